Background: an optimization exercise with open tools, aiming at small area, a short achievable clock period and few clock cycles per item. Do not read the settings as production practice. RTL that was checked went through simulation tests only; none was proved equivalent to the original. Runs are listed by start time; runs that overlapped did not see each other's results, and the first one shown may already differ from the original design. The series may have gaps, and a smaller design here may also do less where the tests do not look. Function not checked in runs 3 to 12, 14, 16 and 24 to 26: the RTL went through the layout flow alone. Power is estimated from default activity; no workload was simulated.

[run.sh]
#!/bin/bash
# synth_recipe.tcl (not shown) runs the flow's synth.tcl, then flattens the netlist and writes it again
# the make line also repeats each setting of config.mk as NAME=value (left out here)
make -C /OpenROAD-flow-scripts/flow DESIGN_CONFIG=/design/flow/config.mk WORK_HOME=/design/flow/orfs CLKGATE_MAP_FILE= SYNTH_SCRIPT=/design/flow/synth_recipe.tcl finish
[config.mk]
export PLATFORM = sky130hd
export DESIGN_NAME = fp32_mul
export DESIGN_NICKNAME = fp32_mul
export VERILOG_FILES = /design/flow/design.v
export SDC_FILE = /design/flow/constraint.sdc
export NUM_CORES = 4
export LEC_CHECK = 0
export CAP_MARGIN = 20
export CORE_MARGIN = 2
export CORE_UTILIZATION = 40
export SLEW_MARGIN = 20
[constraint.sdc]
create_clock -name core_clock -period 11.0 [get_ports {clk}]
set_input_delay 2.2000 -clock core_clock [delete_from_list [all_inputs] [get_ports {clk}]]
set_output_delay 2.2000 -clock core_clock [all_outputs]
set_load 0.01 [all_outputs]
[design.v]
module operand_analyzer (
    input [31:0] operand,
    output is_zero,
    output is_normalized,
    output is_denormalized,
    output is_infinity,
    output is_nan,
    output is_snan,       
    output is_qnan,       
    output sign          
);
    wire sign_bit = operand[31];
    wire [7:0] exponent = operand[30:23];
    wire [22:0] mantissa = operand[22:0];
    wire exponent_all_zero = (exponent == 8'h00);
    wire exponent_all_one = (exponent == 8'hFF);
    wire exponent_normal = !exponent_all_zero && !exponent_all_one;
    wire mantissa_all_zero = (mantissa == 23'h000000);
    wire mantissa_not_zero = (mantissa != 23'h000000);
    assign is_zero = exponent_all_zero && mantissa_all_zero;
    assign is_denormalized = exponent_all_zero && mantissa_not_zero;
    assign is_normalized = exponent_normal;
    assign is_infinity = exponent_all_one && mantissa_all_zero;
    assign is_nan = exponent_all_one && mantissa_not_zero;
    assign is_snan = is_nan && !mantissa[22];   
    assign is_qnan = is_nan && mantissa[22];    
    assign sign = sign_bit;
endmodule
module operation_analyzer (
    input wire [31:0] op_a,
    input wire [31:0] op_b,
    output wire [3:0] special_case  
);
    wire a_zero, a_normalized, a_denormalized, a_infinity, a_nan, a_snan, a_qnan, a_sign;
    operand_analyzer analyzer_a (
        .operand(op_a),
        .is_zero(a_zero),
        .is_normalized(a_normalized),
        .is_denormalized(a_denormalized),
        .is_infinity(a_infinity),
        .is_nan(a_nan),
        .is_snan(a_snan),
        .is_qnan(a_qnan),
        .sign(a_sign)
    );
    wire b_zero, b_normalized, b_denormalized, b_infinity, b_nan, b_snan, b_qnan, b_sign;
    operand_analyzer analyzer_b (
        .operand(op_b),
        .is_zero(b_zero),
        .is_normalized(b_normalized),
        .is_denormalized(b_denormalized),
        .is_infinity(b_infinity),
        .is_nan(b_nan),
        .is_snan(b_snan),
        .is_qnan(b_qnan),
        .sign(b_sign)
    );
    wire a_is_zero = a_zero || a_denormalized;
    wire b_is_zero = b_zero || b_denormalized;
    wire any_zero = a_is_zero || b_is_zero;
    wire any_infinity = a_infinity || b_infinity;
    wire any_nan = a_nan || b_nan;
    assign special_case[3] = any_nan;                             
    assign special_case[2] = any_zero && any_infinity && !any_nan;  
    assign special_case[1] = any_zero && !any_infinity && !any_nan;  
    assign special_case[0] = any_infinity && !any_zero && !any_nan;  
endmodule
module pre_res #(
    parameter EXP_W = 8,      
    parameter MANT_W = 23     
) (
    input wire [31:0] op_a,           
    input wire [31:0] op_b,           
    input wire [3:0] special_case,    
    output wire [31:0] result         
);
    wire sign_a = op_a[31];
    wire sign_b = op_b[31];
    wire [EXP_W-1:0] exp_a = op_a[30:23];
    wire [EXP_W-1:0] exp_b = op_b[30:23];
    wire [MANT_W-1:0] mant_a = op_a[22:0];
    wire [MANT_W-1:0] mant_b = op_b[22:0];
    wire result_sign = sign_a ^ sign_b;
    wire [EXP_W-1:0] exp_all_ones = {EXP_W{1'b1}};
    wire [EXP_W-1:0] exp_all_zeros = {EXP_W{1'b0}};
    wire [MANT_W-1:0] mant_all_zeros = {MANT_W{1'b0}};
    wire [MANT_W-1:0] mant_nan_pattern = {1'b1, {MANT_W-1{1'b0}}};
    wire [31:0] case1_result = {
        op_a[31],        
        op_a[30:23],     
        {1'b1, op_a[21:0]}  
    };
    wire [31:0] case2_result = {
        1'b1,            
        exp_all_ones,    
        mant_nan_pattern  
    };
    wire [31:0] case3_result = {
        result_sign,     
        exp_all_zeros,   
        mant_all_zeros   
    };
    wire [31:0] case4_result = {
        result_sign,     
        exp_all_ones,    
        mant_all_zeros   
    };
    assign result = special_case[3] ? case1_result :   
                   special_case[2] ? case2_result :   
                   special_case[1] ? case3_result :   
                   special_case[0] ? case4_result :   
                   {result_sign, exp_all_zeros, mant_all_zeros};  
endmodule
module rounding_module (
    input wire [1:0] round_mode,           
    input wire [TOTAL_WIDTH-1:0] input_value,   
    input wire sign_bit,                   
    output wire [HIGH_PART_WIDTH-1:0] rounded,  
    output wire precision_flag,            
    output wire overflow_flag,             
    output wire no_rounding_flag           
);
    parameter IS_DOUBLE = 0;
    parameter HIGH_PART_WIDTH = (IS_DOUBLE) ? 52 : 23;
    parameter LOW_PART_WIDTH = (IS_DOUBLE) ? 53 : 24;
    parameter TOTAL_WIDTH = (IS_DOUBLE) ? 106 : 48;
    wire increment_needed;                 
    wire [HIGH_PART_WIDTH-1:0] high_part;  
    wire [LOW_PART_WIDTH-1:0] low_part;    
    wire [HIGH_PART_WIDTH-1:0] incremented_value;  
    wire overflow_detected;                
    assign high_part = input_value[TOTAL_WIDTH-1:LOW_PART_WIDTH];
    assign low_part = input_value[LOW_PART_WIDTH-1:0];
    wire increment_zero;       
    wire increment_pinf;       
    wire increment_ninf;       
    wire increment_nearest;    
    assign increment_zero = 1'b0;
    assign increment_pinf = (!sign_bit) && (|low_part);
    assign increment_ninf = sign_bit && (|low_part);
    wire msb_guard = low_part[LOW_PART_WIDTH-1];
    wire other_guard_bits = |low_part[LOW_PART_WIDTH-2:0];
    wire lsb_high = high_part[0];
    assign increment_nearest = msb_guard && (other_guard_bits || lsb_high);
    assign increment_needed = 
        (round_mode == 2'b00) ? increment_zero :
        (round_mode == 2'b01) ? increment_pinf :
        (round_mode == 2'b10) ? increment_ninf :
        increment_nearest;
    assign incremented_value = high_part + increment_needed;
    assign overflow_detected = (&high_part) && increment_needed;
    assign rounded = overflow_detected ? 
                     {1'b0, {(HIGH_PART_WIDTH-1){1'b1}}} : 
                     incremented_value;
    assign precision_flag = (low_part == {LOW_PART_WIDTH{1'b0}});   
    assign overflow_flag = overflow_detected;
    assign no_rounding_flag = !increment_needed;       
endmodule
module exp_corr  #(
    parameter IS_DOUBLE  = 0,
    parameter EXP_WIDTH  = IS_DOUBLE == 1 ? 11 : 8,
    parameter MANT_WIDTH = IS_DOUBLE == 1 ? 52 : 23
)(
    input  wire                              overflow_flag,
    input  wire [2*MANT_WIDTH+1:0]           mantissa_product,
    input  wire [EXP_WIDTH-1:0]              exponent_a,
    input  wire [EXP_WIDTH-1:0]              exponent_b,
    output wire [EXP_WIDTH-1:0]              exponent_corrected
);
    localparam BIAS = IS_DOUBLE ? 1023 : 127;
    wire [EXP_WIDTH:0] exponent_sum;
    assign exponent_sum = exponent_a + exponent_b - BIAS;
    wire msb_pattern_01 = (mantissa_product[2*MANT_WIDTH+1:2*MANT_WIDTH] == 2'b01);
    wire msb_pattern_10 = (mantissa_product[2*MANT_WIDTH+1:2*MANT_WIDTH] == 2'b10);
    wire msb_pattern_11 = (mantissa_product[2*MANT_WIDTH+1:2*MANT_WIDTH] == 2'b11);
    wire [1:0] exponent_correction;
    assign exponent_correction = msb_pattern_01 ? {1'b0, overflow_flag} :            
                                 msb_pattern_10 ?  2'b01 :                           
                                 msb_pattern_11 ? (overflow_flag ? 2'b10 : 2'b01) :  
                                                   2'b00;                            
    assign exponent_corrected = exponent_sum + exponent_correction;
endmodule 
module real_mul #(
    parameter IS_DOUBLE = 0,
    parameter EXP_W = (IS_DOUBLE) ? 11 : 8,
    parameter MANT_W = (IS_DOUBLE) ? 52 : 23
) (
    input wire clk,
    input wire rst,
    input wire [63:0] op1,
    input wire [63:0] op2,
    output wire [63:0] result
);
    wire [31:0] op_a = IS_DOUBLE ? op1[63:32] : op1[31:0];
    wire [31:0] op_b = IS_DOUBLE ? op2[63:32] : op2[31:0];
    wire [3:0] special_case;
    wire sign_a, sign_b;
    wire [EXP_W-1:0] exp_a, exp_b;
    wire [MANT_W-1:0] mant_a, mant_b;
    wire [2*MANT_W+1:0] mantissa_product;
    wire [MANT_W:0] normalized_mant;
    wire [EXP_W-1:0] product_exp;
    wire exp_overflow;
    localparam TOTAL_WIDTH = (IS_DOUBLE) ? 106 : 48;
    localparam LOW_PART_WIDTH = (IS_DOUBLE) ? 53 : 24;
    wire [MANT_W-1:0] rounded_mant;
    wire rounding_overflow, rounding_precision, rounding_no_rounding;
    operation_analyzer analyzer (
        .op_a(op_a),
        .op_b(op_b),
        .special_case(special_case)
    );
    wire [31:0] result_special;
    pre_res #(
        .EXP_W(EXP_W),
        .MANT_W(MANT_W)
    ) pre_result (
        .op_a(op_a),
        .op_b(op_b),
        .special_case(special_case),
        .result(result_special)
    );
    wire has_special_case = |special_case;
    assign sign_a = op_a[31];
    assign sign_b = op_b[31];
    assign exp_a = op_a[30:23];
    assign exp_b = op_b[30:23];
    assign mant_a = op_a[22:0];
    assign mant_b = op_b[22:0];
    wire a_is_normalized = (exp_a != 0);
    wire b_is_normalized = (exp_b != 0);
    wire [MANT_W:0] extended_mant_a = {a_is_normalized, mant_a};
    wire [MANT_W:0] extended_mant_b = {b_is_normalized, mant_b};
    assign mantissa_product = extended_mant_a * extended_mant_b;
    wire need_normalization = mantissa_product[2*MANT_W+1];
    assign normalized_mant = need_normalization ? 
                            mantissa_product[2*MANT_W:MANT_W] : 
                            mantissa_product[2*MANT_W-1:MANT_W-1];
    exp_corr #(
        .IS_DOUBLE(IS_DOUBLE),
        .EXP_WIDTH(EXP_W),
        .MANT_WIDTH(MANT_W)
    ) exp_corrector (
        .overflow_flag(1'b0),  
        .mantissa_product(mantissa_product),
        .exponent_a(exp_a),
        .exponent_b(exp_b),
        .exponent_corrected(product_exp)
    );
    wire [TOTAL_WIDTH-1:0] rounding_input;
    assign rounding_input = {normalized_mant, mantissa_product[MANT_W-2:0], {(TOTAL_WIDTH-2*MANT_W-1){1'b0}}};
    rounding_module #(
        .IS_DOUBLE(IS_DOUBLE),
        .HIGH_PART_WIDTH(MANT_W),
        .LOW_PART_WIDTH(LOW_PART_WIDTH),
        .TOTAL_WIDTH(TOTAL_WIDTH)
    ) rounder (
        .round_mode(2'b11),  
        .input_value(rounding_input),
        .sign_bit(sign_a ^ sign_b),
        .rounded(rounded_mant),
        .precision_flag(rounding_precision),
        .overflow_flag(rounding_overflow),
        .no_rounding_flag(rounding_no_rounding)
    );
    wire [31:0] normal_result = {
        sign_a ^ sign_b,     
        product_exp,         
        rounded_mant         
    };
    wire [31:0] single_result = has_special_case ? result_special : normal_result;
    assign result = IS_DOUBLE ? {single_result, 32'b0} : {32'b0, single_result};
endmodule
module fp32_mul (
    input  wire        clk,
    input  wire        rst,
    input  wire        in_valid,
    input  wire [31:0] op_a,
    input  wire [31:0] op_b,
    output reg         out_valid,
    output reg  [31:0] result
);
    wire [63:0] product;
    real_mul #(.IS_DOUBLE(0)) u_mul (
        .clk(clk),
        .rst(rst),
        .op1({32'b0, op_a}),
        .op2({32'b0, op_b}),
        .result(product)
    );
    always @(posedge clk) begin
        if (rst)
            out_valid <= 1'b0;
        else
            out_valid <= in_valid;
        result <= product[31:0];
    end
endmodule
==> flow_summary.toml, run 1 <==
[status]
outcome = "complete, no violations"

[die]
rows = 86
ios = 100
start_util = 0.404
die_w_um = 240
core_um2 = 55000
die_area_um2 = 57400
die_y_um = 240

[worst_setup_path]
slowest_stage = "fa_1"
cpMostUsedCell = "fa_1"
worst-path-max-fanout = 13
cp.arrival_ns = 10.73
end_kind = "flop"
cp-start-kind = "input pin"
timing.critical_path.from = "op_b[27]"
path_class = "in -> reg"
slowest_delay_ns = 0.50
required_ns = 11.16

[logic_synthesis]
syn_area_per_cell_um2 = 8.42
postSynthCellCount = 2636
seq_area_frac_synth = 0.0298
ys_ff_latch = 33
synth_area_leaders = "fa_1, ha_1, inv_1, nand2_1, and2_1"
ys_warn_count = 1
synth_area_leader_cell = "fa_1"
synthFlopType = "dfxtp_1"
synth_area_um2 = 22200
ys_types = 89
synth_top_cell_area_share = 0.436
synth_edf_count = 0
async_flop_share = 0

[sta]
clock.fmax_ghz = 0.0946
setup_viol = 0
setup_slack_ns = 0.426
maxSlewHeadroom = 0.335
rsz0062_at_grt = "no"
period_share = 0.961
whs_ns = 2.45
slew_viol_final = 0
min_period_ns = 10.57
worst_slew_pin_slew_ns = 0.981
timing.final.hold_violations = 0

[cts]
cts_htree_levels = 2
root_buffer = "clkbuf_16"
clk_pin_slew_ns = 0.06
clock_tree.buffer_depth = 2
cts_tree = "built"
cts_sinks = 33
cts_buffers = 5

[placed_design]
dp_cells = 3474
port_buffers = 99
place_ws_ns = -0.0640
hpwl_mm = 53.2
gp_congestion = 0.905

[finish]
instances_no_fill = 3485
drive_gt1_frac = 0.0731
syn_to_final_growth_pct = 13.6
finalNetCount = 3473

[routing]
wirelength_mm = 63.8
drt_first_pass_iters = 6
drc = 0
drtAntennaViolNets = 0
wl_per_cell_um = 18.3
routed-via-count = 18300
drtIter0Drc = 1067
viasPerCell = 5.24

[global_routing]
grt_overflow_total = 0
grt_pass1_vias = 20100
grt_max_degree = 38
track_usage = 0.233
grt_pass1_wl_mm = 106
antenna_found_initial = 2

[worst_hold_path]
min-delay-start = "rst"
holdCritPathClass = "in -> reg"

[job]
max_cap_viol_count = 0
-- metrics by stage --
| stage | setup TNS [ns] | utilization | instance area (um^2) |
|---|---|---|---|
| finish | 0 | 0.458 | 25200 |
| global route | 0 | 0.458 | 25200 |
| CTS | 0 | 0.457 | 25100 |
| detailed placement | -0.0640 | 0.454 | 25000 |
| global placement | 0 | 0.454 | 25000 |
| floorplan | 0 | - | 22200 |
-- cell type report --
| cell class | count | area [um^2] |
|---|---|---|
| Sequential cell | 33 | 661 |
| Inverter | 533 | 2000 |
| Fill cell | 5390 | 29800 |
| Clock inverter | 3 | 65.1 |
| Multi-Input combinational cell | 1917 | 19000 |
| Tap cell | 748 | 936 |
| Antenna cell | 2 | 5.00 |
| Timing Repair Buffer | 244 | 2430 |
| Clock buffer | 5 | 125 |
-- worst paths after layout --
kind    endpoint  slack (ns)  cells after the start
max   result[30]        0.43                     37
min    out_valid        2.45                      2
-- state kept, by name, summed over array words and instances (netlist names) --
register	count
result	32
out_valid	1
-- cells in the final DEF, fill, tap and decap left out, drive strengths merged, types with 9 or more instances in the layout --
cell	Yosys	final
clkdlybuf4s50	0	94
o21ai	75	75
and2	218	218
inv	532	532
nand3	15	15
o21bai	9	9
nand4	26	26
xnor2	36	36
xor2	28	28
fa	483	483
a31oi	10	10
a211oi	12	12
dfxtp	33	33
and3	9	9
buf	18	145
a21oi	76	76
nor2	71	71
ha	189	189
nor4	22	22
nor3	26	26
a21o	17	17
nand2	471	471
-- synth_stat cells, drive strengths merged, types with 7 or more instances --
cell type,count
and3,9
xor2,28
and2,218
o21a,7
nor3,26
xnor2,36
nand3,15
o211ai,7
o31ai,8
fa,483
nand4,26
o21bai,9
buf,18
a21oi,76
ha,189
o21ai,75
clkbuf,135
inv,532
or2,8
nor2,71
a31oi,10
nand2b,7
a21o,17
nand2,471
a211oi,12
dfxtp,33
nor4,22
-- kinds of logic (layout without fill, tap and decap cells) --
family / count (synthesis) / in the layout / share of synthesized area
XOR/XNOR: 64 / 64 / 0.0263
adder cells (fa/ha/maj): 672 / 672 / 0.542
flip-flops: 33 / 33 / 0.0298
AND/OR/NAND/NOR: 894 / 894 / 0.193
AO/OA/AOI/OAI: 281 / 281 / 0.0885
buffers and inverters: 686 / 785 / 0.117
other: 0 / 2 / 0
multiplexers: 6 / 6 / 0.00271
-- worst max-delay path: cells and delay by family --
family,cells,cell delay (ns)
adders and majority gates,10,4.12
AOI/OAI and AO/OA,14,2.50
buffers and inverters,8,1.06
and+or+nand+nor,4,0.69
xor gates and xnor gates,1,0.15
-- what timing repair did --
| action | 4_1_cts | 5_1_grt |
|---|---|---|
| buffers inserted | 0 | 1 |
| setup endpoints to repair | 0 | 16 |
| resized for setup | 0 | 15 |
| hold buffers | 0 | 0 |
-- routing by layer --
metal | global-route usage | up-vias | share of wire
met3 | 0.0212 | 86 | 0.048
li1 | - | 8241 | -
met4 | 0.0617 | 0 | 0.026
met5 | 0 | - | 0
met2 | 0.408 | 542 | 0.50
met1 | 0.307 | 9396 | 0.43
Testbench counts, summed over its fixed seeds: cycles 16,000, items 16,000.
Power of run 1 is not shown: default switching activity piles up to over one toggle a cycle in this logic, so the estimate is an artifact.
==> run 2, diff against run 1 <==
==> design.v (replaced) <==
module fp32_mul (
    input  wire        clk,
    input  wire        rst,
    input  wire        in_valid,
    input  wire [31:0] op_a,
    input  wire [31:0] op_b,
    output reg         out_valid,
    output reg  [31:0] result
);
  wire [7:0]  ea = op_a[30:23];
  wire [7:0]  eb = op_b[30:23];
  wire [22:0] fa = op_a[22:0];
  wire [22:0] fb = op_b[22:0];
  wire a_zero = (ea == 8'h00);
  wire b_zero = (eb == 8'h00);
  wire a_emax = (ea == 8'hFF);
  wire b_emax = (eb == 8'hFF);
  wire a_nan = a_emax & (|fa);
  wire b_nan = b_emax & (|fb);
  wire any_nan = a_nan | b_nan;
  wire any_zero = a_zero | b_zero;
  wire any_inf = (a_emax & ~(|fa)) | (b_emax & ~(|fb));
  wire special = a_zero | b_zero | a_emax | b_emax;
  wire zinf = ~any_nan & any_zero & any_inf;
  wire [7:0] esum = ea + eb + 8'd129;
  wire [7:0] e0 = any_nan ? ea : any_zero ? (any_inf ? 8'hFF : 8'h00) :
                  any_inf ? 8'hFF : esum;
  wire s0 = any_nan ? op_a[31] : zinf ? 1'b1 : (op_a[31] ^ op_b[31]);
  wire [22:0] fa0 = (special & ~any_nan) ? 23'd0 : fa;
  wire [22:0] fb0 = special ? 23'd0 : fb;
  reg        v1, s1, q1;
  reg [7:0]  e1;
  reg [22:0] fa1, fb1;
  always @(posedge clk) begin
    if (rst) v1 <= 1'b0; else v1 <= in_valid;
    s1 <= s0;
    q1 <= any_nan | zinf;
    e1 <= e0;
    fa1 <= fa0;
    fb1 <= fb0;
  end
  wire [528:0] pp;
  genvar gi, gj;
  generate
    for (gi = 0; gi < 23; gi = gi + 1) begin : g_ppi
      for (gj = 0; gj < 23; gj = gj + 1) begin : g_ppj
        assign pp[gi*23+gj] = fa1[gi] & fb1[gj];
      end
    end
  endgenerate
  wire [22:0] za, zb;
  assign za[0] = 1'b1;
  assign zb[0] = 1'b1;
  generate
    for (gi = 1; gi < 23; gi = gi + 1) begin : g_tz
      assign za[gi] = za[gi-1] & ~fa1[gi-1];
      assign zb[gi] = zb[gi-1] & ~fb1[gi-1];
    end
  endgenerate
  wire [22:0] zab;
  generate
    for (gi = 0; gi < 23; gi = gi + 1) begin : g_zab
      assign zab[gi] = za[gi] & zb[22-gi];
    end
  endgenerate
  wire sticky1 = ~(|zab);
  wire hs0, hc0, fs0, fc0, hs1, hc1, fs1, fc1, fs2, fc2, hs2, hc2, fs3, fc3, fs4, fc4, fs5, fc5, hs3, hc3, fs6, fc6, fs7, fc7, fs8, fc8, fs9, fc9, hs4, hc4, fs10, fc10, fs11, fc11, fs12, fc12, fs13, fc13, hs5, hc5, fs14, fc14, fs15, fc15, fs16, fc16, fs17, fc17, fs18, fc18, fs19, fc19, fs20, fc20, fs21, fc21, fs22, fc22, fs23, fc23, hs6, hc6, fs24, fc24, hs7, hc7, fs25, fc25, fs26, fc26, hs8, hc8, fs27, fc27, fs28, fc28, fs29, fc29, hs9, hc9, fs30, fc30, fs31, fc31, fs32, fc32, fs33, fc33, hs10, hc10, fs34, fc34, fs35, fc35, fs36, fc36, fs37, fc37, fs38, fc38, hs11, hc11, fs39, fc39, fs40, fc40, fs41, fc41, fs42, fc42, fs43, fc43, fs44, fc44, fs45, fc45, fs46, fc46, fs47, fc47, fs48, fc48, fs49, fc49, fs50, fc50, fs51, fc51, fs52, fc52, fs53, fc53, fs54, fc54, fs55, fc55, fs56, fc56, fs57, fc57, fs58, fc58, fs59, fc59, fs60, fc60, fs61, fc61, fs62, fc62, fs63, fc63, fs64, fc64, fs65, fc65, fs66, fc66, fs67, fc67, fs68, fc68, fs69, fc69, fs70, fc70, fs71, fc71, fs72, fc72, fs73, fc73, fs74, fc74, fs75, fc75, fs76, fc76, fs77, fc77, fs78, fc78, fs79, fc79, fs80, fc80, fs81, fc81, fs82, fc82, fs83, fc83, fs84, fc84, fs85, fc85, fs86, fc86, fs87, fc87, fs88, fc88, fs89, fc89, fs90, fc90, fs91, fc91, fs92, fc92, fs93, fc93, fs94, fc94, fs95, fc95, fs96, fc96, fs97, fc97, fs98, fc98, fs99, fc99, fs100, fc100, fs101, fc101, fs102, fc102, fs103, fc103, fs104, fc104, fs105, fc105, fs106, fc106, fs107, fc107, fs108, fc108, fs109, fc109, fs110, fc110, fs111, fc111, fs112, fc112, fs113, fc113, fs114, fc114, fs115, fc115, fs116, fc116, fs117, fc117, fs118, fc118, fs119, fc119, hs12, hc12, fs120, fc120, hs13, hc13, fs121, fc121, fs122, fc122, hs14, hc14, fs123, fc123, fs124, fc124, fs125, fc125, hs15, hc15, fs126, fc126, fs127, fc127, fs128, fc128, fs129, fc129, fs130, fc130, fs131, fc131, fs132, fc132, fs133, fc133, fs134, fc134, fs135, fc135, fs136, fc136, fs137, fc137, fs138, fc138, fs139, fc139, fs140, fc140, fs141, fc141, fs142, fc142, fs143, fc143, fs144, fc144, fs145, fc145, fs146, fc146, fs147, fc147, fs148, fc148, fs149, fc149, fs150, fc150, fs151, fc151, fs152, fc152, fs153, fc153, fs154, fc154, fs155, fc155, fs156, fc156, fs157, fc157, fs158, fc158, fs159, fc159, fs160, fc160, fs161, fc161, fs162, fc162, fs163, fc163, fs164, fc164, fs165, fc165, fs166, fc166, fs167, fc167, fs168, fc168, fs169, fc169, fs170, fc170, fs171, fc171, fs172, fc172, fs173, fc173, fs174, fc174, fs175, fc175, fs176, fc176, fs177, fc177, fs178, fc178, fs179, fc179, fs180, fc180, fs181, fc181, fs182, fc182, fs183, fc183, fs184, fc184, fs185, fc185, fs186, fc186, fs187, fc187, fs188, fc188, fs189, fc189, fs190, fc190, fs191, fc191, fs192, fc192, fs193, fc193, fs194, fc194, fs195, fc195, fs196, fc196, fs197, fc197, fs198, fc198, fs199, fc199, fs200, fc200, fs201, fc201, fs202, fc202, fs203, fc203, fs204, fc204, fs205, fc205, fs206, fc206, fs207, fc207, fs208, fc208, fs209, fc209, fs210, fc210, fs211, fc211, fs212, fc212, fs213, fc213, fs214, fc214, fs215, fc215, fs216, fc216, fs217, fc217, fs218, fc218, fs219, fc219, fs220, fc220, fs221, fc221, fs222, fc222, fs223, fc223, hs16, hc16, fs224, fc224, hs17, hc17, fs225, fc225, fs226, fc226, hs18, hc18, fs227, fc227, fs228, fc228, fs229, fc229, fs230, fc230, fs231, fc231, fs232, fc232, fs233, fc233, fs234, fc234, fs235, fc235, fs236, fc236, fs237, fc237, fs238, fc238, fs239, fc239, fs240, fc240, fs241, fc241, fs242, fc242, fs243, fc243, fs244, fc244, fs245, fc245, fs246, fc246, fs247, fc247, fs248, fc248, fs249, fc249, fs250, fc250, fs251, fc251, fs252, fc252, fs253, fc253, fs254, fc254, fs255, fc255, fs256, fc256, fs257, fc257, fs258, fc258, fs259, fc259, fs260, fc260, fs261, fc261, fs262, fc262, fs263, fc263, fs264, fc264, fs265, fc265, fs266, fc266, fs267, fc267, fs268, fc268, fs269, fc269, fs270, fc270, fs271, fc271, fs272, fc272, fs273, fc273, fs274, fc274, fs275, fc275, fs276, fc276, fs277, fc277, fs278, fc278, fs279, fc279, fs280, fc280, fs281, fc281, fs282, fc282, fs283, fc283, fs284, fc284, fs285, fc285, fs286, fc286, fs287, fc287, fs288, fc288, fs289, fc289, fs290, fc290, fs291, fc291, fs292, fc292, fs293, fc293, fs294, fc294, fs295, fc295, fs296, fc296, fs297, fc297, fs298, fc298, fs299, fc299, fs300, fc300, fs301, fc301, fs302, fc302, fs303, fc303, fs304, fc304, fs305, fc305, fs306, fc306, fs307, fc307, fs308, fc308, fs309, fc309, fs310, fc310, fs311, fc311, fs312, fc312, fs313, fc313, fs314, fc314, fs315, fc315, fs316, fc316, fs317, fc317, fs318, fc318, fs319, fc319, fs320, fc320, fs321, fc321, fs322, fc322, hs19, hc19, fs323, fc323, hs20, hc20, fs324, fc324, fs325, fc325, fs326, fc326, fs327, fc327, fs328, fc328, fs329, fc329, fs330, fc330, fs331, fc331, fs332, fc332, fs333, fc333, fs334, fc334, fs335, fc335, fs336, fc336, fs337, fc337, fs338, fc338, fs339, fc339, fs340, fc340, fs341, fc341, fs342, fc342, fs343, fc343, fs344, fc344, fs345, fc345, fs346, fc346, fs347, fc347, fs348, fc348, fs349, fc349, fs350, fc350, fs351, fc351, fs352, fc352, fs353, fc353, fs354, fc354, fs355, fc355, fs356, fc356, fs357, fc357, fs358, fc358, fs359, fc359, fs360, fc360, fs361, fc361, fs362, fc362, fs363, fc363, fs364, fc364, fs365, fc365, fs366, fc366, fs367, fc367, fs368, fc368, fs369, fc369, fs370, fc370, fs371, fc371, fs372, fc372, fs373, fc373, fs374, fc374, fs375, fc375, fs376, fc376, fs377, fc377, fs378, fc378, fs379, fc379, fs380, fc380, fs381, fc381, fs382, fc382, fs383, fc383, fs384, fc384, fs385, fc385, fs386, fc386, fs387, fc387, fs388, fc388, fs389, fc389, fs390, fc390, fs391, fc391, fs392, fc392, fs393, fc393, fs394, fc394, fs395, fc395, fs396, fc396, fs397, fc397, fs398, fc398, hs21, hc21, fs399, fc399, fs400, fc400, fs401, fc401, fs402, fc402, fs403, fc403, fs404, fc404, fs405, fc405, fs406, fc406, fs407, fc407, fs408, fc408, fs409, fc409, fs410, fc410, fs411, fc411, fs412, fc412, fs413, fc413, fs414, fc414, fs415, fc415, fs416, fc416, fs417, fc417, fs418, fc418, fs419, fc419, fs420, fc420, fs421, fc421, fs422, fc422, fs423, fc423, fs424, fc424, fs425, fc425, fs426, fc426, fs427, fc427, fs428, fc428, fs429, fc429, fs430, fc430, fs431, fc431, fs432, fc432, fs433, fc433, fs434, fc434, fs435, fc435, fs436, fc436, fs437, fc437, fs438, fc438, fs439, fc439, hs22, hc22, fs440, fc440, fs441, fc441, fs442, fc442, fs443, fc443, fs444, fc444, fs445, fc445, fs446, fc446, fs447, fc447, fs448, fc448, fs449, fc449, fs450, fc450, fs451, fc451, fs452, fc452, fs453, fc453, fs454, fc454, fs455, fc455, fs456, fc456, fs457, fc457, fs458, fc458, fs459, fc459, fs460, fc460, fs461, fc461, fs462, fc462, fs463, fc463, fs464, fc464, fs465, fc465, fs466, fc466, fs467, fc467, fs468, fc468, fs469, fc469, fs470, fc470, fs471, fc471, fs472, fc472, fs473, fc473, fs474, fc474, fs475, fc475, fs476, fc476, fs477, fc477, fs478, fc478, fs479, fc479, fs480, fc480, fs481, fc481, fs482, fc482;
  assign hs0 = pp[19] ^ pp[41];
  assign hc0 = pp[19] & pp[41];
  assign fs0 = pp[20] ^ pp[42] ^ pp[64];
  assign fc0 = (pp[20] & pp[42]) | (pp[20] & pp[64]) | (pp[42] & pp[64]);
  assign hs1 = pp[86] ^ pp[108];
  assign hc1 = pp[86] & pp[108];
  assign fs1 = pp[21] ^ pp[43] ^ pp[65];
  assign fc1 = (pp[21] & pp[43]) | (pp[21] & pp[65]) | (pp[43] & pp[65]);
  assign fs2 = pp[87] ^ pp[109] ^ pp[131];
  assign fc2 = (pp[87] & pp[109]) | (pp[87] & pp[131]) | (pp[109] & pp[131]);
  assign hs2 = pp[153] ^ pp[175];
  assign hc2 = pp[153] & pp[175];
  assign fs3 = pp[22] ^ pp[44] ^ pp[66];
  assign fc3 = (pp[22] & pp[44]) | (pp[22] & pp[66]) | (pp[44] & pp[66]);
  assign fs4 = pp[88] ^ pp[110] ^ pp[132];
  assign fc4 = (pp[88] & pp[110]) | (pp[88] & pp[132]) | (pp[110] & pp[132]);
  assign fs5 = pp[154] ^ pp[176] ^ pp[198];
  assign fc5 = (pp[154] & pp[176]) | (pp[154] & pp[198]) | (pp[176] & pp[198]);
  assign hs3 = pp[220] ^ pp[242];
  assign hc3 = pp[220] & pp[242];
  assign fs6 = fa1[0] ^ fb1[0] ^ pp[45];
  assign fc6 = (fa1[0] & fb1[0]) | (fa1[0] & pp[45]) | (fb1[0] & pp[45]);
  assign fs7 = pp[67] ^ pp[89] ^ pp[111];
  assign fc7 = (pp[67] & pp[89]) | (pp[67] & pp[111]) | (pp[89] & pp[111]);
  assign fs8 = pp[133] ^ pp[155] ^ pp[177];
  assign fc8 = (pp[133] & pp[155]) | (pp[133] & pp[177]) | (pp[155] & pp[177]);
  assign fs9 = pp[199] ^ pp[221] ^ pp[243];
  assign fc9 = (pp[199] & pp[221]) | (pp[199] & pp[243]) | (pp[221] & pp[243]);
  assign hs4 = pp[265] ^ pp[287];
  assign hc4 = pp[265] & pp[287];
  assign fs10 = fa1[1] ^ fb1[1] ^ pp[68];
  assign fc10 = (fa1[1] & fb1[1]) | (fa1[1] & pp[68]) | (fb1[1] & pp[68]);
  assign fs11 = pp[90] ^ pp[112] ^ pp[134];
  assign fc11 = (pp[90] & pp[112]) | (pp[90] & pp[134]) | (pp[112] & pp[134]);
  assign fs12 = pp[156] ^ pp[178] ^ pp[200];
  assign fc12 = (pp[156] & pp[178]) | (pp[156] & pp[200]) | (pp[178] & pp[200]);
  assign fs13 = pp[222] ^ pp[244] ^ pp[266];
  assign fc13 = (pp[222] & pp[244]) | (pp[222] & pp[266]) | (pp[244] & pp[266]);
  assign hs5 = pp[288] ^ pp[310];
  assign hc5 = pp[288] & pp[310];
  assign fs14 = fa1[2] ^ fb1[2] ^ pp[91];
  assign fc14 = (fa1[2] & fb1[2]) | (fa1[2] & pp[91]) | (fb1[2] & pp[91]);
  assign fs15 = pp[113] ^ pp[135] ^ pp[157];
  assign fc15 = (pp[113] & pp[135]) | (pp[113] & pp[157]) | (pp[135] & pp[157]);
  assign fs16 = pp[179] ^ pp[201] ^ pp[223];
  assign fc16 = (pp[179] & pp[201]) | (pp[179] & pp[223]) | (pp[201] & pp[223]);
  assign fs17 = pp[245] ^ pp[267] ^ pp[289];
  assign fc17 = (pp[245] & pp[267]) | (pp[245] & pp[289]) | (pp[267] & pp[289]);
  assign fs18 = fa1[3] ^ fb1[3] ^ pp[114];
  assign fc18 = (fa1[3] & fb1[3]) | (fa1[3] & pp[114]) | (fb1[3] & pp[114]);
  assign fs19 = pp[136] ^ pp[158] ^ pp[180];
  assign fc19 = (pp[136] & pp[158]) | (pp[136] & pp[180]) | (pp[158] & pp[180]);
  assign fs20 = pp[202] ^ pp[224] ^ pp[246];
  assign fc20 = (pp[202] & pp[224]) | (pp[202] & pp[246]) | (pp[224] & pp[246]);
  assign fs21 = fa1[4] ^ fb1[4] ^ pp[137];
  assign fc21 = (fa1[4] & fb1[4]) | (fa1[4] & pp[137]) | (fb1[4] & pp[137]);
  assign fs22 = pp[159] ^ pp[181] ^ pp[203];
  assign fc22 = (pp[159] & pp[181]) | (pp[159] & pp[203]) | (pp[181] & pp[203]);
  assign fs23 = fa1[5] ^ fb1[5] ^ pp[160];
  assign fc23 = (fa1[5] & fb1[5]) | (fa1[5] & pp[160]) | (fb1[5] & pp[160]);
  assign hs6 = pp[13] ^ pp[35];
  assign hc6 = pp[13] & pp[35];
  assign fs24 = pp[14] ^ pp[36] ^ pp[58];
  assign fc24 = (pp[14] & pp[36]) | (pp[14] & pp[58]) | (pp[36] & pp[58]);
  assign hs7 = pp[80] ^ pp[102];
  assign hc7 = pp[80] & pp[102];
  assign fs25 = pp[15] ^ pp[37] ^ pp[59];
  assign fc25 = (pp[15] & pp[37]) | (pp[15] & pp[59]) | (pp[37] & pp[59]);
  assign fs26 = pp[81] ^ pp[103] ^ pp[125];
  assign fc26 = (pp[81] & pp[103]) | (pp[81] & pp[125]) | (pp[103] & pp[125]);
  assign hs8 = pp[147] ^ pp[169];
  assign hc8 = pp[147] & pp[169];
  assign fs27 = pp[16] ^ pp[38] ^ pp[60];
  assign fc27 = (pp[16] & pp[38]) | (pp[16] & pp[60]) | (pp[38] & pp[60]);
  assign fs28 = pp[82] ^ pp[104] ^ pp[126];
  assign fc28 = (pp[82] & pp[104]) | (pp[82] & pp[126]) | (pp[104] & pp[126]);
  assign fs29 = pp[148] ^ pp[170] ^ pp[192];
  assign fc29 = (pp[148] & pp[170]) | (pp[148] & pp[192]) | (pp[170] & pp[192]);
  assign hs9 = pp[214] ^ pp[236];
  assign hc9 = pp[214] & pp[236];
  assign fs30 = pp[17] ^ pp[39] ^ pp[61];
  assign fc30 = (pp[17] & pp[39]) | (pp[17] & pp[61]) | (pp[39] & pp[61]);
  assign fs31 = pp[83] ^ pp[105] ^ pp[127];
  assign fc31 = (pp[83] & pp[105]) | (pp[83] & pp[127]) | (pp[105] & pp[127]);
  assign fs32 = pp[149] ^ pp[171] ^ pp[193];
  assign fc32 = (pp[149] & pp[171]) | (pp[149] & pp[193]) | (pp[171] & pp[193]);
  assign fs33 = pp[215] ^ pp[237] ^ pp[259];
  assign fc33 = (pp[215] & pp[237]) | (pp[215] & pp[259]) | (pp[237] & pp[259]);
  assign hs10 = pp[281] ^ pp[303];
  assign hc10 = pp[281] & pp[303];
  assign fs34 = pp[18] ^ pp[40] ^ pp[62];
  assign fc34 = (pp[18] & pp[40]) | (pp[18] & pp[62]) | (pp[40] & pp[62]);
  assign fs35 = pp[84] ^ pp[106] ^ pp[128];
  assign fc35 = (pp[84] & pp[106]) | (pp[84] & pp[128]) | (pp[106] & pp[128]);
  assign fs36 = pp[150] ^ pp[172] ^ pp[194];
  assign fc36 = (pp[150] & pp[172]) | (pp[150] & pp[194]) | (pp[172] & pp[194]);
  assign fs37 = pp[216] ^ pp[238] ^ pp[260];
  assign fc37 = (pp[216] & pp[238]) | (pp[216] & pp[260]) | (pp[238] & pp[260]);
  assign fs38 = pp[282] ^ pp[304] ^ pp[326];
  assign fc38 = (pp[282] & pp[304]) | (pp[282] & pp[326]) | (pp[304] & pp[326]);
  assign hs11 = pp[348] ^ pp[370];
  assign hc11 = pp[348] & pp[370];
  assign fs39 = pp[63] ^ pp[85] ^ pp[107];
  assign fc39 = (pp[63] & pp[85]) | (pp[63] & pp[107]) | (pp[85] & pp[107]);
  assign fs40 = pp[129] ^ pp[151] ^ pp[173];
  assign fc40 = (pp[129] & pp[151]) | (pp[129] & pp[173]) | (pp[151] & pp[173]);
  assign fs41 = pp[195] ^ pp[217] ^ pp[239];
  assign fc41 = (pp[195] & pp[217]) | (pp[195] & pp[239]) | (pp[217] & pp[239]);
  assign fs42 = pp[261] ^ pp[283] ^ pp[305];
  assign fc42 = (pp[261] & pp[283]) | (pp[261] & pp[305]) | (pp[283] & pp[305]);
  assign fs43 = pp[327] ^ pp[349] ^ pp[371];
  assign fc43 = (pp[327] & pp[349]) | (pp[327] & pp[371]) | (pp[349] & pp[371]);
  assign fs44 = pp[393] ^ pp[415] ^ pp[437];
  assign fc44 = (pp[393] & pp[415]) | (pp[393] & pp[437]) | (pp[415] & pp[437]);
  assign fs45 = pp[130] ^ pp[152] ^ pp[174];
  assign fc45 = (pp[130] & pp[152]) | (pp[130] & pp[174]) | (pp[152] & pp[174]);
  assign fs46 = pp[196] ^ pp[218] ^ pp[240];
  assign fc46 = (pp[196] & pp[218]) | (pp[196] & pp[240]) | (pp[218] & pp[240]);
  assign fs47 = pp[262] ^ pp[284] ^ pp[306];
  assign fc47 = (pp[262] & pp[284]) | (pp[262] & pp[306]) | (pp[284] & pp[306]);
  assign fs48 = pp[328] ^ pp[350] ^ pp[372];
  assign fc48 = (pp[328] & pp[350]) | (pp[328] & pp[372]) | (pp[350] & pp[372]);
  assign fs49 = pp[394] ^ pp[416] ^ pp[438];
  assign fc49 = (pp[394] & pp[416]) | (pp[394] & pp[438]) | (pp[416] & pp[438]);
  assign fs50 = pp[460] ^ hs1 ^ hc0;
  assign fc50 = (pp[460] & hs1) | (pp[460] & hc0) | (hs1 & hc0);
  assign fs51 = pp[197] ^ pp[219] ^ pp[241];
  assign fc51 = (pp[197] & pp[219]) | (pp[197] & pp[241]) | (pp[219] & pp[241]);
  assign fs52 = pp[263] ^ pp[285] ^ pp[307];
  assign fc52 = (pp[263] & pp[285]) | (pp[263] & pp[307]) | (pp[285] & pp[307]);
  assign fs53 = pp[329] ^ pp[351] ^ pp[373];
  assign fc53 = (pp[329] & pp[351]) | (pp[329] & pp[373]) | (pp[351] & pp[373]);
  assign fs54 = pp[395] ^ pp[417] ^ pp[439];
  assign fc54 = (pp[395] & pp[417]) | (pp[395] & pp[439]) | (pp[417] & pp[439]);
  assign fs55 = pp[461] ^ pp[483] ^ hs2;
  assign fc55 = (pp[461] & pp[483]) | (pp[461] & hs2) | (pp[483] & hs2);
  assign fs56 = hc1 ^ fs1 ^ fs2;
  assign fc56 = (hc1 & fs1) | (hc1 & fs2) | (fs1 & fs2);
  assign fs57 = pp[264] ^ pp[286] ^ pp[308];
  assign fc57 = (pp[264] & pp[286]) | (pp[264] & pp[308]) | (pp[286] & pp[308]);
  assign fs58 = pp[330] ^ pp[352] ^ pp[374];
  assign fc58 = (pp[330] & pp[352]) | (pp[330] & pp[374]) | (pp[352] & pp[374]);
  assign fs59 = pp[396] ^ pp[418] ^ pp[440];
  assign fc59 = (pp[396] & pp[418]) | (pp[396] & pp[440]) | (pp[418] & pp[440]);
  assign fs60 = pp[462] ^ pp[484] ^ pp[506];
  assign fc60 = (pp[462] & pp[484]) | (pp[462] & pp[506]) | (pp[484] & pp[506]);
  assign fs61 = hs3 ^ hc2 ^ fs3;
  assign fc61 = (hs3 & hc2) | (hs3 & fs3) | (hc2 & fs3);
  assign fs62 = fs4 ^ fs5 ^ fc1;
  assign fc62 = (fs4 & fs5) | (fs4 & fc1) | (fs5 & fc1);
  assign fs63 = pp[309] ^ pp[331] ^ pp[353];
  assign fc63 = (pp[309] & pp[331]) | (pp[309] & pp[353]) | (pp[331] & pp[353]);
  assign fs64 = pp[375] ^ pp[397] ^ pp[419];
  assign fc64 = (pp[375] & pp[397]) | (pp[375] & pp[419]) | (pp[397] & pp[419]);
  assign fs65 = pp[441] ^ pp[463] ^ pp[485];
  assign fc65 = (pp[441] & pp[463]) | (pp[441] & pp[485]) | (pp[463] & pp[485]);
  assign fs66 = pp[507] ^ hs4 ^ hc3;
  assign fc66 = (pp[507] & hs4) | (pp[507] & hc3) | (hs4 & hc3);
  assign fs67 = fs6 ^ fs7 ^ fs8;
  assign fc67 = (fs6 & fs7) | (fs6 & fs8) | (fs7 & fs8);
  assign fs68 = fs9 ^ fc3 ^ fc4;
  assign fc68 = (fs9 & fc3) | (fs9 & fc4) | (fc3 & fc4);
  assign fs69 = pp[332] ^ pp[354] ^ pp[376];
  assign fc69 = (pp[332] & pp[354]) | (pp[332] & pp[376]) | (pp[354] & pp[376]);
  assign fs70 = pp[398] ^ pp[420] ^ pp[442];
  assign fc70 = (pp[398] & pp[420]) | (pp[398] & pp[442]) | (pp[420] & pp[442]);
  assign fs71 = pp[464] ^ pp[486] ^ pp[508];
  assign fc71 = (pp[464] & pp[486]) | (pp[464] & pp[508]) | (pp[486] & pp[508]);
  assign fs72 = hs5 ^ hc4 ^ fs10;
  assign fc72 = (hs5 & hc4) | (hs5 & fs10) | (hc4 & fs10);
  assign fs73 = fs11 ^ fs12 ^ fs13;
  assign fc73 = (fs11 & fs12) | (fs11 & fs13) | (fs12 & fs13);
  assign fs74 = fc6 ^ fc7 ^ fc8;
  assign fc74 = (fc6 & fc7) | (fc6 & fc8) | (fc7 & fc8);
  assign fs75 = pp[311] ^ pp[333] ^ pp[355];
  assign fc75 = (pp[311] & pp[333]) | (pp[311] & pp[355]) | (pp[333] & pp[355]);
  assign fs76 = pp[377] ^ pp[399] ^ pp[421];
  assign fc76 = (pp[377] & pp[399]) | (pp[377] & pp[421]) | (pp[399] & pp[421]);
  assign fs77 = pp[443] ^ pp[465] ^ pp[487];
  assign fc77 = (pp[443] & pp[465]) | (pp[443] & pp[487]) | (pp[465] & pp[487]);
  assign fs78 = pp[509] ^ hc5 ^ fs14;
  assign fc78 = (pp[509] & hc5) | (pp[509] & fs14) | (hc5 & fs14);
  assign fs79 = fs15 ^ fs16 ^ fs17;
  assign fc79 = (fs15 & fs16) | (fs15 & fs17) | (fs16 & fs17);
  assign fs80 = fc10 ^ fc11 ^ fc12;
  assign fc80 = (fc10 & fc11) | (fc10 & fc12) | (fc11 & fc12);
  assign fs81 = pp[268] ^ pp[290] ^ pp[312];
  assign fc81 = (pp[268] & pp[290]) | (pp[268] & pp[312]) | (pp[290] & pp[312]);
  assign fs82 = pp[334] ^ pp[356] ^ pp[378];
  assign fc82 = (pp[334] & pp[356]) | (pp[334] & pp[378]) | (pp[356] & pp[378]);
  assign fs83 = pp[400] ^ pp[422] ^ pp[444];
  assign fc83 = (pp[400] & pp[422]) | (pp[400] & pp[444]) | (pp[422] & pp[444]);
  assign fs84 = pp[466] ^ pp[488] ^ pp[510];
  assign fc84 = (pp[466] & pp[488]) | (pp[466] & pp[510]) | (pp[488] & pp[510]);
  assign fs85 = fs18 ^ fs19 ^ fs20;
  assign fc85 = (fs18 & fs19) | (fs18 & fs20) | (fs19 & fs20);
  assign fs86 = fc14 ^ fc15 ^ fc16;
  assign fc86 = (fc14 & fc15) | (fc14 & fc16) | (fc15 & fc16);
  assign fs87 = pp[225] ^ pp[247] ^ pp[269];
  assign fc87 = (pp[225] & pp[247]) | (pp[225] & pp[269]) | (pp[247] & pp[269]);
  assign fs88 = pp[291] ^ pp[313] ^ pp[335];
  assign fc88 = (pp[291] & pp[313]) | (pp[291] & pp[335]) | (pp[313] & pp[335]);
  assign fs89 = pp[357] ^ pp[379] ^ pp[401];
  assign fc89 = (pp[357] & pp[379]) | (pp[357] & pp[401]) | (pp[379] & pp[401]);
  assign fs90 = pp[423] ^ pp[445] ^ pp[467];
  assign fc90 = (pp[423] & pp[445]) | (pp[423] & pp[467]) | (pp[445] & pp[467]);
  assign fs91 = pp[489] ^ pp[511] ^ fs21;
  assign fc91 = (pp[489] & pp[511]) | (pp[489] & fs21) | (pp[511] & fs21);
  assign fs92 = fs22 ^ fc18 ^ fc19;
  assign fc92 = (fs22 & fc18) | (fs22 & fc19) | (fc18 & fc19);
  assign fs93 = pp[182] ^ pp[204] ^ pp[226];
  assign fc93 = (pp[182] & pp[204]) | (pp[182] & pp[226]) | (pp[204] & pp[226]);
  assign fs94 = pp[248] ^ pp[270] ^ pp[292];
  assign fc94 = (pp[248] & pp[270]) | (pp[248] & pp[292]) | (pp[270] & pp[292]);
  assign fs95 = pp[314] ^ pp[336] ^ pp[358];
  assign fc95 = (pp[314] & pp[336]) | (pp[314] & pp[358]) | (pp[336] & pp[358]);
  assign fs96 = pp[380] ^ pp[402] ^ pp[424];
  assign fc96 = (pp[380] & pp[402]) | (pp[380] & pp[424]) | (pp[402] & pp[424]);
  assign fs97 = pp[446] ^ pp[468] ^ pp[490];
  assign fc97 = (pp[446] & pp[468]) | (pp[446] & pp[490]) | (pp[468] & pp[490]);
  assign fs98 = pp[512] ^ fs23 ^ fc21;
  assign fc98 = (pp[512] & fs23) | (pp[512] & fc21) | (fs23 & fc21);
  assign fs99 = fa1[6] ^ fb1[6] ^ pp[183];
  assign fc99 = (fa1[6] & fb1[6]) | (fa1[6] & pp[183]) | (fb1[6] & pp[183]);
  assign fs100 = pp[205] ^ pp[227] ^ pp[249];
  assign fc100 = (pp[205] & pp[227]) | (pp[205] & pp[249]) | (pp[227] & pp[249]);
  assign fs101 = pp[271] ^ pp[293] ^ pp[315];
  assign fc101 = (pp[271] & pp[293]) | (pp[271] & pp[315]) | (pp[293] & pp[315]);
  assign fs102 = pp[337] ^ pp[359] ^ pp[381];
  assign fc102 = (pp[337] & pp[359]) | (pp[337] & pp[381]) | (pp[359] & pp[381]);
  assign fs103 = pp[403] ^ pp[425] ^ pp[447];
  assign fc103 = (pp[403] & pp[425]) | (pp[403] & pp[447]) | (pp[425] & pp[447]);
  assign fs104 = pp[469] ^ pp[491] ^ pp[513];
  assign fc104 = (pp[469] & pp[491]) | (pp[469] & pp[513]) | (pp[491] & pp[513]);
  assign fs105 = fa1[7] ^ fb1[7] ^ pp[206];
  assign fc105 = (fa1[7] & fb1[7]) | (fa1[7] & pp[206]) | (fb1[7] & pp[206]);
  assign fs106 = pp[228] ^ pp[250] ^ pp[272];
  assign fc106 = (pp[228] & pp[250]) | (pp[228] & pp[272]) | (pp[250] & pp[272]);
  assign fs107 = pp[294] ^ pp[316] ^ pp[338];
  assign fc107 = (pp[294] & pp[316]) | (pp[294] & pp[338]) | (pp[316] & pp[338]);
  assign fs108 = pp[360] ^ pp[382] ^ pp[404];
  assign fc108 = (pp[360] & pp[382]) | (pp[360] & pp[404]) | (pp[382] & pp[404]);
  assign fs109 = pp[426] ^ pp[448] ^ pp[470];
  assign fc109 = (pp[426] & pp[448]) | (pp[426] & pp[470]) | (pp[448] & pp[470]);
  assign fs110 = fa1[8] ^ fb1[8] ^ pp[229];
  assign fc110 = (fa1[8] & fb1[8]) | (fa1[8] & pp[229]) | (fb1[8] & pp[229]);
  assign fs111 = pp[251] ^ pp[273] ^ pp[295];
  assign fc111 = (pp[251] & pp[273]) | (pp[251] & pp[295]) | (pp[273] & pp[295]);
  assign fs112 = pp[317] ^ pp[339] ^ pp[361];
  assign fc112 = (pp[317] & pp[339]) | (pp[317] & pp[361]) | (pp[339] & pp[361]);
  assign fs113 = pp[383] ^ pp[405] ^ pp[427];
  assign fc113 = (pp[383] & pp[405]) | (pp[383] & pp[427]) | (pp[405] & pp[427]);
  assign fs114 = fa1[9] ^ fb1[9] ^ pp[252];
  assign fc114 = (fa1[9] & fb1[9]) | (fa1[9] & pp[252]) | (fb1[9] & pp[252]);
  assign fs115 = pp[274] ^ pp[296] ^ pp[318];
  assign fc115 = (pp[274] & pp[296]) | (pp[274] & pp[318]) | (pp[296] & pp[318]);
  assign fs116 = pp[340] ^ pp[362] ^ pp[384];
  assign fc116 = (pp[340] & pp[362]) | (pp[340] & pp[384]) | (pp[362] & pp[384]);
  assign fs117 = fa1[10] ^ fb1[10] ^ pp[275];
  assign fc117 = (fa1[10] & fb1[10]) | (fa1[10] & pp[275]) | (fb1[10] & pp[275]);
  assign fs118 = pp[297] ^ pp[319] ^ pp[341];
  assign fc118 = (pp[297] & pp[319]) | (pp[297] & pp[341]) | (pp[319] & pp[341]);
  assign fs119 = fa1[11] ^ fb1[11] ^ pp[298];
  assign fc119 = (fa1[11] & fb1[11]) | (fa1[11] & pp[298]) | (fb1[11] & pp[298]);
  assign hs12 = pp[9] ^ pp[31];
  assign hc12 = pp[9] & pp[31];
  assign fs120 = pp[10] ^ pp[32] ^ pp[54];
  assign fc120 = (pp[10] & pp[32]) | (pp[10] & pp[54]) | (pp[32] & pp[54]);
  assign hs13 = pp[76] ^ pp[98];
  assign hc13 = pp[76] & pp[98];
  assign fs121 = pp[11] ^ pp[33] ^ pp[55];
  assign fc121 = (pp[11] & pp[33]) | (pp[11] & pp[55]) | (pp[33] & pp[55]);
  assign fs122 = pp[77] ^ pp[99] ^ pp[121];
  assign fc122 = (pp[77] & pp[99]) | (pp[77] & pp[121]) | (pp[99] & pp[121]);
  assign hs14 = pp[143] ^ pp[165];
  assign hc14 = pp[143] & pp[165];
  assign fs123 = pp[12] ^ pp[34] ^ pp[56];
  assign fc123 = (pp[12] & pp[34]) | (pp[12] & pp[56]) | (pp[34] & pp[56]);
  assign fs124 = pp[78] ^ pp[100] ^ pp[122];
  assign fc124 = (pp[78] & pp[100]) | (pp[78] & pp[122]) | (pp[100] & pp[122]);
  assign fs125 = pp[144] ^ pp[166] ^ pp[188];
  assign fc125 = (pp[144] & pp[166]) | (pp[144] & pp[188]) | (pp[166] & pp[188]);
  assign hs15 = pp[210] ^ pp[232];
  assign hc15 = pp[210] & pp[232];
  assign fs126 = pp[57] ^ pp[79] ^ pp[101];
  assign fc126 = (pp[57] & pp[79]) | (pp[57] & pp[101]) | (pp[79] & pp[101]);
  assign fs127 = pp[123] ^ pp[145] ^ pp[167];
  assign fc127 = (pp[123] & pp[145]) | (pp[123] & pp[167]) | (pp[145] & pp[167]);
  assign fs128 = pp[189] ^ pp[211] ^ pp[233];
  assign fc128 = (pp[189] & pp[211]) | (pp[189] & pp[233]) | (pp[211] & pp[233]);
  assign fs129 = pp[255] ^ pp[277] ^ pp[299];
  assign fc129 = (pp[255] & pp[277]) | (pp[255] & pp[299]) | (pp[277] & pp[299]);
  assign fs130 = pp[124] ^ pp[146] ^ pp[168];
  assign fc130 = (pp[124] & pp[146]) | (pp[124] & pp[168]) | (pp[146] & pp[168]);
  assign fs131 = pp[190] ^ pp[212] ^ pp[234];
  assign fc131 = (pp[190] & pp[212]) | (pp[190] & pp[234]) | (pp[212] & pp[234]);
  assign fs132 = pp[256] ^ pp[278] ^ pp[300];
  assign fc132 = (pp[256] & pp[278]) | (pp[256] & pp[300]) | (pp[278] & pp[300]);
  assign fs133 = pp[322] ^ hs7 ^ hc6;
  assign fc133 = (pp[322] & hs7) | (pp[322] & hc6) | (hs7 & hc6);
  assign fs134 = pp[191] ^ pp[213] ^ pp[235];
  assign fc134 = (pp[191] & pp[213]) | (pp[191] & pp[235]) | (pp[213] & pp[235]);
  assign fs135 = pp[257] ^ pp[279] ^ pp[301];
  assign fc135 = (pp[257] & pp[279]) | (pp[257] & pp[301]) | (pp[279] & pp[301]);
  assign fs136 = pp[323] ^ pp[345] ^ hs8;
  assign fc136 = (pp[323] & pp[345]) | (pp[323] & hs8) | (pp[345] & hs8);
  assign fs137 = hc7 ^ fs25 ^ fs26;
  assign fc137 = (hc7 & fs25) | (hc7 & fs26) | (fs25 & fs26);
  assign fs138 = pp[258] ^ pp[280] ^ pp[302];
  assign fc138 = (pp[258] & pp[280]) | (pp[258] & pp[302]) | (pp[280] & pp[302]);
  assign fs139 = pp[324] ^ pp[346] ^ pp[368];
  assign fc139 = (pp[324] & pp[346]) | (pp[324] & pp[368]) | (pp[346] & pp[368]);
  assign fs140 = hs9 ^ hc8 ^ fs27;
  assign fc140 = (hs9 & hc8) | (hs9 & fs27) | (hc8 & fs27);
  assign fs141 = fs28 ^ fs29 ^ fc25;
  assign fc141 = (fs28 & fs29) | (fs28 & fc25) | (fs29 & fc25);
  assign fs142 = pp[325] ^ pp[347] ^ pp[369];
  assign fc142 = (pp[325] & pp[347]) | (pp[325] & pp[369]) | (pp[347] & pp[369]);
  assign fs143 = pp[391] ^ hs10 ^ hc9;
  assign fc143 = (pp[391] & hs10) | (pp[391] & hc9) | (hs10 & hc9);
  assign fs144 = fs30 ^ fs31 ^ fs32;
  assign fc144 = (fs30 & fs31) | (fs30 & fs32) | (fs31 & fs32);
  assign fs145 = fs33 ^ fc27 ^ fc28;
  assign fc145 = (fs33 & fc27) | (fs33 & fc28) | (fc27 & fc28);
  assign fs146 = pp[392] ^ pp[414] ^ hs11;
  assign fc146 = (pp[392] & pp[414]) | (pp[392] & hs11) | (pp[414] & hs11);
  assign fs147 = hc10 ^ fs34 ^ fs35;
  assign fc147 = (hc10 & fs34) | (hc10 & fs35) | (fs34 & fs35);
  assign fs148 = fs36 ^ fs37 ^ fs38;
  assign fc148 = (fs36 & fs37) | (fs36 & fs38) | (fs37 & fs38);
  assign fs149 = fc30 ^ fc31 ^ fc32;
  assign fc149 = (fc30 & fc31) | (fc30 & fc32) | (fc31 & fc32);
  assign fs150 = hs0 ^ hc11 ^ fs39;
  assign fc150 = (hs0 & hc11) | (hs0 & fs39) | (hc11 & fs39);
  assign fs151 = fs40 ^ fs41 ^ fs42;
  assign fc151 = (fs40 & fs41) | (fs40 & fs42) | (fs41 & fs42);
  assign fs152 = fs43 ^ fs44 ^ fc34;
  assign fc152 = (fs43 & fs44) | (fs43 & fc34) | (fs44 & fc34);
  assign fs153 = fc35 ^ fc36 ^ fc37;
  assign fc153 = (fc35 & fc36) | (fc35 & fc37) | (fc36 & fc37);
  assign fs154 = fs0 ^ fs45 ^ fs46;
  assign fc154 = (fs0 & fs45) | (fs0 & fs46) | (fs45 & fs46);
  assign fs155 = fs47 ^ fs48 ^ fs49;
  assign fc155 = (fs47 & fs48) | (fs47 & fs49) | (fs48 & fs49);
  assign fs156 = fc39 ^ fc40 ^ fc41;
  assign fc156 = (fc39 & fc40) | (fc39 & fc41) | (fc40 & fc41);
  assign fs157 = fc42 ^ fc43 ^ fc44;
  assign fc157 = (fc42 & fc43) | (fc42 & fc44) | (fc43 & fc44);
  assign fs158 = fc0 ^ fs51 ^ fs52;
  assign fc158 = (fc0 & fs51) | (fc0 & fs52) | (fs51 & fs52);
  assign fs159 = fs53 ^ fs54 ^ fc45;
  assign fc159 = (fs53 & fs54) | (fs53 & fc45) | (fs54 & fc45);
  assign fs160 = fc46 ^ fc47 ^ fc48;
  assign fc160 = (fc46 & fc47) | (fc46 & fc48) | (fc47 & fc48);
  assign fs161 = fc49 ^ fs55 ^ fc50;
  assign fc161 = (fc49 & fs55) | (fc49 & fc50) | (fs55 & fc50);
  assign fs162 = fc2 ^ fs57 ^ fs58;
  assign fc162 = (fc2 & fs57) | (fc2 & fs58) | (fs57 & fs58);
  assign fs163 = fs59 ^ fs60 ^ fc51;
  assign fc163 = (fs59 & fs60) | (fs59 & fc51) | (fs60 & fc51);
  assign fs164 = fc52 ^ fc53 ^ fc54;
  assign fc164 = (fc52 & fc53) | (fc52 & fc54) | (fc53 & fc54);
  assign fs165 = fc55 ^ fs61 ^ fs62;
  assign fc165 = (fc55 & fs61) | (fc55 & fs62) | (fs61 & fs62);
  assign fs166 = fc5 ^ fs63 ^ fs64;
  assign fc166 = (fc5 & fs63) | (fc5 & fs64) | (fs63 & fs64);
  assign fs167 = fs65 ^ fc57 ^ fc58;
  assign fc167 = (fs65 & fc57) | (fs65 & fc58) | (fc57 & fc58);
  assign fs168 = fc59 ^ fc60 ^ fs66;
  assign fc168 = (fc59 & fc60) | (fc59 & fs66) | (fc60 & fs66);
  assign fs169 = fs67 ^ fs68 ^ fc61;
  assign fc169 = (fs67 & fs68) | (fs67 & fc61) | (fs68 & fc61);
  assign fs170 = fc9 ^ fs69 ^ fs70;
  assign fc170 = (fc9 & fs69) | (fc9 & fs70) | (fs69 & fs70);
  assign fs171 = fs71 ^ fc63 ^ fc64;
  assign fc171 = (fs71 & fc63) | (fs71 & fc64) | (fc63 & fc64);
  assign fs172 = fc65 ^ fc66 ^ fs72;
  assign fc172 = (fc65 & fc66) | (fc65 & fs72) | (fc66 & fs72);
  assign fs173 = fs73 ^ fs74 ^ fc67;
  assign fc173 = (fs73 & fs74) | (fs73 & fc67) | (fs74 & fc67);
  assign fs174 = fc13 ^ fs75 ^ fs76;
  assign fc174 = (fc13 & fs75) | (fc13 & fs76) | (fs75 & fs76);
  assign fs175 = fs77 ^ fc69 ^ fc70;
  assign fc175 = (fs77 & fc69) | (fs77 & fc70) | (fc69 & fc70);
  assign fs176 = fc71 ^ fs78 ^ fs79;
  assign fc176 = (fc71 & fs78) | (fc71 & fs79) | (fs78 & fs79);
  assign fs177 = fs80 ^ fc72 ^ fc73;
  assign fc177 = (fs80 & fc72) | (fs80 & fc73) | (fc72 & fc73);
  assign fs178 = fc17 ^ fs81 ^ fs82;
  assign fc178 = (fc17 & fs81) | (fc17 & fs82) | (fs81 & fs82);
  assign fs179 = fs83 ^ fs84 ^ fc75;
  assign fc179 = (fs83 & fs84) | (fs83 & fc75) | (fs84 & fc75);
  assign fs180 = fc76 ^ fc77 ^ fs85;
  assign fc180 = (fc76 & fc77) | (fc76 & fs85) | (fc77 & fs85);
  assign fs181 = fs86 ^ fc78 ^ fc79;
  assign fc181 = (fs86 & fc78) | (fs86 & fc79) | (fc78 & fc79);
  assign fs182 = fc20 ^ fs87 ^ fs88;
  assign fc182 = (fc20 & fs87) | (fc20 & fs88) | (fs87 & fs88);
  assign fs183 = fs89 ^ fs90 ^ fc81;
  assign fc183 = (fs89 & fs90) | (fs89 & fc81) | (fs90 & fc81);
  assign fs184 = fc82 ^ fc83 ^ fc84;
  assign fc184 = (fc82 & fc83) | (fc82 & fc84) | (fc83 & fc84);
  assign fs185 = fs91 ^ fs92 ^ fc85;
  assign fc185 = (fs91 & fs92) | (fs91 & fc85) | (fs92 & fc85);
  assign fs186 = fc22 ^ fs93 ^ fs94;
  assign fc186 = (fc22 & fs93) | (fc22 & fs94) | (fs93 & fs94);
  assign fs187 = fs95 ^ fs96 ^ fs97;
  assign fc187 = (fs95 & fs96) | (fs95 & fs97) | (fs96 & fs97);
  assign fs188 = fc87 ^ fc88 ^ fc89;
  assign fc188 = (fc87 & fc88) | (fc87 & fc89) | (fc88 & fc89);
  assign fs189 = fc90 ^ fs98 ^ fc91;
  assign fc189 = (fc90 & fs98) | (fc90 & fc91) | (fs98 & fc91);
  assign fs190 = fc23 ^ fs99 ^ fs100;
  assign fc190 = (fc23 & fs99) | (fc23 & fs100) | (fs99 & fs100);
  assign fs191 = fs101 ^ fs102 ^ fs103;
  assign fc191 = (fs101 & fs102) | (fs101 & fs103) | (fs102 & fs103);
  assign fs192 = fs104 ^ fc93 ^ fc94;
  assign fc192 = (fs104 & fc93) | (fs104 & fc94) | (fc93 & fc94);
  assign fs193 = fc95 ^ fc96 ^ fc97;
  assign fc193 = (fc95 & fc96) | (fc95 & fc97) | (fc96 & fc97);
  assign fs194 = pp[492] ^ pp[514] ^ fs105;
  assign fc194 = (pp[492] & pp[514]) | (pp[492] & fs105) | (pp[514] & fs105);
  assign fs195 = fs106 ^ fs107 ^ fs108;
  assign fc195 = (fs106 & fs107) | (fs106 & fs108) | (fs107 & fs108);
  assign fs196 = fs109 ^ fc99 ^ fc100;
  assign fc196 = (fs109 & fc99) | (fs109 & fc100) | (fc99 & fc100);
  assign fs197 = fc101 ^ fc102 ^ fc103;
  assign fc197 = (fc101 & fc102) | (fc101 & fc103) | (fc102 & fc103);
  assign fs198 = pp[449] ^ pp[471] ^ pp[493];
  assign fc198 = (pp[449] & pp[471]) | (pp[449] & pp[493]) | (pp[471] & pp[493]);
  assign fs199 = pp[515] ^ fs110 ^ fs111;
  assign fc199 = (pp[515] & fs110) | (pp[515] & fs111) | (fs110 & fs111);
  assign fs200 = fs112 ^ fs113 ^ fc105;
  assign fc200 = (fs112 & fs113) | (fs112 & fc105) | (fs113 & fc105);
  assign fs201 = fc106 ^ fc107 ^ fc108;
  assign fc201 = (fc106 & fc107) | (fc106 & fc108) | (fc107 & fc108);
  assign fs202 = pp[406] ^ pp[428] ^ pp[450];
  assign fc202 = (pp[406] & pp[428]) | (pp[406] & pp[450]) | (pp[428] & pp[450]);
  assign fs203 = pp[472] ^ pp[494] ^ pp[516];
  assign fc203 = (pp[472] & pp[494]) | (pp[472] & pp[516]) | (pp[494] & pp[516]);
  assign fs204 = fs114 ^ fs115 ^ fs116;
  assign fc204 = (fs114 & fs115) | (fs114 & fs116) | (fs115 & fs116);
  assign fs205 = fc110 ^ fc111 ^ fc112;
  assign fc205 = (fc110 & fc111) | (fc110 & fc112) | (fc111 & fc112);
  assign fs206 = pp[363] ^ pp[385] ^ pp[407];
  assign fc206 = (pp[363] & pp[385]) | (pp[363] & pp[407]) | (pp[385] & pp[407]);
  assign fs207 = pp[429] ^ pp[451] ^ pp[473];
  assign fc207 = (pp[429] & pp[451]) | (pp[429] & pp[473]) | (pp[451] & pp[473]);
  assign fs208 = pp[495] ^ pp[517] ^ fs117;
  assign fc208 = (pp[495] & pp[517]) | (pp[495] & fs117) | (pp[517] & fs117);
  assign fs209 = fs118 ^ fc114 ^ fc115;
  assign fc209 = (fs118 & fc114) | (fs118 & fc115) | (fc114 & fc115);
  assign fs210 = pp[320] ^ pp[342] ^ pp[364];
  assign fc210 = (pp[320] & pp[342]) | (pp[320] & pp[364]) | (pp[342] & pp[364]);
  assign fs211 = pp[386] ^ pp[408] ^ pp[430];
  assign fc211 = (pp[386] & pp[408]) | (pp[386] & pp[430]) | (pp[408] & pp[430]);
  assign fs212 = pp[452] ^ pp[474] ^ pp[496];
  assign fc212 = (pp[452] & pp[474]) | (pp[452] & pp[496]) | (pp[474] & pp[496]);
  assign fs213 = pp[518] ^ fs119 ^ fc117;
  assign fc213 = (pp[518] & fs119) | (pp[518] & fc117) | (fs119 & fc117);
  assign fs214 = fa1[12] ^ fb1[12] ^ pp[321];
  assign fc214 = (fa1[12] & fb1[12]) | (fa1[12] & pp[321]) | (fb1[12] & pp[321]);
  assign fs215 = pp[343] ^ pp[365] ^ pp[387];
  assign fc215 = (pp[343] & pp[365]) | (pp[343] & pp[387]) | (pp[365] & pp[387]);
  assign fs216 = pp[409] ^ pp[431] ^ pp[453];
  assign fc216 = (pp[409] & pp[431]) | (pp[409] & pp[453]) | (pp[431] & pp[453]);
  assign fs217 = pp[475] ^ pp[497] ^ pp[519];
  assign fc217 = (pp[475] & pp[497]) | (pp[475] & pp[519]) | (pp[497] & pp[519]);
  assign fs218 = fa1[13] ^ fb1[13] ^ pp[344];
  assign fc218 = (fa1[13] & fb1[13]) | (fa1[13] & pp[344]) | (fb1[13] & pp[344]);
  assign fs219 = pp[366] ^ pp[388] ^ pp[410];
  assign fc219 = (pp[366] & pp[388]) | (pp[366] & pp[410]) | (pp[388] & pp[410]);
  assign fs220 = pp[432] ^ pp[454] ^ pp[476];
  assign fc220 = (pp[432] & pp[454]) | (pp[432] & pp[476]) | (pp[454] & pp[476]);
  assign fs221 = fa1[14] ^ fb1[14] ^ pp[367];
  assign fc221 = (fa1[14] & fb1[14]) | (fa1[14] & pp[367]) | (fb1[14] & pp[367]);
  assign fs222 = pp[389] ^ pp[411] ^ pp[433];
  assign fc222 = (pp[389] & pp[411]) | (pp[389] & pp[433]) | (pp[411] & pp[433]);
  assign fs223 = fa1[15] ^ fb1[15] ^ pp[390];
  assign fc223 = (fa1[15] & fb1[15]) | (fa1[15] & pp[390]) | (fb1[15] & pp[390]);
  assign hs16 = pp[6] ^ pp[28];
  assign hc16 = pp[6] & pp[28];
  assign fs224 = pp[7] ^ pp[29] ^ pp[51];
  assign fc224 = (pp[7] & pp[29]) | (pp[7] & pp[51]) | (pp[29] & pp[51]);
  assign hs17 = pp[73] ^ pp[95];
  assign hc17 = pp[73] & pp[95];
  assign fs225 = pp[8] ^ pp[30] ^ pp[52];
  assign fc225 = (pp[8] & pp[30]) | (pp[8] & pp[52]) | (pp[30] & pp[52]);
  assign fs226 = pp[74] ^ pp[96] ^ pp[118];
  assign fc226 = (pp[74] & pp[96]) | (pp[74] & pp[118]) | (pp[96] & pp[118]);
  assign hs18 = pp[140] ^ pp[162];
  assign hc18 = pp[140] & pp[162];
  assign fs227 = pp[53] ^ pp[75] ^ pp[97];
  assign fc227 = (pp[53] & pp[75]) | (pp[53] & pp[97]) | (pp[75] & pp[97]);
  assign fs228 = pp[119] ^ pp[141] ^ pp[163];
  assign fc228 = (pp[119] & pp[141]) | (pp[119] & pp[163]) | (pp[141] & pp[163]);
  assign fs229 = pp[185] ^ pp[207] ^ hs12;
  assign fc229 = (pp[185] & pp[207]) | (pp[185] & hs12) | (pp[207] & hs12);
  assign fs230 = pp[120] ^ pp[142] ^ pp[164];
  assign fc230 = (pp[120] & pp[142]) | (pp[120] & pp[164]) | (pp[142] & pp[164]);
  assign fs231 = pp[186] ^ pp[208] ^ pp[230];
  assign fc231 = (pp[186] & pp[208]) | (pp[186] & pp[230]) | (pp[208] & pp[230]);
  assign fs232 = hs13 ^ hc12 ^ fs120;
  assign fc232 = (hs13 & hc12) | (hs13 & fs120) | (hc12 & fs120);
  assign fs233 = pp[187] ^ pp[209] ^ pp[231];
  assign fc233 = (pp[187] & pp[209]) | (pp[187] & pp[231]) | (pp[209] & pp[231]);
  assign fs234 = pp[253] ^ hs14 ^ hc13;
  assign fc234 = (pp[253] & hs14) | (pp[253] & hc13) | (hs14 & hc13);
  assign fs235 = fs121 ^ fs122 ^ fc120;
  assign fc235 = (fs121 & fs122) | (fs121 & fc120) | (fs122 & fc120);
  assign fs236 = pp[254] ^ pp[276] ^ hs15;
  assign fc236 = (pp[254] & pp[276]) | (pp[254] & hs15) | (pp[276] & hs15);
  assign fs237 = hc14 ^ fs123 ^ fs124;
  assign fc237 = (hc14 & fs123) | (hc14 & fs124) | (fs123 & fs124);
  assign fs238 = fs125 ^ fc121 ^ fc122;
  assign fc238 = (fs125 & fc121) | (fs125 & fc122) | (fc121 & fc122);
  assign fs239 = hs6 ^ hc15 ^ fs126;
  assign fc239 = (hs6 & hc15) | (hs6 & fs126) | (hc15 & fs126);
  assign fs240 = fs127 ^ fs128 ^ fs129;
  assign fc240 = (fs127 & fs128) | (fs127 & fs129) | (fs128 & fs129);
  assign fs241 = fc123 ^ fc124 ^ fc125;
  assign fc241 = (fc123 & fc124) | (fc123 & fc125) | (fc124 & fc125);
  assign fs242 = fs24 ^ fs130 ^ fs131;
  assign fc242 = (fs24 & fs130) | (fs24 & fs131) | (fs130 & fs131);
  assign fs243 = fs132 ^ fc126 ^ fc127;
  assign fc243 = (fs132 & fc126) | (fs132 & fc127) | (fc126 & fc127);
  assign fs244 = fc128 ^ fc129 ^ fs133;
  assign fc244 = (fc128 & fc129) | (fc128 & fs133) | (fc129 & fs133);
  assign fs245 = fc24 ^ fs134 ^ fs135;
  assign fc245 = (fc24 & fs134) | (fc24 & fs135) | (fs134 & fs135);
  assign fs246 = fc130 ^ fc131 ^ fc132;
  assign fc246 = (fc130 & fc131) | (fc130 & fc132) | (fc131 & fc132);
  assign fs247 = fs136 ^ fc133 ^ fs137;
  assign fc247 = (fs136 & fc133) | (fs136 & fs137) | (fc133 & fs137);
  assign fs248 = fc26 ^ fs138 ^ fs139;
  assign fc248 = (fc26 & fs138) | (fc26 & fs139) | (fs138 & fs139);
  assign fs249 = fc134 ^ fc135 ^ fc136;
  assign fc249 = (fc134 & fc135) | (fc134 & fc136) | (fc135 & fc136);
  assign fs250 = fs140 ^ fs141 ^ fc137;
  assign fc250 = (fs140 & fs141) | (fs140 & fc137) | (fs141 & fc137);
  assign fs251 = fc29 ^ fs142 ^ fc138;
  assign fc251 = (fc29 & fs142) | (fc29 & fc138) | (fs142 & fc138);
  assign fs252 = fc139 ^ fs143 ^ fs144;
  assign fc252 = (fc139 & fs143) | (fc139 & fs144) | (fs143 & fs144);
  assign fs253 = fs145 ^ fc140 ^ fc141;
  assign fc253 = (fs145 & fc140) | (fs145 & fc141) | (fc140 & fc141);
  assign fs254 = fc33 ^ fc142 ^ fs146;
  assign fc254 = (fc33 & fc142) | (fc33 & fs146) | (fc142 & fs146);
  assign fs255 = fc143 ^ fs147 ^ fs148;
  assign fc255 = (fc143 & fs147) | (fc143 & fs148) | (fs147 & fs148);
  assign fs256 = fs149 ^ fc144 ^ fc145;
  assign fc256 = (fs149 & fc144) | (fs149 & fc145) | (fc144 & fc145);
  assign fs257 = fc38 ^ fc146 ^ fs150;
  assign fc257 = (fc38 & fc146) | (fc38 & fs150) | (fc146 & fs150);
  assign fs258 = fs151 ^ fs152 ^ fs153;
  assign fc258 = (fs151 & fs152) | (fs151 & fs153) | (fs152 & fs153);
  assign fs259 = fc147 ^ fc148 ^ fc149;
  assign fc259 = (fc147 & fc148) | (fc147 & fc149) | (fc148 & fc149);
  assign fs260 = fs50 ^ fs154 ^ fs155;
  assign fc260 = (fs50 & fs154) | (fs50 & fs155) | (fs154 & fs155);
  assign fs261 = fs156 ^ fs157 ^ fc150;
  assign fc261 = (fs156 & fs157) | (fs156 & fc150) | (fs157 & fc150);
  assign fs262 = fc151 ^ fc152 ^ fc153;
  assign fc262 = (fc151 & fc152) | (fc151 & fc153) | (fc152 & fc153);
  assign fs263 = fs56 ^ fs158 ^ fs159;
  assign fc263 = (fs56 & fs158) | (fs56 & fs159) | (fs158 & fs159);
  assign fs264 = fs160 ^ fc154 ^ fc155;
  assign fc264 = (fs160 & fc154) | (fs160 & fc155) | (fc154 & fc155);
  assign fs265 = fc156 ^ fc157 ^ fs161;
  assign fc265 = (fc156 & fc157) | (fc156 & fs161) | (fc157 & fs161);
  assign fs266 = fc56 ^ fs162 ^ fs163;
  assign fc266 = (fc56 & fs162) | (fc56 & fs163) | (fs162 & fs163);
  assign fs267 = fs164 ^ fc158 ^ fc159;
  assign fc267 = (fs164 & fc158) | (fs164 & fc159) | (fc158 & fc159);
  assign fs268 = fc160 ^ fc161 ^ fs165;
  assign fc268 = (fc160 & fc161) | (fc160 & fs165) | (fc161 & fs165);
  assign fs269 = fc62 ^ fs166 ^ fs167;
  assign fc269 = (fc62 & fs166) | (fc62 & fs167) | (fs166 & fs167);
  assign fs270 = fc162 ^ fc163 ^ fc164;
  assign fc270 = (fc162 & fc163) | (fc162 & fc164) | (fc163 & fc164);
  assign fs271 = fs168 ^ fs169 ^ fc165;
  assign fc271 = (fs168 & fs169) | (fs168 & fc165) | (fs169 & fc165);
  assign fs272 = fc68 ^ fs170 ^ fs171;
  assign fc272 = (fc68 & fs170) | (fc68 & fs171) | (fs170 & fs171);
  assign fs273 = fc166 ^ fc167 ^ fc168;
  assign fc273 = (fc166 & fc167) | (fc166 & fc168) | (fc167 & fc168);
  assign fs274 = fs172 ^ fs173 ^ fc169;
  assign fc274 = (fs172 & fs173) | (fs172 & fc169) | (fs173 & fc169);
  assign fs275 = fc74 ^ fs174 ^ fs175;
  assign fc275 = (fc74 & fs174) | (fc74 & fs175) | (fs174 & fs175);
  assign fs276 = fc170 ^ fc171 ^ fs176;
  assign fc276 = (fc170 & fc171) | (fc170 & fs176) | (fc171 & fs176);
  assign fs277 = fs177 ^ fc172 ^ fc173;
  assign fc277 = (fs177 & fc172) | (fs177 & fc173) | (fc172 & fc173);
  assign fs278 = fc80 ^ fs178 ^ fs179;
  assign fc278 = (fc80 & fs178) | (fc80 & fs179) | (fs178 & fs179);
  assign fs279 = fc174 ^ fc175 ^ fs180;
  assign fc279 = (fc174 & fc175) | (fc174 & fs180) | (fc175 & fs180);
  assign fs280 = fs181 ^ fc176 ^ fc177;
  assign fc280 = (fs181 & fc176) | (fs181 & fc177) | (fc176 & fc177);
  assign fs281 = fc86 ^ fs182 ^ fs183;
  assign fc281 = (fc86 & fs182) | (fc86 & fs183) | (fs182 & fs183);
  assign fs282 = fs184 ^ fc178 ^ fc179;
  assign fc282 = (fs184 & fc178) | (fs184 & fc179) | (fc178 & fc179);
  assign fs283 = fs185 ^ fc180 ^ fc181;
  assign fc283 = (fs185 & fc180) | (fs185 & fc181) | (fc180 & fc181);
  assign fs284 = fc92 ^ fs186 ^ fs187;
  assign fc284 = (fc92 & fs186) | (fc92 & fs187) | (fs186 & fs187);
  assign fs285 = fs188 ^ fc182 ^ fc183;
  assign fc285 = (fs188 & fc182) | (fs188 & fc183) | (fc182 & fc183);
  assign fs286 = fc184 ^ fs189 ^ fc185;
  assign fc286 = (fc184 & fs189) | (fc184 & fc185) | (fs189 & fc185);
  assign fs287 = fc98 ^ fs190 ^ fs191;
  assign fc287 = (fc98 & fs190) | (fc98 & fs191) | (fs190 & fs191);
  assign fs288 = fs192 ^ fs193 ^ fc186;
  assign fc288 = (fs192 & fs193) | (fs192 & fc186) | (fs193 & fc186);
  assign fs289 = fc187 ^ fc188 ^ fc189;
  assign fc289 = (fc187 & fc188) | (fc187 & fc189) | (fc188 & fc189);
  assign fs290 = fc104 ^ fs194 ^ fs195;
  assign fc290 = (fc104 & fs194) | (fc104 & fs195) | (fs194 & fs195);
  assign fs291 = fs196 ^ fs197 ^ fc190;
  assign fc291 = (fs196 & fs197) | (fs196 & fc190) | (fs197 & fc190);
  assign fs292 = fc191 ^ fc192 ^ fc193;
  assign fc292 = (fc191 & fc192) | (fc191 & fc193) | (fc192 & fc193);
  assign fs293 = fc109 ^ fs198 ^ fs199;
  assign fc293 = (fc109 & fs198) | (fc109 & fs199) | (fs198 & fs199);
  assign fs294 = fs200 ^ fs201 ^ fc194;
  assign fc294 = (fs200 & fs201) | (fs200 & fc194) | (fs201 & fc194);
  assign fs295 = fc195 ^ fc196 ^ fc197;
  assign fc295 = (fc195 & fc196) | (fc195 & fc197) | (fc196 & fc197);
  assign fs296 = fc113 ^ fs202 ^ fs203;
  assign fc296 = (fc113 & fs202) | (fc113 & fs203) | (fs202 & fs203);
  assign fs297 = fc198 ^ fs204 ^ fs205;
  assign fc297 = (fc198 & fs204) | (fc198 & fs205) | (fs204 & fs205);
  assign fs298 = fc199 ^ fc200 ^ fc201;
  assign fc298 = (fc199 & fc200) | (fc199 & fc201) | (fc200 & fc201);
  assign fs299 = fc116 ^ fs206 ^ fs207;
  assign fc299 = (fc116 & fs206) | (fc116 & fs207) | (fs206 & fs207);
  assign fs300 = fc202 ^ fc203 ^ fs208;
  assign fc300 = (fc202 & fc203) | (fc202 & fs208) | (fc203 & fs208);
  assign fs301 = fs209 ^ fc204 ^ fc205;
  assign fc301 = (fs209 & fc204) | (fs209 & fc205) | (fc204 & fc205);
  assign fs302 = fc118 ^ fs210 ^ fs211;
  assign fc302 = (fc118 & fs210) | (fc118 & fs211) | (fs210 & fs211);
  assign fs303 = fs212 ^ fc206 ^ fc207;
  assign fc303 = (fs212 & fc206) | (fs212 & fc207) | (fc206 & fc207);
  assign fs304 = fs213 ^ fc208 ^ fc209;
  assign fc304 = (fs213 & fc208) | (fs213 & fc209) | (fc208 & fc209);
  assign fs305 = fc119 ^ fs214 ^ fs215;
  assign fc305 = (fc119 & fs214) | (fc119 & fs215) | (fs214 & fs215);
  assign fs306 = fs216 ^ fs217 ^ fc210;
  assign fc306 = (fs216 & fs217) | (fs216 & fc210) | (fs217 & fc210);
  assign fs307 = fc211 ^ fc212 ^ fc213;
  assign fc307 = (fc211 & fc212) | (fc211 & fc213) | (fc212 & fc213);
  assign fs308 = pp[498] ^ pp[520] ^ fs218;
  assign fc308 = (pp[498] & pp[520]) | (pp[498] & fs218) | (pp[520] & fs218);
  assign fs309 = fs219 ^ fs220 ^ fc214;
  assign fc309 = (fs219 & fs220) | (fs219 & fc214) | (fs220 & fc214);
  assign fs310 = fc215 ^ fc216 ^ fc217;
  assign fc310 = (fc215 & fc216) | (fc215 & fc217) | (fc216 & fc217);
  assign fs311 = pp[455] ^ pp[477] ^ pp[499];
  assign fc311 = (pp[455] & pp[477]) | (pp[455] & pp[499]) | (pp[477] & pp[499]);
  assign fs312 = pp[521] ^ fs221 ^ fs222;
  assign fc312 = (pp[521] & fs221) | (pp[521] & fs222) | (fs221 & fs222);
  assign fs313 = fc218 ^ fc219 ^ fc220;
  assign fc313 = (fc218 & fc219) | (fc218 & fc220) | (fc219 & fc220);
  assign fs314 = pp[412] ^ pp[434] ^ pp[456];
  assign fc314 = (pp[412] & pp[434]) | (pp[412] & pp[456]) | (pp[434] & pp[456]);
  assign fs315 = pp[478] ^ pp[500] ^ pp[522];
  assign fc315 = (pp[478] & pp[500]) | (pp[478] & pp[522]) | (pp[500] & pp[522]);
  assign fs316 = fs223 ^ fc221 ^ fc222;
  assign fc316 = (fs223 & fc221) | (fs223 & fc222) | (fc221 & fc222);
  assign fs317 = fa1[16] ^ fb1[16] ^ pp[413];
  assign fc317 = (fa1[16] & fb1[16]) | (fa1[16] & pp[413]) | (fb1[16] & pp[413]);
  assign fs318 = pp[435] ^ pp[457] ^ pp[479];
  assign fc318 = (pp[435] & pp[457]) | (pp[435] & pp[479]) | (pp[457] & pp[479]);
  assign fs319 = pp[501] ^ pp[523] ^ fc223;
  assign fc319 = (pp[501] & pp[523]) | (pp[501] & fc223) | (pp[523] & fc223);
  assign fs320 = fa1[17] ^ fb1[17] ^ pp[436];
  assign fc320 = (fa1[17] & fb1[17]) | (fa1[17] & pp[436]) | (fb1[17] & pp[436]);
  assign fs321 = pp[458] ^ pp[480] ^ pp[502];
  assign fc321 = (pp[458] & pp[480]) | (pp[458] & pp[502]) | (pp[480] & pp[502]);
  assign fs322 = fa1[18] ^ fb1[18] ^ pp[459];
  assign fc322 = (fa1[18] & fb1[18]) | (fa1[18] & pp[459]) | (fb1[18] & pp[459]);
  assign hs19 = pp[4] ^ pp[26];
  assign hc19 = pp[4] & pp[26];
  assign fs323 = pp[5] ^ pp[27] ^ pp[49];
  assign fc323 = (pp[5] & pp[27]) | (pp[5] & pp[49]) | (pp[27] & pp[49]);
  assign hs20 = pp[71] ^ pp[93];
  assign hc20 = pp[71] & pp[93];
  assign fs324 = pp[50] ^ pp[72] ^ pp[94];
  assign fc324 = (pp[50] & pp[72]) | (pp[50] & pp[94]) | (pp[72] & pp[94]);
  assign fs325 = pp[116] ^ pp[138] ^ hs16;
  assign fc325 = (pp[116] & pp[138]) | (pp[116] & hs16) | (pp[138] & hs16);
  assign fs326 = pp[117] ^ pp[139] ^ pp[161];
  assign fc326 = (pp[117] & pp[139]) | (pp[117] & pp[161]) | (pp[139] & pp[161]);
  assign fs327 = hs17 ^ hc16 ^ fs224;
  assign fc327 = (hs17 & hc16) | (hs17 & fs224) | (hc16 & fs224);
  assign fs328 = pp[184] ^ hs18 ^ hc17;
  assign fc328 = (pp[184] & hs18) | (pp[184] & hc17) | (hs18 & hc17);
  assign fs329 = fs225 ^ fs226 ^ fc224;
  assign fc329 = (fs225 & fs226) | (fs225 & fc224) | (fs226 & fc224);
  assign fs330 = hc18 ^ fs227 ^ fs228;
  assign fc330 = (hc18 & fs227) | (hc18 & fs228) | (fs227 & fs228);
  assign fs331 = fc225 ^ fc226 ^ fs229;
  assign fc331 = (fc225 & fc226) | (fc225 & fs229) | (fc226 & fs229);
  assign fs332 = fs230 ^ fs231 ^ fc227;
  assign fc332 = (fs230 & fs231) | (fs230 & fc227) | (fs231 & fc227);
  assign fs333 = fc228 ^ fc229 ^ fs232;
  assign fc333 = (fc228 & fc229) | (fc228 & fs232) | (fc229 & fs232);
  assign fs334 = fs233 ^ fc230 ^ fc231;
  assign fc334 = (fs233 & fc230) | (fs233 & fc231) | (fc230 & fc231);
  assign fs335 = fs234 ^ fs235 ^ fc232;
  assign fc335 = (fs234 & fs235) | (fs234 & fc232) | (fs235 & fc232);
  assign fs336 = fc233 ^ fs236 ^ fc234;
  assign fc336 = (fc233 & fs236) | (fc233 & fc234) | (fs236 & fc234);
  assign fs337 = fs237 ^ fs238 ^ fc235;
  assign fc337 = (fs237 & fs238) | (fs237 & fc235) | (fs238 & fc235);
  assign fs338 = fc236 ^ fs239 ^ fs240;
  assign fc338 = (fc236 & fs239) | (fc236 & fs240) | (fs239 & fs240);
  assign fs339 = fs241 ^ fc237 ^ fc238;
  assign fc339 = (fs241 & fc237) | (fs241 & fc238) | (fc237 & fc238);
  assign fs340 = fs242 ^ fs243 ^ fc239;
  assign fc340 = (fs242 & fs243) | (fs242 & fc239) | (fs243 & fc239);
  assign fs341 = fc240 ^ fc241 ^ fs244;
  assign fc341 = (fc240 & fc241) | (fc240 & fs244) | (fc241 & fs244);
  assign fs342 = fs245 ^ fs246 ^ fc242;
  assign fc342 = (fs245 & fs246) | (fs245 & fc242) | (fs246 & fc242);
  assign fs343 = fc243 ^ fc244 ^ fs247;
  assign fc343 = (fc243 & fc244) | (fc243 & fs247) | (fc244 & fs247);
  assign fs344 = fs248 ^ fc245 ^ fc246;
  assign fc344 = (fs248 & fc245) | (fs248 & fc246) | (fc245 & fc246);
  assign fs345 = fs249 ^ fs250 ^ fc247;
  assign fc345 = (fs249 & fs250) | (fs249 & fc247) | (fs250 & fc247);
  assign fs346 = fs251 ^ fc248 ^ fc249;
  assign fc346 = (fs251 & fc248) | (fs251 & fc249) | (fc248 & fc249);
  assign fs347 = fs252 ^ fs253 ^ fc250;
  assign fc347 = (fs252 & fs253) | (fs252 & fc250) | (fs253 & fc250);
  assign fs348 = fc251 ^ fs254 ^ fs255;
  assign fc348 = (fc251 & fs254) | (fc251 & fs255) | (fs254 & fs255);
  assign fs349 = fs256 ^ fc252 ^ fc253;
  assign fc349 = (fs256 & fc252) | (fs256 & fc253) | (fc252 & fc253);
  assign fs350 = fc254 ^ fs257 ^ fs258;
  assign fc350 = (fc254 & fs257) | (fc254 & fs258) | (fs257 & fs258);
  assign fs351 = fs259 ^ fc255 ^ fc256;
  assign fc351 = (fs259 & fc255) | (fs259 & fc256) | (fc255 & fc256);
  assign fs352 = fs260 ^ fs261 ^ fs262;
  assign fc352 = (fs260 & fs261) | (fs260 & fs262) | (fs261 & fs262);
  assign fs353 = fc257 ^ fc258 ^ fc259;
  assign fc353 = (fc257 & fc258) | (fc257 & fc259) | (fc258 & fc259);
  assign fs354 = fs263 ^ fs264 ^ fc260;
  assign fc354 = (fs263 & fs264) | (fs263 & fc260) | (fs264 & fc260);
  assign fs355 = fc261 ^ fc262 ^ fs265;
  assign fc355 = (fc261 & fc262) | (fc261 & fs265) | (fc262 & fs265);
  assign fs356 = fs266 ^ fs267 ^ fc263;
  assign fc356 = (fs266 & fs267) | (fs266 & fc263) | (fs267 & fc263);
  assign fs357 = fc264 ^ fc265 ^ fs268;
  assign fc357 = (fc264 & fc265) | (fc264 & fs268) | (fc265 & fs268);
  assign fs358 = fs269 ^ fs270 ^ fc266;
  assign fc358 = (fs269 & fs270) | (fs269 & fc266) | (fs270 & fc266);
  assign fs359 = fc267 ^ fs271 ^ fc268;
  assign fc359 = (fc267 & fs271) | (fc267 & fc268) | (fs271 & fc268);
  assign fs360 = fs272 ^ fc269 ^ fc270;
  assign fc360 = (fs272 & fc269) | (fs272 & fc270) | (fc269 & fc270);
  assign fs361 = fs273 ^ fs274 ^ fc271;
  assign fc361 = (fs273 & fs274) | (fs273 & fc271) | (fs274 & fc271);
  assign fs362 = fs275 ^ fc272 ^ fc273;
  assign fc362 = (fs275 & fc272) | (fs275 & fc273) | (fc272 & fc273);
  assign fs363 = fs276 ^ fs277 ^ fc274;
  assign fc363 = (fs276 & fs277) | (fs276 & fc274) | (fs277 & fc274);
  assign fs364 = fs278 ^ fc275 ^ fs279;
  assign fc364 = (fs278 & fc275) | (fs278 & fs279) | (fc275 & fs279);
  assign fs365 = fs280 ^ fc276 ^ fc277;
  assign fc365 = (fs280 & fc276) | (fs280 & fc277) | (fc276 & fc277);
  assign fs366 = fs281 ^ fs282 ^ fc278;
  assign fc366 = (fs281 & fs282) | (fs281 & fc278) | (fs282 & fc278);
  assign fs367 = fs283 ^ fc279 ^ fc280;
  assign fc367 = (fs283 & fc279) | (fs283 & fc280) | (fc279 & fc280);
  assign fs368 = fs284 ^ fs285 ^ fc281;
  assign fc368 = (fs284 & fs285) | (fs284 & fc281) | (fs285 & fc281);
  assign fs369 = fc282 ^ fs286 ^ fc283;
  assign fc369 = (fc282 & fs286) | (fc282 & fc283) | (fs286 & fc283);
  assign fs370 = fs287 ^ fs288 ^ fc284;
  assign fc370 = (fs287 & fs288) | (fs287 & fc284) | (fs288 & fc284);
  assign fs371 = fc285 ^ fs289 ^ fc286;
  assign fc371 = (fc285 & fs289) | (fc285 & fc286) | (fs289 & fc286);
  assign fs372 = fs290 ^ fs291 ^ fs292;
  assign fc372 = (fs290 & fs291) | (fs290 & fs292) | (fs291 & fs292);
  assign fs373 = fc287 ^ fc288 ^ fc289;
  assign fc373 = (fc287 & fc288) | (fc287 & fc289) | (fc288 & fc289);
  assign fs374 = fs293 ^ fs294 ^ fs295;
  assign fc374 = (fs293 & fs294) | (fs293 & fs295) | (fs294 & fs295);
  assign fs375 = fc290 ^ fc291 ^ fc292;
  assign fc375 = (fc290 & fc291) | (fc290 & fc292) | (fc291 & fc292);
  assign fs376 = fs296 ^ fs297 ^ fs298;
  assign fc376 = (fs296 & fs297) | (fs296 & fs298) | (fs297 & fs298);
  assign fs377 = fc293 ^ fc294 ^ fc295;
  assign fc377 = (fc293 & fc294) | (fc293 & fc295) | (fc294 & fc295);
  assign fs378 = fs299 ^ fc296 ^ fs300;
  assign fc378 = (fs299 & fc296) | (fs299 & fs300) | (fc296 & fs300);
  assign fs379 = fs301 ^ fc297 ^ fc298;
  assign fc379 = (fs301 & fc297) | (fs301 & fc298) | (fc297 & fc298);
  assign fs380 = fs302 ^ fs303 ^ fc299;
  assign fc380 = (fs302 & fs303) | (fs302 & fc299) | (fs303 & fc299);
  assign fs381 = fs304 ^ fc300 ^ fc301;
  assign fc381 = (fs304 & fc300) | (fs304 & fc301) | (fc300 & fc301);
  assign fs382 = fs305 ^ fs306 ^ fc302;
  assign fc382 = (fs305 & fs306) | (fs305 & fc302) | (fs306 & fc302);
  assign fs383 = fc303 ^ fs307 ^ fc304;
  assign fc383 = (fc303 & fs307) | (fc303 & fc304) | (fs307 & fc304);
  assign fs384 = fs308 ^ fs309 ^ fs310;
  assign fc384 = (fs308 & fs309) | (fs308 & fs310) | (fs309 & fs310);
  assign fs385 = fc305 ^ fc306 ^ fc307;
  assign fc385 = (fc305 & fc306) | (fc305 & fc307) | (fc306 & fc307);
  assign fs386 = fs311 ^ fs312 ^ fs313;
  assign fc386 = (fs311 & fs312) | (fs311 & fs313) | (fs312 & fs313);
  assign fs387 = fc308 ^ fc309 ^ fc310;
  assign fc387 = (fc308 & fc309) | (fc308 & fc310) | (fc309 & fc310);
  assign fs388 = fs314 ^ fs315 ^ fc311;
  assign fc388 = (fs314 & fs315) | (fs314 & fc311) | (fs315 & fc311);
  assign fs389 = fs316 ^ fc312 ^ fc313;
  assign fc389 = (fs316 & fc312) | (fs316 & fc313) | (fc312 & fc313);
  assign fs390 = fs317 ^ fs318 ^ fc314;
  assign fc390 = (fs317 & fs318) | (fs317 & fc314) | (fs318 & fc314);
  assign fs391 = fc315 ^ fs319 ^ fc316;
  assign fc391 = (fc315 & fs319) | (fc315 & fc316) | (fs319 & fc316);
  assign fs392 = pp[524] ^ fs320 ^ fs321;
  assign fc392 = (pp[524] & fs320) | (pp[524] & fs321) | (fs320 & fs321);
  assign fs393 = fc317 ^ fc318 ^ fc319;
  assign fc393 = (fc317 & fc318) | (fc317 & fc319) | (fc318 & fc319);
  assign fs394 = pp[481] ^ pp[503] ^ pp[525];
  assign fc394 = (pp[481] & pp[503]) | (pp[481] & pp[525]) | (pp[503] & pp[525]);
  assign fs395 = fs322 ^ fc320 ^ fc321;
  assign fc395 = (fs322 & fc320) | (fs322 & fc321) | (fc320 & fc321);
  assign fs396 = fa1[19] ^ fb1[19] ^ pp[482];
  assign fc396 = (fa1[19] & fb1[19]) | (fa1[19] & pp[482]) | (fb1[19] & pp[482]);
  assign fs397 = pp[504] ^ pp[526] ^ fc322;
  assign fc397 = (pp[504] & pp[526]) | (pp[504] & fc322) | (pp[526] & fc322);
  assign fs398 = fa1[20] ^ fb1[20] ^ pp[505];
  assign fc398 = (fa1[20] & fb1[20]) | (fa1[20] & pp[505]) | (fb1[20] & pp[505]);
  assign hs21 = pp[3] ^ pp[25];
  assign hc21 = pp[3] & pp[25];
  assign fs399 = pp[48] ^ pp[70] ^ pp[92];
  assign fc399 = (pp[48] & pp[70]) | (pp[48] & pp[92]) | (pp[70] & pp[92]);
  assign fs400 = pp[115] ^ hs20 ^ hc19;
  assign fc400 = (pp[115] & hs20) | (pp[115] & hc19) | (hs20 & hc19);
  assign fs401 = hc20 ^ fs324 ^ fc323;
  assign fc401 = (hc20 & fs324) | (hc20 & fc323) | (fs324 & fc323);
  assign fs402 = fs326 ^ fc324 ^ fc325;
  assign fc402 = (fs326 & fc324) | (fs326 & fc325) | (fc324 & fc325);
  assign fs403 = fc326 ^ fs328 ^ fs329;
  assign fc403 = (fc326 & fs328) | (fc326 & fs329) | (fs328 & fs329);
  assign fs404 = fc328 ^ fs330 ^ fc329;
  assign fc404 = (fc328 & fs330) | (fc328 & fc329) | (fs330 & fc329);
  assign fs405 = fs332 ^ fc330 ^ fc331;
  assign fc405 = (fs332 & fc330) | (fs332 & fc331) | (fc330 & fc331);
  assign fs406 = fs334 ^ fc332 ^ fs335;
  assign fc406 = (fs334 & fc332) | (fs334 & fs335) | (fc332 & fs335);
  assign fs407 = fc334 ^ fs336 ^ fs337;
  assign fc407 = (fc334 & fs336) | (fc334 & fs337) | (fs336 & fs337);
  assign fs408 = fc336 ^ fs338 ^ fs339;
  assign fc408 = (fc336 & fs338) | (fc336 & fs339) | (fs338 & fs339);
  assign fs409 = fs340 ^ fc338 ^ fc339;
  assign fc409 = (fs340 & fc338) | (fs340 & fc339) | (fc338 & fc339);
  assign fs410 = fs342 ^ fc340 ^ fc341;
  assign fc410 = (fs342 & fc340) | (fs342 & fc341) | (fc340 & fc341);
  assign fs411 = fs344 ^ fc342 ^ fs345;
  assign fc411 = (fs344 & fc342) | (fs344 & fs345) | (fc342 & fs345);
  assign fs412 = fc344 ^ fs346 ^ fs347;
  assign fc412 = (fc344 & fs346) | (fc344 & fs347) | (fs346 & fs347);
  assign fs413 = fc346 ^ fs348 ^ fs349;
  assign fc413 = (fc346 & fs348) | (fc346 & fs349) | (fs348 & fs349);
  assign fs414 = fs350 ^ fs351 ^ fc348;
  assign fc414 = (fs350 & fs351) | (fs350 & fc348) | (fs351 & fc348);
  assign fs415 = fs352 ^ fs353 ^ fc350;
  assign fc415 = (fs352 & fs353) | (fs352 & fc350) | (fs353 & fc350);
  assign fs416 = fs354 ^ fc352 ^ fc353;
  assign fc416 = (fs354 & fc352) | (fs354 & fc353) | (fc352 & fc353);
  assign fs417 = fs356 ^ fc354 ^ fc355;
  assign fc417 = (fs356 & fc354) | (fs356 & fc355) | (fc354 & fc355);
  assign fs418 = fs358 ^ fc356 ^ fs359;
  assign fc418 = (fs358 & fc356) | (fs358 & fs359) | (fc356 & fs359);
  assign fs419 = fs360 ^ fc358 ^ fs361;
  assign fc419 = (fs360 & fc358) | (fs360 & fs361) | (fc358 & fs361);
  assign fs420 = fc360 ^ fs362 ^ fs363;
  assign fc420 = (fc360 & fs362) | (fc360 & fs363) | (fs362 & fs363);
  assign fs421 = fc362 ^ fs364 ^ fs365;
  assign fc421 = (fc362 & fs364) | (fc362 & fs365) | (fs364 & fs365);
  assign fs422 = fs366 ^ fs367 ^ fc364;
  assign fc422 = (fs366 & fs367) | (fs366 & fc364) | (fs367 & fc364);
  assign fs423 = fs368 ^ fc366 ^ fs369;
  assign fc423 = (fs368 & fc366) | (fs368 & fs369) | (fc366 & fs369);
  assign fs424 = fs370 ^ fc368 ^ fs371;
  assign fc424 = (fs370 & fc368) | (fs370 & fs371) | (fc368 & fs371);
  assign fs425 = fs372 ^ fc370 ^ fs373;
  assign fc425 = (fs372 & fc370) | (fs372 & fs373) | (fc370 & fs373);
  assign fs426 = fs374 ^ fs375 ^ fc372;
  assign fc426 = (fs374 & fs375) | (fs374 & fc372) | (fs375 & fc372);
  assign fs427 = fs376 ^ fs377 ^ fc374;
  assign fc427 = (fs376 & fs377) | (fs376 & fc374) | (fs377 & fc374);
  assign fs428 = fs378 ^ fs379 ^ fc376;
  assign fc428 = (fs378 & fs379) | (fs378 & fc376) | (fs379 & fc376);
  assign fs429 = fs380 ^ fs381 ^ fc378;
  assign fc429 = (fs380 & fs381) | (fs380 & fc378) | (fs381 & fc378);
  assign fs430 = fs382 ^ fc380 ^ fs383;
  assign fc430 = (fs382 & fc380) | (fs382 & fs383) | (fc380 & fs383);
  assign fs431 = fs384 ^ fc382 ^ fs385;
  assign fc431 = (fs384 & fc382) | (fs384 & fs385) | (fc382 & fs385);
  assign fs432 = fs386 ^ fs387 ^ fc384;
  assign fc432 = (fs386 & fs387) | (fs386 & fc384) | (fs387 & fc384);
  assign fs433 = fs388 ^ fs389 ^ fc386;
  assign fc433 = (fs388 & fs389) | (fs388 & fc386) | (fs389 & fc386);
  assign fs434 = fs390 ^ fc388 ^ fs391;
  assign fc434 = (fs390 & fc388) | (fs390 & fs391) | (fc388 & fs391);
  assign fs435 = fs392 ^ fc390 ^ fs393;
  assign fc435 = (fs392 & fc390) | (fs392 & fs393) | (fc390 & fs393);
  assign fs436 = fs394 ^ fs395 ^ fc392;
  assign fc436 = (fs394 & fs395) | (fs394 & fc392) | (fs395 & fc392);
  assign fs437 = fs396 ^ fc394 ^ fs397;
  assign fc437 = (fs396 & fc394) | (fs396 & fs397) | (fc394 & fs397);
  assign fs438 = pp[527] ^ fs398 ^ fc396;
  assign fc438 = (pp[527] & fs398) | (pp[527] & fc396) | (fs398 & fc396);
  assign fs439 = fa1[21] ^ fb1[21] ^ pp[528];
  assign fc439 = (fa1[21] & fb1[21]) | (fa1[21] & pp[528]) | (fb1[21] & pp[528]);
  assign hs22 = pp[2] ^ pp[24];
  assign hc22 = pp[2] & pp[24];
  assign fs440 = pp[47] ^ pp[69] ^ hs21;
  assign fc440 = (pp[47] & pp[69]) | (pp[47] & hs21) | (pp[69] & hs21);
  assign fs441 = hs19 ^ hc21 ^ fs399;
  assign fc441 = (hs19 & hc21) | (hs19 & fs399) | (hc21 & fs399);
  assign fs442 = fs323 ^ fc399 ^ fs400;
  assign fc442 = (fs323 & fc399) | (fs323 & fs400) | (fc399 & fs400);
  assign fs443 = fs325 ^ fc400 ^ fs401;
  assign fc443 = (fs325 & fc400) | (fs325 & fs401) | (fc400 & fs401);
  assign fs444 = fs327 ^ fc401 ^ fs402;
  assign fc444 = (fs327 & fc401) | (fs327 & fs402) | (fc401 & fs402);
  assign fs445 = fc327 ^ fc402 ^ fs403;
  assign fc445 = (fc327 & fc402) | (fc327 & fs403) | (fc402 & fs403);
  assign fs446 = fs331 ^ fs404 ^ fc403;
  assign fc446 = (fs331 & fs404) | (fs331 & fc403) | (fs404 & fc403);
  assign fs447 = fs333 ^ fc404 ^ fs405;
  assign fc447 = (fs333 & fc404) | (fs333 & fs405) | (fc404 & fs405);
  assign fs448 = fc333 ^ fc405 ^ fs406;
  assign fc448 = (fc333 & fc405) | (fc333 & fs406) | (fc405 & fs406);
  assign fs449 = fc335 ^ fs407 ^ fc406;
  assign fc449 = (fc335 & fs407) | (fc335 & fc406) | (fs407 & fc406);
  assign fs450 = fc337 ^ fs408 ^ fc407;
  assign fc450 = (fc337 & fs408) | (fc337 & fc407) | (fs408 & fc407);
  assign fs451 = fs341 ^ fs409 ^ fc408;
  assign fc451 = (fs341 & fs409) | (fs341 & fc408) | (fs409 & fc408);
  assign fs452 = fs343 ^ fc409 ^ fs410;
  assign fc452 = (fs343 & fc409) | (fs343 & fs410) | (fc409 & fs410);
  assign fs453 = fc343 ^ fc410 ^ fs411;
  assign fc453 = (fc343 & fc410) | (fc343 & fs411) | (fc410 & fs411);
  assign fs454 = fc345 ^ fs412 ^ fc411;
  assign fc454 = (fc345 & fs412) | (fc345 & fc411) | (fs412 & fc411);
  assign fs455 = fc347 ^ fs413 ^ fc412;
  assign fc455 = (fc347 & fs413) | (fc347 & fc412) | (fs413 & fc412);
  assign fs456 = fc349 ^ fs414 ^ fc413;
  assign fc456 = (fc349 & fs414) | (fc349 & fc413) | (fs414 & fc413);
  assign fs457 = fc351 ^ fs415 ^ fc414;
  assign fc457 = (fc351 & fs415) | (fc351 & fc414) | (fs415 & fc414);
  assign fs458 = fs355 ^ fs416 ^ fc415;
  assign fc458 = (fs355 & fs416) | (fs355 & fc415) | (fs416 & fc415);
  assign fs459 = fs357 ^ fc416 ^ fs417;
  assign fc459 = (fs357 & fc416) | (fs357 & fs417) | (fc416 & fs417);
  assign fs460 = fc357 ^ fc417 ^ fs418;
  assign fc460 = (fc357 & fc417) | (fc357 & fs418) | (fc417 & fs418);
  assign fs461 = fc359 ^ fs419 ^ fc418;
  assign fc461 = (fc359 & fs419) | (fc359 & fc418) | (fs419 & fc418);
  assign fs462 = fc361 ^ fs420 ^ fc419;
  assign fc462 = (fc361 & fs420) | (fc361 & fc419) | (fs420 & fc419);
  assign fs463 = fc363 ^ fs421 ^ fc420;
  assign fc463 = (fc363 & fs421) | (fc363 & fc420) | (fs421 & fc420);
  assign fs464 = fc365 ^ fs422 ^ fc421;
  assign fc464 = (fc365 & fs422) | (fc365 & fc421) | (fs422 & fc421);
  assign fs465 = fc367 ^ fs423 ^ fc422;
  assign fc465 = (fc367 & fs423) | (fc367 & fc422) | (fs423 & fc422);
  assign fs466 = fc369 ^ fs424 ^ fc423;
  assign fc466 = (fc369 & fs424) | (fc369 & fc423) | (fs424 & fc423);
  assign fs467 = fc371 ^ fs425 ^ fc424;
  assign fc467 = (fc371 & fs425) | (fc371 & fc424) | (fs425 & fc424);
  assign fs468 = fc373 ^ fs426 ^ fc425;
  assign fc468 = (fc373 & fs426) | (fc373 & fc425) | (fs426 & fc425);
  assign fs469 = fc375 ^ fs427 ^ fc426;
  assign fc469 = (fc375 & fs427) | (fc375 & fc426) | (fs427 & fc426);
  assign fs470 = fc377 ^ fs428 ^ fc427;
  assign fc470 = (fc377 & fs428) | (fc377 & fc427) | (fs428 & fc427);
  assign fs471 = fc379 ^ fs429 ^ fc428;
  assign fc471 = (fc379 & fs429) | (fc379 & fc428) | (fs429 & fc428);
  assign fs472 = fc381 ^ fs430 ^ fc429;
  assign fc472 = (fc381 & fs430) | (fc381 & fc429) | (fs430 & fc429);
  assign fs473 = fc383 ^ fs431 ^ fc430;
  assign fc473 = (fc383 & fs431) | (fc383 & fc430) | (fs431 & fc430);
  assign fs474 = fc385 ^ fs432 ^ fc431;
  assign fc474 = (fc385 & fs432) | (fc385 & fc431) | (fs432 & fc431);
  assign fs475 = fc387 ^ fs433 ^ fc432;
  assign fc475 = (fc387 & fs433) | (fc387 & fc432) | (fs433 & fc432);
  assign fs476 = fc389 ^ fs434 ^ fc433;
  assign fc476 = (fc389 & fs434) | (fc389 & fc433) | (fs434 & fc433);
  assign fs477 = fc391 ^ fs435 ^ fc434;
  assign fc477 = (fc391 & fs435) | (fc391 & fc434) | (fs435 & fc434);
  assign fs478 = fc393 ^ fs436 ^ fc435;
  assign fc478 = (fc393 & fs436) | (fc393 & fc435) | (fs436 & fc435);
  assign fs479 = fc395 ^ fs437 ^ fc436;
  assign fc479 = (fc395 & fs437) | (fc395 & fc436) | (fs437 & fc436);
  assign fs480 = fc397 ^ fs438 ^ fc437;
  assign fc480 = (fc397 & fs438) | (fc397 & fc437) | (fs438 & fc437);
  assign fs481 = fc398 ^ fs439 ^ fc438;
  assign fc481 = (fc398 & fs439) | (fc398 & fc438) | (fs439 & fc438);
  assign fs482 = fa1[22] ^ fb1[22] ^ fc439;
  assign fc482 = (fa1[22] & fb1[22]) | (fa1[22] & fc439) | (fb1[22] & fc439);
  reg [91:0] rq;
  reg        v2, s2, q2, st2;
  reg [7:0]  e2;
  always @(posedge clk) begin
    if (rst) v2 <= 1'b0; else v2 <= v1;
    s2 <= s1;
    q2 <= q1;
    st2 <= sticky1;
    e2 <= e1;
    rq[0] <= pp[0];
    rq[1] <= pp[1];
    rq[2] <= pp[23];
    rq[3] <= pp[46];
    rq[4] <= hs22;
    rq[5] <= fs440;
    rq[6] <= hc22;
    rq[7] <= fs441;
    rq[8] <= fc440;
    rq[9] <= fs442;
    rq[10] <= fc441;
    rq[11] <= fs443;
    rq[12] <= fc442;
    rq[13] <= fs444;
    rq[14] <= fc443;
    rq[15] <= fs445;
    rq[16] <= fc444;
    rq[17] <= fs446;
    rq[18] <= fc445;
    rq[19] <= fs447;
    rq[20] <= fc446;
    rq[21] <= fs448;
    rq[22] <= fc447;
    rq[23] <= fs449;
    rq[24] <= fc448;
    rq[25] <= fs450;
    rq[26] <= fc449;
    rq[27] <= fs451;
    rq[28] <= fc450;
    rq[29] <= fs452;
    rq[30] <= fc451;
    rq[31] <= fs453;
    rq[32] <= fc452;
    rq[33] <= fs454;
    rq[34] <= fc453;
    rq[35] <= fs455;
    rq[36] <= fc454;
    rq[37] <= fs456;
    rq[38] <= fc455;
    rq[39] <= fs457;
    rq[40] <= fc456;
    rq[41] <= fs458;
    rq[42] <= fc457;
    rq[43] <= fs459;
    rq[44] <= fc458;
    rq[45] <= fs460;
    rq[46] <= fc459;
    rq[47] <= fs461;
    rq[48] <= fc460;
    rq[49] <= fs462;
    rq[50] <= fc461;
    rq[51] <= fs463;
    rq[52] <= fc462;
    rq[53] <= fs464;
    rq[54] <= fc463;
    rq[55] <= fs465;
    rq[56] <= fc464;
    rq[57] <= fs466;
    rq[58] <= fc465;
    rq[59] <= fs467;
    rq[60] <= fc466;
    rq[61] <= fs468;
    rq[62] <= fc467;
    rq[63] <= fs469;
    rq[64] <= fc468;
    rq[65] <= fs470;
    rq[66] <= fc469;
    rq[67] <= fs471;
    rq[68] <= fc470;
    rq[69] <= fs472;
    rq[70] <= fc471;
    rq[71] <= fs473;
    rq[72] <= fc472;
    rq[73] <= fs474;
    rq[74] <= fc473;
    rq[75] <= fs475;
    rq[76] <= fc474;
    rq[77] <= fs476;
    rq[78] <= fc475;
    rq[79] <= fs477;
    rq[80] <= fc476;
    rq[81] <= fs478;
    rq[82] <= fc477;
    rq[83] <= fs479;
    rq[84] <= fc478;
    rq[85] <= fs480;
    rq[86] <= fc479;
    rq[87] <= fs481;
    rq[88] <= fc480;
    rq[89] <= fs482;
    rq[90] <= fc481;
    rq[91] <= fc482;
  end
  wire [47:0] xr, yr;
  assign xr = {1'b0, 1'b1, rq[89], rq[87], rq[85], rq[83], rq[81], rq[79], rq[77], rq[75], rq[73], rq[71], rq[69], rq[67], rq[65], rq[63], rq[61], rq[59], rq[57], rq[55], rq[53], rq[51], rq[49], rq[47], rq[45], rq[43], rq[41], rq[39], rq[37], rq[35], rq[33], rq[31], rq[29], rq[27], rq[25], rq[23], rq[21], rq[19], rq[17], rq[15], rq[13], rq[11], rq[9], rq[7], rq[5], rq[3], rq[1], rq[0]};
  assign yr = {1'b0, rq[91], rq[90], rq[88], rq[86], rq[84], rq[82], rq[80], rq[78], rq[76], rq[74], rq[72], rq[70], rq[68], rq[66], rq[64], rq[62], rq[60], rq[58], rq[56], rq[54], rq[52], rq[50], rq[48], rq[46], rq[44], rq[42], rq[40], rq[38], rq[36], rq[34], rq[32], rq[30], rq[28], rq[26], rq[24], rq[22], rq[20], rq[18], rq[16], rq[14], rq[12], rq[10], rq[8], rq[6], rq[4], rq[2], 1'b0};
  wire [47:0] p = xr + yr;
  wire p47 = p[47];
  wire [22:0] frac = p47 ? p[46:24] : p[45:23];
  wire guard = p47 ? p[23] : p[22];
  wire inc = guard & (st2 | frac[0]);
  wire [22:0] rnd = (inc & (&frac)) ? 23'h3FFFFF : frac + {22'd0, inc};
  wire [31:0] res = {s2, e2 + {7'd0, p47}, rnd[22] | q2, rnd[21:0]};
  always @(posedge clk) begin
    if (rst) out_valid <= 1'b0; else out_valid <= v2;
    result <= res;
  end
endmodule
==> run 2 against run 1 <==
Still clean on timing, DRC and antenna; non-clock buffer count fell by 97; clock-buffer cell count up 13; fmax grew 100%; via count grew 0.39%; synthesized area up 11%; cell area grew 7.5%; hold slack worse by 2.1 ns; first-iteration DRC count increased by 3.5%; sequential share of layout area is 12 points higher; critical path type is now reg -> reg; largest cell class unchanged.
==> flow_summary.toml, run 2 <==
[status]
outcome = "complete, no violations"

[cts]
cts_resized = 0
clock_tree.buffer_depth = 2
cts_buffers = 17
clk_latency_ns = 0.50
hold_buffers = 0
clk_pin_slew_ns = 0.08
root_buffer = "clkbuf_16"
cts_tree = "built"
cts_htree_levels = 4
cts_sinks = 193
post_cts_buffers = 0

[worst_setup_path]
reg2reg_slack_ns = 5.80
slowest_stage = "dfxtp_1"
worst-path-max-fanout = 25
critical-path-top-delay-family = "adder cells"
cp.arrival_ns = 5.58
path_class = "reg -> reg"
path_cells = "nand2_1 -> fa_1 -> inv_1 -> fa_1 -> inv_1 -> fa_1 -> inv_1 -> fa_1 -> inv_1 -> fa_1 -> fa_1 -> inv_1 -> fa_1"
cp-start-kind = "flop"
r2r-start = "fb1[21]"
end_kind = "flop"
slowest_delay_ns = 1.00
required_ns = 11.38
reg2reg_depth = 13
r2r-end = "rq[53]"
cpMostUsedCell = "fa_1"
critPathBufInv = 5

[logic_synthesis]
synth_top_cell_area_share = 0.392
synth_edf_count = 0
synth_compound_area_frac = 0.0749
syn_area_per_cell_um2 = 9.29
postSynthCellCount = 2658
synth_common_cells = "inv_1, fa_1, and2_1, nand2_1, dfxtp_1"
synth_area_leaders = "fa_1, dfxtp_1, and2_1, inv_1, ha_1"
synth_area_leader_cell = "fa_1"
synth_mux_area_frac = 0.00324
ys_types = 93
seq_area_frac_synth = 0.156
synthFlopType = "dfxtp_1"
synth_fa_ha_area_frac = 0.446
yosys.area_share.simple = 0.200
synthXorXnorAreaFrac = 0.0159
ys_ff_latch = 193
async_flop_share = 0
ys_warn_count = 1
synth_top_family_by_area = "adder cells"
yosysMostFrequentCell = "inv_1"
synth_area_um2 = 24700

[routing]
drtIter0Drc = 1104
drtAntennaViolNets = 0
wl_per_cell_um = 20.6
viasPerCell = 5.23
routed-via-count = 18300
drt_first_pass_iters = 5
drc = 0
wirelength_mm = 72.0

[pwr]
ir_drop_v = 0.000156
leakagePower_uw = 0.0125
p_per_area_nw_per_um2 = 275

[die]
start_util = 0.402
die_area_um2 = 63700
core_um2 = 61400
die_y_um = 252
rows = 91
die_w_um = 252
ios = 100

[sta]
period_share = 0.473
slew_viol_final = 0
setup_viol = 0
clock.fmax_ghz = 0.192
finalSetupTns_ns = 0
skew_ns = 0.0168
timing.final.hold_violations = 0
setup_slack_ns = 5.80
worst_slew_pin_slew_ns = 1.03
min_period_ns = 5.20
rsz0062_at_grt = "no"
whs_ns = 0.330
maxSlewHeadroom = 0.312

[global_routing]
track_usage = 0.236
grt_pass1_wl_mm = 113
grt_overflow_total = 0
antenna_found_initial = 2
grt_max_degree = 36
grt_pass1_vias = 20000

[worst_hold_path]
min-delay-start = "s1"
holdCritPathClass = "reg -> reg"
holdPathEnd = "s2"
whs_path_depth = 0

[finish]
finalNetCount = 3358
drive_gt1_frac = 0.0479
final_common_cell = "inv_1"
top_register = "rq"
fillers = 5883
diodes = 0
largest_reg_flops = 91
final_cell_mix = "inv_1, fa_1, and2_1, nand2_1, dfxtp_1"
syn_to_final_growth_pct = 9.71
largestRegisters = "rq x91, result x32"

[placed_design]
hpwl_mm = 53.4
port_buffers = 99
gp_congestion = 0.935
place_ws_ns = 5.79

[job]
max_cap_viol_count = 0
run 2: cell count changes after synthesis, moves of 9 or more:
cell | before | now
a21o_1 | 17 | 6
and2_1 | 218 | 402
and3_1 | 9 | 30
buf_2 | 14 | 4
clkbuf_1 | 134 | 107
dfxtp_1 | 33 | 193
ha_1 | 189 | 106
nand2_1 | 470 | 206
nand3_1 | 15 | 33
nor2_1 | 70 | 102
o211ai_1 | 7 | 16
o21ai_0 | 63 | 44
xor2_1 | 28 | 16
run 2: logic make-up after synthesis:
kind of cell,count (synthesis)
fa+ha+maj,590
flops,193
simple gates,902
mux,8
xor+xnor,44
buf+inv,656
compound gates,265
run 2: worst max-delay path by stage:
stage                  to  cells past startpoint     from
2_1_floorplan      rq[53]                     15  fb1[20]
3_3_place_gp       rq[53]                     13  fb1[21]
3_5_place_dp       rq[53]                     13  fb1[21]
4_1_cts            rq[53]                     13  fb1[21]
5_1_grt        result[21]                     17   rq[53]
6_report           rq[53]                     13  fb1[21]
run 2: power by group:
part | total (uW) | internal (uW) | switching [uW] | leakage (uW)
Combinational | 5690 | 2230 | 3460 | 0.0106
Sequential | 1110 | 1020 | 84.8 | 0.00162
Clock | 649 | 324 | 325 | 0.000287
run 2: cell type report:
class                           count  area, um^2  area share
Clock inverter                     14         170     0.00628
Inverter                          533        2000      0.0738
Tap cell                          790         988      0.0365
Clock buffer                       18         429      0.0158
Sequential cell                   193        3860       0.143
Timing Repair Buffer              147        1350      0.0499
Multi-Input combinational cell   1809       18300       0.675
run 2: metrics by stage:
step           instances  total power, uW   util  cell area [um^2]
6_report            3504             7440  0.441             27100
5_1_grt             3504             8250  0.441             27100
4_1_cts             3504             7460  0.441             27100
3_5_place_dp        3472             6790  0.432             26500
3_3_place_gp        3472             6670  0.432             26500
2_1_floorplan       2658             4960      -             24700
run 2: per-layer routing:
metal | share of wire | up-vias | global-route usage | wire length, um
met5 | 0 | - | 0 | 0
met4 | 0.030 | 0 | 0.0845 | 2150
met3 | 0.087 | 151 | 0.0590 | 6250
met2 | 0.46 | 766 | 0.379 | 33100
met1 | 0.42 | 9231 | 0.310 | 30500
li1 | - | 8189 | - | -
Testbench counts for the RTL of run 2, summed over its fixed seeds: cycles 16,016, items 16,000.
## Run 3: large edit since run 2, in outline
design.v: 1196 -> 698 lines; modules unchanged: 0
  fp32_mul: edited, 1196 -> 690 lines, shown in part
  fa: new, 4 lines
  ha: new, 4 lines
==> module fp32_mul as of run 3, first 48 of 690 lines <==
module fp32_mul (
    input  wire        clk,
    input  wire        rst,
    input  wire        in_valid,
    input  wire [31:0] op_a,
    input  wire [31:0] op_b,
    output reg         out_valid,
    output reg  [31:0] result
);
  wire [7:0]  ea = op_a[30:23];
  wire [7:0]  eb = op_b[30:23];
  wire [22:0] fa = op_a[22:0];
  wire [22:0] fb = op_b[22:0];
  wire a_zero = (ea == 8'h00);
  wire b_zero = (eb == 8'h00);
  wire a_emax = (ea == 8'hFF);
  wire b_emax = (eb == 8'hFF);
  wire a_nan = a_emax & (|fa);
  wire b_nan = b_emax & (|fb);
  wire any_nan = a_nan | b_nan;
  wire any_zero = a_zero | b_zero;
  wire any_inf = (a_emax & ~(|fa)) | (b_emax & ~(|fb));
  wire special = a_zero | b_zero | a_emax | b_emax;
  wire zinf = ~any_nan & any_zero & any_inf;
  wire [7:0] esum = ea + eb + 8'd129;
  wire [7:0] e0 = any_nan ? ea : any_zero ? (any_inf ? 8'hFF : 8'h00) :
                  any_inf ? 8'hFF : esum;
  wire s0 = any_nan ? op_a[31] : zinf ? 1'b1 : (op_a[31] ^ op_b[31]);
  wire [22:0] fa0 = (special & ~any_nan) ? 23'd0 : fa;
  wire [22:0] fb0 = special ? 23'd0 : fb;
  reg        v1, s1, q1;
  reg [7:0]  e1;
  reg [22:0] fa1, fb1;
  always @(posedge clk) begin
    if (rst) v1 <= 1'b0; else v1 <= in_valid;
    s1 <= s0;
    q1 <= any_nan | zinf;
    e1 <= e0;
    fa1 <= fa0;
    fb1 <= fb0;
  end
  wire [528:0] pp;
  genvar gi, gj;
  generate
    for (gi = 0; gi < 23; gi = gi + 1) begin : g_ppi
      for (gj = 0; gj < 23; gj = gj + 1) begin : g_ppj
        assign pp[gi*23+gj] = fa1[gi] & fb1[gj];
      end
==> module fa as of run 3 <==
module fa (input wire a, input wire b, input wire c, output wire s, output wire co);
  assign s = a ^ b ^ c;
  assign co = (a & b) | (a & c) | (b & c);
endmodule
==> module ha as of run 3 <==
module ha (input wire a, input wire b, output wire s, output wire co);
  assign s = a ^ b;
  assign co = a & b;
endmodule
--- a/config.mk
+++ b/config.mk
@@ -9,3 +9,4 @@
 export CORE_MARGIN = 2
 export CORE_UTILIZATION = 40
 export SLEW_MARGIN = 20
+export SYNTH_HIERARCHICAL = 1
==> run 3 against run 2 <==
Still clean on timing, DRC and antenna; synthesized area is 7.1% lower; first-iteration DRC count grew 7.9%; clock-buffer cell count down 1; cell count shrank 16%; via count shrank 10%; non-clock buffer count down 8; clock skew down 0.0031 ns; setup slack better by 0.0030 ns; flip-flop and latch count unchanged; die area down 6.9%; critical path type unchanged; largest cell class unchanged.
==> flow_summary.toml, run 3 <==
[die]
rows = 87
die_w_um = 244
die_y_um = 244
start_util = 0.405
core_um2 = 56600
die_area_um2 = 59300
ios = 100

[global_routing]
grt_pass1_vias = 18400
grt_use_met2 = 0.385
use_met1 = 0.327
antenna_found_initial = 2
grt_overflow_total = 0
gr-usage-met3 = 0.0552
track_usage = 0.242
busiest_layer = "met2"
grt_pass1_wl_mm = 108
grt_max_degree = 34

[logic_synthesis]
postSynthCellCount = 2130
synth_common_cells = "and2_1, fa_1, dfxtp_1, clkbuf_1, nand2_1"
ys_ff_latch = 193
synth_edf_count = 0
yosysMostFrequentCell = "and2_1"
synth_area_leader_cell = "fa_1"
synth_mux_area_frac = 0.00354
synth_area_leaders = "fa_1, dfxtp_1, and2_1, ha_1, clkbuf_1"
synth_top_family_by_area = "adder cells"
yosys.area_share.simple = 0.235
syn_area_per_cell_um2 = 10.8
synth_area_um2 = 23000
synthXorXnorAreaFrac = 0.0167
synthFlopType = "dfxtp_1"
ys_types = 97
async_flop_share = 0
seq_area_frac_synth = 0.168
synth_top_cell_area_share = 0.422
synth_compound_area_frac = 0.0828
synth_fa_ha_area_frac = 0.468
ys_warn_count = 7

[finish]
largestRegisters = "rq x91, result x32"
finalNetCount = 2799
fillers = 5341
final_cell_mix = "and2_1, fa_1, dfxtp_1, clkdlybuf4s50_1, nand2_1"
syn_to_final_growth_pct = 10.2
top_register = "rq"
diodes = 0
design_area_um2 = 25300
final_common_cell = "and2_1"
drive_gt1_frac = 0.0602
largest_reg_flops = 91

[worst_setup_path]
path_class = "reg -> reg"
reg2reg_slack_ns = 5.81
required_ns = 11.36
worst-path-max-fanout = 31
cpMostUsedCell = "ha_1"
reg2reg_depth = 18
r2r-end = "result[22]"
r2r-start = "rq[63]"
cp.arrival_ns = 5.56
timing.critical_path.from = "rq[63]"
path_cells = "ha_1 -> a21oi_1 -> o21ai_0 -> a221oi_1 -> o2bb2ai_1 -> nor3_4 -> buf_4 -> clkinv_2 -> a21oi_1 -> o21a_1 -> ha_1 -> ha_1 -> nand2_1 -> a21o_2 -> nor4_4 -> nand3_2 -> and3_1 -> or3_1"
cp-start-kind = "flop"
slowest_delay_ns = 0.53
slowest_stage = "a221oi_1"
end_kind = "flop"
crit_end = "result[22]"

[routing]
viasPerCell = 5.61
drt_first_pass_iters = 10
routed-via-count = 16400
wl_per_cell_um = 23.6
drc = 0
drtIter0Drc = 1191
drtAntennaViolNets = 0
wirelength_mm = 69.3

[cts]
root_buffer = "clkbuf_16"
hold_buffers = 0
clk_pin_slew_ns = 0.07
cts_buffers = 17
cts_resized = 0
cts_htree_levels = 4
cts_sinks = 193
cts_tree = "built"
clock_tree.buffer_depth = 2
post_cts_buffers = 0
clk_latency_ns = 0.49

[sta]
whs_ns = 0.328
finalSetupTns_ns = 0
timing.final.hold_violations = 0
skew_ns = 0.0138
setup_viol = 0
clock.fmax_ghz = 0.192
slew_viol_final = 0
min_period_ns = 5.19
rsz0062_at_grt = "no"
worst_slew_pin_slew_ns = 1.19
maxSlewHeadroom = 0.209
period_share = 0.472

[placed_design]
hpwl_mm = 50.7
gp_congestion = 0.924
port_buffers = 99
place_area_um2 = 24700

[status]
outcome = "complete, no violations"

[job]
max_cap_viol_count = 0

[worst_hold_path]
holdCritPathClass = "reg -> reg"
-- run 3: cell count changes after synthesis, moves of 6 or more --
| cell | before | now |
|---|---|---|
| inv_1 | 532 | 18 |
| ha_1 | 106 | 84 |
| nor2_1 | 102 | 72 |
| o21a_1 | 13 | 7 |
| nand2b_1 | 12 | 5 |
| and2_1 | 402 | 559 |
| nand3_1 | 33 | 22 |
| nor3_1 | 26 | 19 |
| a21oi_1 | 81 | 75 |
| a21o_1 | 6 | 23 |
| nand2_1 | 206 | 88 |
-- run 3: cell type report --
class                   instances  area, um^2  share of cell area
inverters                      19        72.6             0.00287
multi-input cells            1794       18500               0.731
repair buffers                139        1290              0.0510
well taps                     756         946              0.0374
flip-flops and latches        193        3870               0.153
clock inverters                15         185             0.00732
clock buffers                  17         425              0.0168
-- run 3: modules after synthesis, one instance, submodules excluded --
module / cells / flip-flops and latches / times used
fp32_mul: 1624 / 193 / 1
fa: 1 / 0 / 483
ha: 1 / 0 / 23
-- run 3: cells by family after synthesis --
group	Yosys count
AND/OR/NAND/NOR	906
adder cells (fa/ha/maj)	568
AO/OA/AOI/OAI	269
flip-flops	193
buffers and inverters	143
XOR/XNOR	43
multiplexers	8
-- run 3: worst min path at each step --
stage	from	end	slack, ns	cells after the start
3_3_place_gp	e1[0]	e2[0]	0.31	0
4_1_cts	e1[6]	e2[6]	0.33	0
5_1_grt	e1[3]	e2[3]	0.34	0
2_1_floorplan	e1[0]	e2[0]	0.31	0
3_5_place_dp	e1[6]	e2[6]	0.31	0
6_report	e1[0]	e2[0]	0.33	0
-- run 3: routing by layer --
metal,vias up,share of wire
met5,-,0
met4,0,0.030
met3,131,0.077
met2,664,0.46
met1,8526,0.43
li1,7121,-
-- run 3: worst max-delay path: cells and delay by family, from the launching register on --
| kind | cells | cell delay [ns] |
|---|---|---|
| AOI/OAI and AO/OA | 7 | 1.91 |
| adders and majority gates | 3 | 0.78 |
| buffers and inverters | 2 | 0.77 |
| DFF | 1 | 0.30 |
| and+or+nand+nor | 6 | 1.32 |
-- run 3: per-stage QoR --
stage / utilization / setup WS, ns / cells
floorplan: - / 6.38 / 2130
global placement: 0.436 / 5.99 / 2901
detailed placement: 0.436 / 5.91 / 2901
CTS: 0.447 / 5.90 / 2933
global route: 0.447 / 5.40 / 2933
finish: 0.447 / 5.81 / 2933
Power of run 3 is not shown: the default activity estimate is doubtful for this run.
==> run 4, diff against run 3 <==
--- a/config.mk
+++ b/config.mk
@@ -8,5 +8,5 @@
 export CAP_MARGIN = 20
 export CORE_MARGIN = 2
 export CORE_UTILIZATION = 40
-export SLEW_MARGIN = 20
+export SLEW_MARGIN = 60
 export SYNTH_HIERARCHICAL = 1
==> run 4 against run 3 <==
Setup slack improved by 0.022 ns; synthesized area did not move; critical path depth unchanged; largest cell class unchanged; non-clock buffer count rose by 2; cell area rose by 0.52%.
==> flow_summary.toml, run 4 <==
[status]
outcome = "complete, no violations"

[worst_setup_path]
slowest_stage = "a221oi_1"
critPathBufInv = 2
path_cells = "ha_1 -> a21oi_1 -> o21ai_0 -> a221oi_1 -> o2bb2ai_1 -> nor3_4 -> buf_4 -> clkinv_2 -> a21oi_1 -> o21a_1 -> ha_1 -> ha_1 -> nand2_1 -> a21o_2 -> nor4_4 -> nand3_2 -> and3_1 -> or3_1"
cp.arrival_ns = 5.54
cpMostUsedCell = "ha_1"
path_class = "reg -> reg"
end_kind = "flop"
slowest_delay_ns = 0.49
critical-path-top-delay-family = "compound AO/OA/AOI/OAI gates"
required_ns = 11.37
cp-start-kind = "flop"
worst-path-max-fanout = 31

[logic_synthesis]
seq_area_frac_synth = 0.168
synth_common_cells = "and2_1, fa_1, dfxtp_1, clkbuf_1, nand2_1"
async_flop_share = 0
synth_area_um2 = 23000
ys_ff_latch = 193
syn_area_per_cell_um2 = 10.8
postSynthCellCount = 2130
synth_area_leaders = "fa_1, dfxtp_1, and2_1, ha_1, clkbuf_1"
synth_area_leader_cell = "fa_1"
synthFlopType = "dfxtp_1"
yosysMostFrequentCell = "and2_1"
ys_types = 97
synth_top_cell_area_share = 0.422
synth_edf_count = 0
ys_warn_count = 7

[global_routing]
grt_max_degree = 34
grt_pass1_vias = 18400
track_usage = 0.244
antenna_found_initial = 4
grt_overflow_total = 0
grt_pass1_wl_mm = 109

[worst_hold_path]
holdCritPathClass = "reg -> reg"

[sta]
slew_viol_final = 0
worst_slew_pin_slew_ns = 0.603
min_period_ns = 5.17
clock.fmax_ghz = 0.193
timing.final.hold_violations = 0
rsz0062_at_grt = "no"
maxSlewHeadroom = 0.598
skew_ns = 0.0194
finalSetupTns_ns = 0
setup_viol = 0
period_share = 0.470

[die]
die_area_um2 = 59300
start_util = 0.405
die_w_um = 244
rows = 87
ios = 100
core_um2 = 56600
die_y_um = 244

[cts]
cts_sinks = 193
hold_buffers = 0
cts_resized = 0
cts_htree_levels = 4
clock_tree.buffer_depth = 2
post_cts_buffers = 0
root_buffer = "clkbuf_16"
clk_pin_slew_ns = 0.09
cts_buffers = 17
clk_latency_ns = 0.50
cts_tree = "built"

[finish]
seq_area_um2 = 3910
drive_gt1_frac = 0.0693
fillers = 5308
largest_reg_flops = 91
final_common_cell = "and2_1"
largestRegisters = "rq x91, result x32"
syn_to_final_growth_pct = 10.8
final_cell_mix = "and2_1, fa_1, dfxtp_1, clkdlybuf4s50_1, nand2_1"
top_register = "rq"
multi_input_area_um2 = 18600
finalNetCount = 2801

[routing]
drc = 0
viasPerCell = 5.60
routed-via-count = 16400
drt_first_pass_iters = 5
drtIter0Drc = 1109
wl_per_cell_um = 23.7
drtAntennaViolNets = 0
wirelength_mm = 69.7

[placed_design]
port_buffers = 99
hpwl_mm = 50.6
gp_congestion = 0.924

[job]
max_cap_viol_count = 0
## run 4: area by class of cell
cell class                      instances  area share
Antenna cell                            1   0.0000984
Timing Repair Buffer                  141      0.0512
Inverter                               19     0.00285
Tap cell                              756      0.0372
Clock inverter                         15     0.00733
Clock buffer                           17      0.0167
Sequential cell                       193       0.154
Multi-Input combinational cell       1794       0.731
## run 4: path summary, 6_finish.rpt
kind / start / end / slack, ns / cells past startpoint
worst max-delay path: rq[63] / result[22] / 5.83 / 18
worst min-delay path: e1[0] / e2[0] / 0.33 / 0
worst max register to register: rq[63] / result[22] / 5.83 / 18
worst min register to register: e1[0] / e2[0] / 0.33 / 0
## run 4: kinds of logic (layout without fill, tap and decap cells)
| group | count (synthesis) | after routing | synth area share |
|---|---|---|---|
| adders and majority gates | 568 | 568 | 0.468 |
| xor gates and xnor gates | 43 | 43 | 0.0167 |
| buffers and inverters | 143 | 192 | 0.0257 |
| AOI/OAI and AO/OA | 269 | 269 | 0.0828 |
| DFF | 193 | 193 | 0.168 |
| and+or+nand+nor | 906 | 906 | 0.235 |
| muxes | 8 | 8 | 0.00354 |
| other | 0 | 1 | 0 |
## run 4: worst reg2reg max path: cells and delay by family (launching register included)
family                     cells  cell delay [ns]
buffers and inverters          2             0.78
adders and majority gates      3             0.78
and+or+nand+nor                6             1.35
DFF                            1             0.31
AOI/OAI and AO/OA              7             1.83
## run 4: metrics by stage
step / hold WS, ns / worst slack [ns] / util / std cells / instance area (um^2)
after floorplan: 0.310 / 6.38 / - / 2130 / 23000
after global placement: 0.311 / 5.99 / 0.436 / 2901 / 24700
after detailed placement: 0.312 / 5.90 / 0.438 / 2901 / 24800
after CTS: 0.330 / 5.86 / 0.449 / 2933 / 25400
after global routing: 0.335 / 5.35 / 0.449 / 2935 / 25400
final: 0.327 / 5.83 / 0.449 / 2936 / 25400
## run 4: per-module statistics from Yosys, one instance, submodules excluded
module / area, um^2 / cells
fp32_mul: 13000 / 1624
fa: 20.0 / 1
ha: 12.5 / 1
## run 4: metal layers
metal / vias up / track usage / share of wire
met3: 117 / 0.0532 / 0.068
met5: - / 0 / 0
met2: 592 / 0.391 / 0.46
li1: 7113 / - / -
met4: 0 / 0.0734 / 0.027
met1: 8613 / 0.332 / 0.44
Power of run 4 is not shown: the default activity estimate is doubtful for this run.
==> run 5: too many edits to list; what changed since run 4 <==
design.v: 698 -> 749 lines; modules unchanged: 2
  fp32_mul: edited, 690 -> 722 lines, shown in part
  rnd23: new, 11 lines
  add8c: new, 4 lines
  fa1: new, 4 lines
==> module fp32_mul, changes in run 5, first 28 of 1345 lines <==
@@ -22,667 +22,699 @@
   wire any_inf = (a_emax & ~(|fa)) | (b_emax & ~(|fb));
   wire special = a_zero | b_zero | a_emax | b_emax;
   wire zinf = ~any_nan & any_zero & any_inf;
-  wire [7:0] esum = ea + eb + 8'd129;
-  wire [7:0] e0 = any_nan ? ea : any_zero ? (any_inf ? 8'hFF : 8'h00) :
-                  any_inf ? 8'hFF : esum;
   wire s0 = any_nan ? op_a[31] : zinf ? 1'b1 : (op_a[31] ^ op_b[31]);
   wire [22:0] fa0 = (special & ~any_nan) ? 23'd0 : fa;
   wire [22:0] fb0 = special ? 23'd0 : fb;
-  reg        v1, s1, q1;
-  reg [7:0]  e1;
-  reg [22:0] fa1, fb1;
+  wire [25:0] bx = {2'b01, fb0, 1'b0};
+  wire [11:0] one0, two0, neg0;
+  genvar gi;
+  generate
+    for (gi = 0; gi < 12; gi = gi + 1) begin : g_booth
+      assign one0[gi] = bx[2*gi+1] ^ bx[2*gi];
+      assign two0[gi] = (bx[2*gi+2] & ~bx[2*gi+1] & ~bx[2*gi]) |
+                        (~bx[2*gi+2] & bx[2*gi+1] & bx[2*gi]);
+      assign neg0[gi] = bx[2*gi+2] & ~(bx[2*gi+1] & bx[2*gi]);
+    end
+  endgenerate
+  reg        v1, s1, q1, nan1, zero1, inf1;
+  reg [7:0]  ea1, eb1;
+  reg [22:0] fa1;
+  reg [11:0] one1, two1, neg1;
==> module rnd23 as of run 5 <==
module rnd23 (input wire [22:0] f, input wire inc, output wire [22:0] r);
  wire [23:0] t;   
  assign t[0] = 1'b1;
  genvar i;
  generate
    for (i = 1; i < 24; i = i + 1) begin : g_t
      assign t[i] = &f[i-1:0];
    end
  endgenerate
  assign r = (inc & t[23]) ? 23'h3FFFFF : (f ^ ({23{inc}} & t[22:0]));
endmodule
==> module add8c as of run 5 <==
module add8c (input wire [7:0] a, input wire [7:0] b, output wire [7:0] s);
  wire [8:0] t = {a, 1'b1} + {b, 1'b1};
  assign s = t[8:1];
endmodule
==> module fa1 as of run 5 <==
module fa1 (input wire a, input wire b, output wire s, output wire co);
  assign s = ~(a ^ b);
  assign co = a | b;
endmodule
--- a/config.mk
+++ b/config.mk
@@ -8,5 +8,5 @@
 export CAP_MARGIN = 20
 export CORE_MARGIN = 2
 export CORE_UTILIZATION = 40
-export SLEW_MARGIN = 60
+export SLEW_MARGIN = 20
 export SYNTH_HIERARCHICAL = 1
==> run 5 against run 4 <==
Still clean; first-iteration DRC count up 31%; die area down 7.6%; synthesized cell count about the same; hold slack better by 0.0010 ns; flip-flop and latch count rose by 27.
==> flow_summary.toml, run 5 <==
[worst_setup_path]
end_kind = "flop"
cp.arrival_ns = 5.60
worst-path-max-fanout = 17
r2r-end = "result[0]"
timing.critical_path.from = "rq[11]"
reg2reg_slack_ns = 5.91
cp-start-kind = "flop"
path_class = "reg -> reg"
r2r-start = "rq[11]"
reg2reg_depth = 14
required_ns = 11.51

[global_routing]
grt_use_met2 = 0.406
grt_pass1_vias = 17900
track_usage = 0.233
grt_pass1_wl_mm = 99.2
grt_max_degree = 30
grt_overflow_total = 0
use_met1 = 0.281
gr-usage-met3 = 0.0378
busiest_layer = "met2"
antenna_found_initial = 0

[die]
rows = 84
core_um2 = 52400
ios = 100
die_y_um = 234
start_util = 0.404
die_area_um2 = 54800
die_w_um = 234

[worst_hold_path]
whs_path_depth = 0
holdPathEnd = "result[31]"
min-delay-start = "s2"
holdCritPathClass = "reg -> reg"

[sta]
timing.final.hold_violations = 0
maxSlewHeadroom = 0.186
period_share = 0.463
min_period_ns = 5.09
setup_viol = 0
skew_ns = 0.0170
rsz0062_at_grt = "no"
slew_viol_final = 0
finalSetupTns_ns = 0
worst_slew_pin_slew_ns = 1.22
clock.fmax_ghz = 0.197

[routing]
routed-via-count = 16600
drc = 0
drtIter0Drc = 1450
drtAntennaViolNets = 0
wirelength_mm = 62.5
drt_first_pass_iters = 5
viasPerCell = 5.80
wl_per_cell_um = 21.9

[cts]
clk_latency_ns = 0.57
post_cts_buffers = 0
hold_buffers = 0
clock_tree.buffer_depth = 3
clk_pin_slew_ns = 0.06
cts_resized = 0
cts_sinks = 220
cts_tree = "built"
cts_buffers = 27
cts_htree_levels = 1
root_buffer = "clkbuf_16"

[finish]
final_cell_mix = "xnor2_1, a22oi_1, fa_1, dfxtp_1, ha_1"
largest_reg_flops = 95
final_common_cell = "xnor2_1"
largestRegisters = "rq x95, result x32, fa1 x23"
top_register = "rq"
drive_gt1_frac = 0.0640
syn_to_final_growth_pct = 12.0
fillers = 4944
finalNetCount = 2603

[placed_design]
hpwl_mm = 42.9
port_buffers = 99
gp_congestion = 0.912

[logic_synthesis]
postSynthCellCount = 2129
synth_area_um2 = 21200
ys_warn_count = 7
syn_area_per_cell_um2 = 9.94

[status]
outcome = "complete, no violations"

[job]
max_cap_viol_count = 0
-- run 5: cell types whose count changed in the layout (fill, tap and decap cells not counted), sizes merged, moves of 45 or more --
cell,delta
and2,-514
xnor2,+304
a22oi,+260
fa,-228
inv,+90
ha,+45
-- run 5: per-stage QoR --
step | instances | utilization | instance area [um^2] | setup WS [ns] | hold WS [ns]
after floorplan | 2129 | - | 21200 | 6.88 | 0.310
after global placement | 2810 | 0.434 | 22800 | 6.13 | 0.316
after detailed placement | 2810 | 0.434 | 22800 | 6.07 | 0.318
after CTS | 2860 | 0.452 | 23700 | 6.02 | 0.333
after global routing | 2860 | 0.452 | 23700 | 5.53 | 0.339
final | 2861 | 0.452 | 23700 | 5.91 | 0.328
-- run 5: how the worst max path moves through the flow --
stage | end | slack, ns | cells past startpoint
2_1_floorplan | result[16] | 6.88 | 19
3_3_place_gp | result[7] | 6.13 | 16
3_5_place_dp | result[0] | 6.07 | 17
4_1_cts | result[0] | 6.02 | 17
5_1_grt | result[0] | 5.53 | 14
6_report | result[0] | 5.91 | 14
-- run 5: final cells by class --
type | count | area (um^2) | share of cell area
multi-input combinational | 1640 | 15700 | 0.662
clock inverter | 17 | 198 | 0.00833
inverter | 113 | 424 | 0.0179
tap | 688 | 861 | 0.0363
timing repair buffer | 149 | 1370 | 0.0576
antenna | 1 | 2.50 | 0.000105
clock buffer | 33 | 748 | 0.0315
sequential | 220 | 4410 | 0.186
-- run 5: metal layers --
layer  part of all wire  up-vias
li1                   -     7385
met1               0.39     8301
met2               0.49      710
met3              0.074      189
met4              0.045        0
met5                  0        -
-- run 5: worst max-delay path, stage by stage, from the launching register on --
cell and delay, ns:
dfxtp_1 0.33, inv_1 0.05, ha_1 0.34, and3_1 0.19, a2111oi_0 0.06, a211o_1 0.32, a211oi_1 0.62, a21oi_1 0.23
o21ai_0 0.25, xor2_1 0.45, and4_1 0.53, and3_1 0.62, nand4_1 0.60, nand2b_1 0.26, mux2_2 0.17
Power of run 5 is not shown: the default activity estimate is doubtful for this run.
==> run 6, diff against run 5 <==
--- a/design.v
+++ b/design.v
@@ -676,34 +676,413 @@
     e2 <= e1;
     rq <= {fc262, fs263, fc261, fs262, fc260, fs261, fc259, fs260, fc258, fs259, fc257, fs258, fc256, fs257, fc255, fs256, fc254, fs255, fc253, fs254, fc252, fs253, fc251, fs252, fc250, fs251, fc249, fs250, fc248, fs249, fc247, fs248, fc246, fs247, fc245, fs246, fc244, fs245, fc243, fs244, fc242, fs243, fc241, fs242, fc240, fs241, fc239, fs240, fc238, fs239, fc237, fs238, fc236, fs237, fc235, fs236, fc234, fs235, fc233, fs234, fc232, fs233, fc231, fs232, fc230, fs231, fc229, fs230, fc228, fs229, fc227, fs228, fc226, fs227, fc225, fs226, fc224, fs225, fc223, fs224, fc222, fs223, fc221, fs222, fc220, fs221, hc29, fs220, hc28, hs29, hs28, bp1[0], bp0[1], bp0[0], neg1[0]};
   end
-  wire z1, z2, z3, z4, z5, z6, z7, z8, z9, z10, z11, z12, z13, z14, z15, z16, z17, z18, z19, z20, z21, z22;
-  wire [47:0] xr = {rq[93], rq[91], rq[89], rq[87], rq[85], rq[83], rq[81], rq[79], rq[77], rq[75], rq[73], rq[71], rq[69], rq[67], rq[65], rq[63], rq[61], rq[59], rq[57], rq[55], rq[53], rq[51], rq[49], rq[47], rq[45], rq[43], rq[41], rq[39], rq[37], rq[35], rq[33], rq[31], rq[29], rq[27], rq[25], rq[23], rq[21], rq[19], rq[17], rq[15], rq[13], rq[11], rq[9], rq[7], rq[5], rq[3], rq[2], rq[0]};
-  wire [47:0] yr = {rq[94], rq[92], rq[90], rq[88], rq[86], rq[84], rq[82], rq[80], rq[78], rq[76], rq[74], rq[72], rq[70], rq[68], rq[66], rq[64], rq[62], rq[60], rq[58], rq[56], rq[54], rq[52], rq[50], rq[48], rq[46], rq[44], rq[42], rq[40], rq[38], rq[36], rq[34], rq[32], rq[30], rq[28], rq[26], rq[24], rq[22], rq[20], rq[18], rq[16], rq[14], rq[12], rq[10], rq[8], rq[6], rq[4], 1'b0, rq[1]};
-  wire [47:0] psum = xr + yr;
-  wire [25:0] h = psum[47:22];
-  assign z1 = rq[0] ^ rq[1];
-  assign z2 = (rq[2] ^ 1'b0) ^ (rq[0] | rq[1]);
-  assign z3 = (rq[3] ^ rq[4]) ^ (rq[2] | 1'b0);
-  assign z4 = (rq[5] ^ rq[6]) ^ (rq[3] | rq[4]);
-  assign z5 = (rq[7] ^ rq[8]) ^ (rq[5] | rq[6]);
-  assign z6 = (rq[9] ^ rq[10]) ^ (rq[7] | rq[8]);
-  assign z7 = (rq[11] ^ rq[12]) ^ (rq[9] | rq[10]);
-  assign z8 = (rq[13] ^ rq[14]) ^ (rq[11] | rq[12]);
-  assign z9 = (rq[15] ^ rq[16]) ^ (rq[13] | rq[14]);
-  assign z10 = (rq[17] ^ rq[18]) ^ (rq[15] | rq[16]);
-  assign z11 = (rq[19] ^ rq[20]) ^ (rq[17] | rq[18]);
-  assign z12 = (rq[21] ^ rq[22]) ^ (rq[19] | rq[20]);
-  assign z13 = (rq[23] ^ rq[24]) ^ (rq[21] | rq[22]);
-  assign z14 = (rq[25] ^ rq[26]) ^ (rq[23] | rq[24]);
-  assign z15 = (rq[27] ^ rq[28]) ^ (rq[25] | rq[26]);
-  assign z16 = (rq[29] ^ rq[30]) ^ (rq[27] | rq[28]);
-  assign z17 = (rq[31] ^ rq[32]) ^ (rq[29] | rq[30]);
-  assign z18 = (rq[33] ^ rq[34]) ^ (rq[31] | rq[32]);
-  assign z19 = (rq[35] ^ rq[36]) ^ (rq[33] | rq[34]);
-  assign z20 = (rq[37] ^ rq[38]) ^ (rq[35] | rq[36]);
-  assign z21 = (rq[39] ^ rq[40]) ^ (rq[37] | rq[38]);
-  assign z22 = (rq[41] ^ rq[42]) ^ (rq[39] | rq[40]);
-  wire sticky = z1 | z2 | z3 | z4 | z5 | z6 | z7 | z8 | z9 | z10 | z11 | z12 | z13 | z14 | z15 | z16 | z17 | z18 | z19 | z20 | z21 | z22;
+  wire gg1, pp2, gg3, pp4, gg5, pp6, gg7, pp8, gg9, pp10, gg11, pp12, gg13, pp14, gg15, pp16, gg17, pp18, gg19, pp20, gg21, pp22, gg23, pp24, gg25, pp26, gg27, pp28, gg29, pp30, gg31, pp32, gg33, pp34, gg35, pp36, gg37, pp38, gg39, pp40, gg41, pp42, gg43, pp44, gg45, pp46, gg47, pp48, gg49, pp50, gg51, pp52, gg53, pp54, gg55, pp56, gg57, pp58, gg59, pp60, gg61, pp62, gg63, pp64, gg65, pp66, gg67, pp68, gg69, pp70, gg71, pp72, gg73, pp74, gg75, pp76, gg77, pp78, gg79, pp80, gg81, pp82, gg83, pp84, gg85, pp86, gg87, pp88, gg89, pp90, gg91, pp92, gg93, pp94, gg95, pp96, g97, p98, g99, p100, g101, p102, g103, p104, g105, p106, g107, p108, g109, p110, g111, p112, g113, p114, g115, p116, g117, p118, g119, p120, g121, p122, g123, p124, g125, p126, g127, p128, g129, p130, g131, p132, g133, p134, g135, p136, g137, p138, g139, p140, g141, p142, g143, p144, g145, p146, g147, p148, g149, p150, g151, p152, g153, p154, g155, p156, g157, p158, g159, p160, g161, p162, g163, p164, g165, p166, g167, p168, g169, p170, g171, p172, g173, p174, g175, p176, g177, p178, g179, p180, g181, p182, g183, p184, g185, p186, g187, p188, g189, p190, g191, p192, g193, p194, g195, p196, g197, p198, g199, p200, g201, p202, g203, p204, g205, p206, g207, p208, g209, p210, g211, p212, g213, p214, g215, p216, g217, p218, g219, p220, g221, p222, g223, p224, g225, p226, g227, p228, g229, p230, g231, p232, g233, p234, g235, p236, g237, p238, g239, p240, g241, p242, g243, p244, g245, p246, g247, p248, g249, p250, g251, p252, g253, p254, g255, p256, g257, p258, g259, p260, g261, p262, g263, p264, g265, p266, g267, p268, g269, p270, g271, p272, g273, p274, g275, p276, g277, p278, g279, p280, g281, p282, g283, p284, g285, p286, g287, p288, g289, p290, g291, p292, g293, p294, g295, p296, g297, p298, g299, p300, g301, p302, g303, p304, g305, p306, g307, p308, g309, p310, g311, p312, g313, p314, g315, p316, g317, p318, g319, p320, g321, p322, g323, p324, g325, p326, g327, p328, g329, p330, g331, p332, g333, p334, g335, p336, g337, p338, g339, p340, g341, p342, g343, p344, g345, p346, g347, p348, g349, p350, g351, p352, g353, p354, g355, p356, z357, z358, z359, z360, z361, z362, z363, z364, z365, z366, z367, z368, z369, z370, z371, z372, z373, z374, z375, z376, z377, z378;
+  assign gg1 = rq[0] & rq[1];
+  assign pp2 = rq[0] ^ rq[1];
+  assign gg3 = rq[2] & 1'b0;
+  assign pp4 = rq[2] ^ 1'b0;
+  assign gg5 = rq[3] & rq[4];
+  assign pp6 = rq[3] ^ rq[4];
+  assign gg7 = rq[5] & rq[6];
+  assign pp8 = rq[5] ^ rq[6];
+  assign gg9 = rq[7] & rq[8];
+  assign pp10 = rq[7] ^ rq[8];
+  assign gg11 = rq[9] & rq[10];
+  assign pp12 = rq[9] ^ rq[10];
+  assign gg13 = rq[11] & rq[12];
+  assign pp14 = rq[11] ^ rq[12];
+  assign gg15 = rq[13] & rq[14];
+  assign pp16 = rq[13] ^ rq[14];
+  assign gg17 = rq[15] & rq[16];
+  assign pp18 = rq[15] ^ rq[16];
+  assign gg19 = rq[17] & rq[18];
+  assign pp20 = rq[17] ^ rq[18];
+  assign gg21 = rq[19] & rq[20];
+  assign pp22 = rq[19] ^ rq[20];
+  assign gg23 = rq[21] & rq[22];
+  assign pp24 = rq[21] ^ rq[22];
+  assign gg25 = rq[23] & rq[24];
+  assign pp26 = rq[23] ^ rq[24];
+  assign gg27 = rq[25] & rq[26];
+  assign pp28 = rq[25] ^ rq[26];
+  assign gg29 = rq[27] & rq[28];
+  assign pp30 = rq[27] ^ rq[28];
+  assign gg31 = rq[29] & rq[30];
+  assign pp32 = rq[29] ^ rq[30];
+  assign gg33 = rq[31] & rq[32];
+  assign pp34 = rq[31] ^ rq[32];
+  assign gg35 = rq[33] & rq[34];
+  assign pp36 = rq[33] ^ rq[34];
+  assign gg37 = rq[35] & rq[36];
+  assign pp38 = rq[35] ^ rq[36];
+  assign gg39 = rq[37] & rq[38];
+  assign pp40 = rq[37] ^ rq[38];
+  assign gg41 = rq[39] & rq[40];
+  assign pp42 = rq[39] ^ rq[40];
+  assign gg43 = rq[41] & rq[42];
+  assign pp44 = rq[41] ^ rq[42];
+  assign gg45 = rq[43] & rq[44];
+  assign pp46 = rq[43] ^ rq[44];
+  assign gg47 = rq[45] & rq[46];
+  assign pp48 = rq[45] ^ rq[46];
+  assign gg49 = rq[47] & rq[48];
+  assign pp50 = rq[47] ^ rq[48];
+  assign gg51 = rq[49] & rq[50];
+  assign pp52 = rq[49] ^ rq[50];
+  assign gg53 = rq[51] & rq[52];
+  assign pp54 = rq[51] ^ rq[52];
+  assign gg55 = rq[53] & rq[54];
+  assign pp56 = rq[53] ^ rq[54];
+  assign gg57 = rq[55] & rq[56];
+  assign pp58 = rq[55] ^ rq[56];
+  assign gg59 = rq[57] & rq[58];
+  assign pp60 = rq[57] ^ rq[58];
+  assign gg61 = rq[59] & rq[60];
+  assign pp62 = rq[59] ^ rq[60];
+  assign gg63 = rq[61] & rq[62];
+  assign pp64 = rq[61] ^ rq[62];
+  assign gg65 = rq[63] & rq[64];
+  assign pp66 = rq[63] ^ rq[64];
+  assign gg67 = rq[65] & rq[66];
+  assign pp68 = rq[65] ^ rq[66];
+  assign gg69 = rq[67] & rq[68];
+  assign pp70 = rq[67] ^ rq[68];
+  assign gg71 = rq[69] & rq[70];
+  assign pp72 = rq[69] ^ rq[70];
+  assign gg73 = rq[71] & rq[72];
+  assign pp74 = rq[71] ^ rq[72];
+  assign gg75 = rq[73] & rq[74];
+  assign pp76 = rq[73] ^ rq[74];
+  assign gg77 = rq[75] & rq[76];
+  assign pp78 = rq[75] ^ rq[76];
+  assign gg79 = rq[77] & rq[78];
+  assign pp80 = rq[77] ^ rq[78];
+  assign gg81 = rq[79] & rq[80];
+  assign pp82 = rq[79] ^ rq[80];
+  assign gg83 = rq[81] & rq[82];
+  assign pp84 = rq[81] ^ rq[82];
+  assign gg85 = rq[83] & rq[84];
+  assign pp86 = rq[83] ^ rq[84];
+  assign gg87 = rq[85] & rq[86];
+  assign pp88 = rq[85] ^ rq[86];
+  assign gg89 = rq[87] & rq[88];
+  assign pp90 = rq[87] ^ rq[88];
+  assign gg91 = rq[89] & rq[90];
+  assign pp92 = rq[89] ^ rq[90];
+  assign gg93 = rq[91] & rq[92];
+  assign pp94 = rq[91] ^ rq[92];
+  assign gg95 = rq[93] & rq[94];
+  assign pp96 = rq[93] ^ rq[94];
+  assign g97 = gg1 | (pp2 & 1'b0);
+  assign p98 = pp2 & 1'b0;
+  assign g99 = gg5 | (pp6 & gg3);
+  assign p100 = pp6 & pp4;
+  assign g101 = gg9 | (pp10 & gg7);
+  assign p102 = pp10 & pp8;
+  assign g103 = gg13 | (pp14 & gg11);
+  assign p104 = pp14 & pp12;
+  assign g105 = gg17 | (pp18 & gg15);
+  assign p106 = pp18 & pp16;
+  assign g107 = gg21 | (pp22 & gg19);
+  assign p108 = pp22 & pp20;
+  assign g109 = gg25 | (pp26 & gg23);
+  assign p110 = pp26 & pp24;
+  assign g111 = gg29 | (pp30 & gg27);
+  assign p112 = pp30 & pp28;
+  assign g113 = gg33 | (pp34 & gg31);
+  assign p114 = pp34 & pp32;
+  assign g115 = gg37 | (pp38 & gg35);
+  assign p116 = pp38 & pp36;
+  assign g117 = gg41 | (pp42 & gg39);
+  assign p118 = pp42 & pp40;
+  assign g119 = gg45 | (pp46 & gg43);
+  assign p120 = pp46 & pp44;
+  assign g121 = gg49 | (pp50 & gg47);
+  assign p122 = pp50 & pp48;
+  assign g123 = gg53 | (pp54 & gg51);
+  assign p124 = pp54 & pp52;
+  assign g125 = gg57 | (pp58 & gg55);
+  assign p126 = pp58 & pp56;
+  assign g127 = gg61 | (pp62 & gg59);
+  assign p128 = pp62 & pp60;
+  assign g129 = gg65 | (pp66 & gg63);
+  assign p130 = pp66 & pp64;
+  assign g131 = gg69 | (pp70 & gg67);
+  assign p132 = pp70 & pp68;
+  assign g133 = gg73 | (pp74 & gg71);
+  assign p134 = pp74 & pp72;
+  assign g135 = gg77 | (pp78 & gg75);
+  assign p136 = pp78 & pp76;
+  assign g137 = gg81 | (pp82 & gg79);
+  assign p138 = pp82 & pp80;
+  assign g139 = gg85 | (pp86 & gg83);
+  assign p140 = pp86 & pp84;
+  assign g141 = gg89 | (pp90 & gg87);
+  assign p142 = pp90 & pp88;
+  assign g143 = gg93 | (pp94 & gg91);
+  assign p144 = pp94 & pp92;
+  assign g145 = gg3 | (pp4 & g97);
+  assign p146 = pp4 & p98;
+  assign g147 = g99 | (p100 & g97);
+  assign p148 = p100 & p98;
+  assign g149 = gg11 | (pp12 & g101);
+  assign p150 = pp12 & p102;
+  assign g151 = g103 | (p104 & g101);
+  assign p152 = p104 & p102;
+  assign g153 = gg19 | (pp20 & g105);
+  assign p154 = pp20 & p106;
+  assign g155 = g107 | (p108 & g105);
+  assign p156 = p108 & p106;
+  assign g157 = gg27 | (pp28 & g109);
+  assign p158 = pp28 & p110;
+  assign g159 = g111 | (p112 & g109);
+  assign p160 = p112 & p110;
+  assign g161 = gg35 | (pp36 & g113);
+  assign p162 = pp36 & p114;
+  assign g163 = g115 | (p116 & g113);
+  assign p164 = p116 & p114;
+  assign g165 = gg43 | (pp44 & g117);
+  assign p166 = pp44 & p118;
+  assign g167 = g119 | (p120 & g117);
+  assign p168 = p120 & p118;
+  assign g169 = gg51 | (pp52 & g121);
+  assign p170 = pp52 & p122;
+  assign g171 = g123 | (p124 & g121);
+  assign p172 = p124 & p122;
+  assign g173 = gg59 | (pp60 & g125);
+  assign p174 = pp60 & p126;
+  assign g175 = g127 | (p128 & g125);
+  assign p176 = p128 & p126;
+  assign g177 = gg67 | (pp68 & g129);
+  assign p178 = pp68 & p130;
+  assign g179 = g131 | (p132 & g129);
+  assign p180 = p132 & p130;
+  assign g181 = gg75 | (pp76 & g133);
+  assign p182 = pp76 & p134;
+  assign g183 = g135 | (p136 & g133);
+  assign p184 = p136 & p134;
+  assign g185 = gg83 | (pp84 & g137);
+  assign p186 = pp84 & p138;
+  assign g187 = g139 | (p140 & g137);
+  assign p188 = p140 & p138;
+  assign g189 = gg91 | (pp92 & g141);
+  assign p190 = pp92 & p142;
+  assign g191 = g143 | (p144 & g141);
+  assign p192 = p144 & p142;
+  assign g193 = gg7 | (pp8 & g147);
+  assign p194 = pp8 & p148;
+  assign g195 = g101 | (p102 & g147);
+  assign p196 = p102 & p148;
+  assign g197 = g149 | (p150 & g147);
+  assign p198 = p150 & p148;
+  assign g199 = g151 | (p152 & g147);
+  assign p200 = p152 & p148;
+  assign g201 = gg23 | (pp24 & g155);
+  assign p202 = pp24 & p156;
+  assign g203 = g109 | (p110 & g155);
+  assign p204 = p110 & p156;
+  assign g205 = g157 | (p158 & g155);
+  assign p206 = p158 & p156;
+  assign g207 = g159 | (p160 & g155);
+  assign p208 = p160 & p156;
+  assign g209 = gg39 | (pp40 & g163);
+  assign p210 = pp40 & p164;
+  assign g211 = g117 | (p118 & g163);
+  assign p212 = p118 & p164;
+  assign g213 = g165 | (p166 & g163);
+  assign p214 = p166 & p164;
+  assign g215 = g167 | (p168 & g163);
+  assign p216 = p168 & p164;
+  assign g217 = gg55 | (pp56 & g171);
+  assign p218 = pp56 & p172;
+  assign g219 = g125 | (p126 & g171);
+  assign p220 = p126 & p172;
+  assign g221 = g173 | (p174 & g171);
+  assign p222 = p174 & p172;
+  assign g223 = g175 | (p176 & g171);
+  assign p224 = p176 & p172;
+  assign g225 = gg71 | (pp72 & g179);
+  assign p226 = pp72 & p180;
+  assign g227 = g133 | (p134 & g179);
+  assign p228 = p134 & p180;
+  assign g229 = g181 | (p182 & g179);
+  assign p230 = p182 & p180;
+  assign g231 = g183 | (p184 & g179);
+  assign p232 = p184 & p180;
+  assign g233 = gg87 | (pp88 & g187);
+  assign p234 = pp88 & p188;
+  assign g235 = g141 | (p142 & g187);
+  assign p236 = p142 & p188;
+  assign g237 = g189 | (p190 & g187);
+  assign p238 = p190 & p188;
+  assign g239 = g191 | (p192 & g187);
+  assign p240 = p192 & p188;
+  assign g241 = gg15 | (pp16 & g199);
+  assign p242 = pp16 & p200;
+  assign g243 = g105 | (p106 & g199);
+  assign p244 = p106 & p200;
+  assign g245 = g153 | (p154 & g199);
+  assign p246 = p154 & p200;
+  assign g247 = g155 | (p156 & g199);
+  assign p248 = p156 & p200;
+  assign g249 = g201 | (p202 & g199);
+  assign p250 = p202 & p200;
+  assign g251 = g203 | (p204 & g199);
+  assign p252 = p204 & p200;
+  assign g253 = g205 | (p206 & g199);
+  assign p254 = p206 & p200;
+  assign g255 = g207 | (p208 & g199);
+  assign p256 = p208 & p200;
+  assign g257 = gg47 | (pp48 & g215);
+  assign p258 = pp48 & p216;
+  assign g259 = g121 | (p122 & g215);
+  assign p260 = p122 & p216;
+  assign g261 = g169 | (p170 & g215);
+  assign p262 = p170 & p216;
+  assign g263 = g171 | (p172 & g215);
+  assign p264 = p172 & p216;
+  assign g265 = g217 | (p218 & g215);
+  assign p266 = p218 & p216;
+  assign g267 = g219 | (p220 & g215);
+  assign p268 = p220 & p216;
+  assign g269 = g221 | (p222 & g215);
+  assign p270 = p222 & p216;
+  assign g271 = g223 | (p224 & g215);
+  assign p272 = p224 & p216;
+  assign g273 = gg79 | (pp80 & g231);
+  assign p274 = pp80 & p232;
+  assign g275 = g137 | (p138 & g231);
+  assign p276 = p138 & p232;
+  assign g277 = g185 | (p186 & g231);
+  assign p278 = p186 & p232;
+  assign g279 = g187 | (p188 & g231);
+  assign p280 = p188 & p232;
+  assign g281 = g233 | (p234 & g231);
+  assign p282 = p234 & p232;
+  assign g283 = g235 | (p236 & g231);
+  assign p284 = p236 & p232;
+  assign g285 = g237 | (p238 & g231);
+  assign p286 = p238 & p232;
+  assign g287 = g239 | (p240 & g231);
+  assign p288 = p240 & p232;
+  assign g289 = gg31 | (pp32 & g255);
+  assign p290 = pp32 & p256;
+  assign g291 = g113 | (p114 & g255);
+  assign p292 = p114 & p256;
+  assign g293 = g161 | (p162 & g255);
+  assign p294 = p162 & p256;
+  assign g295 = g163 | (p164 & g255);
+  assign p296 = p164 & p256;
+  assign g297 = g209 | (p210 & g255);
+  assign p298 = p210 & p256;
+  assign g299 = g211 | (p212 & g255);
+  assign p300 = p212 & p256;
+  assign g301 = g213 | (p214 & g255);
+  assign p302 = p214 & p256;
+  assign g303 = g215 | (p216 & g255);
+  assign p304 = p216 & p256;
+  assign g305 = g257 | (p258 & g255);
+  assign p306 = p258 & p256;
+  assign g307 = g259 | (p260 & g255);
+  assign p308 = p260 & p256;
+  assign g309 = g261 | (p262 & g255);
+  assign p310 = p262 & p256;
+  assign g311 = g263 | (p264 & g255);
+  assign p312 = p264 & p256;
+  assign g313 = g265 | (p266 & g255);
+  assign p314 = p266 & p256;
+  assign g315 = g267 | (p268 & g255);
+  assign p316 = p268 & p256;
+  assign g317 = g269 | (p270 & g255);
+  assign p318 = p270 & p256;
+  assign g319 = g271 | (p272 & g255);
+  assign p320 = p272 & p256;
+  assign g321 = gg95 | (pp96 & g287);
+  assign p322 = pp96 & p288;
+  assign g323 = gg63 | (pp64 & g319);
+  assign p324 = pp64 & p320;
+  assign g325 = g129 | (p130 & g319);
+  assign p326 = p130 & p320;
+  assign g327 = g177 | (p178 & g319);
+  assign p328 = p178 & p320;
+  assign g329 = g179 | (p180 & g319);
+  assign p330 = p180 & p320;
+  assign g331 = g225 | (p226 & g319);
+  assign p332 = p226 & p320;
+  assign g333 = g227 | (p228 & g319);
+  assign p334 = p228 & p320;
+  assign g335 = g229 | (p230 & g319);
+  assign p336 = p230 & p320;
+  assign g337 = g231 | (p232 & g319);
+  assign p338 = p232 & p320;
+  assign g339 = g273 | (p274 & g319);
+  assign p340 = p274 & p320;
+  assign g341 = g275 | (p276 & g319);
+  assign p342 = p276 & p320;
+  assign g343 = g277 | (p278 & g319);
+  assign p344 = p278 & p320;
+  assign g345 = g279 | (p280 & g319);
+  assign p346 = p280 & p320;
+  assign g347 = g281 | (p282 & g319);
+  assign p348 = p282 & p320;
+  assign g349 = g283 | (p284 & g319);
+  assign p350 = p284 & p320;
+  assign g351 = g285 | (p286 & g319);
+  assign p352 = p286 & p320;
+  assign g353 = g287 | (p288 & g319);
+  assign p354 = p288 & p320;
+  assign g355 = g321 | (p322 & g319);
+  assign p356 = p322 & p320;
+  wire [25:0] h;
+  assign h[0] = pp46 ^ g301;
+  assign h[1] = pp48 ^ g303;
+  assign h[2] = pp50 ^ g305;
+  assign h[3] = pp52 ^ g307;
+  assign h[4] = pp54 ^ g309;
+  assign h[5] = pp56 ^ g311;
+  assign h[6] = pp58 ^ g313;
+  assign h[7] = pp60 ^ g315;
+  assign h[8] = pp62 ^ g317;
+  assign h[9] = pp64 ^ g319;
+  assign h[10] = pp66 ^ g323;
+  assign h[11] = pp68 ^ g325;
+  assign h[12] = pp70 ^ g327;
+  assign h[13] = pp72 ^ g329;
+  assign h[14] = pp74 ^ g331;
+  assign h[15] = pp76 ^ g333;
+  assign h[16] = pp78 ^ g335;
+  assign h[17] = pp80 ^ g337;
+  assign h[18] = pp82 ^ g339;
+  assign h[19] = pp84 ^ g341;
+  assign h[20] = pp86 ^ g343;
+  assign h[21] = pp88 ^ g345;
+  assign h[22] = pp90 ^ g347;
+  assign h[23] = pp92 ^ g349;
+  assign h[24] = pp94 ^ g351;
+  assign h[25] = pp96 ^ g353;
+  assign z357 = rq[0] ^ rq[1];
+  assign z358 = (rq[2] ^ 1'b0) ^ (rq[0] | rq[1]);
+  assign z359 = (rq[3] ^ rq[4]) ^ (rq[2] | 1'b0);
+  assign z360 = (rq[5] ^ rq[6]) ^ (rq[3] | rq[4]);
+  assign z361 = (rq[7] ^ rq[8]) ^ (rq[5] | rq[6]);
+  assign z362 = (rq[9] ^ rq[10]) ^ (rq[7] | rq[8]);
+  assign z363 = (rq[11] ^ rq[12]) ^ (rq[9] | rq[10]);
+  assign z364 = (rq[13] ^ rq[14]) ^ (rq[11] | rq[12]);
+  assign z365 = (rq[15] ^ rq[16]) ^ (rq[13] | rq[14]);
+  assign z366 = (rq[17] ^ rq[18]) ^ (rq[15] | rq[16]);
+  assign z367 = (rq[19] ^ rq[20]) ^ (rq[17] | rq[18]);
+  assign z368 = (rq[21] ^ rq[22]) ^ (rq[19] | rq[20]);
+  assign z369 = (rq[23] ^ rq[24]) ^ (rq[21] | rq[22]);
+  assign z370 = (rq[25] ^ rq[26]) ^ (rq[23] | rq[24]);
+  assign z371 = (rq[27] ^ rq[28]) ^ (rq[25] | rq[26]);
+  assign z372 = (rq[29] ^ rq[30]) ^ (rq[27] | rq[28]);
+  assign z373 = (rq[31] ^ rq[32]) ^ (rq[29] | rq[30]);
+  assign z374 = (rq[33] ^ rq[34]) ^ (rq[31] | rq[32]);
+  assign z375 = (rq[35] ^ rq[36]) ^ (rq[33] | rq[34]);
+  assign z376 = (rq[37] ^ rq[38]) ^ (rq[35] | rq[36]);
+  assign z377 = (rq[39] ^ rq[40]) ^ (rq[37] | rq[38]);
+  assign z378 = (rq[41] ^ rq[42]) ^ (rq[39] | rq[40]);
+  wire sticky = z357 | z358 | z359 | z360 | z361 | z362 | z363 | z364 | z365 | z366 | z367 | z368 | z369 | z370 | z371 | z372 | z373 | z374 | z375 | z376 | z377 | z378;
   wire [22:0] f0 = h[23:1];
   wire [22:0] f1 = h[24:2];
   wire i0 = h[0] & (sticky | h[1]);
==> run 6 against run 5 <==
Non-clock buffer count increased by 5; global-route usage decreased by 1.0 points; fmax increased by 5.7%; die area shrank 2.1%; utilization shrank 0.084 points; setup slack better by 0.27 ns; cell count shrank 3.0%; clock-buffer cell count increased by 2; hold slack improved by 0.00095 ns; synthesized area down 2.1%; first-iteration DRC count is 1.0% higher.
==> flow_summary.toml, run 6 <==
[status]
outcome = "complete, no violations"

[global_routing]
track_usage = 0.223
grt_pass1_vias = 16700
grt_overflow_total = 0
antenna_found_initial = 0
grt_max_degree = 30
grt_pass1_wl_mm = 93.9

[routing]
wirelength_mm = 59.8
routed-via-count = 15700
drtIter0Drc = 1465
wl_per_cell_um = 21.5
drt_first_pass_iters = 6
viasPerCell = 5.67
drc = 0
drtAntennaViolNets = 0

[placed_design]
hpwl_mm = 39.8
place_area_um2 = 22300
gp_congestion = 0.894
port_buffers = 99

[finish]
diodes = 0
final_common_cell = "xnor2_1"
final_cell_mix = "xnor2_1, a22oi_1, fa_1, dfxtp_1, ha_1"
finalNetCount = 2528
top_register = "rq"
design_area_um2 = 23200
fillers = 4892
syn_to_final_growth_pct = 11.8
largest_reg_flops = 95
largestRegisters = "rq x95, result x32, fa1 x23"
drive_gt1_frac = 0.0654

[die]
rows = 83
start_util = 0.404
die_w_um = 232
ios = 100
die_y_um = 232
core_um2 = 51300
die_area_um2 = 53600

[logic_synthesis]
syn_area_per_cell_um2 = 10.1
synth_area_um2 = 20700
postSynthCellCount = 2049
ys_warn_count = 7

[worst_setup_path]
cp.arrival_ns = 5.33
required_ns = 11.52
path_class = "reg -> reg"
cp-start-kind = "flop"
worst-path-max-fanout = 17
end_kind = "flop"

[job]
max_cap_viol_count = 0

[cts]
clock_tree.buffer_depth = 3
post_cts_buffers = 0
cts_tree = "built"
cts_sinks = 220
hold_buffers = 0
cts_htree_levels = 1
clk_pin_slew_ns = 0.06
root_buffer = "clkbuf_16"
cts_resized = 0
clk_latency_ns = 0.58
cts_buffers = 26

[sta]
skew_ns = 0.0366
rsz0062_at_grt = "no"
slew_viol_final = 0
setup_viol = 0
min_period_ns = 4.82
timing.final.hold_violations = 0
maxSlewHeadroom = 0.209
worst_slew_pin_slew_ns = 1.19
period_share = 0.438
finalSetupTns_ns = 0
clock.fmax_ghz = 0.208

[worst_hold_path]
holdCritPathClass = "reg -> reg"
[run 6: final timing paths]
check / start / to / slack, ns / cells past startpoint
setup reg to reg: rq[4] / result[0] / 6.18 / 16
hold / removal: s1 / s2 / 0.33 / 0
setup / recovery: rq[4] / result[0] / 6.18 / 16
hold reg to reg: s1 / s2 / 0.33 / 0
[run 6: per-layer routing]
layer / vias to the layer above / wire (um) / global-route usage
met5: - / 0 / 0
met4: 0 / 1900 / 0.0783
met3: 158 / 6190 / 0.0481
met2: 826 / 27000 / 0.361
met1: 7667 / 24600 / 0.294
li1: 7073 / - / -
[run 6: critical path: stages, from the launching register on]
cell and delay [ns]:
dfxtp_1 0.34, inv_1 0.05, ha_1 0.27, ha_1 0.18, a211oi_1 0.27, nor2_1 0.11
o2111ai_1 0.37, nand2_1 0.11, o21ai_0 0.30, nand2b_1 0.13, xor2_1 0.42, o21a_1 0.21
and4_1 0.41, and3_1 0.59, nand4_1 0.59, nand2b_1 0.23, mux2_2 0.18
[run 6: per-stage QoR]
stage / std cells / hold WS (ns) / worst slack (ns) / util
floorplan: 2049 / 0.310 / 6.42 / -
global placement: 2727 / 0.318 / 6.26 / 0.435
detailed placement: 2727 / 0.316 / 6.09 / 0.435
CTS: 2774 / 0.330 / 6.11 / 0.451
global route: 2774 / 0.346 / 5.54 / 0.452
finish: 2774 / 0.329 / 6.18 / 0.452
[run 6: area by class of cell]
| cell class | count | area (um^2) | area share |
|---|---|---|---|
| clock buffer | 35 | 734 | 0.0317 |
| inverter | 114 | 428 | 0.0185 |
| multi-input combinational | 1559 | 15200 | 0.657 |
| tap | 680 | 851 | 0.0367 |
| clock inverter | 12 | 116 | 0.00502 |
| sequential | 220 | 4410 | 0.190 |
| timing repair buffer | 154 | 1400 | 0.0606 |
Power of run 6 is not shown: the default activity estimate is doubtful for this run.
==> run 7, diff against run 6 <==
--- a/design.v
+++ b/design.v
@@ -23,7 +23,7 @@
   wire special = a_zero | b_zero | a_emax | b_emax;
   wire zinf = ~any_nan & any_zero & any_inf;
   wire s0 = any_nan ? op_a[31] : zinf ? 1'b1 : (op_a[31] ^ op_b[31]);
-  wire [22:0] fa0 = (special & ~any_nan) ? 23'd0 : fa;
+  wire kill0 = special & ~any_nan;
   wire [22:0] fb0 = special ? 23'd0 : fb;
   wire [25:0] bx = {2'b01, fb0, 1'b0};
   wire [11:0] one0, two0, neg0;
@@ -36,7 +36,7 @@
       assign neg0[gi] = bx[2*gi+2] & ~(bx[2*gi+1] & bx[2*gi]);
     end
   endgenerate
-  reg        v1, s1, q1, nan1, zero1, inf1;
+  reg        v1, s1, q1, kill1, nan1, zero1, inf1;
   reg [7:0]  ea1, eb1;
   reg [22:0] fa1;
   reg [11:0] one1, two1, neg1;
@@ -49,7 +49,8 @@
     inf1 <= any_inf;
     ea1 <= ea;
     eb1 <= eb;
-    fa1 <= fa0;
+    fa1 <= fa;
+    kill1 <= kill0;
     one1 <= one0;
     two1 <= two0;
     neg1 <= neg0;
@@ -667,12 +668,13 @@
   fa1 u_fa262 (.a(hs27), .b(fc219), .s(fs262), .co(fc262));
   fa1 u_fa263 (.a(~neg1[11]), .b(hc27), .s(fs263), .co(fc263));
   reg [94:0] rq;
-  reg        v2, s2, q2;
+  reg        v2, s2, q2, kill2;
   reg [7:0]  e2;
   always @(posedge clk) begin
     if (rst) v2 <= 1'b0; else v2 <= v1;
     s2 <= s1;
     q2 <= q1;
+    kill2 <= kill1;
     e2 <= e1;
     rq <= {fc262, fs263, fc261, fs262, fc260, fs261, fc259, fs260, fc258, fs259, fc257, fs258, fc256, fs257, fc255, fs256, fc254, fs255, fc253, fs254, fc252, fs253, fc251, fs252, fc250, fs251, fc249, fs250, fc248, fs249, fc247, fs248, fc246, fs247, fc245, fs246, fc244, fs245, fc243, fs244, fc242, fs243, fc241, fs242, fc240, fs241, fc239, fs240, fc238, fs239, fc237, fs238, fc236, fs237, fc235, fs236, fc234, fs235, fc233, fs234, fc232, fs233, fc231, fs232, fc230, fs231, fc229, fs230, fc228, fs229, fc227, fs228, fc226, fs227, fc225, fs226, fc224, fs225, fc223, fs224, fc222, fs223, fc221, fs222, fc220, fs221, hc29, fs220, hc28, hs29, hs28, bp1[0], bp0[1], bp0[0], neg1[0]};
   end
@@ -1083,19 +1085,30 @@
   assign z377 = (rq[39] ^ rq[40]) ^ (rq[37] | rq[38]);
   assign z378 = (rq[41] ^ rq[42]) ^ (rq[39] | rq[40]);
   wire sticky = z357 | z358 | z359 | z360 | z361 | z362 | z363 | z364 | z365 | z366 | z367 | z368 | z369 | z370 | z371 | z372 | z373 | z374 | z375 | z376 | z377 | z378;
-  wire [22:0] f0 = h[23:1];
-  wire [22:0] f1 = h[24:2];
-  wire i0 = h[0] & (sticky | h[1]);
-  wire i1 = h[1] & (sticky | h[2]);
+  reg        v3, s3, q3, st3;
+  reg [7:0]  e3;
+  reg [25:0] h3;
+  always @(posedge clk) begin
+    if (rst) v3 <= 1'b0; else v3 <= v2;
+    s3 <= s2;
+    q3 <= q2;
+    e3 <= e2;
+    st3 <= sticky & ~kill2;
+    h3 <= kill2 ? 26'd0 : h;
+  end
+  wire [22:0] f0 = h3[23:1];
+  wire [22:0] f1 = h3[24:2];
+  wire i0 = h3[0] & (st3 | h3[1]);
+  wire i1 = h3[1] & (st3 | h3[2]);
   wire [22:0] r0, r1;
   rnd23 u_r0 (.f(f0), .inc(i0), .r(r0));
   rnd23 u_r1 (.f(f1), .inc(i1), .r(r1));
-  wire p47 = h[25];
+  wire p47 = h3[25];
   wire [22:0] rnd = p47 ? r1 : r0;
-  wire [7:0] eo = e2 + {7'd0, p47};
-  wire [31:0] res = {s2, eo, rnd[22] | q2, rnd[21:0]};
+  wire [7:0] eo = e3 + {7'd0, p47};
+  wire [31:0] res = {s3, eo, rnd[22] | q3, rnd[21:0]};
   always @(posedge clk) begin
-    if (rst) out_valid <= 1'b0; else out_valid <= v2;
+    if (rst) out_valid <= 1'b0; else out_valid <= v3;
     result <= res;
   end
 endmodule
--- a/config.mk
+++ b/config.mk
@@ -7,6 +7,6 @@
 export LEC_CHECK = 0
 export CAP_MARGIN = 20
 export CORE_MARGIN = 2
-export CORE_UTILIZATION = 40
-export SLEW_MARGIN = 20
+export CORE_UTILIZATION = 60
+export SLEW_MARGIN = 70
 export SYNTH_HIERARCHICAL = 1
==> run 7 against run 6 <==
Register-to-register slack improved by 0.87 ns; setup slack improved by 0.87 ns; clock-buffer cell count increased by 4; critical path depth decreased by 8; via count increased by 1.2%; non-clock buffer count increased by 11; hold slack got worse by 0.0030 ns; first-iteration DRC count decreased by 10%.
==> flow_summary.toml, run 7 <==
[status]
outcome = "complete, no violations"

[worst_setup_path]
path_class = "reg -> reg"
reg2reg_slack_ns = 7.06
end_kind = "flop"
cp-start-kind = "flop"
worst-path-max-fanout = 18
reg2reg_depth = 8
required_ns = 11.44
cp.arrival_ns = 4.38

[cts]
post_cts_buffers = 0
clk_latency_ns = 0.58
root_buffer = "clkbuf_16"
clk_pin_slew_ns = 0.06
clock_tree.buffer_depth = 3
cts_htree_levels = 1
hold_buffers = 0
cts_tree = "built"
cts_resized = 0
cts_sinks = 260
cts_buffers = 30

[worst_hold_path]
holdCritPathClass = "reg -> reg"
whs_path_depth = 0

[die]
ios = 100
die_y_um = 193
core_um2 = 35300
start_util = 0.605
rows = 69
die_area_um2 = 37200
die_w_um = 193

[routing]
drtIter0Drc = 1316
drc = 0
drtAntennaViolNets = 0
wl_per_cell_um = 22.4
viasPerCell = 6.14
drt_first_pass_iters = 6
wirelength_mm = 58.0
routed-via-count = 15900

[sta]
setup_viol = 0
worst_slew_pin_slew_ns = 0.446
rsz0062_at_grt = "no"
setup_slack_ns = 7.06
whs_ns = 0.326
clock.fmax_ghz = 0.254
finalSetupTns_ns = 0
min_period_ns = 3.94
slew_viol_final = 0
period_share = 0.358
timing.final.hold_violations = 0
skew_ns = 0.0128
maxSlewHeadroom = 0.700

[placed_design]
port_buffers = 99
gp_congestion = 0.842
hpwl_mm = 38.9
place_ws_ns = 6.69

[pwr]
finalPower_uw = 7280
p_per_area_nw_per_um2 = 303
ir_drop_v = 0.000239
leakagePower_uw = 0.00963

[finish]
fillers = 2758
final_core_util = 0.679
syn_to_final_growth_pct = 12.2
drive_gt1_frac = 0.0839
final_common_cell = "xnor2_1"
largest_reg_flops = 95
seq_area_um2 = 5210
finalNetCount = 2562
final_cell_mix = "xnor2_1, a22oi_1, fa_1, dfxtp_1, ha_1"
largestRegisters = "rq x95, result x32, h3 x26"
top_register = "rq"
diodes = 0
multi_input_area_um2 = 15200

[global_routing]
grt_pass1_wl_mm = 90.1
grt_overflow_total = 0
grt_pass1_vias = 16200
antenna_found_initial = 0
track_usage = 0.317
grt_max_degree = 34

[job]
max_cap_viol_count = 0

[logic_synthesis]
syn_area_per_cell_um2 = 10.3
ys_warn_count = 7
postSynthCellCount = 2069
synth_area_um2 = 21400
-- run 7: routing by layer --
metal / vias to the layer above / track usage / part of all wire / routed length (um)
met5: - / 0 / 0 / 0
met4: 0 / 0.109 / 0.034 / 1990
met3: 166 / 0.0658 / 0.093 / 5370
met2: 762 / 0.505 / 0.45 / 26100
met1: 7821 / 0.431 / 0.42 / 24500
li1: 7167 / - / - / -
-- run 7: critical path, stage by stage (launching register included) --
cell and delay, ns:
dfxtp_1 0.55, buf_4 0.36, a22oi_1 0.13, xnor2_1 0.20
fa_1 0.48, fa_1 0.54, fa_1 0.55, fa_1 0.45
fa_1 0.53
-- run 7: final timing paths --
check | startpoint | endpoint
setup / recovery | fa1[16] | rq[61]
hold / removal | e2[3] | e3[3]
setup reg to reg | fa1[16] | rq[61]
hold reg to reg | e2[3] | e3[3]
-- run 7: stage by stage --
stage | cell area, um^2 | instances
floorplan | 21400 | 2069
global placement | 22800 | 2534
detailed placement | 22900 | 2538
CTS | 24000 | 2594
global route | 24000 | 2594
finish | 24000 | 2594
-- run 7: report_power, final --
group	switching (uW)	internal (uW)	total (uW)
registers	212	1370	1580
logic	2450	2170	4620
clock network	415	659	1070
-- run 7: layout make-up --
cell class | instances | area share
inverter | 111 | 0.0174
tap | 461 | 0.0240
clock inverter | 17 | 0.0112
timing repair buffer | 165 | 0.0635
sequential | 260 | 0.217
multi-input combinational | 1541 | 0.632
clock buffer | 39 | 0.0348
==> run 8, diff against run 7 <==
--- a/config.mk
+++ b/config.mk
@@ -7,6 +7,6 @@
 export LEC_CHECK = 0
 export CAP_MARGIN = 20
 export CORE_MARGIN = 2
-export CORE_UTILIZATION = 60
-export SLEW_MARGIN = 70
+export CORE_UTILIZATION = 40
+export SLEW_MARGIN = 20
 export SYNTH_HIERARCHICAL = 1
==> run 8 against run 7 <==
Still clean; clock skew up 0.036 ns; non-clock buffer count down 11; hold slack better by 0.00071 ns; total power down 1.4%; routed wire length up 2.8%; cell count up 8.2%; setup slack worse by 0.46 ns; sequential power about the same; first-iteration DRC count up 1.2%; sequential share of layout area down 0.10 points; largest cell class unchanged; highest routed layer unchanged.
==> flow_summary.toml, run 8 <==
[cts]
cts_resized = 0
cts_sinks = 260
clk_pin_slew_ns = 0.07
clk_latency_ns = 0.61
clock_tree.buffer_depth = 3
post_cts_buffers = 0
cts_tree = "built"
hold_buffers = 0
root_buffer = "clkbuf_16"
cts_htree_levels = 1
cts_buffers = 30

[sta]
rsz0062_at_grt = "no"
timing.final.hold_violations = 0
period_share = 0.401
maxSlewHeadroom = 0.132
min_period_ns = 4.41
slew_viol_final = 0
finalSetupTns_ns = 0
setup_viol = 0
skew_ns = 0.0489
clock.fmax_ghz = 0.227
worst_slew_pin_slew_ns = 1.30

[die]
start_util = 0.406
rows = 84
ios = 100
die_area_um2 = 55300
die_y_um = 235
core_um2 = 52700
die_w_um = 235

[placed_design]
gp_congestion = 0.856
hpwl_mm = 40.1
dp_cells = 2754
port_buffers = 99

[finish]
top_register = "rq"
drive_gt1_frac = 0.0722
final_common_cell = "xnor2_1"
largest_reg_flops = 95
finalNetCount = 2551
syn_to_final_growth_pct = 12.6
largestRegisters = "rq x95, result x32, h3 x26"
diodes = 0
final_cell_mix = "xnor2_1, a22oi_1, dfxtp_1, fa_1, ha_1"
fillers = 4843
instances_no_fill = 2807

[status]
outcome = "complete, no violations"

[worst_setup_path]
path_cells = "a22oi_1 -> xnor2_1 -> fa_1 -> fa_1 -> fa_1 -> fa_1 -> fa_1"
cp.arrival_ns = 4.85
cp-start-kind = "flop"
slowest_delay_ns = 1.18
critPathBufInv = 0
r2r-start = "two1[7]"
reg2reg_depth = 7
end_kind = "flop"
cp.depth = 7
path_class = "reg -> reg"
required_ns = 11.45
worst-path-max-fanout = 24
timing.critical_path.from = "two1[7]"
cpMostUsedCell = "fa_1"
critical-path-top-delay-family = "adder cells"
slowest_stage = "dfxtp_1"

[global_routing]
grt_max_degree = 34
track_usage = 0.214
grt_overflow_total = 0
antenna_found_initial = 0
grt_pass1_wl_mm = 94.6
grt_pass1_vias = 16800

[routing]
wl_per_cell_um = 21.2
drtIter0Drc = 1332
wirelength_mm = 59.6
routed-via-count = 15900
drc = 0
drt_first_pass_iters = 6
viasPerCell = 5.66
drtAntennaViolNets = 0

[worst_hold_path]
whs_path_depth = 0
holdCritPathClass = "reg -> reg"
min-delay-start = "e2[3]"

[pwr]
leakagePower_uw = 0.00954
ir_drop_v = 0.000169
p_per_area_nw_per_um2 = 298

[logic_synthesis]
syn_area_per_cell_um2 = 10.3
ys_warn_count = 7
postSynthCellCount = 2069
synth_area_um2 = 21400

[job]
max_cap_viol_count = 0
run 8: cell types whose count changed in the layout (fill, tap and decap cells not counted), sizes merged:
cell,delta
inv,-2
clkbuf,-4
buf,-10
clkinv,+2
run 8: worst register-to-register path: cells and delay by family, from the launching register on:
family                     cells  cell delay (ns)
DFF                            1             1.18
adders and majority gates      5             2.58
xor gates and xnor gates       1             0.27
AOI/OAI and AO/OA              1             0.21
run 8: layer usage:
layer	vias to the layer above	share of wire	global-route usage
met5	-	0	0
met2	762	0.45	0.343
met1	7848	0.43	0.288
li1	7136	-	-
met3	130	0.087	0.0430
met4	0	0.029	0.0761
run 8: report_power, final:
group | total, uW | internal (uW) | switching (uW)
clock | 1060 | 645 | 416
sequential | 1590 | 1370 | 218
combinational | 4530 | 2140 | 2390
total | 7180 | 4150 | 3020
run 8: worst paths after layout:
check	endpoint	slack, ns
worst min-delay path	e3[3]	0.33
worst max register to register	rq[53]	6.59
worst min register to register	e3[3]	0.33
worst max-delay path	rq[53]	6.59
run 8: area by class of cell:
cell class | count | area (um^2) | area share
Clock buffer | 36 | 813 | 0.0338
Clock inverter | 17 | 254 | 0.0105
Inverter | 111 | 417 | 0.0173
Multi-Input combinational cell | 1541 | 15100 | 0.628
Sequential cell | 260 | 5200 | 0.216
Tap cell | 688 | 861 | 0.0358
Timing Repair Buffer | 154 | 1400 | 0.0583
run 8: stage by stage:
stage / area (um^2) / hold slack (ns) / worst slack [ns] / power (uW) / utilization
global placement: 23000 / 0.313 / 6.51 / 6070 / 0.437
finish: 24100 / 0.327 / 6.59 / 7180 / 0.457
detailed placement: 23000 / 0.312 / 6.34 / 6170 / 0.437
global route: 24100 / 0.331 / 6.51 / 7990 / 0.457
floorplan: 21400 / 0.310 / 7.07 / 4820 / -
CTS: 24100 / 0.327 / 6.69 / 7270 / 0.457
==> run 9, diff against run 8 <==
--- a/config.mk
+++ b/config.mk
@@ -7,6 +7,6 @@
 export LEC_CHECK = 0
 export CAP_MARGIN = 20
 export CORE_MARGIN = 2
-export CORE_UTILIZATION = 40
-export SLEW_MARGIN = 20
+export CORE_UTILIZATION = 70
+export SLEW_MARGIN = 80
 export SYNTH_HIERARCHICAL = 1
==> run 9 against run 8 <==
Fmax grew 3.9%; utilization grew 37 points; die area shrank 42%; cell count decreased by 9.4%; combinational power up 4%; clock-buffer cell count down 8; clock power shrank 7%; synthesized cell count is the same; critical path depth up 2; global-route usage is 16 points higher; critical endpoint is now rq[55].
==> flow_summary.toml, run 9 <==
[global_routing]
grt_use_met2 = 0.593
antenna_found_initial = 1
grt_max_degree = 32
busiest_layer = "met2"
gr-usage-met3 = 0.102
grt_pass1_vias = 17600
grt_overflow_total = 0
track_usage = 0.371
use_met1 = 0.478
grt_pass1_wl_mm = 91.9

[sta]
timing.final.hold_violations = 0
setup_slack_ns = 6.76
whs_ns = 0.326
worst_slew_pin_slew_ns = 0.324
finalSetupTns_ns = 0
skew_ns = 0.0151
maxSlewHeadroom = 0.783
slew_viol_final = 0
rsz0062_at_grt = "no"
min_period_ns = 4.24
setup_viol = 0
period_share = 0.386
clock.fmax_ghz = 0.236

[finish]
finalNetCount = 2584
largestRegisters = "rq x95, result x32, h3 x26"
final_common_cell = "xnor2_1"
final_cell_mix = "xnor2_1, a22oi_1, fa_1, dfxtp_1, ha_1"
drive_gt1_frac = 0.108
largest_reg_flops = 95
syn_to_final_growth_pct = 15.2
diodes = 0
top_register = "rq"
final_core_util = 0.824

[die]
rows = 63
die_w_um = 179
die_y_um = 179
die_area_um2 = 32000
core_um2 = 29900
ios = 100
start_util = 0.716

[pwr]
p_seq_frac = 0.220
p_int_uw = 4170
leakagePower_uw = 0.00988
swShare = 0.430
switchingPower_uw = 3140
p_per_area_nw_per_um2 = 297
pwr-share-clk = 0.135
p_comb_frac = 0.645
ir_drop_v = 0.000174

[logic_synthesis]
synth_area_um2 = 21400
ys_warn_count = 7
syn_area_per_cell_um2 = 10.3
postSynthCellCount = 2069

[worst_setup_path]
worst-path-max-fanout = 17
cpMostUsedCell = "fa_1"
path_class = "reg -> reg"
cp.arrival_ns = 4.69
slowest_stage = "fa_1"
cp-start-kind = "flop"
end_kind = "flop"
path_cells = "buf_4 -> a22oi_1 -> clkdlybuf4s50_1 -> xnor2_2 -> fa_1 -> fa_1 -> fa_1 -> fa_1 -> fa_1"
required_ns = 11.44
slowest_delay_ns = 0.58

[placed_design]
place_ws_ns = 6.89
hpwl_mm = 40.1
gp_congestion = 0.896
port_buffers = 99

[routing]
drtAntennaViolNets = 0
viasPerCell = 6.57
drtIter0Drc = 1896
wl_per_cell_um = 23.1
drt_first_pass_iters = 8
drc = 0
routed-via-count = 16700
wirelength_mm = 58.8

[cts]
cts_buffers = 27
clk_latency_ns = 0.58
cts_tree = "built"
root_buffer = "clkbuf_16"
cts_htree_levels = 1
hold_buffers = 0
post_cts_buffers = 0
cts_resized = 0
clk_pin_slew_ns = 0.07
clock_tree.buffer_depth = 3
cts_sinks = 260

[worst_hold_path]
holdCritPathClass = "reg -> reg"

[job]
max_cap_viol_count = 0

[status]
outcome = "complete, no violations"
-- run 9: routing by layer --
layer / up-vias / share of wire
li1: 7215 / -
met2: 1070 / 0.46
met5: - / 0.00020
met4: 2 / 0.042
met3: 245 / 0.12
met1: 8181 / 0.38
-- run 9: cell type report --
class                      count  area [um^2]
sequential                   260         5240
multi-input combinational   1541        15400
clock buffer                  28          701
clock inverter                22          262
tap                          390          488
fill                        1775         5250
timing repair buffer         190         2140
inverter                     111          417
-- run 9: critical path, delay by kind of cell (launching register included) --
| family | cells | cell delay (ns) |
|---|---|---|
| buffers and inverters | 2 | 0.81 |
| DFF | 1 | 0.45 |
| adders and majority gates | 5 | 2.52 |
| AOI/OAI and AO/OA | 1 | 0.15 |
| xor gates and xnor gates | 1 | 0.16 |
-- run 9: path summary, 6_finish.rpt --
kind	startpoint	endpoint	slack, ns	cells after the start
setup / recovery	fa1[18]	rq[55]	6.76	9
hold / removal	e2[5]	e3[5]	0.33	0
setup reg to reg	fa1[18]	rq[55]	6.76	9
hold reg to reg	e2[5]	e3[5]	0.33	0
-- run 9: per-stage QoR --
step,area [um^2],cells,power [uW]
floorplan,21400,2069,4820
finish,24600,2542,7320
global route,24600,2542,7980
CTS,24400,2533,7270
detailed placement,23400,2483,6270
global placement,22700,2460,5920
-- run 9: power groups by stage --
stage | Clock [uW] | Combinational [uW] | Sequential [uW]
2_1_floorplan | 0 | 3240 | 1570
3_3_place_gp | 0 | 4310 | 1610
3_5_place_dp | 0 | 4650 | 1620
4_1_cts | 995 | 4670 | 1600
5_1_grt | 1030 | 5300 | 1640
6_report | 988 | 4720 | 1610
==> run 10, diff against run 9 <==
--- a/design.v
+++ b/design.v
@@ -372,7 +372,7 @@
   assign bp11[22] = ((one1[11] & am[23]) | (two1[11] & am[22])) ^ neg1[11];
   assign bp11[23] = ((one1[11] & am[24]) | (two1[11] & am[23])) ^ neg1[11];
   assign bp11[24] = (two1[11] & am[24]) ^ neg1[11];
-  wire hs0, hc0, hs1, hc1, fs0, fc0, hs2, hc2, fs1, fc1, hs3, hc3, fs2, fc2, fs3, fc3, hs4, hc4, fs4, fc4, fs5, fc5, hs5, hc5, fs6, fc6, fs7, fc7, fs8, fc8, hs6, hc6, fs9, fc9, fs10, fc10, fs11, fc11, hs7, hc7, fs12, fc12, fs13, fc13, fs14, fc14, fs15, fc15, fs16, fc16, fs17, fc17, fs18, fc18, fs19, fc19, fs20, fc20, fs21, fc21, fs22, fc22, fs23, fc23, fs24, fc24, fs25, fc25, fs26, fc26, fs27, fc27, fs28, fc28, fs29, fc29, fs30, fc30, hs8, hc8, fs31, fc31, fs32, fc32, fs33, fc33, fs34, fc34, fs35, fc35, hs9, hc9, fs36, fc36, fs37, fc37, fs38, fc38, hs10, hc10, fs39, fc39, hs11, hc11, hs12, hc12, hs13, hc13, fs40, fc40, hs14, hc14, fs41, fc41, hs15, hc15, fs42, fc42, fs43, fc43, hs16, hc16, fs44, fc44, fs45, fc45, hs17, hc17, fs46, fc46, fs47, fc47, fs48, fc48, fs49, fc49, fs50, fc50, fs51, fc51, fs52, fc52, fs53, fc53, fs54, fc54, fs55, fc55, fs56, fc56, fs57, fc57, fs58, fc58, fs59, fc59, fs60, fc60, fs61, fc61, fs62, fc62, fs63, fc63, fs64, fc64, fs65, fc65, fs66, fc66, fs67, fc67, fs68, fc68, fs69, fc69, fs70, fc70, fs71, fc71, fs72, fc72, fs73, fc73, fs74, fc74, fs75, fc75, fs76, fc76, fs77, fc77, fs78, fc78, fs79, fc79, fs80, fc80, fs81, fc81, fs82, fc82, fs83, fc83, fs84, fc84, fs85, fc85, fs86, fc86, fs87, fc87, fs88, fc88, fs89, fc89, fs90, fc90, fs91, fc91, fs92, fc92, fs93, fc93, fs94, fc94, fs95, fc95, fs96, fc96, fs97, fc97, fs98, fc98, fs99, fc99, fs100, fc100, fs101, fc101, fs102, fc102, fs103, fc103, fs104, fc104, fs105, fc105, fs106, fc106, fs107, fc107, fs108, fc108, fs109, fc109, fs110, fc110, hs18, hc18, fs111, fc111, hs19, hc19, hs20, hc20, hs21, hc21, fs112, fc112, hs22, hc22, fs113, fc113, hs23, hc23, fs114, fc114, fs115, fc115, fs116, fc116, fs117, fc117, fs118, fc118, fs119, fc119, fs120, fc120, fs121, fc121, fs122, fc122, fs123, fc123, fs124, fc124, fs125, fc125, fs126, fc126, fs127, fc127, fs128, fc128, fs129, fc129, fs130, fc130, fs131, fc131, fs132, fc132, fs133, fc133, fs134, fc134, fs135, fc135, fs136, fc136, fs137, fc137, fs138, fc138, fs139, fc139, fs140, fc140, fs141, fc141, fs142, fc142, fs143, fc143, fs144, fc144, fs145, fc145, fs146, fc146, fs147, fc147, fs148, fc148, fs149, fc149, fs150, fc150, fs151, fc151, fs152, fc152, fs153, fc153, fs154, fc154, fs155, fc155, fs156, fc156, fs157, fc157, fs158, fc158, fs159, fc159, fs160, fc160, fs161, fc161, fs162, fc162, fs163, fc163, fs164, fc164, fs165, fc165, fs166, fc166, fs167, fc167, fs168, fc168, fs169, fc169, fs170, fc170, fs171, fc171, fs172, fc172, fs173, fc173, fs174, fc174, fs175, fc175, fs176, fc176, fs177, fc177, fs178, fc178, fs179, fc179, hs24, hc24, hs25, hc25, hs26, hc26, fs180, fc180, fs181, fc181, fs182, fc182, fs183, fc183, fs184, fc184, fs185, fc185, fs186, fc186, fs187, fc187, fs188, fc188, fs189, fc189, fs190, fc190, fs191, fc191, fs192, fc192, fs193, fc193, fs194, fc194, fs195, fc195, fs196, fc196, fs197, fc197, fs198, fc198, fs199, fc199, fs200, fc200, fs201, fc201, fs202, fc202, fs203, fc203, fs204, fc204, fs205, fc205, fs206, fc206, fs207, fc207, fs208, fc208, fs209, fc209, fs210, fc210, fs211, fc211, fs212, fc212, fs213, fc213, fs214, fc214, fs215, fc215, fs216, fc216, fs217, fc217, fs218, fc218, fs219, fc219, hs27, hc27, hs28, hc28, hs29, hc29, fs220, fc220, fs221, fc221, fs222, fc222, fs223, fc223, fs224, fc224, fs225, fc225, fs226, fc226, fs227, fc227, fs228, fc228, fs229, fc229, fs230, fc230, fs231, fc231, fs232, fc232, fs233, fc233, fs234, fc234, fs235, fc235, fs236, fc236, fs237, fc237, fs238, fc238, fs239, fc239, fs240, fc240, fs241, fc241, fs242, fc242, fs243, fc243, fs244, fc244, fs245, fc245, fs246, fc246, fs247, fc247, fs248, fc248, fs249, fc249, fs250, fc250, fs251, fc251, fs252, fc252, fs253, fc253, fs254, fc254, fs255, fc255, fs256, fc256, fs257, fc257, fs258, fc258, fs259, fc259, fs260, fc260, fs261, fc261, fs262, fc262, fs263, fc263;
+  wire hs0, hc0, hs1, hc1, fs0, fc0, hs2, hc2, fs1, fc1, hs3, hc3, fs2, fc2, fs3, fc3, hs4, hc4, fs4, fc4, fs5, fc5, hs5, hc5, fs6, fc6, fs7, fc7, fs8, fc8, hs6, hc6, fs9, fc9, fs10, fc10, fs11, fc11, hs7, hc7, fs12, fc12, fs13, fc13, fs14, fc14, fs15, fc15, fs16, fc16, fs17, fc17, fs18, fc18, fs19, fc19, fs20, fc20, fs21, fc21, fs22, fc22, fs23, fc23, fs24, fc24, fs25, fc25, fs26, fc26, fs27, fc27, fs28, fc28, fs29, fc29, fs30, fc30, hs8, hc8, fs31, fc31, fs32, fc32, fs33, fc33, fs34, fc34, fs35, fc35, hs9, hc9, fs36, fc36, fs37, fc37, fs38, fc38, hs10, hc10, fs39, fc39, hs11, hc11, hs12, hc12, hs13, hc13, fs40, fc40, hs14, hc14, fs41, fc41, hs15, hc15, fs42, fc42, fs43, fc43, hs16, hc16, fs44, fc44, fs45, fc45, hs17, hc17, fs46, fc46, fs47, fc47, fs48, fc48, fs49, fc49, fs50, fc50, fs51, fc51, fs52, fc52, fs53, fc53, fs54, fc54, fs55, fc55, fs56, fc56, fs57, fc57, fs58, fc58, fs59, fc59, fs60, fc60, fs61, fc61, fs62, fc62, fs63, fc63, fs64, fc64, fs65, fc65, fs66, fc66, fs67, fc67, fs68, fc68, fs69, fc69, fs70, fc70, fs71, fc71, fs72, fc72, fs73, fc73, fs74, fc74, fs75, fc75, fs76, fc76, fs77, fc77, fs78, fc78, fs79, fc79, fs80, fc80, fs81, fc81, fs82, fc82, fs83, fc83, fs84, fc84, fs85, fc85, fs86, fc86, fs87, fc87, fs88, fc88, fs89, fc89, fs90, fc90, fs91, fc91, fs92, fc92, fs93, fc93, fs94, fc94, fs95, fc95, fs96, fc96, fs97, fc97, fs98, fc98, fs99, fc99, fs100, fc100, fs101, fc101, fs102, fc102, fs103, fc103, fs104, fc104, fs105, fc105, fs106, fc106, fs107, fc107, fs108, fc108, fs109, fc109, fs110, fc110, hs18, hc18, fs111, fc111, hs19, hc19, hs20, hc20, hs21, hc21, fs112, fc112, hs22, hc22, fs113, fc113, hs23, hc23, fs114, fc114, fs115, fc115, fs116, fc116, fs117, fc117, fs118, fc118, fs119, fc119, fs120, fc120, fs121, fc121, fs122, fc122, fs123, fc123, fs124, fc124, fs125, fc125, fs126, fc126, fs127, fc127, fs128, fc128, fs129, fc129, fs130, fc130, fs131, fc131, fs132, fc132, fs133, fc133, fs134, fc134, fs135, fc135, fs136, fc136, fs137, fc137, fs138, fc138, fs139, fc139, fs140, fc140, fs141, fc141, fs142, fc142, fs143, fc143, fs144, fc144, fs145, fc145, fs146, fc146, fs147, fc147, fs148, fc148, fs149, fc149, fs150, fc150, fs151, fc151, fs152, fc152, fs153, fc153, fs154, fc154, fs155, fc155, fs156, fc156, fs157, fc157, fs158, fc158, fs159, fc159, fs160, fc160, fs161, fc161, fs162, fc162, fs163, fc163, fs164, fc164, fs165, fc165, fs166, fc166, fs167, fc167, fs168, fc168, fs169, fc169, fs170, fc170, fs171, fc171, fs172, fc172, fs173, fc173, fs174, fc174, fs175, fc175, fs176, fc176, fs177, fc177, fs178, fc178, fs179, fc179, hs24, hc24, hs25, hc25, hs26, hc26, fs180, fc180, fs181, fc181, fs182, fc182, fs183, fc183, fs184, fc184, fs185, fc185, fs186, fc186, fs187, fc187, fs188, fc188, fs189, fc189, fs190, fc190, fs191, fc191, fs192, fc192, fs193, fc193, fs194, fc194, fs195, fc195, fs196, fc196, fs197, fc197, fs198, fc198, fs199, fc199, fs200, fc200, fs201, fc201, fs202, fc202, fs203, fc203, fs204, fc204, fs205, fc205, fs206, fc206, fs207, fc207, fs208, fc208, fs209, fc209, fs210, fc210, fs211, fc211, fs212, fc212, fs213, fc213, fs214, fc214, fs215, fc215, fs216, fc216, fs217, fc217, fs218, fc218, fs219, fc219, hs27, hc27;
   ha u_ha0 (.a(neg1[8]), .b(bp0[16]), .s(hs0), .co(hc0));
   ha u_ha1 (.a(bp0[17]), .b(bp1[15]), .s(hs1), .co(hc1));
   fa u_fa0 (.a(neg1[9]), .b(bp0[18]), .c(bp1[16]), .s(fs0), .co(fc0));
@@ -621,53 +621,7 @@
   fa u_fa218 (.a(bp11[22]), .b(hs24), .c(fc179), .s(fs218), .co(fc218));
   fa u_fa219 (.a(fa1[21]), .b(~neg1[10]), .c(bp11[23]), .s(fs219), .co(fc219));
   ha u_ha27 (.a(fa1[22]), .b(bp11[24]), .s(hs27), .co(hc27));
-  ha u_ha28 (.a(neg1[1]), .b(bp0[2]), .s(hs28), .co(hc28));
-  ha u_ha29 (.a(bp0[3]), .b(bp1[1]), .s(hs29), .co(hc29));
-  fa u_fa220 (.a(bp1[2]), .b(bp2[0]), .c(hs25), .s(fs220), .co(fc220));
-  fa u_fa221 (.a(bp2[1]), .b(hs26), .c(hc25), .s(fs221), .co(fc221));
-  fa u_fa222 (.a(hs20), .b(hc26), .c(fs180), .s(fs222), .co(fc222));
-  fa u_fa223 (.a(hc20), .b(fc180), .c(fs181), .s(fs223), .co(fc223));
-  fa u_fa224 (.a(fs112), .b(fs182), .c(fc181), .s(fs224), .co(fc224));
-  fa u_fa225 (.a(fc112), .b(fc182), .c(fs183), .s(fs225), .co(fc225));
-  fa u_fa226 (.a(fs115), .b(fs184), .c(fc183), .s(fs226), .co(fc226));
-  fa u_fa227 (.a(fc115), .b(fc184), .c(fs185), .s(fs227), .co(fc227));
-  fa u_fa228 (.a(fs119), .b(fs186), .c(fc185), .s(fs228), .co(fc228));
-  fa u_fa229 (.a(fc119), .b(fc186), .c(fs187), .s(fs229), .co(fc229));
-  fa u_fa230 (.a(fc121), .b(fs188), .c(fc187), .s(fs230), .co(fc230));
-  fa u_fa231 (.a(fc123), .b(fs189), .c(fc188), .s(fs231), .co(fc231));
-  fa u_fa232 (.a(fs127), .b(fs190), .c(fc189), .s(fs232), .co(fc232));
-  fa u_fa233 (.a(fc127), .b(fc190), .c(fs191), .s(fs233), .co(fc233));
-  fa u_fa234 (.a(fs131), .b(fs192), .c(fc191), .s(fs234), .co(fc234));
-  fa u_fa235 (.a(fc131), .b(fc192), .c(fs193), .s(fs235), .co(fc235));
-  fa u_fa236 (.a(fc133), .b(fs194), .c(fc193), .s(fs236), .co(fc236));
-  fa u_fa237 (.a(fc135), .b(fs195), .c(fc194), .s(fs237), .co(fc237));
-  fa u_fa238 (.a(fc137), .b(fs196), .c(fc195), .s(fs238), .co(fc238));
-  fa u_fa239 (.a(fc139), .b(fs197), .c(fc196), .s(fs239), .co(fc239));
-  fa u_fa240 (.a(fc141), .b(fs198), .c(fc197), .s(fs240), .co(fc240));
-  fa u_fa241 (.a(fc143), .b(fs199), .c(fc198), .s(fs241), .co(fc241));
-  fa u_fa242 (.a(fc145), .b(fs200), .c(fc199), .s(fs242), .co(fc242));
-  fa u_fa243 (.a(fc147), .b(fs201), .c(fc200), .s(fs243), .co(fc243));
-  fa u_fa244 (.a(fc149), .b(fs202), .c(fc201), .s(fs244), .co(fc244));
-  fa u_fa245 (.a(fc151), .b(fs203), .c(fc202), .s(fs245), .co(fc245));
-  fa u_fa246 (.a(fc153), .b(fs204), .c(fc203), .s(fs246), .co(fc246));
-  fa u_fa247 (.a(fc155), .b(fs205), .c(fc204), .s(fs247), .co(fc247));
-  fa u_fa248 (.a(fc157), .b(fs206), .c(fc205), .s(fs248), .co(fc248));
-  fa u_fa249 (.a(fc159), .b(fs207), .c(fc206), .s(fs249), .co(fc249));
-  fa u_fa250 (.a(fc161), .b(fs208), .c(fc207), .s(fs250), .co(fc250));
-  fa u_fa251 (.a(fc163), .b(fs209), .c(fc208), .s(fs251), .co(fc251));
-  fa u_fa252 (.a(fc165), .b(fs210), .c(fc209), .s(fs252), .co(fc252));
-  fa u_fa253 (.a(fc167), .b(fs211), .c(fc210), .s(fs253), .co(fc253));
-  fa u_fa254 (.a(fc169), .b(fs212), .c(fc211), .s(fs254), .co(fc254));
-  fa u_fa255 (.a(fc170), .b(fs213), .c(fc212), .s(fs255), .co(fc255));
-  fa u_fa256 (.a(fc173), .b(fs214), .c(fc213), .s(fs256), .co(fc256));
-  fa u_fa257 (.a(fc175), .b(fs215), .c(fc214), .s(fs257), .co(fc257));
-  fa u_fa258 (.a(fc177), .b(fs216), .c(fc215), .s(fs258), .co(fc258));
-  fa u_fa259 (.a(fc178), .b(fs217), .c(fc216), .s(fs259), .co(fc259));
-  fa1 u_fa260 (.a(fs218), .b(fc217), .s(fs260), .co(fc260));
-  fa u_fa261 (.a(hc24), .b(fs219), .c(fc218), .s(fs261), .co(fc261));
-  fa1 u_fa262 (.a(hs27), .b(fc219), .s(fs262), .co(fc262));
-  fa1 u_fa263 (.a(~neg1[11]), .b(hc27), .s(fs263), .co(fc263));
-  reg [94:0] rq;
+  reg [136:0] rq;
   reg        v2, s2, q2, kill2;
   reg [7:0]  e2;
   always @(posedge clk) begin
@@ -676,105 +630,152 @@
     q2 <= q1;
     kill2 <= kill1;
     e2 <= e1;
-    rq <= {fc262, fs263, fc261, fs262, fc260, fs261, fc259, fs260, fc258, fs259, fc257, fs258, fc256, fs257, fc255, fs256, fc254, fs255, fc253, fs254, fc252, fs253, fc251, fs252, fc250, fs251, fc249, fs250, fc248, fs249, fc247, fs248, fc246, fs247, fc245, fs246, fc244, fs245, fc243, fs244, fc242, fs243, fc241, fs242, fc240, fs241, fc239, fs240, fc238, fs239, fc237, fs238, fc236, fs237, fc235, fs236, fc234, fs235, fc233, fs234, fc232, fs233, fc231, fs232, fc230, fs231, fc229, fs230, fc228, fs229, fc227, fs228, fc226, fs227, fc225, fs226, fc224, fs225, fc223, fs224, fc222, fs223, fc221, fs222, fc220, fs221, hc29, fs220, hc28, hs29, hs28, bp1[0], bp0[1], bp0[0], neg1[0]};
+    rq <= {hc27, ~neg1[11], fc219, hs27, fc218, fs219, hc24, fc217, fs218, fc216, fs217, fc178, fc215, fs216, fc177, fc214, fs215, fc175, fc213, fs214, fc173, fc212, fs213, fc170, fc211, fs212, fc169, fc210, fs211, fc167, fc209, fs210, fc165, fc208, fs209, fc163, fc207, fs208, fc161, fc206, fs207, fc159, fc205, fs206, fc157, fc204, fs205, fc155, fc203, fs204, fc153, fc202, fs203, fc151, fc201, fs202, fc149, fc200, fs201, fc147, fc199, fs200, fc145, fc198, fs199, fc143, fc197, fs198, fc141, fc196, fs197, fc139, fc195, fs196, fc137, fc194, fs195, fc135, fc193, fs194, fc133, fc192, fs193, fc131, fc191, fs192, fs131, fc190, fs191, fc127, fc189, fs190, fs127, fc188, fs189, fc123, fc187, fs188, fc121, fc186, fs187, fc119, fc185, fs186, fs119, fc184, fs185, fc115, fc183, fs184, fs115, fc182, fs183, fc112, fc181, fs182, fs112, fc180, fs181, hc20, hc26, fs180, hs20, hc25, hs26, bp2[1], hs25, bp2[0], bp1[2], bp1[1], bp0[3], bp1[0], bp0[2], neg1[1], bp0[1], bp0[0], neg1[0]};
   end
+  wire hs28, hc28, hs29, hc29, fs220, fc220, fs221, fc221, fs222, fc222, fs223, fc223, fs224, fc224, fs225, fc225, fs226, fc226, fs227, fc227, fs228, fc228, fs229, fc229, fs230, fc230, fs231, fc231, fs232, fc232, fs233, fc233, fs234, fc234, fs235, fc235, fs236, fc236, fs237, fc237, fs238, fc238, fs239, fc239, fs240, fc240, fs241, fc241, fs242, fc242, fs243, fc243, fs244, fc244, fs245, fc245, fs246, fc246, fs247, fc247, fs248, fc248, fs249, fc249, fs250, fc250, fs251, fc251, fs252, fc252, fs253, fc253, fs254, fc254, fs255, fc255, fs256, fc256, fs257, fc257, fs258, fc258, fs259, fc259, fs260, fc260, fs261, fc261, fs262, fc262, fs263, fc263;
+  ha u_ha28 (.a(rq[3]), .b(rq[4]), .s(hs28), .co(hc28));
+  ha u_ha29 (.a(rq[6]), .b(rq[7]), .s(hs29), .co(hc29));
+  fa u_fa220 (.a(rq[8]), .b(rq[9]), .c(rq[10]), .s(fs220), .co(fc220));
+  fa u_fa221 (.a(rq[11]), .b(rq[12]), .c(rq[13]), .s(fs221), .co(fc221));
+  fa u_fa222 (.a(rq[14]), .b(rq[15]), .c(rq[16]), .s(fs222), .co(fc222));
+  fa u_fa223 (.a(rq[17]), .b(rq[18]), .c(rq[19]), .s(fs223), .co(fc223));
+  fa u_fa224 (.a(rq[20]), .b(rq[21]), .c(rq[22]), .s(fs224), .co(fc224));
+  fa u_fa225 (.a(rq[23]), .b(rq[24]), .c(rq[25]), .s(fs225), .co(fc225));
+  fa u_fa226 (.a(rq[26]), .b(rq[27]), .c(rq[28]), .s(fs226), .co(fc226));
+  fa u_fa227 (.a(rq[29]), .b(rq[30]), .c(rq[31]), .s(fs227), .co(fc227));
+  fa u_fa228 (.a(rq[32]), .b(rq[33]), .c(rq[34]), .s(fs228), .co(fc228));
+  fa u_fa229 (.a(rq[35]), .b(rq[36]), .c(rq[37]), .s(fs229), .co(fc229));
+  fa u_fa230 (.a(rq[38]), .b(rq[39]), .c(rq[40]), .s(fs230), .co(fc230));
+  fa u_fa231 (.a(rq[41]), .b(rq[42]), .c(rq[43]), .s(fs231), .co(fc231));
+  fa u_fa232 (.a(rq[44]), .b(rq[45]), .c(rq[46]), .s(fs232), .co(fc232));
+  fa u_fa233 (.a(rq[47]), .b(rq[48]), .c(rq[49]), .s(fs233), .co(fc233));
+  fa u_fa234 (.a(rq[50]), .b(rq[51]), .c(rq[52]), .s(fs234), .co(fc234));
+  fa u_fa235 (.a(rq[53]), .b(rq[54]), .c(rq[55]), .s(fs235), .co(fc235));
+  fa u_fa236 (.a(rq[56]), .b(rq[57]), .c(rq[58]), .s(fs236), .co(fc236));
+  fa u_fa237 (.a(rq[59]), .b(rq[60]), .c(rq[61]), .s(fs237), .co(fc237));
+  fa u_fa238 (.a(rq[62]), .b(rq[63]), .c(rq[64]), .s(fs238), .co(fc238));
+  fa u_fa239 (.a(rq[65]), .b(rq[66]), .c(rq[67]), .s(fs239), .co(fc239));
+  fa u_fa240 (.a(rq[68]), .b(rq[69]), .c(rq[70]), .s(fs240), .co(fc240));
+  fa u_fa241 (.a(rq[71]), .b(rq[72]), .c(rq[73]), .s(fs241), .co(fc241));
+  fa u_fa242 (.a(rq[74]), .b(rq[75]), .c(rq[76]), .s(fs242), .co(fc242));
+  fa u_fa243 (.a(rq[77]), .b(rq[78]), .c(rq[79]), .s(fs243), .co(fc243));
+  fa u_fa244 (.a(rq[80]), .b(rq[81]), .c(rq[82]), .s(fs244), .co(fc244));
+  fa u_fa245 (.a(rq[83]), .b(rq[84]), .c(rq[85]), .s(fs245), .co(fc245));
+  fa u_fa246 (.a(rq[86]), .b(rq[87]), .c(rq[88]), .s(fs246), .co(fc246));
+  fa u_fa247 (.a(rq[89]), .b(rq[90]), .c(rq[91]), .s(fs247), .co(fc247));
+  fa u_fa248 (.a(rq[92]), .b(rq[93]), .c(rq[94]), .s(fs248), .co(fc248));
+  fa u_fa249 (.a(rq[95]), .b(rq[96]), .c(rq[97]), .s(fs249), .co(fc249));
+  fa u_fa250 (.a(rq[98]), .b(rq[99]), .c(rq[100]), .s(fs250), .co(fc250));
+  fa u_fa251 (.a(rq[101]), .b(rq[102]), .c(rq[103]), .s(fs251), .co(fc251));
+  fa u_fa252 (.a(rq[104]), .b(rq[105]), .c(rq[106]), .s(fs252), .co(fc252));
+  fa u_fa253 (.a(rq[107]), .b(rq[108]), .c(rq[109]), .s(fs253), .co(fc253));
+  fa u_fa254 (.a(rq[110]), .b(rq[111]), .c(rq[112]), .s(fs254), .co(fc254));
+  fa u_fa255 (.a(rq[113]), .b(rq[114]), .c(rq[115]), .s(fs255), .co(fc255));
+  fa u_fa256 (.a(rq[116]), .b(rq[117]), .c(rq[118]), .s(fs256), .co(fc256));
+  fa u_fa257 (.a(rq[119]), .b(rq[120]), .c(rq[121]), .s(fs257), .co(fc257));
+  fa u_fa258 (.a(rq[122]), .b(rq[123]), .c(rq[124]), .s(fs258), .co(fc258));
+  fa u_fa259 (.a(rq[125]), .b(rq[126]), .c(rq[127]), .s(fs259), .co(fc259));
+  fa1 u_fa260 (.a(rq[128]), .b(rq[129]), .s(fs260), .co(fc260));
+  fa u_fa261 (.a(rq[130]), .b(rq[131]), .c(rq[132]), .s(fs261), .co(fc261));
+  fa1 u_fa262 (.a(rq[133]), .b(rq[134]), .s(fs262), .co(fc262));
+  fa1 u_fa263 (.a(rq[135]), .b(rq[136]), .s(fs263), .co(fc263));
   wire gg1, pp2, gg3, pp4, gg5, pp6, gg7, pp8, gg9, pp10, gg11, pp12, gg13, pp14, gg15, pp16, gg17, pp18, gg19, pp20, gg21, pp22, gg23, pp24, gg25, pp26, gg27, pp28, gg29, pp30, gg31, pp32, gg33, pp34, gg35, pp36, gg37, pp38, gg39, pp40, gg41, pp42, gg43, pp44, gg45, pp46, gg47, pp48, gg49, pp50, gg51, pp52, gg53, pp54, gg55, pp56, gg57, pp58, gg59, pp60, gg61, pp62, gg63, pp64, gg65, pp66, gg67, pp68, gg69, pp70, gg71, pp72, gg73, pp74, gg75, pp76, gg77, pp78, gg79, pp80, gg81, pp82, gg83, pp84, gg85, pp86, gg87, pp88, gg89, pp90, gg91, pp92, gg93, pp94, gg95, pp96, g97, p98, g99, p100, g101, p102, g103, p104, g105, p106, g107, p108, g109, p110, g111, p112, g113, p114, g115, p116, g117, p118, g119, p120, g121, p122, g123, p124, g125, p126, g127, p128, g129, p130, g131, p132, g133, p134, g135, p136, g137, p138, g139, p140, g141, p142, g143, p144, g145, p146, g147, p148, g149, p150, g151, p152, g153, p154, g155, p156, g157, p158, g159, p160, g161, p162, g163, p164, g165, p166, g167, p168, g169, p170, g171, p172, g173, p174, g175, p176, g177, p178, g179, p180, g181, p182, g183, p184, g185, p186, g187, p188, g189, p190, g191, p192, g193, p194, g195, p196, g197, p198, g199, p200, g201, p202, g203, p204, g205, p206, g207, p208, g209, p210, g211, p212, g213, p214, g215, p216, g217, p218, g219, p220, g221, p222, g223, p224, g225, p226, g227, p228, g229, p230, g231, p232, g233, p234, g235, p236, g237, p238, g239, p240, g241, p242, g243, p244, g245, p246, g247, p248, g249, p250, g251, p252, g253, p254, g255, p256, g257, p258, g259, p260, g261, p262, g263, p264, g265, p266, g267, p268, g269, p270, g271, p272, g273, p274, g275, p276, g277, p278, g279, p280, g281, p282, g283, p284, g285, p286, g287, p288, g289, p290, g291, p292, g293, p294, g295, p296, g297, p298, g299, p300, g301, p302, g303, p304, g305, p306, g307, p308, g309, p310, g311, p312, g313, p314, g315, p316, g317, p318, g319, p320, g321, p322, g323, p324, g325, p326, g327, p328, g329, p330, g331, p332, g333, p334, g335, p336, g337, p338, g339, p340, g341, p342, g343, p344, g345, p346, g347, p348, g349, p350, g351, p352, g353, p354, g355, p356, z357, z358, z359, z360, z361, z362, z363, z364, z365, z366, z367, z368, z369, z370, z371, z372, z373, z374, z375, z376, z377, z378;
   assign gg1 = rq[0] & rq[1];
   assign pp2 = rq[0] ^ rq[1];
   assign gg3 = rq[2] & 1'b0;
   assign pp4 = rq[2] ^ 1'b0;
-  assign gg5 = rq[3] & rq[4];
-  assign pp6 = rq[3] ^ rq[4];
-  assign gg7 = rq[5] & rq[6];
-  assign pp8 = rq[5] ^ rq[6];
-  assign gg9 = rq[7] & rq[8];
-  assign pp10 = rq[7] ^ rq[8];
-  assign gg11 = rq[9] & rq[10];
-  assign pp12 = rq[9] ^ rq[10];
-  assign gg13 = rq[11] & rq[12];
-  assign pp14 = rq[11] ^ rq[12];
-  assign gg15 = rq[13] & rq[14];
-  assign pp16 = rq[13] ^ rq[14];
-  assign gg17 = rq[15] & rq[16];
-  assign pp18 = rq[15] ^ rq[16];
-  assign gg19 = rq[17] & rq[18];
-  assign pp20 = rq[17] ^ rq[18];
-  assign gg21 = rq[19] & rq[20];
-  assign pp22 = rq[19] ^ rq[20];
-  assign gg23 = rq[21] & rq[22];
-  assign pp24 = rq[21] ^ rq[22];
-  assign gg25 = rq[23] & rq[24];
-  assign pp26 = rq[23] ^ rq[24];
-  assign gg27 = rq[25] & rq[26];
-  assign pp28 = rq[25] ^ rq[26];
-  assign gg29 = rq[27] & rq[28];
-  assign pp30 = rq[27] ^ rq[28];
-  assign gg31 = rq[29] & rq[30];
-  assign pp32 = rq[29] ^ rq[30];
-  assign gg33 = rq[31] & rq[32];
-  assign pp34 = rq[31] ^ rq[32];
-  assign gg35 = rq[33] & rq[34];
-  assign pp36 = rq[33] ^ rq[34];
-  assign gg37 = rq[35] & rq[36];
-  assign pp38 = rq[35] ^ rq[36];
-  assign gg39 = rq[37] & rq[38];
-  assign pp40 = rq[37] ^ rq[38];
-  assign gg41 = rq[39] & rq[40];
-  assign pp42 = rq[39] ^ rq[40];
-  assign gg43 = rq[41] & rq[42];
-  assign pp44 = rq[41] ^ rq[42];
-  assign gg45 = rq[43] & rq[44];
-  assign pp46 = rq[43] ^ rq[44];
-  assign gg47 = rq[45] & rq[46];
-  assign pp48 = rq[45] ^ rq[46];
-  assign gg49 = rq[47] & rq[48];
-  assign pp50 = rq[47] ^ rq[48];
-  assign gg51 = rq[49] & rq[50];
-  assign pp52 = rq[49] ^ rq[50];
-  assign gg53 = rq[51] & rq[52];
-  assign pp54 = rq[51] ^ rq[52];
-  assign gg55 = rq[53] & rq[54];
-  assign pp56 = rq[53] ^ rq[54];
-  assign gg57 = rq[55] & rq[56];
-  assign pp58 = rq[55] ^ rq[56];
-  assign gg59 = rq[57] & rq[58];
-  assign pp60 = rq[57] ^ rq[58];
-  assign gg61 = rq[59] & rq[60];
-  assign pp62 = rq[59] ^ rq[60];
-  assign gg63 = rq[61] & rq[62];
-  assign pp64 = rq[61] ^ rq[62];
-  assign gg65 = rq[63] & rq[64];
-  assign pp66 = rq[63] ^ rq[64];
-  assign gg67 = rq[65] & rq[66];
-  assign pp68 = rq[65] ^ rq[66];
-  assign gg69 = rq[67] & rq[68];
-  assign pp70 = rq[67] ^ rq[68];
-  assign gg71 = rq[69] & rq[70];
-  assign pp72 = rq[69] ^ rq[70];
-  assign gg73 = rq[71] & rq[72];
-  assign pp74 = rq[71] ^ rq[72];
-  assign gg75 = rq[73] & rq[74];
-  assign pp76 = rq[73] ^ rq[74];
-  assign gg77 = rq[75] & rq[76];
-  assign pp78 = rq[75] ^ rq[76];
-  assign gg79 = rq[77] & rq[78];
-  assign pp80 = rq[77] ^ rq[78];
-  assign gg81 = rq[79] & rq[80];
-  assign pp82 = rq[79] ^ rq[80];
-  assign gg83 = rq[81] & rq[82];
-  assign pp84 = rq[81] ^ rq[82];
-  assign gg85 = rq[83] & rq[84];
-  assign pp86 = rq[83] ^ rq[84];
-  assign gg87 = rq[85] & rq[86];
-  assign pp88 = rq[85] ^ rq[86];
-  assign gg89 = rq[87] & rq[88];
-  assign pp90 = rq[87] ^ rq[88];
-  assign gg91 = rq[89] & rq[90];
-  assign pp92 = rq[89] ^ rq[90];
-  assign gg93 = rq[91] & rq[92];
-  assign pp94 = rq[91] ^ rq[92];
-  assign gg95 = rq[93] & rq[94];
-  assign pp96 = rq[93] ^ rq[94];
+  assign gg5 = rq[5] & hs28;
+  assign pp6 = rq[5] ^ hs28;
+  assign gg7 = hs29 & hc28;
+  assign pp8 = hs29 ^ hc28;
+  assign gg9 = fs220 & hc29;
+  assign pp10 = fs220 ^ hc29;
+  assign gg11 = fs221 & fc220;
+  assign pp12 = fs221 ^ fc220;
+  assign gg13 = fs222 & fc221;
+  assign pp14 = fs222 ^ fc221;
+  assign gg15 = fs223 & fc222;
+  assign pp16 = fs223 ^ fc222;
+  assign gg17 = fs224 & fc223;
+  assign pp18 = fs224 ^ fc223;
+  assign gg19 = fs225 & fc224;
+  assign pp20 = fs225 ^ fc224;
+  assign gg21 = fs226 & fc225;
+  assign pp22 = fs226 ^ fc225;
+  assign gg23 = fs227 & fc226;
+  assign pp24 = fs227 ^ fc226;
+  assign gg25 = fs228 & fc227;
+  assign pp26 = fs228 ^ fc227;
+  assign gg27 = fs229 & fc228;
+  assign pp28 = fs229 ^ fc228;
+  assign gg29 = fs230 & fc229;
+  assign pp30 = fs230 ^ fc229;
+  assign gg31 = fs231 & fc230;
+  assign pp32 = fs231 ^ fc230;
+  assign gg33 = fs232 & fc231;
+  assign pp34 = fs232 ^ fc231;
+  assign gg35 = fs233 & fc232;
+  assign pp36 = fs233 ^ fc232;
+  assign gg37 = fs234 & fc233;
+  assign pp38 = fs234 ^ fc233;
+  assign gg39 = fs235 & fc234;
+  assign pp40 = fs235 ^ fc234;
+  assign gg41 = fs236 & fc235;
+  assign pp42 = fs236 ^ fc235;
+  assign gg43 = fs237 & fc236;
+  assign pp44 = fs237 ^ fc236;
+  assign gg45 = fs238 & fc237;
+  assign pp46 = fs238 ^ fc237;
+  assign gg47 = fs239 & fc238;
+  assign pp48 = fs239 ^ fc238;
+  assign gg49 = fs240 & fc239;
+  assign pp50 = fs240 ^ fc239;
+  assign gg51 = fs241 & fc240;
+  assign pp52 = fs241 ^ fc240;
+  assign gg53 = fs242 & fc241;
+  assign pp54 = fs242 ^ fc241;
+  assign gg55 = fs243 & fc242;
+  assign pp56 = fs243 ^ fc242;
+  assign gg57 = fs244 & fc243;
+  assign pp58 = fs244 ^ fc243;
+  assign gg59 = fs245 & fc244;
+  assign pp60 = fs245 ^ fc244;
+  assign gg61 = fs246 & fc245;
+  assign pp62 = fs246 ^ fc245;
+  assign gg63 = fs247 & fc246;
+  assign pp64 = fs247 ^ fc246;
+  assign gg65 = fs248 & fc247;
+  assign pp66 = fs248 ^ fc247;
+  assign gg67 = fs249 & fc248;
+  assign pp68 = fs249 ^ fc248;
+  assign gg69 = fs250 & fc249;
+  assign pp70 = fs250 ^ fc249;
+  assign gg71 = fs251 & fc250;
+  assign pp72 = fs251 ^ fc250;
+  assign gg73 = fs252 & fc251;
+  assign pp74 = fs252 ^ fc251;
+  assign gg75 = fs253 & fc252;
+  assign pp76 = fs253 ^ fc252;
+  assign gg77 = fs254 & fc253;
+  assign pp78 = fs254 ^ fc253;
+  assign gg79 = fs255 & fc254;
+  assign pp80 = fs255 ^ fc254;
+  assign gg81 = fs256 & fc255;
+  assign pp82 = fs256 ^ fc255;
+  assign gg83 = fs257 & fc256;
+  assign pp84 = fs257 ^ fc256;
+  assign gg85 = fs258 & fc257;
+  assign pp86 = fs258 ^ fc257;
+  assign gg87 = fs259 & fc258;
+  assign pp88 = fs259 ^ fc258;
+  assign gg89 = fs260 & fc259;
+  assign pp90 = fs260 ^ fc259;
+  assign gg91 = fs261 & fc260;
+  assign pp92 = fs261 ^ fc260;
+  assign gg93 = fs262 & fc261;
+  assign pp94 = fs262 ^ fc261;
+  assign gg95 = fs263 & fc262;
+  assign pp96 = fs263 ^ fc262;
   assign g97 = gg1 | (pp2 & 1'b0);
   assign p98 = pp2 & 1'b0;
   assign g99 = gg5 | (pp6 & gg3);
@@ -1064,26 +1065,26 @@
   assign h[25] = pp96 ^ g353;
   assign z357 = rq[0] ^ rq[1];
   assign z358 = (rq[2] ^ 1'b0) ^ (rq[0] | rq[1]);
-  assign z359 = (rq[3] ^ rq[4]) ^ (rq[2] | 1'b0);
-  assign z360 = (rq[5] ^ rq[6]) ^ (rq[3] | rq[4]);
-  assign z361 = (rq[7] ^ rq[8]) ^ (rq[5] | rq[6]);
-  assign z362 = (rq[9] ^ rq[10]) ^ (rq[7] | rq[8]);
-  assign z363 = (rq[11] ^ rq[12]) ^ (rq[9] | rq[10]);
-  assign z364 = (rq[13] ^ rq[14]) ^ (rq[11] | rq[12]);
-  assign z365 = (rq[15] ^ rq[16]) ^ (rq[13] | rq[14]);
-  assign z366 = (rq[17] ^ rq[18]) ^ (rq[15] | rq[16]);
-  assign z367 = (rq[19] ^ rq[20]) ^ (rq[17] | rq[18]);
-  assign z368 = (rq[21] ^ rq[22]) ^ (rq[19] | rq[20]);
-  assign z369 = (rq[23] ^ rq[24]) ^ (rq[21] | rq[22]);
-  assign z370 = (rq[25] ^ rq[26]) ^ (rq[23] | rq[24]);
-  assign z371 = (rq[27] ^ rq[28]) ^ (rq[25] | rq[26]);
-  assign z372 = (rq[29] ^ rq[30]) ^ (rq[27] | rq[28]);
-  assign z373 = (rq[31] ^ rq[32]) ^ (rq[29] | rq[30]);
-  assign z374 = (rq[33] ^ rq[34]) ^ (rq[31] | rq[32]);
-  assign z375 = (rq[35] ^ rq[36]) ^ (rq[33] | rq[34]);
-  assign z376 = (rq[37] ^ rq[38]) ^ (rq[35] | rq[36]);
-  assign z377 = (rq[39] ^ rq[40]) ^ (rq[37] | rq[38]);
-  assign z378 = (rq[41] ^ rq[42]) ^ (rq[39] | rq[40]);
+  assign z359 = (rq[5] ^ hs28) ^ (rq[2] | 1'b0);
+  assign z360 = (hs29 ^ hc28) ^ (rq[5] | hs28);
+  assign z361 = (fs220 ^ hc29) ^ (hs29 | hc28);
+  assign z362 = (fs221 ^ fc220) ^ (fs220 | hc29);
+  assign z363 = (fs222 ^ fc221) ^ (fs221 | fc220);
+  assign z364 = (fs223 ^ fc222) ^ (fs222 | fc221);
+  assign z365 = (fs224 ^ fc223) ^ (fs223 | fc222);
+  assign z366 = (fs225 ^ fc224) ^ (fs224 | fc223);
+  assign z367 = (fs226 ^ fc225) ^ (fs225 | fc224);
+  assign z368 = (fs227 ^ fc226) ^ (fs226 | fc225);
+  assign z369 = (fs228 ^ fc227) ^ (fs227 | fc226);
+  assign z370 = (fs229 ^ fc228) ^ (fs228 | fc227);
+  assign z371 = (fs230 ^ fc229) ^ (fs229 | fc228);
+  assign z372 = (fs231 ^ fc230) ^ (fs230 | fc229);
+  assign z373 = (fs232 ^ fc231) ^ (fs231 | fc230);
+  assign z374 = (fs233 ^ fc232) ^ (fs232 | fc231);
+  assign z375 = (fs234 ^ fc233) ^ (fs233 | fc232);
+  assign z376 = (fs235 ^ fc234) ^ (fs234 | fc233);
+  assign z377 = (fs236 ^ fc235) ^ (fs235 | fc234);
+  assign z378 = (fs237 ^ fc236) ^ (fs236 | fc235);
   wire sticky = z357 | z358 | z359 | z360 | z361 | z362 | z363 | z364 | z365 | z366 | z367 | z368 | z369 | z370 | z371 | z372 | z373 | z374 | z375 | z376 | z377 | z378;
   reg        v3, s3, q3, st3;
   reg [7:0]  e3;
--- a/config.mk
+++ b/config.mk
@@ -7,6 +7,6 @@
 export LEC_CHECK = 0
 export CAP_MARGIN = 20
 export CORE_MARGIN = 2
-export CORE_UTILIZATION = 70
-export SLEW_MARGIN = 80
+export CORE_UTILIZATION = 60
+export SLEW_MARGIN = 70
 export SYNTH_HIERARCHICAL = 1
==> run 10 against run 9 <==
Setup slack gained 0.53 ns; fmax is 14% higher; via count shrank 0.90%; global-route usage is 5.5 points lower; clock skew is 0.0033 ns higher; highest routed layer is now met4; still clean on timing, DRC and antenna.
==> flow_summary.toml, run 10 <==
[cts]
post_cts_buffers = 0
clock_tree.buffer_depth = 3
cts_htree_levels = 2
clk_latency_ns = 0.55
root_buffer = "clkbuf_16"
cts_tree = "built"
cts_sinks = 302
cts_resized = 0
hold_buffers = 0
clk_pin_slew_ns = 0.05
cts_buffers = 35

[worst_setup_path]
path_class = "in -> reg"
critical-path-top-delay-family = "simple AND/OR/NAND/NOR gates"
cp.arrival_ns = 4.15
worst-path-max-fanout = 13
end_kind = "flop"
path_cells = "clkdlybuf4s50_1 -> nor4_1 -> nand2_1 -> nand2_1 -> nor3_4 -> buf_2 -> buf_2 -> and2_1 -> ha_1"
critPathBufInv = 3
slowest_stage = "clkdlybuf4s50_1"
cp.depth = 9
required_ns = 11.44
reg2reg_depth = 12
cp-start-kind = "input pin"
slowest_delay_ns = 0.43

[logic_synthesis]
syn_area_per_cell_um2 = 10.4
ys_warn_count = 7
postSynthCellCount = 2131
synth_area_um2 = 22300

[finish]
syn_to_final_growth_pct = 12.3
final_cell_mix = "xnor2_1, dfxtp_1, a22oi_1, fa_1, ha_1"
largestRegisters = "rq x137, result x32, h3 x26"
final_core_util = 0.683
diodes = 0
final_common_cell = "xnor2_1"
largest_reg_flops = 137
finalNetCount = 2629
design_area_um2 = 25000
top_register = "rq"
drive_gt1_frac = 0.0817
fillers = 2874

[die]
ios = 100
rows = 70
start_util = 0.608
core_um2 = 36600
die_y_um = 197
die_w_um = 197
die_area_um2 = 38600

[sta]
timing.final.hold_violations = 0
clock.fmax_ghz = 0.269
worst_slew_pin_slew_ns = 0.456
period_share = 0.338
slew_viol_final = 0
finalSetupTns_ns = 0
maxSlewHeadroom = 0.696
rsz0062_at_grt = "no"
setup_slack_ns = 7.29
skew_ns = 0.0184
min_period_ns = 3.71
setup_viol = 0

[pwr]
ir_drop_v = 0.000211
p_int_uw = 4540
leakagePower_uw = 0.0100
pwr-share-clk = 0.149
p_per_area_nw_per_um2 = 318
p_comb_frac = 0.625
p_seq_frac = 0.227
switchingPower_uw = 3410
swShare = 0.429

[routing]
drtAntennaViolNets = 0
drc = 0
drt_first_pass_iters = 6
viasPerCell = 6.20
drtIter0Drc = 1422
wirelength_mm = 58.6
wl_per_cell_um = 21.9
routed-via-count = 16600

[global_routing]
grt_pass1_wl_mm = 94.7
grt_pass1_vias = 17700
track_usage = 0.316
grt_max_degree = 30
grt_overflow_total = 0
antenna_found_initial = 0

[status]
outcome = "complete, no violations"

[worst_hold_path]
holdCritPathClass = "reg -> reg"
whs_path_depth = 0

[placed_design]
port_buffers = 99
place_ws_ns = 6.71
gp_congestion = 0.870
hpwl_mm = 39.7
place_area_um2 = 23800

[job]
max_cap_viol_count = 0
-- run 10: routing by layer --
metal  global-route usage  vias to the layer above  wire length (um)
met5                    0                        -                 0
met1                0.396                     8070             22900
met2                0.515                      913             27200
met4                0.128                        0              2220
li1                     -                     7395                 -
met3               0.0914                      185              6310
-- run 10: power groups by stage --
stage	combinational, uW	clock (uW)	sequential (uW)
6_report	4960	1180	1800
2_1_floorplan	3590	0	1800
5_1_grt	5670	1250	1850
3_3_place_gp	4810	0	1820
3_5_place_dp	4970	0	1830
4_1_cts	5000	1210	1800
-- run 10: final timing paths --
check / start / end / slack [ns]
min reg2reg: e2[5] / e3[5] / 0.32
max reg2reg: rq[38] / h3[9] / 7.44
min: e2[5] / e3[5] / 0.32
max: op_a[27] / one1[1] / 7.29
-- run 10: layout make-up --
| type | count | area [um^2] | share of cell area |
|---|---|---|---|
| tap | 468 | 586 | 0.0234 |
| clock inverter | 14 | 184 | 0.00736 |
| timing repair buffer | 166 | 1530 | 0.0612 |
| sequential | 302 | 6060 | 0.242 |
| clock buffer | 49 | 1000 | 0.0400 |
| multi-input combinational | 1556 | 15200 | 0.608 |
| inverter | 115 | 432 | 0.0173 |
-- run 10: per-stage QoR --
step,power (uW),cells,hold WS [ns]
6_report,7950,2670,0.324
4_1_cts,8010,2669,0.325
3_3_place_gp,6620,2599,0.310
5_1_grt,8770,2670,0.324
3_5_place_dp,6790,2606,0.312
2_1_floorplan,5400,2131,0.310
==> run 11, diff against run 10 <==
==> flow/run.sh (new file) <==
#!/bin/bash
# Layout flow: the standard ORFS flow (standard.sh, unchanged synthesis),
# with the port buffers made from a regular buffer cell rather than the
# delay-buffer cell that buffer_ports picks by default.
set -euo pipefail
cd "$(dirname "$0")/.."
bash standard.sh "BUFFER_PORTS_ARGS=-buffer_cell sky130_fd_sc_hd__buf_2" finish > flow_make.log 2>&1
==> standard.sh (new file) <==
#!/bin/bash
# synth_recipe.tcl (not shown) runs the flow's synth.tcl, then flattens the netlist and writes it again
# the make line also repeats each setting of config.mk as NAME=value (left out here)
make -C /OpenROAD-flow-scripts/flow DESIGN_CONFIG=/design/flow/config.mk WORK_HOME=/design/flow/orfs CLKGATE_MAP_FILE= SYNTH_SCRIPT=/design/flow/synth_recipe.tcl "${@:-finish}"
removed: run.sh
==> run 11 against run 10 <==
Fmax increased by 4.1%; clock skew increased by 0.0071 ns; utilization decreased by 1.6 points; routed wire length decreased by 0.28%; cell count decreased by 0.19%; critical path type is now reg -> reg; critical endpoint is now h3[9]; largest power group unchanged.
==> flow_summary.toml, run 11 <==
[sta]
clock.fmax_ghz = 0.280
worst_slew_pin_slew_ns = 0.446
skew_ns = 0.0254
slew_viol_final = 0
timing.final.hold_violations = 0
finalSetupTns_ns = 0
setup_viol = 0
min_period_ns = 3.57
period_share = 0.324
rsz0062_at_grt = "no"
maxSlewHeadroom = 0.703

[routing]
viasPerCell = 6.17
wirelength_mm = 58.4
drc = 0
drt_first_pass_iters = 6
drtIter0Drc = 1342
drtAntennaViolNets = 0
wl_per_cell_um = 21.9
routed-via-count = 16400

[worst_setup_path]
r2r-start = "rq[38]"
worst-path-max-fanout = 4
r2r-end = "h3[9]"
path_cells = "fa_1 -> inv_1 -> ha_1 -> and4_1 -> o211a_1 -> a211oi_2 -> a21oi_2 -> o21ai_2 -> inv_1 -> a21boi_0 -> fa_1 -> nor2_1"
critical-path-top-delay-family = "adder cells"
cp.arrival_ns = 4.04
end_kind = "flop"
critPathBufInv = 2
reg2reg_slack_ns = 7.43
cp-start-kind = "flop"
slowest_delay_ns = 0.57
slowest_stage = "fa_1"
reg2reg_depth = 12
path_class = "reg -> reg"
required_ns = 11.48
cp.depth = 12

[placed_design]
port_buffers = 99
gp_congestion = 0.844
hpwl_mm = 39.3

[cts]
post_cts_buffers = 0
hold_buffers = 0
root_buffer = "clkbuf_16"
cts_buffers = 34
clk_latency_ns = 0.56
cts_sinks = 302
clk_pin_slew_ns = 0.06
cts_htree_levels = 2
cts_tree = "built"
cts_resized = 0
clock_tree.buffer_depth = 3

[die]
die_w_um = 197
rows = 70
core_um2 = 36600
die_y_um = 197
ios = 100
start_util = 0.608
die_area_um2 = 38600

[job]
max_cap_viol_count = 0

[finish]
drive_gt1_frac = 0.128
largest_reg_flops = 137
final_core_util = 0.666
syn_to_final_growth_pct = 9.64
finalNetCount = 2623
final_cell_mix = "xnor2_1, dfxtp_1, a22oi_1, fa_1, ha_1"
fillers = 2963
top_register = "rq"
largestRegisters = "rq x137, result x32, h3 x26"
final_common_cell = "xnor2_1"

[global_routing]
track_usage = 0.313
antenna_found_initial = 3
grt_max_degree = 30
grt_overflow_total = 0
grt_pass1_vias = 17300
grt_pass1_wl_mm = 93.8

[worst_hold_path]
holdPathEnd = "e3[3]"
holdCritPathClass = "reg -> reg"
whs_path_depth = 0
min-delay-start = "e2[3]"

[status]
outcome = "complete, no violations"

[logic_synthesis]
ys_warn_count = 7
syn_area_per_cell_um2 = 10.4
postSynthCellCount = 2131
synth_area_um2 = 22300

[pwr]
p_per_area_nw_per_um2 = 319
ir_drop_v = 0.000207
leakagePower_uw = 0.00995
## run 11: how the worst max path moves through the flow
| stage | start | to | slack, ns |
|---|---|---|---|
| global placement | op_b[23] | one1[11] | 6.99 |
| detailed placement | op_a[27] | one1[1] | 7.01 |
| finish | rq[38] | h3[9] | 7.43 |
| CTS | rq[38] | h3[9] | 7.45 |
| floorplan | op_a[24] | one1[1] | 7.55 |
| global route | rq[38] | h3[9] | 7.26 |
## run 11: per-layer routing
layer | track usage | vias up | part of all wire
met3 | 0.0787 | 149 | 0.098
met5 | 0 | - | 0.00022
met2 | 0.505 | 793 | 0.46
li1 | - | 7376 | -
met4 | 0.119 | 2 | 0.033
met1 | 0.410 | 8115 | 0.41
## run 11: final cells by class
type,count,area [um^2],share of cell area
tap,468,586,0.0240
sequential,302,6080,0.249
inverter,115,432,0.0177
multi-input combinational,1556,15200,0.623
antenna,2,5.00,0.000205
timing repair buffer,161,996,0.0408
clock buffer,46,978,0.0401
clock inverter,15,128,0.00523
## run 11: through the flow
| stage | hold WS, ns | power [uW] | std cells | setup slack, ns | cell area, um^2 |
|---|---|---|---|---|---|
| 3_5_place_dp | 0.312 | 6710 | 2602 | 7.01 | 23300 |
| 3_3_place_gp | 0.310 | 6540 | 2595 | 6.99 | 23100 |
| 6_report | 0.324 | 7790 | 2665 | 7.43 | 24400 |
| 2_1_floorplan | 0.310 | 5400 | 2131 | 7.55 | 22300 |
| 4_1_cts | 0.326 | 7860 | 2663 | 7.45 | 24400 |
| 5_1_grt | 0.338 | 8590 | 2665 | 7.26 | 24400 |
## run 11: report_power, final
part           leakage (uW)  internal, uW  switching (uW)  total [uW]
sequential          0.00254          1550             254        1810
combinational       0.00686          2210            2660        4870
clock              0.000544           654             461        1110
--- run 12: outline of the changes from run 11 ---
design.v: 1142 -> 1345 lines; modules unchanged: 5
  fp32_mul: edited, 1115 -> 1318 lines, shown in part
==> module fp32_mul, changes in run 12, first 58 of 927 lines <==
@@ -9,21 +9,12 @@
 );
   wire [7:0]  ea = op_a[30:23];
   wire [7:0]  eb = op_b[30:23];
-  wire [22:0] fa = op_a[22:0];
   wire [22:0] fb = op_b[22:0];
   wire a_zero = (ea == 8'h00);
   wire b_zero = (eb == 8'h00);
   wire a_emax = (ea == 8'hFF);
   wire b_emax = (eb == 8'hFF);
-  wire a_nan = a_emax & (|fa);
-  wire b_nan = b_emax & (|fb);
-  wire any_nan = a_nan | b_nan;
-  wire any_zero = a_zero | b_zero;
-  wire any_inf = (a_emax & ~(|fa)) | (b_emax & ~(|fb));
   wire special = a_zero | b_zero | a_emax | b_emax;
-  wire zinf = ~any_nan & any_zero & any_inf;
-  wire s0 = any_nan ? op_a[31] : zinf ? 1'b1 : (op_a[31] ^ op_b[31]);
-  wire kill0 = special & ~any_nan;
   wire [22:0] fb0 = special ? 23'd0 : fb;
   wire [25:0] bx = {2'b01, fb0, 1'b0};
   wire [11:0] one0, two0, neg0;
@@ -36,29 +27,37 @@
       assign neg0[gi] = bx[2*gi+2] & ~(bx[2*gi+1] & bx[2*gi]);
     end
   endgenerate
-  reg        v1, s1, q1, kill1, nan1, zero1, inf1;
+  reg        v1, sa1, sb1, az1, bz1, am1, bm1, fbnz1;
   reg [7:0]  ea1, eb1;
   reg [22:0] fa1;
   reg [11:0] one1, two1, neg1;
   always @(posedge clk) begin
     if (rst) v1 <= 1'b0; else v1 <= in_valid;
-    s1 <= s0;
-    q1 <= any_nan | zinf;
-    nan1 <= any_nan;
-    zero1 <= any_zero;
-    inf1 <= any_inf;
+    sa1 <= op_a[31];
+    sb1 <= op_b[31];
+    az1 <= a_zero;
+    bz1 <= b_zero;
+    am1 <= a_emax;
+    bm1 <= b_emax;
+    fbnz1 <= |fb;
     ea1 <= ea;
     eb1 <= eb;
-    fa1 <= fa;
-    kill1 <= kill0;
+    fa1 <= op_a[22:0];
     one1 <= one0;
     two1 <= two0;
     neg1 <= neg0;
   end
+  wire any_nan = (am1 & (|fa1)) | (bm1 & fbnz1);
+  wire any_zero = az1 | bz1;
+  wire any_inf = (am1 & ~(|fa1)) | (bm1 & ~fbnz1);
+  wire zinf = ~any_nan & any_zero & any_inf;
==> run 12 against run 11 <==
Cell area up 2.9%; sequential share of layout area is 0.63 points lower; hold slack lost 0.0015 ns; register-to-register slack gained 0.04 ns; first-iteration DRC count up 40%; critical path type unchanged; cell count is 4.4% higher; fmax is 1.1% higher; via count rose by 4.7%.
==> flow_summary.toml, run 12 <==
[global_routing]
antenna_found_initial = 2
track_usage = 0.326
grt_max_degree = 30
grt_overflow_total = 0
grt_pass1_vias = 17500
grt_pass1_wl_mm = 97.9

[die]
ios = 100
start_util = 0.608
die_area_um2 = 39800
die_y_um = 199
core_um2 = 37700
rows = 71
die_w_um = 199

[finish]
design_area_um2 = 25100
multi_input_area_um2 = 15700
final_cell_mix = "xnor2_1, dfxtp_1, a22oi_1, fa_1, ha_1"
final_common_cell = "xnor2_1"
final_core_util = 0.667
largest_reg_flops = 137
largestRegisters = "rq x137, result x32, h3 x26"
fillers = 3075
finalNetCount = 2697
seq_area_um2 = 6100
top_register = "rq"
drive_gt1_frac = 0.121
syn_to_final_growth_pct = 9.59

[sta]
clock.fmax_ghz = 0.283
setup_viol = 0
maxSlewHeadroom = 0.687
min_period_ns = 3.53
period_share = 0.321
worst_slew_pin_slew_ns = 0.470
timing.final.hold_violations = 0
finalSetupTns_ns = 0
skew_ns = 0.0159
slew_viol_final = 0
rsz0062_at_grt = "no"
setup_slack_ns = 7.47

[worst_setup_path]
cp-start-kind = "flop"
path_class = "reg -> reg"
end_kind = "flop"
cp.arrival_ns = 3.97
worst-path-max-fanout = 5
required_ns = 11.44

[placed_design]
place_ws_ns = 7.14
port_buffers = 99
gp_congestion = 0.889
place_area_um2 = 23900
hpwl_mm = 42.2

[routing]
viasPerCell = 6.19
wirelength_mm = 63.4
drc = 0
drt_first_pass_iters = 7
drtIter0Drc = 1885
wl_per_cell_um = 22.8
routed-via-count = 17200
drtAntennaViolNets = 0

[cts]
cts_sinks = 304
cts_htree_levels = 2
cts_resized = 0
clk_latency_ns = 0.57
root_buffer = "clkbuf_16"
post_cts_buffers = 0
hold_buffers = 0
cts_tree = "built"
cts_buffers = 35
clock_tree.buffer_depth = 3
clk_pin_slew_ns = 0.06

[logic_synthesis]
ys_warn_count = 7
postSynthCellCount = 2224
syn_area_per_cell_um2 = 10.3
synth_area_um2 = 22900

[worst_hold_path]
holdCritPathClass = "reg -> reg"

[job]
max_cap_viol_count = 0

[status]
outcome = "complete, no violations"
## run 12: final cells by class
| cell class | instances | area share |
|---|---|---|
| Inverter | 117 | 0.0175 |
| Clock inverter | 14 | 0.00712 |
| Antenna cell | 1 | 0.0000996 |
| Tap cell | 511 | 0.0255 |
| Timing Repair Buffer | 163 | 0.0412 |
| Multi-Input combinational cell | 1624 | 0.627 |
| Sequential cell | 304 | 0.243 |
| Clock buffer | 47 | 0.0391 |
## run 12: path summary, 6_finish.rpt
path	start	endpoint	slack, ns	cells after the start
worst max register to register	rq[29]	h3[18]	7.47	11
worst min-delay path	q2	q3	0.32	0
worst min register to register	q2	q3	0.32	0
worst max-delay path	rq[29]	h3[18]	7.47	11
## run 12: stage by stage
| stage | cells | hold slack [ns] |
|---|---|---|
| floorplan | 2224 | 0.310 |
| global placement | 2714 | 0.311 |
| detailed placement | 2717 | 0.312 |
| CTS | 2778 | 0.325 |
| global route | 2780 | 0.338 |
| finish | 2781 | 0.323 |
## run 12: critical path: stages (launching register included)
cell and delay, ns:
dfxtp_1 0.31, fa_1 0.69, inv_1 0.07, ha_1 0.41, nor2_1 0.07, o31ai_1 0.39
nand4_1 0.23, a211oi_2 0.41, o211ai_2 0.23, a21boi_2 0.25, nor4_1 0.07, a311o_1 0.27
## run 12: layer usage
metal	global-route usage	vias up	share of wire
met5	0	-	0.00020
met4	0.123	2	0.037
met3	0.0942	218	0.11
met2	0.505	963	0.43
met1	0.434	8352	0.42
li1	-	7677	-
Power of run 12 is not shown: the default activity estimate is doubtful for this run.
==> run 13, diff against run 12 <==
--- a/design.v
+++ b/design.v
@@ -678,7 +678,7 @@
   fa u_fa261 (.a(rq[130]), .b(rq[131]), .c(rq[132]), .s(fs261), .co(fc261));
   fa1 u_fa262 (.a(rq[133]), .b(rq[134]), .s(fs262), .co(fc262));
   fa1 u_fa263 (.a(rq[135]), .b(rq[136]), .s(fs263), .co(fc263));
-  wire gg1, pp2, gg3, pp4, gg5, pp6, gg7, pp8, gg9, pp10, gg11, pp12, gg13, pp14, gg15, pp16, gg17, pp18, gg19, pp20, gg21, pp22, gg23, pp24, gg25, pp26, gg27, pp28, gg29, pp30, gg31, pp32, gg33, pp34, gg35, pp36, gg37, pp38, gg39, pp40, gg41, pp42, gg43, pp44, gg45, pp46, gg47, pp48, gg49, pp50, gg51, pp52, gg53, pp54, gg55, pp56, gg57, pp58, gg59, pp60, gg61, pp62, gg63, pp64, gg65, pp66, gg67, pp68, gg69, pp70, gg71, pp72, gg73, pp74, gg75, pp76, gg77, pp78, gg79, pp80, gg81, pp82, gg83, pp84, gg85, pp86, gg87, pp88, gg89, pp90, gg91, pp92, gg93, pp94, gg95, pp96, g97, p98, g99, p100, g101, p102, g103, p104, g105, p106, g107, p108, g109, p110, g111, p112, g113, p114, g115, p116, g117, p118, g119, p120, g121, p122, g123, p124, g125, p126, g127, p128, g129, p130, g131, p132, g133, p134, g135, p136, g137, p138, g139, p140, g141, p142, g143, p144, g145, p146, g147, p148, g149, p150, g151, p152, g153, p154, g155, p156, g157, p158, g159, p160, g161, p162, g163, p164, g165, p166, g167, p168, g169, p170, g171, p172, g173, p174, g175, p176, g177, p178, g179, p180, g181, p182, g183, p184, g185, p186, g187, p188, g189, p190, g191, p192, g193, p194, g195, p196, g197, p198, g199, p200, g201, p202, g203, p204, g205, p206, g207, p208, g209, p210, g211, p212, g213, p214, g215, p216, g217, p218, g219, p220, g221, p222, g223, p224, g225, p226, g227, p228, g229, p230, g231, p232, g233, p234, g235, p236, g237, p238, g239, p240, g241, p242, g243, p244, g245, p246, g247, p248, g249, p250, g251, p252, g253, p254, g255, p256, g257, p258, g259, p260, g261, p262, g263, p264, g265, p266, g267, p268, g269, p270, g271, p272, g273, p274, g275, p276, g277, p278, g279, p280, g281, p282, g283, p284, g285, p286, g287, p288, g289, p290, g291, p292, g293, p294, g295, p296, g297, p298, g299, p300, g301, p302, g303, p304, g305, p306, g307, p308, g309, p310, g311, p312, g313, p314, g315, p316, g317, p318, g319, p320, g321, p322, g323, p324, g325, p326, g327, p328, g329, p330, g331, p332, g333, p334, g335, p336, g337, p338, g339, p340, g341, p342, g343, p344, g345, p346, g347, p348, g349, p350, g351, p352, g353, p354, g355, p356, g357, p358, g359, p360, g361, p362, g363, p364, g365, p366, g367, p368, g369, p370, g371, p372, g373, p374, g375, p376, g377, p378, g379, p380, g381, p382, g383, p384, g385, p386, g387, p388, g389, p390, g391, p392, g393, p394, g395, p396, g397, p398, g399, p400, g401, p402, g403, p404, g405, p406, g407, p408, g409, p410, g411, p412, g413, p414, g415, p416, g417, p418, g419, p420, g421, p422, g423, p424, g425, p426, g427, p428, g429, p430, g431, p432, g433, p434, g435, p436, g437, p438, g439, p440, g441, p442, g443, p444, g445, p446, g447, p448, g449, p450, g451, p452, g453, p454, g455, p456, g457, p458, g459, p460, g461, p462, g463, p464, g465, p466, g467, p468, g469, p470, g471, p472, g473, p474, g475, p476, g477, p478, g479, p480, g481, p482, g483, p484, g485, p486, g487, p488, g489, p490, g491, p492, g493, p494, g495, p496, g497, p498, g499, p500, g501, p502, g503, p504, g505, p506, g507, p508, g509, p510, g511, p512, g513, p514, g515, p516, g517, p518, g519, p520, g521, p522, g523, p524, g525, p526, g527, p528, g529, p530, g531, p532, g533, p534, g535, p536, g537, p538, g539, p540, g541, p542, g543, p544, g545, p546, g547, p548, g549, p550, g551, p552, g553, p554, g555, p556, g557, p558, z559, z560, z561, z562, z563, z564, z565, z566, z567, z568, z569, z570, z571, z572, z573, z574, z575, z576, z577, z578, z579, z580;
+  wire gg1, pp2, gg3, pp4, gg5, pp6, gg7, pp8, gg9, pp10, gg11, pp12, gg13, pp14, gg15, pp16, gg17, pp18, gg19, pp20, gg21, pp22, gg23, pp24, gg25, pp26, gg27, pp28, gg29, pp30, gg31, pp32, gg33, pp34, gg35, pp36, gg37, pp38, gg39, pp40, gg41, pp42, gg43, pp44, gg45, pp46, gg47, pp48, gg49, pp50, gg51, pp52, gg53, pp54, gg55, pp56, gg57, pp58, gg59, pp60, gg61, pp62, gg63, pp64, gg65, pp66, gg67, pp68, gg69, pp70, gg71, pp72, gg73, pp74, gg75, pp76, gg77, pp78, gg79, pp80, gg81, pp82, gg83, pp84, gg85, pp86, gg87, pp88, gg89, pp90, gg91, pp92, gg93, pp94, gg95, pp96, g97, p98, g99, p100, g101, p102, g103, p104, g105, p106, g107, p108, g109, p110, g111, p112, g113, p114, g115, p116, g117, p118, g119, p120, g121, p122, g123, p124, g125, p126, g127, p128, g129, p130, g131, p132, g133, p134, g135, p136, g137, p138, g139, p140, g141, p142, g143, p144, g145, p146, g147, p148, g149, p150, g151, p152, g153, p154, g155, p156, g157, p158, g159, p160, g161, p162, g163, p164, g165, p166, g167, p168, g169, p170, g171, p172, g173, p174, g175, p176, g177, p178, g179, p180, g181, p182, g183, p184, g185, p186, g187, p188, g189, p190, g191, p192, g193, p194, g195, p196, g197, p198, g199, p200, g201, p202, g203, p204, g205, p206, g207, p208, g209, p210, g211, p212, g213, p214, g215, p216, g217, p218, g219, p220, g221, p222, g223, p224, g225, p226, g227, p228, g229, p230, g231, p232, g233, p234, g235, p236, g237, p238, g239, p240, g241, p242, g243, p244, g245, p246, g247, p248, g249, p250, g251, p252, g253, p254, g255, p256, g257, p258, g259, p260, g261, p262, g263, p264, g265, p266, g267, p268, g269, p270, g271, p272, g273, p274, g275, p276, g277, p278, g279, p280, g281, p282, g283, p284, g285, p286, g287, p288, g289, p290, g291, p292, g293, p294, g295, p296, g297, p298, g299, p300, g301, p302, g303, p304, g305, p306, g307, p308, g309, p310, g311, p312, g313, p314, g315, p316, g317, p318, g319, p320, g321, p322, g323, p324, g325, p326, g327, p328, g329, p330, g331, p332, g333, p334, g335, p336, g337, p338, g339, p340, g341, p342, g343, p344, g345, p346, g347, p348, g349, p350, g351, p352, g353, p354, g355, p356, z357, z358, z359, z360, z361, z362, z363, z364, z365, z366, z367, z368, z369, z370, z371, z372, z373, z374, z375, z376, z377, z378;
   assign gg1 = rq[0] & rq[1];
   assign pp2 = rq[0] ^ rq[1];
   assign gg3 = rq[2] & 1'b0;
@@ -777,516 +777,314 @@
   assign pp96 = fs263 ^ fc262;
   assign g97 = gg1 | (pp2 & 1'b0);
   assign p98 = pp2 & 1'b0;
-  assign g99 = gg3 | (pp4 & gg1);
-  assign p100 = pp4 & pp2;
-  assign g101 = gg5 | (pp6 & gg3);
-  assign p102 = pp6 & pp4;
-  assign g103 = gg7 | (pp8 & gg5);
-  assign p104 = pp8 & pp6;
-  assign g105 = gg9 | (pp10 & gg7);
-  assign p106 = pp10 & pp8;
-  assign g107 = gg11 | (pp12 & gg9);
-  assign p108 = pp12 & pp10;
-  assign g109 = gg13 | (pp14 & gg11);
-  assign p110 = pp14 & pp12;
-  assign g111 = gg15 | (pp16 & gg13);
-  assign p112 = pp16 & pp14;
-  assign g113 = gg17 | (pp18 & gg15);
-  assign p114 = pp18 & pp16;
-  assign g115 = gg19 | (pp20 & gg17);
-  assign p116 = pp20 & pp18;
-  assign g117 = gg21 | (pp22 & gg19);
-  assign p118 = pp22 & pp20;
-  assign g119 = gg23 | (pp24 & gg21);
-  assign p120 = pp24 & pp22;
-  assign g121 = gg25 | (pp26 & gg23);
-  assign p122 = pp26 & pp24;
-  assign g123 = gg27 | (pp28 & gg25);
-  assign p124 = pp28 & pp26;
-  assign g125 = gg29 | (pp30 & gg27);
-  assign p126 = pp30 & pp28;
-  assign g127 = gg31 | (pp32 & gg29);
-  assign p128 = pp32 & pp30;
-  assign g129 = gg33 | (pp34 & gg31);
-  assign p130 = pp34 & pp32;
-  assign g131 = gg35 | (pp36 & gg33);
-  assign p132 = pp36 & pp34;
-  assign g133 = gg37 | (pp38 & gg35);
-  assign p134 = pp38 & pp36;
-  assign g135 = gg39 | (pp40 & gg37);
-  assign p136 = pp40 & pp38;
-  assign g137 = gg41 | (pp42 & gg39);
-  assign p138 = pp42 & pp40;
-  assign g139 = gg43 | (pp44 & gg41);
-  assign p140 = pp44 & pp42;
-  assign g141 = gg45 | (pp46 & gg43);
-  assign p142 = pp46 & pp44;
-  assign g143 = gg47 | (pp48 & gg45);
-  assign p144 = pp48 & pp46;
-  assign g145 = gg49 | (pp50 & gg47);
-  assign p146 = pp50 & pp48;
-  assign g147 = gg51 | (pp52 & gg49);
-  assign p148 = pp52 & pp50;
-  assign g149 = gg53 | (pp54 & gg51);
-  assign p150 = pp54 & pp52;
-  assign g151 = gg55 | (pp56 & gg53);
-  assign p152 = pp56 & pp54;
-  assign g153 = gg57 | (pp58 & gg55);
-  assign p154 = pp58 & pp56;
-  assign g155 = gg59 | (pp60 & gg57);
-  assign p156 = pp60 & pp58;
-  assign g157 = gg61 | (pp62 & gg59);
-  assign p158 = pp62 & pp60;
-  assign g159 = gg63 | (pp64 & gg61);
-  assign p160 = pp64 & pp62;
-  assign g161 = gg65 | (pp66 & gg63);
-  assign p162 = pp66 & pp64;
-  assign g163 = gg67 | (pp68 & gg65);
-  assign p164 = pp68 & pp66;
-  assign g165 = gg69 | (pp70 & gg67);
-  assign p166 = pp70 & pp68;
-  assign g167 = gg71 | (pp72 & gg69);
-  assign p168 = pp72 & pp70;
-  assign g169 = gg73 | (pp74 & gg71);
-  assign p170 = pp74 & pp72;
-  assign g171 = gg75 | (pp76 & gg73);
-  assign p172 = pp76 & pp74;
-  assign g173 = gg77 | (pp78 & gg75);
-  assign p174 = pp78 & pp76;
-  assign g175 = gg79 | (pp80 & gg77);
-  assign p176 = pp80 & pp78;
-  assign g177 = gg81 | (pp82 & gg79);
-  assign p178 = pp82 & pp80;
-  assign g179 = gg83 | (pp84 & gg81);
-  assign p180 = pp84 & pp82;
-  assign g181 = gg85 | (pp86 & gg83);
-  assign p182 = pp86 & pp84;
-  assign g183 = gg87 | (pp88 & gg85);
-  assign p184 = pp88 & pp86;
-  assign g185 = gg89 | (pp90 & gg87);
-  assign p186 = pp90 & pp88;
-  assign g187 = gg91 | (pp92 & gg89);
-  assign p188 = pp92 & pp90;
-  assign g189 = gg93 | (pp94 & gg91);
-  assign p190 = pp94 & pp92;
-  assign g191 = gg95 | (pp96 & gg93);
-  assign p192 = pp96 & pp94;
-  assign g193 = g99 | (p100 & 1'b0);
-  assign p194 = p100 & 1'b0;
-  assign g195 = g101 | (p102 & g97);
-  assign p196 = p102 & p98;
-  assign g197 = g103 | (p104 & g99);
-  assign p198 = p104 & p100;
-  assign g199 = g105 | (p106 & g101);
-  assign p200 = p106 & p102;
-  assign g201 = g107 | (p108 & g103);
-  assign p202 = p108 & p104;
-  assign g203 = g109 | (p110 & g105);
-  assign p204 = p110 & p106;
-  assign g205 = g111 | (p112 & g107);
-  assign p206 = p112 & p108;
-  assign g207 = g113 | (p114 & g109);
-  assign p208 = p114 & p110;
-  assign g209 = g115 | (p116 & g111);
-  assign p210 = p116 & p112;
-  assign g211 = g117 | (p118 & g113);
-  assign p212 = p118 & p114;
-  assign g213 = g119 | (p120 & g115);
-  assign p214 = p120 & p116;
-  assign g215 = g121 | (p122 & g117);
-  assign p216 = p122 & p118;
-  assign g217 = g123 | (p124 & g119);
-  assign p218 = p124 & p120;
-  assign g219 = g125 | (p126 & g121);
-  assign p220 = p126 & p122;
-  assign g221 = g127 | (p128 & g123);
-  assign p222 = p128 & p124;
-  assign g223 = g129 | (p130 & g125);
-  assign p224 = p130 & p126;
-  assign g225 = g131 | (p132 & g127);
-  assign p226 = p132 & p128;
-  assign g227 = g133 | (p134 & g129);
-  assign p228 = p134 & p130;
-  assign g229 = g135 | (p136 & g131);
-  assign p230 = p136 & p132;
-  assign g231 = g137 | (p138 & g133);
-  assign p232 = p138 & p134;
-  assign g233 = g139 | (p140 & g135);
-  assign p234 = p140 & p136;
-  assign g235 = g141 | (p142 & g137);
-  assign p236 = p142 & p138;
-  assign g237 = g143 | (p144 & g139);
-  assign p238 = p144 & p140;
-  assign g239 = g145 | (p146 & g141);
-  assign p240 = p146 & p142;
-  assign g241 = g147 | (p148 & g143);
-  assign p242 = p148 & p144;
-  assign g243 = g149 | (p150 & g145);
-  assign p244 = p150 & p146;
-  assign g245 = g151 | (p152 & g147);
-  assign p246 = p152 & p148;
-  assign g247 = g153 | (p154 & g149);
-  assign p248 = p154 & p150;
-  assign g249 = g155 | (p156 & g151);
-  assign p250 = p156 & p152;
-  assign g251 = g157 | (p158 & g153);
-  assign p252 = p158 & p154;
-  assign g253 = g159 | (p160 & g155);
-  assign p254 = p160 & p156;
-  assign g255 = g161 | (p162 & g157);
-  assign p256 = p162 & p158;
-  assign g257 = g163 | (p164 & g159);
-  assign p258 = p164 & p160;
-  assign g259 = g165 | (p166 & g161);
-  assign p260 = p166 & p162;
-  assign g261 = g167 | (p168 & g163);
-  assign p262 = p168 & p164;
-  assign g263 = g169 | (p170 & g165);
-  assign p264 = p170 & p166;
-  assign g265 = g171 | (p172 & g167);
-  assign p266 = p172 & p168;
-  assign g267 = g173 | (p174 & g169);
-  assign p268 = p174 & p170;
-  assign g269 = g175 | (p176 & g171);
-  assign p270 = p176 & p172;
-  assign g271 = g177 | (p178 & g173);
-  assign p272 = p178 & p174;
-  assign g273 = g179 | (p180 & g175);
-  assign p274 = p180 & p176;
-  assign g275 = g181 | (p182 & g177);
-  assign p276 = p182 & p178;
-  assign g277 = g183 | (p184 & g179);
-  assign p278 = p184 & p180;
-  assign g279 = g185 | (p186 & g181);
-  assign p280 = p186 & p182;
-  assign g281 = g187 | (p188 & g183);
-  assign p282 = p188 & p184;
-  assign g283 = g189 | (p190 & g185);
-  assign p284 = p190 & p186;
-  assign g285 = g191 | (p192 & g187);
-  assign p286 = p192 & p188;
-  assign g287 = g197 | (p198 & 1'b0);
-  assign p288 = p198 & 1'b0;
-  assign g289 = g199 | (p200 & g97);
-  assign p290 = p200 & p98;
-  assign g291 = g201 | (p202 & g193);
-  assign p292 = p202 & p194;
-  assign g293 = g203 | (p204 & g195);
-  assign p294 = p204 & p196;
-  assign g295 = g205 | (p206 & g197);
-  assign p296 = p206 & p198;
-  assign g297 = g207 | (p208 & g199);
-  assign p298 = p208 & p200;
-  assign g299 = g209 | (p210 & g201);
-  assign p300 = p210 & p202;
-  assign g301 = g211 | (p212 & g203);
-  assign p302 = p212 & p204;
-  assign g303 = g213 | (p214 & g205);
-  assign p304 = p214 & p206;
-  assign g305 = g215 | (p216 & g207);
-  assign p306 = p216 & p208;
-  assign g307 = g217 | (p218 & g209);
-  assign p308 = p218 & p210;
-  assign g309 = g219 | (p220 & g211);
-  assign p310 = p220 & p212;
-  assign g311 = g221 | (p222 & g213);
-  assign p312 = p222 & p214;
-  assign g313 = g223 | (p224 & g215);
-  assign p314 = p224 & p216;
-  assign g315 = g225 | (p226 & g217);
-  assign p316 = p226 & p218;
-  assign g317 = g227 | (p228 & g219);
-  assign p318 = p228 & p220;
-  assign g319 = g229 | (p230 & g221);
-  assign p320 = p230 & p222;
-  assign g321 = g231 | (p232 & g223);
-  assign p322 = p232 & p224;
-  assign g323 = g233 | (p234 & g225);
-  assign p324 = p234 & p226;
-  assign g325 = g235 | (p236 & g227);
-  assign p326 = p236 & p228;
-  assign g327 = g237 | (p238 & g229);
-  assign p328 = p238 & p230;
-  assign g329 = g239 | (p240 & g231);
-  assign p330 = p240 & p232;
-  assign g331 = g241 | (p242 & g233);
-  assign p332 = p242 & p234;
-  assign g333 = g243 | (p244 & g235);
-  assign p334 = p244 & p236;
-  assign g335 = g245 | (p246 & g237);
-  assign p336 = p246 & p238;
-  assign g337 = g247 | (p248 & g239);
-  assign p338 = p248 & p240;
-  assign g339 = g249 | (p250 & g241);
-  assign p340 = p250 & p242;
-  assign g341 = g251 | (p252 & g243);
-  assign p342 = p252 & p244;
-  assign g343 = g253 | (p254 & g245);
-  assign p344 = p254 & p246;
-  assign g345 = g255 | (p256 & g247);
-  assign p346 = p256 & p248;
-  assign g347 = g257 | (p258 & g249);
-  assign p348 = p258 & p250;
-  assign g349 = g259 | (p260 & g251);
-  assign p350 = p260 & p252;
-  assign g351 = g261 | (p262 & g253);
-  assign p352 = p262 & p254;
-  assign g353 = g263 | (p264 & g255);
-  assign p354 = p264 & p256;
-  assign g355 = g265 | (p266 & g257);
-  assign p356 = p266 & p258;
-  assign g357 = g267 | (p268 & g259);
-  assign p358 = p268 & p260;
-  assign g359 = g269 | (p270 & g261);
-  assign p360 = p270 & p262;
-  assign g361 = g271 | (p272 & g263);
-  assign p362 = p272 & p264;
-  assign g363 = g273 | (p274 & g265);
-  assign p364 = p274 & p266;
-  assign g365 = g275 | (p276 & g267);
-  assign p366 = p276 & p268;
-  assign g367 = g277 | (p278 & g269);
-  assign p368 = p278 & p270;
-  assign g369 = g279 | (p280 & g271);
-  assign p370 = p280 & p272;
-  assign g371 = g281 | (p282 & g273);
-  assign p372 = p282 & p274;
-  assign g373 = g283 | (p284 & g275);
-  assign p374 = p284 & p276;
-  assign g375 = g285 | (p286 & g277);
-  assign p376 = p286 & p278;
-  assign g377 = g295 | (p296 & 1'b0);
-  assign p378 = p296 & 1'b0;
-  assign g379 = g297 | (p298 & g97);
-  assign p380 = p298 & p98;
-  assign g381 = g299 | (p300 & g193);
-  assign p382 = p300 & p194;
-  assign g383 = g301 | (p302 & g195);
-  assign p384 = p302 & p196;
-  assign g385 = g303 | (p304 & g287);
-  assign p386 = p304 & p288;
-  assign g387 = g305 | (p306 & g289);
-  assign p388 = p306 & p290;
-  assign g389 = g307 | (p308 & g291);
-  assign p390 = p308 & p292;
-  assign g391 = g309 | (p310 & g293);
-  assign p392 = p310 & p294;
-  assign g393 = g311 | (p312 & g295);
-  assign p394 = p312 & p296;
-  assign g395 = g313 | (p314 & g297);
-  assign p396 = p314 & p298;
-  assign g397 = g315 | (p316 & g299);
-  assign p398 = p316 & p300;
-  assign g399 = g317 | (p318 & g301);
-  assign p400 = p318 & p302;
-  assign g401 = g319 | (p320 & g303);
-  assign p402 = p320 & p304;
-  assign g403 = g321 | (p322 & g305);
-  assign p404 = p322 & p306;
-  assign g405 = g323 | (p324 & g307);
-  assign p406 = p324 & p308;
-  assign g407 = g325 | (p326 & g309);
-  assign p408 = p326 & p310;
-  assign g409 = g327 | (p328 & g311);
-  assign p410 = p328 & p312;
-  assign g411 = g329 | (p330 & g313);
-  assign p412 = p330 & p314;
-  assign g413 = g331 | (p332 & g315);
-  assign p414 = p332 & p316;
-  assign g415 = g333 | (p334 & g317);
-  assign p416 = p334 & p318;
-  assign g417 = g335 | (p336 & g319);
-  assign p418 = p336 & p320;
-  assign g419 = g337 | (p338 & g321);
-  assign p420 = p338 & p322;
-  assign g421 = g339 | (p340 & g323);
-  assign p422 = p340 & p324;
-  assign g423 = g341 | (p342 & g325);
-  assign p424 = p342 & p326;
-  assign g425 = g343 | (p344 & g327);
-  assign p426 = p344 & p328;
-  assign g427 = g345 | (p346 & g329);
-  assign p428 = p346 & p330;
-  assign g429 = g347 | (p348 & g331);
-  assign p430 = p348 & p332;
-  assign g431 = g349 | (p350 & g333);
-  assign p432 = p350 & p334;
-  assign g433 = g351 | (p352 & g335);
-  assign p434 = p352 & p336;
-  assign g435 = g353 | (p354 & g337);
-  assign p436 = p354 & p338;
-  assign g437 = g355 | (p356 & g339);
-  assign p438 = p356 & p340;
-  assign g439 = g357 | (p358 & g341);
-  assign p440 = p358 & p342;
-  assign g441 = g359 | (p360 & g343);
-  assign p442 = p360 & p344;
-  assign g443 = g361 | (p362 & g345);
-  assign p444 = p362 & p346;
-  assign g445 = g363 | (p364 & g347);
-  assign p446 = p364 & p348;
-  assign g447 = g365 | (p366 & g349);
-  assign p448 = p366 & p350;
-  assign g449 = g367 | (p368 & g351);
-  assign p450 = p368 & p352;
-  assign g451 = g369 | (p370 & g353);
-  assign p452 = p370 & p354;
-  assign g453 = g371 | (p372 & g355);
-  assign p454 = p372 & p356;
-  assign g455 = g373 | (p374 & g357);
-  assign p456 = p374 & p358;
-  assign g457 = g375 | (p376 & g359);
-  assign p458 = p376 & p360;
-  assign g459 = g393 | (p394 & 1'b0);
-  assign p460 = p394 & 1'b0;
-  assign g461 = g395 | (p396 & g97);
-  assign p462 = p396 & p98;
-  assign g463 = g397 | (p398 & g193);
-  assign p464 = p398 & p194;
-  assign g465 = g399 | (p400 & g195);
-  assign p466 = p400 & p196;
-  assign g467 = g401 | (p402 & g287);
-  assign p468 = p402 & p288;
-  assign g469 = g403 | (p404 & g289);
-  assign p470 = p404 & p290;
-  assign g471 = g405 | (p406 & g291);
-  assign p472 = p406 & p292;
-  assign g473 = g407 | (p408 & g293);
-  assign p474 = p408 & p294;
-  assign g475 = g409 | (p410 & g377);
-  assign p476 = p410 & p378;
-  assign g477 = g411 | (p412 & g379);
-  assign p478 = p412 & p380;
-  assign g479 = g413 | (p414 & g381);
-  assign p480 = p414 & p382;
-  assign g481 = g415 | (p416 & g383);
-  assign p482 = p416 & p384;
-  assign g483 = g417 | (p418 & g385);
-  assign p484 = p418 & p386;
-  assign g485 = g419 | (p420 & g387);
-  assign p486 = p420 & p388;
-  assign g487 = g421 | (p422 & g389);
-  assign p488 = p422 & p390;
-  assign g489 = g423 | (p424 & g391);
-  assign p490 = p424 & p392;
-  assign g491 = g425 | (p426 & g393);
-  assign p492 = p426 & p394;
-  assign g493 = g427 | (p428 & g395);
-  assign p494 = p428 & p396;
-  assign g495 = g429 | (p430 & g397);
-  assign p496 = p430 & p398;
-  assign g497 = g431 | (p432 & g399);
-  assign p498 = p432 & p400;
-  assign g499 = g433 | (p434 & g401);
-  assign p500 = p434 & p402;
-  assign g501 = g435 | (p436 & g403);
-  assign p502 = p436 & p404;
-  assign g503 = g437 | (p438 & g405);
-  assign p504 = p438 & p406;
-  assign g505 = g439 | (p440 & g407);
-  assign p506 = p440 & p408;
-  assign g507 = g441 | (p442 & g409);
-  assign p508 = p442 & p410;
-  assign g509 = g443 | (p444 & g411);
-  assign p510 = p444 & p412;
-  assign g511 = g445 | (p446 & g413);
-  assign p512 = p446 & p414;
-  assign g513 = g447 | (p448 & g415);
-  assign p514 = p448 & p416;
-  assign g515 = g449 | (p450 & g417);
-  assign p516 = p450 & p418;
-  assign g517 = g451 | (p452 & g419);
-  assign p518 = p452 & p420;
-  assign g519 = g453 | (p454 & g421);
-  assign p520 = p454 & p422;
-  assign g521 = g455 | (p456 & g423);
-  assign p522 = p456 & p424;
-  assign g523 = g457 | (p458 & g425);
-  assign p524 = p458 & p426;
-  assign g525 = g491 | (p492 & 1'b0);
-  assign p526 = p492 & 1'b0;
-  assign g527 = g493 | (p494 & g97);
-  assign p528 = p494 & p98;
-  assign g529 = g495 | (p496 & g193);
-  assign p530 = p496 & p194;
-  assign g531 = g497 | (p498 & g195);
-  assign p532 = p498 & p196;
-  assign g533 = g499 | (p500 & g287);
-  assign p534 = p500 & p288;
-  assign g535 = g501 | (p502 & g289);
-  assign p536 = p502 & p290;
-  assign g537 = g503 | (p504 & g291);
-  assign p538 = p504 & p292;
-  assign g539 = g505 | (p506 & g293);
-  assign p540 = p506 & p294;
-  assign g541 = g507 | (p508 & g377);
-  assign p542 = p508 & p378;
-  assign g543 = g509 | (p510 & g379);
-  assign p544 = p510 & p380;
-  assign g545 = g511 | (p512 & g381);
-  assign p546 = p512 & p382;
-  assign g547 = g513 | (p514 & g383);
-  assign p548 = p514 & p384;
-  assign g549 = g515 | (p516 & g385);
-  assign p550 = p516 & p386;
-  assign g551 = g517 | (p518 & g387);
-  assign p552 = p518 & p388;
-  assign g553 = g519 | (p520 & g389);
-  assign p554 = p520 & p390;
-  assign g555 = g521 | (p522 & g391);
-  assign p556 = p522 & p392;
-  assign g557 = g523 | (p524 & g459);
-  assign p558 = p524 & p460;
+  assign g99 = gg5 | (pp6 & gg3);
+  assign p100 = pp6 & pp4;
+  assign g101 = gg9 | (pp10 & gg7);
+  assign p102 = pp10 & pp8;
+  assign g103 = gg13 | (pp14 & gg11);
+  assign p104 = pp14 & pp12;
+  assign g105 = gg17 | (pp18 & gg15);
+  assign p106 = pp18 & pp16;
+  assign g107 = gg21 | (pp22 & gg19);
+  assign p108 = pp22 & pp20;
+  assign g109 = gg25 | (pp26 & gg23);
+  assign p110 = pp26 & pp24;
+  assign g111 = gg29 | (pp30 & gg27);
+  assign p112 = pp30 & pp28;
+  assign g113 = gg33 | (pp34 & gg31);
+  assign p114 = pp34 & pp32;
+  assign g115 = gg37 | (pp38 & gg35);
+  assign p116 = pp38 & pp36;
+  assign g117 = gg41 | (pp42 & gg39);
+  assign p118 = pp42 & pp40;
+  assign g119 = gg45 | (pp46 & gg43);
+  assign p120 = pp46 & pp44;
+  assign g121 = gg49 | (pp50 & gg47);
+  assign p122 = pp50 & pp48;
+  assign g123 = gg53 | (pp54 & gg51);
+  assign p124 = pp54 & pp52;
+  assign g125 = gg57 | (pp58 & gg55);
+  assign p126 = pp58 & pp56;
+  assign g127 = gg61 | (pp62 & gg59);
+  assign p128 = pp62 & pp60;
+  assign g129 = gg65 | (pp66 & gg63);
+  assign p130 = pp66 & pp64;
+  assign g131 = gg69 | (pp70 & gg67);
+  assign p132 = pp70 & pp68;
+  assign g133 = gg73 | (pp74 & gg71);
+  assign p134 = pp74 & pp72;
+  assign g135 = gg77 | (pp78 & gg75);
+  assign p136 = pp78 & pp76;
+  assign g137 = gg81 | (pp82 & gg79);
+  assign p138 = pp82 & pp80;
+  assign g139 = gg85 | (pp86 & gg83);
+  assign p140 = pp86 & pp84;
+  assign g141 = gg89 | (pp90 & gg87);
+  assign p142 = pp90 & pp88;
+  assign g143 = gg93 | (pp94 & gg91);
+  assign p144 = pp94 & pp92;
+  assign g145 = gg3 | (pp4 & g97);
+  assign p146 = pp4 & p98;
+  assign g147 = g99 | (p100 & g97);
+  assign p148 = p100 & p98;
+  assign g149 = gg11 | (pp12 & g101);
+  assign p150 = pp12 & p102;
+  assign g151 = g103 | (p104 & g101);
+  assign p152 = p104 & p102;
+  assign g153 = gg19 | (pp20 & g105);
+  assign p154 = pp20 & p106;
+  assign g155 = g107 | (p108 & g105);
+  assign p156 = p108 & p106;
+  assign g157 = gg27 | (pp28 & g109);
+  assign p158 = pp28 & p110;
+  assign g159 = g111 | (p112 & g109);
+  assign p160 = p112 & p110;
+  assign g161 = gg35 | (pp36 & g113);
+  assign p162 = pp36 & p114;
+  assign g163 = g115 | (p116 & g113);
+  assign p164 = p116 & p114;
+  assign g165 = gg43 | (pp44 & g117);
+  assign p166 = pp44 & p118;
+  assign g167 = g119 | (p120 & g117);
+  assign p168 = p120 & p118;
+  assign g169 = gg51 | (pp52 & g121);
+  assign p170 = pp52 & p122;
+  assign g171 = g123 | (p124 & g121);
+  assign p172 = p124 & p122;
+  assign g173 = gg59 | (pp60 & g125);
+  assign p174 = pp60 & p126;
+  assign g175 = g127 | (p128 & g125);
+  assign p176 = p128 & p126;
+  assign g177 = gg67 | (pp68 & g129);
+  assign p178 = pp68 & p130;
+  assign g179 = g131 | (p132 & g129);
+  assign p180 = p132 & p130;
+  assign g181 = gg75 | (pp76 & g133);
+  assign p182 = pp76 & p134;
+  assign g183 = g135 | (p136 & g133);
+  assign p184 = p136 & p134;
+  assign g185 = gg83 | (pp84 & g137);
+  assign p186 = pp84 & p138;
+  assign g187 = g139 | (p140 & g137);
+  assign p188 = p140 & p138;
+  assign g189 = gg91 | (pp92 & g141);
+  assign p190 = pp92 & p142;
+  assign g191 = g143 | (p144 & g141);
+  assign p192 = p144 & p142;
+  assign g193 = gg7 | (pp8 & g147);
+  assign p194 = pp8 & p148;
+  assign g195 = g101 | (p102 & g147);
+  assign p196 = p102 & p148;
+  assign g197 = g149 | (p150 & g147);
+  assign p198 = p150 & p148;
+  assign g199 = g151 | (p152 & g147);
+  assign p200 = p152 & p148;
+  assign g201 = gg23 | (pp24 & g155);
+  assign p202 = pp24 & p156;
+  assign g203 = g109 | (p110 & g155);
+  assign p204 = p110 & p156;
+  assign g205 = g157 | (p158 & g155);
+  assign p206 = p158 & p156;
+  assign g207 = g159 | (p160 & g155);
+  assign p208 = p160 & p156;
+  assign g209 = gg39 | (pp40 & g163);
+  assign p210 = pp40 & p164;
+  assign g211 = g117 | (p118 & g163);
+  assign p212 = p118 & p164;
+  assign g213 = g165 | (p166 & g163);
+  assign p214 = p166 & p164;
+  assign g215 = g167 | (p168 & g163);
+  assign p216 = p168 & p164;
+  assign g217 = gg55 | (pp56 & g171);
+  assign p218 = pp56 & p172;
+  assign g219 = g125 | (p126 & g171);
+  assign p220 = p126 & p172;
+  assign g221 = g173 | (p174 & g171);
+  assign p222 = p174 & p172;
+  assign g223 = g175 | (p176 & g171);
+  assign p224 = p176 & p172;
+  assign g225 = gg71 | (pp72 & g179);
+  assign p226 = pp72 & p180;
+  assign g227 = g133 | (p134 & g179);
+  assign p228 = p134 & p180;
+  assign g229 = g181 | (p182 & g179);
+  assign p230 = p182 & p180;
+  assign g231 = g183 | (p184 & g179);
+  assign p232 = p184 & p180;
+  assign g233 = gg87 | (pp88 & g187);
+  assign p234 = pp88 & p188;
+  assign g235 = g141 | (p142 & g187);
+  assign p236 = p142 & p188;
+  assign g237 = g189 | (p190 & g187);
+  assign p238 = p190 & p188;
+  assign g239 = g191 | (p192 & g187);
+  assign p240 = p192 & p188;
+  assign g241 = gg15 | (pp16 & g199);
+  assign p242 = pp16 & p200;
+  assign g243 = g105 | (p106 & g199);
+  assign p244 = p106 & p200;
+  assign g245 = g153 | (p154 & g199);
+  assign p246 = p154 & p200;
+  assign g247 = g155 | (p156 & g199);
+  assign p248 = p156 & p200;
+  assign g249 = g201 | (p202 & g199);
+  assign p250 = p202 & p200;
+  assign g251 = g203 | (p204 & g199);
+  assign p252 = p204 & p200;
+  assign g253 = g205 | (p206 & g199);
+  assign p254 = p206 & p200;
+  assign g255 = g207 | (p208 & g199);
+  assign p256 = p208 & p200;
+  assign g257 = gg47 | (pp48 & g215);
+  assign p258 = pp48 & p216;
+  assign g259 = g121 | (p122 & g215);
+  assign p260 = p122 & p216;
+  assign g261 = g169 | (p170 & g215);
+  assign p262 = p170 & p216;
+  assign g263 = g171 | (p172 & g215);
+  assign p264 = p172 & p216;
+  assign g265 = g217 | (p218 & g215);
+  assign p266 = p218 & p216;
+  assign g267 = g219 | (p220 & g215);
+  assign p268 = p220 & p216;
+  assign g269 = g221 | (p222 & g215);
+  assign p270 = p222 & p216;
+  assign g271 = g223 | (p224 & g215);
+  assign p272 = p224 & p216;
+  assign g273 = gg79 | (pp80 & g231);
+  assign p274 = pp80 & p232;
+  assign g275 = g137 | (p138 & g231);
+  assign p276 = p138 & p232;
+  assign g277 = g185 | (p186 & g231);
+  assign p278 = p186 & p232;
+  assign g279 = g187 | (p188 & g231);
+  assign p280 = p188 & p232;
+  assign g281 = g233 | (p234 & g231);
+  assign p282 = p234 & p232;
+  assign g283 = g235 | (p236 & g231);
+  assign p284 = p236 & p232;
+  assign g285 = g237 | (p238 & g231);
+  assign p286 = p238 & p232;
+  assign g287 = g239 | (p240 & g231);
+  assign p288 = p240 & p232;
+  assign g289 = gg31 | (pp32 & g255);
+  assign p290 = pp32 & p256;
+  assign g291 = g113 | (p114 & g255);
+  assign p292 = p114 & p256;
+  assign g293 = g161 | (p162 & g255);
+  assign p294 = p162 & p256;
+  assign g295 = g163 | (p164 & g255);
+  assign p296 = p164 & p256;
+  assign g297 = g209 | (p210 & g255);
+  assign p298 = p210 & p256;
+  assign g299 = g211 | (p212 & g255);
+  assign p300 = p212 & p256;
+  assign g301 = g213 | (p214 & g255);
+  assign p302 = p214 & p256;
+  assign g303 = g215 | (p216 & g255);
+  assign p304 = p216 & p256;
+  assign g305 = g257 | (p258 & g255);
+  assign p306 = p258 & p256;
+  assign g307 = g259 | (p260 & g255);
+  assign p308 = p260 & p256;
+  assign g309 = g261 | (p262 & g255);
+  assign p310 = p262 & p256;
+  assign g311 = g263 | (p264 & g255);
+  assign p312 = p264 & p256;
+  assign g313 = g265 | (p266 & g255);
+  assign p314 = p266 & p256;
+  assign g315 = g267 | (p268 & g255);
+  assign p316 = p268 & p256;
+  assign g317 = g269 | (p270 & g255);
+  assign p318 = p270 & p256;
+  assign g319 = g271 | (p272 & g255);
+  assign p320 = p272 & p256;
+  assign g321 = gg95 | (pp96 & g287);
+  assign p322 = pp96 & p288;
+  assign g323 = gg63 | (pp64 & g319);
+  assign p324 = pp64 & p320;
+  assign g325 = g129 | (p130 & g319);
+  assign p326 = p130 & p320;
+  assign g327 = g177 | (p178 & g319);
+  assign p328 = p178 & p320;
+  assign g329 = g179 | (p180 & g319);
+  assign p330 = p180 & p320;
+  assign g331 = g225 | (p226 & g319);
+  assign p332 = p226 & p320;
+  assign g333 = g227 | (p228 & g319);
+  assign p334 = p228 & p320;
+  assign g335 = g229 | (p230 & g319);
+  assign p336 = p230 & p320;
+  assign g337 = g231 | (p232 & g319);
+  assign p338 = p232 & p320;
+  assign g339 = g273 | (p274 & g319);
+  assign p340 = p274 & p320;
+  assign g341 = g275 | (p276 & g319);
+  assign p342 = p276 & p320;
+  assign g343 = g277 | (p278 & g319);
+  assign p344 = p278 & p320;
+  assign g345 = g279 | (p280 & g319);
+  assign p346 = p280 & p320;
+  assign g347 = g281 | (p282 & g319);
+  assign p348 = p282 & p320;
+  assign g349 = g283 | (p284 & g319);
+  assign p350 = p284 & p320;
+  assign g351 = g285 | (p286 & g319);
+  assign p352 = p286 & p320;
+  assign g353 = g287 | (p288 & g319);
+  assign p354 = p288 & p320;
+  assign g355 = g321 | (p322 & g319);
+  assign p356 = p322 & p320;
   wire [25:0] h;
-  assign h[0] = pp46 ^ g471;
-  assign h[1] = pp48 ^ g473;
-  assign h[2] = pp50 ^ g475;
-  assign h[3] = pp52 ^ g477;
-  assign h[4] = pp54 ^ g479;
-  assign h[5] = pp56 ^ g481;
-  assign h[6] = pp58 ^ g483;
-  assign h[7] = pp60 ^ g485;
-  assign h[8] = pp62 ^ g487;
-  assign h[9] = pp64 ^ g489;
-  assign h[10] = pp66 ^ g525;
-  assign h[11] = pp68 ^ g527;
-  assign h[12] = pp70 ^ g529;
-  assign h[13] = pp72 ^ g531;
-  assign h[14] = pp74 ^ g533;
-  assign h[15] = pp76 ^ g535;
-  assign h[16] = pp78 ^ g537;
-  assign h[17] = pp80 ^ g539;
-  assign h[18] = pp82 ^ g541;
-  assign h[19] = pp84 ^ g543;
-  assign h[20] = pp86 ^ g545;
-  assign h[21] = pp88 ^ g547;
-  assign h[22] = pp90 ^ g549;
-  assign h[23] = pp92 ^ g551;
-  assign h[24] = pp94 ^ g553;
-  assign h[25] = pp96 ^ g555;
-  assign z559 = rq[0] ^ rq[1];
-  assign z560 = (rq[2] ^ 1'b0) ^ (rq[0] | rq[1]);
-  assign z561 = (rq[5] ^ hs28) ^ (rq[2] | 1'b0);
-  assign z562 = (hs29 ^ hc28) ^ (rq[5] | hs28);
-  assign z563 = (fs220 ^ hc29) ^ (hs29 | hc28);
-  assign z564 = (fs221 ^ fc220) ^ (fs220 | hc29);
-  assign z565 = (fs222 ^ fc221) ^ (fs221 | fc220);
-  assign z566 = (fs223 ^ fc222) ^ (fs222 | fc221);
-  assign z567 = (fs224 ^ fc223) ^ (fs223 | fc222);
-  assign z568 = (fs225 ^ fc224) ^ (fs224 | fc223);
-  assign z569 = (fs226 ^ fc225) ^ (fs225 | fc224);
-  assign z570 = (fs227 ^ fc226) ^ (fs226 | fc225);
-  assign z571 = (fs228 ^ fc227) ^ (fs227 | fc226);
-  assign z572 = (fs229 ^ fc228) ^ (fs228 | fc227);
-  assign z573 = (fs230 ^ fc229) ^ (fs229 | fc228);
-  assign z574 = (fs231 ^ fc230) ^ (fs230 | fc229);
-  assign z575 = (fs232 ^ fc231) ^ (fs231 | fc230);
-  assign z576 = (fs233 ^ fc232) ^ (fs232 | fc231);
-  assign z577 = (fs234 ^ fc233) ^ (fs233 | fc232);
-  assign z578 = (fs235 ^ fc234) ^ (fs234 | fc233);
-  assign z579 = (fs236 ^ fc235) ^ (fs235 | fc234);
-  assign z580 = (fs237 ^ fc236) ^ (fs236 | fc235);
-  wire sticky = z559 | z560 | z561 | z562 | z563 | z564 | z565 | z566 | z567 | z568 | z569 | z570 | z571 | z572 | z573 | z574 | z575 | z576 | z577 | z578 | z579 | z580;
+  assign h[0] = pp46 ^ g301;
+  assign h[1] = pp48 ^ g303;
+  assign h[2] = pp50 ^ g305;
+  assign h[3] = pp52 ^ g307;
+  assign h[4] = pp54 ^ g309;
+  assign h[5] = pp56 ^ g311;
+  assign h[6] = pp58 ^ g313;
+  assign h[7] = pp60 ^ g315;
+  assign h[8] = pp62 ^ g317;
+  assign h[9] = pp64 ^ g319;
+  assign h[10] = pp66 ^ g323;
+  assign h[11] = pp68 ^ g325;
+  assign h[12] = pp70 ^ g327;
+  assign h[13] = pp72 ^ g329;
+  assign h[14] = pp74 ^ g331;
+  assign h[15] = pp76 ^ g333;
+  assign h[16] = pp78 ^ g335;
+  assign h[17] = pp80 ^ g337;
+  assign h[18] = pp82 ^ g339;
+  assign h[19] = pp84 ^ g341;
+  assign h[20] = pp86 ^ g343;
+  assign h[21] = pp88 ^ g345;
+  assign h[22] = pp90 ^ g347;
+  assign h[23] = pp92 ^ g349;
+  assign h[24] = pp94 ^ g351;
+  assign h[25] = pp96 ^ g353;
+  assign z357 = rq[0] ^ rq[1];
+  assign z358 = (rq[2] ^ 1'b0) ^ (rq[0] | rq[1]);
+  assign z359 = (rq[5] ^ hs28) ^ (rq[2] | 1'b0);
+  assign z360 = (hs29 ^ hc28) ^ (rq[5] | hs28);
+  assign z361 = (fs220 ^ hc29) ^ (hs29 | hc28);
+  assign z362 = (fs221 ^ fc220) ^ (fs220 | hc29);
+  assign z363 = (fs222 ^ fc221) ^ (fs221 | fc220);
+  assign z364 = (fs223 ^ fc222) ^ (fs222 | fc221);
+  assign z365 = (fs224 ^ fc223) ^ (fs223 | fc222);
+  assign z366 = (fs225 ^ fc224) ^ (fs224 | fc223);
+  assign z367 = (fs226 ^ fc225) ^ (fs225 | fc224);
+  assign z368 = (fs227 ^ fc226) ^ (fs226 | fc225);
+  assign z369 = (fs228 ^ fc227) ^ (fs227 | fc226);
+  assign z370 = (fs229 ^ fc228) ^ (fs228 | fc227);
+  assign z371 = (fs230 ^ fc229) ^ (fs229 | fc228);
+  assign z372 = (fs231 ^ fc230) ^ (fs230 | fc229);
+  assign z373 = (fs232 ^ fc231) ^ (fs231 | fc230);
+  assign z374 = (fs233 ^ fc232) ^ (fs232 | fc231);
+  assign z375 = (fs234 ^ fc233) ^ (fs233 | fc232);
+  assign z376 = (fs235 ^ fc234) ^ (fs234 | fc233);
+  assign z377 = (fs236 ^ fc235) ^ (fs235 | fc234);
+  assign z378 = (fs237 ^ fc236) ^ (fs236 | fc235);
+  wire sticky = z357 | z358 | z359 | z360 | z361 | z362 | z363 | z364 | z365 | z366 | z367 | z368 | z369 | z370 | z371 | z372 | z373 | z374 | z375 | z376 | z377 | z378;
   reg        v3, s3, q3, st3, kill3;
   reg [7:0]  e3;
   reg [25:0] h3;
==> run 13 against run 12 <==
Still clean; setup slack got worse by 0.013 ns; hold slack improved by 0.0019 ns; sequential share of layout area increased by 0.64 points; first-iteration DRC count decreased by 15%; register-to-register slack about the same; synthesized cell count decreased by 4.0%; cell area decreased by 2.4%; critical endpoint is now h3[19].
==> flow_summary.toml, run 13 <==
[status]
outcome = "complete, no violations"

[global_routing]
grt_pass1_wl_mm = 97.2
antenna_found_initial = 1
grt_pass1_vias = 17700
grt_overflow_total = 0
track_usage = 0.327
grt_max_degree = 30

[finish]
syn_to_final_growth_pct = 9.80
largestRegisters = "rq x137, result x32, h3 x26"
largest_reg_flops = 137
top_register = "rq"
design_area_um2 = 24500
final_common_cell = "xnor2_1"
drive_gt1_frac = 0.117
finalNetCount = 2606
final_cell_mix = "xnor2_1, dfxtp_1, a22oi_1, fa_1, ha_1"

[sta]
worst_slew_pin_slew_ns = 0.472
maxSlewHeadroom = 0.686
setup_viol = 0
clock.fmax_ghz = 0.282
finalSetupTns_ns = 0
min_period_ns = 3.54
slew_viol_final = 0
period_share = 0.322
rsz0062_at_grt = "no"
skew_ns = 0.0221
timing.final.hold_violations = 0

[die]
rows = 70
start_util = 0.610
ios = 100
die_y_um = 197
core_um2 = 36600
die_w_um = 197
die_area_um2 = 38700

[pwr]
p_per_area_nw_per_um2 = 326
ir_drop_v = 0.000185
leakagePower_uw = 0.0100

[routing]
drtAntennaViolNets = 0
drt_first_pass_iters = 6
wl_per_cell_um = 23.3
wirelength_mm = 61.5
viasPerCell = 6.23
drtIter0Drc = 1600
routed-via-count = 16500
drc = 0

[worst_setup_path]
worst-path-max-fanout = 9
slowest_stage = "fa_1"
r2r-end = "h3[19]"
cp-start-kind = "flop"
reg2reg_depth = 11
end_kind = "flop"
timing.critical_path.from = "rq[38]"
path_cells = "fa_1 -> inv_1 -> ha_1 -> and4_1 -> a221oi_2 -> a21oi_2 -> o2111ai_2 -> a21boi_1 -> o21a_1 -> or4b_1 -> o311ai_1"
r2r-start = "rq[38]"
crit_end = "h3[19]"
path_class = "reg -> reg"
slowest_delay_ns = 0.56
cp.arrival_ns = 4.02
required_ns = 11.48
reg2reg_slack_ns = 7.46

[worst_hold_path]
holdCritPathClass = "reg -> reg"
whs_path_depth = 0

[placed_design]
gp_congestion = 0.862
hpwl_mm = 39.9
port_buffers = 99
place_area_um2 = 23200

[cts]
clk_latency_ns = 0.58
root_buffer = "clkbuf_16"
cts_tree = "built"
clk_pin_slew_ns = 0.05
hold_buffers = 0
cts_buffers = 37
cts_resized = 0
clock_tree.buffer_depth = 3
post_cts_buffers = 0
cts_sinks = 304
cts_htree_levels = 2

[job]
max_cap_viol_count = 0

[logic_synthesis]
synth_area_um2 = 22300
postSynthCellCount = 2134
ys_warn_count = 7
syn_area_per_cell_um2 = 10.5
==> run 13: per-layer routing <==
metal,up-vias,track usage,routed length (um)
met1,8141,0.443,25500
li1,7302,-,-
met2,886,0.503,27500
met4,0,0.132,1970
met5,-,0,0
met3,155,0.0818,6550
==> run 13: worst min-delay path by stage <==
stage	from	endpoint	slack, ns
6_report	e2[3]	e3[3]	0.32
5_1_grt	e2[4]	e3[4]	0.33
2_1_floorplan	e2[0]	e3[0]	0.31
4_1_cts	e2[3]	e3[3]	0.32
3_5_place_dp	e2[0]	e3[0]	0.31
3_3_place_gp	s3	result[31]	0.31
==> run 13: final cells by class <==
class                   count  area [um^2]
diodes                      1         2.50
clock buffers              47         1000
clock inverters            16          239
fillers                  2914        12100
inverters                 113          424
multi-input cells        1537        15100
flip-flops and latches    304         6100
well taps                 468          586
repair buffers            160         1020
==> run 13: through the flow <==
| step | setup WS [ns] | power, uW | std cells | util | hold WS (ns) |
|---|---|---|---|---|---|
| finish | 7.46 | 7980 | 2646 | 0.669 | 0.325 |
| global route | 7.23 | 8730 | 2645 | 0.669 | 0.329 |
| CTS | 7.47 | 8010 | 2644 | 0.667 | 0.324 |
| detailed placement | 7.11 | 6710 | 2581 | 0.634 | 0.312 |
| global placement | 7.09 | 6530 | 2578 | 0.631 | 0.310 |
| floorplan | 7.37 | 5320 | 2134 | - | 0.310 |
==> run 13: report_power, final <==
| part | internal [uW] | switching (uW) |
|---|---|---|
| logic | 2170 | 2740 |
| registers | 1560 | 267 |
| clock network | 746 | 494 |
==> run 13: critical path: cells and delay by family, from the launching register on <==
kind            cells  cell delay, ns
compound gates      6            1.37
fa+ha+maj           2            0.90
buf+inv             1            0.05
flops               1            0.31
simple gates        2            0.78
Testbench counts for the RTL of run 13, summed over its fixed seeds: cycles 16,024, items 16,000.
## Run 14: large edit since run 13, in outline
design.v: 1143 -> 1027 lines; modules unchanged: 5
  fp32_mul: edited, 1116 -> 987 lines, shown in part
  pgc: new, 4 lines
  ao21: new, 3 lines
  and2m: new, 3 lines
  xor2m: new, 3 lines
==> module fp32_mul, changes in run 14, first 4 of 645 lines <==
@@ -678,390 +678,261 @@
   fa u_fa261 (.a(rq[130]), .b(rq[131]), .c(rq[132]), .s(fs261), .co(fc261));
   fa1 u_fa262 (.a(rq[133]), .b(rq[134]), .s(fs262), .co(fc262));
   fa1 u_fa263 (.a(rq[135]), .b(rq[136]), .s(fs263), .co(fc263));
==> module pgc as of run 14 <==
module pgc (input wire gh, input wire ph, input wire gl, input wire pl, output wire g, output wire p);
  assign g = gh | (ph & gl);
  assign p = ph & pl;
endmodule
==> module ao21 as of run 14 <==
module ao21 (input wire a, input wire b, input wire c, output wire y);
  assign y = (a & b) | c;
endmodule
==> module and2m as of run 14 <==
module and2m (input wire a, input wire b, output wire y);
  assign y = a & b;
endmodule
==> module xor2m as of run 14 <==
module xor2m (input wire a, input wire b, output wire y);
  assign y = a ^ b;
endmodule
==> run 14 against run 13 <==
Hold slack worse by 0.0029 ns; critical path type is now in -> reg; still clean on timing, DRC and antenna; combinational power increased by 7.7%; synthesized area grew 3.6%; cell area rose by 3.4%; clock-buffer cell count rose by 4; total power grew 4.5%; clock skew increased by 0.0028 ns; sequential share of layout area shrank 0.84 points.
==> flow_summary.toml, run 14 <==
[status]
outcome = "complete, no violations"

[worst_setup_path]
worst-path-max-fanout = 21
reg2reg_slack_ns = 7.64
reg2reg_depth = 7
end_kind = "flop"
cp.arrival_ns = 3.97
cp-start-kind = "input pin"
path_class = "in -> reg"
r2r-end = "rq[63]"
r2r-start = "fa1[12]"
required_ns = 11.49

[die]
die_area_um2 = 40100
die_y_um = 200
rows = 71
ios = 100
core_um2 = 37800
die_w_um = 200
start_util = 0.611

[cts]
cts_htree_levels = 2
cts_resized = 0
cts_sinks = 304
hold_buffers = 0
clock_tree.buffer_depth = 3
root_buffer = "clkbuf_16"
clk_latency_ns = 0.57
post_cts_buffers = 0
cts_buffers = 35
cts_tree = "built"
clk_pin_slew_ns = 0.06

[finish]
drive_gt1_frac = 0.125
largestRegisters = "rq x137, result x32, h3 x26"
top_register = "rq"
final_common_cell = "xnor2_1"
syn_to_final_growth_pct = 9.60
final_cell_mix = "xnor2_1, dfxtp_1, a22oi_1, fa_1, and2_1"
diodes = 0
finalNetCount = 2646
design_area_um2 = 25300
largest_reg_flops = 137

[pwr]
p_per_area_nw_per_um2 = 329
switchingPower_uw = 3610
p_seq_frac = 0.218
swShare = 0.433
ir_drop_v = 0.000168
p_comb_frac = 0.635
pwr-share-clk = 0.147
leakagePower_uw = 0.0108
p_int_uw = 4730

[routing]
drtIter0Drc = 1532
drc = 0
routed-via-count = 16800
wl_per_cell_um = 22.1
wirelength_mm = 61.4
drtAntennaViolNets = 0
viasPerCell = 6.04
drt_first_pass_iters = 8

[global_routing]
grt_use_met2 = 0.475
antenna_found_initial = 0
use_met1 = 0.421
track_usage = 0.308
grt_max_degree = 30
busiest_layer = "met2"
grt_pass1_wl_mm = 96.8
grt_overflow_total = 0
gr-usage-met3 = 0.0887
grt_pass1_vias = 17400

[sta]
skew_ns = 0.0250
finalSetupTns_ns = 0
setup_viol = 0
timing.final.hold_violations = 0
rsz0062_at_grt = "no"
slew_viol_final = 0
clock.fmax_ghz = 0.288
setup_slack_ns = 7.53
min_period_ns = 3.47
period_share = 0.316

[placed_design]
hpwl_mm = 40.6
port_buffers = 99
place_area_um2 = 24000
gp_congestion = 0.838
place_ws_ns = 6.93

[worst_hold_path]
holdCritPathClass = "reg -> reg"
min-delay-start = "e2[4]"
whs_path_depth = 0
holdPathEnd = "e3[4]"

[logic_synthesis]
synth_area_um2 = 23100
ys_warn_count = 7
syn_area_per_cell_um2 = 10.4
postSynthCellCount = 2215

[job]
max_cap_viol_count = 0
run 14: layer usage:
metal | share of wire | vias to the layer above | wire length [um]
met2 | 0.45 | 830 | 27700
met5 | 0 | - | 0
li1 | - | 7536 | -
met4 | 0.027 | 0 | 1650
met1 | 0.42 | 8274 | 25800
met3 | 0.10 | 145 | 6320
run 14: how the worst max path moves through the flow:
stage	cells after the start	slack, ns	startpoint	to
detailed placement	9	6.93	op_b[23]	neg1[7]
CTS	9	7.52	op_b[23]	neg1[7]
floorplan	7	7.33	op_b[23]	neg1[1]
global placement	8	6.96	op_b[23]	neg1[4]
global route	9	7.40	op_b[23]	neg1[7]
finish	9	7.53	op_b[23]	neg1[7]
run 14: cell type report:
type,count,area (um^2)
Timing Repair Buffer,167,1130
Fill cell,2990,12500
Clock inverter,12,206
Clock buffer,51,1020
Sequential cell,304,6100
Inverter,107,402
Multi-Input combinational cell,1626,15800
Tap cell,511,639
run 14: power groups by stage:
stage	registers (uW)	clock network, uW	logic [uW]
6_report	1820	1230	5290
4_1_cts	1830	1260	5310
2_1_floorplan	1820	0	3900
3_3_place_gp	1840	0	5120
5_1_grt	1870	1300	5950
3_5_place_dp	1850	0	5280
run 14: through the flow:
step	utilization	hold slack [ns]	std cells	power, uW
after floorplan	-	0.310	2217	5720
after global placement	0.631	0.311	2706	6960
after detailed placement	0.635	0.313	2713	7130
after CTS	0.668	0.322	2776	8400
after global routing	0.670	0.327	2778	9120
final	0.670	0.322	2778	8340
run 14: critical path: stages:
cell and delay, ns:
buf_2 0.11, or4_1 0.57, nor2_4 0.14, or4_1 0.13, buf_4 0.22, buf_16 0.20
nor2_1 0.06, ha_1 0.19, nor3_2 0.15
==> run 15, diff against run 14 <==
==> design.v: back to that of run 13 <==
--- a/config.mk
+++ b/config.mk
@@ -8,5 +8,7 @@
 export CAP_MARGIN = 20
 export CORE_MARGIN = 2
 export CORE_UTILIZATION = 60
+export CTS_CLUSTER_DIAMETER = 60
+export CTS_CLUSTER_SIZE = 30
 export SLEW_MARGIN = 70
 export SYNTH_HIERARCHICAL = 1
==> run 15 against run 14 <==
Cell area down 3.6%; critical endpoint is now h3[19]; largest power group unchanged; die area shrank 3.4%; setup slack got worse by 0.055 ns; largest cell class unchanged; total power decreased by 4.6%; cell count fell by 5.0%; sequential power about the same; hold slack about the same.
==> flow_summary.toml, run 15 <==
[worst_setup_path]
worst-path-max-fanout = 9
cp-start-kind = "flop"
cp.arrival_ns = 4.05
end_kind = "flop"
path_class = "reg -> reg"
required_ns = 11.52

[finish]
final_core_util = 0.668
largestRegisters = "rq x137, result x32, h3 x26"
top_register = "rq"
finalNetCount = 2600
final_common_cell = "xnor2_1"
fillers = 2927
diodes = 0
drive_gt1_frac = 0.117
final_cell_mix = "xnor2_1, dfxtp_1, a22oi_1, fa_1, ha_1"
instances_no_fill = 2639
largest_reg_flops = 137
syn_to_final_growth_pct = 9.53

[sta]
slew_viol_final = 0
min_period_ns = 3.53
clock.fmax_ghz = 0.283
whs_ns = 0.322
period_share = 0.321
setup_viol = 0
timing.final.hold_violations = 0
skew_ns = 0.0328
finalSetupTns_ns = 0
rsz0062_at_grt = "no"
maxSlewHeadroom = 0.695
worst_slew_pin_slew_ns = 0.457

[worst_hold_path]
holdCritPathClass = "reg -> reg"

[routing]
drtIter0Drc = 1684
drt_first_pass_iters = 6
drtAntennaViolNets = 0
wl_per_cell_um = 23.2
drc = 0
viasPerCell = 6.27
routed-via-count = 16500
wirelength_mm = 61.2

[job]
max_cap_viol_count = 0

[global_routing]
antenna_found_initial = 1
grt_pass1_wl_mm = 97.0
grt_pass1_vias = 17600
grt_max_degree = 30
track_usage = 0.323
grt_overflow_total = 0

[pwr]
ir_drop_v = 0.000224
leakagePower_uw = 0.00999
p_per_area_nw_per_um2 = 326

[logic_synthesis]
synth_area_um2 = 22300
ys_warn_count = 7
postSynthCellCount = 2134
syn_area_per_cell_um2 = 10.5

[die]
die_area_um2 = 38700
die_y_um = 197
die_w_um = 197
core_um2 = 36600
start_util = 0.610
ios = 100
rows = 70

[cts]
clk_latency_ns = 0.61
post_cts_buffers = 0
root_buffer = "clkbuf_16"
clk_pin_slew_ns = 0.09
hold_buffers = 0
cts_htree_levels = 1
cts_resized = 0
cts_buffers = 31
cts_tree = "built"
cts_sinks = 304
clock_tree.buffer_depth = 3

[placed_design]
dp_cells = 2581
port_buffers = 99
gp_congestion = 0.862
hpwl_mm = 39.9

[status]
outcome = "complete, no violations"
-- run 15: area by class of cell --
cell class                      count  area (um^2)  area share
Clock buffer                       36          825      0.0337
Inverter                          113          424      0.0174
Clock inverter                     21          352      0.0144
Timing Repair Buffer              160         1020      0.0418
Tap cell                          468          586      0.0240
Multi-Input combinational cell   1537        15100       0.619
Sequential cell                   304         6100       0.250
-- run 15: worst paths after layout --
check | slack (ns) | endpoint | startpoint | depth (start not counted)
setup reg to reg | 7.47 | h3[19] | rq[38] | 11
hold / removal | 0.32 | e3[5] | e2[5] | 0
hold reg to reg | 0.32 | e3[5] | e2[5] | 0
setup / recovery | 7.47 | h3[19] | rq[38] | 11
-- run 15: worst max-delay path, cell delays in order (launching register included) --
cell and delay [ns]:
dfxtp_1 0.32, fa_1 0.56, inv_1 0.05, ha_1 0.34, and4_1 0.29, a221oi_2 0.38
a21oi_2 0.17, o2111ai_2 0.30, a21boi_1 0.13, o21a_1 0.30, or4b_1 0.50, o311ai_1 0.10
-- run 15: report_power, final --
part / switching (uW) / internal [uW]
combinational: 2760 / 2180
sequential: 269 / 1560
clock: 538 / 651
-- run 15: layer usage --
metal	share of wire	up-vias	track usage
li1	-	7295	-
met1	0.41	8156	0.439
met2	0.45	912	0.510
met3	0.11	178	0.0813
met4	0.029	2	0.102
met5	0.00020	-	0
-- run 15: metrics by stage --
step | area, um^2 | worst slack, ns | power [uW]
finish | 24400 | 7.47 | 7960
global route | 24400 | 7.20 | 8700
CTS | 24400 | 7.46 | 7960
detailed placement | 23200 | 7.11 | 6710
global placement | 23100 | 7.09 | 6530
floorplan | 22300 | 7.37 | 5320
Testbench counts for the RTL of run 15, summed over its fixed seeds: cycles 16,024, items 16,000.
==> run 16: too many edits to list; what changed since run 15 <==
design.v: 1143 -> 1044 lines; modules unchanged: 5
  fp32_mul: edited, 1116 -> 984 lines, shown in part
  pgc: new, 4 lines, not shown
  ao21: new, 3 lines
  pgn: new, 4 lines, not shown
  pgp: new, 4 lines, not shown
  aoi21m: new, 3 lines
  oai21m: new, 3 lines
  nand2m: new, 3 lines
  xnor2m: new, 3 lines
  and2m: new, 3 lines
  xor2m: new, 3 lines
==> module fp32_mul, changes in run 16, first 4 of 688 lines <==
@@ -678,413 +678,281 @@
   fa u_fa261 (.a(rq[130]), .b(rq[131]), .c(rq[132]), .s(fs261), .co(fc261));
   fa1 u_fa262 (.a(rq[133]), .b(rq[134]), .s(fs262), .co(fc262));
   fa1 u_fa263 (.a(rq[135]), .b(rq[136]), .s(fs263), .co(fc263));
==> module ao21 as of run 16 <==
module ao21 (input wire a, input wire b, input wire c, output wire y);
  assign y = (a & b) | c;
endmodule
==> module aoi21m as of run 16 <==
module aoi21m (input wire a, input wire b, input wire c, output wire y);
  assign y = ~((a & b) | c);
endmodule
==> module oai21m as of run 16 <==
module oai21m (input wire a, input wire b, input wire c, output wire y);
  assign y = ~((a | b) & c);
endmodule
==> module nand2m as of run 16 <==
module nand2m (input wire a, input wire b, output wire y);
  assign y = ~(a & b);
endmodule
==> module xnor2m as of run 16 <==
module xnor2m (input wire a, input wire b, output wire y);
  assign y = ~(a ^ b);
endmodule
==> module and2m as of run 16 <==
module and2m (input wire a, input wire b, output wire y);
  assign y = a & b;
endmodule
==> module xor2m as of run 16 <==
module xor2m (input wire a, input wire b, output wire y);
  assign y = a ^ b;
endmodule
--- a/config.mk
+++ b/config.mk
@@ -8,7 +8,5 @@
 export CAP_MARGIN = 20
 export CORE_MARGIN = 2
 export CORE_UTILIZATION = 60
-export CTS_CLUSTER_DIAMETER = 60
-export CTS_CLUSTER_SIZE = 30
 export SLEW_MARGIN = 70
 export SYNTH_HIERARCHICAL = 1
==> run 16 against run 15 <==
Flip-flop and latch count stayed put; still clean; synthesized cell count is 5.4% higher; highest routed layer is now met4; critical path type is now in -> reg; sequential share of layout area is 0.84 points lower; hold slack better by 0.0011 ns; clock-buffer cell count is 15 higher; routed wire length is 1.0% lower; die area is 3.0% higher.
==> flow_summary.toml, run 16 <==
[routing]
routed-via-count = 17000
viasPerCell = 6.03
drt_first_pass_iters = 6
drtIter0Drc = 1445
drc = 0
wl_per_cell_um = 21.5
wirelength_mm = 60.6
drtAntennaViolNets = 0

[sta]
rsz0062_at_grt = "no"
timing.final.hold_violations = 0
whs_ns = 0.323
finalSetupTns_ns = 0
min_period_ns = 3.44
setup_viol = 0
clock.fmax_ghz = 0.291
skew_ns = 0.0137
period_share = 0.313
slew_viol_final = 0

[worst_setup_path]
critical-path-top-delay-family = "simple AND/OR/NAND/NOR gates"
r2r-start = "fa1[12]"
end_kind = "flop"
cp.arrival_ns = 3.91
critPathBufInv = 2
path_class = "in -> reg"
cpMostUsedCell = "or4_1"
slowest_delay_ns = 0.58
r2r-end = "rq[63]"
reg2reg_slack_ns = 7.67
worst-path-max-fanout = 31
cp-start-kind = "input pin"
path_cells = "buf_2 -> or4_1 -> nor2_4 -> or4_1 -> buf_6 -> nor2_1 -> ha_1 -> nor3_2"
required_ns = 11.47
slowest_stage = "or4_1"
reg2reg_depth = 7

[die]
rows = 71
ios = 100
die_area_um2 = 39900
die_y_um = 200
start_util = 0.610
core_um2 = 37700
die_w_um = 200

[cts]
cts_sinks = 304
clock_tree.buffer_depth = 3
cts_buffers = 36
clk_pin_slew_ns = 0.06
root_buffer = "clkbuf_16"
post_cts_buffers = 0
clk_latency_ns = 0.55
hold_buffers = 0
cts_resized = 0
cts_htree_levels = 2
cts_tree = "built"

[global_routing]
grt_max_degree = 32
antenna_found_initial = 0
track_usage = 0.309
grt_overflow_total = 0
grt_pass1_wl_mm = 94.8
grt_pass1_vias = 17400

[finish]
diodes = 0
drive_gt1_frac = 0.161
top_register = "rq"
design_area_um2 = 25200
fillers = 3082
syn_to_final_growth_pct = 9.75
largest_reg_flops = 137
final_common_cell = "xnor2_1"
final_cell_mix = "xnor2_1, dfxtp_1, a22oi_1, fa_1, inv_1"
finalNetCount = 2683
largestRegisters = "rq x137, result x32, h3 x26"

[worst_hold_path]
whs_path_depth = 0
min-delay-start = "kill2"
holdCritPathClass = "reg -> reg"
holdPathEnd = "kill3"

[logic_synthesis]
syn_area_per_cell_um2 = 10.2
ys_warn_count = 7
synth_area_um2 = 23000
postSynthCellCount = 2250

[status]
outcome = "complete, no violations"

[placed_design]
place_area_um2 = 23900
gp_congestion = 0.818
port_buffers = 99
hpwl_mm = 40.3

[job]
max_cap_viol_count = 0
## run 16: layer usage
layer  part of all wire  global-route usage
met5                  0                   0
met4              0.022              0.0922
met1               0.42               0.421
met2               0.46               0.490
met3              0.099              0.0768
## run 16: layout make-up
type | count | area [um^2] | area share
tap | 511 | 639 | 0.0253
multi-input combinational | 1622 | 15700 | 0.622
inverter | 145 | 544 | 0.0216
timing repair buffer | 169 | 1110 | 0.0440
clock inverter | 14 | 141 | 0.00560
clock buffer | 51 | 1020 | 0.0404
sequential | 304 | 6090 | 0.241
## run 16: through the flow
step,setup slack [ns],cells,util
floorplan,7.33,2251,-
finish,7.56,2816,0.670
detailed placement,7.00,2750,0.636
global placement,6.95,2746,0.632
global route,7.43,2816,0.670
CTS,7.54,2815,0.666
## run 16: how the worst max path moves through the flow
stage	slack, ns	start	cells after the start	endpoint
6_report	7.56	op_b[23]	8	neg1[3]
5_1_grt	7.43	op_b[23]	8	neg1[3]
3_5_place_dp	7.00	op_b[23]	8	neg1[9]
3_3_place_gp	6.95	op_b[23]	8	neg1[4]
4_1_cts	7.54	op_b[23]	8	neg1[3]
2_1_floorplan	7.33	op_b[23]	7	neg1[1]
Power of run 16 is not shown: the default activity estimate is doubtful for this run.
==> run 17, diff against run 16 <==
==> design.v: back to that of run 13 <==
--- a/config.mk
+++ b/config.mk
@@ -8,5 +8,7 @@
 export CAP_MARGIN = 20
 export CORE_MARGIN = 2
 export CORE_UTILIZATION = 60
+export CTS_CLUSTER_DIAMETER = 120
+export CTS_CLUSTER_SIZE = 25
 export SLEW_MARGIN = 70
 export SYNTH_HIERARCHICAL = 1
==> run 17 against run 16 <==
Global-route usage up 0.87 points; synthesized cell count is 5.2% lower; still clean; sequential share of layout area up 1.6 points; fmax decreased by 3.9%; critical path depth rose by 4; setup slack worse by 0.14 ns; routed wire length decreased by 0.73%; cell area shrank 6.0%; highest routed layer is now met5; flip-flop and latch count did not move.
==> flow_summary.toml, run 17 <==
[cts]
cts_tree = "built"
cts_buffers = 16
clk_latency_ns = 0.55
hold_buffers = 0
root_buffer = "clkbuf_16"
clock_tree.buffer_depth = 3
post_cts_buffers = 0
cts_sinks = 304
cts_resized = 0
clk_pin_slew_ns = 0.11
cts_htree_levels = 1

[sta]
min_period_ns = 3.58
clock.fmax_ghz = 0.279
rsz0062_at_grt = "no"
skew_ns = 0.0420
period_share = 0.325
slew_viol_final = 0
worst_slew_pin_slew_ns = 0.453
maxSlewHeadroom = 0.696
timing.final.hold_violations = 0
finalSetupTns_ns = 0
setup_viol = 0

[pwr]
leakagePower_uw = 0.00964
finalPower_uw = 7340
ir_drop_v = 0.000177
p_per_area_nw_per_um2 = 309

[global_routing]
grt_pass1_vias = 17400
grt_overflow_total = 0
grt_pass1_wl_mm = 95.4
track_usage = 0.318
antenna_found_initial = 1
grt_max_degree = 30

[routing]
viasPerCell = 6.29
drt_first_pass_iters = 8
drc = 0
drtIter0Drc = 1629
wl_per_cell_um = 23.1
wirelength_mm = 60.1
routed-via-count = 16400
drtAntennaViolNets = 0

[placed_design]
gp_congestion = 0.862
hpwl_mm = 39.9
place_area_um2 = 23200
port_buffers = 99

[finish]
final_cell_mix = "xnor2_1, dfxtp_1, a22oi_1, fa_1, ha_1"
syn_to_final_growth_pct = 6.35
final_core_util = 0.648
final_common_cell = "xnor2_1"
design_area_um2 = 23700
finalNetCount = 2586
top_register = "rq"
diodes = 0
drive_gt1_frac = 0.101
largest_reg_flops = 137
largestRegisters = "rq x137, result x32, h3 x26"
fillers = 3020

[job]
max_cap_viol_count = 0

[die]
ios = 100
die_w_um = 197
die_area_um2 = 38700
start_util = 0.610
rows = 70
die_y_um = 197
core_um2 = 36600

[worst_hold_path]
whs_path_depth = 0
min-delay-start = "e2[2]"
holdPathEnd = "e3[2]"
holdCritPathClass = "reg -> reg"

[worst_setup_path]
r2r-start = "rq[26]"
cp-start-kind = "flop"
r2r-end = "h3[19]"
cp.arrival_ns = 4.03
reg2reg_slack_ns = 7.42
worst-path-max-fanout = 9
required_ns = 11.45
end_kind = "flop"
reg2reg_depth = 12
path_class = "reg -> reg"

[logic_synthesis]
syn_area_per_cell_um2 = 10.5
ys_warn_count = 7
postSynthCellCount = 2134
synth_area_um2 = 22300

[status]
outcome = "complete, no violations"
## run 17: layer usage
layer,track usage,part of all wire,up-vias
met2,0.499,0.45,876
met3,0.0729,0.10,157
met4,0.0955,0.029,4
met1,0.440,0.42,8086
li1,-,-,7244
met5,0.0102,0.00083,-
## run 17: critical path, cell delays in order (launching register included)
cell and delay (ns):
dfxtp_1 0.33, fa_1 0.57, inv_1 0.05, ha_1 0.31
a21oi_1 0.13, o21ai_0 0.15, a221oi_2 0.42, a21oi_2 0.17
o2111ai_2 0.30, a21boi_1 0.13, o21a_1 0.30, or4b_1 0.50
o311ai_1 0.10
## run 17: power breakdown
| part | internal (uW) | switching [uW] |
|---|---|---|
| Sequential | 1560 | 265 |
| Clock | 272 | 367 |
| Combinational | 2160 | 2720 |
| Total | 3990 | 3350 |
## run 17: worst max path at each step
stage                  start      end  depth (start not counted)
floorplan           op_a[23]  one1[2]                          7
detailed placement  op_a[23]  one1[1]                          6
global placement    op_a[23]  one1[1]                          6
finish                rq[26]   h3[19]                         12
global route          rq[56]   h3[25]                         12
CTS                   rq[26]   h3[19]                         12
## run 17: cell type report
| type | count | area (um^2) | area share |
|---|---|---|---|
| clock buffers | 17 | 404 | 0.0170 |
| multi-input cells | 1537 | 15100 | 0.637 |
| inverters | 113 | 424 | 0.0179 |
| flip-flops and latches | 304 | 6100 | 0.257 |
| repair buffers | 161 | 1050 | 0.0443 |
| well taps | 468 | 586 | 0.0247 |
| clock inverters | 3 | 41.3 | 0.00174 |
## run 17: metrics by stage
step / std cells / setup WS, ns / hold slack (ns)
6_report: 2603 / 7.42 / 0.324
5_1_grt: 2603 / 7.19 / 0.337
4_1_cts: 2601 / 7.44 / 0.324
3_5_place_dp: 2581 / 7.11 / 0.312
3_3_place_gp: 2578 / 7.09 / 0.310
2_1_floorplan: 2134 / 7.37 / 0.310
Testbench counts for the RTL of run 17, summed over its fixed seeds: cycles 16,024, items 16,000.
## Run 18: large edit since run 17, in outline
design.v: 1143 -> 1051 lines; modules unchanged: 5
  fp32_mul: edited, 1116 -> 991 lines, shown in part
  pgc: new, 4 lines, not shown
  ao21: new, 3 lines
  pgn: new, 4 lines, not shown
  pgp: new, 4 lines, not shown
  aoi21m: new, 3 lines
  oai21m: new, 3 lines
  nand2m: new, 3 lines
  xnor2m: new, 3 lines
  and2m: new, 3 lines
  xor2m: new, 3 lines
==> module fp32_mul, changes in run 18, first 17 of 718 lines <==
@@ -15,16 +15,23 @@
   wire a_emax = (ea == 8'hFF);
   wire b_emax = (eb == 8'hFF);
   wire special = a_zero | b_zero | a_emax | b_emax;
-  wire [22:0] fb0 = special ? 23'd0 : fb;
-  wire [25:0] bx = {2'b01, fb0, 1'b0};
+  wire [25:0] bx = {2'b01, fb, 1'b0};
   wire [11:0] one0, two0, neg0;
   genvar gi;
   generate
     for (gi = 0; gi < 12; gi = gi + 1) begin : g_booth
-      assign one0[gi] = bx[2*gi+1] ^ bx[2*gi];
-      assign two0[gi] = (bx[2*gi+2] & ~bx[2*gi+1] & ~bx[2*gi]) |
-                        (~bx[2*gi+2] & bx[2*gi+1] & bx[2*gi]);
-      assign neg0[gi] = bx[2*gi+2] & ~(bx[2*gi+1] & bx[2*gi]);
+      wire one_r = bx[2*gi+1] ^ bx[2*gi];
+      wire two_r = (bx[2*gi+2] & ~bx[2*gi+1] & ~bx[2*gi]) |
==> module ao21 as of run 18 <==
module ao21 (input wire a, input wire b, input wire c, output wire y);
  assign y = (a & b) | c;
endmodule
==> module aoi21m as of run 18 <==
module aoi21m (input wire a, input wire b, input wire c, output wire y);
  assign y = ~((a & b) | c);
endmodule
==> module oai21m as of run 18 <==
module oai21m (input wire a, input wire b, input wire c, output wire y);
  assign y = ~((a | b) & c);
endmodule
==> module nand2m as of run 18 <==
module nand2m (input wire a, input wire b, output wire y);
  assign y = ~(a & b);
endmodule
==> module xnor2m as of run 18 <==
module xnor2m (input wire a, input wire b, output wire y);
  assign y = ~(a ^ b);
endmodule
==> module and2m as of run 18 <==
module and2m (input wire a, input wire b, output wire y);
  assign y = a & b;
endmodule
==> module xor2m as of run 18 <==
module xor2m (input wire a, input wire b, output wire y);
  assign y = a ^ b;
endmodule
--- a/config.mk
+++ b/config.mk
@@ -8,7 +8,5 @@
 export CAP_MARGIN = 20
 export CORE_MARGIN = 2
 export CORE_UTILIZATION = 60
-export CTS_CLUSTER_DIAMETER = 120
-export CTS_CLUSTER_SIZE = 25
 export SLEW_MARGIN = 70
 export SYNTH_HIERARCHICAL = 1
==> run 18 against run 17 <==
First-iteration DRC count is 15% lower; utilization grew 2.3 points; synthesized area grew 2.7%; critical path type unchanged.
==> flow_summary.toml, run 18 <==
[status]
outcome = "complete, no violations"

[global_routing]
grt_use_met2 = 0.486
antenna_found_initial = 0
use_met1 = 0.438
grt_overflow_total = 0
busiest_layer = "met2"
grt_pass1_wl_mm = 96.1
gr-usage-met3 = 0.0790
track_usage = 0.315
grt_max_degree = 30
grt_pass1_vias = 17300

[routing]
wirelength_mm = 60.8
drc = 0
wl_per_cell_um = 21.6
drtAntennaViolNets = 0
viasPerCell = 6.02
drt_first_pass_iters = 6
routed-via-count = 16900
drtIter0Drc = 1377

[worst_setup_path]
path_cells = "buf_4 -> a22oi_1 -> xnor2_1 -> fa_1 -> fa_1 -> fa_1 -> fa_1"
r2r-end = "rq[60]"
r2r-start = "fa1[15]"
cp-start-kind = "flop"
required_ns = 11.43
slowest_delay_ns = 0.57
cpMostUsedCell = "fa_1"
cp.arrival_ns = 3.78
reg2reg_depth = 7
path_class = "reg -> reg"
end_kind = "flop"
worst-path-max-fanout = 22
reg2reg_slack_ns = 7.65
slowest_stage = "fa_1"

[worst_hold_path]
whs_path_depth = 0
holdPathEnd = "kill3"
holdCritPathClass = "reg -> reg"
min-delay-start = "kill2"

[job]
max_cap_viol_count = 0

[sta]
setup_viol = 0
timing.final.hold_violations = 0
rsz0062_at_grt = "no"
setup_slack_ns = 7.65
slew_viol_final = 0
skew_ns = 0.0168
period_share = 0.305
finalSetupTns_ns = 0
min_period_ns = 3.35
clock.fmax_ghz = 0.298

[placed_design]
place_ws_ns = 7.22
port_buffers = 99
hpwl_mm = 40.5
gp_congestion = 0.831
dp_cells = 2750

[die]
die_w_um = 199
ios = 100
rows = 71
start_util = 0.608
die_y_um = 199
die_area_um2 = 39800
core_um2 = 37700

[logic_synthesis]
ys_warn_count = 7
synth_area_um2 = 22900
postSynthCellCount = 2247
syn_area_per_cell_um2 = 10.2

[cts]
cts_buffers = 35
clock_tree.buffer_depth = 3
post_cts_buffers = 0
hold_buffers = 0
cts_sinks = 304
cts_resized = 0
clk_latency_ns = 0.56
root_buffer = "clkbuf_16"
clk_pin_slew_ns = 0.06
cts_tree = "built"
cts_htree_levels = 2

[finish]
final_cell_mix = "xnor2_1, dfxtp_1, a22oi_1, fa_1, inv_1"
final_common_cell = "xnor2_1"
largestRegisters = "rq x137, result x32, h3 x26"
instances_no_fill = 2815
top_register = "rq"
drive_gt1_frac = 0.160
syn_to_final_growth_pct = 10.4
diodes = 0
finalNetCount = 2684
largest_reg_flops = 137
[run 18: how the worst max path moves through the flow]
stage                     depth (start not counted)       to  slack, ns  startpoint
after floorplan                                   5  one1[0]       7.64    op_b[23]
after detailed placement                          7  one1[2]       7.22    op_a[23]
after CTS                                         7   rq[78]       7.66     fa1[15]
final                                             7   rq[60]       7.65     fa1[15]
after global routing                              7   rq[60]       7.53     fa1[15]
after global placement                            5  one1[3]       7.08    op_a[24]
[run 18: final cells by class]
class / count / area, um^2
Multi-Input combinational cell: 1630 / 15700
Fill cell: 3075 / 12400
Sequential cell: 304 / 6100
Timing Repair Buffer: 172 / 1160
Clock buffer: 47 / 982
Tap cell: 511 / 639
Inverter: 136 / 510
Clock inverter: 15 / 205
[run 18: metrics by stage]
stage / utilization / hold slack (ns) / instance area (um^2)
floorplan: - / 0.310 / 22900
detailed placement: 0.636 / 0.314 / 23900
global route: 0.672 / 0.330 / 25300
CTS: 0.667 / 0.328 / 25100
finish: 0.672 / 0.326 / 25300
global placement: 0.629 / 0.314 / 23700
[run 18: worst max-delay path: cells and delay by family (launching register included)]
family	cells	cell delay [ns]
AO/OA/AOI/OAI	1	0.16
buffers and inverters	1	0.36
adder cells (fa/ha/maj)	4	2.07
flip-flops	1	0.44
XOR/XNOR	1	0.18
[run 18: layer usage]
metal | vias up | share of wire
met5 | - | 0
met4 | 0 | 0.028
met3 | 149 | 0.10
met2 | 854 | 0.45
met1 | 8329 | 0.42
li1 | 7612 | -
Testbench counts for the RTL of run 18, summed over its fixed seeds: cycles 16,024, items 16,000.
Power of run 18 is not shown: the default activity estimate is doubtful for this run.
==> run 19, diff against run 18 <==
==> flow/run.sh (replaced) <==
#!/bin/bash
# Layout flow: the standard ORFS flow (standard.sh, unchanged synthesis),
# with the port buffers made from a regular buffer cell rather than the
# delay-buffer cell that buffer_ports picks by default, and a clock tree
# built without dummy loads.
set -euo pipefail
cd "$(dirname "$0")/.."
bash standard.sh "BUFFER_PORTS_ARGS=-buffer_cell sky130_fd_sc_hd__buf_1" \
  "CTS_ARGS=-sink_clustering_enable -repair_clock_nets -dont_use_dummy_load -sink_clustering_size 25 -sink_clustering_max_diameter 120" \
  finish > flow_make.log 2>&1
--- a/config.mk
+++ b/config.mk
@@ -8,5 +8,7 @@
 export CAP_MARGIN = 20
 export CORE_MARGIN = 2
 export CORE_UTILIZATION = 60
+export CTS_CLUSTER_DIAMETER = 120
+export CTS_CLUSTER_SIZE = 25
 export SLEW_MARGIN = 70
 export SYNTH_HIERARCHICAL = 1
==> run 19 against run 18 <==
Fmax is 3.5% lower; critical path depth stayed put; clock skew is 0.035 ns higher; routed wire length is 1.7% lower; setup slack worse by 0.12 ns; global-route usage is 0.72 points lower; die area stayed put; register-to-register slack worse by 0.12 ns; clock-buffer cell count is 31 lower; cell count is 1.7% lower; utilization is 2.5 points lower; hold slack worse by 0.016 ns; critical endpoint is now rq[72].
==> flow_summary.toml, run 19 <==
[status]
outcome = "complete, no violations"

[sta]
clock.fmax_ghz = 0.288
timing.final.hold_violations = 0
setup_viol = 0
rsz0062_at_grt = "no"
min_period_ns = 3.48
slew_viol_final = 0
skew_ns = 0.0513
finalSetupTns_ns = 0
period_share = 0.316

[finish]
final_cell_mix = "xnor2_1, dfxtp_1, a22oi_1, fa_1, inv_1"
drive_gt1_frac = 0.102
top_register = "rq"
largest_reg_flops = 137
syn_to_final_growth_pct = 6.42
finalNetCount = 2662
diodes = 0
final_common_cell = "xnor2_1"
largestRegisters = "rq x137, result x32, h3 x26"

[cts]
post_cts_buffers = 0
cts_resized = 0
cts_tree = "built"
cts_buffers = 16
cts_sinks = 304
clk_pin_slew_ns = 0.10
hold_buffers = 0
clk_latency_ns = 0.54
clock_tree.buffer_depth = 3
cts_htree_levels = 1
root_buffer = "clkbuf_16"

[placed_design]
gp_congestion = 0.840
hpwl_mm = 40.1
port_buffers = 99

[routing]
wl_per_cell_um = 21.6
drt_first_pass_iters = 6
drtIter0Drc = 1702
viasPerCell = 6.09
routed-via-count = 16800
drc = 0
drtAntennaViolNets = 0
wirelength_mm = 59.8

[worst_hold_path]
holdCritPathClass = "reg -> reg"
whs_path_depth = 0
holdPathEnd = "e3[1]"
min-delay-start = "e2[1]"

[worst_setup_path]
reg2reg_depth = 7
worst-path-max-fanout = 20
r2r-end = "rq[72]"
required_ns = 11.38
r2r-start = "fa1[15]"
path_class = "reg -> reg"
end_kind = "flop"
cp-start-kind = "flop"
reg2reg_slack_ns = 7.52
cp.arrival_ns = 3.86

[global_routing]
grt_pass1_wl_mm = 94.4
antenna_found_initial = 0
grt_pass1_vias = 17000
track_usage = 0.308
grt_max_degree = 30
grt_overflow_total = 0

[die]
rows = 71
start_util = 0.608
die_y_um = 199
ios = 100
core_um2 = 37700
die_w_um = 199
die_area_um2 = 39800

[logic_synthesis]
syn_area_per_cell_um2 = 10.2
postSynthCellCount = 2247
ys_warn_count = 7
synth_area_um2 = 22900

[job]
max_cap_viol_count = 0
==> run 19: metrics by stage <==
stage / hold slack (ns) / utilization / cells / setup slack (ns) / area, um^2
floorplan: 0.310 / - / 2248 / 7.64 / 22900
global placement: 0.312 / 0.626 / 2739 / 7.05 / 23600
detailed placement: 0.312 / 0.632 / 2748 / 7.11 / 23800
CTS: 0.307 / 0.643 / 2764 / 7.56 / 24200
global route: 0.315 / 0.647 / 2766 / 7.40 / 24400
finish: 0.310 / 0.647 / 2766 / 7.52 / 24400
==> run 19: layout make-up <==
cell class                 instances  area (um^2)
clock buffer                      16          400
fill                            3197        13300
inverter                         136          510
multi-input combinational       1630        15700
sequential                       304         6100
tap                              511          639
timing repair buffer             169         1010
==> run 19: worst max path at each step <==
stage,from,endpoint,slack [ns],depth (start not counted)
final,fa1[15],rq[72],7.52,7
after CTS,fa1[15],rq[72],7.56,7
after floorplan,op_b[23],one1[0],7.64,5
after global placement,op_a[24],one1[0],7.05,5
after detailed placement,op_a[23],one1[3],7.11,7
after global routing,fa1[15],rq[72],7.40,7
==> run 19: critical path: stages (launching register included) <==
cell and delay, ns:
dfxtp_1 0.53, buf_4 0.37, a22oi_1 0.16, xnor2_1 0.18, fa_1 0.56, fa_1 0.58
fa_1 0.45, fa_1 0.48
==> run 19: routing by layer <==
layer / global-route usage / vias to the layer above / wire, um
li1: - / 7527 / -
met1: 0.440 / 8253 / 25300
met2: 0.476 / 945 / 26600
met3: 0.0643 / 113 / 6260
met4: 0.0856 / 0 / 1560
met5: 0 / - / 0
Power of run 19 is not shown: the default activity estimate is doubtful for this run.
==> run 20, diff against run 19 <==
==> flow/run.sh (replaced) <==
#!/bin/bash
# Layout flow: the standard ORFS flow (standard.sh, unchanged synthesis)
# with two changes to how the layout is made:
#  - flip-flops that drive many loads get a stronger drive (dfxtp_1 ->
#    dfxtp_4, same cell type) right after synthesis (flow/upsize_ff.tcl);
#  - the port buffers are a regular buffer cell (buf_2) rather than the
#    delay-buffer cell that buffer_ports picks by default;
#  - the clock tree is built without dummy loads.
set -euo pipefail
cd "$(dirname "$0")/.."
PORTS="BUFFER_PORTS_ARGS=-buffer_cell sky130_fd_sc_hd__buf_2"
bash standard.sh "$PORTS" synth > flow_synth.log 2>&1
UPSIZE_DB=orfs/results/sky130hd/fp32_mul/base/1_synth.odb \
  openroad -no_init -exit flow/upsize_ff.tcl > flow_upsize.log 2>&1
bash standard.sh "$PORTS" "CTS_ARGS=-sink_clustering_enable -repair_clock_nets -dont_use_dummy_load -sink_clustering_size 25 -sink_clustering_max_diameter 120" finish > flow_make.log 2>&1
==> flow/upsize_ff.tcl (new file) <==
# Give flip-flops that drive many loads a stronger drive: dfxtp_1 becomes
# dfxtp_4 (same cell type, larger drive strength) when its output reaches
# more than fanout_min cell inputs, counting through the buffers synthesis
# put on the net (global placement removes those buffers).
set db_file $::env(UPSIZE_DB)
set fanout_min 12
read_db $db_file
set block [ord::get_db_block]
set strong [[ord::get_db] findMaster sky130_fd_sc_hd__dfxtp_4]

proc leaves {net depth} {
  set n 0
  foreach it [$net getITerms] {
    if {[$it isOutputSignal]} { continue }
    set inst [$it getInst]
    set m [[$inst getMaster] getName]
    if {$depth < 8 && [regexp {__(clk)?buf_[0-9]+$} $m]} {
      set o [$inst findITerm X]
      if {$o ne "NULL" && [$o getNet] ne "NULL"} {
        incr n [leaves [$o getNet] [expr {$depth + 1}]]
        continue
      }
    }
    incr n
  }
  return $n
}

set n 0
foreach inst [$block getInsts] {
  if {[[$inst getMaster] getName] ne "sky130_fd_sc_hd__dfxtp_1"} { continue }
  set net [[$inst findITerm Q] getNet]
  if {$net eq "NULL"} { continue }
  set f [leaves $net 0]
  if {$f > $fanout_min} {
    puts "upsize [$inst getName] fanout $f"
    $inst swapMaster $strong
    incr n
  }
}
puts "upsized $n flip-flops"
write_db $db_file
==> run 20 against run 19 <==
Largest cell class unchanged; utilization up 1.4 points; fmax up 4.2%; critical path depth down 1.
==> flow_summary.toml, run 20 <==
[cts]
clk_pin_slew_ns = 0.10
post_cts_buffers = 0
clock_tree.buffer_depth = 3
root_buffer = "clkbuf_16"
cts_htree_levels = 1
clk_latency_ns = 0.54
cts_resized = 0
hold_buffers = 0
cts_tree = "built"
cts_sinks = 304
cts_buffers = 16

[finish]
final_common_cell = "xnor2_1"
syn_to_final_growth_pct = 8.17
largest_reg_flops = 137
top_register = "rq"
diodes = 0
finalNetCount = 2636
largestRegisters = "rq x137, result x32, h3 x26"
multi_input_area_um2 = 15700
fillers = 3096
final_cell_mix = "xnor2_1, a22oi_1, fa_1, dfxtp_1, inv_1"
drive_gt1_frac = 0.161
seq_area_um2 = 6320

[worst_setup_path]
r2r-start = "fa1[10]"
cp-start-kind = "flop"
end_kind = "flop"
worst-path-max-fanout = 26
reg2reg_depth = 6
required_ns = 11.39
cp.arrival_ns = 3.73
r2r-end = "rq[63]"
reg2reg_slack_ns = 7.66
path_class = "reg -> reg"

[global_routing]
grt_max_degree = 27
grt_overflow_total = 0
grt_pass1_wl_mm = 96.8
grt_pass1_vias = 17200
antenna_found_initial = 1
track_usage = 0.305

[status]
outcome = "complete, no violations"

[sta]
setup_viol = 0
finalSetupTns_ns = 0
rsz0062_at_grt = "no"
min_period_ns = 3.34
clock.fmax_ghz = 0.300
timing.final.hold_violations = 0
slew_viol_final = 0
skew_ns = 0.0576
period_share = 0.303

[die]
die_y_um = 200
die_w_um = 200
ios = 100
die_area_um2 = 40100
core_um2 = 37800
start_util = 0.611
rows = 71

[worst_hold_path]
min-delay-start = "kill2"
holdCritPathClass = "reg -> reg"
holdPathEnd = "kill3"
whs_path_depth = 0

[routing]
wirelength_mm = 60.8
viasPerCell = 6.07
drt_first_pass_iters = 6
drc = 0
drtAntennaViolNets = 0
routed-via-count = 16600
wl_per_cell_um = 22.2
drtIter0Drc = 1493

[job]
max_cap_viol_count = 0

[logic_synthesis]
postSynthCellCount = 2247
syn_area_per_cell_um2 = 10.3
ys_warn_count = 7
synth_area_um2 = 23100

[placed_design]
hpwl_mm = 42.8
port_buffers = 99
gp_congestion = 0.870
run 20: per-layer routing:
| metal | wire length [um] | GRT usage |
|---|---|---|
| met3 | 5560 | 0.0596 |
| met2 | 26800 | 0.474 |
| met1 | 26900 | 0.442 |
| met5 | 87 | 0 |
| met4 | 1440 | 0.0683 |
run 20: final cells by class:
cell class,count,area share
timing repair buffer,143,0.0576
tap,511,0.0255
clock buffer,16,0.0160
multi-input combinational,1630,0.628
inverter,136,0.0204
sequential,304,0.252
run 20: how the worst max path moves through the flow:
stage | startpoint | depth (start not counted) | end | slack [ns]
floorplan | op_b[23] | 5 | one1[0] | 7.64
CTS | fa1[15] | 6 | rq[72] | 7.70
global route | fa1[12] | 7 | rq[72] | 7.59
global placement | op_a[24] | 5 | one1[7] | 7.27
finish | fa1[10] | 6 | rq[63] | 7.66
detailed placement | op_a[23] | 7 | neg1[0] | 7.12
run 20: metrics by stage:
stage	util	hold slack [ns]	cells	setup WS, ns	cell area, um^2
2_1_floorplan	-	0.309	2248	7.64	23100
3_3_place_gp	0.621	0.310	2680	7.27	23500
3_5_place_dp	0.644	0.313	2717	7.12	24400
4_1_cts	0.654	0.332	2733	7.70	24800
5_1_grt	0.661	0.336	2740	7.59	25000
6_report	0.661	0.330	2740	7.66	25000
run 20: worst max-delay path: stages (launching register included):
cell     delay [ns]
dfxtp_4        0.65
a22oi_1        0.18
xnor2_1        0.23
fa_1           0.48
fa_1           0.52
fa_1           0.68
fa_1           0.44
Power of run 20 is not shown: the default activity estimate is doubtful for this run.
==> run 21, diff against run 20 <==
==> flow/run.sh (replaced) <==
#!/bin/bash
# Layout flow: the standard ORFS flow (standard.sh, unchanged synthesis)
# with two changes to how the layout is made:
#  - flip-flops that drive many loads get a stronger drive (dfxtp_1 ->
#    dfxtp_4, same cell type) right after synthesis (flow/upsize_ff.tcl);
#  - the port buffers are a regular buffer cell (buf_2) rather than the
#    delay-buffer cell that buffer_ports picks by default.
set -euo pipefail
cd "$(dirname "$0")/.."
PORTS="BUFFER_PORTS_ARGS=-buffer_cell sky130_fd_sc_hd__buf_2"
bash standard.sh "$PORTS" synth > flow_synth.log 2>&1
UPSIZE_DB=orfs/results/sky130hd/fp32_mul/base/1_synth.odb \
  openroad -no_init -exit flow/upsize_ff.tcl > flow_upsize.log 2>&1
bash standard.sh "$PORTS" finish > flow_make.log 2>&1
==> run 21 against run 20 <==
Still clean on timing, DRC and antenna; hold slack better by 0.0017 ns; utilization up 0.28 points; sequential share of layout area is 0.11 points lower; cell count is 0.44% higher; synthesized cell count unchanged; routed wire length is essentially flat; clock-buffer cell count increased by 9; synthesized area unchanged; via count shrank 0.34%; clock skew decreased by 0.029 ns; largest cell class unchanged.
==> flow_summary.toml, run 21 <==
[cts]
hold_buffers = 0
post_cts_buffers = 0
clk_pin_slew_ns = 0.10
cts_resized = 0
clk_latency_ns = 0.54
cts_tree = "built"
cts_buffers = 16
root_buffer = "clkbuf_16"
clock_tree.buffer_depth = 3
cts_htree_levels = 1
cts_sinks = 304

[placed_design]
gp_congestion = 0.870
hpwl_mm = 42.8
port_buffers = 99

[finish]
drive_gt1_frac = 0.162
largestRegisters = "rq x137, result x32, h3 x26"
finalNetCount = 2637
top_register = "rq"
diodes = 0
final_common_cell = "xnor2_1"
final_cell_mix = "xnor2_1, a22oi_1, fa_1, dfxtp_1, inv_1"
syn_to_final_growth_pct = 8.62
largest_reg_flops = 137

[worst_hold_path]
holdCritPathClass = "reg -> reg"
whs_path_depth = 0

[routing]
wl_met2_mm = 27.0
routed-via-count = 16600
drtAntennaViolNets = 0
drtIter0Drc = 1484
top_layer = "met4"
wl_per_cell_um = 22.1
viasPerCell = 6.02
drc = 0
drt_first_pass_iters = 9
wirelength_mm = 60.8
wl_met3_mm = 6.01
drt-met1-wl_mm = 26.6

[die]
ios = 100
rows = 71
die_area_um2 = 40100
die_y_um = 200
die_w_um = 200
core_um2 = 37800
start_util = 0.611

[sta]
skew_ns = 0.0288
setup_viol = 0
rsz0062_at_grt = "no"
finalSetupTns_ns = 0
min_period_ns = 3.34
timing.final.hold_violations = 0
whs_ns = 0.332
period_share = 0.304
clock.fmax_ghz = 0.299
slew_viol_final = 0

[worst_setup_path]
critPathBufInv = 0
reg2reg_depth = 6
slowest_stage = "fa_1"
cp.arrival_ns = 3.75
required_ns = 11.41
path_class = "reg -> reg"
path_cells = "a22oi_1 -> xnor2_1 -> fa_1 -> fa_1 -> fa_1 -> fa_1"
worst-path-max-fanout = 26
cp-start-kind = "flop"
critical-path-top-delay-family = "adder cells"
cpMostUsedCell = "fa_1"
end_kind = "flop"
cp.depth = 6
slowest_delay_ns = 0.69

[global_routing]
grt_pass1_wl_mm = 97.0
antenna_found_initial = 1
grt_overflow_total = 0
grt_max_degree = 27
track_usage = 0.305
grt_pass1_vias = 17300

[logic_synthesis]
postSynthCellCount = 2247
synth_area_um2 = 23100
ys_warn_count = 7
syn_area_per_cell_um2 = 10.3

[status]
outcome = "complete, no violations"

[job]
max_cap_viol_count = 0
[run 21: cell types whose count changed in the layout (fill, tap and decap cells not counted)]
cell | before | now
buf_8 | 4 | 5
clkbuf_1 | 0 | 7
clkbuf_16 | 16 | 17
clkinv_8 | 0 | 1
inv_6 | 0 | 1
clkbuf_8 | 0 | 1
[run 21: worst register-to-register path: stages (launching register included)]
cell and delay, ns:
dfxtp_4 0.65, a22oi_1 0.20, xnor2_1 0.22, fa_1 0.48
fa_1 0.53, fa_1 0.69, fa_1 0.45
[run 21: worst paths after layout]
| kind | start | end | slack (ns) |
|---|---|---|---|
| worst max-delay path | fa1[10] | rq[63] | 7.66 |
| worst min-delay path | kill2 | kill3 | 0.33 |
| worst max register to register | fa1[10] | rq[63] | 7.66 |
| worst min register to register | kill2 | kill3 | 0.33 |
[run 21: layer usage]
metal | up-vias | global-route usage
li1 | 7501 | -
met4 | 0 | 0.0656
met5 | - | 0
met1 | 8152 | 0.442
met3 | 109 | 0.0626
met2 | 813 | 0.474
[run 21: stage by stage]
stage	instances	setup WS, ns	utilization	cell area (um^2)
2_1_floorplan	2248	7.64	-	23100
3_5_place_dp	2717	7.12	0.644	24400
5_1_grt	2752	7.60	0.664	25100
6_report	2752	7.66	0.664	25100
4_1_cts	2744	7.69	0.657	24900
3_3_place_gp	2680	7.27	0.621	23500
[run 21: layout make-up]
cell class,instances,area (um^2)
Multi-Input combinational cell,1630,15700
Fill cell,3084,12700
Sequential cell,304,6320
Timing Repair Buffer,144,1460
Tap cell,511,639
Inverter,136,510
Clock buffer,25,465
Clock inverter,2,25.0
Power of run 21 is not shown: the default activity estimate is doubtful for this run.
==> run 22, diff against run 21 <==
==> flow/run.sh (replaced) <==
#!/bin/bash
# Layout flow: the standard ORFS flow (standard.sh, unchanged synthesis),
# with the port buffers made from a regular buffer cell rather than the
# delay-buffer cell that buffer_ports picks by default.
set -euo pipefail
cd "$(dirname "$0")/.."
bash standard.sh "BUFFER_PORTS_ARGS=-buffer_cell sky130_fd_sc_hd__buf_2" finish > flow_make.log 2>&1
--- a/config.mk
+++ b/config.mk
@@ -7,8 +7,8 @@
 export LEC_CHECK = 0
 export CAP_MARGIN = 20
 export CORE_MARGIN = 2
-export CORE_UTILIZATION = 60
+export CORE_UTILIZATION = 65
 export CTS_CLUSTER_DIAMETER = 120
 export CTS_CLUSTER_SIZE = 25
-export SLEW_MARGIN = 70
+export SLEW_MARGIN = 60
 export SYNTH_HIERARCHICAL = 1
removed: flow/upsize_ff.tcl
==> run 22 against run 21 <==
Still clean; die area shrank 8.4%; setup slack got worse by 0.17 ns; synthesized area shrank 0.99%; register-to-register slack lost 0.17 ns; utilization grew 3.4 points; synthesized cell count did not move; sequential share of layout area grew 0.11 points; cell area decreased by 3.9%; cell count fell by 1.6%; flip-flop and latch count unchanged; highest routed layer unchanged.
==> flow_summary.toml, run 22 <==
[status]
outcome = "complete, no violations"

[cts]
clk_latency_ns = 0.54
clock_tree.buffer_depth = 3
cts_buffers = 16
cts_sinks = 304
post_cts_buffers = 0
clk_pin_slew_ns = 0.10
cts_htree_levels = 1
root_buffer = "clkbuf_16"
cts_tree = "built"
cts_resized = 0
hold_buffers = 0

[global_routing]
grt_max_degree = 30
grt_pass1_vias = 17200
grt_overflow_total = 0
antenna_found_initial = 0
track_usage = 0.320
grt_pass1_wl_mm = 91.8

[finish]
final_common_cell = "xnor2_1"
syn_to_final_growth_pct = 5.46
fillers = 2727
diodes = 0
top_register = "rq"
finalNetCount = 2654
seq_area_um2 = 6100
final_core_util = 0.698
largest_reg_flops = 137
final_cell_mix = "xnor2_1, dfxtp_1, a22oi_1, fa_1, inv_1"
multi_input_area_um2 = 15600
largestRegisters = "rq x137, result x32, h3 x26"
drive_gt1_frac = 0.135

[worst_setup_path]
cpMostUsedCell = "fa_1"
path_cells = "buf_4 -> a22oi_1 -> xnor2_1 -> fa_1 -> fa_1 -> fa_1 -> fa_1"
cp-start-kind = "flop"
reg2reg_slack_ns = 7.49
r2r-start = "fa1[10]"
end_kind = "flop"
worst-path-max-fanout = 16
slowest_stage = "dfxtp_1"
required_ns = 11.41
cp.arrival_ns = 3.92
reg2reg_depth = 7
r2r-end = "rq[63]"
path_class = "reg -> reg"
slowest_delay_ns = 0.64
timing.critical_path.from = "fa1[10]"

[sta]
setup_viol = 0
clock.fmax_ghz = 0.285
min_period_ns = 3.51
finalSetupTns_ns = 0
skew_ns = 0.0222
maxSlewHeadroom = 0.595
setup_slack_ns = 7.49
period_share = 0.319
slew_viol_final = 0
timing.final.hold_violations = 0
rsz0062_at_grt = "no"
worst_slew_pin_slew_ns = 0.608

[logic_synthesis]
syn_area_per_cell_um2 = 10.2
ys_warn_count = 7
synth_area_um2 = 22900
postSynthCellCount = 2247

[die]
die_w_um = 192
die_y_um = 192
start_util = 0.662
rows = 68
die_area_um2 = 36800
ios = 100
core_um2 = 34600

[routing]
drt_first_pass_iters = 9
routed-via-count = 16900
drtAntennaViolNets = 0
wirelength_mm = 58.0
drc = 0
wl_per_cell_um = 21.4
viasPerCell = 6.23
drtIter0Drc = 1656

[worst_hold_path]
min-delay-start = "e2[7]"
holdPathEnd = "e3[7]"
whs_path_depth = 0
holdCritPathClass = "reg -> reg"

[placed_design]
port_buffers = 99
gp_congestion = 0.835
hpwl_mm = 38.9
place_ws_ns = 7.34

[job]
max_cap_viol_count = 0
run 22: changes by cell type in the layout (fill, tap and decap cells not counted), sizes merged:
cell,change
clkbuf,-5
clkdlybuf4s18,-1
clkinv,+1
buf,+16
run 22: critical path: cells and delay by family, from the launching register on:
family	cells	cell delay, ns
AOI/OAI and AO/OA	1	0.16
xor gates and xnor gates	1	0.23
adders and majority gates	4	1.96
buffers and inverters	1	0.38
DFF	1	0.64
run 22: layout make-up:
class                           instances  share of cell area
Multi-Input combinational cell       1630               0.644
Timing Repair Buffer                  161              0.0400
Inverter                              136              0.0211
Tap cell                              455              0.0236
Clock inverter                          3             0.00171
Clock buffer                           18              0.0169
Sequential cell                       304               0.252
run 22: worst max-delay path by stage:
stage | end | cells after the start
6_report | rq[63] | 7
5_1_grt | rq[63] | 7
4_1_cts | rq[63] | 7
3_5_place_dp | two1[0] | 5
3_3_place_gp | one1[2] | 5
2_1_floorplan | one1[0] | 5
run 22: metrics by stage:
stage | hold slack, ns | area, um^2 | cells
finish | 0.331 | 24200 | 2707
global route | 0.344 | 24200 | 2707
CTS | 0.332 | 24100 | 2705
detailed placement | 0.314 | 23700 | 2684
global placement | 0.311 | 23600 | 2682
floorplan | 0.310 | 22900 | 2248
run 22: per-layer routing:
layer	up-vias	track usage	wire (um)
li1	7526	-	-
met1	8197	0.446	23700
met2	1004	0.490	25700
met3	143	0.0769	6550
met4	0	0.111	1970
met5	-	0	0
Power of run 22 is not shown: the default activity estimate is doubtful for this run.
==> run 23, diff against run 22 <==
--- a/config.mk
+++ b/config.mk
@@ -7,8 +7,8 @@
 export LEC_CHECK = 0
 export CAP_MARGIN = 20
 export CORE_MARGIN = 2
-export CORE_UTILIZATION = 65
+export CORE_UTILIZATION = 60
 export CTS_CLUSTER_DIAMETER = 120
 export CTS_CLUSTER_SIZE = 25
-export SLEW_MARGIN = 60
+export SLEW_MARGIN = 70
 export SYNTH_HIERARCHICAL = 1
==> run 23 against run 22 <==
Via count is 0.58% lower; sequential share of layout area decreased by 0.42 points; largest cell class unchanged; clock skew grew 0.012 ns; first-iteration DRC count decreased by 15%; flip-flop and latch count unchanged; utilization decreased by 4.5 points; non-clock buffer count rose by 11; critical path type unchanged; critical path depth is the same.
==> flow_summary.toml, run 23 <==
[status]
outcome = "complete, no violations"

[global_routing]
grt_pass1_vias = 17100
grt_overflow_total = 0
track_usage = 0.309
grt_max_degree = 30
grt_pass1_wl_mm = 95.1
antenna_found_initial = 0

[routing]
wl_met3_mm = 5.75
drc = 0
routed-via-count = 16800
drt_first_pass_iters = 8
drt-met1-wl_mm = 25.6
wirelength_mm = 60.0
viasPerCell = 6.05
top_layer = "met4"
drtIter0Drc = 1402
wl_met2_mm = 27.2
wl_per_cell_um = 21.6
drtAntennaViolNets = 0

[worst_setup_path]
reg2reg_depth = 7
cp.arrival_ns = 3.80
cp-start-kind = "flop"
end_kind = "flop"
worst-path-max-fanout = 22
path_class = "reg -> reg"
reg2reg_slack_ns = 7.60
required_ns = 11.40

[cts]
cts_sinks = 304
hold_buffers = 0
clk_latency_ns = 0.55
post_cts_buffers = 0
cts_buffers = 16
cts_resized = 0
cts_tree = "built"
clk_pin_slew_ns = 0.10
root_buffer = "clkbuf_16"
clock_tree.buffer_depth = 3
cts_htree_levels = 1

[finish]
syn_to_final_growth_pct = 7.28
largest_reg_flops = 137
top_register = "rq"
diodes = 0
finalNetCount = 2665
drive_gt1_frac = 0.147
largestRegisters = "rq x137, result x32, h3 x26"
final_common_cell = "xnor2_1"
final_cell_mix = "xnor2_1, dfxtp_1, a22oi_1, fa_1, inv_1"
fillers = 3183

[sta]
slew_viol_final = 0
period_share = 0.309
timing.final.hold_violations = 0
skew_ns = 0.0347
rsz0062_at_grt = "no"
setup_viol = 0
clock.fmax_ghz = 0.294
min_period_ns = 3.40
finalSetupTns_ns = 0

[logic_synthesis]
syn_area_per_cell_um2 = 10.2
postSynthCellCount = 2247
synth_area_um2 = 22900
ys_warn_count = 7

[job]
max_cap_viol_count = 0

[die]
die_w_um = 199
die_area_um2 = 39800
core_um2 = 37700
ios = 100
rows = 71
start_util = 0.608
die_y_um = 199

[worst_hold_path]
whs_path_depth = 0
holdCritPathClass = "reg -> reg"

[placed_design]
port_buffers = 99
hpwl_mm = 40.5
gp_congestion = 0.831
==> run 23: cell types whose count changed in the layout (fill, tap and decap cells not counted), sizes merged <==
cell / before / now
inv: 137 / 136
buf: 159 / 172
clkinvlp: 0 / 1
clkbuf: 20 / 18
==> run 23: metrics by stage <==
stage / hold WS (ns) / util / setup WS [ns] / std cells / area, um^2
after global routing: 0.339 / 0.652 / 7.50 / 2774 / 24600
after CTS: 0.329 / 0.648 / 7.61 / 2771 / 24400
final: 0.323 / 0.652 / 7.60 / 2774 / 24600
after floorplan: 0.310 / - / 7.64 / 2248 / 22900
after detailed placement: 0.314 / 0.636 / 7.22 / 2750 / 23900
after global placement: 0.314 / 0.629 / 7.08 / 2740 / 23700
==> run 23: layout make-up <==
cell class,count,area [um^2],share of cell area
Multi-Input combinational cell,1630,15700,0.639
Sequential cell,304,6100,0.248
Timing Repair Buffer,172,1160,0.0470
Tap cell,511,639,0.0260
Inverter,136,510,0.0208
Clock buffer,18,429,0.0175
Clock inverter,3,40.0,0.00163
==> run 23: layer usage <==
layer  up-vias  track usage
met1      8299        0.439
met5         -            0
li1       7556            -
met3       104       0.0682
met2       813        0.484
met4         0       0.0722
==> run 23: critical path, stage by stage (launching register included) <==
cell	delay, ns
dfxtp_1	0.44
buf_4	0.36
a22oi_1	0.13
xnor2_1	0.17
fa_1	0.58
fa_1	0.61
fa_1	0.45
fa_1	0.48
==> run 23: final timing paths <==
check	to	from
max	rq[75]	fa1[15]
min	s3	s2
max reg2reg	rq[75]	fa1[15]
min reg2reg	s3	s2
Power of run 23 is not shown: the default activity estimate is doubtful for this run.
--- run 24: outline of the changes from run 23 ---
design.v: 1051 -> 1079 lines; modules unchanged: 15
  fp32_mul: edited, 991 -> 1019 lines, shown in part
==> module fp32_mul as of run 24, first 59 of 1019 lines <==
module fp32_mul (
    input  wire        clk,
    input  wire        rst,
    input  wire        in_valid,
    input  wire [31:0] op_a,
    input  wire [31:0] op_b,
    output reg         out_valid,
    output reg  [31:0] result
);
  wire [7:0]  ea = op_a[30:23];
  wire [7:0]  eb = op_b[30:23];
  wire [22:0] fb = op_b[22:0];
  wire a_zero = (ea == 8'h00);
  wire b_zero = (eb == 8'h00);
  wire a_emax = (ea == 8'hFF);
  wire b_emax = (eb == 8'hFF);
  wire special = a_zero | b_zero | a_emax | b_emax;
  wire [25:0] bx = {2'b01, fb, 1'b0};
  wire [11:0] one0, two0, neg0;
  genvar gi;
  generate
    for (gi = 0; gi < 12; gi = gi + 1) begin : g_booth
      wire one_r = bx[2*gi+1] ^ bx[2*gi];
      wire two_r = (bx[2*gi+2] & ~bx[2*gi+1] & ~bx[2*gi]) |
                   (~bx[2*gi+2] & bx[2*gi+1] & bx[2*gi]);
      wire neg_r = bx[2*gi+2] & ~(bx[2*gi+1] & bx[2*gi]);
      assign one0[gi] = one_r & ~special;
      if (gi == 11) begin : g_top
        assign two0[gi] = two_r | special;
        assign neg0[gi] = neg_r | special;
      end else begin : g_low
        assign two0[gi] = two_r & ~special;
        assign neg0[gi] = neg_r & ~special;
      end
    end
  endgenerate
  reg        v1, sa1, sb1, az1, bz1, am1, bm1, fbnz1;
  reg [7:0]  ea1, eb1;
  reg [22:0] fa1;
  reg [11:0] one1, two1, neg1;
  always @(posedge clk) begin
    if (rst) v1 <= 1'b0; else v1 <= in_valid;
    sa1 <= op_a[31];
    sb1 <= op_b[31];
    az1 <= a_zero;
    bz1 <= b_zero;
    am1 <= a_emax;
    bm1 <= b_emax;
    fbnz1 <= |fb;
    ea1 <= ea;
    eb1 <= eb;
    fa1 <= op_a[22:0];
    one1 <= one0;
    two1 <= two0;
    neg1 <= neg0;
  end
  wire any_nan = (am1 & (|fa1)) | (bm1 & fbnz1);
  wire any_zero = az1 | bz1;
  wire any_inf = (am1 & ~(|fa1)) | (bm1 & ~fbnz1);
==> run 24 against run 23 <==
First-iteration DRC count increased by 14%; critical path type unchanged; global-route usage rose by 0.48 points; synthesized area decreased by 1.4%; critical path depth unchanged; via count down 0.38%; setup slack lost 0.12 ns; register-to-register slack worse by 0.12 ns; routed wire length increased by 0.82%; highest routed layer unchanged; cell count increased by 0.61%; die area shrank 1.4%; synthesized cell count about the same; clock-buffer cell count is 1 lower.
==> flow_summary.toml, run 24 <==
[finish]
final_common_cell = "xnor2_1"
top_register = "rq"
largestRegisters = "rq x112, result x32, h3 x26"
seq_area_um2 = 5640
drive_gt1_frac = 0.146
syn_to_final_growth_pct = 7.25
final_cell_mix = "xnor2_1, dfxtp_1, a22oi_1, fa_1"
multi_input_area_um2 = 15900
fillers = 3033
finalNetCount = 2681
largest_reg_flops = 112

[die]
start_util = 0.604
die_area_um2 = 39200
die_y_um = 198
ios = 100
core_um2 = 37400
die_w_um = 198
rows = 71

[worst_setup_path]
path_cells = "buf_4 -> a22oi_1 -> xnor2_1 -> fa_1 -> fa_1 -> fa_1 -> fa_1"
slowest_delay_ns = 0.65
critical-path-top-delay-family = "adder cells"
required_ns = 11.40
end_kind = "flop"
slowest_stage = "fa_1"
critPathBufInv = 1
path_class = "reg -> reg"
worst-path-max-fanout = 19
cpMostUsedCell = "fa_1"
cp.arrival_ns = 3.92
cp-start-kind = "flop"

[sta]
rsz0062_at_grt = "no"
timing.final.hold_violations = 0
setup_viol = 0
skew_ns = 0.0229
finalSetupTns_ns = 0
slew_viol_final = 0
min_period_ns = 3.52
period_share = 0.320
clock.fmax_ghz = 0.284
setup_slack_ns = 7.48

[routing]
drt_first_pass_iters = 6
wl_per_cell_um = 21.7
wirelength_mm = 60.5
routed-via-count = 16700
drc = 0
drtIter0Drc = 1600
drtAntennaViolNets = 0
viasPerCell = 5.99

[job]
max_cap_viol_count = 0

[placed_design]
place_ws_ns = 7.25
hpwl_mm = 41.6
gp_congestion = 0.860
port_buffers = 99

[status]
outcome = "complete, no violations"

[cts]
hold_buffers = 0
clk_latency_ns = 0.53
clk_pin_slew_ns = 0.10
root_buffer = "clkbuf_16"
cts_tree = "built"
clock_tree.buffer_depth = 3
cts_buffers = 15
cts_htree_levels = 1
post_cts_buffers = 0
cts_sinks = 281
cts_resized = 0

[logic_synthesis]
postSynthCellCount = 2245
syn_area_per_cell_um2 = 10.1
synth_area_um2 = 22600
ys_warn_count = 7

[global_routing]
grt_max_degree = 28
grt_pass1_vias = 17000
antenna_found_initial = 1
grt_overflow_total = 0
grt_pass1_wl_mm = 95.2
track_usage = 0.314

[worst_hold_path]
holdCritPathClass = "reg -> reg"
==> run 24: metal layers <==
metal,vias up,share of wire,global-route usage
met5,-,0,0
met4,0,0.024,0.0838
met3,131,0.11,0.0864
met2,831,0.45,0.485
met1,8189,0.42,0.436
li1,7558,-,-
==> run 24: worst paths after layout <==
check / startpoint / to / slack [ns] / cells after the start
max: fa1[21] / rq[36] / 7.48 / 7
min: e2[4] / e3[4] / 0.31 / 0
max reg2reg: fa1[21] / rq[36] / 7.48 / 7
min reg2reg: e2[4] / e3[4] / 0.31 / 0
==> run 24: through the flow <==
step	util	hold WS, ns	cell area, um^2	instances
6_report	0.648	0.310	24200	2791
5_1_grt	0.648	0.312	24200	2790
4_1_cts	0.644	0.312	24100	2789
3_5_place_dp	0.633	0.312	23700	2769
3_3_place_gp	0.627	0.312	23500	2760
2_1_floorplan	-	0.310	22700	2268
==> run 24: area by class of cell <==
type	instances	area share
Inverter	139	0.0215
Clock buffer	17	0.0162
Clock inverter	3	0.00124
Tap cell	511	0.0264
Antenna cell	1	0.000103
Sequential cell	281	0.233
Multi-Input combinational cell	1670	0.657
Timing Repair Buffer	169	0.0452
Power of run 24 is not shown: the default activity estimate is doubtful for this run.
==> run 25, diff against run 24 <==
--- a/design.v
+++ b/design.v
@@ -988,28 +988,26 @@
   assign z406 = (fs236 ^ fc235) ^ (fs235 | fc234);
   assign z407 = (fs237 ^ fc236) ^ (fs236 | fc235);
   wire sticky = z393 | z394 | z395 | z396 | z397 | z398 | z399 | z400 | z401 | z402 | z403 | z404 | z405 | z406 | z407 | lownz2;
-  reg        v3, s3, q3, st3, kill3;
+  wire p47 = h[25];
+  wire [22:0] frac = p47 ? h[24:2] : h[23:1];
+  wire guard = p47 ? h[1] : h[0];
+  wire inc = guard & (sticky | frac[0]);
+  reg        v3, s3, q3, kill3, p47_3, inc3;
   reg [7:0]  e3;
-  reg [25:0] h3;
+  reg [22:0] f3;
   always @(posedge clk) begin
     if (rst) v3 <= 1'b0; else v3 <= v2;
     s3 <= s2;
     q3 <= q2;
     kill3 <= kill2;
     e3 <= e2;
-    st3 <= sticky;
-    h3 <= h;
+    p47_3 <= p47;
+    inc3 <= inc;
+    f3 <= frac;
   end
-  wire [22:0] f0 = h3[23:1];
-  wire [22:0] f1 = h3[24:2];
-  wire i0 = h3[0] & (st3 | h3[1]);
-  wire i1 = h3[1] & (st3 | h3[2]);
-  wire [22:0] r0, r1;
-  rnd23 u_r0 (.f(f0), .inc(i0), .r(r0));
-  rnd23 u_r1 (.f(f1), .inc(i1), .r(r1));
-  wire p47 = h3[25];
-  wire [22:0] rnd = p47 ? r1 : r0;
-  wire [7:0] eo = e3 + {7'd0, p47};
+  wire [22:0] rnd;
+  rnd23 u_rnd (.f(f3), .inc(inc3), .r(rnd));
+  wire [7:0] eo = e3 + {7'd0, p47_3};
   wire [22:0] fo = kill3 ? 23'd0 : rnd;
   wire [31:0] res = {s3, eo, fo[22] | q3, fo[21:0]};
   always @(posedge clk) begin
==> run 25 against run 24 <==
Synthesized cell count decreased by 3.9%; utilization is essentially flat; non-clock buffer count fell by 8; routed wire length fell by 4.9%; synthesized area is 2.3% lower; register-to-register slack got worse by 0.53 ns; cell area fell by 2.5%; critical path type unchanged; global-route usage down 0.85 points; clock skew decreased by 0.0011 ns; via count fell by 4.9%; setup slack lost 0.53 ns.
==> flow_summary.toml, run 25 <==
[worst_setup_path]
slowest_stage = "fa_1"
r2r-end = "inc3"
cp.arrival_ns = 4.45
slowest_delay_ns = 0.54
path_cells = "fa_1 -> xnor2_2 -> nor2_1 -> nand2_1 -> nor2_1 -> nand2_1 -> o21ai_4 -> buf_4 -> inv_1 -> o21ai_1 -> xnor2_2 -> buf_4 -> mux2_2 -> nor4_1 -> a31oi_1"
required_ns = 11.40
worst-path-max-fanout = 25
reg2reg_depth = 15
reg2reg_slack_ns = 6.95
r2r-start = "rq[44]"
end_kind = "flop"
crit_end = "inc3"
path_class = "reg -> reg"
cp-start-kind = "flop"
timing.critical_path.from = "rq[44]"

[logic_synthesis]
ys_warn_count = 7
synth_area_um2 = 22100
postSynthCellCount = 2158
syn_area_per_cell_um2 = 10.2

[cts]
root_buffer = "clkbuf_16"
clk_latency_ns = 0.52
clock_tree.buffer_depth = 3
cts_resized = 0
cts_sinks = 279
cts_buffers = 15
clk_pin_slew_ns = 0.10
post_cts_buffers = 0
hold_buffers = 0
cts_tree = "built"
cts_htree_levels = 1

[finish]
diodes = 0
final_cell_mix = "xnor2_1, dfxtp_1, a22oi_1, fa_1, inv_1"
finalNetCount = 2593
largestRegisters = "rq x112, result x32"
top_register = "rq"
fillers = 3023
largest_reg_flops = 112
syn_to_final_growth_pct = 7.04
drive_gt1_frac = 0.159
final_common_cell = "xnor2_1"
design_area_um2 = 23600

[sta]
skew_ns = 0.0217
setup_viol = 0
clock.fmax_ghz = 0.247
min_period_ns = 4.05
whs_ns = 0.318
finalSetupTns_ns = 0
rsz0062_at_grt = "no"
setup_slack_ns = 6.95
period_share = 0.368
timing.final.hold_violations = 0
slew_viol_final = 0

[global_routing]
grt_overflow_total = 0
grt_pass1_wl_mm = 91.3
track_usage = 0.305
grt_max_degree = 28
antenna_found_initial = 0
grt_pass1_vias = 16500

[routing]
wl_per_cell_um = 21.6
viasPerCell = 5.98
routed-via-count = 15900
drtIter0Drc = 1497
drt_first_pass_iters = 6
drc = 0
wirelength_mm = 57.5
drtAntennaViolNets = 0

[status]
outcome = "complete, no violations"

[placed_design]
place_area_um2 = 23100
hpwl_mm = 39.6
port_buffers = 99
place_ws_ns = 6.86
gp_congestion = 0.869

[die]
core_um2 = 36400
die_w_um = 196
die_area_um2 = 38300
rows = 70
die_y_um = 196
ios = 100
start_util = 0.605

[worst_hold_path]
holdCritPathClass = "reg -> reg"

[job]
max_cap_viol_count = 0
run 25: changes by cell type in the layout (fill, tap and decap cells not counted), sizes merged, moves of 8 or more:
cell / delta
mux2: +20
mux2i: -22
nand4: -10
nor2b: +22
nor2: -25
nand2: -14
buf: -8
run 25: how the worst min path moves through the flow:
stage | start | endpoint | cells past startpoint
floorplan | e2[0] | e3[0] | 0
global placement | e2[4] | e3[4] | 0
detailed placement | e2[5] | e3[5] | 0
CTS | e2[2] | e3[2] | 0
global route | e2[2] | e3[2] | 0
finish | e2[2] | e3[2] | 0
run 25: per-stage QoR:
stage,std cells,util
floorplan,2181,-
global placement,2635,0.629
detailed placement,2638,0.633
CTS,2657,0.644
global route,2659,0.648
finish,2659,0.648
run 25: cell type report:
type	count	area, um^2	share of cell area
clock inverter	3	33.8	0.00143
multi-input combinational	1593	15500	0.655
clock buffer	16	379	0.0161
sequential	279	5620	0.238
inverter	139	522	0.0221
tap	468	586	0.0248
timing repair buffer	161	1010	0.0430
run 25: layer usage:
layer | track usage | share of wire | vias to the layer above
met4 | 0.0746 | 0.025 | 0
met1 | 0.426 | 0.44 | 7804
met2 | 0.480 | 0.43 | 760
met3 | 0.0770 | 0.11 | 123
li1 | - | - | 7205
met5 | 0 | 0 | -
run 25: worst max-delay path: cells and delay by family, from the launching register on:
kind | cells | cell delay, ns
xor gates and xnor gates | 2 | 0.33
and+or+nand+nor | 5 | 1.08
muxes | 1 | 0.39
adders and majority gates | 1 | 0.54
DFF | 1 | 0.33
AOI/OAI and AO/OA | 3 | 0.58
buffers and inverters | 3 | 0.68
Power of run 25 is not shown: the default activity estimate is doubtful for this run.
==> run 26, diff against run 25 <==
--- a/config.mk
+++ b/config.mk
@@ -10,5 +10,6 @@
 export CORE_UTILIZATION = 60
 export CTS_CLUSTER_DIAMETER = 120
 export CTS_CLUSTER_SIZE = 25
+export PLACE_DENSITY = 0.8
 export SLEW_MARGIN = 70
 export SYNTH_HIERARCHICAL = 1
==> run 26 against run 25 <==
Clock skew fell by 0.0085 ns; synthesized area is the same; die area did not move; flip-flop and latch count unchanged; register-to-register slack about the same; clock-buffer cell count up 2; setup slack worse by 0.013 ns.
==> flow_summary.toml, run 26 <==
[cts]
cts_tree = "built"
clock_tree.buffer_depth = 3
cts_resized = 0
root_buffer = "clkbuf_16"
cts_buffers = 15
cts_sinks = 279
hold_buffers = 0
post_cts_buffers = 0
clk_latency_ns = 0.51
clk_pin_slew_ns = 0.09
cts_htree_levels = 1

[routing]
drt_first_pass_iters = 6
drtAntennaViolNets = 0
viasPerCell = 6.22
wl_per_cell_um = 21.4
drc = 0
routed-via-count = 16500
drtIter0Drc = 2008
wirelength_mm = 56.7

[worst_hold_path]
holdCritPathClass = "reg -> reg"
whs_path_depth = 0

[sta]
whs_ns = 0.328
skew_ns = 0.0132
rsz0062_at_grt = "no"
slew_viol_final = 0
setup_viol = 0
period_share = 0.369
timing.final.hold_violations = 0
clock.fmax_ghz = 0.246
min_period_ns = 4.06
finalSetupTns_ns = 0

[logic_synthesis]
synth_area_um2 = 22100
postSynthCellCount = 2158
syn_area_per_cell_um2 = 10.2
ys_warn_count = 7

[placed_design]
hpwl_mm = 38.7
gp_congestion = 0.881
port_buffers = 99

[worst_setup_path]
reg2reg_depth = 15
cp-start-kind = "flop"
required_ns = 11.39
slowest_stage = "fa_1"
path_cells = "fa_1 -> xnor2_1 -> nor2_1 -> nand2_1 -> nor2_2 -> nand2_1 -> o21ai_4 -> buf_4 -> inv_1 -> o21ai_1 -> xnor2_2 -> buf_4 -> mux2_2 -> nor4_1 -> a31oi_1"
cp.arrival_ns = 4.45
end_kind = "flop"
slowest_delay_ns = 0.52
worst-path-max-fanout = 25
path_class = "reg -> reg"

[finish]
fillers = 2804
finalNetCount = 2584
top_register = "rq"
multi_input_area_um2 = 15500
drive_gt1_frac = 0.157
diodes = 0
largest_reg_flops = 112
syn_to_final_growth_pct = 6.87
largestRegisters = "rq x112, result x32"
seq_area_um2 = 5630
final_cell_mix = "xnor2_1, dfxtp_1, a22oi_1, fa_1, inv_1"
final_common_cell = "xnor2_1"

[global_routing]
antenna_found_initial = 3
track_usage = 0.296
grt_overflow_total = 0
grt_max_degree = 29
grt_pass1_vias = 17100
grt_pass1_wl_mm = 90.1

[status]
outcome = "complete, no violations"

[die]
die_w_um = 196
die_y_um = 196
ios = 100
die_area_um2 = 38300
start_util = 0.605
core_um2 = 36400
rows = 70

[job]
max_cap_viol_count = 0
-- run 26: layout make-up --
cell class | instances | area share
multi-input cells | 1593 | 0.656
flip-flops and latches | 279 | 0.239
repair buffers | 152 | 0.0399
well taps | 468 | 0.0248
inverters | 139 | 0.0221
clock buffers | 18 | 0.0168
clock inverters | 3 | 0.00133
-- run 26: final timing paths --
check	start	to	slack, ns
setup / recovery	rq[41]	inc3	6.94
hold / removal	kill2	kill3	0.33
setup reg to reg	rq[41]	inc3	6.94
hold reg to reg	kill2	kill3	0.33
-- run 26: metrics by stage --
step / setup slack, ns / area (um^2) / utilization / cells
after global placement: 6.82 / 22900 / 0.627 / 2627
after CTS: 6.91 / 23500 / 0.644 / 2651
final: 6.94 / 23600 / 0.647 / 2652
after detailed placement: 6.93 / 23000 / 0.633 / 2630
after global routing: 6.69 / 23600 / 0.647 / 2652
after floorplan: 7.34 / 22100 / - / 2181
-- run 26: metal layers --
metal | vias up | GRT usage | share of wire
li1 | 7193 | - | -
met1 | 7968 | 0.389 | 0.39
met2 | 1075 | 0.472 | 0.44
met3 | 245 | 0.0844 | 0.13
met4 | 2 | 0.105 | 0.042
met5 | - | 0 | 0.00016
-- run 26: critical path: cells and delay by family (launching register included) --
family | cells | cell delay (ns)
xor+xnor | 2 | 0.35
fa+ha+maj | 1 | 0.52
flops | 1 | 0.34
compound gates | 3 | 0.55
buf+inv | 3 | 0.67
mux | 1 | 0.38
simple gates | 5 | 1.12
Power of run 26 is not shown: the default activity estimate is doubtful for this run.
==> run 27, diff against run 26 <==
--- a/design.v
+++ b/design.v
@@ -988,26 +988,26 @@
   assign z406 = (fs236 ^ fc235) ^ (fs235 | fc234);
   assign z407 = (fs237 ^ fc236) ^ (fs236 | fc235);
   wire sticky = z393 | z394 | z395 | z396 | z397 | z398 | z399 | z400 | z401 | z402 | z403 | z404 | z405 | z406 | z407 | lownz2;
-  wire p47 = h[25];
-  wire [22:0] frac = p47 ? h[24:2] : h[23:1];
-  wire guard = p47 ? h[1] : h[0];
-  wire inc = guard & (sticky | frac[0]);
-  reg        v3, s3, q3, kill3, p47_3, inc3;
+  reg        v3, s3, q3, st3, kill3;
   reg [7:0]  e3;
-  reg [22:0] f3;
+  reg [25:0] h3;
   always @(posedge clk) begin
     if (rst) v3 <= 1'b0; else v3 <= v2;
     s3 <= s2;
     q3 <= q2;
     kill3 <= kill2;
     e3 <= e2;
-    p47_3 <= p47;
-    inc3 <= inc;
-    f3 <= frac;
+    st3 <= sticky;
+    h3 <= h;
   end
+  wire p47 = h3[25];
+  wire i0 = h3[0] & (st3 | h3[1]);
+  wire i1 = h3[1] & (st3 | h3[2]);
+  wire [22:0] frac = p47 ? h3[24:2] : h3[23:1];
+  wire inc = p47 ? i1 : i0;
   wire [22:0] rnd;
-  rnd23 u_rnd (.f(f3), .inc(inc3), .r(rnd));
-  wire [7:0] eo = e3 + {7'd0, p47_3};
+  rnd23 u_rnd (.f(frac), .inc(inc), .r(rnd));
+  wire [7:0] eo = e3 + {7'd0, p47};
   wire [22:0] fo = kill3 ? 23'd0 : rnd;
   wire [31:0] res = {s3, eo, fo[22] | q3, fo[21:0]};
   always @(posedge clk) begin
--- a/config.mk
+++ b/config.mk
@@ -10,6 +10,5 @@
 export CORE_UTILIZATION = 60
 export CTS_CLUSTER_DIAMETER = 120
 export CTS_CLUSTER_SIZE = 25
-export PLACE_DENSITY = 0.8
 export SLEW_MARGIN = 70
 export SYNTH_HIERARCHICAL = 1
==> run 27 against run 26 <==
Routed wire length rose by 2.1%; critical path depth decreased by 5; first-iteration DRC count decreased by 29%; setup slack improved by 0.75 ns; synthesized area is 0.25% higher; clock skew up 0.016 ns.
==> flow_summary.toml, run 27 <==
[sta]
finalSetupTns_ns = 0
skew_ns = 0.0295
min_period_ns = 3.31
whs_ns = 0.329
timing.final.hold_violations = 0
setup_viol = 0
slew_viol_final = 0
clock.fmax_ghz = 0.302
rsz0062_at_grt = "no"
period_share = 0.301

[cts]
cts_resized = 0
clk_pin_slew_ns = 0.10
root_buffer = "clkbuf_16"
cts_buffers = 15
cts_htree_levels = 1
post_cts_buffers = 0
hold_buffers = 0
clk_latency_ns = 0.52
cts_tree = "built"
cts_sinks = 281
clock_tree.buffer_depth = 3

[pwr]
finalPower_uw = 7680
switchingPower_uw = 3590
ir_drop_v = 0.000162
leakagePower_uw = 0.00930
p_int_uw = 4090
swShare = 0.468
p_per_area_nw_per_um2 = 324
p_comb_frac = 0.709
p_seq_frac = 0.214
pwr-share-clk = 0.077

[die]
die_area_um2 = 38400
die_y_um = 196
ios = 100
die_w_um = 196
start_util = 0.607
core_um2 = 36400
rows = 70

[routing]
drtIter0Drc = 1431
drt_first_pass_iters = 6
drc = 0
drtAntennaViolNets = 0
wl_per_cell_um = 21.7
routed-via-count = 16100
viasPerCell = 6.03
wirelength_mm = 57.9

[global_routing]
antenna_found_initial = 1
track_usage = 0.312
grt_max_degree = 29
grt_pass1_vias = 16800
grt_pass1_wl_mm = 93.3
grt_overflow_total = 0

[finish]
final_cell_mix = "xnor2_1, dfxtp_1, a22oi_1, fa_1, inv_1"
instances_no_fill = 2666
drive_gt1_frac = 0.157
top_register = "rq"
syn_to_final_growth_pct = 7.17
finalNetCount = 2599
fillers = 3047
largestRegisters = "rq x112, result x32, h3 x26"
largest_reg_flops = 112
final_core_util = 0.650
final_common_cell = "xnor2_1"

[worst_setup_path]
path_class = "reg -> reg"
r2r-start = "fa1[2]"
end_kind = "flop"
r2r-end = "lownz2"
required_ns = 11.36
reg2reg_slack_ns = 7.69
cp-start-kind = "flop"
worst-path-max-fanout = 26
reg2reg_depth = 10
cp.arrival_ns = 3.67

[logic_synthesis]
synth_area_um2 = 22100
ys_warn_count = 7
postSynthCellCount = 2161
syn_area_per_cell_um2 = 10.2

[worst_hold_path]
holdCritPathClass = "reg -> reg"
min-delay-start = "e2[2]"
whs_path_depth = 0
holdPathEnd = "e3[2]"

[job]
max_cap_viol_count = 0

[placed_design]
gp_congestion = 0.840
hpwl_mm = 39.1
port_buffers = 99
dp_cells = 2646

[status]
outcome = "complete, no violations"
-- run 27: how the worst max path moves through the flow --
stage | start | to | depth (start not counted)
6_report | fa1[2] | lownz2 | 10
5_1_grt | rq[29] | h3[21] | 11
4_1_cts | fa1[2] | lownz2 | 10
3_5_place_dp | op_a[23] | one1[3] | 6
3_3_place_gp | op_a[24] | one1[7] | 5
2_1_floorplan | op_b[23] | one1[0] | 5
-- run 27: power groups by stage --
stage               logic, uW  registers, uW  clock network [uW]
floorplan                4050           1670                   0
global placement         5120           1670                   0
detailed placement       5340           1670                   0
CTS                      5380           1650                 612
global route             6120           1690                 646
finish                   5450           1640                 591
-- run 27: stage by stage --
stage | worst slack (ns) | area (um^2)
floorplan | 7.64 | 22200
global placement | 7.15 | 23000
detailed placement | 7.28 | 23200
CTS | 7.71 | 23600
global route | 7.55 | 23700
finish | 7.69 | 23700
-- run 27: cell type report --
type	instances	area [um^2]	share of cell area
clock inverters	2	20.0	0.000845
repair buffers	164	1060	0.0449
inverters	139	522	0.0220
diodes	1	2.50	0.000106
well taps	468	586	0.0247
clock buffers	17	383	0.0162
multi-input cells	1594	15500	0.653
flip-flops and latches	281	5640	0.238
-- run 27: metal layers --
metal	GRT usage	vias up	part of all wire
met5	0	-	0.00017
li1	-	7228	-
met2	0.510	766	0.46
met3	0.0636	129	0.094
met1	0.425	7951	0.42
met4	0.0808	2	0.029
-- run 27: worst max-delay path: stages, from the launching register on --
cell       delay [ns]
dfxtp_1          0.33
buf_4            0.40
a22oi_1          0.19
xnor2_1          0.22
fa_1             0.48
fa_1             0.67
inv_1            0.08
ha_1             0.29
xnor2_1          0.13
nor3_1           0.17
o2111ai_1        0.19
Testbench counts for the RTL of run 27, summed over its fixed seeds: cycles 16,024, items 16,000.
==> run 28, diff against run 27 <==
==> flow/run.sh (replaced) <==
#!/bin/bash
# Layout flow: the standard ORFS flow (standard.sh, unchanged synthesis),
# with two changes to how the layout is made: the port buffers are a regular
# buffer cell (buf_1) rather than the delay-buffer cell that buffer_ports
# picks by default, and the clock tree is built without dummy loads.
set -euo pipefail
cd "$(dirname "$0")/.."
bash standard.sh "BUFFER_PORTS_ARGS=-buffer_cell sky130_fd_sc_hd__buf_1" \
  "CTS_ARGS=-sink_clustering_enable -repair_clock_nets -dont_use_dummy_load -sink_clustering_size 25 -sink_clustering_max_diameter 120" \
  finish > flow_make.log 2>&1
==> run 28 against run 27 <==
Via count decreased by 0.46%; sequential share of layout area increased by 0.16 points; clock-buffer cell count decreased by 2; critical path type unchanged; synthesized cell count unchanged; cell count decreased by 0.19%; non-clock buffer count unchanged; die area unchanged; synthesized area unchanged; cell area decreased by 0.58%; global-route usage decreased by 0.27 points; still clean; routed wire length about the same.
==> flow_summary.toml, run 28 <==
[global_routing]
grt_pass1_wl_mm = 92.4
use_met1 = 0.423
antenna_found_initial = 2
grt_use_met2 = 0.503
gr-usage-met3 = 0.0545
grt_max_degree = 29
grt_pass1_vias = 16700
busiest_layer = "met2"
track_usage = 0.309
grt_overflow_total = 0

[worst_setup_path]
reg2reg_depth = 10
reg2reg_slack_ns = 7.61
r2r-start = "fa1[4]"
end_kind = "flop"
path_cells = "buf_4 -> a22oi_1 -> xnor2_1 -> fa_1 -> fa_1 -> inv_1 -> ha_1 -> xnor2_1 -> nor3_1 -> o2111ai_1"
required_ns = 11.34
slowest_stage = "fa_1"
timing.critical_path.from = "fa1[4]"
cp.arrival_ns = 3.73
path_class = "reg -> reg"
worst-path-max-fanout = 26
r2r-end = "lownz2"
slowest_delay_ns = 0.64
cp-start-kind = "flop"

[die]
ios = 100
rows = 70
core_um2 = 36400
die_area_um2 = 38400
start_util = 0.607
die_w_um = 196
die_y_um = 196

[worst_hold_path]
holdPathEnd = "e3[0]"
whs_path_depth = 0
min-delay-start = "e2[0]"
holdCritPathClass = "reg -> reg"

[cts]
cts_sinks = 281
cts_resized = 0
cts_htree_levels = 1
post_cts_buffers = 0
root_buffer = "clkbuf_16"
hold_buffers = 0
cts_tree = "built"
clk_latency_ns = 0.54
cts_buffers = 15
clock_tree.buffer_depth = 3
clk_pin_slew_ns = 0.10

[sta]
rsz0062_at_grt = "no"
clock.fmax_ghz = 0.295
setup_viol = 0
timing.final.hold_violations = 0
min_period_ns = 3.39
finalSetupTns_ns = 0
slew_viol_final = 0
setup_slack_ns = 7.61
period_share = 0.308
skew_ns = 0.0753

[finish]
final_cell_mix = "xnor2_1, dfxtp_1, a22oi_1, fa_1, inv_1"
final_common_cell = "xnor2_1"
largest_reg_flops = 112
fillers = 3009
largestRegisters = "rq x112, result x32, h3 x26"
design_area_um2 = 23600
syn_to_final_growth_pct = 6.55
instances_no_fill = 2661
top_register = "rq"
finalNetCount = 2599
diodes = 0
drive_gt1_frac = 0.110

[placed_design]
hpwl_mm = 39.3
gp_congestion = 0.837
dp_cells = 2646
place_ws_ns = 7.04
port_buffers = 99
place_area_um2 = 23100

[routing]
wirelength_mm = 57.9
drtIter0Drc = 1296
viasPerCell = 6.01
routed-via-count = 16000
drc = 0
drtAntennaViolNets = 0
drt_first_pass_iters = 6
wl_per_cell_um = 21.8

[logic_synthesis]
postSynthCellCount = 2161
synth_area_um2 = 22100
ys_warn_count = 7
syn_area_per_cell_um2 = 10.2

[job]
max_cap_viol_count = 0

[status]
outcome = "complete, no violations"
run 28: area by class of cell:
type	count	area, um^2	share of cell area
Inverter	139	522	0.0221
Sequential cell	281	5640	0.239
Clock buffer	15	375	0.0159
Multi-Input combinational cell	1594	15500	0.656
Timing Repair Buffer	164	973	0.0413
Tap cell	468	586	0.0249
run 28: routing by layer:
layer,wire (um),up-vias
met3,5080,123
li1,-,7226
met4,1540,2
met2,27000,730
met1,24300,7921
met5,13,-
run 28: worst max-delay path by stage:
stage	end	slack (ns)	cells after the start
after floorplan	one1[0]	7.64	5
after global placement	one1[1]	7.18	5
after detailed placement	one1[1]	7.04	7
after CTS	one1[8]	7.61	7
after global routing	lownz2	7.45	10
final	lownz2	7.61	10
run 28: critical path: cells and delay by family, from the launching register on:
family | cells | cell delay, ns
fa+ha+maj | 3 | 1.44
buf+inv | 2 | 0.47
compound gates | 2 | 0.45
simple gates | 1 | 0.23
flops | 1 | 0.32
xor+xnor | 2 | 0.32
run 28: stage by stage:
step	hold slack [ns]	utilization
6_report	0.322	0.647
5_1_grt	0.322	0.647
4_1_cts	0.324	0.644
3_5_place_dp	0.313	0.633
3_3_place_gp	0.311	0.627
2_1_floorplan	0.310	-
Power of run 28 is not shown: the default activity estimate is doubtful for this run.
==> run 29, diff against run 28 <==
==> flow/run.sh (replaced) <==
#!/bin/bash
# Layout flow: the standard ORFS flow (standard.sh, unchanged synthesis),
# with the port buffers made from a regular buffer cell rather than the
# delay-buffer cell that buffer_ports picks by default.
set -euo pipefail
cd "$(dirname "$0")/.."
bash standard.sh "BUFFER_PORTS_ARGS=-buffer_cell sky130_fd_sc_hd__buf_2" finish > flow_make.log 2>&1
--- a/config.mk
+++ b/config.mk
@@ -10,5 +10,6 @@
 export CORE_UTILIZATION = 60
 export CTS_CLUSTER_DIAMETER = 120
 export CTS_CLUSTER_SIZE = 25
+export GPL_ROUTABILITY_DRIVEN = 0
 export SLEW_MARGIN = 70
 export SYNTH_HIERARCHICAL = 1
==> run 29 against run 28 <==
Clock skew fell by 0.046 ns; routed wire length barely moved; fmax rose by 2.4%; highest routed layer unchanged; still clean on timing, DRC and antenna; non-clock buffer count did not move; utilization rose by 0.38 points; cell area rose by 0.58%.
==> flow_summary.toml, run 29 <==
[status]
outcome = "complete, no violations"

[global_routing]
antenna_found_initial = 1
grt_pass1_wl_mm = 93.3
grt_pass1_vias = 16800
track_usage = 0.312
grt_overflow_total = 0
grt_max_degree = 29

[die]
start_util = 0.607
rows = 70
die_area_um2 = 38400
die_y_um = 196
core_um2 = 36400
die_w_um = 196
ios = 100

[placed_design]
port_buffers = 99
place_area_um2 = 23200
hpwl_mm = 39.1

[cts]
cts_tree = "built"
cts_buffers = 15
clk_latency_ns = 0.52
cts_sinks = 281
cts_resized = 0
post_cts_buffers = 0
cts_htree_levels = 1
clk_pin_slew_ns = 0.10
root_buffer = "clkbuf_16"
hold_buffers = 0
clock_tree.buffer_depth = 3

[worst_setup_path]
worst-path-max-fanout = 26
slowest_delay_ns = 0.67
path_cells = "buf_4 -> a22oi_1 -> xnor2_1 -> fa_1 -> fa_1 -> inv_1 -> ha_1 -> xnor2_1 -> nor3_1 -> o2111ai_1"
path_class = "reg -> reg"
slowest_stage = "fa_1"
reg2reg_depth = 10
cp.arrival_ns = 3.67
required_ns = 11.36
cp-start-kind = "flop"
end_kind = "flop"

[routing]
drtIter0Drc = 1431
top_layer = "met5"
wl_met3_mm = 5.44
wl_met2_mm = 26.6
viasPerCell = 6.03
drt-met1-wl_mm = 24.2
wl_per_cell_um = 21.7
drc = 0
wirelength_mm = 57.9
drt_first_pass_iters = 6
routed-via-count = 16100
drtAntennaViolNets = 0

[finish]
syn_to_final_growth_pct = 7.17
fillers = 3047
final_cell_mix = "xnor2_1, dfxtp_1, a22oi_1, fa_1, inv_1"
drive_gt1_frac = 0.157
multi_input_area_um2 = 15500
seq_area_um2 = 5640
design_area_um2 = 23700
final_common_cell = "xnor2_1"
finalNetCount = 2599
largest_reg_flops = 112
largestRegisters = "rq x112, result x32, h3 x26"
top_register = "rq"

[logic_synthesis]
ys_warn_count = 7
postSynthCellCount = 2161
syn_area_per_cell_um2 = 10.2
synth_area_um2 = 22100

[sta]
finalSetupTns_ns = 0
setup_viol = 0
skew_ns = 0.0295
period_share = 0.301
slew_viol_final = 0
timing.final.hold_violations = 0
min_period_ns = 3.31
clock.fmax_ghz = 0.302
rsz0062_at_grt = "no"

[pwr]
leakagePower_uw = 0.00930
ir_drop_v = 0.000162
p_per_area_nw_per_um2 = 324

[job]
max_cap_viol_count = 0

[worst_hold_path]
holdCritPathClass = "reg -> reg"
whs_path_depth = 0
==> run 29: worst paths after layout <==
check             startpoint  endpoint  slack, ns
setup / recovery      fa1[2]    lownz2       7.69
hold / removal         e2[2]     e3[2]       0.33
setup reg to reg      fa1[2]    lownz2       7.69
hold reg to reg        e2[2]     e3[2]       0.33
==> run 29: critical path: cells and delay by family (launching register included) <==
family	cells	cell delay [ns]
buffers and inverters	2	0.48
AO/OA/AOI/OAI	2	0.38
XOR/XNOR	2	0.35
AND/OR/NAND/NOR	1	0.17
flip-flops	1	0.33
adder cells (fa/ha/maj)	3	1.44
==> run 29: layout make-up <==
class	count	area share
tap	468	0.0247
multi-input combinational	1594	0.653
timing repair buffer	164	0.0449
antenna	1	0.000106
clock inverter	2	0.000845
inverter	139	0.0220
clock buffer	17	0.0162
sequential	281	0.238
==> run 29: routing by layer <==
layer	track usage	vias up
met1	0.425	7951
met2	0.510	766
li1	-	7228
met4	0.0808	2
met5	0	-
met3	0.0636	129
==> run 29: power by group <==
group	internal, uW	total, uW	leakage, uW	switching [uW]
logic	2370	5450	0.00674	3080
registers	1470	1640	0.00236	179
clock network	254	591	0.000198	337
total	4090	7680	0.00930	3590
==> run 29: per-stage QoR <==
step	hold WS, ns	total power, uW	setup slack (ns)	util	cells
floorplan	0.310	5710	7.64	-	2184
global placement	0.310	6790	7.15	0.631	2640
detailed placement	0.312	7010	7.28	0.636	2646
CTS	0.331	7630	7.71	0.647	2665
global route	0.336	8450	7.55	0.650	2665
finish	0.329	7680	7.69	0.650	2666
==> run 30, diff against run 29 <==
--- a/config.mk
+++ b/config.mk
@@ -10,6 +10,6 @@
 export CORE_UTILIZATION = 60
 export CTS_CLUSTER_DIAMETER = 120
 export CTS_CLUSTER_SIZE = 25
-export GPL_ROUTABILITY_DRIVEN = 0
+export PLACE_DENSITY = 0.8
 export SLEW_MARGIN = 70
 export SYNTH_HIERARCHICAL = 1
==> run 30 against run 29 <==
Via count grew 2.6%; register-to-register slack is essentially flat; non-clock buffer count shrank 8; largest cell class unchanged.
==> flow_summary.toml, run 30 <==
[die]
start_util = 0.607
rows = 70
ios = 100
die_area_um2 = 38400
die_y_um = 196
core_um2 = 36400
die_w_um = 196

[sta]
finalSetupTns_ns = 0
slew_viol_final = 0
clock.fmax_ghz = 0.302
skew_ns = 0.0218
rsz0062_at_grt = "no"
setup_viol = 0
min_period_ns = 3.32
timing.final.hold_violations = 0
period_share = 0.301

[routing]
drt_first_pass_iters = 9
top_layer = "met4"
wl_per_cell_um = 21.4
wl_met2_mm = 26.2
drtIter0Drc = 1793
drtAntennaViolNets = 0
drt-met1-wl_mm = 21.8
wl_met3_mm = 6.45
routed-via-count = 16500
drc = 0
viasPerCell = 6.20
wirelength_mm = 56.8

[global_routing]
grt_max_degree = 29
grt_pass1_wl_mm = 91.1
track_usage = 0.300
antenna_found_initial = 0
grt_overflow_total = 0
grt_pass1_vias = 17400

[logic_synthesis]
syn_area_per_cell_um2 = 10.2
synth_area_um2 = 22100
postSynthCellCount = 2161
ys_warn_count = 7

[placed_design]
port_buffers = 99
gp_congestion = 0.954
hpwl_mm = 38.3

[cts]
clk_latency_ns = 0.52
clk_pin_slew_ns = 0.10
cts_resized = 0
post_cts_buffers = 0
hold_buffers = 0
clock_tree.buffer_depth = 3
cts_tree = "built"
cts_sinks = 281
cts_htree_levels = 1
cts_buffers = 15
root_buffer = "clkbuf_16"

[finish]
drive_gt1_frac = 0.157
final_common_cell = "xnor2_1"
syn_to_final_growth_pct = 6.90
finalNetCount = 2591
largest_reg_flops = 112
top_register = "rq"
diodes = 0
final_cell_mix = "xnor2_1, dfxtp_1, a22oi_1, fa_1, inv_1"
largestRegisters = "rq x112, result x32, h3 x26"

[status]
outcome = "complete, no violations"

[worst_setup_path]
required_ns = 11.46
r2r-start = "fa1[17]"
reg2reg_slack_ns = 7.68
cp-start-kind = "flop"
path_class = "reg -> reg"
worst-path-max-fanout = 26
end_kind = "flop"
cp.arrival_ns = 3.77
reg2reg_depth = 7
r2r-end = "rq[42]"

[worst_hold_path]
whs_path_depth = 0
holdPathEnd = "e3[3]"
holdCritPathClass = "reg -> reg"
min-delay-start = "e2[3]"

[job]
max_cap_viol_count = 0
-- run 30: worst max-delay path by stage --
stage / slack [ns] / from / end
after floorplan: 7.64 / op_b[23] / one1[0]
after global placement: 7.24 / op_a[24] / one1[7]
after detailed placement: 7.15 / op_b[23] / one1[2]
after CTS: 7.69 / op_b[23] / one1[2]
after global routing: 7.57 / fa1[17] / rq[42]
final: 7.68 / fa1[17] / rq[42]
-- run 30: layout make-up --
class,instances,area [um^2]
multi-input combinational,1594,15400
fill,2819,12800
sequential,281,5670
timing repair buffer,156,996
tap,468,586
inverter,139,522
clock buffer,18,397
clock inverter,2,23.8
-- run 30: metal layers --
| layer | up-vias | track usage |
|---|---|---|
| li1 | 7221 | - |
| met1 | 7956 | 0.385 |
| met2 | 1080 | 0.485 |
| met3 | 229 | 0.0725 |
| met4 | 0 | 0.132 |
| met5 | - | 0 |
-- run 30: through the flow --
stage,worst slack [ns],hold WS [ns],cell area [um^2],std cells,util
finish,7.68,0.325,23600,2658,0.649
global route,7.57,0.336,23600,2658,0.649
CTS,7.69,0.328,23500,2657,0.646
detailed placement,7.15,0.312,23100,2637,0.634
global placement,7.24,0.312,22900,2632,0.629
floorplan,7.64,0.310,22200,2184,-
-- run 30: critical path, cell delays in order (launching register included) --
cell	delay, ns
dfxtp_1	0.33
buf_4	0.38
a22oi_1	0.20
xnor2_1	0.19
fa_1	0.52
fa_1	0.61
fa_1	0.47
fa_1	0.54
Power of run 30 is not shown: the default activity estimate is doubtful for this run.
==> run 31, diff against run 30 <==
--- a/config.mk
+++ b/config.mk
@@ -11,5 +11,5 @@
 export CTS_CLUSTER_DIAMETER = 120
 export CTS_CLUSTER_SIZE = 25
 export PLACE_DENSITY = 0.8
-export SLEW_MARGIN = 70
+export SLEW_MARGIN = 80
 export SYNTH_HIERARCHICAL = 1
==> run 31 against run 30 <==
Still clean on timing, DRC and antenna; setup slack got worse by 0.40 ns; flip-flop and latch count stayed put; first-iteration DRC count is 19% higher; cell area up 5.9%; critical endpoint is now rq[51].
==> flow_summary.toml, run 31 <==
[status]
outcome = "complete, no violations"

[cts]
cts_tree = "built"
cts_buffers = 15
clock_tree.buffer_depth = 3
hold_buffers = 0
clk_pin_slew_ns = 0.10
root_buffer = "clkbuf_16"
cts_sinks = 281
cts_htree_levels = 1
cts_resized = 0
clk_latency_ns = 0.52
post_cts_buffers = 0

[worst_setup_path]
r2r-start = "fa1[14]"
required_ns = 11.45
cp-start-kind = "flop"
path_class = "reg -> reg"
worst-path-max-fanout = 17
end_kind = "flop"
cp.arrival_ns = 4.16
timing.critical_path.from = "fa1[14]"

[routing]
wirelength_mm = 59.0
wl_per_cell_um = 21.8
drtAntennaViolNets = 0
drtIter0Drc = 2141
drc = 0
viasPerCell = 6.28
drt_first_pass_iters = 9
routed-via-count = 17000

[finish]
largestRegisters = "rq x112, result x32, h3 x26"
instances_no_fill = 2708
fillers = 2526
largest_reg_flops = 112
drive_gt1_frac = 0.189
diodes = 0
final_common_cell = "xnor2_1"
syn_to_final_growth_pct = 13.2
top_register = "rq"
final_cell_mix = "xnor2_1, dfxtp_1, a22oi_1, fa_1, inv_1"
finalNetCount = 2640

[placed_design]
port_buffers = 99
dp_cells = 2661
hpwl_mm = 40.0
gp_congestion = 0.954

[global_routing]
grt_overflow_total = 0
antenna_found_initial = 1
track_usage = 0.303
grt_pass1_wl_mm = 91.9
grt_pass1_vias = 17400
grt_max_degree = 28

[sta]
skew_ns = 0.0332
period_share = 0.338
slew_viol_final = 0
min_period_ns = 3.71
timing.final.hold_violations = 0
rsz0062_at_grt = "no"
finalSetupTns_ns = 0
setup_viol = 0
whs_ns = 0.327
clock.fmax_ghz = 0.269

[logic_synthesis]
syn_area_per_cell_um2 = 10.2
synth_area_um2 = 22100
postSynthCellCount = 2161
ys_warn_count = 7

[die]
die_area_um2 = 38400
die_w_um = 196
start_util = 0.607
die_y_um = 196
ios = 100
core_um2 = 36400
rows = 70

[job]
max_cap_viol_count = 0

[worst_hold_path]
holdCritPathClass = "reg -> reg"
min-delay-start = "e2[4]"
==> run 31: stage by stage <==
step	util	setup WS [ns]	cell area [um^2]
after floorplan	-	7.64	22200
after detailed placement	0.656	7.05	23900
after global routing	0.687	7.20	25000
after CTS	0.668	7.57	24300
after global placement	0.629	7.24	22900
final	0.687	7.29	25000
==> run 31: cell type report <==
class	instances	area, um^2	share of cell area
clock buffer	19	400	0.0160
clock inverter	2	25.0	0.00100
inverter	139	522	0.0208
multi-input combinational	1594	15900	0.637
sequential	281	5670	0.226
tap	468	586	0.0234
timing repair buffer	205	1890	0.0757
==> run 31: layer usage <==
layer  share of wire  global-route usage  up-vias
li1                -                   -     7331
met1            0.37               0.389     8158
met2            0.46               0.493     1239
met3            0.12              0.0772      263
met4           0.043               0.120        2
met5         0.00031                   0        -
==> run 31: worst max-delay path, cell delays in order (launching register included) <==
cell and delay, ns:
dfxtp_1 0.32, buf_6 0.16, buf_16 0.17, a22oi_1 0.18, clkdlybuf4s50_1 0.56, xnor2_2 0.15, fa_1 0.49, fa_1 0.60
fa_1 0.47, fa_1 0.54
==> run 31: worst paths after layout <==
kind | to | slack, ns | cells after the start
worst min-delay path | e3[4] | 0.33 | 0
worst min register to register | e3[4] | 0.33 | 0
worst max-delay path | rq[51] | 7.29 | 9
worst max register to register | rq[51] | 7.29 | 9
Power of run 31 is not shown: the default activity estimate is doubtful for this run.

==> afterwards: timing with drivers on the ports <==
Ports are ideal in the flow. The routed layouts listed here were re-timed in OpenROAD.
Step 1 sets driving cells, clkbuf_16 on the clock port and buf_2 on the other inputs (assumed; they add their load-dependent delay and slew).
Step 2, shift: input delay + t, output delay - t, t = (earliest + latest rising clock arrival at the registers) / 2. This alone moves slack from input paths to output paths.
Three values: ideal, step 1, step 2; two values: the first two.
| run | t, ns | setup WS [ns] | hold slack, ns | clock arrival spread, ns | worst data-port slew with drivers (ns) |
|---|---|---|---|---|---|
| run 1 | 0.310 | 0.426 / 0.433 / 0.122 | 2.451 / 2.436 / 2.747 | 0.005 / 0.005 | 0.09 |
| run 2 | 0.554 | 5.802 / 5.802 / 5.802 | 0.330 / 0.330 / 0.330 | 0.017 / 0.018 | 0.04 |
| run 3 | 0.537 | 5.805 / 5.805 / 5.805 | 0.328 / 0.328 / 0.328 | 0.014 / 0.014 | 0.07 |
| run 4 | 0.544 | 5.827 / 5.827 / 5.827 | 0.327 / 0.327 / 0.327 | 0.020 / 0.019 | 0.07 |
| run 5 | 0.617 | 5.911 / 5.911 / 5.911 | 0.328 / 0.328 / 0.328 | 0.017 / 0.017 | 0.06 |
| run 6 | 0.614 | 6.184 / 6.184 / 6.184 | 0.329 / 0.329 / 0.329 | 0.037 / 0.038 | 0.04 |
| run 7 | 0.635 | 7.058 / 7.058 / 6.821 | 0.326 / 0.326 / 0.326 | 0.013 / 0.013 | 0.04 |
| run 8 | 0.645 | 6.594 / 6.594 / 6.439 | 0.327 / 0.327 / 0.327 | 0.050 / 0.049 | 0.08 |
| run 9 | 0.623 | 6.757 / 6.757 / 6.757 | 0.326 / 0.326 / 0.326 | 0.017 / 0.017 | 0.05 |
| run 10 | 0.601 | 7.286 / 7.305 / 6.718 | 0.324 / 0.324 / 0.324 | 0.019 / 0.019 | 0.05 |
| run 11 | 0.607 | 7.433 / 7.433 / 7.022 | 0.324 / 0.324 / 0.324 | 0.027 / 0.027 | 0.06 |
| run 12 | 0.620 | 7.472 / 7.472 / 7.200 | 0.323 / 0.323 / 0.323 | 0.016 / 0.016 | 0.05 |
| run 13 | 0.623 | 7.460 / 7.460 / 7.159 | 0.325 / 0.325 / 0.325 | 0.023 / 0.023 | 0.04 |
| run 14 | 0.619 | 7.526 / 7.561 / 6.943 | 0.322 / 0.322 / 0.322 | 0.027 / 0.027 | 0.06 |
| run 15 | 0.649 | 7.471 / 7.471 / 7.178 | 0.322 / 0.322 / 0.322 | 0.033 / 0.033 | 0.05 |
| run 16 | 0.598 | 7.562 / 7.601 / 7.003 | 0.323 / 0.323 / 0.323 | 0.016 / 0.016 | 0.05 |
| run 17 | 0.587 | 7.421 / 7.421 / 7.189 | 0.324 / 0.324 / 0.324 | 0.042 / 0.042 | 0.04 |
| run 18 | 0.611 | 7.647 / 7.647 / 7.230 | 0.326 / 0.326 / 0.326 | 0.017 / 0.017 | 0.04 |
| run 19 | 0.572 | 7.524 / 7.524 / 7.168 | 0.310 / 0.310 / 0.310 | 0.052 / 0.052 | 0.04 |
| run 20 | 0.571 | 7.665 / 7.665 / 7.168 | 0.330 / 0.330 / 0.330 | 0.058 / 0.058 | 0.03 |
| run 21 | 0.577 | 7.661 / 7.661 / 7.139 | 0.332 / 0.332 / 0.332 | 0.029 / 0.029 | 0.04 |
| run 22 | 0.581 | 7.492 / 7.492 / 7.363 | 0.331 / 0.331 / 0.331 | 0.023 / 0.023 | 0.05 |
| run 23 | 0.584 | 7.598 / 7.598 / 7.256 | 0.323 / 0.323 / 0.323 | 0.035 / 0.034 | 0.04 |
| run 24 | 0.575 | 7.479 / 7.479 / 7.267 | 0.310 / 0.310 / 0.310 | 0.022 / 0.023 | 0.05 |
| run 25 | 0.565 | 6.950 / 6.950 / 6.950 | 0.318 / 0.318 / 0.318 | 0.022 / 0.022 | 0.05 |
| run 26 | 0.556 | 6.937 / 6.937 / 6.937 | 0.328 / 0.328 / 0.328 | 0.017 / 0.016 | 0.04 |
| run 27 | 0.561 | 7.689 / 7.688 / 7.304 | 0.329 / 0.329 / 0.329 | 0.030 / 0.030 | 0.04 |
| run 28 | 0.552 | 7.608 / 7.608 / 7.094 | 0.322 / 0.322 / 0.322 | 0.075 / 0.075 | 0.04 |
| run 29 | 0.561 | 7.689 / 7.688 / 7.304 | 0.329 / 0.329 / 0.329 | 0.030 / 0.030 | 0.04 |
| run 30 | 0.568 | 7.684 / 7.684 / 7.166 | 0.325 / 0.325 / 0.325 | 0.022 / 0.022 | 0.03 |
| run 31 | 0.554 | 7.286 / 7.286 / 7.015 | 0.327 / 0.327 / 0.327 | 0.033 / 0.033 | 0.03 |
After both steps every run listed still meets setup and hold. For run 14, which loses most, drivers alone change the setup slack by +0.035 ns; drivers and shift together by -0.583 ns.
